This is an optimization exercise on Yosys and OpenROAD, whose aim is small area and a short achievable clock period, not a production implementation.
At most, simulation tests tie the RTL to the original design; equivalence was not proved.
Runs are listed by start time; runs that overlapped did not see each other's results, and the first one shown may already differ from the original design.
Not every run is shown, and edits may drop behaviour that the tests do not exercise.
For runs 3, 4, 10 to 14, 16, 17, 19, 22, 24 and 31, only the layout was checked, not whether the RTL still works.
Power is estimated from default activity; no workload was simulated.

==> flow/design.v <==
`timescale 1ns/100ps
module	mfsr10 (
		count_i,
		count_o
	);
	input	[9:0]	count_i;
	output	[9:0]	count_o;
	assign	count_o	= {count_i[8:1], count_i[0]^count_i[3], count_i[9]};
endmodule	 
`timescale 1ns/100ps
module fastbits #(
	parameter	WIDTH	= 16,
	parameter	MSB	= WIDTH - 1
) (
	input	[MSB:0]	a_i,
	input	[MSB:0]	b_i,
	input	[1:0]	m_i,
	output	[MSB:0]	b_no,
	output		z_o
);
wire	[WIDTH:0]	c;
assign	c[0]	= 1'b1;
assign	z_o	= c[WIDTH];
genvar	ii;
generate
for (ii=0; ii<WIDTH; ii=ii+1)
begin : FASTBITS
	single_bit SB (
		.a_i	(a_i[ii]),
		.b_i	(b_i[ii]),
		.c_i	(c[ii]),
		.m_i	(m_i),
		.b_no	(b_no[ii]),
		.c_o	(c[ii+1])
	);
end	 
endgenerate
endmodule	 
module single_bit (
	input		a_i,
	input		b_i,
	input		c_i,
	input	[1:0]	m_i,
	output		b_no,
	output		c_o
);
assign	b_no	= m_i[1] ? (m_i[0] ? ~(a_i ^ b_i) : ~(a_i | b_i)) :	 
			   (m_i[0] ? (a_i & b_i) : ~(a_i & b_i)) ;	 
assign	c_o	= b_no ? c_i : 1'b0 ;
endmodule	 
`timescale 1ns/100ps
module tta_stream4to4_sync #(
	parameter	WIDTH	= 18,
	parameter	MSB	= WIDTH - 1,
	parameter	ENCLR	= 1
) (
	input		clock_i,
	input		enable_i,
	input	[1:0]	src_i,
	input	[1:0]	dst_i,
	input	[MSB:0]	data0_i,
	input	[MSB:0]	data1_i,
	input	[MSB:0]	data2_i,
	input	[MSB:0]	data3_i,
	output	reg [3:0]	srcsels_o,
	output	reg [3:0]	dstsels_o,
	output	reg [1:0]	dstpack_o,
	output	reg [MSB:0]	data_o
);
always @(posedge clock_i)
	if (enable_i) begin
		case (src_i)
		0:	srcsels_o	<= 1;
		1:	srcsels_o	<= 2;
		2:	srcsels_o	<= 4;
		3:	srcsels_o	<= 8;
		endcase
		case (src_i)
		0:	data_o		<= data0_i;
		1:	data_o		<= data1_i;	
		2:	data_o		<= data2_i;
		3:	data_o		<= data3_i;
		endcase
		case (dst_i)
		0:	dstsels_o	<= 1;
		1:	dstsels_o	<= 2;
		2:	dstsels_o	<= 4;
		3:	dstsels_o	<= 8;
		endcase
		dstpack_o	<= dst_i;
	end else begin
		srcsels_o	<= ENCLR ? 0 : srcsels_o;
		dstsels_o	<= ENCLR ? 0 : dstsels_o;
		dstpack_o	<= ENCLR ? 0 : dstpack_o;
	end
endmodule	 
`timescale 1ns/100ps
module tta_stream4to8_sync #(
	parameter	WIDTH	= 18,
	parameter	MSB	= WIDTH - 1,
	parameter	ENCLR	= 1
) (
	input		clock_i,
	input		enable_i,
	input	[1:0]	src_i,
	input	[2:0]	dst_i,
	input	[MSB:0]	data0_i,
	input	[MSB:0]	data1_i,
	input	[MSB:0]	data2_i,
	input	[MSB:0]	data3_i,
	output	reg [3:0]	srcsels_o,
	output	reg [2:0]	dstpack_o,
	output	reg [7:0]	dstsels_o,
	output	reg [MSB:0]	data_o
);
always @(posedge clock_i)
	if (enable_i) begin
		case (src_i)
		0:	srcsels_o	<= 1;
		1:	srcsels_o	<= 2;
		2:	srcsels_o	<= 4;
		3:	srcsels_o	<= 8;
		endcase
		case (src_i)
		0:	data_o		<= data0_i;
		1:	data_o		<= data1_i;	
		2:	data_o		<= data2_i;
		3:	data_o		<= data3_i;
		endcase
		case (dst_i)
		0:	dstsels_o	<= 1;
		1:	dstsels_o	<= 2;
		2:	dstsels_o	<= 4;
		3:	dstsels_o	<= 8;
		4:	dstsels_o	<= 16;
		5:	dstsels_o	<= 32;
		6:	dstsels_o	<= 64;
		7:	dstsels_o	<= 128;
		endcase
		dstpack_o	<= dst_i;
	end else begin
		srcsels_o	<= ENCLR ? 0 : srcsels_o;
		dstsels_o	<= ENCLR ? 0 : dstsels_o;
		dstpack_o	<= ENCLR ? 0 : dstpack_o;
	end
endmodule	 
`timescale 1ns/100ps
module tta_stream8to8_sync #(
	parameter	WIDTH	= 18,
	parameter	MSB	= WIDTH - 1,
	parameter	ENCLR	= 1
) (
	input	clock_i,
	input	enable_i,
	input	[2:0]	src_i,
	input	[2:0]	dst_i,
	input	[MSB:0]	data0_i,
	input	[MSB:0]	data1_i,
	input	[MSB:0]	data2_i,
	input	[MSB:0]	data3_i,
	input	[MSB:0]	data4_i,
	input	[MSB:0]	data5_i,
	input	[MSB:0]	data6_i,
	input	[MSB:0]	data7_i,
	output	reg	[7:0]	srcsels_o,
	output	reg	[7:0]	dstsels_o,
	output	reg	[2:0]	dstpack_o,
	output	reg	[MSB:0]	data_o
);
always @(posedge clock_i)
	if (enable_i) begin
		case (src_i)
		0:	srcsels_o	<= 1;
		1:	srcsels_o	<= 2;
		2:	srcsels_o	<= 4;
		3:	srcsels_o	<= 8;
		4:	srcsels_o	<= 16;
		5:	srcsels_o	<= 32;
		6:	srcsels_o	<= 64;
		7:	srcsels_o	<= 128;
		endcase
		case (src_i)
		0:	data_o		<= data0_i;
		1:	data_o		<= data1_i;	
		2:	data_o		<= data2_i;
		3:	data_o		<= data3_i;
		4:	data_o		<= data4_i;
		5:	data_o		<= data5_i;	
		6:	data_o		<= data6_i;
		7:	data_o		<= data7_i;
		endcase
		case (dst_i)
		0:	dstsels_o	<= 1;
		1:	dstsels_o	<= 2;
		2:	dstsels_o	<= 4;
		3:	dstsels_o	<= 8;
		4:	dstsels_o	<= 16;
		5:	dstsels_o	<= 32;
		6:	dstsels_o	<= 64;
		7:	dstsels_o	<= 128;
		endcase
		dstpack_o	<= dst_i;
	end else begin
		srcsels_o	<= ENCLR ? 0 : srcsels_o;
		dstsels_o	<= ENCLR ? 0 : dstsels_o;
		dstpack_o	<= ENCLR ? 0 : dstpack_o;
	end
endmodule	 
`timescale 1ns/100ps
module tta16 #(
	parameter	PCINIT	= 1,
	parameter	HIGHZ	= 0,
	parameter	WIDTH	= 16,
	parameter	INSTR	= 36,
	parameter	ADDRESS	= 23,
	parameter	PCBITS	= 10,
	parameter	WBBITS	= WIDTH,	 
	parameter	ENABLES	= WBBITS / 8,
	parameter	SEGBITS	= ADDRESS - WIDTH,	 
	parameter	PSB	= PCBITS - 1,
	parameter	MSB	= WIDTH - 1,
	parameter	ISB	= INSTR - 1,
	parameter	ESB	= ENABLES - 1,
	parameter	ASB	= ADDRESS - 1,
	parameter	WSB	= WBBITS - 1,
	parameter	SSB	= SEGBITS - 1
) (
	input		cpu_clk_i,
	input		cpu_rst_i,
	output	reg		wb_cyc_o,
 	output	reg	[1:0]	wb_stb_o,
	output	reg		wb_we_o,
	input			wb_ack_i,
	input			wb_rty_i,
	input			wb_err_i,
	output		[2:0]	wb_cti_o,
	output		[1:0]	wb_bte_o,
	output		[ASB:0]	wb_adr_o,
	output		[ESB:0]	wb_sel_o,
	output		[WSB:0]	wb_dat_o,
	input		[ESB:0]	wb_sel_i,
	input		[WSB:0]	wb_dat_i,
	output			imem_en_o,
	output		[PSB:0]	imem_adr_o,
	input		[31:0]	imem_dat_i,
	output		[1:0]	imem_we_o,
	output		[PSB:0]	imem_wadr_o,
	output		[MSB:0]	imem_wdat_o
);	 
reg	mem_stl_n;
wire	mem_op;
wire	bra_inhibit;
wire	bram0_wr, bram1_wr;
wire	[31:0]	instr;
reg	[PSB:0]	iadr;	 
reg	[MSB:0]	rf[15:0];	 
reg	[MSB:0]	t_reg0, t_reg1;
reg	[PSB:0]	pc_prev;
wire	[PSB:0]	pc, pc_next;
wire	[MSB-PCBITS:0]	pc_pad	= 0;
assign	wb_cti_o	= 0;
assign	wb_bte_o	= 0;
assign	wb_sel_o	= {ENABLES{1'b1}};
assign	imem_en_o	= f_stall_n;
assign	imem_adr_o	= pc;
assign	imem_we_o	= {bram1_wr, bram0_wr};
assign	imem_wadr_o	= iadr;
assign	imem_wdat_o	= t_com;
wire	[1:0]	f_src_a, f_src_b, f_src_c, f_dst_c;
wire	[2:0]	f_dst_a, f_dst_b, f_com;
wire	[3:0]	f_reg0, f_reg1;
wire	[MSB:0]	f_immed, f_limm;
wire	[MSB:0]	t_data_a, t_data_b, t_data_c, t_com;
wire	[7:0]	t_sels_a, t_sels_b;
wire	[2:0]	t_pack_a, t_pack_b;
wire	[3:0]	t_sels_c;
wire	[1:0]	t_pack_c;
reg	x_zf;
reg	x_bf;
reg	[MSB:0]	x_diff, x_plo, x_phi, x_bits_n, x_mem;
assign	mem_op	= (f_dst_a == 3'b010 || f_dst_a == 3'b011);
reg	mem_op_r;
always @(posedge cpu_clk_i)
	mem_op_r	<= mem_op;
wire	f_stall_n	= mem_stl_n;
wire	t_stall_n	= mem_stl_n;
wire	x_stall_n	= mem_stl_n;
always @(posedge cpu_clk_i)
	if (cpu_rst_i)		mem_stl_n	<= 1;
	else if (wb_ack_i)	mem_stl_n	<= 1;
	else if (mem_op)	mem_stl_n	<= 0;
assign	instr	= imem_dat_i;
assign	f_src_a	= instr[31:30];				 
assign	f_dst_a	= instr[29:27];
assign	f_src_b	= instr[26:25];				 
assign	f_dst_b	= instr[24:22];
assign	f_src_c	= instr[21:20];				 
assign	f_dst_c	= instr[19:18];
assign	f_com	= instr[17:15];				 
assign	f_reg1	= instr[14:11];				 
assign	f_reg0	= {instr[14], instr[10:8]};		 
assign	f_immed	= {{(WIDTH-7){instr[7]}}, instr[6:0]};	 
assign	f_limm	= {{(WIDTH-10){instr[10]}}, instr[9:0]}; 
tta_stream4to8_sync #(
	.WIDTH		(WIDTH),
	.ENCLR		(1)
) DPA (
	.clock_i	(cpu_clk_i),
	.enable_i	(t_stall_n),
	.src_i		(f_src_a),
	.dst_i		(f_dst_a),
	.data0_i	(t_com),
	.data1_i	(f_limm),
	.data2_i	(t_reg0),	 
	.data3_i	(x_mem),
	.data_o		(t_data_a),
	.dstsels_o	(t_sels_a),
	.dstpack_o	(t_pack_a)
);
tta_stream4to8_sync #(
	.WIDTH		(WIDTH),
	.ENCLR		(0)
) DPB (
	.clock_i	(cpu_clk_i),
	.enable_i	(t_stall_n),
	.src_i		(f_src_b),
	.dst_i		(f_dst_b),
	.data0_i	(t_com),
	.data1_i	(f_immed),
	.data2_i	(t_reg0),	 
	.data3_i	(x_mem),
	.data_o		(t_data_b),
	.dstsels_o	(t_sels_b),
	.dstpack_o	(t_pack_b)
);
tta_stream4to4_sync #(
	.WIDTH		(WIDTH),
	.ENCLR		(0)
) DPC (
	.clock_i	(cpu_clk_i),
	.enable_i	(t_stall_n),
	.src_i		(f_src_c),
	.dst_i		(f_dst_c),
	.data0_i	(t_com),
	.data1_i	(x_diff),
	.data2_i	(t_reg1),
	.data3_i	({pc_pad, pc_next}),
	.data_o		(t_data_c),
	.dstsels_o	(t_sels_c),
	.dstpack_o	(t_pack_c)
);
tta_stream8to8_sync #(
	.WIDTH		(WIDTH),
	.ENCLR		(1)
) COM (
	.clock_i	(cpu_clk_i),
	.enable_i	(t_stall_n),
	.src_i		(f_com),
	.dst_i		(0),
	.data0_i	(t_com),
	.data1_i	(f_immed),
	.data2_i	(t_reg1),
	.data3_i	(x_mem),
	.data4_i	(x_diff),
	.data5_i	(~x_bits_n),
	.data6_i	(x_plo),
	.data7_i	(x_phi),
	.srcsels_o	(),
	.dstsels_o	(),
	.data_o		(t_com)
);
wire	jmp;
reg	t_bra;
assign	jmp = (f_dst_a == 3'b001)          ||
		 (f_dst_a == 3'b101 && !x_bf) ||
		 (f_dst_a == 3'b100 && x_bf)   ||
		 (f_dst_a == 3'b111 && !x_zf) ||
		 (f_dst_a == 3'b110 && x_zf);
assign	pc	= t_bra ? t_data_a[PSB:0] : pc_next;
assign	bra_inhibit	= t_bra;
always @(posedge cpu_clk_i)
	if (cpu_rst_i)
		t_bra	<= 0;
	else if (!t_stall_n)
		t_bra	<= t_bra;
	else if (bra_inhibit)
		t_bra	<= 0;
	else
		t_bra	<= jmp;
always @(posedge cpu_clk_i)
	if (cpu_rst_i)		pc_prev	<= PCINIT;
	else if (!t_stall_n)	pc_prev	<= pc_prev;
	else			pc_prev	<= pc;
mfsr10 PC_NEXT (
	.count_i	(pc_prev),
	.count_o	(pc_next)
);
wire	rf_wr	= (x_stall_n && t_sels_c[2'b01]);
always @(posedge cpu_clk_i)
	if (t_stall_n) begin
		t_reg0	<= rf[f_reg0];
		t_reg1	<= rf[f_reg1];
	end
always @(posedge cpu_clk_i)
	if (rf_wr)	rf[f_reg1]	<= t_data_c;
wire	[WIDTH:0]	sub	= {t_data_b, 1'b0};
wire	[WIDTH:0]	min	= {t_com, t_sels_b[3'b010] & x_bf};	 
reg	unused;
wire	sub_t	= x_stall_n && (t_sels_b[3'b001] || t_sels_b[3'b010]);
always @(posedge cpu_clk_i)
	if (cpu_rst_i)	x_bf	<= 0;
	else if (sub_t)	{x_bf, x_diff, unused}	<= min - sub;
wire	mult_t	= x_stall_n && t_sels_c[2'b10];
always @(posedge cpu_clk_i)
	if (mult_t)	{x_phi, x_plo}	<= t_data_c * t_com;
wire	[MSB:0]	bits_n;
wire	zf;
wire	bits_t	= x_stall_n && (t_sels_b[3'b011] || t_pack_b[2]);
always @(posedge cpu_clk_i)
	if (cpu_rst_i)
		x_zf	<= 1;
	else if (bits_t) begin
		x_bits_n	<= bits_n;
		x_zf		<= zf;
	end
fastbits #(WIDTH) BITS (
	.a_i	(t_data_b),
	.b_i	(t_com),
	.m_i	(t_pack_b[1:0]),
	.b_no	(bits_n),
	.z_o	(zf)
);
reg	[SSB:0]	rseg;	 
reg	[SSB:0]	wseg;	 
assign	bram0_wr	= (x_stall_n && t_sels_c[2'b11] && t_data_c[2:0] == 4);
assign	bram1_wr	= (x_stall_n && t_sels_c[2'b11] && t_data_c[2:0] == 5);
always @(posedge cpu_clk_i)
	if (cpu_rst_i)	{rseg, wseg, iadr}	<= 0;
	else if (t_sels_c[2'b11]) case (t_data_c[2:0])
		0:	rseg	<= t_com;
		1:	wseg	<= t_com;
		2:	iadr	<= t_com[PSB:0];
	endcase
reg	[ASB:0]	wb_adr;
reg	[WSB:0]	wb_dat;
wire	wb_rd, wb_wr;
assign	wb_adr_o	= wb_adr;
assign	wb_dat_o	= wb_dat;
assign	wb_rd	= t_sels_a[3'b010]; 
assign	wb_wr	= t_sels_a[3'b011]; 
always @(posedge cpu_clk_i)
	if (cpu_rst_i)
		{wb_we_o, wb_cyc_o, wb_stb_o}	<= 0;
	else if (wb_wr) begin
		wb_cyc_o	<= 1;
		wb_we_o		<= 1;
		wb_adr		<= {wseg, t_data_a};
		wb_dat		<= t_data_c;
		wb_stb_o	<= wseg[SSB] ? 2'b10 : 2'b01 ;
	end else if (wb_rd) begin
		wb_cyc_o	<= 1;
		wb_we_o		<= 0;
		wb_adr		<= {rseg, t_data_a};
		wb_stb_o	<= rseg[SSB] ? 2'b10 : 2'b01 ;
	end else if (wb_ack_i || wb_rty_i)
		{wb_we_o, wb_cyc_o, wb_stb_o}	<= 0;
always @(posedge cpu_clk_i)
	if (wb_ack_i)	x_mem	<= wb_dat_i;
endmodule	 
==> flow/run.sh <==
#!/bin/bash
# synth_recipe.tcl (not shown) runs the flow's synth.tcl, then flattens the netlist and writes it again
# the make line also repeats each setting of config.mk as NAME=value (left out here)
make -C /OpenROAD-flow-scripts/flow DESIGN_CONFIG=/design/flow/config.mk WORK_HOME=/design/flow/orfs CLKGATE_MAP_FILE= SYNTH_SCRIPT=/design/flow/synth_recipe.tcl finish
==> flow/config.mk <==
export PLATFORM = sky130hd
export DESIGN_NAME = tta16
export DESIGN_NICKNAME = tta16
export VERILOG_FILES = /design/flow/design.v
export SDC_FILE = /design/flow/constraint.sdc
export NUM_CORES = 4
export LEC_CHECK = 0
export CAP_MARGIN = 20
export CORE_MARGIN = 2
export CORE_UTILIZATION = 40
export PLACE_DENSITY = 0.6
export SLEW_MARGIN = 20
==> flow/constraint.sdc <==
create_clock -name core_clock -period 8.0 [get_ports {cpu_clk_i}]
set_input_delay 1.6000 -clock core_clock [delete_from_list [all_inputs] [get_ports {cpu_clk_i}]]
set_output_delay 1.6000 -clock core_clock [all_outputs]
set_load 0.01 [all_outputs]
==> results of run 1 <==
-- per-layer routing --
layer	GRT usage [%]	up-vias	wire length (um)
li1	-	8667	-
met1	29.9	10712	38000
met2	35.9	869	44000
met3	3.57	166	6490
met4	7.77	2	3450
met5	0	-	13
-- through the flow --
stage	hold WS [ns]	instance area (um^2)	worst slack, ns	std cells
2_1_floorplan	0.400	32700	1.94	2387
3_3_place_gp	0.412	35200	1.23	3491
3_5_place_dp	0.405	35200	1.23	3491
4_1_cts	0.421	37200	1.12	3594
5_1_grt	0.437	37200	0.806	3595
6_report	0.419	37200	1.07	3595
-- Yosys cell counts (25+ instances only) --
cell type	count	area, um^2
buf_4	25	188
mux2_2	26	293
clkbuf_1	109	409
nor2_1	113	424
inv_1	315	1180
mux4_2	216	4860
ha_1	152	1900
a21oi_1	83	415
o21ai_0	32	160
dfxtp_1	44	881
xnor2_1	28	245
edfxtp_1	480	14400
nand2_1	180	676
and2_1	120	751
a211oi_1	28	210
a21o_1	31	233
mux2i_1	38	380
fa_1	195	3900
-- worst paths after layout --
check | from | to | slack, ns | cells past startpoint
worst min-delay path | DPA.data_o[15] | wb_adr[15] | 0.42 | 0
worst max register to register | DPC.data_o[9] | x_phi[15] | 1.07 | 17
worst min register to register | DPA.data_o[15] | wb_adr[15] | 0.42 | 0
worst max-delay path | DPC.data_o[9] | x_phi[15] | 1.07 | 17
-- worst max-delay path, cell delays in order (launching register included) --
cell and delay (ns):
edfxtp_1 0.98, nand2_1 0.18, fa_1 0.53, fa_1 0.58, fa_1 0.46, fa_1 0.54, inv_1 0.05, fa_1 0.47
inv_1 0.05, fa_1 0.47, inv_1 0.04, ha_1 0.33, o21ai_0 0.16, a2111oi_2 0.70, o311ai_1 0.25, a21oi_1 0.20
o22ai_1 0.11, xnor2_1 0.47
-- cell families (layout without fill, tap and decap cells) --
group,Yosys count,in the layout,synth area share [%]
mux,280,280,16.9
flops,524,524,46.8
simple gates,484,484,7.08
compound gates,227,227,4.55
other cells,2,7,0.0230
xor+xnor,41,41,1.10
buf+inv,477,625,5.82
fa+ha+maj,347,347,17.7
-- final cells by class --
type	count	share of cell area (%)
Clock buffer	71	4.08
Clock inverter	32	1.26
Inverter	315	3.18
Multi-Input combinational cell	1386	41.8
Sequential cell	524	41.1
Tap cell	1060	3.56
Timing Repair Buffer	207	4.98
-- placed cells by master, fill, tap and decap left out, drive strengths merged, types with 71 or more instances in the layout --
master and count:
mux4 216, clkbuf 71, nor2 113, nand2 180
edfxtp 480, buf 83, clkdlybuf4s50 124, ha 152
inv 317, and2 120, a21oi 85, fa 195
==> reports/results.tsv, run 1 <==
stage	metric	value	unit
drt	wire_per_inst	25.6	um
final_layout	ff_latch_area	15300	um^2
cts	clk_path_buf_depth	3	
final_layout	fillers	7050	
cts	clk-insertion-delay-late	0.64	ns
job	max_cap_violations	0	
timing	fmaxAchievable	0.144	GHz
floorplan	core_area	80800	um^2
synthesis	syn_inst	2382	
final_layout	final_nets	2891	
final_layout	area_growth	13.8	%
final_layout	largest-register	rf	
timing	setup_violations	0	
cts	clk_pin_slew_worst_paths	0.07	ns
floorplan	dieArea	84100	um^2
synthesis	ys_warn_count	6	
synthesis	yosys_register_bits	524	
drt	drc	0	
floorplan	start_util	40.5	%
cts	cts_tree	done	
timing	fin_tns_setup	0	ns
cts	clkSinkCount	524	
floorplan	fp.dieH	290	um
timing	slew_viol_final	0	
floorplan	die_w	290	um
floorplan	fp-row-count	104	
worst_setup_path	worstPathRequired	8.31	ns
global_routing	grt_pass1_vias	21430	
floorplan	io_pins	144	
cts	cts_root_buffer	clkbuf_16	
cts	hold_buffers	0	
global_routing	grt_overflow_total	0	
cts	post_cts_resized	0	
global_routing	grt_pass1_wl	138	mm
cts	cts_setup_buffers	0	
synthesis	ys_seq_area_share	46.8	%
placement	dp_hpwl	64.9	mm
timing	hold_violations	0	
drt	drtPass1Iterations	5	
cts	cts_made_buffers	55	
worst_setup_path	end_kind	register	
global_routing	grt_start_max_net_pins	69	
final_layout	multiInputGateArea	15600	um^2
timing	fin_skew	0.0564	ns
worst_setup_path	setup.worst_path.class	reg -> reg	
synthesis	netlist_area	32700	um^2
timing	maxSlewHeadroom	21.9	%
final_layout	final_core_util	46.1	%
drt	via_per_inst	5.68	
timing	rsz0062_at_grt	false	
synthesis	syn_area_per_cell	13.7	um^2
global_routing	grt_usage	22.0	%
synthesis	synth_flop_cell	edfxtp_1	
placement	gp_congestion	0.883	
worst_hold_path	hold_class	reg -> reg	
final_layout	largest_reg_flops	256	
synthesis	ys_types	67	
timing	tightest_slew	1.17	ns
timing	fin_crit_sh	86.6	%
drt	wl	91.9	mm
drt	ant_nets	0	
final_layout	drive_above_1_share	17.4	%
cts	htree_levels	2	
worst_setup_path	startpoint_type	register	
synthesis	async_flop_share	0	%
synthesis	synth_edf_count	480	
timing	min_period	6.93	ns
placement	io_buffers	133	
final_layout	num_antenna_cells	0	
drt	drtIter0Drc	1933	
worst_setup_path	worstPathMaxFanout	16	
global_routing	antenna_found_initial	4	
worst_setup_path	crit_arrival	7.24	ns
drt	dr_total_vias	20416	
run_status	status	timing/DRC/antenna clean	
Power of run 1 is left out: the tool's default activity adds up to more than one toggle a clock period on the data nets, which glitch-free logic cannot reach.
==> run 2, diff against run 1 <==
--- a/flow/config.mk
+++ b/flow/config.mk
@@ -5,8 +5,10 @@
 export SDC_FILE = /design/flow/constraint.sdc
 export NUM_CORES = 4
 export LEC_CHECK = 0
+export ABC_CLOCK_PERIOD_IN_PS = 5000
 export CAP_MARGIN = 20
 export CORE_MARGIN = 2
 export CORE_UTILIZATION = 40
 export PLACE_DENSITY = 0.6
+export SETUP_SLACK_MARGIN = 2.5
 export SLEW_MARGIN = 20
==> reports/results.tsv, run 2 <==
stage	metric	value	unit
synthesis	netlist_area	32700	um^2
cts	clkSinkCount	524	
timing	hold_violations	0	
final_layout	drive_above_1_share	22.6	%
synthesis	ys_warn_count	6	
global_routing	grt_pass1_wl	145	mm
timing	fin_crit_sh	75.0	%
floorplan	die_w	290	um
synthesis	syn_area_per_cell	13.7	um^2
cts	clk-insertion-delay-late	0.65	ns
floorplan	io_pins	144	
placement	dp.cells	3488	
drt	via_per_inst	5.72	
floorplan	fp.dieH	290	um
synthesis	ys_seq_area_share	46.8	%
synthesis	synth_area_leaders	edfxtp_1 (44%), mux4_2 (15%), fa_1 (12%)	
floorplan	core_area	80800	um^2
worst_setup_path	worstPathMaxFanout	5	
drt	wire_per_inst	26.3	um
worst_hold_path	hold_class	reg -> reg	
final_layout	largest-register	rf	
final_layout	fin_cells	3685	
floorplan	start_util	40.5	%
worst_setup_path	r2r-start	DPC.data_o[6]	
timing	worst_slack	2.00	ns
timing	fin_skew	0.0595	ns
job	max_cap_violations	0	
global_routing	antenna_found_initial	6	
placement	io_buffers	133	
worst_setup_path	worstPathRequired	8.40	ns
final_layout	final_nets	2980	
placement	dp_hpwl	65.2	mm
synthesis	yosys_register_bits	524	
worst_setup_path	startpoint_type	register	
run_status	status	timing/DRC/antenna clean	
timing	rsz0062_at_grt	true	
drt	drtIter0Drc	1888	
global_routing	grt_overflow_total	0	
synthesis	synth_edf_count	480	
worst_setup_path	setup.worst_path.class	reg -> reg	
synthesis	synth_top_cell_by_area	edfxtp_1	
cts	clk_pin_slew_worst_paths	0.06	ns
cts	clk_path_buf_depth	3	
synthesis	synth_top_area_share	44.1	%
drt	drtPass1Iterations	7	
timing	maxSlewHeadroom	22.8	%
placement	gp_congestion	0.866	
timing	fin_tns_setup	0	ns
final_layout	largest_reg_flops	256	
synthesis	yosysMostFrequentCell	edfxtp_1	
timing	fmaxAchievable	0.167	GHz
synthesis	ys_types	67	
synthesis	async_flop_share	0	%
final_layout	final_common_cell	edfxtp_1	
cts	cts_made_buffers	55	
timing	slew_viol_final	0	
timing	tightest_slew	1.16	ns
worst_setup_path	r2r_setup_slack	2.00	ns
drt	dr_total_vias	21074	
synthesis	syn_inst	2382	
synthesis	synth_flop_cell	edfxtp_1	
drt	wl	97.0	mm
drt	ant_nets	0	
worst_hold_path	min_path_cells	0	
worst_setup_path	regToRegEndpoint	x_phi[14]	
worst_hold_path	hold_start	DPA.data_o[10]	
cts	htree_levels	2	
floorplan	dieArea	84100	um^2
final_layout	num_antenna_cells	0	
timing	min_period	6.00	ns
worst_setup_path	crit_arrival	6.40	ns
worst_setup_path	end_kind	register	
cts	cts_root_buffer	clkbuf_16	
global_routing	grt_pass1_vias	21993	
final_layout	layout_common_cells	edfxtp_1 (480), inv_1 (310), mux4_2 (216)	
global_routing	grt_start_max_net_pins	66	
final_layout	fillers	6911	
global_routing	grt_usage	23.2	%
worst_hold_path	holdPathEnd	wb_adr[10]	
worst_setup_path	worstRegToRegCells	21	
synthesis	ys_top_cells_by_count	edfxtp_1 (480), inv_1 (315), mux4_2 (216)	
final_layout	area_growth	17.8	%
floorplan	fp-row-count	104	
timing	setup_violations	0	
cts	cts_tree	done	
drt	drc	0	
placement	preCtsSetupSlack	1.37	ns
run 2: cell count changes in the layout (fill, tap and decap cells not counted), sizes merged:
cell | previous run | this run
clkbuf | 71 | 72
buf | 83 | 171
clkinv | 16 | 19
bufinv | 9 | 6
inv | 317 | 316
clkinvlp | 5 | 7
run 2: area by class of cell:
class | count | area [um^2] | area share, %
clock buffer | 71 | 1470 | 3.80
clock inverter | 33 | 379 | 0.984
inverter | 315 | 1180 | 3.07
multi-input combinational | 1386 | 16000 | 41.6
sequential | 524 | 15300 | 39.7
tap | 1060 | 1330 | 3.44
timing repair buffer | 296 | 2850 | 7.40
run 2: metrics by stage:
step / util, % / area [um^2] / hold WS (ns)
final: 47.7 / 38500 / 0.430
after global placement: 43.8 / 35400 / 0.415
after global routing: 47.7 / 38500 / 0.438
after detailed placement: 43.8 / 35400 / 0.418
after CTS: 47.5 / 38400 / 0.433
after floorplan: - / 33100 / 0.400
run 2: what timing repair did:
| action | in CTS | in global routing |
|---|---|---|
| pin swaps | 21 | 5 |
| buffers inserted | 84 | 5 |
| cloned | 2 | 1 |
| resized for setup | 58 | 16 |
| hold buffers | 0 | 0 |
| setup endpoints to repair | 22 | 19 |
run 2: worst max-delay path: stages, from the launching register on:
cell,delay [ns]
edfxtp_1,0.44
buf_12,0.18
buf_4,0.15
and2_4,0.15
fa_1,0.49
inv_2,0.05
fa_2,0.53
fa_1,0.40
inv_1,0.08
fa_1,0.44
fa_1,0.50
inv_1,0.05
fa_1,0.49
inv_2,0.05
ha_4,0.29
nand2_4,0.07
or3b_4,0.41
nand3_4,0.11
o21ai_4,0.09
o31a_1,0.32
o31ai_2,0.20
xor2_1,0.27
run 2: worst max path at each step:
stage / slack (ns) / end / from
after floorplan: 2.25 / x_phi[13] / DPC.data_o[14]
after global placement: 1.45 / x_phi[10] / DPC.data_o[11]
after detailed placement: 1.37 / x_phi[10] / DPC.data_o[11]
after CTS: 2.01 / x_phi[14] / DPC.data_o[7]
after global routing: 1.85 / x_phi[14] / DPC.data_o[7]
final: 2.00 / x_phi[14] / DPC.data_o[6]
run 2: per-layer routing:
layer	wire length [um]	vias to the layer above	track usage, %
met2	46400	944	37.8
met5	16	-	0
met1	39000	11082	31.4
met3	7380	196	3.65
li1	-	8850	-
met4	4230	2	9.17
run 2: cells by family after synthesis:
family | Yosys count | share of synthesized area [%]
muxes | 280 | 16.9
xor gates and xnor gates | 41 | 1.10
and+or+nand+nor | 484 | 7.08
DFF | 524 | 46.8
buffers and inverters | 477 | 5.82
other | 2 | 0.0230
adders and majority gates | 347 | 17.7
AOI/OAI and AO/OA | 227 | 4.55
Power of run 2 is left out for the same reason.
==> run 3, diff against run 2 <==
==> flow/design.v (replaced) <==
module mul16_cs (
	input	[15:0]	a,
	input	[15:0]	b,
	output	[31:0]	s,
	output	[31:0]	c
);
wire one0 = b[0] ^ 1'b0;
wire two0 = (b[1] & ~b[0] & ~1'b0) | (~b[1] & b[0] & 1'b0);
wire neg0 = b[1];
wire pp0_0 = ((one0 & a[0]) | (two0 & 1'b0)) ^ neg0;
wire pp0_1 = ((one0 & a[1]) | (two0 & a[0])) ^ neg0;
wire pp0_2 = ((one0 & a[2]) | (two0 & a[1])) ^ neg0;
wire pp0_3 = ((one0 & a[3]) | (two0 & a[2])) ^ neg0;
wire pp0_4 = ((one0 & a[4]) | (two0 & a[3])) ^ neg0;
wire pp0_5 = ((one0 & a[5]) | (two0 & a[4])) ^ neg0;
wire pp0_6 = ((one0 & a[6]) | (two0 & a[5])) ^ neg0;
wire pp0_7 = ((one0 & a[7]) | (two0 & a[6])) ^ neg0;
wire pp0_8 = ((one0 & a[8]) | (two0 & a[7])) ^ neg0;
wire pp0_9 = ((one0 & a[9]) | (two0 & a[8])) ^ neg0;
wire pp0_10 = ((one0 & a[10]) | (two0 & a[9])) ^ neg0;
wire pp0_11 = ((one0 & a[11]) | (two0 & a[10])) ^ neg0;
wire pp0_12 = ((one0 & a[12]) | (two0 & a[11])) ^ neg0;
wire pp0_13 = ((one0 & a[13]) | (two0 & a[12])) ^ neg0;
wire pp0_14 = ((one0 & a[14]) | (two0 & a[13])) ^ neg0;
wire pp0_15 = ((one0 & a[15]) | (two0 & a[14])) ^ neg0;
wire pp0_16 = ((one0 & 1'b0) | (two0 & a[15])) ^ neg0;
wire one1 = b[2] ^ b[1];
wire two1 = (b[3] & ~b[2] & ~b[1]) | (~b[3] & b[2] & b[1]);
wire neg1 = b[3];
wire pp1_0 = ((one1 & a[0]) | (two1 & 1'b0)) ^ neg1;
wire pp1_1 = ((one1 & a[1]) | (two1 & a[0])) ^ neg1;
wire pp1_2 = ((one1 & a[2]) | (two1 & a[1])) ^ neg1;
wire pp1_3 = ((one1 & a[3]) | (two1 & a[2])) ^ neg1;
wire pp1_4 = ((one1 & a[4]) | (two1 & a[3])) ^ neg1;
wire pp1_5 = ((one1 & a[5]) | (two1 & a[4])) ^ neg1;
wire pp1_6 = ((one1 & a[6]) | (two1 & a[5])) ^ neg1;
wire pp1_7 = ((one1 & a[7]) | (two1 & a[6])) ^ neg1;
wire pp1_8 = ((one1 & a[8]) | (two1 & a[7])) ^ neg1;
wire pp1_9 = ((one1 & a[9]) | (two1 & a[8])) ^ neg1;
wire pp1_10 = ((one1 & a[10]) | (two1 & a[9])) ^ neg1;
wire pp1_11 = ((one1 & a[11]) | (two1 & a[10])) ^ neg1;
wire pp1_12 = ((one1 & a[12]) | (two1 & a[11])) ^ neg1;
wire pp1_13 = ((one1 & a[13]) | (two1 & a[12])) ^ neg1;
wire pp1_14 = ((one1 & a[14]) | (two1 & a[13])) ^ neg1;
wire pp1_15 = ((one1 & a[15]) | (two1 & a[14])) ^ neg1;
wire pp1_16 = ((one1 & 1'b0) | (two1 & a[15])) ^ neg1;
wire one2 = b[4] ^ b[3];
wire two2 = (b[5] & ~b[4] & ~b[3]) | (~b[5] & b[4] & b[3]);
wire neg2 = b[5];
wire pp2_0 = ((one2 & a[0]) | (two2 & 1'b0)) ^ neg2;
wire pp2_1 = ((one2 & a[1]) | (two2 & a[0])) ^ neg2;
wire pp2_2 = ((one2 & a[2]) | (two2 & a[1])) ^ neg2;
wire pp2_3 = ((one2 & a[3]) | (two2 & a[2])) ^ neg2;
wire pp2_4 = ((one2 & a[4]) | (two2 & a[3])) ^ neg2;
wire pp2_5 = ((one2 & a[5]) | (two2 & a[4])) ^ neg2;
wire pp2_6 = ((one2 & a[6]) | (two2 & a[5])) ^ neg2;
wire pp2_7 = ((one2 & a[7]) | (two2 & a[6])) ^ neg2;
wire pp2_8 = ((one2 & a[8]) | (two2 & a[7])) ^ neg2;
wire pp2_9 = ((one2 & a[9]) | (two2 & a[8])) ^ neg2;
wire pp2_10 = ((one2 & a[10]) | (two2 & a[9])) ^ neg2;
wire pp2_11 = ((one2 & a[11]) | (two2 & a[10])) ^ neg2;
wire pp2_12 = ((one2 & a[12]) | (two2 & a[11])) ^ neg2;
wire pp2_13 = ((one2 & a[13]) | (two2 & a[12])) ^ neg2;
wire pp2_14 = ((one2 & a[14]) | (two2 & a[13])) ^ neg2;
wire pp2_15 = ((one2 & a[15]) | (two2 & a[14])) ^ neg2;
wire pp2_16 = ((one2 & 1'b0) | (two2 & a[15])) ^ neg2;
wire one3 = b[6] ^ b[5];
wire two3 = (b[7] & ~b[6] & ~b[5]) | (~b[7] & b[6] & b[5]);
wire neg3 = b[7];
wire pp3_0 = ((one3 & a[0]) | (two3 & 1'b0)) ^ neg3;
wire pp3_1 = ((one3 & a[1]) | (two3 & a[0])) ^ neg3;
wire pp3_2 = ((one3 & a[2]) | (two3 & a[1])) ^ neg3;
wire pp3_3 = ((one3 & a[3]) | (two3 & a[2])) ^ neg3;
wire pp3_4 = ((one3 & a[4]) | (two3 & a[3])) ^ neg3;
wire pp3_5 = ((one3 & a[5]) | (two3 & a[4])) ^ neg3;
wire pp3_6 = ((one3 & a[6]) | (two3 & a[5])) ^ neg3;
wire pp3_7 = ((one3 & a[7]) | (two3 & a[6])) ^ neg3;
wire pp3_8 = ((one3 & a[8]) | (two3 & a[7])) ^ neg3;
wire pp3_9 = ((one3 & a[9]) | (two3 & a[8])) ^ neg3;
wire pp3_10 = ((one3 & a[10]) | (two3 & a[9])) ^ neg3;
wire pp3_11 = ((one3 & a[11]) | (two3 & a[10])) ^ neg3;
wire pp3_12 = ((one3 & a[12]) | (two3 & a[11])) ^ neg3;
wire pp3_13 = ((one3 & a[13]) | (two3 & a[12])) ^ neg3;
wire pp3_14 = ((one3 & a[14]) | (two3 & a[13])) ^ neg3;
wire pp3_15 = ((one3 & a[15]) | (two3 & a[14])) ^ neg3;
wire pp3_16 = ((one3 & 1'b0) | (two3 & a[15])) ^ neg3;
wire one4 = b[8] ^ b[7];
wire two4 = (b[9] & ~b[8] & ~b[7]) | (~b[9] & b[8] & b[7]);
wire neg4 = b[9];
wire pp4_0 = ((one4 & a[0]) | (two4 & 1'b0)) ^ neg4;
wire pp4_1 = ((one4 & a[1]) | (two4 & a[0])) ^ neg4;
wire pp4_2 = ((one4 & a[2]) | (two4 & a[1])) ^ neg4;
wire pp4_3 = ((one4 & a[3]) | (two4 & a[2])) ^ neg4;
wire pp4_4 = ((one4 & a[4]) | (two4 & a[3])) ^ neg4;
wire pp4_5 = ((one4 & a[5]) | (two4 & a[4])) ^ neg4;
wire pp4_6 = ((one4 & a[6]) | (two4 & a[5])) ^ neg4;
wire pp4_7 = ((one4 & a[7]) | (two4 & a[6])) ^ neg4;
wire pp4_8 = ((one4 & a[8]) | (two4 & a[7])) ^ neg4;
wire pp4_9 = ((one4 & a[9]) | (two4 & a[8])) ^ neg4;
wire pp4_10 = ((one4 & a[10]) | (two4 & a[9])) ^ neg4;
wire pp4_11 = ((one4 & a[11]) | (two4 & a[10])) ^ neg4;
wire pp4_12 = ((one4 & a[12]) | (two4 & a[11])) ^ neg4;
wire pp4_13 = ((one4 & a[13]) | (two4 & a[12])) ^ neg4;
wire pp4_14 = ((one4 & a[14]) | (two4 & a[13])) ^ neg4;
wire pp4_15 = ((one4 & a[15]) | (two4 & a[14])) ^ neg4;
wire pp4_16 = ((one4 & 1'b0) | (two4 & a[15])) ^ neg4;
wire one5 = b[10] ^ b[9];
wire two5 = (b[11] & ~b[10] & ~b[9]) | (~b[11] & b[10] & b[9]);
wire neg5 = b[11];
wire pp5_0 = ((one5 & a[0]) | (two5 & 1'b0)) ^ neg5;
wire pp5_1 = ((one5 & a[1]) | (two5 & a[0])) ^ neg5;
wire pp5_2 = ((one5 & a[2]) | (two5 & a[1])) ^ neg5;
wire pp5_3 = ((one5 & a[3]) | (two5 & a[2])) ^ neg5;
wire pp5_4 = ((one5 & a[4]) | (two5 & a[3])) ^ neg5;
wire pp5_5 = ((one5 & a[5]) | (two5 & a[4])) ^ neg5;
wire pp5_6 = ((one5 & a[6]) | (two5 & a[5])) ^ neg5;
wire pp5_7 = ((one5 & a[7]) | (two5 & a[6])) ^ neg5;
wire pp5_8 = ((one5 & a[8]) | (two5 & a[7])) ^ neg5;
wire pp5_9 = ((one5 & a[9]) | (two5 & a[8])) ^ neg5;
wire pp5_10 = ((one5 & a[10]) | (two5 & a[9])) ^ neg5;
wire pp5_11 = ((one5 & a[11]) | (two5 & a[10])) ^ neg5;
wire pp5_12 = ((one5 & a[12]) | (two5 & a[11])) ^ neg5;
wire pp5_13 = ((one5 & a[13]) | (two5 & a[12])) ^ neg5;
wire pp5_14 = ((one5 & a[14]) | (two5 & a[13])) ^ neg5;
wire pp5_15 = ((one5 & a[15]) | (two5 & a[14])) ^ neg5;
wire pp5_16 = ((one5 & 1'b0) | (two5 & a[15])) ^ neg5;
wire one6 = b[12] ^ b[11];
wire two6 = (b[13] & ~b[12] & ~b[11]) | (~b[13] & b[12] & b[11]);
wire neg6 = b[13];
wire pp6_0 = ((one6 & a[0]) | (two6 & 1'b0)) ^ neg6;
wire pp6_1 = ((one6 & a[1]) | (two6 & a[0])) ^ neg6;
wire pp6_2 = ((one6 & a[2]) | (two6 & a[1])) ^ neg6;
wire pp6_3 = ((one6 & a[3]) | (two6 & a[2])) ^ neg6;
wire pp6_4 = ((one6 & a[4]) | (two6 & a[3])) ^ neg6;
wire pp6_5 = ((one6 & a[5]) | (two6 & a[4])) ^ neg6;
wire pp6_6 = ((one6 & a[6]) | (two6 & a[5])) ^ neg6;
wire pp6_7 = ((one6 & a[7]) | (two6 & a[6])) ^ neg6;
wire pp6_8 = ((one6 & a[8]) | (two6 & a[7])) ^ neg6;
wire pp6_9 = ((one6 & a[9]) | (two6 & a[8])) ^ neg6;
wire pp6_10 = ((one6 & a[10]) | (two6 & a[9])) ^ neg6;
wire pp6_11 = ((one6 & a[11]) | (two6 & a[10])) ^ neg6;
wire pp6_12 = ((one6 & a[12]) | (two6 & a[11])) ^ neg6;
wire pp6_13 = ((one6 & a[13]) | (two6 & a[12])) ^ neg6;
wire pp6_14 = ((one6 & a[14]) | (two6 & a[13])) ^ neg6;
wire pp6_15 = ((one6 & a[15]) | (two6 & a[14])) ^ neg6;
wire pp6_16 = ((one6 & 1'b0) | (two6 & a[15])) ^ neg6;
wire one7 = b[14] ^ b[13];
wire two7 = (b[15] & ~b[14] & ~b[13]) | (~b[15] & b[14] & b[13]);
wire neg7 = b[15];
wire pp7_0 = ((one7 & a[0]) | (two7 & 1'b0)) ^ neg7;
wire pp7_1 = ((one7 & a[1]) | (two7 & a[0])) ^ neg7;
wire pp7_2 = ((one7 & a[2]) | (two7 & a[1])) ^ neg7;
wire pp7_3 = ((one7 & a[3]) | (two7 & a[2])) ^ neg7;
wire pp7_4 = ((one7 & a[4]) | (two7 & a[3])) ^ neg7;
wire pp7_5 = ((one7 & a[5]) | (two7 & a[4])) ^ neg7;
wire pp7_6 = ((one7 & a[6]) | (two7 & a[5])) ^ neg7;
wire pp7_7 = ((one7 & a[7]) | (two7 & a[6])) ^ neg7;
wire pp7_8 = ((one7 & a[8]) | (two7 & a[7])) ^ neg7;
wire pp7_9 = ((one7 & a[9]) | (two7 & a[8])) ^ neg7;
wire pp7_10 = ((one7 & a[10]) | (two7 & a[9])) ^ neg7;
wire pp7_11 = ((one7 & a[11]) | (two7 & a[10])) ^ neg7;
wire pp7_12 = ((one7 & a[12]) | (two7 & a[11])) ^ neg7;
wire pp7_13 = ((one7 & a[13]) | (two7 & a[12])) ^ neg7;
wire pp7_14 = ((one7 & a[14]) | (two7 & a[13])) ^ neg7;
wire pp7_15 = ((one7 & a[15]) | (two7 & a[14])) ^ neg7;
wire pp7_16 = ((one7 & 1'b0) | (two7 & a[15])) ^ neg7;
wire pp8_0 = a[0] & b[15];
wire pp8_1 = a[1] & b[15];
wire pp8_2 = a[2] & b[15];
wire pp8_3 = a[3] & b[15];
wire pp8_4 = a[4] & b[15];
wire pp8_5 = a[5] & b[15];
wire pp8_6 = a[6] & b[15];
wire pp8_7 = a[7] & b[15];
wire pp8_8 = a[8] & b[15];
wire pp8_9 = a[9] & b[15];
wire pp8_10 = a[10] & b[15];
wire pp8_11 = a[11] & b[15];
wire pp8_12 = a[12] & b[15];
wire pp8_13 = a[13] & b[15];
wire pp8_14 = a[14] & b[15];
wire pp8_15 = a[15] & b[15];
wire hs1 = neg1 ^ pp0_2;
wire hc2 = neg1 & pp0_2;
wire hs3 = pp0_3 ^ pp1_1;
wire hc4 = pp0_3 & pp1_1;
wire fs5 = neg2 ^ pp0_4 ^ pp1_2;
wire fc6 = (neg2 & pp0_4) | (pp1_2 & (neg2 ^ pp0_4));
wire hs7 = pp2_0 ^ hc4;
wire hc8 = pp2_0 & hc4;
wire fs9 = pp0_5 ^ pp1_3 ^ pp2_1;
wire fc10 = (pp0_5 & pp1_3) | (pp2_1 & (pp0_5 ^ pp1_3));
wire hs11 = fc6 ^ fs9;
wire hc12 = fc6 & fs9;
wire fs13 = neg3 ^ pp0_6 ^ pp1_4;
wire fc14 = (neg3 & pp0_6) | (pp1_4 & (neg3 ^ pp0_6));
wire fs15 = pp2_2 ^ pp3_0 ^ fc10;
wire fc16 = (pp2_2 & pp3_0) | (fc10 & (pp2_2 ^ pp3_0));
wire hs17 = fs13 ^ hc12;
wire hc18 = fs13 & hc12;
wire fs19 = pp0_7 ^ pp1_5 ^ pp2_3;
wire fc20 = (pp0_7 & pp1_5) | (pp2_3 & (pp0_7 ^ pp1_5));
wire fs21 = pp3_1 ^ fc14 ^ fs19;
wire fc22 = (pp3_1 & fc14) | (fs19 & (pp3_1 ^ fc14));
wire hs23 = fc16 ^ fs21;
wire hc24 = fc16 & fs21;
wire fs25 = neg4 ^ pp0_8 ^ pp1_6;
wire fc26 = (neg4 & pp0_8) | (pp1_6 & (neg4 ^ pp0_8));
wire fs27 = pp2_4 ^ pp3_2 ^ pp4_0;
wire fc28 = (pp2_4 & pp3_2) | (pp4_0 & (pp2_4 ^ pp3_2));
wire fs29 = fc20 ^ fs25 ^ fs27;
wire fc30 = (fc20 & fs25) | (fs27 & (fc20 ^ fs25));
wire hs31 = fc22 ^ fs29;
wire hc32 = fc22 & fs29;
wire fs33 = pp0_9 ^ pp1_7 ^ pp2_5;
wire fc34 = (pp0_9 & pp1_7) | (pp2_5 & (pp0_9 ^ pp1_7));
wire fs35 = pp3_3 ^ pp4_1 ^ fc26;
wire fc36 = (pp3_3 & pp4_1) | (fc26 & (pp3_3 ^ pp4_1));
wire fs37 = fc28 ^ fs33 ^ fc30;
wire fc38 = (fc28 & fs33) | (fc30 & (fc28 ^ fs33));
wire hs39 = fs35 ^ hc32;
wire hc40 = fs35 & hc32;
wire fs41 = neg5 ^ pp0_10 ^ pp1_8;
wire fc42 = (neg5 & pp0_10) | (pp1_8 & (neg5 ^ pp0_10));
wire fs43 = pp2_6 ^ pp3_4 ^ pp4_2;
wire fc44 = (pp2_6 & pp3_4) | (pp4_2 & (pp2_6 ^ pp3_4));
wire fs45 = pp5_0 ^ fc34 ^ fs41;
wire fc46 = (pp5_0 & fc34) | (fs41 & (pp5_0 ^ fc34));
wire fs47 = fs43 ^ fc36 ^ fs45;
wire fc48 = (fs43 & fc36) | (fs45 & (fs43 ^ fc36));
wire hs49 = fc38 ^ fs47;
wire hc50 = fc38 & fs47;
wire fs51 = pp0_11 ^ pp1_9 ^ pp2_7;
wire fc52 = (pp0_11 & pp1_9) | (pp2_7 & (pp0_11 ^ pp1_9));
wire fs53 = pp3_5 ^ pp4_3 ^ pp5_1;
wire fc54 = (pp3_5 & pp4_3) | (pp5_1 & (pp3_5 ^ pp4_3));
wire fs55 = fc42 ^ fc44 ^ fs51;
wire fc56 = (fc42 & fc44) | (fs51 & (fc42 ^ fc44));
wire fs57 = fs53 ^ fc46 ^ fs55;
wire fc58 = (fs53 & fc46) | (fs55 & (fs53 ^ fc46));
wire hs59 = fc48 ^ fs57;
wire hc60 = fc48 & fs57;
wire fs61 = neg6 ^ pp0_12 ^ pp1_10;
wire fc62 = (neg6 & pp0_12) | (pp1_10 & (neg6 ^ pp0_12));
wire fs63 = pp2_8 ^ pp3_6 ^ pp4_4;
wire fc64 = (pp2_8 & pp3_6) | (pp4_4 & (pp2_8 ^ pp3_6));
wire fs65 = pp5_2 ^ pp6_0 ^ fc52;
wire fc66 = (pp5_2 & pp6_0) | (fc52 & (pp5_2 ^ pp6_0));
wire fs67 = fc54 ^ fs61 ^ fs63;
wire fc68 = (fc54 & fs61) | (fs63 & (fc54 ^ fs61));
wire fs69 = fc56 ^ fs65 ^ fs67;
wire fc70 = (fc56 & fs65) | (fs67 & (fc56 ^ fs65));
wire hs71 = fc58 ^ fs69;
wire hc72 = fc58 & fs69;
wire fs73 = pp0_13 ^ pp1_11 ^ pp2_9;
wire fc74 = (pp0_13 & pp1_11) | (pp2_9 & (pp0_13 ^ pp1_11));
wire fs75 = pp3_7 ^ pp4_5 ^ pp5_3;
wire fc76 = (pp3_7 & pp4_5) | (pp5_3 & (pp3_7 ^ pp4_5));
wire fs77 = pp6_1 ^ fc62 ^ fc64;
wire fc78 = (pp6_1 & fc62) | (fc64 & (pp6_1 ^ fc62));
wire fs79 = fs73 ^ fs75 ^ fc66;
wire fc80 = (fs73 & fs75) | (fc66 & (fs73 ^ fs75));
wire fs81 = fc68 ^ fs77 ^ fs79;
wire fc82 = (fc68 & fs77) | (fs79 & (fc68 ^ fs77));
wire hs83 = fc70 ^ hc72;
wire hc84 = fc70 & hc72;
wire fs85 = neg7 ^ pp0_14 ^ pp1_12;
wire fc86 = (neg7 & pp0_14) | (pp1_12 & (neg7 ^ pp0_14));
wire fs87 = pp2_10 ^ pp3_8 ^ pp4_6;
wire fc88 = (pp2_10 & pp3_8) | (pp4_6 & (pp2_10 ^ pp3_8));
wire fs89 = pp5_4 ^ pp6_2 ^ pp7_0;
wire fc90 = (pp5_4 & pp6_2) | (pp7_0 & (pp5_4 ^ pp6_2));
wire fs91 = fc74 ^ fc76 ^ fs85;
wire fc92 = (fc74 & fc76) | (fs85 & (fc74 ^ fc76));
wire fs93 = fs87 ^ fs89 ^ fc78;
wire fc94 = (fs87 & fs89) | (fc78 & (fs87 ^ fs89));
wire fs95 = fs91 ^ fc80 ^ fs93;
wire fc96 = (fs91 & fc80) | (fs93 & (fs91 ^ fc80));
wire hs97 = fc82 ^ fs95;
wire hc98 = fc82 & fs95;
wire fs99 = pp0_15 ^ pp1_13 ^ pp2_11;
wire fc100 = (pp0_15 & pp1_13) | (pp2_11 & (pp0_15 ^ pp1_13));
wire fs101 = pp3_9 ^ pp4_7 ^ pp5_5;
wire fc102 = (pp3_9 & pp4_7) | (pp5_5 & (pp3_9 ^ pp4_7));
wire fs103 = pp6_3 ^ pp7_1 ^ fc86;
wire fc104 = (pp6_3 & pp7_1) | (fc86 & (pp6_3 ^ pp7_1));
wire fs105 = fc88 ^ fc90 ^ fs99;
wire fc106 = (fc88 & fc90) | (fs99 & (fc88 ^ fc90));
wire fs107 = fs101 ^ fc92 ^ fs103;
wire fc108 = (fs101 & fc92) | (fs103 & (fs101 ^ fc92));
wire fs109 = fs105 ^ fc94 ^ fs107;
wire fc110 = (fs105 & fc94) | (fs107 & (fs105 ^ fc94));
wire hs111 = fc96 ^ fs109;
wire hc112 = fc96 & fs109;
wire fs113 = pp8_0 ^ pp0_16 ^ pp1_14;
wire fc114 = (pp8_0 & pp0_16) | (pp1_14 & (pp8_0 ^ pp0_16));
wire fs115 = pp2_12 ^ pp3_10 ^ pp4_8;
wire fc116 = (pp2_12 & pp3_10) | (pp4_8 & (pp2_12 ^ pp3_10));
wire fs117 = pp5_6 ^ pp6_4 ^ pp7_2;
wire fc118 = (pp5_6 & pp6_4) | (pp7_2 & (pp5_6 ^ pp6_4));
wire fs119 = fc100 ^ fc102 ^ fs113;
wire fc120 = (fc100 & fc102) | (fs113 & (fc100 ^ fc102));
wire fs121 = fs115 ^ fs117 ^ fc104;
wire fc122 = (fs115 & fs117) | (fc104 & (fs115 ^ fs117));
wire fs123 = fc106 ^ fs119 ^ fc108;
wire fc124 = (fc106 & fs119) | (fc108 & (fc106 ^ fs119));
wire fs125 = fs121 ^ fc110 ^ fs123;
wire fc126 = (fs121 & fc110) | (fs123 & (fs121 ^ fc110));
wire fs127 = neg0 ^ pp8_1 ^ pp1_15;
wire fc128 = (neg0 & pp8_1) | (pp1_15 & (neg0 ^ pp8_1));
wire fs129 = pp2_13 ^ pp3_11 ^ pp4_9;
wire fc130 = (pp2_13 & pp3_11) | (pp4_9 & (pp2_13 ^ pp3_11));
wire fs131 = pp5_7 ^ pp6_5 ^ pp7_3;
wire fc132 = (pp5_7 & pp6_5) | (pp7_3 & (pp5_7 ^ pp6_5));
wire fs133 = fc114 ^ fc116 ^ fc118;
wire fc134 = (fc114 & fc116) | (fc118 & (fc114 ^ fc116));
wire fs135 = fs127 ^ fs129 ^ fs131;
wire fc136 = (fs127 & fs129) | (fs131 & (fs127 ^ fs129));
wire fs137 = fc120 ^ fs133 ^ fs135;
wire fc138 = (fc120 & fs133) | (fs135 & (fc120 ^ fs133));
wire fs139 = fc122 ^ fs137 ^ fc124;
wire fc140 = (fc122 & fs137) | (fc124 & (fc122 ^ fs137));
wire fs141 = neg0 ^ pp8_2 ^ pp1_16;
wire fc142 = (neg0 & pp8_2) | (pp1_16 & (neg0 ^ pp8_2));
wire fs143 = pp2_14 ^ pp3_12 ^ pp4_10;
wire fc144 = (pp2_14 & pp3_12) | (pp4_10 & (pp2_14 ^ pp3_12));
wire fs145 = pp5_8 ^ pp6_6 ^ pp7_4;
wire fc146 = (pp5_8 & pp6_6) | (pp7_4 & (pp5_8 ^ pp6_6));
wire fs147 = fc128 ^ fc130 ^ fc132;
wire fc148 = (fc128 & fc130) | (fc132 & (fc128 ^ fc130));
wire fs149 = fs141 ^ fs143 ^ fs145;
wire fc150 = (fs141 & fs143) | (fs145 & (fs141 ^ fs143));
wire fs151 = fc134 ^ fc136 ^ fs147;
wire fc152 = (fc134 & fc136) | (fs147 & (fc134 ^ fc136));
wire fs153 = fs149 ^ fc138 ^ fs151;
wire fc154 = (fs149 & fc138) | (fs151 & (fs149 ^ fc138));
wire fs155 = ~neg0 ^ ~neg1 ^ pp8_3;
wire fc156 = (~neg0 & ~neg1) | (pp8_3 & (~neg0 ^ ~neg1));
wire fs157 = pp2_15 ^ pp3_13 ^ pp4_11;
wire fc158 = (pp2_15 & pp3_13) | (pp4_11 & (pp2_15 ^ pp3_13));
wire fs159 = pp5_9 ^ pp6_7 ^ pp7_5;
wire fc160 = (pp5_9 & pp6_7) | (pp7_5 & (pp5_9 ^ pp6_7));
wire fs161 = fs155 ^ fc142 ^ fc144;
wire fc162 = (fs155 & fc142) | (fc144 & (fs155 ^ fc142));
wire fs163 = fc146 ^ fs157 ^ fs159;
wire fc164 = (fc146 & fs157) | (fs159 & (fc146 ^ fs157));
wire fs165 = fc148 ^ fc150 ^ fs161;
wire fc166 = (fc148 & fc150) | (fs161 & (fc148 ^ fc150));
wire fs167 = fs163 ^ fc152 ^ fs165;
wire fc168 = (fs163 & fc152) | (fs165 & (fs163 ^ fc152));
wire fs169 = 1'b1 ^ pp8_4 ^ fc156;
wire fc170 = (1'b1 & pp8_4) | (fc156 & (1'b1 ^ pp8_4));
wire fs171 = pp2_16 ^ pp3_14 ^ pp4_12;
wire fc172 = (pp2_16 & pp3_14) | (pp4_12 & (pp2_16 ^ pp3_14));
wire fs173 = pp5_10 ^ pp6_8 ^ pp7_6;
wire fc174 = (pp5_10 & pp6_8) | (pp7_6 & (pp5_10 ^ pp6_8));
wire fs175 = fs169 ^ fc158 ^ fc160;
wire fc176 = (fs169 & fc158) | (fc160 & (fs169 ^ fc158));
wire fs177 = fs171 ^ fs173 ^ fc162;
wire fc178 = (fs171 & fs173) | (fc162 & (fs171 ^ fs173));
wire fs179 = fc164 ^ fs175 ^ fc166;
wire fc180 = (fc164 & fs175) | (fc166 & (fc164 ^ fs175));
wire hs181 = fs177 ^ fc168;
wire hc182 = fs177 & fc168;
wire fs183 = ~neg2 ^ pp8_5 ^ pp3_15;
wire fc184 = (~neg2 & pp8_5) | (pp3_15 & (~neg2 ^ pp8_5));
wire fs185 = pp4_13 ^ pp5_11 ^ pp6_9;
wire fc186 = (pp4_13 & pp5_11) | (pp6_9 & (pp4_13 ^ pp5_11));
wire fs187 = pp7_7 ^ fc170 ^ fc172;
wire fc188 = (pp7_7 & fc170) | (fc172 & (pp7_7 ^ fc170));
wire fs189 = fc174 ^ fs183 ^ fs185;
wire fc190 = (fc174 & fs183) | (fs185 & (fc174 ^ fs183));
wire fs191 = fc176 ^ fs187 ^ fs189;
wire fc192 = (fc176 & fs187) | (fs189 & (fc176 ^ fs187));
wire fs193 = fc178 ^ fs191 ^ fc180;
wire fc194 = (fc178 & fs191) | (fc180 & (fc178 ^ fs191));
wire fs195 = 1'b1 ^ pp8_6 ^ pp3_16;
wire fc196 = (1'b1 & pp8_6) | (pp3_16 & (1'b1 ^ pp8_6));
wire fs197 = pp4_14 ^ pp5_12 ^ pp6_10;
wire fc198 = (pp4_14 & pp5_12) | (pp6_10 & (pp4_14 ^ pp5_12));
wire fs199 = pp7_8 ^ fc184 ^ fc186;
wire fc200 = (pp7_8 & fc184) | (fc186 & (pp7_8 ^ fc184));
wire fs201 = fs195 ^ fs197 ^ fc188;
wire fc202 = (fs195 & fs197) | (fc188 & (fs195 ^ fs197));
wire fs203 = fc190 ^ fs199 ^ fs201;
wire fc204 = (fc190 & fs199) | (fs201 & (fc190 ^ fs199));
wire hs205 = fc192 ^ fs203;
wire hc206 = fc192 & fs203;
wire fs207 = ~neg3 ^ pp8_7 ^ pp4_15;
wire fc208 = (~neg3 & pp8_7) | (pp4_15 & (~neg3 ^ pp8_7));
wire fs209 = pp5_13 ^ pp6_11 ^ pp7_9;
wire fc210 = (pp5_13 & pp6_11) | (pp7_9 & (pp5_13 ^ pp6_11));
wire fs211 = fc196 ^ fc198 ^ fs207;
wire fc212 = (fc196 & fc198) | (fs207 & (fc196 ^ fc198));
wire fs213 = fs209 ^ fc200 ^ fs211;
wire fc214 = (fs209 & fc200) | (fs211 & (fs209 ^ fc200));
wire fs215 = fc202 ^ fs213 ^ fc204;
wire fc216 = (fc202 & fs213) | (fc204 & (fc202 ^ fs213));
wire fs217 = 1'b1 ^ pp8_8 ^ pp4_16;
wire fc218 = (1'b1 & pp8_8) | (pp4_16 & (1'b1 ^ pp8_8));
wire fs219 = pp5_14 ^ pp6_12 ^ pp7_10;
wire fc220 = (pp5_14 & pp6_12) | (pp7_10 & (pp5_14 ^ pp6_12));
wire fs221 = fc208 ^ fc210 ^ fs217;
wire fc222 = (fc208 & fc210) | (fs217 & (fc208 ^ fc210));
wire fs223 = fs219 ^ fc212 ^ fs221;
wire fc224 = (fs219 & fc212) | (fs221 & (fs219 ^ fc212));
wire hs225 = fc214 ^ fs223;
wire hc226 = fc214 & fs223;
wire fs227 = ~neg4 ^ pp8_9 ^ pp5_15;
wire fc228 = (~neg4 & pp8_9) | (pp5_15 & (~neg4 ^ pp8_9));
wire fs229 = pp6_13 ^ pp7_11 ^ fc218;
wire fc230 = (pp6_13 & pp7_11) | (fc218 & (pp6_13 ^ pp7_11));
wire fs231 = fc220 ^ fs227 ^ fc222;
wire fc232 = (fc220 & fs227) | (fc222 & (fc220 ^ fs227));
wire fs233 = fs229 ^ fc224 ^ fs231;
wire fc234 = (fs229 & fc224) | (fs231 & (fs229 ^ fc224));
wire fs235 = 1'b1 ^ pp8_10 ^ pp5_16;
wire fc236 = (1'b1 & pp8_10) | (pp5_16 & (1'b1 ^ pp8_10));
wire fs237 = pp6_14 ^ pp7_12 ^ fc228;
wire fc238 = (pp6_14 & pp7_12) | (fc228 & (pp6_14 ^ pp7_12));
wire fs239 = fs235 ^ fc230 ^ fs237;
wire fc240 = (fs235 & fc230) | (fs237 & (fs235 ^ fc230));
wire hs241 = fc232 ^ fs239;
wire hc242 = fc232 & fs239;
wire fs243 = ~neg5 ^ pp8_11 ^ pp6_15;
wire fc244 = (~neg5 & pp8_11) | (pp6_15 & (~neg5 ^ pp8_11));
wire fs245 = pp7_13 ^ fc236 ^ fs243;
wire fc246 = (pp7_13 & fc236) | (fs243 & (pp7_13 ^ fc236));
wire fs247 = fc238 ^ fs245 ^ fc240;
wire fc248 = (fc238 & fs245) | (fc240 & (fc238 ^ fs245));
wire fs249 = 1'b1 ^ pp8_12 ^ pp6_16;
wire fc250 = (1'b1 & pp8_12) | (pp6_16 & (1'b1 ^ pp8_12));
wire fs251 = pp7_14 ^ fc244 ^ fs249;
wire fc252 = (pp7_14 & fc244) | (fs249 & (pp7_14 ^ fc244));
wire hs253 = fc246 ^ fs251;
wire hc254 = fc246 & fs251;
wire fs255 = ~neg6 ^ pp8_13 ^ pp7_15;
wire fc256 = (~neg6 & pp8_13) | (pp7_15 & (~neg6 ^ pp8_13));
wire fs257 = fc250 ^ fs255 ^ fc252;
wire fc258 = (fc250 & fs255) | (fc252 & (fc250 ^ fs255));
wire fs259 = 1'b1 ^ pp8_14 ^ pp7_16;
wire fc260 = (1'b1 & pp8_14) | (pp7_16 & (1'b1 ^ pp8_14));
wire hs261 = fc256 ^ fs259;
wire hc262 = fc256 & fs259;
wire fs263 = ~neg7 ^ pp8_15 ^ fc260;
wire fc264 = (~neg7 & pp8_15) | (fc260 & (~neg7 ^ pp8_15));
assign s[0] = pp0_0;
assign c[0] = neg0;
assign s[1] = pp0_1;
assign c[1] = 1'b0;
assign s[2] = pp1_0;
assign c[2] = hs1;
assign s[3] = hc2;
assign c[3] = hs3;
assign s[4] = fs5;
assign c[4] = hs7;
assign s[5] = hc8;
assign c[5] = hs11;
assign s[6] = fs15;
assign c[6] = hs17;
assign s[7] = hc18;
assign c[7] = hs23;
assign s[8] = hc24;
assign c[8] = hs31;
assign s[9] = fs37;
assign c[9] = hs39;
assign s[10] = hc40;
assign c[10] = hs49;
assign s[11] = hc50;
assign c[11] = hs59;
assign s[12] = hc60;
assign c[12] = hs71;
assign s[13] = fs81;
assign c[13] = hs83;
assign s[14] = hc84;
assign c[14] = hs97;
assign s[15] = hc98;
assign c[15] = hs111;
assign s[16] = hc112;
assign c[16] = fs125;
assign s[17] = fc126;
assign c[17] = fs139;
assign s[18] = fc140;
assign c[18] = fs153;
assign s[19] = fc154;
assign c[19] = fs167;
assign s[20] = fs179;
assign c[20] = hs181;
assign s[21] = hc182;
assign c[21] = fs193;
assign s[22] = fc194;
assign c[22] = hs205;
assign s[23] = hc206;
assign c[23] = fs215;
assign s[24] = fc216;
assign c[24] = hs225;
assign s[25] = hc226;
assign c[25] = fs233;
assign s[26] = fc234;
assign c[26] = hs241;
assign s[27] = hc242;
assign c[27] = fs247;
assign s[28] = fc248;
assign c[28] = hs253;
assign s[29] = hc254;
assign c[29] = fs257;
assign s[30] = fc258;
assign c[30] = hs261;
assign s[31] = hc262;
assign c[31] = fs263;
endmodule
`timescale 1ns/100ps
module tta16 (
	input		cpu_clk_i,
	input		cpu_rst_i,
	output	reg		wb_cyc_o,
	output		[1:0]	wb_stb_o,
	output	reg		wb_we_o,
	input			wb_ack_i,
	input			wb_rty_i,
	input			wb_err_i,
	output		[2:0]	wb_cti_o,
	output		[1:0]	wb_bte_o,
	output		[22:0]	wb_adr_o,
	output		[1:0]	wb_sel_o,
	output		[15:0]	wb_dat_o,
	input		[1:0]	wb_sel_i,
	input		[15:0]	wb_dat_i,
	output			imem_en_o,
	output		[9:0]	imem_adr_o,
	input		[31:0]	imem_dat_i,
	output		[1:0]	imem_we_o,
	output		[9:0]	imem_wadr_o,
	output		[15:0]	imem_wdat_o
);
reg		run;		 
reg	[15:0]	rf[15:0];
reg	[15:0]	t_reg0, t_reg1;
reg	[9:0]	pc_prev;
reg		t_bra;
reg	[9:0]	iadr;
reg	[6:0]	rseg, wseg;
reg	[15:0]	t_data_a, t_data_b, t_data_c, t_com;
reg		t_rad, t_wad;			 
reg		t_sub, t_bits;			 
reg	[1:0]	t_mode;				 
reg		t_reg, t_mul, t_msr;		 
reg		x_zf, x_bf;
reg	[15:0]	x_diff, x_bits, x_mem;
reg	[31:0]	x_ps;				 
reg	[31:0]	x_pc;				 
reg	[22:0]	wb_adr;
reg	[15:0]	wb_dat;
wire	[31:0]	instr	= imem_dat_i;
wire	[1:0]	f_src_a	= instr[31:30];
wire	[2:0]	f_dst_a	= instr[29:27];
wire	[1:0]	f_src_b	= instr[26:25];
wire	[2:0]	f_dst_b	= instr[24:22];
wire	[1:0]	f_src_c	= instr[21:20];
wire	[1:0]	f_dst_c	= instr[19:18];
wire	[2:0]	f_com	= instr[17:15];
wire	[3:0]	f_reg1	= instr[14:11];
wire	[3:0]	f_reg0	= {instr[14], instr[10:8]};
wire	[15:0]	f_immed	= {{9{instr[7]}}, instr[6:0]};
wire	[15:0]	f_limm	= {{6{instr[10]}}, instr[9:0]};
wire	[9:0]	pc_next	= {pc_prev[8:1], pc_prev[0]^pc_prev[3], pc_prev[9]};
wire	[9:0]	pc	= t_bra ? t_data_a[9:0] : pc_next;
wire	[31:0]	prod	= x_ps + {x_pc[31:2], 1'b0, x_pc[0]};
assign	wb_cti_o	= 3'b000;
assign	wb_bte_o	= 2'b00;
assign	wb_sel_o	= 2'b11;
assign	wb_adr_o	= wb_adr;
assign	wb_dat_o	= wb_dat;
assign	wb_stb_o	= {wb_adr[22], ~wb_adr[22]};
assign	imem_en_o	= run;
assign	imem_adr_o	= pc;
assign	imem_we_o	= {run & t_msr & (t_data_c[2:0] == 3'd5),
			   run & t_msr & (t_data_c[2:0] == 3'd4)};
assign	imem_wadr_o	= iadr;
assign	imem_wdat_o	= t_com;
wire	mem_op	= (f_dst_a == 3'd2 || f_dst_a == 3'd3);
always @(posedge cpu_clk_i)
	if (cpu_rst_i)		run	<= 1;
	else if (wb_ack_i)	run	<= 1;
	else if (mem_op)	run	<= 0;
always @(posedge cpu_clk_i)
	if (run) begin
		case (f_src_a)
		0:	t_data_a	<= t_com;
		1:	t_data_a	<= f_limm;
		2:	t_data_a	<= t_reg0;
		3:	t_data_a	<= x_mem;
		endcase
		case (f_src_b)
		0:	t_data_b	<= t_com;
		1:	t_data_b	<= f_immed;
		2:	t_data_b	<= t_reg0;
		3:	t_data_b	<= x_mem;
		endcase
		case (f_src_c)
		0:	t_data_c	<= t_com;
		1:	t_data_c	<= x_diff;
		2:	t_data_c	<= t_reg1;
		3:	t_data_c	<= {6'd0, pc_next};
		endcase
		case (f_com)
		0:	t_com	<= t_com;
		1:	t_com	<= f_immed;
		2:	t_com	<= t_reg1;
		3:	t_com	<= x_mem;
		4:	t_com	<= x_diff;
		5:	t_com	<= x_bits;
		6:	t_com	<= prod[15:0];
		7:	t_com	<= prod[31:16];
		endcase
		t_sub	<= (f_dst_b == 3'd1 || f_dst_b == 3'd2);
		t_bits	<= (f_dst_b == 3'd3 || f_dst_b[2]);
		t_mode	<= f_dst_b[1:0];
		t_reg	<= (f_dst_c == 2'd1);
		t_mul	<= (f_dst_c == 2'd2);
		t_msr	<= (f_dst_c == 2'd3);
		t_reg0	<= rf[f_reg0];
		t_reg1	<= rf[f_reg1];
	end
always @(posedge cpu_clk_i) begin
	t_rad	<= run & (f_dst_a == 3'd2);
	t_wad	<= run & (f_dst_a == 3'd3);
end
wire	jmp	= (f_dst_a == 3'd1) ||
		  (f_dst_a == 3'd5 && !x_bf) ||
		  (f_dst_a == 3'd4 && x_bf) ||
		  (f_dst_a == 3'd7 && !x_zf) ||
		  (f_dst_a == 3'd6 && x_zf);
always @(posedge cpu_clk_i)
	if (cpu_rst_i)		t_bra	<= 0;
	else if (run)		t_bra	<= !t_bra && jmp;
always @(posedge cpu_clk_i)
	if (cpu_rst_i)		pc_prev	<= 10'd1;
	else if (run)		pc_prev	<= pc;
always @(posedge cpu_clk_i)
	if (run && t_reg)	rf[f_reg1]	<= t_data_c;
always @(posedge cpu_clk_i)
	if (cpu_rst_i)		x_bf	<= 0;
	else if (run && t_sub)	{x_bf, x_diff}	<= {1'b0, t_com} - {1'b0, t_data_b};
wire	[31:0]	mul_s, mul_c;
mul16_cs MUL (
	.a	(t_data_c),
	.b	(t_com),
	.s	(mul_s),
	.c	(mul_c)
);
always @(posedge cpu_clk_i)
	if (run && t_mul) begin
		x_ps	<= mul_s;
		x_pc	<= mul_c;
	end
reg	[15:0]	bits_n;
always @(*)
	case (t_mode)
	0:	bits_n	= ~(t_data_b & t_com);
	1:	bits_n	= t_data_b & t_com;
	2:	bits_n	= ~(t_data_b | t_com);
	3:	bits_n	= ~(t_data_b ^ t_com);
	endcase
always @(posedge cpu_clk_i)
	if (cpu_rst_i)
		x_zf	<= 1;
	else if (run && t_bits) begin
		x_bits	<= ~bits_n;
		x_zf	<= &bits_n;
	end
always @(posedge cpu_clk_i)
	if (cpu_rst_i)	{rseg, wseg, iadr}	<= 0;
	else if (t_msr) case (t_data_c[2:0])
		0:	rseg	<= t_com[6:0];
		1:	wseg	<= t_com[6:0];
		2:	iadr	<= t_com[9:0];
	endcase
always @(posedge cpu_clk_i)
	if (cpu_rst_i)
		{wb_we_o, wb_cyc_o}	<= 0;
	else if (t_wad) begin
		wb_cyc_o	<= 1;
		wb_we_o		<= 1;
		wb_adr		<= {wseg, t_data_a};
		wb_dat		<= t_data_c;
	end else if (t_rad) begin
		wb_cyc_o	<= 1;
		wb_we_o		<= 0;
		wb_adr		<= {rseg, t_data_a};
	end else if (wb_ack_i || wb_rty_i)
		{wb_we_o, wb_cyc_o}	<= 0;
always @(posedge cpu_clk_i)
	if (wb_ack_i)	x_mem	<= wb_dat_i;
endmodule	 
==> flow/config.mk (replaced) <==
export PLATFORM = sky130hd
export DESIGN_NAME = tta16
export DESIGN_NICKNAME = tta16
export VERILOG_FILES = /design/flow/design.v
export SDC_FILE = /design/flow/constraint.sdc
export NUM_CORES = 4
export LEC_CHECK = 0
export ABC_CLOCK_PERIOD_IN_PS = 3500
export CAP_MARGIN = 20
export CORE_MARGIN = 2
export CORE_UTILIZATION = 40
export PLACE_DENSITY = 0.6
export SETUP_SLACK_MARGIN = 4.5
export SLEW_MARGIN = 20
==> reports/results.tsv, run 3 <==
stage	metric	value	unit
final_layout	final_common_cell	edfxtp_1	
cts	cts_tree	done	
worst_setup_path	worstPathMaxFanout	7	
cts	clkSinkCount	551	
final_layout	largest-register	rf	
run_status	status	timing/DRC/antenna clean	
timing	fin_tns_setup	0	ns
drt	dr_total_vias	27450	
synthesis	ys_types	75	
synthesis	syn_area_per_cell	11.7	um^2
drt	drtIter0Drc	3793	
drt	drtPass1Iterations	6	
synthesis	ys_warn_count	1	
global_routing	grt_start_max_net_pins	66	
timing	hold_violations	0	
cts	cts_root_buffer	clkbuf_16	
synthesis	netlist_area	35000	um^2
cts	clk_path_buf_depth	3	
synthesis	yosysMostFrequentCell	edfxtp_1	
floorplan	start_util	40.3	%
timing	fin_skew	0.0692	ns
cts	hold_buffers	0	
cts	cts_made_buffers	60	
floorplan	core_area	86800	um^2
timing	maxSlewHeadroom	29.5	%
worst_setup_path	startpoint_type	register	
synthesis	synth_flop_cell	edfxtp_1	
final_layout	fillers	7459	
timing	setup_violations	0	
synthesis	async_flop_share	0	%
drt	drc	0	
synthesis	yosys_register_bits	551	
placement	gp_congestion	0.930	
floorplan	fp.dieH	300	um
worst_setup_path	setup.worst_path.class	reg -> reg	
synthesis	synth_top_area_share	43.7	%
synthesis	ys_top_cells_by_count	edfxtp_1 (509), a21oi_1 (286), nor2_1 (215)	
final_layout	layout_common_cells	edfxtp_1 (509), a21oi_1 (276), nand2_1 (204)	
cts	clk-insertion-delay-late	0.67	ns
global_routing	antenna_found_initial	10	
worst_hold_path	hold_class	reg -> reg	
final_layout	multiInputGateArea	17900	um^2
job	max_cap_violations	0	
synthesis	synth_area_leaders	edfxtp_1 (44%), mux4_2 (13%), fa_1 (6.1%)	
placement	io_buffers	133	
floorplan	dieArea	89900	um^2
drt	wl	127	mm
global_routing	grt_usage	27.7	%
synthesis	ys_seq_area_share	46.1	%
cts	clk_pin_slew_worst_paths	0.06	ns
floorplan	fp-row-count	108	
timing	fmaxAchievable	0.255	GHz
timing	rsz0062_at_grt	true	
timing	tightest_slew	1.06	ns
final_layout	largest_reg_flops	256	
final_layout	drive_above_1_share	25.8	%
floorplan	io_pins	144	
timing	fin_crit_sh	49.1	%
global_routing	grt_pass1_wl	182	mm
synthesis	synth_top_cell_by_area	edfxtp_1	
timing	min_period	3.92	ns
placement	dp_hpwl	77.0	mm
synthesis	synth_edf_count	509	
synthesis	syn_inst	2991	
floorplan	die_w	300	um
final_layout	ff_latch_area	16100	um^2
timing	slew_viol_final	0	
drt	ant_nets	0	
worst_setup_path	worstPathRequired	8.35	ns
global_routing	grt_overflow_total	0	
worst_setup_path	crit_arrival	4.27	ns
final_layout	area_growth	22.7	%
worst_setup_path	end_kind	register	
final_layout	final_nets	3423	
global_routing	grt_pass1_vias	26113	
drt	via_per_inst	6.29	
cts	htree_levels	2	
drt	wire_per_inst	29.2	um
[run 3: cell count changes in the layout (fill, tap and decap cells not counted), sizes merged, moves of 37 or more]
| cell | previous run | this run |
|---|---|---|
| nand2b | 4 | 47 |
| ha | 152 | 105 |
| or3 | 4 | 43 |
| fa | 195 | 106 |
| o211ai | 6 | 50 |
| o21ai | 33 | 189 |
| and2 | 120 | 6 |
| nor2 | 113 | 216 |
| inv | 316 | 180 |
| buf | 171 | 218 |
| o22ai | 2 | 67 |
| maj3 | 0 | 37 |
| a21oi | 85 | 289 |
[run 3: worst paths after layout]
kind,start,to,slack (ns),cells past startpoint
max reg2reg,t_com[2],x_pc[16],4.08,12
min reg2reg,t_data_a[14],wb_adr[14],0.42,0
min,t_data_a[14],wb_adr[14],0.42,0
max,t_com[2],x_pc[16],4.08,12
[run 3: cells by family after synthesis]
family | count (synthesis) | share of synthesized area [%]
AOI/OAI and AO/OA | 745 | 12.9
xor gates and xnor gates | 69 | 1.73
adders and majority gates | 248 | 10.9
buffers and inverters | 462 | 5.11
DFF | 551 | 46.1
muxes | 260 | 14.7
other | 2 | 0.0215
and+or+nand+nor | 654 | 8.53
[run 3: routing by layer]
| layer | track usage [%] | wire, um |
|---|---|---|
| met1 | 38.3 | 49800 |
| met2 | 43.1 | 57300 |
| met3 | 5.62 | 14600 |
| met4 | 10.4 | 5710 |
| met5 | 0 | 26 |
[run 3: worst max-delay path, cell delays in order, from the launching register on]
cell and delay [ns]:
edfxtp_1 0.44, buf_12 0.18, buf_16 0.15, maj3_2 0.31, o22ai_2 0.17, a21oi_2 0.05
fa_2 0.54, inv_2 0.04, fa_2 0.34, fa_2 0.39, fa_1 0.51, inv_2 0.05
fa_2 0.45
[run 3: cell type report]
| class | instances | area share (%) |
|---|---|---|
| diodes | 3 | 0.0175 |
| clock buffers | 74 | 3.82 |
| clock inverters | 39 | 1.00 |
| inverters | 191 | 1.86 |
| multi-input cells | 1984 | 41.8 |
| flip-flops and latches | 551 | 37.6 |
| well taps | 1155 | 3.36 |
| repair buffers | 369 | 10.6 |
[run 3: what timing repair did]
item / CTS / global route
endpoints found under the hold margin: 0 / 0
buffers inserted: 104 / 26
pin swaps: 53 / 66
gates cloned: 27 / 5
endpoints found under the setup margin: 121 / 81
gates resized for setup: 300 / 148
[run 3: through the flow]
stage	instances	instance area, um^2	setup slack [ns]	utilization (%)	hold slack (ns)
5_1_grt	4363	42900	4.01	49.5	0.427
3_5_place_dp	4088	37500	2.98	43.2	0.406
2_1_floorplan	2996	35500	4.25	-	0.400
6_report	4366	43000	4.08	49.5	0.425
4_1_cts	4332	42200	4.15	48.7	0.420
3_3_place_gp	4084	37400	3.06	43.1	0.413
Power of run 3 is not shown: the default activity estimate is doubtful for this run.
==> run 4, diff against run 3 <==
==> flow/config.mk (replaced) <==
export PLATFORM = sky130hd
export DESIGN_NAME = tta16
export DESIGN_NICKNAME = tta16
export VERILOG_FILES = /design/flow/design.v
export SDC_FILE = /design/flow/constraint.sdc
export NUM_CORES = 4
export LEC_CHECK = 0
export CAP_MARGIN = 20
export CORE_MARGIN = 2
export CORE_UTILIZATION = 40
export PLACE_DENSITY = 0.6
export SLEW_MARGIN = 20
==> reports/results.tsv, run 4 <==
stage	metric	value	unit
cts	clk-insertion-delay-late	0.68	ns
worst_setup_path	crit_top_cell	fa_1	
timing	maxSlewHeadroom	26.5	%
timing	slew_viol_final	0	
timing	fin_crit_sh	63.6	%
synthesis	syn_inst	2991	
worst_setup_path	critPathSlowestCell	clkinv_1	
worst_setup_path	r2r-start	t_com[3]	
worst_hold_path	min_path_cells	0	
global_routing	grt_start_max_net_pins	100	
cts	post_cts_resized	0	
final_layout	fillers	7819	
placement	placed_area	37400	um^2
cts	cts_made_buffers	60	
synthesis	synth-adder-area-share	10.9	%
final_layout	largest_reg_flops	256	
run_status	status	timing/DRC/antenna clean	
worst_setup_path	worstPathMaxFanout	99	
placement	io_buffers	133	
floorplan	dieArea	89900	um^2
drt	wire_per_inst	25.1	um
worst_setup_path	end_kind	register	
final_layout	num_antenna_cells	0	
worst_setup_path	crit_arrival	5.43	ns
final_layout	final_nets	3268	
worst_setup_path	worstPathRequired	8.35	ns
drt	drtIter0Drc	2890	
cts	clkSinkCount	551	
drt	dr_total_vias	25570	
cts	cts_tree	done	
final_layout	drive_above_1_share	15.5	%
floorplan	core_area	86800	um^2
drt	ant_nets	0	
global_routing	grt_pass1_wl	157	mm
final_layout	largest-register	rf	
drt	drtPass1Iterations	6	
floorplan	die_w	300	um
final_layout	final_common_cell	edfxtp_1	
cts	htree_levels	2	
timing	fin_skew	0.0768	ns
synthesis	synth_area_leaders	edfxtp_1 (44%), mux4_2 (13%), fa_1 (6.1%)	
synthesis	synth_top_family_by_area	multiplexers	
synthesis	ys_seq_area_share	46.1	%
cts	clk_path_buf_depth	3	
cts	cts_root_buffer	clkbuf_16	
worst_hold_path	hold_class	reg -> reg	
synthesis	yosysMostFrequentCell	edfxtp_1	
placement	dp_hpwl	73.2	mm
synthesis	ys_top_cells_by_count	edfxtp_1 (509), a21oi_1 (286), nor2_1 (215)	
final_layout	area_growth	12.9	%
synthesis	netlist_area	35000	um^2
synthesis	muxShareOfSynthArea	14.7	%
timing	holdWs	0.388	ns
synthesis	synth_top_cell_by_area	edfxtp_1	
synthesis	synth_top_area_share	43.7	%
floorplan	fp-row-count	108	
global_routing	antenna_found_initial	5	
synthesis	ys_warn_count	1	
synthesis	synth_simple_gate_area_share	8.53	%
synthesis	yosys_register_bits	551	
worst_setup_path	critPathBufInv	4	
floorplan	fp.dieH	300	um
worst_setup_path	startpoint_type	register	
worst_setup_path	critPathTopFamily	adder cells	
worst_setup_path	r2r_setup_slack	2.91	ns
timing	worst_slack	2.91	ns
worst_setup_path	regToRegEndpoint	x_pc[16]	
synthesis	synth_edf_count	509	
timing	fin_tns_setup	0	ns
worst_setup_path	setup.worst_path.class	reg -> reg	
drt	via_per_inst	6.08	
worst_setup_path	worstRegToRegCells	12	
synthesis	ys_types	75	
worst_hold_path	holdPathEnd	wb_adr[12]	
cts	clk_pin_slew_worst_paths	0.06	ns
global_routing	grt_pass1_vias	25088	
floorplan	start_util	40.3	%
synthesis	async_flop_share	0	%
worst_hold_path	hold_start	t_data_a[12]	
cts	cts_setup_buffers	0	
timing	hold_violations	0	
synthesis	synth_flop_cell	edfxtp_1	
timing	rsz0062_at_grt	false	
final_layout	layout_common_cells	edfxtp_1 (509), a21oi_1 (286), nand2_1 (207)	
global_routing	grt_overflow_total	0	
drt	drc	0	
worst_setup_path	max_stage_delay	0.85	ns
synthesis	syn_area_per_cell	11.7	um^2
timing	setup_violations	0	
global_routing	grt_usage	23.1	%
placement	gp_congestion	0.905	
worst_setup_path	crit_chain	buf_4, clkinv_1, nand3_1, o21ai_0, a21oi_1, fa_1, inv_1, fa_1, fa_1, fa_1, inv_1, fa_1	
synthesis	synth_compound_gate_area_share	12.9	%
job	max_cap_violations	0	
cts	hold_buffers	0	
placement	preCtsSetupSlack	3.01	ns
final_layout	final_area	39500	um^2
timing	tightest_slew	1.10	ns
drt	wl	106	mm
timing	fmaxAchievable	0.197	GHz
floorplan	io_pins	144	
synthesis	synth-xor-area-share	1.73	%
timing	min_period	5.09	ns
==> run 4: cell types whose count changed in the layout (fill, tap and decap cells not counted), sizes merged, moves of 2 or more <==
cell	delta
clkdlybuf4s50	+22
bufbuf	-23
clkinvlp	-11
dlygate4sd2	-18
diode	-3
buf	-126
inv	+9
clkbuf	-5
dlymetal6s2s	-3
bufinv	+2
==> run 4: cell families after synthesis <==
group | Yosys count
mux | 260
compound gates | 745
other cells | 2
fa+ha+maj | 248
simple gates | 654
xor+xnor | 69
buf+inv | 462
flops | 551
==> run 4: worst register-to-register path: cells and delay by family (launching register included) <==
family | cells | cell delay, ns
flip-flops | 1 | 0.32
buffers and inverters | 4 | 1.82
AO/OA/AOI/OAI | 2 | 0.34
adder cells (fa/ha/maj) | 5 | 2.07
AND/OR/NAND/NOR | 1 | 0.27
==> run 4: how the worst max path moves through the flow <==
stage	slack, ns	startpoint	depth (start not counted)	to
2_1_floorplan	2.96	run	3	x_pc[0]
3_3_place_gp	3.04	t_com[3]	12	x_pc[16]
3_5_place_dp	3.01	t_com[3]	12	x_pc[16]
4_1_cts	2.98	t_com[3]	12	x_pc[16]
5_1_grt	2.66	t_com[3]	12	x_pc[16]
6_report	2.91	t_com[3]	12	x_pc[16]
==> run 4: area by class of cell <==
cell class                 instances  area (um^2)  area share (%)
clock buffer                      75         1670            4.23
tap                             1155         1450            3.66
inverter                         191          717            1.81
timing repair buffer             215         1890            4.79
multi-input combinational       1983        17200            43.5
sequential                       551        16100            40.8
clock inverter                    39          489            1.24
==> run 4: routing by layer <==
layer | share of wire [%] | GRT usage (%) | wire length, um
met5 | 0.024 | 0 | 25
met4 | 3.2 | 7.73 | 3350
met1 | 40 | 30.8 | 42000
met3 | 9.0 | 4.14 | 9530
met2 | 48 | 38.2 | 50600
==> run 4: metrics by stage <==
stage,cells,utilization [%]
2_1_floorplan,2996,-
3_3_place_gp,4093,43.1
3_5_place_dp,4093,43.1
4_1_cts,4207,45.6
5_1_grt,4209,45.6
6_report,4209,45.6
Power of run 4 is not shown: the default activity estimate is doubtful for this run.
==> run 5, diff against run 4 <==
==> flow/design.v (replaced) <==
module mul16_cs (
	input	[15:0]	a,
	input	[15:0]	b,
	output	[95:0]	r
);
wire one0 = b[0] ^ 1'b0;
wire two0 = (b[1] & ~b[0] & ~1'b0) | (~b[1] & b[0] & 1'b0);
wire neg0 = b[1];
wire pp0_0 = ((one0 & a[0]) | (two0 & 1'b0)) ^ neg0;
wire pp0_1 = ((one0 & a[1]) | (two0 & a[0])) ^ neg0;
wire pp0_2 = ((one0 & a[2]) | (two0 & a[1])) ^ neg0;
wire pp0_3 = ((one0 & a[3]) | (two0 & a[2])) ^ neg0;
wire pp0_4 = ((one0 & a[4]) | (two0 & a[3])) ^ neg0;
wire pp0_5 = ((one0 & a[5]) | (two0 & a[4])) ^ neg0;
wire pp0_6 = ((one0 & a[6]) | (two0 & a[5])) ^ neg0;
wire pp0_7 = ((one0 & a[7]) | (two0 & a[6])) ^ neg0;
wire pp0_8 = ((one0 & a[8]) | (two0 & a[7])) ^ neg0;
wire pp0_9 = ((one0 & a[9]) | (two0 & a[8])) ^ neg0;
wire pp0_10 = ((one0 & a[10]) | (two0 & a[9])) ^ neg0;
wire pp0_11 = ((one0 & a[11]) | (two0 & a[10])) ^ neg0;
wire pp0_12 = ((one0 & a[12]) | (two0 & a[11])) ^ neg0;
wire pp0_13 = ((one0 & a[13]) | (two0 & a[12])) ^ neg0;
wire pp0_14 = ((one0 & a[14]) | (two0 & a[13])) ^ neg0;
wire pp0_15 = ((one0 & a[15]) | (two0 & a[14])) ^ neg0;
wire pp0_16 = ((one0 & 1'b0) | (two0 & a[15])) ^ neg0;
wire one1 = b[2] ^ b[1];
wire two1 = (b[3] & ~b[2] & ~b[1]) | (~b[3] & b[2] & b[1]);
wire neg1 = b[3];
wire pp1_0 = ((one1 & a[0]) | (two1 & 1'b0)) ^ neg1;
wire pp1_1 = ((one1 & a[1]) | (two1 & a[0])) ^ neg1;
wire pp1_2 = ((one1 & a[2]) | (two1 & a[1])) ^ neg1;
wire pp1_3 = ((one1 & a[3]) | (two1 & a[2])) ^ neg1;
wire pp1_4 = ((one1 & a[4]) | (two1 & a[3])) ^ neg1;
wire pp1_5 = ((one1 & a[5]) | (two1 & a[4])) ^ neg1;
wire pp1_6 = ((one1 & a[6]) | (two1 & a[5])) ^ neg1;
wire pp1_7 = ((one1 & a[7]) | (two1 & a[6])) ^ neg1;
wire pp1_8 = ((one1 & a[8]) | (two1 & a[7])) ^ neg1;
wire pp1_9 = ((one1 & a[9]) | (two1 & a[8])) ^ neg1;
wire pp1_10 = ((one1 & a[10]) | (two1 & a[9])) ^ neg1;
wire pp1_11 = ((one1 & a[11]) | (two1 & a[10])) ^ neg1;
wire pp1_12 = ((one1 & a[12]) | (two1 & a[11])) ^ neg1;
wire pp1_13 = ((one1 & a[13]) | (two1 & a[12])) ^ neg1;
wire pp1_14 = ((one1 & a[14]) | (two1 & a[13])) ^ neg1;
wire pp1_15 = ((one1 & a[15]) | (two1 & a[14])) ^ neg1;
wire pp1_16 = ((one1 & 1'b0) | (two1 & a[15])) ^ neg1;
wire one2 = b[4] ^ b[3];
wire two2 = (b[5] & ~b[4] & ~b[3]) | (~b[5] & b[4] & b[3]);
wire neg2 = b[5];
wire pp2_0 = ((one2 & a[0]) | (two2 & 1'b0)) ^ neg2;
wire pp2_1 = ((one2 & a[1]) | (two2 & a[0])) ^ neg2;
wire pp2_2 = ((one2 & a[2]) | (two2 & a[1])) ^ neg2;
wire pp2_3 = ((one2 & a[3]) | (two2 & a[2])) ^ neg2;
wire pp2_4 = ((one2 & a[4]) | (two2 & a[3])) ^ neg2;
wire pp2_5 = ((one2 & a[5]) | (two2 & a[4])) ^ neg2;
wire pp2_6 = ((one2 & a[6]) | (two2 & a[5])) ^ neg2;
wire pp2_7 = ((one2 & a[7]) | (two2 & a[6])) ^ neg2;
wire pp2_8 = ((one2 & a[8]) | (two2 & a[7])) ^ neg2;
wire pp2_9 = ((one2 & a[9]) | (two2 & a[8])) ^ neg2;
wire pp2_10 = ((one2 & a[10]) | (two2 & a[9])) ^ neg2;
wire pp2_11 = ((one2 & a[11]) | (two2 & a[10])) ^ neg2;
wire pp2_12 = ((one2 & a[12]) | (two2 & a[11])) ^ neg2;
wire pp2_13 = ((one2 & a[13]) | (two2 & a[12])) ^ neg2;
wire pp2_14 = ((one2 & a[14]) | (two2 & a[13])) ^ neg2;
wire pp2_15 = ((one2 & a[15]) | (two2 & a[14])) ^ neg2;
wire pp2_16 = ((one2 & 1'b0) | (two2 & a[15])) ^ neg2;
wire one3 = b[6] ^ b[5];
wire two3 = (b[7] & ~b[6] & ~b[5]) | (~b[7] & b[6] & b[5]);
wire neg3 = b[7];
wire pp3_0 = ((one3 & a[0]) | (two3 & 1'b0)) ^ neg3;
wire pp3_1 = ((one3 & a[1]) | (two3 & a[0])) ^ neg3;
wire pp3_2 = ((one3 & a[2]) | (two3 & a[1])) ^ neg3;
wire pp3_3 = ((one3 & a[3]) | (two3 & a[2])) ^ neg3;
wire pp3_4 = ((one3 & a[4]) | (two3 & a[3])) ^ neg3;
wire pp3_5 = ((one3 & a[5]) | (two3 & a[4])) ^ neg3;
wire pp3_6 = ((one3 & a[6]) | (two3 & a[5])) ^ neg3;
wire pp3_7 = ((one3 & a[7]) | (two3 & a[6])) ^ neg3;
wire pp3_8 = ((one3 & a[8]) | (two3 & a[7])) ^ neg3;
wire pp3_9 = ((one3 & a[9]) | (two3 & a[8])) ^ neg3;
wire pp3_10 = ((one3 & a[10]) | (two3 & a[9])) ^ neg3;
wire pp3_11 = ((one3 & a[11]) | (two3 & a[10])) ^ neg3;
wire pp3_12 = ((one3 & a[12]) | (two3 & a[11])) ^ neg3;
wire pp3_13 = ((one3 & a[13]) | (two3 & a[12])) ^ neg3;
wire pp3_14 = ((one3 & a[14]) | (two3 & a[13])) ^ neg3;
wire pp3_15 = ((one3 & a[15]) | (two3 & a[14])) ^ neg3;
wire pp3_16 = ((one3 & 1'b0) | (two3 & a[15])) ^ neg3;
wire one4 = b[8] ^ b[7];
wire two4 = (b[9] & ~b[8] & ~b[7]) | (~b[9] & b[8] & b[7]);
wire neg4 = b[9];
wire pp4_0 = ((one4 & a[0]) | (two4 & 1'b0)) ^ neg4;
wire pp4_1 = ((one4 & a[1]) | (two4 & a[0])) ^ neg4;
wire pp4_2 = ((one4 & a[2]) | (two4 & a[1])) ^ neg4;
wire pp4_3 = ((one4 & a[3]) | (two4 & a[2])) ^ neg4;
wire pp4_4 = ((one4 & a[4]) | (two4 & a[3])) ^ neg4;
wire pp4_5 = ((one4 & a[5]) | (two4 & a[4])) ^ neg4;
wire pp4_6 = ((one4 & a[6]) | (two4 & a[5])) ^ neg4;
wire pp4_7 = ((one4 & a[7]) | (two4 & a[6])) ^ neg4;
wire pp4_8 = ((one4 & a[8]) | (two4 & a[7])) ^ neg4;
wire pp4_9 = ((one4 & a[9]) | (two4 & a[8])) ^ neg4;
wire pp4_10 = ((one4 & a[10]) | (two4 & a[9])) ^ neg4;
wire pp4_11 = ((one4 & a[11]) | (two4 & a[10])) ^ neg4;
wire pp4_12 = ((one4 & a[12]) | (two4 & a[11])) ^ neg4;
wire pp4_13 = ((one4 & a[13]) | (two4 & a[12])) ^ neg4;
wire pp4_14 = ((one4 & a[14]) | (two4 & a[13])) ^ neg4;
wire pp4_15 = ((one4 & a[15]) | (two4 & a[14])) ^ neg4;
wire pp4_16 = ((one4 & 1'b0) | (two4 & a[15])) ^ neg4;
wire one5 = b[10] ^ b[9];
wire two5 = (b[11] & ~b[10] & ~b[9]) | (~b[11] & b[10] & b[9]);
wire neg5 = b[11];
wire pp5_0 = ((one5 & a[0]) | (two5 & 1'b0)) ^ neg5;
wire pp5_1 = ((one5 & a[1]) | (two5 & a[0])) ^ neg5;
wire pp5_2 = ((one5 & a[2]) | (two5 & a[1])) ^ neg5;
wire pp5_3 = ((one5 & a[3]) | (two5 & a[2])) ^ neg5;
wire pp5_4 = ((one5 & a[4]) | (two5 & a[3])) ^ neg5;
wire pp5_5 = ((one5 & a[5]) | (two5 & a[4])) ^ neg5;
wire pp5_6 = ((one5 & a[6]) | (two5 & a[5])) ^ neg5;
wire pp5_7 = ((one5 & a[7]) | (two5 & a[6])) ^ neg5;
wire pp5_8 = ((one5 & a[8]) | (two5 & a[7])) ^ neg5;
wire pp5_9 = ((one5 & a[9]) | (two5 & a[8])) ^ neg5;
wire pp5_10 = ((one5 & a[10]) | (two5 & a[9])) ^ neg5;
wire pp5_11 = ((one5 & a[11]) | (two5 & a[10])) ^ neg5;
wire pp5_12 = ((one5 & a[12]) | (two5 & a[11])) ^ neg5;
wire pp5_13 = ((one5 & a[13]) | (two5 & a[12])) ^ neg5;
wire pp5_14 = ((one5 & a[14]) | (two5 & a[13])) ^ neg5;
wire pp5_15 = ((one5 & a[15]) | (two5 & a[14])) ^ neg5;
wire pp5_16 = ((one5 & 1'b0) | (two5 & a[15])) ^ neg5;
wire one6 = b[12] ^ b[11];
wire two6 = (b[13] & ~b[12] & ~b[11]) | (~b[13] & b[12] & b[11]);
wire neg6 = b[13];
wire pp6_0 = ((one6 & a[0]) | (two6 & 1'b0)) ^ neg6;
wire pp6_1 = ((one6 & a[1]) | (two6 & a[0])) ^ neg6;
wire pp6_2 = ((one6 & a[2]) | (two6 & a[1])) ^ neg6;
wire pp6_3 = ((one6 & a[3]) | (two6 & a[2])) ^ neg6;
wire pp6_4 = ((one6 & a[4]) | (two6 & a[3])) ^ neg6;
wire pp6_5 = ((one6 & a[5]) | (two6 & a[4])) ^ neg6;
wire pp6_6 = ((one6 & a[6]) | (two6 & a[5])) ^ neg6;
wire pp6_7 = ((one6 & a[7]) | (two6 & a[6])) ^ neg6;
wire pp6_8 = ((one6 & a[8]) | (two6 & a[7])) ^ neg6;
wire pp6_9 = ((one6 & a[9]) | (two6 & a[8])) ^ neg6;
wire pp6_10 = ((one6 & a[10]) | (two6 & a[9])) ^ neg6;
wire pp6_11 = ((one6 & a[11]) | (two6 & a[10])) ^ neg6;
wire pp6_12 = ((one6 & a[12]) | (two6 & a[11])) ^ neg6;
wire pp6_13 = ((one6 & a[13]) | (two6 & a[12])) ^ neg6;
wire pp6_14 = ((one6 & a[14]) | (two6 & a[13])) ^ neg6;
wire pp6_15 = ((one6 & a[15]) | (two6 & a[14])) ^ neg6;
wire pp6_16 = ((one6 & 1'b0) | (two6 & a[15])) ^ neg6;
wire one7 = b[14] ^ b[13];
wire two7 = (b[15] & ~b[14] & ~b[13]) | (~b[15] & b[14] & b[13]);
wire neg7 = b[15];
wire pp7_0 = ((one7 & a[0]) | (two7 & 1'b0)) ^ neg7;
wire pp7_1 = ((one7 & a[1]) | (two7 & a[0])) ^ neg7;
wire pp7_2 = ((one7 & a[2]) | (two7 & a[1])) ^ neg7;
wire pp7_3 = ((one7 & a[3]) | (two7 & a[2])) ^ neg7;
wire pp7_4 = ((one7 & a[4]) | (two7 & a[3])) ^ neg7;
wire pp7_5 = ((one7 & a[5]) | (two7 & a[4])) ^ neg7;
wire pp7_6 = ((one7 & a[6]) | (two7 & a[5])) ^ neg7;
wire pp7_7 = ((one7 & a[7]) | (two7 & a[6])) ^ neg7;
wire pp7_8 = ((one7 & a[8]) | (two7 & a[7])) ^ neg7;
wire pp7_9 = ((one7 & a[9]) | (two7 & a[8])) ^ neg7;
wire pp7_10 = ((one7 & a[10]) | (two7 & a[9])) ^ neg7;
wire pp7_11 = ((one7 & a[11]) | (two7 & a[10])) ^ neg7;
wire pp7_12 = ((one7 & a[12]) | (two7 & a[11])) ^ neg7;
wire pp7_13 = ((one7 & a[13]) | (two7 & a[12])) ^ neg7;
wire pp7_14 = ((one7 & a[14]) | (two7 & a[13])) ^ neg7;
wire pp7_15 = ((one7 & a[15]) | (two7 & a[14])) ^ neg7;
wire pp7_16 = ((one7 & 1'b0) | (two7 & a[15])) ^ neg7;
wire pp8_0 = a[0] & b[15];
wire pp8_1 = a[1] & b[15];
wire pp8_2 = a[2] & b[15];
wire pp8_3 = a[3] & b[15];
wire pp8_4 = a[4] & b[15];
wire pp8_5 = a[5] & b[15];
wire pp8_6 = a[6] & b[15];
wire pp8_7 = a[7] & b[15];
wire pp8_8 = a[8] & b[15];
wire pp8_9 = a[9] & b[15];
wire pp8_10 = a[10] & b[15];
wire pp8_11 = a[11] & b[15];
wire pp8_12 = a[12] & b[15];
wire pp8_13 = a[13] & b[15];
wire pp8_14 = a[14] & b[15];
wire pp8_15 = a[15] & b[15];
wire hs1 = neg2 ^ pp0_4;
wire hc2 = neg2 & pp0_4;
wire hs3 = pp0_5 ^ pp1_3;
wire hc4 = pp0_5 & pp1_3;
wire fs5 = neg3 ^ pp0_6 ^ pp1_4;
wire fc6 = (neg3 & pp0_6) | (pp1_4 & (neg3 ^ pp0_6));
wire hs7 = pp2_2 ^ pp3_0;
wire hc8 = pp2_2 & pp3_0;
wire fs9 = pp0_7 ^ pp1_5 ^ pp2_3;
wire fc10 = (pp0_7 & pp1_5) | (pp2_3 & (pp0_7 ^ pp1_5));
wire hs11 = pp3_1 ^ hc8;
wire hc12 = pp3_1 & hc8;
wire fs13 = neg4 ^ pp0_8 ^ pp1_6;
wire fc14 = (neg4 & pp0_8) | (pp1_6 & (neg4 ^ pp0_8));
wire fs15 = pp2_4 ^ pp3_2 ^ pp4_0;
wire fc16 = (pp2_4 & pp3_2) | (pp4_0 & (pp2_4 ^ pp3_2));
wire hs17 = fc10 ^ fs13;
wire hc18 = fc10 & fs13;
wire fs19 = pp0_9 ^ pp1_7 ^ pp2_5;
wire fc20 = (pp0_9 & pp1_7) | (pp2_5 & (pp0_9 ^ pp1_7));
wire fs21 = pp3_3 ^ pp4_1 ^ fc14;
wire fc22 = (pp3_3 & pp4_1) | (fc14 & (pp3_3 ^ pp4_1));
wire hs23 = fc16 ^ fs19;
wire hc24 = fc16 & fs19;
wire fs25 = neg5 ^ pp0_10 ^ pp1_8;
wire fc26 = (neg5 & pp0_10) | (pp1_8 & (neg5 ^ pp0_10));
wire fs27 = pp2_6 ^ pp3_4 ^ pp4_2;
wire fc28 = (pp2_6 & pp3_4) | (pp4_2 & (pp2_6 ^ pp3_4));
wire fs29 = pp5_0 ^ fc20 ^ fs25;
wire fc30 = (pp5_0 & fc20) | (fs25 & (pp5_0 ^ fc20));
wire hs31 = fs27 ^ hc24;
wire hc32 = fs27 & hc24;
wire fs33 = pp0_11 ^ pp1_9 ^ pp2_7;
wire fc34 = (pp0_11 & pp1_9) | (pp2_7 & (pp0_11 ^ pp1_9));
wire fs35 = pp3_5 ^ pp4_3 ^ pp5_1;
wire fc36 = (pp3_5 & pp4_3) | (pp5_1 & (pp3_5 ^ pp4_3));
wire fs37 = fc26 ^ fc28 ^ fs33;
wire fc38 = (fc26 & fc28) | (fs33 & (fc26 ^ fc28));
wire hs39 = fs35 ^ fc30;
wire hc40 = fs35 & fc30;
wire fs41 = neg6 ^ pp0_12 ^ pp1_10;
wire fc42 = (neg6 & pp0_12) | (pp1_10 & (neg6 ^ pp0_12));
wire fs43 = pp2_8 ^ pp3_6 ^ pp4_4;
wire fc44 = (pp2_8 & pp3_6) | (pp4_4 & (pp2_8 ^ pp3_6));
wire fs45 = pp5_2 ^ pp6_0 ^ fc34;
wire fc46 = (pp5_2 & pp6_0) | (fc34 & (pp5_2 ^ pp6_0));
wire fs47 = fc36 ^ fs41 ^ fs43;
wire fc48 = (fc36 & fs41) | (fs43 & (fc36 ^ fs41));
wire hs49 = fc38 ^ fs45;
wire hc50 = fc38 & fs45;
wire fs51 = pp0_13 ^ pp1_11 ^ pp2_9;
wire fc52 = (pp0_13 & pp1_11) | (pp2_9 & (pp0_13 ^ pp1_11));
wire fs53 = pp3_7 ^ pp4_5 ^ pp5_3;
wire fc54 = (pp3_7 & pp4_5) | (pp5_3 & (pp3_7 ^ pp4_5));
wire fs55 = pp6_1 ^ fc42 ^ fc44;
wire fc56 = (pp6_1 & fc42) | (fc44 & (pp6_1 ^ fc42));
wire fs57 = fs51 ^ fs53 ^ fc46;
wire fc58 = (fs51 & fs53) | (fc46 & (fs51 ^ fs53));
wire hs59 = fc48 ^ fs55;
wire hc60 = fc48 & fs55;
wire fs61 = neg7 ^ pp0_14 ^ pp1_12;
wire fc62 = (neg7 & pp0_14) | (pp1_12 & (neg7 ^ pp0_14));
wire fs63 = pp2_10 ^ pp3_8 ^ pp4_6;
wire fc64 = (pp2_10 & pp3_8) | (pp4_6 & (pp2_10 ^ pp3_8));
wire fs65 = pp5_4 ^ pp6_2 ^ pp7_0;
wire fc66 = (pp5_4 & pp6_2) | (pp7_0 & (pp5_4 ^ pp6_2));
wire fs67 = fc52 ^ fc54 ^ fs61;
wire fc68 = (fc52 & fc54) | (fs61 & (fc52 ^ fc54));
wire fs69 = fs63 ^ fs65 ^ fc56;
wire fc70 = (fs63 & fs65) | (fc56 & (fs63 ^ fs65));
wire hs71 = fs67 ^ hc60;
wire hc72 = fs67 & hc60;
wire fs73 = pp0_15 ^ pp1_13 ^ pp2_11;
wire fc74 = (pp0_15 & pp1_13) | (pp2_11 & (pp0_15 ^ pp1_13));
wire fs75 = pp3_9 ^ pp4_7 ^ pp5_5;
wire fc76 = (pp3_9 & pp4_7) | (pp5_5 & (pp3_9 ^ pp4_7));
wire fs77 = pp6_3 ^ pp7_1 ^ fc62;
wire fc78 = (pp6_3 & pp7_1) | (fc62 & (pp6_3 ^ pp7_1));
wire fs79 = fc64 ^ fc66 ^ fs73;
wire fc80 = (fc64 & fc66) | (fs73 & (fc64 ^ fc66));
wire fs81 = fs75 ^ fc68 ^ fs77;
wire fc82 = (fs75 & fc68) | (fs77 & (fs75 ^ fc68));
wire hs83 = fs79 ^ fc70;
wire hc84 = fs79 & fc70;
wire fs85 = pp8_0 ^ pp0_16 ^ pp1_14;
wire fc86 = (pp8_0 & pp0_16) | (pp1_14 & (pp8_0 ^ pp0_16));
wire fs87 = pp2_12 ^ pp3_10 ^ pp4_8;
wire fc88 = (pp2_12 & pp3_10) | (pp4_8 & (pp2_12 ^ pp3_10));
wire fs89 = pp5_6 ^ pp6_4 ^ pp7_2;
wire fc90 = (pp5_6 & pp6_4) | (pp7_2 & (pp5_6 ^ pp6_4));
wire fs91 = fc74 ^ fc76 ^ fs85;
wire fc92 = (fc74 & fc76) | (fs85 & (fc74 ^ fc76));
wire fs93 = fs87 ^ fs89 ^ fc78;
wire fc94 = (fs87 & fs89) | (fc78 & (fs87 ^ fs89));
wire fs95 = fc80 ^ fs91 ^ fc82;
wire fc96 = (fc80 & fs91) | (fc82 & (fc80 ^ fs91));
wire fs97 = neg0 ^ pp8_1 ^ pp1_15;
wire fc98 = (neg0 & pp8_1) | (pp1_15 & (neg0 ^ pp8_1));
wire fs99 = pp2_13 ^ pp3_11 ^ pp4_9;
wire fc100 = (pp2_13 & pp3_11) | (pp4_9 & (pp2_13 ^ pp3_11));
wire fs101 = pp5_7 ^ pp6_5 ^ pp7_3;
wire fc102 = (pp5_7 & pp6_5) | (pp7_3 & (pp5_7 ^ pp6_5));
wire fs103 = fc86 ^ fc88 ^ fc90;
wire fc104 = (fc86 & fc88) | (fc90 & (fc86 ^ fc88));
wire fs105 = fs97 ^ fs99 ^ fs101;
wire fc106 = (fs97 & fs99) | (fs101 & (fs97 ^ fs99));
wire fs107 = fc92 ^ fs103 ^ fs105;
wire fc108 = (fc92 & fs103) | (fs105 & (fc92 ^ fs103));
wire fs109 = neg0 ^ pp8_2 ^ pp1_16;
wire fc110 = (neg0 & pp8_2) | (pp1_16 & (neg0 ^ pp8_2));
wire fs111 = pp2_14 ^ pp3_12 ^ pp4_10;
wire fc112 = (pp2_14 & pp3_12) | (pp4_10 & (pp2_14 ^ pp3_12));
wire fs113 = pp5_8 ^ pp6_6 ^ pp7_4;
wire fc114 = (pp5_8 & pp6_6) | (pp7_4 & (pp5_8 ^ pp6_6));
wire fs115 = fc98 ^ fc100 ^ fc102;
wire fc116 = (fc98 & fc100) | (fc102 & (fc98 ^ fc100));
wire fs117 = fs109 ^ fs111 ^ fs113;
wire fc118 = (fs109 & fs111) | (fs113 & (fs109 ^ fs111));
wire fs119 = fc104 ^ fc106 ^ fs115;
wire fc120 = (fc104 & fc106) | (fs115 & (fc104 ^ fc106));
wire fs121 = ~neg0 ^ ~neg1 ^ pp8_3;
wire fc122 = (~neg0 & ~neg1) | (pp8_3 & (~neg0 ^ ~neg1));
wire fs123 = pp2_15 ^ pp3_13 ^ pp4_11;
wire fc124 = (pp2_15 & pp3_13) | (pp4_11 & (pp2_15 ^ pp3_13));
wire fs125 = pp5_9 ^ pp6_7 ^ pp7_5;
wire fc126 = (pp5_9 & pp6_7) | (pp7_5 & (pp5_9 ^ pp6_7));
wire fs127 = fs121 ^ fc110 ^ fc112;
wire fc128 = (fs121 & fc110) | (fc112 & (fs121 ^ fc110));
wire fs129 = fc114 ^ fs123 ^ fs125;
wire fc130 = (fc114 & fs123) | (fs125 & (fc114 ^ fs123));
wire fs131 = fc116 ^ fc118 ^ fs127;
wire fc132 = (fc116 & fc118) | (fs127 & (fc116 ^ fc118));
wire fs133 = 1'b1 ^ pp8_4 ^ fc122;
wire fc134 = (1'b1 & pp8_4) | (fc122 & (1'b1 ^ pp8_4));
wire fs135 = pp2_16 ^ pp3_14 ^ pp4_12;
wire fc136 = (pp2_16 & pp3_14) | (pp4_12 & (pp2_16 ^ pp3_14));
wire fs137 = pp5_10 ^ pp6_8 ^ pp7_6;
wire fc138 = (pp5_10 & pp6_8) | (pp7_6 & (pp5_10 ^ pp6_8));
wire fs139 = fs133 ^ fc124 ^ fc126;
wire fc140 = (fs133 & fc124) | (fc126 & (fs133 ^ fc124));
wire fs141 = fs135 ^ fs137 ^ fc128;
wire fc142 = (fs135 & fs137) | (fc128 & (fs135 ^ fs137));
wire hs143 = fc130 ^ fs139;
wire hc144 = fc130 & fs139;
wire fs145 = ~neg2 ^ pp8_5 ^ pp3_15;
wire fc146 = (~neg2 & pp8_5) | (pp3_15 & (~neg2 ^ pp8_5));
wire fs147 = pp4_13 ^ pp5_11 ^ pp6_9;
wire fc148 = (pp4_13 & pp5_11) | (pp6_9 & (pp4_13 ^ pp5_11));
wire fs149 = pp7_7 ^ fc134 ^ fc136;
wire fc150 = (pp7_7 & fc134) | (fc136 & (pp7_7 ^ fc134));
wire fs151 = fc138 ^ fs145 ^ fs147;
wire fc152 = (fc138 & fs145) | (fs147 & (fc138 ^ fs145));
wire fs153 = fc140 ^ fs149 ^ fs151;
wire fc154 = (fc140 & fs149) | (fs151 & (fc140 ^ fs149));
wire fs155 = 1'b1 ^ pp8_6 ^ pp3_16;
wire fc156 = (1'b1 & pp8_6) | (pp3_16 & (1'b1 ^ pp8_6));
wire fs157 = pp4_14 ^ pp5_12 ^ pp6_10;
wire fc158 = (pp4_14 & pp5_12) | (pp6_10 & (pp4_14 ^ pp5_12));
wire fs159 = pp7_8 ^ fc146 ^ fc148;
wire fc160 = (pp7_8 & fc146) | (fc148 & (pp7_8 ^ fc146));
wire fs161 = fs155 ^ fs157 ^ fc150;
wire fc162 = (fs155 & fs157) | (fc150 & (fs155 ^ fs157));
wire hs163 = fc152 ^ fs159;
wire hc164 = fc152 & fs159;
wire fs165 = ~neg3 ^ pp8_7 ^ pp4_15;
wire fc166 = (~neg3 & pp8_7) | (pp4_15 & (~neg3 ^ pp8_7));
wire fs167 = pp5_13 ^ pp6_11 ^ pp7_9;
wire fc168 = (pp5_13 & pp6_11) | (pp7_9 & (pp5_13 ^ pp6_11));
wire fs169 = fc156 ^ fc158 ^ fs165;
wire fc170 = (fc156 & fc158) | (fs165 & (fc156 ^ fc158));
wire fs171 = fs167 ^ fc160 ^ fs169;
wire fc172 = (fs167 & fc160) | (fs169 & (fs167 ^ fc160));
wire fs173 = 1'b1 ^ pp8_8 ^ pp4_16;
wire fc174 = (1'b1 & pp8_8) | (pp4_16 & (1'b1 ^ pp8_8));
wire fs175 = pp5_14 ^ pp6_12 ^ pp7_10;
wire fc176 = (pp5_14 & pp6_12) | (pp7_10 & (pp5_14 ^ pp6_12));
wire fs177 = fc166 ^ fc168 ^ fs173;
wire fc178 = (fc166 & fc168) | (fs173 & (fc166 ^ fc168));
wire hs179 = fs175 ^ fc170;
wire hc180 = fs175 & fc170;
wire fs181 = ~neg4 ^ pp8_9 ^ pp5_15;
wire fc182 = (~neg4 & pp8_9) | (pp5_15 & (~neg4 ^ pp8_9));
wire fs183 = pp6_13 ^ pp7_11 ^ fc174;
wire fc184 = (pp6_13 & pp7_11) | (fc174 & (pp6_13 ^ pp7_11));
wire fs185 = fc176 ^ fs181 ^ fc178;
wire fc186 = (fc176 & fs181) | (fc178 & (fc176 ^ fs181));
wire fs187 = 1'b1 ^ pp8_10 ^ pp5_16;
wire fc188 = (1'b1 & pp8_10) | (pp5_16 & (1'b1 ^ pp8_10));
wire fs189 = pp6_14 ^ pp7_12 ^ fc182;
wire fc190 = (pp6_14 & pp7_12) | (fc182 & (pp6_14 ^ pp7_12));
wire hs191 = fs187 ^ fc184;
wire hc192 = fs187 & fc184;
wire fs193 = ~neg5 ^ pp8_11 ^ pp6_15;
wire fc194 = (~neg5 & pp8_11) | (pp6_15 & (~neg5 ^ pp8_11));
wire fs195 = pp7_13 ^ fc188 ^ fs193;
wire fc196 = (pp7_13 & fc188) | (fs193 & (pp7_13 ^ fc188));
wire fs197 = 1'b1 ^ pp8_12 ^ pp6_16;
wire fc198 = (1'b1 & pp8_12) | (pp6_16 & (1'b1 ^ pp8_12));
wire hs199 = pp7_14 ^ fc194;
wire hc200 = pp7_14 & fc194;
wire fs201 = ~neg6 ^ pp8_13 ^ pp7_15;
wire fc202 = (~neg6 & pp8_13) | (pp7_15 & (~neg6 ^ pp8_13));
wire hs203 = 1'b1 ^ pp8_14;
wire hc204 = 1'b1 & pp8_14;
assign r[0] = pp0_0;
assign r[32] = neg0;
assign r[64] = 1'b0;
assign r[1] = pp0_1;
assign r[33] = 1'b0;
assign r[65] = 1'b0;
assign r[2] = pp0_2;
assign r[34] = pp1_0;
assign r[66] = neg1;
assign r[3] = pp0_3;
assign r[35] = pp1_1;
assign r[67] = 1'b0;
assign r[4] = pp1_2;
assign r[36] = pp2_0;
assign r[68] = hs1;
assign r[5] = pp2_1;
assign r[37] = hc2;
assign r[69] = hs3;
assign r[6] = hc4;
assign r[38] = fs5;
assign r[70] = hs7;
assign r[7] = fc6;
assign r[39] = fs9;
assign r[71] = hs11;
assign r[8] = fs15;
assign r[40] = hc12;
assign r[72] = hs17;
assign r[9] = hc18;
assign r[41] = fs21;
assign r[73] = hs23;
assign r[10] = fc22;
assign r[42] = fs29;
assign r[74] = hs31;
assign r[11] = fs37;
assign r[43] = hc32;
assign r[75] = hs39;
assign r[12] = fs47;
assign r[44] = hc40;
assign r[76] = hs49;
assign r[13] = hc50;
assign r[45] = fs57;
assign r[77] = hs59;
assign r[14] = fc58;
assign r[46] = fs69;
assign r[78] = hs71;
assign r[15] = fs81;
assign r[47] = hc72;
assign r[79] = hs83;
assign r[16] = fs93;
assign r[48] = hc84;
assign r[80] = fs95;
assign r[17] = fc94;
assign r[49] = fc96;
assign r[81] = fs107;
assign r[18] = fs117;
assign r[50] = fc108;
assign r[82] = fs119;
assign r[19] = fs129;
assign r[51] = fc120;
assign r[83] = fs131;
assign r[20] = fc132;
assign r[52] = fs141;
assign r[84] = hs143;
assign r[21] = hc144;
assign r[53] = fc142;
assign r[85] = fs153;
assign r[22] = fs161;
assign r[54] = fc154;
assign r[86] = hs163;
assign r[23] = hc164;
assign r[55] = fc162;
assign r[87] = fs171;
assign r[24] = fs177;
assign r[56] = fc172;
assign r[88] = hs179;
assign r[25] = fs183;
assign r[57] = hc180;
assign r[89] = fs185;
assign r[26] = fs189;
assign r[58] = fc186;
assign r[90] = hs191;
assign r[27] = fc190;
assign r[59] = hc192;
assign r[91] = fs195;
assign r[28] = fs197;
assign r[60] = fc196;
assign r[92] = hs199;
assign r[29] = fc198;
assign r[61] = hc200;
assign r[93] = fs201;
assign r[30] = pp7_16;
assign r[62] = fc202;
assign r[94] = hs203;
assign r[31] = ~neg7;
assign r[63] = pp8_15;
assign r[95] = hc204;
endmodule
module mul16_add (
	input	[95:0]	r,
	output	[31:0]	p
);
wire [31:0] x = r[31:0], y = r[63:32], z = r[95:64];
wire [31:0] s = x ^ y ^ z;
wire [31:0] c = (x & y) | (z & (x ^ y));
assign p = s + {c[30:0], 1'b0};
endmodule
`timescale 1ns/100ps
module tta16 (
	input		cpu_clk_i,
	input		cpu_rst_i,
	output	reg		wb_cyc_o,
	output		[1:0]	wb_stb_o,
	output	reg		wb_we_o,
	input			wb_ack_i,
	input			wb_rty_i,
	input			wb_err_i,
	output		[2:0]	wb_cti_o,
	output		[1:0]	wb_bte_o,
	output		[22:0]	wb_adr_o,
	output		[1:0]	wb_sel_o,
	output		[15:0]	wb_dat_o,
	input		[1:0]	wb_sel_i,
	input		[15:0]	wb_dat_i,
	output			imem_en_o,
	output		[9:0]	imem_adr_o,
	input		[31:0]	imem_dat_i,
	output		[1:0]	imem_we_o,
	output		[9:0]	imem_wadr_o,
	output		[15:0]	imem_wdat_o
);
reg		run;		 
reg	[15:0]	rf[15:0];
reg	[15:0]	t_reg0, t_reg1;
reg	[9:0]	pc_prev;
reg		t_bra;
reg	[9:0]	iadr;
reg	[6:0]	rseg, wseg;
reg	[15:0]	t_data_a, t_data_b, t_data_c, t_com;
reg		t_rad, t_wad;			 
reg		t_sub, t_bits;			 
reg	[1:0]	t_mode;				 
reg		t_reg, t_mul, t_msr;		 
reg		x_zf, x_bf;
reg	[15:0]	x_diff, x_bits, x_mem;
reg	[95:0]	x_prod;				 
reg	[22:0]	wb_adr;
reg	[15:0]	wb_dat;
wire	[31:0]	instr	= imem_dat_i;
wire	[1:0]	f_src_a	= instr[31:30];
wire	[2:0]	f_dst_a	= instr[29:27];
wire	[1:0]	f_src_b	= instr[26:25];
wire	[2:0]	f_dst_b	= instr[24:22];
wire	[1:0]	f_src_c	= instr[21:20];
wire	[1:0]	f_dst_c	= instr[19:18];
wire	[2:0]	f_com	= instr[17:15];
wire	[3:0]	f_reg1	= instr[14:11];
wire	[3:0]	f_reg0	= {instr[14], instr[10:8]};
wire	[15:0]	f_immed	= {{9{instr[7]}}, instr[6:0]};
wire	[15:0]	f_limm	= {{6{instr[10]}}, instr[9:0]};
wire	[9:0]	pc_next	= {pc_prev[8:1], pc_prev[0]^pc_prev[3], pc_prev[9]};
wire	[9:0]	pc	= t_bra ? t_data_a[9:0] : pc_next;
wire	[31:0]	prod;
mul16_add MULADD (
	.r	(x_prod),
	.p	(prod)
);
assign	wb_cti_o	= 3'b000;
assign	wb_bte_o	= 2'b00;
assign	wb_sel_o	= 2'b11;
assign	wb_adr_o	= wb_adr;
assign	wb_dat_o	= wb_dat;
assign	wb_stb_o	= {wb_adr[22], ~wb_adr[22]};
assign	imem_en_o	= run;
assign	imem_adr_o	= pc;
assign	imem_we_o	= {run & t_msr & (t_data_c[2:0] == 3'd5),
			   run & t_msr & (t_data_c[2:0] == 3'd4)};
assign	imem_wadr_o	= iadr;
assign	imem_wdat_o	= t_com;
wire	mem_op	= (f_dst_a == 3'd2 || f_dst_a == 3'd3);
always @(posedge cpu_clk_i)
	if (cpu_rst_i)		run	<= 1;
	else if (wb_ack_i)	run	<= 1;
	else if (mem_op)	run	<= 0;
always @(posedge cpu_clk_i)
	if (run) begin
		case (f_src_a)
		0:	t_data_a	<= t_com;
		1:	t_data_a	<= f_limm;
		2:	t_data_a	<= t_reg0;
		3:	t_data_a	<= x_mem;
		endcase
		case (f_src_b)
		0:	t_data_b	<= t_com;
		1:	t_data_b	<= f_immed;
		2:	t_data_b	<= t_reg0;
		3:	t_data_b	<= x_mem;
		endcase
		case (f_src_c)
		0:	t_data_c	<= t_com;
		1:	t_data_c	<= x_diff;
		2:	t_data_c	<= t_reg1;
		3:	t_data_c	<= {6'd0, pc_next};
		endcase
		case (f_com)
		0:	t_com	<= t_com;
		1:	t_com	<= f_immed;
		2:	t_com	<= t_reg1;
		3:	t_com	<= x_mem;
		4:	t_com	<= x_diff;
		5:	t_com	<= x_bits;
		6:	t_com	<= prod[15:0];
		7:	t_com	<= prod[31:16];
		endcase
		t_sub	<= (f_dst_b == 3'd1 || f_dst_b == 3'd2);
		t_bits	<= (f_dst_b == 3'd3 || f_dst_b[2]);
		t_mode	<= f_dst_b[1:0];
		t_reg	<= (f_dst_c == 2'd1);
		t_mul	<= (f_dst_c == 2'd2);
		t_msr	<= (f_dst_c == 2'd3);
		t_reg0	<= rf[f_reg0];
		t_reg1	<= rf[f_reg1];
	end
always @(posedge cpu_clk_i) begin
	t_rad	<= run & (f_dst_a == 3'd2);
	t_wad	<= run & (f_dst_a == 3'd3);
end
wire	jmp	= (f_dst_a == 3'd1) ||
		  (f_dst_a == 3'd5 && !x_bf) ||
		  (f_dst_a == 3'd4 && x_bf) ||
		  (f_dst_a == 3'd7 && !x_zf) ||
		  (f_dst_a == 3'd6 && x_zf);
always @(posedge cpu_clk_i)
	if (cpu_rst_i)		t_bra	<= 0;
	else if (run)		t_bra	<= !t_bra && jmp;
always @(posedge cpu_clk_i)
	if (cpu_rst_i)		pc_prev	<= 10'd1;
	else if (run)		pc_prev	<= pc;
always @(posedge cpu_clk_i)
	if (run && t_reg)	rf[f_reg1]	<= t_data_c;
always @(posedge cpu_clk_i)
	if (cpu_rst_i)		x_bf	<= 0;
	else if (run && t_sub)	{x_bf, x_diff}	<= {1'b0, t_com} - {1'b0, t_data_b};
wire	[95:0]	mul_r;
mul16_cs MUL (
	.a	(t_data_c),
	.b	(t_com),
	.r	(mul_r)
);
always @(posedge cpu_clk_i)
	if (run && t_mul)	x_prod	<= mul_r;
reg	[15:0]	bits_n;
always @(*)
	case (t_mode)
	0:	bits_n	= ~(t_data_b & t_com);
	1:	bits_n	= t_data_b & t_com;
	2:	bits_n	= ~(t_data_b | t_com);
	3:	bits_n	= ~(t_data_b ^ t_com);
	endcase
always @(posedge cpu_clk_i)
	if (cpu_rst_i)
		x_zf	<= 1;
	else if (run && t_bits) begin
		x_bits	<= ~bits_n;
		x_zf	<= &bits_n;
	end
always @(posedge cpu_clk_i)
	if (cpu_rst_i)	{rseg, wseg, iadr}	<= 0;
	else if (t_msr) case (t_data_c[2:0])
		0:	rseg	<= t_com[6:0];
		1:	wseg	<= t_com[6:0];
		2:	iadr	<= t_com[9:0];
	endcase
always @(posedge cpu_clk_i)
	if (cpu_rst_i)
		{wb_we_o, wb_cyc_o}	<= 0;
	else if (t_wad) begin
		wb_cyc_o	<= 1;
		wb_we_o		<= 1;
		wb_adr		<= {wseg, t_data_a};
		wb_dat		<= t_data_c;
	end else if (t_rad) begin
		wb_cyc_o	<= 1;
		wb_we_o		<= 0;
		wb_adr		<= {rseg, t_data_a};
	end else if (wb_ack_i || wb_rty_i)
		{wb_we_o, wb_cyc_o}	<= 0;
always @(posedge cpu_clk_i)
	if (wb_ack_i)	x_mem	<= wb_dat_i;
endmodule	 
--- a/flow/config.mk
+++ b/flow/config.mk
@@ -5,8 +5,10 @@
 export SDC_FILE = /design/flow/constraint.sdc
 export NUM_CORES = 4
 export LEC_CHECK = 0
+export ABC_CLOCK_PERIOD_IN_PS = 3500
 export CAP_MARGIN = 20
 export CORE_MARGIN = 2
 export CORE_UTILIZATION = 40
 export PLACE_DENSITY = 0.6
+export SETUP_SLACK_MARGIN = 4.5
 export SLEW_MARGIN = 20
==> reports/results.tsv, run 5 <==
stage	metric	value	unit
global_routing	antenna_found_initial	3	
global_routing	grt_start_max_net_pins	79	
cts	cts_tree	done	
synthesis	synth_area_leaders	edfxtp_1 (45%), mux4_2 (13%), fa_1 (6.1%)	
worst_setup_path	setup.worst_path.class	in -> reg	
cts	cts_made_buffers	59	
job	max_cap_violations	0	
final_layout	final_nets	3316	
floorplan	fp-row-count	109	
synthesis	synth_top_area_share	45.4	%
worst_setup_path	r2r-start	x_prod[18]	
floorplan	start_util	40.3	%
timing	slew_viol_final	0	
timing	tightest_slew	1.17	ns
worst_setup_path	worstRegToRegCells	8	
synthesis	synth_edf_count	538	
floorplan	io_pins	144	
timing	setup_violations	0	
synthesis	syn_inst	2968	
final_layout	layout_common_cells	edfxtp_1 (538), a21oi_1 (311), mux4_2 (202)	
final_layout	drive_above_1_share	18.6	%
timing	fin_skew	0.0484	ns
worst_hold_path	min_path_cells	0	
synthesis	ys_warn_count	1	
worst_setup_path	regToRegEndpoint	t_com[8]	
run_status	status	timing/DRC/antenna clean	
drt	drc	0	
synthesis	ys_types	76	
floorplan	core_area	88400	um^2
cts	clkSinkCount	580	
placement	gp_congestion	0.937	
synthesis	synth_flop_cell	edfxtp_1	
placement	io_buffers	133	
floorplan	die_w	302	um
worst_setup_path	r2r_setup_slack	4.48	ns
global_routing	grt_usage	24.0	%
floorplan	dieArea	91400	um^2
timing	fmaxAchievable	0.281	GHz
worst_setup_path	crit_arrival	3.88	ns
final_layout	area_growth	16.3	%
timing	fin_tns_setup	0	ns
worst_hold_path	hold_class	reg -> reg	
worst_setup_path	startpoint_type	primary input	
placement	dp_hpwl	73.9	mm
timing	maxSlewHeadroom	21.6	%
final_layout	largest-register	rf	
synthesis	synth_top_cell_by_area	edfxtp_1	
global_routing	grt_pass1_vias	24914	
final_layout	final_common_cell	edfxtp_1	
synthesis	ys_top_cells_by_count	edfxtp_1 (538), a21oi_1 (311), clkbuf_1 (215)	
cts	clk-insertion-delay-late	0.65	ns
synthesis	ys_seq_area_share	47.7	%
worst_setup_path	end_kind	register	
drt	drtIter0Drc	3186	
drt	drtPass1Iterations	8	
cts	cts_root_buffer	clkbuf_16	
cts	hold_buffers	0	
cts	clk_pin_slew_worst_paths	0.06	ns
worst_hold_path	holdPathEnd	wb_adr[12]	
synthesis	netlist_area	35600	um^2
timing	hold_violations	0	
cts	htree_levels	2	
drt	wl	112	mm
synthesis	yosys_register_bits	580	
drt	wire_per_inst	26.3	um
final_layout	largest_reg_flops	256	
cts	clk_path_buf_depth	3	
drt	via_per_inst	6.09	
drt	ant_nets	0	
worst_setup_path	worstPathRequired	8.33	ns
global_routing	grt_pass1_wl	163	mm
synthesis	yosysMostFrequentCell	edfxtp_1	
timing	rsz0062_at_grt	true	
timing	min_period	3.55	ns
global_routing	grt_overflow_total	0	
synthesis	async_flop_share	0	%
drt	dr_total_vias	25981	
floorplan	fp.dieH	302	um
worst_hold_path	hold_start	t_data_a[12]	
worst_setup_path	worstPathMaxFanout	23	
synthesis	syn_area_per_cell	12.0	um^2
timing	fin_crit_sh	44.4	%
==> run 5: cell count changes after synthesis, sizes merged, moves of 20 or more <==
cell,delta
inv,-47
or3,-24
nand2,-22
a21oi,+23
mux2i,+20
nand3,+20
edfxtp,+29
==> run 5: routing by layer <==
metal  wire length (um)  share of wire, %  vias to the layer above  global-route usage (%)
met5                 23             0.021                        -                       0
met4               3390               3.0                        4                    6.23
met3               9910               8.8                      221                    4.15
met2              53900                48                     1357                    39.8
met1              44900                40                    13077                    32.7
li1                   -                 -                    11322                       -
==> run 5: cells by family after synthesis <==
family / synth area share, %
flip-flops: 47.7
adder cells (fa/ha/maj): 10.3
multiplexers: 14.8
XOR/XNOR: 1.70
other: 0.0211
AND/OR/NAND/NOR: 8.08
buffers and inverters: 4.76
AO/OA/AOI/OAI: 12.6
==> run 5: how the worst max path moves through the flow <==
stage | from | endpoint | depth (start not counted)
after CTS | t_data_c[0] | imem_we_o[1] | 5
after global placement | imem_dat_i[16] | t_com[5] | 7
after detailed placement | imem_dat_i[16] | t_com[5] | 7
final | imem_dat_i[13] | rf[14][6] | 5
after global routing | imem_dat_i[13] | rf[14][6] | 5
after floorplan | imem_dat_i[14] | rf[13][0] | 4
==> run 5: cell type report <==
type | count | area [um^2]
Antenna cell | 1 | 2.50
Clock buffer | 68 | 1530
Clock inverter | 43 | 405
Fill cell | 7783 | 46900
Inverter | 145 | 591
Multi-Input combinational cell | 1961 | 17200
Sequential cell | 580 | 17000
Tap cell | 1165 | 1460
Timing Repair Buffer | 304 | 3260
==> run 5: worst max-delay path, cell delays in order <==
cell and delay [ns]:
clkdlybuf4s50_1 0.47, buf_4 0.42, nand2_1 0.20, nor2_1 0.77
buf_4 0.40
==> run 5: per-stage QoR <==
stage	util [%]	cell area, um^2	setup WS (ns)	hold WS [ns]	std cells
finish	46.9	41400	4.45	0.415	4267
detailed placement	42.9	37900	3.16	0.405	4065
CTS	46.4	41000	4.31	0.414	4241
global placement	42.9	37900	3.27	0.411	4064
floorplan	-	35700	4.27	0.400	2973
global route	46.9	41400	4.40	0.424	4266
==> run 5: timing repair <==
action,CTS,global route
cloned,9,5
buffers inserted,56,20
pin swaps,1,6
setup endpoints to repair,198,79
endpoints found under the hold margin,0,0
resized for setup,132,45
Power of run 5 is not shown: the default activity estimate is doubtful for this run.
==> run 6, diff against run 5 <==
==> flow/config.mk (replaced) <==
export PLATFORM = sky130hd
export DESIGN_NAME = tta16
export DESIGN_NICKNAME = tta16
export VERILOG_FILES = /design/flow/design.v
export SDC_FILE = /design/flow/constraint.sdc
export NUM_CORES = 4
export LEC_CHECK = 0
export ABC_CLOCK_PERIOD_IN_PS = 3000
export CAP_MARGIN = 20
export CORE_MARGIN = 2
export CORE_UTILIZATION = 40
export PLACE_DENSITY = 0.6
export SETUP_SLACK_MARGIN = 5
export SLEW_MARGIN = 20
==> reports/results.tsv, run 6 <==
stage	metric	value	unit
floorplan	io_pins	144	
run_status	status	timing/DRC/antenna clean	
synthesis	ys_warn_count	1	
drt	drt-met1-wl	47.5	mm
synthesis	syn_inst	2968	
worst_setup_path	critPathBufInv	5	
timing	hold_violations	0	
cts	clk_path_buf_depth	3	
drt	dr_total_vias	28669	
floorplan	fp-row-count	109	
cts	cts_root_buffer	clkbuf_16	
timing	fin_tns_setup	0	ns
worst_setup_path	max_stage_delay	0.80	ns
synthesis	ys_types	76	
floorplan	fp.dieH	302	um
timing	worst_slack	4.43	ns
cts	clkSinkCount	580	
timing	maxSlewHeadroom	25.5	%
global_routing	grt_start_max_net_pins	70	
drt	via_per_inst	6.34	
final_layout	final_nets	3572	
final_layout	fillers	7188	
synthesis	synth_flop_cell	edfxtp_1	
worst_setup_path	worstPathRequired	8.39	ns
placement	io_buffers	133	
synthesis	ys_seq_area_share	47.7	%
timing	setup_violations	0	
timing	fin_crit_sh	44.6	%
timing	tightest_slew	1.11	ns
floorplan	dieArea	91400	um^2
global_routing	grt_overflow_total	0	
worst_hold_path	hold_class	reg -> reg	
worst_setup_path	critPathSlowestCell	o21ai_0	
cts	htree_levels	2	
drt	wl_met3	14.8	mm
synthesis	yosys_register_bits	580	
timing	holdWs	0.426	ns
worst_setup_path	worst-path-stages	11	
cts	clk_pin_slew_worst_paths	0.06	ns
synthesis	synth_top_area_share	45.4	%
placement	dp_hpwl	74.0	mm
worst_setup_path	crit_chain	buf_6, buf_6, buf_4, bufbuf_16, o22ai_1, nor2_1, o21ai_0, fa_2, inv_2, fa_2, ha_4	
drt	wire_per_inst	29.0	um
worst_setup_path	worstPathMaxFanout	18	
synthesis	synth_top_cell_by_area	edfxtp_1	
placement	dp.cells	4054	
worst_setup_path	end_kind	register	
floorplan	die_w	302	um
timing	slew_viol_final	0	
worst_setup_path	critPathTopFamily	adder cells	
drt	ant_nets	0	
final_layout	area_growth	31.7	%
drt	wl_met2	60.8	mm
drt	drtIter0Drc	4411	
final_layout	fin_cells	4524	
synthesis	synth_area_leaders	edfxtp_1 (45%), mux4_2 (13%), fa_1 (6.1%)	
worst_hold_path	min_path_cells	0	
timing	rsz0062_at_grt	true	
cts	clk-insertion-delay-late	0.67	ns
worst_setup_path	setup.worst_path.class	reg -> reg	
global_routing	grt_pass1_vias	27114	
cts	cts_made_buffers	61	
synthesis	ys_top_cells_by_count	edfxtp_1 (538), a21oi_1 (311), clkbuf_1 (215)	
synthesis	yosysMostFrequentCell	edfxtp_1	
final_layout	largest-register	rf	
timing	fmaxAchievable	0.280	GHz
drt	drtPass1Iterations	9	
global_routing	antenna_found_initial	8	
final_layout	drive_above_1_share	34.6	%
floorplan	core_area	88400	um^2
worst_setup_path	startpoint_type	register	
synthesis	syn_area_per_cell	12.0	um^2
final_layout	layout_common_cells	edfxtp_1 (538), a21oi_1 (277), buf_4 (231)	
final_layout	num_antenna_cells	0	
worst_setup_path	worstRegToRegCells	11	
drt	highest_layer	met5	
global_routing	grt_pass1_wl	180	mm
timing	fin_skew	0.0382	ns
synthesis	async_flop_share	0	%
job	max_cap_violations	0	
placement	preCtsSetupSlack	3.38	ns
global_routing	grt_usage	26.8	%
final_layout	final_common_cell	edfxtp_1	
final_layout	largest_reg_flops	256	
drt	drc	0	
synthesis	netlist_area	35600	um^2
placement	gp_congestion	0.923	
timing	min_period	3.57	ns
cts	cts_tree	done	
floorplan	start_util	40.3	%
synthesis	synth_edf_count	538	
worst_setup_path	crit_arrival	3.96	ns
drt	wl	131	mm
cts	hold_buffers	0	
[run 6: cell counts after synthesis]
No cell type changed its count.
[run 6: final cells by class]
| cell class | instances | area, um^2 | share of cell area [%] |
|---|---|---|---|
| flip-flops and latches | 580 | 17000 | 36.3 |
| well taps | 1165 | 1460 | 3.11 |
| repair buffers | 556 | 6880 | 14.7 |
| inverters | 145 | 631 | 1.34 |
| clock buffers | 80 | 1650 | 3.52 |
| repair inverters | 1 | 5.00 | 0.0107 |
| clock inverters | 35 | 420 | 0.897 |
| multi-input cells | 1962 | 18800 | 40.2 |
[run 6: per-layer routing]
metal,vias to the layer above,GRT usage (%)
met5,-,0
met4,12,10.4
met3,577,5.60
met2,1968,43.9
met1,14264,35.0
li1,11848,-
[run 6: logic make-up (layout without fill, tap and decap cells)]
kind of cell    Yosys count  count (layout)  share of synthesized area (%)
compound gates          752             752                           12.6
simple gates            625             627                           8.08
flops                   580             580                           47.7
buf+inv                 433             817                           4.76
mux                     273             273                           14.8
fa+ha+maj               234             234                           10.3
xor+xnor                 69              69                           1.70
other cells               2               7                         0.0211
[run 6: path summary, 6_finish.rpt]
kind,end,startpoint,slack (ns)
setup / recovery,x_prod[79],t_com[11],4.43
setup reg to reg,x_prod[79],t_com[11],4.43
hold reg to reg,wb_adr[14],t_data_a[14],0.43
hold / removal,wb_adr[14],t_data_a[14],0.43
[run 6: what timing repair did]
action | 4_1_cts | 5_1_grt
gates cloned | 39 | 20
gates resized for setup | 536 | 314
pin swaps | 73 | 147
setup endpoints to repair | 470 | 105
setup buffers | 193 | 103
[run 6: stage by stage]
stage	utilization (%)	cell area, um^2
after floorplan	-	36300
after global placement	43.1	38000
after detailed placement	43.1	38000
after CTS	50.4	44500
after global routing	53.1	46900
final	53.1	46900
Power of run 6 is not shown: the default activity estimate is doubtful for this run.
==> run 7, diff against run 6 <==
==> flow/flow/run.sh (new file) <==
#!/bin/bash
# The standard layout, with faster port buffers (buf_4 in place of the
# delay-buffer cell buffer_ports picks by default), which the resizer may
# then size as usual.
set -euo pipefail
export BUFFER_PORTS_ARGS="-buffer_cell sky130_fd_sc_hd__buf_4"
bash standard.sh > standard.log 2>&1
==> flow/standard.sh (new file) <==
#!/bin/bash
# synth_recipe.tcl (not shown) runs the flow's synth.tcl, then flattens the netlist and writes it again
# the make line also repeats each setting of config.mk as NAME=value (left out here)
make -C /OpenROAD-flow-scripts/flow DESIGN_CONFIG=/design/flow/config.mk WORK_HOME=/design/flow/orfs CLKGATE_MAP_FILE= SYNTH_SCRIPT=/design/flow/synth_recipe.tcl "${@:-finish}"
==> flow/config.mk (replaced) <==
export PLATFORM = sky130hd
export DESIGN_NAME = tta16
export DESIGN_NICKNAME = tta16
export VERILOG_FILES = /design/flow/design.v
export SDC_FILE = /design/flow/constraint.sdc
export NUM_CORES = 4
export LEC_CHECK = 0
export ABC_CLOCK_PERIOD_IN_PS = 3500
export CAP_MARGIN = 20
export CORE_MARGIN = 2
export CORE_UTILIZATION = 40
export PLACE_DENSITY = 0.6
export SETUP_SLACK_MARGIN = 4.5
export SLEW_MARGIN = 20
removed: flow/run.sh
==> reports/results.tsv, run 7 <==
stage	metric	value	unit
run_status	status	timing/DRC/antenna clean	
synthesis	async_flop_share	0	%
synthesis	synth_top_cell_by_area	edfxtp_1	
floorplan	start_util	40.3	%
worst_setup_path	regToRegEndpoint	t_com[8]	
timing	min_period	3.51	ns
drt	drtPass1Iterations	6	
global_routing	grt_overflow_total	0	
job	max_cap_violations	0	
global_routing	grt_usage	23.4	%
floorplan	die_w	302	um
worst_setup_path	crit_chain	fa_1, ha_1, nand2_1, a2111o_1, o21ai_1, a21oi_1, xor2_1, o21ai_0	
cts	clk_path_buf_depth	3	
final_layout	num_antenna_cells	0	
timing	tightest_slew	1.02	ns
global_routing	grt_start_max_net_pins	72	
synthesis	synth-adder-area-share	10.3	%
drt	wire_per_inst	25.9	um
worst_hold_path	min_path_cells	0	
timing	setup_violations	0	
floorplan	fp.dieH	302	um
floorplan	dieArea	91400	um^2
cts	htree_levels	2	
final_layout	largest-register	rf	
worst_hold_path	holdPathEnd	wb_adr[13]	
final_layout	largest_reg_flops	256	
synthesis	synth_compound_gate_area_share	12.6	%
placement	io_buffers	133	
worst_setup_path	end_kind	register	
placement	dp_hpwl	73.5	mm
synthesis	synth_simple_gate_area_share	8.08	%
timing	maxSlewHeadroom	31.9	%
placement	gp_congestion	0.973	
synthesis	syn_area_per_cell	12.0	um^2
synthesis	synth_edf_count	538	
worst_setup_path	max_stage_delay	0.60	ns
final_layout	final_common_cell	edfxtp_1	
worst_setup_path	r2r_setup_slack	4.49	ns
timing	hold_violations	0	
worst_setup_path	worstPathRequired	8.38	ns
final_layout	final_core_util	46.3	%
synthesis	syn_inst	2968	
timing	slew_viol_final	0	
synthesis	netlist_area	35600	um^2
synthesis	synth_area_leaders	edfxtp_1 (45%), mux4_2 (13%), fa_1 (6.1%)	
worst_setup_path	critPathTopFamily	compound AO/OA/AOI/OAI gates	
timing	fin_crit_sh	43.9	%
cts	clk_pin_slew_worst_paths	0.07	ns
synthesis	ys_warn_count	1	
global_routing	grt_pass1_vias	24841	
drt	drc	0	
synthesis	yosysMostFrequentCell	edfxtp_1	
worst_setup_path	startpoint_type	register	
global_routing	grt_pass1_wl	159	mm
drt	dr_total_vias	25977	
synthesis	yosys_register_bits	580	
synthesis	ys_top_cells_by_count	edfxtp_1 (538), a21oi_1 (311), clkbuf_1 (215)	
final_layout	fillers	7870	
worst_setup_path	worstPathMaxFanout	9	
synthesis	ys_types	76	
cts	cts_made_buffers	61	
cts	cts_tree	done	
floorplan	fp-row-count	109	
final_layout	drive_above_1_share	22.2	%
synthesis	muxShareOfSynthArea	14.8	%
worst_setup_path	setup.worst_path.class	reg -> reg	
global_routing	antenna_found_initial	4	
worst_setup_path	critPathSlowestCell	ha_1	
worst_hold_path	hold_start	t_data_a[13]	
floorplan	io_pins	144	
synthesis	synth_top_family_by_area	multiplexers	
timing	fin_skew	0.0181	ns
worst_setup_path	r2r-start	x_prod[18]	
synthesis	synth_flop_cell	edfxtp_1	
floorplan	core_area	88400	um^2
cts	clk-insertion-delay-late	0.65	ns
timing	fin_tns_setup	0	ns
worst_setup_path	critPathBufInv	0	
drt	via_per_inst	6.11	
cts	clkSinkCount	580	
worst_setup_path	crit_arrival	3.89	ns
cts	hold_buffers	0	
timing	fmaxAchievable	0.285	GHz
final_layout	area_growth	14.8	%
final_layout	final_nets	3301	
drt	drtIter0Drc	3002	
synthesis	ys_seq_area_share	47.7	%
timing	rsz0062_at_grt	true	
final_layout	layout_common_cells	edfxtp_1 (538), a21oi_1 (311), buf_4 (233)	
cts	cts_root_buffer	clkbuf_16	
synthesis	synth-xor-area-share	1.70	%
worst_hold_path	hold_class	reg -> reg	
worst_setup_path	worstRegToRegCells	8	
drt	wl	110	mm
synthesis	synth_top_area_share	45.4	%
drt	ant_nets	0	
-- run 7: cell counts after synthesis --
Identical to the previous run, type by type.
-- run 7: worst register-to-register path, stage by stage (launching register included) --
cell and delay (ns):
edfxtp_1 0.40, fa_1 0.49, ha_1 0.60, nand2_1 0.23, a2111o_1 0.39, o21ai_1 0.50
a21oi_1 0.17, xor2_1 0.35, o21ai_0 0.13
-- run 7: metal layers --
layer  vias to the layer above  track usage (%)  share of wire (%)
li1                      11299                -                  -
met4                         8             6.94                3.1
met2                      1390             38.0                 48
met3                       205             3.72                9.0
met5                         -                0              0.043
met1                     13075             32.4                 40
-- run 7: final cells by class --
class	count	area, um^2	area share, %
clock inverters	37	345	0.845
well taps	1165	1460	3.57
repair buffers	287	2710	6.62
multi-input cells	1960	17100	41.9
flip-flops and latches	580	17000	41.6
repair inverters	1	5.00	0.0122
clock buffers	78	1620	3.97
inverters	145	603	1.48
-- run 7: metrics by stage --
stage | hold WS, ns | cell area, um^2 | setup WS, ns | cells
after floorplan | 0.400 | 35700 | 4.27 | 2973
after global placement | 0.410 | 37600 | 3.57 | 4056
after detailed placement | 0.405 | 37600 | 3.57 | 4057
after CTS | 0.421 | 40100 | 4.29 | 4208
after global routing | 0.426 | 40900 | 4.40 | 4253
final | 0.420 | 40900 | 4.49 | 4253
-- run 7: repair_timing --
action | CTS | global route
endpoints found under the setup margin | 151 | 90
pin swaps | 0 | 2
gates resized for setup | 67 | 62
cloned | 1 | 9
endpoints found under the hold margin | 0 | 0
buffers inserted | 35 | 35
-- run 7: worst max path at each step --
stage | from | to | cells after the start
after floorplan | imem_dat_i[14] | rf[13][0] | 4
after global placement | imem_dat_i[12] | rf[11][14] | 4
after detailed placement | imem_dat_i[12] | rf[11][12] | 4
after CTS | t_com[4] | x_prod[80] | 11
after global routing | t_com[3] | x_prod[80] | 11
final | x_prod[18] | t_com[8] | 8
-- run 7: logic make-up after synthesis --
group | Yosys count
AOI/OAI and AO/OA | 752
xor gates and xnor gates | 69
adders and majority gates | 234
buffers and inverters | 433
DFF | 580
muxes | 273
other | 2
and+or+nand+nor | 625
Power of run 7 is not shown: the default activity estimate is doubtful for this run.
==> run 8, diff against run 7 <==
==> flow/config.mk (replaced) <==
export PLATFORM = sky130hd
export DESIGN_NAME = tta16
export DESIGN_NICKNAME = tta16
export VERILOG_FILES = /design/flow/design.v
export SDC_FILE = /design/flow/constraint.sdc
export NUM_CORES = 4
export LEC_CHECK = 0
export ABC_CLOCK_PERIOD_IN_PS = 3200
export CAP_MARGIN = 20
export CORE_MARGIN = 2
export CORE_UTILIZATION = 40
export PLACE_DENSITY = 0.6
export SETUP_SLACK_MARGIN = 4.8
export SLEW_MARGIN = 20
==> reports/results.tsv, run 8 <==
stage	metric	value	unit
job	max_cap_violations	0	
final_layout	layout_common_cells	edfxtp_1 (538), a21oi_1 (302), buf_4 (276)	
global_routing	grt_start_max_net_pins	80	
worst_hold_path	hold_class	reg -> reg	
drt	via_per_inst	6.18	
cts	hold_buffers	0	
final_layout	final_common_cell	edfxtp_1	
floorplan	start_util	40.3	%
placement	gp_congestion	0.913	
floorplan	core_area	88400	um^2
timing	tightest_slew	1.10	ns
drt	drc	0	
drt	drtIter0Drc	3503	
final_layout	largest_reg_flops	256	
drt	wl	120	mm
placement	io_buffers	133	
global_routing	grt_pass1_wl	170	mm
synthesis	synth_top_cell_by_area	edfxtp_1	
worst_setup_path	end_kind	output port	
cts	clkSinkCount	580	
worst_setup_path	setup.worst_path.class	reg -> out	
floorplan	die_w	302	um
synthesis	yosys_register_bits	580	
worst_setup_path	startpoint_type	register	
timing	maxSlewHeadroom	26.5	%
timing	fin_tns_setup	0	ns
final_layout	fillers	7565	
worst_setup_path	r2r_setup_slack	4.73	ns
worst_setup_path	worstPathMaxFanout	4	
cts	clk_path_buf_depth	3	
final_layout	largest-register	rf	
cts	clk_pin_slew_worst_paths	0.06	ns
final_layout	final_nets	3417	
floorplan	fp-row-count	109	
synthesis	yosysMostFrequentCell	edfxtp_1	
synthesis	ys_types	76	
final_layout	final_area	43500	um^2
floorplan	dieArea	91400	um^2
synthesis	synth_edf_count	538	
synthesis	syn_inst	2968	
timing	fin_crit_sh	41.4	%
timing	fin_skew	0.0215	ns
final_layout	multiInputGateArea	17600	um^2
cts	htree_levels	2	
worst_setup_path	crit_arrival	1.71	ns
timing	slew_viol_final	0	
cts	cts_tree	done	
synthesis	netlist_area	35600	um^2
run_status	status	timing/DRC/antenna clean	
global_routing	grt_pass1_vias	25724	
placement	dp_hpwl	74.2	mm
synthesis	async_flop_share	0	%
timing	fmaxAchievable	0.302	GHz
cts	cts_made_buffers	61	
global_routing	grt_usage	25.1	%
drt	dr_total_vias	26989	
synthesis	synth_flop_cell	edfxtp_1	
synthesis	ys_seq_area_share	47.7	%
drt	drtPass1Iterations	8	
worst_setup_path	worstPathRequired	6.40	ns
final_layout	drive_above_1_share	28.0	%
timing	rsz0062_at_grt	true	
timing	hold_violations	0	
synthesis	ys_warn_count	1	
floorplan	io_pins	144	
synthesis	ys_top_cells_by_count	edfxtp_1 (538), a21oi_1 (311), clkbuf_1 (215)	
timing	setup_violations	0	
cts	clk-insertion-delay-late	0.65	ns
global_routing	antenna_found_initial	8	
synthesis	synth_top_area_share	45.4	%
timing	holdWs	0.420	ns
synthesis	syn_area_per_cell	12.0	um^2
floorplan	fp.dieH	302	um
synthesis	synth_area_leaders	edfxtp_1 (45%), mux4_2 (13%), fa_1 (6.1%)	
drt	ant_nets	0	
final_layout	num_antenna_cells	0	
timing	min_period	3.31	ns
final_layout	area_growth	22.0	%
placement	placed_area	37600	um^2
global_routing	grt_overflow_total	0	
final_layout	ff_latch_area	17000	um^2
cts	cts_root_buffer	clkbuf_16	
drt	wire_per_inst	27.4	um
==> run 8: cell counts after synthesis <==
No cell type changed its count.
==> run 8: through the flow <==
stage | util [%] | cells | worst slack (ns)
floorplan | - | 2973 | 4.69
global placement | 42.5 | 4045 | 3.27
detailed placement | 42.5 | 4045 | 3.21
CTS | 47.8 | 4297 | 4.69
global route | 49.2 | 4370 | 4.64
finish | 49.2 | 4370 | 4.69
==> run 8: cell type report <==
cell class              count  share of cell area [%]
multi-input cells        1961                    40.6
flip-flops and latches    580                    39.1
repair buffers            403                    10.6
clock buffers              83                    4.03
well taps                1165                    3.35
inverters                 145                    1.46
clock inverters            33                   0.823
==> run 8: path summary, 6_finish.rpt <==
path	start	endpoint	depth (start not counted)
setup reg to reg	t_com[3]	x_prod[80]	13
hold reg to reg	t_data_a[11]	wb_adr[11]	0
hold / removal	t_data_a[11]	wb_adr[11]	0
setup / recovery	t_com[3]	imem_wdat_o[3]	4
==> run 8: kinds of logic after synthesis <==
family / after synthesis / synth area share (%)
AOI/OAI and AO/OA: 752 / 12.6
and+or+nand+nor: 625 / 8.08
DFF: 580 / 47.7
buffers and inverters: 433 / 4.76
muxes: 273 / 14.8
adders and majority gates: 234 / 10.3
xor gates and xnor gates: 69 / 1.70
other: 2 / 0.0211
==> run 8: routing by layer <==
layer	up-vias	GRT usage, %	share of wire [%]
met5	-	0	0.057
met4	12	9.50	4.7
met3	362	5.89	11
met2	1553	39.8	46
met1	13515	33.7	38
li1	11547	-	-
==> run 8: timing repair <==
action	4_1_cts	5_1_grt
cloned	22	14
endpoints found under the hold margin	0	0
endpoints found under the setup margin	362	149
gates resized for setup	206	122
setup buffers	114	59
pin swaps	20	39
==> run 8: critical path, stage by stage (launching register included) <==
cell and delay (ns):
edfxtp_1 0.50, buf_12 0.19, buf_12 0.12, buf_16 0.13, buf_6 0.11
Power of run 8 is not shown: the default activity estimate is doubtful for this run.
==> run 9, diff against run 8 <==
--- a/flow/design.v
+++ b/flow/design.v
@@ -494,7 +494,7 @@
 	input		cpu_clk_i,
 	input		cpu_rst_i,
 	output	reg		wb_cyc_o,
-	output		[1:0]	wb_stb_o,
+	output	reg	[1:0]	wb_stb_o,
 	output	reg		wb_we_o,
 	input			wb_ack_i,
 	input			wb_rty_i,
@@ -507,11 +507,11 @@
 	input		[1:0]	wb_sel_i,
 	input		[15:0]	wb_dat_i,
 	output			imem_en_o,
-	output		[9:0]	imem_adr_o,
+	output	reg	[9:0]	imem_adr_o,
 	input		[31:0]	imem_dat_i,
-	output		[1:0]	imem_we_o,
+	output	reg	[1:0]	imem_we_o,
 	output		[9:0]	imem_wadr_o,
-	output		[15:0]	imem_wdat_o
+	output	reg	[15:0]	imem_wdat_o
 );
 reg		run;		 
 reg	[15:0]	rf[15:0];
@@ -543,7 +543,7 @@
 wire	[15:0]	f_immed	= {{9{instr[7]}}, instr[6:0]};
 wire	[15:0]	f_limm	= {{6{instr[10]}}, instr[9:0]};
 wire	[9:0]	pc_next	= {pc_prev[8:1], pc_prev[0]^pc_prev[3], pc_prev[9]};
-wire	[9:0]	pc	= t_bra ? t_data_a[9:0] : pc_next;
+wire	[9:0]	pc	= imem_adr_o;	 
 wire	[31:0]	prod;
 mul16_add MULADD (
 	.r	(x_prod),
@@ -554,56 +554,67 @@
 assign	wb_sel_o	= 2'b11;
 assign	wb_adr_o	= wb_adr;
 assign	wb_dat_o	= wb_dat;
-assign	wb_stb_o	= {wb_adr[22], ~wb_adr[22]};
 assign	imem_en_o	= run;
-assign	imem_adr_o	= pc;
-assign	imem_we_o	= {run & t_msr & (t_data_c[2:0] == 3'd5),
-			   run & t_msr & (t_data_c[2:0] == 3'd4)};
 assign	imem_wadr_o	= iadr;
-assign	imem_wdat_o	= t_com;
 wire	mem_op	= (f_dst_a == 3'd2 || f_dst_a == 3'd3);
 always @(posedge cpu_clk_i)
 	if (cpu_rst_i)		run	<= 1;
 	else if (wb_ack_i)	run	<= 1;
 	else if (mem_op)	run	<= 0;
+reg	[15:0]	rd0, rd1;
+integer	k;
+always @(*) begin
+	rd0	= 16'd0;
+	rd1	= 16'd0;
+	for (k = 0; k < 16; k = k + 1) begin
+		rd0	= rd0 | (rf[k] & {16{f_reg0 == k}});
+		rd1	= rd1 | (rf[k] & {16{f_reg1 == k}});
+	end
+end
+reg	[15:0]	data_a, data_c, com;
+always @(*) begin
+	case (f_src_a)
+	0:	data_a	= t_com;
+	1:	data_a	= f_limm;
+	2:	data_a	= t_reg0;
+	3:	data_a	= x_mem;
+	endcase
+	case (f_src_c)
+	0:	data_c	= t_com;
+	1:	data_c	= x_diff;
+	2:	data_c	= t_reg1;
+	3:	data_c	= {6'd0, pc_next};
+	endcase
+	case (f_com)
+	0:	com	= t_com;
+	1:	com	= f_immed;
+	2:	com	= t_reg1;
+	3:	com	= x_mem;
+	4:	com	= x_diff;
+	5:	com	= x_bits;
+	6:	com	= prod[15:0];
+	7:	com	= prod[31:16];
+	endcase
+end
 always @(posedge cpu_clk_i)
 	if (run) begin
-		case (f_src_a)
-		0:	t_data_a	<= t_com;
-		1:	t_data_a	<= f_limm;
-		2:	t_data_a	<= t_reg0;
-		3:	t_data_a	<= x_mem;
-		endcase
+		t_data_a	<= data_a;
+		t_data_c	<= data_c;
+		t_com		<= com;
 		case (f_src_b)
 		0:	t_data_b	<= t_com;
 		1:	t_data_b	<= f_immed;
 		2:	t_data_b	<= t_reg0;
 		3:	t_data_b	<= x_mem;
 		endcase
-		case (f_src_c)
-		0:	t_data_c	<= t_com;
-		1:	t_data_c	<= x_diff;
-		2:	t_data_c	<= t_reg1;
-		3:	t_data_c	<= {6'd0, pc_next};
-		endcase
-		case (f_com)
-		0:	t_com	<= t_com;
-		1:	t_com	<= f_immed;
-		2:	t_com	<= t_reg1;
-		3:	t_com	<= x_mem;
-		4:	t_com	<= x_diff;
-		5:	t_com	<= x_bits;
-		6:	t_com	<= prod[15:0];
-		7:	t_com	<= prod[31:16];
-		endcase
 		t_sub	<= (f_dst_b == 3'd1 || f_dst_b == 3'd2);
 		t_bits	<= (f_dst_b == 3'd3 || f_dst_b[2]);
 		t_mode	<= f_dst_b[1:0];
 		t_reg	<= (f_dst_c == 2'd1);
 		t_mul	<= (f_dst_c == 2'd2);
 		t_msr	<= (f_dst_c == 2'd3);
-		t_reg0	<= rf[f_reg0];
-		t_reg1	<= rf[f_reg1];
+		t_reg0	<= rd0;
+		t_reg1	<= rd1;
 	end
 always @(posedge cpu_clk_i) begin
 	t_rad	<= run & (f_dst_a == 3'd2);
@@ -614,13 +625,25 @@
 		  (f_dst_a == 3'd4 && x_bf) ||
 		  (f_dst_a == 3'd7 && !x_zf) ||
 		  (f_dst_a == 3'd6 && x_zf);
+wire	bra	= !t_bra && jmp;
 always @(posedge cpu_clk_i)
 	if (cpu_rst_i)		t_bra	<= 0;
-	else if (run)		t_bra	<= !t_bra && jmp;
+	else if (run)		t_bra	<= bra;
 always @(posedge cpu_clk_i)
 	if (cpu_rst_i)		pc_prev	<= 10'd1;
 	else if (run)		pc_prev	<= pc;
 always @(posedge cpu_clk_i)
+	if (cpu_rst_i)		imem_adr_o	<= 10'd2;
+	else if (run)		imem_adr_o	<= bra ? data_a[9:0] : {pc[8:1], pc[0]^pc[3], pc[9]};
+wire	run_n	= cpu_rst_i || wb_ack_i || (run && !mem_op);
+wire	msr_n	= run ? (f_dst_c == 2'd3) : t_msr;
+wire	[2:0]	dc_n	= run ? data_c[2:0] : t_data_c[2:0];
+always @(posedge cpu_clk_i)
+	imem_we_o	<= {run_n && msr_n && dc_n == 3'd5,
+			    run_n && msr_n && dc_n == 3'd4};
+always @(posedge cpu_clk_i)
+	if (run && f_dst_c == 2'd3)	imem_wdat_o	<= com;
+always @(posedge cpu_clk_i)
 	if (run && t_reg)	rf[f_reg1]	<= t_data_c;
 always @(posedge cpu_clk_i)
 	if (cpu_rst_i)		x_bf	<= 0;
@@ -657,18 +680,20 @@
 	endcase
 always @(posedge cpu_clk_i)
 	if (cpu_rst_i)
-		{wb_we_o, wb_cyc_o}	<= 0;
+		{wb_we_o, wb_cyc_o, wb_stb_o}	<= 0;
 	else if (t_wad) begin
 		wb_cyc_o	<= 1;
 		wb_we_o		<= 1;
 		wb_adr		<= {wseg, t_data_a};
 		wb_dat		<= t_data_c;
+		wb_stb_o	<= wseg[6] ? 2'b10 : 2'b01;
 	end else if (t_rad) begin
 		wb_cyc_o	<= 1;
 		wb_we_o		<= 0;
 		wb_adr		<= {rseg, t_data_a};
+		wb_stb_o	<= rseg[6] ? 2'b10 : 2'b01;
 	end else if (wb_ack_i || wb_rty_i)
-		{wb_we_o, wb_cyc_o}	<= 0;
+		{wb_we_o, wb_cyc_o, wb_stb_o}	<= 0;
 always @(posedge cpu_clk_i)
 	if (wb_ack_i)	x_mem	<= wb_dat_i;
 endmodule	 
==> flow/config.mk (replaced) <==
export PLATFORM = sky130hd
export DESIGN_NAME = tta16
export DESIGN_NICKNAME = tta16
export VERILOG_FILES = /design/flow/design.v
export SDC_FILE = /design/flow/constraint.sdc
export NUM_CORES = 4
export LEC_CHECK = 0
export ABC_CLOCK_PERIOD_IN_PS = 3500
export CAP_MARGIN = 20
export CORE_MARGIN = 2
export CORE_UTILIZATION = 40
export PLACE_DENSITY = 0.6
export SETUP_SLACK_MARGIN = 4.5
export SLEW_MARGIN = 20
==> reports/results.tsv, run 9 <==
stage	metric	value	unit
run_status	status	timing/DRC/antenna clean	
drt	dr_total_vias	28351	
timing	hold_violations	0	
synthesis	yosysMostFrequentCell	edfxtp_1	
worst_setup_path	critPathSlowestCell	nor3_4	
placement	gp_congestion	0.907	
floorplan	start_util	40.2	%
global_routing	grt_start_max_net_pins	77	
worst_hold_path	min_path_cells	0	
placement	io_buffers	133	
cts	hold_buffers	0	
drt	drtPass1Iterations	8	
timing	fin_tns_setup	0	ns
timing	fin_crit_sh	42.9	%
worst_setup_path	worstRegToRegCells	11	
drt	wl	128	mm
synthesis	async_flop_share	0	%
synthesis	ys_warn_count	1	
worst_setup_path	r2r_setup_slack	4.57	ns
cts	clk-insertion-delay-late	0.65	ns
synthesis	synth_top_cell_by_area	edfxtp_1	
cts	cts_tree	done	
synthesis	synth_edf_count	553	
synthesis	netlist_area	35400	um^2
drt	drtIter0Drc	4210	
job	max_cap_violations	0	
placement	dp_hpwl	80.8	mm
synthesis	syn_area_per_cell	11.1	um^2
worst_setup_path	r2r-start	x_prod[4]	
worst_setup_path	crit_arrival	3.69	ns
synthesis	synth_flop_cell	edfxtp_1	
worst_setup_path	end_kind	register	
timing	slew_viol_final	0	
final_layout	fillers	7945	
global_routing	grt_overflow_total	0	
synthesis	ys_seq_area_share	50.2	%
final_layout	ff_latch_area	17800	um^2
final_layout	drive_above_1_share	16.3	%
final_layout	layout_common_cells	edfxtp_1 (553), a21oi_1 (322), buf_4 (227)	
timing	min_period	3.43	ns
worst_hold_path	hold_class	reg -> reg	
final_layout	largest-register	rf	
global_routing	antenna_found_initial	6	
cts	cts_root_buffer	clkbuf_16	
cts	clk_path_buf_depth	3	
worst_setup_path	crit_start	imem_dat_i[12]	
timing	setup_violations	0	
worst_setup_path	critPathCapture	rf[1][10]	
synthesis	synth_area_leaders	edfxtp_1 (47%), fa_1 (6.1%), a21oi_1 (4.6%)	
drt	ant_nets	0	
final_layout	final_common_cell	edfxtp_1	
final_layout	final_core_util	46.5	%
timing	fin_skew	0.0414	ns
final_layout	multiInputGateArea	16300	um^2
worst_setup_path	regToRegEndpoint	imem_wdat_o[15]	
timing	maxSlewHeadroom	14.1	%
worst_setup_path	worstPathRequired	8.26	ns
worst_setup_path	worstPathMaxFanout	17	
cts	htree_levels	3	
worst_setup_path	startpoint_type	primary input	
worst_setup_path	crit_chain	buf_4, nand2b_1, nor3_4, and3_2	
floorplan	dieArea	90800	um^2
floorplan	fp.dieH	301	um
worst_setup_path	max_stage_delay	0.95	ns
floorplan	die_w	301	um
synthesis	syn_inst	3175	
timing	tightest_slew	1.28	ns
drt	wire_per_inst	28.6	um
final_layout	final_area	40900	um^2
floorplan	io_pins	144	
timing	rsz0062_at_grt	true	
synthesis	ys_top_cells_by_count	edfxtp_1 (553), a21oi_1 (323), clkbuf_1 (227)	
synthesis	yosys_register_bits	610	
final_layout	final_nets	3501	
global_routing	grt_pass1_vias	26054	
synthesis	ys_types	70	
synthesis	synth_top_area_share	47.0	%
global_routing	grt_pass1_wl	180	mm
worst_setup_path	setup.worst_path.class	in -> reg	
floorplan	core_area	88000	um^2
global_routing	grt_usage	27.3	%
timing	fmaxAchievable	0.291	GHz
placement	placed_area	37600	um^2
cts	cts_made_buffers	69	
final_layout	area_growth	15.6	%
cts	clkSinkCount	610	
drt	via_per_inst	6.36	
floorplan	fp-row-count	109	
cts	clk_pin_slew_worst_paths	0.06	ns
drt	drc	0	
final_layout	largest_reg_flops	256	
==> run 9: metrics by stage <==
stage               cells  hold slack, ns  worst slack (ns)
global route         4456           0.414              4.39
floorplan            3180           0.400              4.29
detailed placement   4280           0.406              3.52
CTS                  4440           0.406              4.48
global placement     4280           0.403              3.48
finish               4457           0.409              4.57
==> run 9: how the worst min path moves through the flow <==
| stage | start | to | slack, ns |
|---|---|---|---|
| floorplan | t_data_a[0] | wb_adr[0] | 0.40 |
| global placement | t_data_a[13] | wb_adr[13] | 0.40 |
| detailed placement | t_data_a[4] | wb_adr[4] | 0.41 |
| CTS | t_data_a[0] | wb_adr[0] | 0.41 |
| global route | t_data_a[1] | wb_adr[1] | 0.41 |
| finish | t_data_a[0] | wb_adr[0] | 0.41 |
==> run 9: worst max-delay path, delay by kind of cell <==
| family | cells | cell delay [ns] |
|---|---|---|
| buffers and inverters | 1 | 0.14 |
| and+or+nand+nor | 3 | 1.93 |
==> run 9: final cells by class <==
cell class	instances	share of cell area, %
Multi-Input combinational cell	2129	39.9
Tap cell	1165	3.56
Clock inverter	42	1.22
Antenna cell	1	0.00612
Sequential cell	610	43.4
Clock buffer	84	4.46
Timing Repair Buffer	270	5.93
Inverter	156	1.54
==> run 9: repair_timing <==
| action | 4_1_cts | 5_1_grt |
|---|---|---|
| buffers inserted | 32 | 11 |
| pin swaps | 1 | 15 |
| hold endpoints to repair | 0 | 0 |
| endpoints found under the setup margin | 82 | 94 |
| gates resized for setup | 68 | 77 |
| cloned | 2 | 3 |
==> run 9: cell families after synthesis <==
family / count (synthesis) / synth area share, %
simple gates: 662 / 8.49
xor+xnor: 67 / 1.66
other cells: 2 / 0.0212
fa+ha+maj: 237 / 10.5
mux: 112 / 4.70
flops: 610 / 50.2
compound gates: 1044 / 19.7
buf+inv: 441 / 4.77
==> run 9: metal layers <==
metal / GRT usage [%] / vias to the layer above / routed length (um)
met3: 6.02 / 350 / 15100
met5: 0 / - / 27
met4: 11.5 / 4 / 5710
li1: - / 12170 / -
met2: 41.7 / 1900 / 56600
met1: 37.6 / 13927 / 50200
Power of run 9 is not shown: the default activity estimate is doubtful for this run.
==> run 10, diff against run 9 <==
--- a/flow/design.v
+++ b/flow/design.v
@@ -648,10 +648,16 @@
 always @(posedge cpu_clk_i)
 	if (cpu_rst_i)		x_bf	<= 0;
 	else if (run && t_sub)	{x_bf, x_diff}	<= {1'b0, t_com} - {1'b0, t_data_b};
+reg	[15:0]	mul_a, mul_b;
+always @(posedge cpu_clk_i)
+	if (run && f_dst_c == 2'd2) begin
+		mul_a	<= data_c;
+		mul_b	<= com;
+	end
 wire	[95:0]	mul_r;
 mul16_cs MUL (
-	.a	(t_data_c),
-	.b	(t_com),
+	.a	(mul_a),
+	.b	(mul_b),
 	.r	(mul_r)
 );
 always @(posedge cpu_clk_i)
==> reports/results.tsv, run 10 <==
stage	metric	value	unit
global_routing	antenna_found_initial	7	
global_routing	grt_start_max_net_pins	75	
pwr	p_per_area	331	nW/um^2
timing	tightest_slew	1.18	ns
cts	cts_made_buffers	70	
worst_setup_path	r2r_setup_slack	4.42	ns
floorplan	fp-row-count	110	
floorplan	fp.dieH	305	um
final_layout	num_antenna_cells	0	
worst_setup_path	critPathSlowestCell	fa_1	
timing	min_period	3.58	ns
drt	dr_total_vias	28324	
synthesis	async_flop_share	0	%
worst_setup_path	critPathBufInv	2	
synthesis	synth_compound_gate_area_share	16.8	%
worst_setup_path	r2r-start	mul_b[1]	
final_layout	largest_reg_flops	256	
synthesis	ys_types	77	
synthesis	syn_inst	3215	
synthesis	muxShareOfSynthArea	5.23	%
floorplan	core_area	89900	um^2
drt	drc	0	
worst_setup_path	crit_chain	buf_8, buf_16, xor2_1, and2_1, a221oi_1, fa_1, fa_1, fa_1	
global_routing	grt_overflow_total	0	
pwr	seqPwrFrac	35.6	%
worst_setup_path	critPathTopFamily	adder cells	
pwr	switching_share	38.2	%
cts	clk_pin_slew_worst_paths	0.06	ns
floorplan	dieArea	93100	um^2
timing	fin_skew	0.0329	ns
synthesis	yosys_register_bits	642	
placement	dp_hpwl	84.4	mm
placement	placed_area	38600	um^2
worst_setup_path	worstPathRequired	8.35	ns
timing	hold_violations	0	
pwr	ir_drop	0.000225	V
pwr	power_switching	0.00531	W
timing	fin_tns_setup	0	ns
timing	rsz0062_at_grt	true	
pwr	pwr-share-comb	39.7	%
timing	maxSlewHeadroom	21.0	%
synthesis	synth_flop_cell	edfxtp_1	
worst_setup_path	crit_start	mul_b[1]	
final_layout	final_common_cell	edfxtp_1	
timing	setup_violations	0	
synthesis	ys_seq_area_share	51.6	%
synthesis	yosysMostFrequentCell	edfxtp_1	
worst_setup_path	max_stage_delay	0.57	ns
worst_setup_path	regToRegEndpoint	x_prod[80]	
cts	clk-insertion-delay-late	0.64	ns
global_routing	grt_pass1_vias	26255	
synthesis	syn_area_per_cell	11.3	um^2
global_routing	grt_pass1_wl	179	mm
final_layout	drive_above_1_share	16.3	%
drt	wire_per_inst	27.5	um
final_layout	area_growth	15.8	%
worst_setup_path	critPathCapture	x_prod[80]	
worst_setup_path	end_kind	register	
placement	gp_congestion	0.956	
worst_setup_path	worstPathMaxFanout	26	
pwr	p_leak	15.3	nW
synthesis	netlist_area	36300	um^2
timing	fmaxAchievable	0.279	GHz
cts	cts_tree	done	
synthesis	synth_simple_gate_area_share	9.81	%
worst_setup_path	setup.worst_path.class	reg -> reg	
floorplan	io_pins	144	
floorplan	start_util	40.3	%
timing	slew_viol_final	0	
synthesis	ys_warn_count	1	
timing	fin_crit_sh	44.8	%
synthesis	synth_top_family_by_area	compound AO/OA/AOI/OAI gates	
synthesis	synth-adder-area-share	10.3	%
cts	htree_levels	3	
worst_setup_path	startpoint_type	register	
cts	clkSinkCount	642	
cts	cts_root_buffer	clkbuf_16	
synthesis	synth_top_area_share	48.4	%
drt	drtIter0Drc	3852	
final_layout	final_nets	3572	
pwr	p_clk_share	24.7	%
drt	ant_nets	0	
cts	clk_path_buf_depth	3	
synthesis	synth-xor-area-share	1.79	%
worst_hold_path	hold_class	reg -> reg	
final_layout	largest-register	rf	
final_layout	fillers	8086	
floorplan	die_w	305	um
drt	wl	125	mm
synthesis	synth_top_cell_by_area	edfxtp_1	
pwr	internal-power	0.00859	W
worst_setup_path	worstRegToRegCells	8	
drt	drtPass1Iterations	8	
synthesis	synth_edf_count	585	
final_layout	ff_latch_area	18700	um^2
final_layout	multiInputGateArea	16500	um^2
global_routing	grt_usage	26.0	%
worst_setup_path	crit_arrival	3.93	ns
worst_setup_path	crit_top_cell	fa_1	
worst_setup_path	worst-path-stages	8	
final_layout	final_area	42000	um^2
job	max_cap_violations	0	
drt	via_per_inst	6.24	
synthesis	ys_top_cells_by_count	edfxtp_1 (585), nand2_1 (293), nor2_1 (262)	
synthesis	synth_area_leaders	edfxtp_1 (48%), fa_1 (6.0%), ha_1 (3.5%)	
placement	io_buffers	133	
run_status	status	timing/DRC/antenna clean	
final_layout	layout_common_cells	edfxtp_1 (585), nand2_1 (285), buf_4 (249)	
## run 10: cell count changes after synthesis, moves of 13 or more
cell      delta
a211oi_1    +14
a21oi_1     -81
a221oi_1    -60
a222oi_1    +23
a22o_1      -74
a22oi_1     +89
and2_1      +17
buf_1       -13
buf_2       +18
clkbuf_1    -33
edfxtp_1    +32
nand2_1     +87
nor2_1      +38
o22ai_1     -44
## run 10: timing repair
action	CTS	global route
hold buffers	0	0
setup endpoints to repair	204	108
cloned	1	1
gates resized for setup	64	43
pin swaps	6	8
buffers inserted	27	30
## run 10: final cells by class
type | count | share of cell area [%]
clock buffer | 83 | 4.36
clock inverter | 46 | 1.38
inverter | 153 | 1.44
multi-input combinational | 2168 | 39.3
sequential | 642 | 44.5
tap | 1176 | 3.50
timing repair buffer | 272 | 5.49
## run 10: how the worst min path moves through the flow
stage                       to  slack (ns)  depth (start not counted)         start
finish               wb_adr[7]        0.42                          0   t_data_a[7]
global route         wb_adr[7]        0.42                          0   t_data_a[7]
CTS                  wb_adr[2]        0.42                          0   t_data_a[2]
detailed placement   wb_adr[2]        0.41                          0   t_data_a[2]
global placement    wb_adr[11]        0.40                          0  t_data_a[11]
floorplan            wb_adr[0]        0.40                          0   t_data_a[0]
## run 10: cells by family (layout without fill, tap and decap cells)
| group | count (synthesis) | in the layout |
|---|---|---|
| AO/OA/AOI/OAI | 914 | 914 |
| XOR/XNOR | 74 | 74 |
| adder cells (fa/ha/maj) | 241 | 241 |
| buffers and inverters | 410 | 554 |
| flip-flops | 642 | 642 |
| multiplexers | 134 | 134 |
| other | 2 | 7 |
| AND/OR/NAND/NOR | 798 | 798 |
## run 10: metal layers
metal  vias to the layer above  wire length [um]  GRT usage [%]
li1                      12251                 -              -
met1                     13864             50300           36.0
met2                      1835             55600           39.6
met3                       368             13900           6.16
met4                         6              5120           9.69
met5                         -                34              0
## run 10: power by group through the flow
stage	Combinational [W]	Clock (W)	Sequential, W
3_3_place_gp	0.00524	0	0.00500
2_1_floorplan	0.00364	0	0.00477
5_1_grt	0.00605	0.00360	0.00499
6_report	0.00552	0.00343	0.00496
4_1_cts	0.00539	0.00347	0.00494
3_5_place_dp	0.00530	0	0.00500
## run 10: per-stage QoR
stage | hold slack (ns) | cells | total power (W) | util (%) | setup slack [ns]
finish | 0.422 | 4540 | 0.0139 | 46.7 | 4.42
global route | 0.424 | 4540 | 0.0146 | 46.7 | 4.37
CTS | 0.419 | 4509 | 0.0138 | 46.2 | 4.43
detailed placement | 0.405 | 4352 | 0.0103 | 42.9 | 3.36
global placement | 0.401 | 4352 | 0.0102 | 42.9 | 3.37
floorplan | 0.400 | 3220 | 0.00841 | - | 3.92
## run 10: worst register-to-register path: stages, from the launching register on
cell      delay, ns
edfxtp_1       0.40
buf_8          0.19
buf_16         0.21
xor2_1         0.19
and2_1         0.23
a221oi_1       0.54
fa_1           0.53
fa_1           0.57
fa_1           0.43
==> run 11, diff against run 10 <==
--- a/flow/design.v
+++ b/flow/design.v
@@ -179,306 +179,348 @@
 wire pp8_13 = a[13] & b[15];
 wire pp8_14 = a[14] & b[15];
 wire pp8_15 = a[15] & b[15];
-wire hs1 = neg2 ^ pp0_4;
-wire hc2 = neg2 & pp0_4;
-wire hs3 = pp0_5 ^ pp1_3;
-wire hc4 = pp0_5 & pp1_3;
-wire fs5 = neg3 ^ pp0_6 ^ pp1_4;
-wire fc6 = (neg3 & pp0_6) | (pp1_4 & (neg3 ^ pp0_6));
-wire hs7 = pp2_2 ^ pp3_0;
-wire hc8 = pp2_2 & pp3_0;
-wire fs9 = pp0_7 ^ pp1_5 ^ pp2_3;
-wire fc10 = (pp0_7 & pp1_5) | (pp2_3 & (pp0_7 ^ pp1_5));
-wire hs11 = pp3_1 ^ hc8;
-wire hc12 = pp3_1 & hc8;
-wire fs13 = neg4 ^ pp0_8 ^ pp1_6;
-wire fc14 = (neg4 & pp0_8) | (pp1_6 & (neg4 ^ pp0_8));
-wire fs15 = pp2_4 ^ pp3_2 ^ pp4_0;
-wire fc16 = (pp2_4 & pp3_2) | (pp4_0 & (pp2_4 ^ pp3_2));
-wire hs17 = fc10 ^ fs13;
-wire hc18 = fc10 & fs13;
-wire fs19 = pp0_9 ^ pp1_7 ^ pp2_5;
-wire fc20 = (pp0_9 & pp1_7) | (pp2_5 & (pp0_9 ^ pp1_7));
-wire fs21 = pp3_3 ^ pp4_1 ^ fc14;
-wire fc22 = (pp3_3 & pp4_1) | (fc14 & (pp3_3 ^ pp4_1));
-wire hs23 = fc16 ^ fs19;
-wire hc24 = fc16 & fs19;
-wire fs25 = neg5 ^ pp0_10 ^ pp1_8;
-wire fc26 = (neg5 & pp0_10) | (pp1_8 & (neg5 ^ pp0_10));
-wire fs27 = pp2_6 ^ pp3_4 ^ pp4_2;
-wire fc28 = (pp2_6 & pp3_4) | (pp4_2 & (pp2_6 ^ pp3_4));
-wire fs29 = pp5_0 ^ fc20 ^ fs25;
-wire fc30 = (pp5_0 & fc20) | (fs25 & (pp5_0 ^ fc20));
-wire hs31 = fs27 ^ hc24;
-wire hc32 = fs27 & hc24;
-wire fs33 = pp0_11 ^ pp1_9 ^ pp2_7;
-wire fc34 = (pp0_11 & pp1_9) | (pp2_7 & (pp0_11 ^ pp1_9));
-wire fs35 = pp3_5 ^ pp4_3 ^ pp5_1;
-wire fc36 = (pp3_5 & pp4_3) | (pp5_1 & (pp3_5 ^ pp4_3));
-wire fs37 = fc26 ^ fc28 ^ fs33;
-wire fc38 = (fc26 & fc28) | (fs33 & (fc26 ^ fc28));
-wire hs39 = fs35 ^ fc30;
-wire hc40 = fs35 & fc30;
-wire fs41 = neg6 ^ pp0_12 ^ pp1_10;
-wire fc42 = (neg6 & pp0_12) | (pp1_10 & (neg6 ^ pp0_12));
-wire fs43 = pp2_8 ^ pp3_6 ^ pp4_4;
-wire fc44 = (pp2_8 & pp3_6) | (pp4_4 & (pp2_8 ^ pp3_6));
-wire fs45 = pp5_2 ^ pp6_0 ^ fc34;
-wire fc46 = (pp5_2 & pp6_0) | (fc34 & (pp5_2 ^ pp6_0));
-wire fs47 = fc36 ^ fs41 ^ fs43;
-wire fc48 = (fc36 & fs41) | (fs43 & (fc36 ^ fs41));
-wire hs49 = fc38 ^ fs45;
-wire hc50 = fc38 & fs45;
-wire fs51 = pp0_13 ^ pp1_11 ^ pp2_9;
-wire fc52 = (pp0_13 & pp1_11) | (pp2_9 & (pp0_13 ^ pp1_11));
-wire fs53 = pp3_7 ^ pp4_5 ^ pp5_3;
-wire fc54 = (pp3_7 & pp4_5) | (pp5_3 & (pp3_7 ^ pp4_5));
-wire fs55 = pp6_1 ^ fc42 ^ fc44;
-wire fc56 = (pp6_1 & fc42) | (fc44 & (pp6_1 ^ fc42));
-wire fs57 = fs51 ^ fs53 ^ fc46;
-wire fc58 = (fs51 & fs53) | (fc46 & (fs51 ^ fs53));
-wire hs59 = fc48 ^ fs55;
-wire hc60 = fc48 & fs55;
-wire fs61 = neg7 ^ pp0_14 ^ pp1_12;
-wire fc62 = (neg7 & pp0_14) | (pp1_12 & (neg7 ^ pp0_14));
-wire fs63 = pp2_10 ^ pp3_8 ^ pp4_6;
-wire fc64 = (pp2_10 & pp3_8) | (pp4_6 & (pp2_10 ^ pp3_8));
-wire fs65 = pp5_4 ^ pp6_2 ^ pp7_0;
-wire fc66 = (pp5_4 & pp6_2) | (pp7_0 & (pp5_4 ^ pp6_2));
-wire fs67 = fc52 ^ fc54 ^ fs61;
-wire fc68 = (fc52 & fc54) | (fs61 & (fc52 ^ fc54));
-wire fs69 = fs63 ^ fs65 ^ fc56;
-wire fc70 = (fs63 & fs65) | (fc56 & (fs63 ^ fs65));
-wire hs71 = fs67 ^ hc60;
-wire hc72 = fs67 & hc60;
-wire fs73 = pp0_15 ^ pp1_13 ^ pp2_11;
-wire fc74 = (pp0_15 & pp1_13) | (pp2_11 & (pp0_15 ^ pp1_13));
-wire fs75 = pp3_9 ^ pp4_7 ^ pp5_5;
-wire fc76 = (pp3_9 & pp4_7) | (pp5_5 & (pp3_9 ^ pp4_7));
-wire fs77 = pp6_3 ^ pp7_1 ^ fc62;
-wire fc78 = (pp6_3 & pp7_1) | (fc62 & (pp6_3 ^ pp7_1));
-wire fs79 = fc64 ^ fc66 ^ fs73;
-wire fc80 = (fc64 & fc66) | (fs73 & (fc64 ^ fc66));
-wire fs81 = fs75 ^ fc68 ^ fs77;
-wire fc82 = (fs75 & fc68) | (fs77 & (fs75 ^ fc68));
-wire hs83 = fs79 ^ fc70;
-wire hc84 = fs79 & fc70;
-wire fs85 = pp8_0 ^ pp0_16 ^ pp1_14;
-wire fc86 = (pp8_0 & pp0_16) | (pp1_14 & (pp8_0 ^ pp0_16));
-wire fs87 = pp2_12 ^ pp3_10 ^ pp4_8;
-wire fc88 = (pp2_12 & pp3_10) | (pp4_8 & (pp2_12 ^ pp3_10));
-wire fs89 = pp5_6 ^ pp6_4 ^ pp7_2;
-wire fc90 = (pp5_6 & pp6_4) | (pp7_2 & (pp5_6 ^ pp6_4));
-wire fs91 = fc74 ^ fc76 ^ fs85;
-wire fc92 = (fc74 & fc76) | (fs85 & (fc74 ^ fc76));
-wire fs93 = fs87 ^ fs89 ^ fc78;
-wire fc94 = (fs87 & fs89) | (fc78 & (fs87 ^ fs89));
-wire fs95 = fc80 ^ fs91 ^ fc82;
-wire fc96 = (fc80 & fs91) | (fc82 & (fc80 ^ fs91));
-wire fs97 = neg0 ^ pp8_1 ^ pp1_15;
-wire fc98 = (neg0 & pp8_1) | (pp1_15 & (neg0 ^ pp8_1));
-wire fs99 = pp2_13 ^ pp3_11 ^ pp4_9;
-wire fc100 = (pp2_13 & pp3_11) | (pp4_9 & (pp2_13 ^ pp3_11));
-wire fs101 = pp5_7 ^ pp6_5 ^ pp7_3;
-wire fc102 = (pp5_7 & pp6_5) | (pp7_3 & (pp5_7 ^ pp6_5));
-wire fs103 = fc86 ^ fc88 ^ fc90;
-wire fc104 = (fc86 & fc88) | (fc90 & (fc86 ^ fc88));
-wire fs105 = fs97 ^ fs99 ^ fs101;
-wire fc106 = (fs97 & fs99) | (fs101 & (fs97 ^ fs99));
-wire fs107 = fc92 ^ fs103 ^ fs105;
-wire fc108 = (fc92 & fs103) | (fs105 & (fc92 ^ fs103));
-wire fs109 = neg0 ^ pp8_2 ^ pp1_16;
-wire fc110 = (neg0 & pp8_2) | (pp1_16 & (neg0 ^ pp8_2));
-wire fs111 = pp2_14 ^ pp3_12 ^ pp4_10;
-wire fc112 = (pp2_14 & pp3_12) | (pp4_10 & (pp2_14 ^ pp3_12));
-wire fs113 = pp5_8 ^ pp6_6 ^ pp7_4;
-wire fc114 = (pp5_8 & pp6_6) | (pp7_4 & (pp5_8 ^ pp6_6));
-wire fs115 = fc98 ^ fc100 ^ fc102;
-wire fc116 = (fc98 & fc100) | (fc102 & (fc98 ^ fc100));
-wire fs117 = fs109 ^ fs111 ^ fs113;
-wire fc118 = (fs109 & fs111) | (fs113 & (fs109 ^ fs111));
-wire fs119 = fc104 ^ fc106 ^ fs115;
-wire fc120 = (fc104 & fc106) | (fs115 & (fc104 ^ fc106));
-wire fs121 = ~neg0 ^ ~neg1 ^ pp8_3;
-wire fc122 = (~neg0 & ~neg1) | (pp8_3 & (~neg0 ^ ~neg1));
-wire fs123 = pp2_15 ^ pp3_13 ^ pp4_11;
-wire fc124 = (pp2_15 & pp3_13) | (pp4_11 & (pp2_15 ^ pp3_13));
-wire fs125 = pp5_9 ^ pp6_7 ^ pp7_5;
-wire fc126 = (pp5_9 & pp6_7) | (pp7_5 & (pp5_9 ^ pp6_7));
-wire fs127 = fs121 ^ fc110 ^ fc112;
-wire fc128 = (fs121 & fc110) | (fc112 & (fs121 ^ fc110));
-wire fs129 = fc114 ^ fs123 ^ fs125;
-wire fc130 = (fc114 & fs123) | (fs125 & (fc114 ^ fs123));
-wire fs131 = fc116 ^ fc118 ^ fs127;
-wire fc132 = (fc116 & fc118) | (fs127 & (fc116 ^ fc118));
-wire fs133 = 1'b1 ^ pp8_4 ^ fc122;
-wire fc134 = (1'b1 & pp8_4) | (fc122 & (1'b1 ^ pp8_4));
-wire fs135 = pp2_16 ^ pp3_14 ^ pp4_12;
-wire fc136 = (pp2_16 & pp3_14) | (pp4_12 & (pp2_16 ^ pp3_14));
-wire fs137 = pp5_10 ^ pp6_8 ^ pp7_6;
-wire fc138 = (pp5_10 & pp6_8) | (pp7_6 & (pp5_10 ^ pp6_8));
-wire fs139 = fs133 ^ fc124 ^ fc126;
-wire fc140 = (fs133 & fc124) | (fc126 & (fs133 ^ fc124));
-wire fs141 = fs135 ^ fs137 ^ fc128;
-wire fc142 = (fs135 & fs137) | (fc128 & (fs135 ^ fs137));
-wire hs143 = fc130 ^ fs139;
-wire hc144 = fc130 & fs139;
-wire fs145 = ~neg2 ^ pp8_5 ^ pp3_15;
-wire fc146 = (~neg2 & pp8_5) | (pp3_15 & (~neg2 ^ pp8_5));
-wire fs147 = pp4_13 ^ pp5_11 ^ pp6_9;
-wire fc148 = (pp4_13 & pp5_11) | (pp6_9 & (pp4_13 ^ pp5_11));
-wire fs149 = pp7_7 ^ fc134 ^ fc136;
-wire fc150 = (pp7_7 & fc134) | (fc136 & (pp7_7 ^ fc134));
-wire fs151 = fc138 ^ fs145 ^ fs147;
-wire fc152 = (fc138 & fs145) | (fs147 & (fc138 ^ fs145));
-wire fs153 = fc140 ^ fs149 ^ fs151;
-wire fc154 = (fc140 & fs149) | (fs151 & (fc140 ^ fs149));
-wire fs155 = 1'b1 ^ pp8_6 ^ pp3_16;
-wire fc156 = (1'b1 & pp8_6) | (pp3_16 & (1'b1 ^ pp8_6));
-wire fs157 = pp4_14 ^ pp5_12 ^ pp6_10;
-wire fc158 = (pp4_14 & pp5_12) | (pp6_10 & (pp4_14 ^ pp5_12));
-wire fs159 = pp7_8 ^ fc146 ^ fc148;
-wire fc160 = (pp7_8 & fc146) | (fc148 & (pp7_8 ^ fc146));
-wire fs161 = fs155 ^ fs157 ^ fc150;
-wire fc162 = (fs155 & fs157) | (fc150 & (fs155 ^ fs157));
-wire hs163 = fc152 ^ fs159;
-wire hc164 = fc152 & fs159;
-wire fs165 = ~neg3 ^ pp8_7 ^ pp4_15;
-wire fc166 = (~neg3 & pp8_7) | (pp4_15 & (~neg3 ^ pp8_7));
-wire fs167 = pp5_13 ^ pp6_11 ^ pp7_9;
-wire fc168 = (pp5_13 & pp6_11) | (pp7_9 & (pp5_13 ^ pp6_11));
-wire fs169 = fc156 ^ fc158 ^ fs165;
-wire fc170 = (fc156 & fc158) | (fs165 & (fc156 ^ fc158));
-wire fs171 = fs167 ^ fc160 ^ fs169;
-wire fc172 = (fs167 & fc160) | (fs169 & (fs167 ^ fc160));
-wire fs173 = 1'b1 ^ pp8_8 ^ pp4_16;
-wire fc174 = (1'b1 & pp8_8) | (pp4_16 & (1'b1 ^ pp8_8));
-wire fs175 = pp5_14 ^ pp6_12 ^ pp7_10;
-wire fc176 = (pp5_14 & pp6_12) | (pp7_10 & (pp5_14 ^ pp6_12));
-wire fs177 = fc166 ^ fc168 ^ fs173;
-wire fc178 = (fc166 & fc168) | (fs173 & (fc166 ^ fc168));
-wire hs179 = fs175 ^ fc170;
-wire hc180 = fs175 & fc170;
-wire fs181 = ~neg4 ^ pp8_9 ^ pp5_15;
-wire fc182 = (~neg4 & pp8_9) | (pp5_15 & (~neg4 ^ pp8_9));
-wire fs183 = pp6_13 ^ pp7_11 ^ fc174;
-wire fc184 = (pp6_13 & pp7_11) | (fc174 & (pp6_13 ^ pp7_11));
-wire fs185 = fc176 ^ fs181 ^ fc178;
-wire fc186 = (fc176 & fs181) | (fc178 & (fc176 ^ fs181));
-wire fs187 = 1'b1 ^ pp8_10 ^ pp5_16;
-wire fc188 = (1'b1 & pp8_10) | (pp5_16 & (1'b1 ^ pp8_10));
-wire fs189 = pp6_14 ^ pp7_12 ^ fc182;
-wire fc190 = (pp6_14 & pp7_12) | (fc182 & (pp6_14 ^ pp7_12));
-wire hs191 = fs187 ^ fc184;
-wire hc192 = fs187 & fc184;
-wire fs193 = ~neg5 ^ pp8_11 ^ pp6_15;
-wire fc194 = (~neg5 & pp8_11) | (pp6_15 & (~neg5 ^ pp8_11));
-wire fs195 = pp7_13 ^ fc188 ^ fs193;
-wire fc196 = (pp7_13 & fc188) | (fs193 & (pp7_13 ^ fc188));
-wire fs197 = 1'b1 ^ pp8_12 ^ pp6_16;
-wire fc198 = (1'b1 & pp8_12) | (pp6_16 & (1'b1 ^ pp8_12));
-wire hs199 = pp7_14 ^ fc194;
-wire hc200 = pp7_14 & fc194;
-wire fs201 = ~neg6 ^ pp8_13 ^ pp7_15;
-wire fc202 = (~neg6 & pp8_13) | (pp7_15 & (~neg6 ^ pp8_13));
-wire hs203 = 1'b1 ^ pp8_14;
-wire hc204 = 1'b1 & pp8_14;
-assign r[0] = pp0_0;
-assign r[32] = neg0;
+wire hs1 = neg0 ^ pp0_0;
+wire hc2 = neg0 & pp0_0;
+wire hs3 = pp0_1 ^ hc2;
+wire hc4 = pp0_1 & hc2;
+wire hs5 = neg1 ^ pp0_2;
+wire hc6 = neg1 & pp0_2;
+wire fs7 = pp1_0 ^ hs5 ^ hc4;
+wire fc8 = (pp1_0 & hs5) | (hc4 & (pp1_0 ^ hs5));
+wire hs9 = pp0_3 ^ pp1_1;
+wire hc10 = pp0_3 & pp1_1;
+wire fs11 = hc6 ^ hs9 ^ fc8;
+wire fc12 = (hc6 & hs9) | (fc8 & (hc6 ^ hs9));
+wire fs13 = neg2 ^ pp0_4 ^ pp1_2;
+wire fc14 = (neg2 & pp0_4) | (pp1_2 & (neg2 ^ pp0_4));
+wire hs15 = pp2_0 ^ hc10;
+wire hc16 = pp2_0 & hc10;
+wire fs17 = pp0_5 ^ pp1_3 ^ pp2_1;
+wire fc18 = (pp0_5 & pp1_3) | (pp2_1 & (pp0_5 ^ pp1_3));
+wire fs19 = fc14 ^ fs17 ^ hc16;
+wire fc20 = (fc14 & fs17) | (hc16 & (fc14 ^ fs17));
+wire fs21 = neg3 ^ pp0_6 ^ pp1_4;
+wire fc22 = (neg3 & pp0_6) | (pp1_4 & (neg3 ^ pp0_6));
+wire fs23 = pp2_2 ^ pp3_0 ^ fc18;
+wire fc24 = (pp2_2 & pp3_0) | (fc18 & (pp2_2 ^ pp3_0));
+wire fs25 = fs21 ^ fs23 ^ fc20;
+wire fc26 = (fs21 & fs23) | (fc20 & (fs21 ^ fs23));
+wire fs27 = pp0_7 ^ pp1_5 ^ pp2_3;
+wire fc28 = (pp0_7 & pp1_5) | (pp2_3 & (pp0_7 ^ pp1_5));
+wire fs29 = pp3_1 ^ fc22 ^ fs27;
+wire fc30 = (pp3_1 & fc22) | (fs27 & (pp3_1 ^ fc22));
+wire fs31 = neg4 ^ pp0_8 ^ pp1_6;
+wire fc32 = (neg4 & pp0_8) | (pp1_6 & (neg4 ^ pp0_8));
+wire fs33 = pp2_4 ^ pp3_2 ^ pp4_0;
+wire fc34 = (pp2_4 & pp3_2) | (pp4_0 & (pp2_4 ^ pp3_2));
+wire hs35 = fc28 ^ fs31;
+wire hc36 = fc28 & fs31;
+wire fs37 = fs33 ^ hs35 ^ fc30;
+wire fc38 = (fs33 & hs35) | (fc30 & (fs33 ^ hs35));
+wire fs39 = pp0_9 ^ pp1_7 ^ pp2_5;
+wire fc40 = (pp0_9 & pp1_7) | (pp2_5 & (pp0_9 ^ pp1_7));
+wire fs41 = pp3_3 ^ pp4_1 ^ fc32;
+wire fc42 = (pp3_3 & pp4_1) | (fc32 & (pp3_3 ^ pp4_1));
+wire fs43 = fc34 ^ fs39 ^ hc36;
+wire fc44 = (fc34 & fs39) | (hc36 & (fc34 ^ fs39));
+wire fs45 = fs41 ^ fs43 ^ fc38;
+wire fc46 = (fs41 & fs43) | (fc38 & (fs41 ^ fs43));
+wire fs47 = neg5 ^ pp0_10 ^ pp1_8;
+wire fc48 = (neg5 & pp0_10) | (pp1_8 & (neg5 ^ pp0_10));
+wire fs49 = pp2_6 ^ pp3_4 ^ pp4_2;
+wire fc50 = (pp2_6 & pp3_4) | (pp4_2 & (pp2_6 ^ pp3_4));
+wire fs51 = pp5_0 ^ fc40 ^ fs47;
+wire fc52 = (pp5_0 & fc40) | (fs47 & (pp5_0 ^ fc40));
+wire fs53 = fs49 ^ fc42 ^ fs51;
+wire fc54 = (fs49 & fc42) | (fs51 & (fs49 ^ fc42));
+wire fs55 = pp0_11 ^ pp1_9 ^ pp2_7;
+wire fc56 = (pp0_11 & pp1_9) | (pp2_7 & (pp0_11 ^ pp1_9));
+wire fs57 = pp3_5 ^ pp4_3 ^ pp5_1;
+wire fc58 = (pp3_5 & pp4_3) | (pp5_1 & (pp3_5 ^ pp4_3));
+wire fs59 = fc48 ^ fc50 ^ fs55;
+wire fc60 = (fc48 & fc50) | (fs55 & (fc48 ^ fc50));
+wire hs61 = fs57 ^ fc52;
+wire hc62 = fs57 & fc52;
+wire fs63 = neg6 ^ pp0_12 ^ pp1_10;
+wire fc64 = (neg6 & pp0_12) | (pp1_10 & (neg6 ^ pp0_12));
+wire fs65 = pp2_8 ^ pp3_6 ^ pp4_4;
+wire fc66 = (pp2_8 & pp3_6) | (pp4_4 & (pp2_8 ^ pp3_6));
+wire fs67 = pp5_2 ^ pp6_0 ^ fc56;
+wire fc68 = (pp5_2 & pp6_0) | (fc56 & (pp5_2 ^ pp6_0));
+wire fs69 = fc58 ^ fs63 ^ fs65;
+wire fc70 = (fc58 & fs63) | (fs65 & (fc58 ^ fs63));
+wire hs71 = fc60 ^ fs67;
+wire hc72 = fc60 & fs67;
+wire fs73 = fs69 ^ hc62 ^ hs71;
+wire fc74 = (fs69 & hc62) | (hs71 & (fs69 ^ hc62));
+wire fs75 = pp0_13 ^ pp1_11 ^ pp2_9;
+wire fc76 = (pp0_13 & pp1_11) | (pp2_9 & (pp0_13 ^ pp1_11));
+wire fs77 = pp3_7 ^ pp4_5 ^ pp5_3;
+wire fc78 = (pp3_7 & pp4_5) | (pp5_3 & (pp3_7 ^ pp4_5));
+wire fs79 = pp6_1 ^ fc64 ^ fc66;
+wire fc80 = (pp6_1 & fc64) | (fc66 & (pp6_1 ^ fc64));
+wire fs81 = fs75 ^ fs77 ^ fc68;
+wire fc82 = (fs75 & fs77) | (fc68 & (fs75 ^ fs77));
+wire fs83 = fc70 ^ fs79 ^ hc72;
+wire fc84 = (fc70 & fs79) | (hc72 & (fc70 ^ fs79));
+wire fs85 = neg7 ^ pp0_14 ^ pp1_12;
+wire fc86 = (neg7 & pp0_14) | (pp1_12 & (neg7 ^ pp0_14));
+wire fs87 = pp2_10 ^ pp3_8 ^ pp4_6;
+wire fc88 = (pp2_10 & pp3_8) | (pp4_6 & (pp2_10 ^ pp3_8));
+wire fs89 = pp5_4 ^ pp6_2 ^ pp7_0;
+wire fc90 = (pp5_4 & pp6_2) | (pp7_0 & (pp5_4 ^ pp6_2));
+wire fs91 = fc76 ^ fc78 ^ fs85;
+wire fc92 = (fc76 & fc78) | (fs85 & (fc76 ^ fc78));
+wire fs93 = fs87 ^ fs89 ^ fc80;
+wire fc94 = (fs87 & fs89) | (fc80 & (fs87 ^ fs89));
+wire hs95 = fs91 ^ fc82;
+wire hc96 = fs91 & fc82;
+wire fs97 = pp0_15 ^ pp1_13 ^ pp2_11;
+wire fc98 = (pp0_15 & pp1_13) | (pp2_11 & (pp0_15 ^ pp1_13));
+wire fs99 = pp3_9 ^ pp4_7 ^ pp5_5;
+wire fc100 = (pp3_9 & pp4_7) | (pp5_5 & (pp3_9 ^ pp4_7));
+wire fs101 = pp6_3 ^ pp7_1 ^ fc86;
+wire fc102 = (pp6_3 & pp7_1) | (fc86 & (pp6_3 ^ pp7_1));
+wire fs103 = fc88 ^ fc90 ^ fs97;
+wire fc104 = (fc88 & fc90) | (fs97 & (fc88 ^ fc90));
+wire fs105 = fs99 ^ fc92 ^ fs101;
+wire fc106 = (fs99 & fc92) | (fs101 & (fs99 ^ fc92));
+wire hs107 = fs103 ^ fc94;
+wire hc108 = fs103 & fc94;
+wire fs109 = pp8_0 ^ pp0_16 ^ pp1_14;
+wire fc110 = (pp8_0 & pp0_16) | (pp1_14 & (pp8_0 ^ pp0_16));
+wire fs111 = pp2_12 ^ pp3_10 ^ pp4_8;
+wire fc112 = (pp2_12 & pp3_10) | (pp4_8 & (pp2_12 ^ pp3_10));
+wire fs113 = pp5_6 ^ pp6_4 ^ pp7_2;
+wire fc114 = (pp5_6 & pp6_4) | (pp7_2 & (pp5_6 ^ pp6_4));
+wire fs115 = fc98 ^ fc100 ^ fs109;
+wire fc116 = (fc98 & fc100) | (fs109 & (fc98 ^ fc100));
+wire fs117 = fs111 ^ fs113 ^ fc102;
+wire fc118 = (fs111 & fs113) | (fc102 & (fs111 ^ fs113));
+wire fs119 = fc104 ^ fs115 ^ fc106;
+wire fc120 = (fc104 & fs115) | (fc106 & (fc104 ^ fs115));
+wire fs121 = neg0 ^ pp8_1 ^ pp1_15;
+wire fc122 = (neg0 & pp8_1) | (pp1_15 & (neg0 ^ pp8_1));
+wire fs123 = pp2_13 ^ pp3_11 ^ pp4_9;
+wire fc124 = (pp2_13 & pp3_11) | (pp4_9 & (pp2_13 ^ pp3_11));
+wire fs125 = pp5_7 ^ pp6_5 ^ pp7_3;
+wire fc126 = (pp5_7 & pp6_5) | (pp7_3 & (pp5_7 ^ pp6_5));
+wire fs127 = fc110 ^ fc112 ^ fc114;
+wire fc128 = (fc110 & fc112) | (fc114 & (fc110 ^ fc112));
+wire fs129 = fs121 ^ fs123 ^ fs125;
+wire fc130 = (fs121 & fs123) | (fs125 & (fs121 ^ fs123));
+wire fs131 = fc116 ^ fs127 ^ fs129;
+wire fc132 = (fc116 & fs127) | (fs129 & (fc116 ^ fs127));
+wire fs133 = neg0 ^ pp8_2 ^ pp1_16;
+wire fc134 = (neg0 & pp8_2) | (pp1_16 & (neg0 ^ pp8_2));
+wire fs135 = pp2_14 ^ pp3_12 ^ pp4_10;
+wire fc136 = (pp2_14 & pp3_12) | (pp4_10 & (pp2_14 ^ pp3_12));
+wire fs137 = pp5_8 ^ pp6_6 ^ pp7_4;
+wire fc138 = (pp5_8 & pp6_6) | (pp7_4 & (pp5_8 ^ pp6_6));
+wire fs139 = fc122 ^ fc124 ^ fc126;
+wire fc140 = (fc122 & fc124) | (fc126 & (fc122 ^ fc124));
+wire fs141 = fs133 ^ fs135 ^ fs137;
+wire fc142 = (fs133 & fs135) | (fs137 & (fs133 ^ fs135));
+wire fs143 = fc128 ^ fc130 ^ fs139;
+wire fc144 = (fc128 & fc130) | (fs139 & (fc128 ^ fc130));
+wire fs145 = ~neg0 ^ ~neg1 ^ pp8_3;
+wire fc146 = (~neg0 & ~neg1) | (pp8_3 & (~neg0 ^ ~neg1));
+wire fs147 = pp2_15 ^ pp3_13 ^ pp4_11;
+wire fc148 = (pp2_15 & pp3_13) | (pp4_11 & (pp2_15 ^ pp3_13));
+wire fs149 = pp5_9 ^ pp6_7 ^ pp7_5;
+wire fc150 = (pp5_9 & pp6_7) | (pp7_5 & (pp5_9 ^ pp6_7));
+wire fs151 = fs145 ^ fc134 ^ fc136;
+wire fc152 = (fs145 & fc134) | (fc136 & (fs145 ^ fc134));
+wire fs153 = fc138 ^ fs147 ^ fs149;
+wire fc154 = (fc138 & fs147) | (fs149 & (fc138 ^ fs147));
+wire fs155 = fc140 ^ fc142 ^ fs151;
+wire fc156 = (fc140 & fc142) | (fs151 & (fc140 ^ fc142));
+wire fs157 = 1'b1 ^ pp8_4 ^ fc146;
+wire fc158 = (1'b1 & pp8_4) | (fc146 & (1'b1 ^ pp8_4));
+wire fs159 = pp2_16 ^ pp3_14 ^ pp4_12;
+wire fc160 = (pp2_16 & pp3_14) | (pp4_12 & (pp2_16 ^ pp3_14));
+wire fs161 = pp5_10 ^ pp6_8 ^ pp7_6;
+wire fc162 = (pp5_10 & pp6_8) | (pp7_6 & (pp5_10 ^ pp6_8));
+wire fs163 = fs157 ^ fc148 ^ fc150;
+wire fc164 = (fs157 & fc148) | (fc150 & (fs157 ^ fc148));
+wire fs165 = fs159 ^ fs161 ^ fc152;
+wire fc166 = (fs159 & fs161) | (fc152 & (fs159 ^ fs161));
+wire hs167 = fc154 ^ fs163;
+wire hc168 = fc154 & fs163;
+wire fs169 = hs167 ^ fc156 ^ fs165;
+wire fc170 = (hs167 & fc156) | (fs165 & (hs167 ^ fc156));
+wire fs171 = ~neg2 ^ pp8_5 ^ pp3_15;
+wire fc172 = (~neg2 & pp8_5) | (pp3_15 & (~neg2 ^ pp8_5));
+wire fs173 = pp4_13 ^ pp5_11 ^ pp6_9;
+wire fc174 = (pp4_13 & pp5_11) | (pp6_9 & (pp4_13 ^ pp5_11));
+wire fs175 = pp7_7 ^ fc158 ^ fc160;
+wire fc176 = (pp7_7 & fc158) | (fc160 & (pp7_7 ^ fc158));
+wire fs177 = fc162 ^ fs171 ^ fs173;
+wire fc178 = (fc162 & fs171) | (fs173 & (fc162 ^ fs171));
+wire fs179 = fc164 ^ fs175 ^ fs177;
+wire fc180 = (fc164 & fs175) | (fs177 & (fc164 ^ fs175));
+wire hs181 = hc168 ^ fc166;
+wire hc182 = hc168 & fc166;
+wire fs183 = 1'b1 ^ pp8_6 ^ pp3_16;
+wire fc184 = (1'b1 & pp8_6) | (pp3_16 & (1'b1 ^ pp8_6));
+wire fs185 = pp4_14 ^ pp5_12 ^ pp6_10;
+wire fc186 = (pp4_14 & pp5_12) | (pp6_10 & (pp4_14 ^ pp5_12));
+wire fs187 = pp7_8 ^ fc172 ^ fc174;
+wire fc188 = (pp7_8 & fc172) | (fc174 & (pp7_8 ^ fc172));
+wire fs189 = fs183 ^ fs185 ^ fc176;
+wire fc190 = (fs183 & fs185) | (fc176 & (fs183 ^ fs185));
+wire fs191 = fc178 ^ fs187 ^ fs189;
+wire fc192 = (fc178 & fs187) | (fs189 & (fc178 ^ fs187));
+wire fs193 = ~neg3 ^ pp8_7 ^ pp4_15;
+wire fc194 = (~neg3 & pp8_7) | (pp4_15 & (~neg3 ^ pp8_7));
+wire fs195 = pp5_13 ^ pp6_11 ^ pp7_9;
+wire fc196 = (pp5_13 & pp6_11) | (pp7_9 & (pp5_13 ^ pp6_11));
+wire fs197 = fc184 ^ fc186 ^ fs193;
+wire fc198 = (fc184 & fc186) | (fs193 & (fc184 ^ fc186));
+wire fs199 = fs195 ^ fc188 ^ fs197;
+wire fc200 = (fs195 & fc188) | (fs197 & (fs195 ^ fc188));
+wire fs201 = 1'b1 ^ pp8_8 ^ pp4_16;
+wire fc202 = (1'b1 & pp8_8) | (pp4_16 & (1'b1 ^ pp8_8));
+wire fs203 = pp5_14 ^ pp6_12 ^ pp7_10;
+wire fc204 = (pp5_14 & pp6_12) | (pp7_10 & (pp5_14 ^ pp6_12));
+wire fs205 = fc194 ^ fc196 ^ fs201;
+wire fc206 = (fc194 & fc196) | (fs201 & (fc194 ^ fc196));
+wire hs207 = fs203 ^ fc198;
+wire hc208 = fs203 & fc198;
+wire fs209 = ~neg4 ^ pp8_9 ^ pp5_15;
+wire fc210 = (~neg4 & pp8_9) | (pp5_15 & (~neg4 ^ pp8_9));
+wire fs211 = pp6_13 ^ pp7_11 ^ fc202;
+wire fc212 = (pp6_13 & pp7_11) | (fc202 & (pp6_13 ^ pp7_11));
+wire fs213 = fc204 ^ fs209 ^ fc206;
+wire fc214 = (fc204 & fs209) | (fc206 & (fc204 ^ fs209));
+wire fs215 = 1'b1 ^ pp8_10 ^ pp5_16;
+wire fc216 = (1'b1 & pp8_10) | (pp5_16 & (1'b1 ^ pp8_10));
+wire fs217 = pp6_14 ^ pp7_12 ^ fc210;
+wire fc218 = (pp6_14 & pp7_12) | (fc210 & (pp6_14 ^ pp7_12));
+wire hs219 = fs215 ^ fc212;
+wire hc220 = fs215 & fc212;
+wire fs221 = fs217 ^ hs219 ^ fc214;
+wire fc222 = (fs217 & hs219) | (fc214 & (fs217 ^ hs219));
+wire fs223 = ~neg5 ^ pp8_11 ^ pp6_15;
+wire fc224 = (~neg5 & pp8_11) | (pp6_15 & (~neg5 ^ pp8_11));
+wire fs225 = pp7_13 ^ fc216 ^ fs223;
+wire fc226 = (pp7_13 & fc216) | (fs223 & (pp7_13 ^ fc216));
+wire hs227 = fc218 ^ fs225;
+wire hc228 = fc218 & fs225;
+wire fs229 = 1'b1 ^ pp8_12 ^ pp6_16;
+wire fc230 = (1'b1 & pp8_12) | (pp6_16 & (1'b1 ^ pp8_12));
+wire fs231 = pp7_14 ^ fc224 ^ fs229;
+wire fc232 = (pp7_14 & fc224) | (fs229 & (pp7_14 ^ fc224));
+wire fs233 = fc226 ^ fs231 ^ hc228;
+wire fc234 = (fc226 & fs231) | (hc228 & (fc226 ^ fs231));
+wire fs235 = ~neg6 ^ pp8_13 ^ pp7_15;
+wire fc236 = (~neg6 & pp8_13) | (pp7_15 & (~neg6 ^ pp8_13));
+wire hs237 = fc230 ^ fs235;
+wire hc238 = fc230 & fs235;
+wire fs239 = 1'b1 ^ pp8_14 ^ pp7_16;
+wire fc240 = (1'b1 & pp8_14) | (pp7_16 & (1'b1 ^ pp8_14));
+wire fs241 = fc236 ^ fs239 ^ hc238;
+wire fc242 = (fc236 & fs239) | (hc238 & (fc236 ^ fs239));
+wire hs243 = ~neg7 ^ pp8_15;
+wire hc244 = ~neg7 & pp8_15;
+wire fs245 = hs243 ^ fc240 ^ fc242;
+wire fc246 = (hs243 & fc240) | (fc242 & (hs243 ^ fc240));
+assign r[0] = hs1;
+assign r[32] = 1'b0;
 assign r[64] = 1'b0;
-assign r[1] = pp0_1;
+assign r[1] = hs3;
 assign r[33] = 1'b0;
 assign r[65] = 1'b0;
-assign r[2] = pp0_2;
-assign r[34] = pp1_0;
-assign r[66] = neg1;
-assign r[3] = pp0_3;
-assign r[35] = pp1_1;
+assign r[2] = fs7;
+assign r[34] = 1'b0;
+assign r[66] = 1'b0;
+assign r[3] = fs11;
+assign r[35] = 1'b0;
 assign r[67] = 1'b0;
-assign r[4] = pp1_2;
-assign r[36] = pp2_0;
-assign r[68] = hs1;
-assign r[5] = pp2_1;
-assign r[37] = hc2;
-assign r[69] = hs3;
-assign r[6] = hc4;
-assign r[38] = fs5;
-assign r[70] = hs7;
-assign r[7] = fc6;
-assign r[39] = fs9;
-assign r[71] = hs11;
-assign r[8] = fs15;
-assign r[40] = hc12;
-assign r[72] = hs17;
-assign r[9] = hc18;
-assign r[41] = fs21;
-assign r[73] = hs23;
-assign r[10] = fc22;
-assign r[42] = fs29;
-assign r[74] = hs31;
-assign r[11] = fs37;
-assign r[43] = hc32;
-assign r[75] = hs39;
-assign r[12] = fs47;
-assign r[44] = hc40;
-assign r[76] = hs49;
-assign r[13] = hc50;
-assign r[45] = fs57;
-assign r[77] = hs59;
-assign r[14] = fc58;
-assign r[46] = fs69;
-assign r[78] = hs71;
-assign r[15] = fs81;
-assign r[47] = hc72;
-assign r[79] = hs83;
-assign r[16] = fs93;
-assign r[48] = hc84;
-assign r[80] = fs95;
-assign r[17] = fc94;
-assign r[49] = fc96;
-assign r[81] = fs107;
-assign r[18] = fs117;
-assign r[50] = fc108;
-assign r[82] = fs119;
-assign r[19] = fs129;
-assign r[51] = fc120;
-assign r[83] = fs131;
-assign r[20] = fc132;
-assign r[52] = fs141;
-assign r[84] = hs143;
-assign r[21] = hc144;
-assign r[53] = fc142;
-assign r[85] = fs153;
-assign r[22] = fs161;
-assign r[54] = fc154;
-assign r[86] = hs163;
-assign r[23] = hc164;
-assign r[55] = fc162;
-assign r[87] = fs171;
-assign r[24] = fs177;
-assign r[56] = fc172;
-assign r[88] = hs179;
-assign r[25] = fs183;
-assign r[57] = hc180;
-assign r[89] = fs185;
-assign r[26] = fs189;
-assign r[58] = fc186;
-assign r[90] = hs191;
-assign r[27] = fc190;
-assign r[59] = hc192;
-assign r[91] = fs195;
-assign r[28] = fs197;
-assign r[60] = fc196;
-assign r[92] = hs199;
-assign r[29] = fc198;
-assign r[61] = hc200;
-assign r[93] = fs201;
-assign r[30] = pp7_16;
-assign r[62] = fc202;
-assign r[94] = hs203;
-assign r[31] = ~neg7;
-assign r[63] = pp8_15;
-assign r[95] = hc204;
+assign r[4] = fs13;
+assign r[36] = hs15;
+assign r[68] = fc12;
+assign r[5] = fs19;
+assign r[37] = 1'b0;
+assign r[69] = 1'b0;
+assign r[6] = fs25;
+assign r[38] = 1'b0;
+assign r[70] = 1'b0;
+assign r[7] = fc24;
+assign r[39] = fs29;
+assign r[71] = fc26;
+assign r[8] = fs37;
+assign r[40] = 1'b0;
+assign r[72] = 1'b0;
+assign r[9] = fs45;
+assign r[41] = 1'b0;
+assign r[73] = 1'b0;
+assign r[10] = fc44;
+assign r[42] = fs53;
+assign r[74] = fc46;
+assign r[11] = fs59;
+assign r[43] = hs61;
+assign r[75] = fc54;
+assign r[12] = fs73;
+assign r[44] = 1'b0;
+assign r[76] = 1'b0;
+assign r[13] = fs81;
+assign r[45] = fc74;
+assign r[77] = fs83;
+assign r[14] = fs93;
+assign r[46] = hs95;
+assign r[78] = fc84;
+assign r[15] = fs105;
+assign r[47] = hc96;
+assign r[79] = hs107;
+assign r[16] = fs117;
+assign r[48] = hc108;
+assign r[80] = fs119;
+assign r[17] = fc118;
+assign r[49] = fs131;
+assign r[81] = fc120;
+assign r[18] = fs141;
+assign r[50] = fc132;
+assign r[82] = fs143;
+assign r[19] = fs153;
+assign r[51] = fc144;
+assign r[83] = fs155;
+assign r[20] = fs169;
+assign r[52] = 1'b0;
+assign r[84] = 1'b0;
+assign r[21] = fs179;
+assign r[53] = hs181;
+assign r[85] = fc170;
+assign r[22] = fc180;
+assign r[54] = hc182;
+assign r[86] = fs191;
+assign r[23] = fc190;
+assign r[55] = fs199;
+assign r[87] = fc192;
+assign r[24] = fs205;
+assign r[56] = hs207;
+assign r[88] = fc200;
+assign r[25] = fs211;
+assign r[57] = hc208;
+assign r[89] = fs213;
+assign r[26] = fs221;
+assign r[58] = 1'b0;
+assign r[90] = 1'b0;
+assign r[27] = hc220;
+assign r[59] = hs227;
+assign r[91] = fc222;
+assign r[28] = fs233;
+assign r[60] = 1'b0;
+assign r[92] = 1'b0;
+assign r[29] = hs237;
+assign r[61] = fc232;
+assign r[93] = fc234;
+assign r[30] = fs241;
+assign r[62] = 1'b0;
+assign r[94] = 1'b0;
+assign r[31] = fs245;
+assign r[63] = 1'b0;
+assign r[95] = 1'b0;
 endmodule
 module mul16_add (
 	input	[95:0]	r,
@@ -648,16 +690,10 @@
 always @(posedge cpu_clk_i)
 	if (cpu_rst_i)		x_bf	<= 0;
 	else if (run && t_sub)	{x_bf, x_diff}	<= {1'b0, t_com} - {1'b0, t_data_b};
-reg	[15:0]	mul_a, mul_b;
-always @(posedge cpu_clk_i)
-	if (run && f_dst_c == 2'd2) begin
-		mul_a	<= data_c;
-		mul_b	<= com;
-	end
 wire	[95:0]	mul_r;
 mul16_cs MUL (
-	.a	(mul_a),
-	.b	(mul_b),
+	.a	(t_data_c),
+	.b	(t_com),
 	.r	(mul_r)
 );
 always @(posedge cpu_clk_i)
==> reports/results.tsv, run 11 <==
stage	metric	value	unit
run_status	status	timing/DRC/antenna clean	
worst_setup_path	critPathTopFamily	simple AND/OR/NAND/NOR gates	
cts	clk-insertion-delay-late	0.65	ns
timing	rsz0062_at_grt	true	
synthesis	muxShareOfSynthArea	5.01	%
worst_setup_path	critPathSlowestCell	buf_4	
cts	clkSinkCount	586	
cts	clk_path_buf_depth	3	
placement	gp_congestion	0.931	
final_layout	final_common_cell	edfxtp_1	
placement	io_buffers	133	
timing	fmaxAchievable	0.280	GHz
worst_setup_path	r2r-start	t_com[3]	
worst_hold_path	holdPathEnd	wb_adr[11]	
final_layout	largest-register	rf	
worst_setup_path	crit_top_cell	buf_4	
drt	drtIter0Drc	4684	
global_routing	grt_overflow_total	0	
placement	dp_hpwl	82.1	mm
worst_setup_path	worstPathMaxFanout	30	
worst_setup_path	worstRegToRegCells	11	
synthesis	synth_compound_gate_area_share	18.8	%
synthesis	yosys_register_bits	586	
worst_hold_path	hold_start	t_data_a[11]	
final_layout	layout_common_cells	edfxtp_1 (529), buf_4 (279), a21oi_1 (273)	
synthesis	netlist_area	35200	um^2
worst_setup_path	worstPathRequired	8.40	ns
floorplan	dieArea	90400	um^2
worst_setup_path	end_kind	register	
synthesis	ys_seq_area_share	48.3	%
timing	fin_tns_setup	0	ns
floorplan	start_util	40.5	%
floorplan	fp.dieH	301	um
cts	clk_pin_slew_worst_paths	0.06	ns
drt	drc	0	
synthesis	async_flop_share	0	%
final_layout	fillers	7757	
global_routing	antenna_found_initial	6	
worst_hold_path	hold_class	reg -> reg	
placement	dp.cells	4298	
synthesis	syn_inst	3212	
worst_hold_path	min_path_cells	0	
worst_setup_path	regToRegEndpoint	MULADD.r[20]	
synthesis	synth_top_area_share	45.1	%
drt	ant_nets	0	
final_layout	final_nets	3593	
global_routing	grt_pass1_wl	190	mm
timing	maxSlewHeadroom	16.5	%
synthesis	ys_types	88	
timing	hold_violations	0	
drt	dr_total_vias	29286	
global_routing	grt_start_max_net_pins	70	
worst_setup_path	startpoint_type	primary input	
drt	via_per_inst	6.45	
final_layout	final_core_util	48.0	%
worst_setup_path	worst-path-stages	8	
global_routing	grt_pass1_vias	27336	
synthesis	synth_area_leaders	edfxtp_1 (45%), fa_1 (6.7%), a21oi_1 (4.0%)	
timing	fin_skew	0.0362	ns
placement	preCtsSetupSlack	3.19	ns
worst_setup_path	r2r_setup_slack	4.48	ns
floorplan	core_area	87000	um^2
timing	worst_slack	4.43	ns
synthesis	synth_edf_count	529	
final_layout	drive_above_1_share	19.2	%
synthesis	synth_flop_cell	edfxtp_1	
synthesis	ys_warn_count	1	
worst_setup_path	max_stage_delay	0.46	ns
floorplan	fp-row-count	108	
worst_setup_path	crit_chain	buf_4, nand2_2, nor2_2, buf_4, a22o_1, a221oi_1, o2111ai_1, o21bai_1	
timing	tightest_slew	1.25	ns
final_layout	fin_cells	4542	
synthesis	syn_area_per_cell	11.0	um^2
global_routing	grt_usage	28.9	%
timing	setup_violations	0	
job	max_cap_violations	0	
synthesis	synth-xor-area-share	1.59	%
floorplan	die_w	301	um
worst_setup_path	setup.worst_path.class	in -> reg	
timing	slew_viol_final	0	
synthesis	yosysMostFrequentCell	edfxtp_1	
synthesis	synth_simple_gate_area_share	10.1	%
final_layout	area_growth	18.5	%
final_layout	largest_reg_flops	256	
drt	wl	135	mm
worst_setup_path	critPathBufInv	2	
synthesis	synth-adder-area-share	10.9	%
cts	cts_tree	done	
drt	wire_per_inst	29.6	um
floorplan	io_pins	144	
cts	cts_made_buffers	66	
synthesis	synth_top_family_by_area	compound AO/OA/AOI/OAI gates	
drt	drtPass1Iterations	8	
synthesis	ys_top_cells_by_count	edfxtp_1 (529), a21oi_1 (281), nor2_1 (224)	
timing	min_period	3.57	ns
timing	fin_crit_sh	44.7	%
synthesis	synth_top_cell_by_area	edfxtp_1	
worst_setup_path	crit_arrival	3.98	ns
cts	htree_levels	3	
cts	cts_root_buffer	clkbuf_16	
run 11: how the worst max path moves through the flow:
stage	endpoint	start
floorplan	rf[10][0]	imem_dat_i[11]
global placement	t_reg1[1]	imem_dat_i[14]
detailed placement	t_reg1[7]	imem_dat_i[14]
CTS	MULADD.r[20]	t_com[11]
global route	MULADD.r[20]	t_com[2]
finish	t_reg1[1]	imem_dat_i[12]
run 11: layout make-up:
| type | count | area [um^2] | area share (%) |
|---|---|---|---|
| Antenna cell | 2 | 5.00 | 0.0120 |
| Clock buffer | 82 | 1740 | 4.17 |
| Clock inverter | 40 | 483 | 1.16 |
| Inverter | 170 | 688 | 1.65 |
| Multi-Input combinational cell | 2165 | 16900 | 40.5 |
| Sequential cell | 586 | 17000 | 40.8 |
| Tap cell | 1155 | 1450 | 3.46 |
| Timing Repair Buffer | 341 | 3430 | 8.23 |
| Timing Repair inverter | 1 | 7.51 | 0.0180 |
run 11: logic make-up (layout without fill, tap and decap cells):
family / count (synthesis) / count (layout)
other: 2 / 9
multiplexers: 121 / 121
AO/OA/AOI/OAI: 987 / 987
flip-flops: 586 / 586
AND/OR/NAND/NOR: 743 / 743
adder cells (fa/ha/maj): 243 / 243
buffers and inverters: 466 / 634
XOR/XNOR: 64 / 64
run 11: routing by layer:
| layer | wire [um] | share of wire, % | vias to the layer above | GRT usage, % |
|---|---|---|---|---|
| met4 | 9710 | 7.2 | 4 | 16.8 |
| met5 | 26 | 0.019 | - | 0 |
| met1 | 48900 | 36 | 14215 | 37.3 |
| met3 | 17000 | 13 | 517 | 7.89 |
| met2 | 58900 | 44 | 2183 | 43.6 |
| li1 | - | - | 12367 | - |
run 11: through the flow:
step,hold slack (ns),cell area (um^2)
floorplan,0.400,35400
global placement,0.405,37400
detailed placement,0.405,37400
CTS,0.418,40900
global route,0.423,41700
finish,0.417,41700
run 11: worst reg2reg max path, delay by kind of cell (launching register included):
family | cells | cell delay, ns
AO/OA/AOI/OAI | 2 | 0.22
adder cells (fa/ha/maj) | 5 | 2.11
buffers and inverters | 4 | 0.47
flip-flops | 1 | 0.45
run 11: timing repair:
item	4_1_cts	5_1_grt
buffers inserted	62	33
hold buffers	0	0
pin swaps	4	22
gates resized for setup	83	101
gates cloned	15	9
endpoints found under the setup margin	183	97
hold endpoints to repair	0	0
Power of run 11 is not shown: the default activity estimate is doubtful for this run.
==> run 12, diff against run 11 <==
==> flow/flow/run.sh (replaced) <==
#!/bin/bash
# The standard layout, with faster port buffers (buf_2 in place of the
# delay-buffer cell buffer_ports picks by default), which the resizer may
# then size as usual.
set -euo pipefail
export BUFFER_PORTS_ARGS="-buffer_cell sky130_fd_sc_hd__buf_2"
bash standard.sh > standard.log 2>&1
--- a/flow/config.mk
+++ b/flow/config.mk
@@ -8,7 +8,7 @@
 export ABC_CLOCK_PERIOD_IN_PS = 3500
 export CAP_MARGIN = 20
 export CORE_MARGIN = 2
-export CORE_UTILIZATION = 40
-export PLACE_DENSITY = 0.6
+export CORE_UTILIZATION = 55
+export PLACE_DENSITY = 0.7
 export SETUP_SLACK_MARGIN = 4.5
 export SLEW_MARGIN = 20
==> reports/results.tsv, run 12 <==
stage	metric	value	unit
run_status	status	timing/DRC/antenna clean	
synthesis	syn_inst	3212	
timing	fmaxAchievable	0.276	GHz
floorplan	fp-row-count	92	
final_layout	fillers	4733	
drt	ant_nets	0	
cts	htree_levels	2	
drt	wire_per_inst	30.8	um
cts	cts_made_buffers	61	
drt	drtPass1Iterations	10	
cts	clk_pin_slew_worst_paths	0.06	ns
global_routing	grt_pass1_vias	28141	
synthesis	synth_flop_cell	edfxtp_1	
final_layout	final_core_util	64.3	%
timing	tightest_slew	1.23	ns
worst_setup_path	worstPathMaxFanout	22	
placement	gp_congestion	1.04	
worst_setup_path	end_kind	register	
timing	fin_skew	0.0438	ns
floorplan	io_pins	144	
drt	drc	0	
final_layout	final_common_cell	edfxtp_1	
worst_setup_path	startpoint_type	primary input	
final_layout	final_nets	3569	
drt	drtIter0Drc	5724	
synthesis	yosysMostFrequentCell	edfxtp_1	
drt	dr_total_vias	30110	
placement	io_buffers	133	
timing	maxSlewHeadroom	17.8	%
synthesis	netlist_area	35200	um^2
floorplan	die_w	257	um
global_routing	grt_overflow_total	0	
final_layout	layout_common_cells	edfxtp_1 (529), a21oi_1 (279), nand2_1 (211)	
floorplan	start_util	55.7	%
global_routing	grt_start_max_net_pins	86	
timing	setup_violations	0	
timing	min_period	3.63	ns
timing	slew_viol_final	0	
job	max_cap_violations	0	
synthesis	yosys_register_bits	586	
synthesis	ys_types	88	
floorplan	core_area	63200	um^2
global_routing	grt_pass1_wl	183	mm
worst_setup_path	setup.worst_path.class	in -> reg	
synthesis	syn_area_per_cell	11.0	um^2
cts	clk-insertion-delay-late	0.68	ns
global_routing	antenna_found_initial	6	
timing	holdWs	0.425	ns
drt	wl	129	mm
global_routing	grt_usage	37.2	%
worst_hold_path	hold_class	reg -> reg	
final_layout	drive_above_1_share	18.6	%
synthesis	ys_top_cells_by_count	edfxtp_1 (529), a21oi_1 (281), nor2_1 (224)	
cts	cts_root_buffer	clkbuf_16	
floorplan	dieArea	66100	um^2
placement	dp_hpwl	80.0	mm
timing	fin_crit_sh	45.3	%
floorplan	fp.dieH	257	um
synthesis	synth_area_leaders	edfxtp_1 (45%), fa_1 (6.7%), a21oi_1 (4.0%)	
timing	hold_violations	0	
cts	clk_path_buf_depth	3	
final_layout	largest-register	rf	
timing	rsz0062_at_grt	true	
synthesis	synth_top_area_share	45.1	%
synthesis	ys_seq_area_share	48.3	%
cts	cts_tree	done	
synthesis	ys_warn_count	1	
worst_setup_path	worstPathRequired	8.30	ns
synthesis	synth_top_cell_by_area	edfxtp_1	
synthesis	async_flop_share	0	%
final_layout	largest_reg_flops	256	
final_layout	area_growth	15.3	%
drt	via_per_inst	7.17	
worst_setup_path	crit_arrival	3.93	ns
cts	clkSinkCount	586	
timing	fin_tns_setup	0	ns
synthesis	synth_edf_count	529	
run 12: cell type report:
cell class | count | area (um^2) | share of cell area (%)
antenna | 1 | 2.50 | 0.00616
clock buffer | 75 | 1670 | 4.12
clock inverter | 35 | 390 | 0.961
inverter | 170 | 683 | 1.68
multi-input combinational | 2165 | 16800 | 41.4
sequential | 586 | 17000 | 41.9
tap | 846 | 1060 | 2.61
timing repair buffer | 323 | 2960 | 7.29
run 12: repair_timing:
action	4_1_cts	5_1_grt
setup buffers	41	37
setup endpoints to repair	140	51
cloned	10	10
gates resized for setup	127	100
pin swaps	12	50
hold buffers	0	0
run 12: per-layer routing:
metal | global-route usage (%) | share of wire [%] | vias to the layer above
li1 | - | - | 12316
met3 | 9.31 | 15 | 645
met4 | 18.7 | 6.3 | 6
met2 | 56.8 | 44 | 2696
met5 | 0 | 0.037 | -
met1 | 49.6 | 35 | 14447
run 12: critical path, stage by stage:
cell and delay [ns]:
buf_6 0.23, nand2b_1 0.52, nor3_4 0.21, buf_4 0.25
a22oi_1 0.26, nand2_1 0.07, a2111oi_0 0.44, nand4_1 0.31
run 12: logic make-up after synthesis:
family                   after synthesis  synth area share [%]
XOR/XNOR                              64                  1.59
multiplexers                         121                  5.01
other                                  2                0.0213
flip-flops                           586                  48.3
buffers and inverters                466                  5.29
adder cells (fa/ha/maj)              243                  10.9
AO/OA/AOI/OAI                        987                  18.8
AND/OR/NAND/NOR                      743                  10.1
run 12: worst paths after layout:
kind / start / to / slack (ns) / cells after the start
setup / recovery: imem_dat_i[14] / t_reg0[12] / 4.37 / 8
hold / removal: t_data_a[15] / wb_adr[15] / 0.42 / 0
setup reg to reg: t_com[12] / MULADD.r[20] / 4.51 / 10
hold reg to reg: t_data_a[15] / wb_adr[15] / 0.42 / 0
run 12: metrics by stage:
step                cells  setup slack, ns  instance area [um^2]
CTS                  4152             4.42                 39900
detailed placement   3991             3.21                 36600
finish               4201             4.37                 40600
floorplan            3217             4.35                 35400
global placement     3991             3.25                 36600
global route         4200             4.44                 40600
Power of run 12 is not shown: the default activity estimate is doubtful for this run.
--- run 13: outline of the changes from run 12 ---
flow/design.v: 741 -> 707 lines; modules unchanged: 1
  mul16_cs: edited, 524 -> 482 lines, shown in part
  tta16: edited, 207 -> 215 lines
==> module mul16_cs as of run 13, first 39 of 482 lines <==
module mul16_cs (
	input	[15:0]	a,
	input	[15:0]	b,
	output	[95:0]	r
);
wire one0 = b[0] ^ 1'b0;
wire two0 = (b[1] & ~b[0] & ~1'b0) | (~b[1] & b[0] & 1'b0);
wire neg0 = b[1];
wire pp0_0 = ((one0 & a[0]) | (two0 & 1'b0)) ^ neg0;
wire pp0_1 = ((one0 & a[1]) | (two0 & a[0])) ^ neg0;
wire pp0_2 = ((one0 & a[2]) | (two0 & a[1])) ^ neg0;
wire pp0_3 = ((one0 & a[3]) | (two0 & a[2])) ^ neg0;
wire pp0_4 = ((one0 & a[4]) | (two0 & a[3])) ^ neg0;
wire pp0_5 = ((one0 & a[5]) | (two0 & a[4])) ^ neg0;
wire pp0_6 = ((one0 & a[6]) | (two0 & a[5])) ^ neg0;
wire pp0_7 = ((one0 & a[7]) | (two0 & a[6])) ^ neg0;
wire pp0_8 = ((one0 & a[8]) | (two0 & a[7])) ^ neg0;
wire pp0_9 = ((one0 & a[9]) | (two0 & a[8])) ^ neg0;
wire pp0_10 = ((one0 & a[10]) | (two0 & a[9])) ^ neg0;
wire pp0_11 = ((one0 & a[11]) | (two0 & a[10])) ^ neg0;
wire pp0_12 = ((one0 & a[12]) | (two0 & a[11])) ^ neg0;
wire pp0_13 = ((one0 & a[13]) | (two0 & a[12])) ^ neg0;
wire pp0_14 = ((one0 & a[14]) | (two0 & a[13])) ^ neg0;
wire pp0_15 = ((one0 & a[15]) | (two0 & a[14])) ^ neg0;
wire pp0_16 = ((one0 & 1'b0) | (two0 & a[15])) ^ neg0;
wire one1 = b[2] ^ b[1];
wire two1 = (b[3] & ~b[2] & ~b[1]) | (~b[3] & b[2] & b[1]);
wire neg1 = b[3];
wire pp1_0 = ((one1 & a[0]) | (two1 & 1'b0)) ^ neg1;
wire pp1_1 = ((one1 & a[1]) | (two1 & a[0])) ^ neg1;
wire pp1_2 = ((one1 & a[2]) | (two1 & a[1])) ^ neg1;
wire pp1_3 = ((one1 & a[3]) | (two1 & a[2])) ^ neg1;
wire pp1_4 = ((one1 & a[4]) | (two1 & a[3])) ^ neg1;
wire pp1_5 = ((one1 & a[5]) | (two1 & a[4])) ^ neg1;
wire pp1_6 = ((one1 & a[6]) | (two1 & a[5])) ^ neg1;
wire pp1_7 = ((one1 & a[7]) | (two1 & a[6])) ^ neg1;
wire pp1_8 = ((one1 & a[8]) | (two1 & a[7])) ^ neg1;
wire pp1_9 = ((one1 & a[9]) | (two1 & a[8])) ^ neg1;
wire pp1_10 = ((one1 & a[10]) | (two1 & a[9])) ^ neg1;
==> module tta16, changes in run 13 <==
@@ -23,7 +23,10 @@
 );
 reg		run;		 
 reg	[15:0]	rf[15:0];
-reg	[15:0]	t_reg0, t_reg1;
+reg	[3:0]	t_idx0, t_idx1;		 
+reg		w_en;			 
+reg	[3:0]	w_idx;
+reg	[15:0]	w_data;
 reg	[9:0]	pc_prev;
 reg		t_bra;
 reg	[9:0]	iadr;
@@ -69,16 +72,23 @@
 	if (cpu_rst_i)		run	<= 1;
 	else if (wb_ack_i)	run	<= 1;
 	else if (mem_op)	run	<= 0;
-reg	[15:0]	rd0, rd1;
+reg	[15:0]	t_reg0, t_reg1;
 integer	k;
 always @(*) begin
-	rd0	= 16'd0;
-	rd1	= 16'd0;
+	t_reg0	= 16'd0;
+	t_reg1	= 16'd0;
 	for (k = 0; k < 16; k = k + 1) begin
-		rd0	= rd0 | (rf[k] & {16{f_reg0 == k}});
-		rd1	= rd1 | (rf[k] & {16{f_reg1 == k}});
+		t_reg0	= t_reg0 | (rf[k] & {16{t_idx0 == k}});
+		t_reg1	= t_reg1 | (rf[k] & {16{t_idx1 == k}});
 	end
 end
+always @(posedge cpu_clk_i)
+	if (run) begin
+		if (w_en)	rf[w_idx]	<= w_data;
+		w_en	<= t_reg;
+		w_idx	<= f_reg1;
+		w_data	<= t_data_c;
+	end
 reg	[15:0]	data_a, data_c, com;
 always @(*) begin
 	case (f_src_a)
@@ -121,8 +131,8 @@
 		t_reg	<= (f_dst_c == 2'd1);
 		t_mul	<= (f_dst_c == 2'd2);
 		t_msr	<= (f_dst_c == 2'd3);
-		t_reg0	<= rd0;
-		t_reg1	<= rd1;
+		t_idx0	<= f_reg0;
+		t_idx1	<= f_reg1;
 	end
 always @(posedge cpu_clk_i) begin
 	t_rad	<= run & (f_dst_a == 3'd2);
@@ -151,8 +161,6 @@
 			    run_n && msr_n && dc_n == 3'd4};
 always @(posedge cpu_clk_i)
 	if (run && f_dst_c == 2'd3)	imem_wdat_o	<= com;
-always @(posedge cpu_clk_i)
-	if (run && t_reg)	rf[f_reg1]	<= t_data_c;
 always @(posedge cpu_clk_i)
 	if (cpu_rst_i)		x_bf	<= 0;
 	else if (run && t_sub)	{x_bf, x_diff}	<= {1'b0, t_com} - {1'b0, t_data_b};
==> flow/flow/run.sh (replaced) <==
#!/bin/bash
# The standard layout, with faster port buffers (buf_4 in place of the
# delay-buffer cell buffer_ports picks by default), which the resizer may
# then size as usual.
set -euo pipefail
export BUFFER_PORTS_ARGS="-buffer_cell sky130_fd_sc_hd__buf_4"
bash standard.sh > standard.log 2>&1
--- a/flow/config.mk
+++ b/flow/config.mk
@@ -8,7 +8,7 @@
 export ABC_CLOCK_PERIOD_IN_PS = 3500
 export CAP_MARGIN = 20
 export CORE_MARGIN = 2
-export CORE_UTILIZATION = 55
-export PLACE_DENSITY = 0.7
+export CORE_UTILIZATION = 40
+export PLACE_DENSITY = 0.6
 export SETUP_SLACK_MARGIN = 4.5
 export SLEW_MARGIN = 20
==> reports/results.tsv, run 13 <==
stage	metric	value	unit
worst_setup_path	max_stage_delay	0.55	ns
worst_setup_path	crit_chain	fa_1, ha_4, or2_4, o221a_4, a2111oi_4, nor4_4, o41ai_4, o22ai_2, or4_4, a31oi_4	
timing	setup_violations	0	
cts	clk-insertion-delay-late	0.64	ns
floorplan	core_area	88800	um^2
synthesis	synth_flop_cell	edfxtp_1	
synthesis	synth_top_area_share	45.5	%
drt	drtIter0Drc	4571	
cts	htree_levels	3	
cts	clk_path_buf_depth	3	
global_routing	antenna_found_initial	5	
synthesis	ys_types	87	
drt	via_per_inst	6.37	
synthesis	ys_seq_area_share	48.7	%
synthesis	netlist_area	36000	um^2
worst_setup_path	worstPathRequired	8.45	ns
floorplan	fp.dieH	304	um
cts	cts_tree	done	
global_routing	grt_pass1_wl	189	mm
synthesis	ys_top_cells_by_count	edfxtp_1 (545), a21oi_1 (367), nand2_1 (271)	
worst_setup_path	crit_arrival	4.09	ns
worst_setup_path	critPathSlowestCell	fa_1	
timing	fin_skew	0.0350	ns
final_layout	final_nets	3757	
cts	hold_buffers	0	
synthesis	yosys_register_bits	602	
final_layout	area_growth	17.2	%
synthesis	synth_top_cell_by_area	edfxtp_1	
synthesis	synth_area_leaders	edfxtp_1 (45%), fa_1 (6.0%), a21oi_1 (5.1%)	
global_routing	grt_start_max_net_pins	83	
job	max_cap_violations	0	
final_layout	drive_above_1_share	17.7	%
cts	cts_root_buffer	clkbuf_16	
drt	drc	0	
placement	dp.cells	4509	
worst_hold_path	hold_class	reg -> reg	
final_layout	largest-register	rf	
floorplan	die_w	304	um
timing	slew_viol_final	0	
cts	clk_pin_slew_worst_paths	0.06	ns
final_layout	layout_common_cells	edfxtp_1 (545), a21oi_1 (358), buf_4 (275)	
final_layout	fillers	8027	
synthesis	syn_area_per_cell	10.6	um^2
worst_setup_path	setup.worst_path.class	reg -> reg	
global_routing	grt_usage	27.5	%
synthesis	synth_edf_count	545	
timing	maxSlewHeadroom	19.3	%
worst_setup_path	worstPathMaxFanout	3	
synthesis	ys_warn_count	1	
final_layout	fin_cells	4711	
cts	clkSinkCount	602	
floorplan	fp-row-count	109	
drt	wire_per_inst	28.1	um
timing	fin_tns_setup	0	ns
floorplan	dieArea	92400	um^2
global_routing	grt_pass1_vias	27675	
drt	drtPass1Iterations	8	
drt	dr_total_vias	30027	
timing	hold_violations	0	
synthesis	yosysMostFrequentCell	edfxtp_1	
timing	tightest_slew	1.21	ns
global_routing	grt_overflow_total	0	
timing	rsz0062_at_grt	true	
drt	wl	132	mm
final_layout	final_common_cell	edfxtp_1	
timing	fin_crit_sh	45.6	%
synthesis	async_flop_share	0	%
placement	dp_hpwl	87.8	mm
run_status	status	timing/DRC/antenna clean	
floorplan	start_util	40.5	%
cts	cts_made_buffers	67	
timing	min_period	3.65	ns
placement	gp_congestion	0.932	
synthesis	syn_inst	3402	
drt	ant_nets	0	
placement	io_buffers	133	
floorplan	io_pins	144	
timing	fmaxAchievable	0.274	GHz
final_layout	largest_reg_flops	256	
timing	worst_slack	4.35	ns
worst_setup_path	end_kind	register	
placement	preCtsSetupSlack	3.31	ns
worst_setup_path	startpoint_type	register	
-- run 13: kinds of logic after synthesis --
logic type	count (synthesis)	share of synthesized area, %
other	2	0.0209
buffers and inverters	470	5.01
adder cells (fa/ha/maj)	232	10.2
multiplexers	110	4.35
flip-flops	602	48.7
XOR/XNOR	70	1.70
AO/OA/AOI/OAI	1106	19.6
AND/OR/NAND/NOR	810	10.5
-- run 13: final timing paths --
kind | from | cells past startpoint | slack [ns] | to
worst max-delay path | x_prod[69] | 10 | 4.35 | t_com[14]
worst max register to register | x_prod[69] | 10 | 4.35 | t_com[14]
worst min-delay path | t_data_a[12] | 0 | 0.42 | wb_adr[12]
worst min register to register | t_data_a[12] | 0 | 0.42 | wb_adr[12]
-- run 13: layout make-up --
type,instances,area (um^2),share of cell area [%]
flip-flops and latches,602,17500,41.5
multi-input cells,2335,17300,41.1
diodes,1,2.50,0.00593
repair buffers,325,3000,7.12
clock buffers,86,1820,4.32
clock inverters,36,357,0.846
well taps,1165,1460,3.46
inverters,161,666,1.58
-- run 13: critical path, delay by kind of cell (launching register included) --
kind | cells | cell delay [ns]
compound gates | 5 | 1.53
fa+ha+maj | 2 | 0.74
flops | 1 | 0.39
simple gates | 3 | 0.81
-- run 13: metrics by stage --
step,utilization [%],area (um^2),hold slack [ns]
floorplan,-,36000,0.400
global placement,43.1,38300,0.405
detailed placement,43.1,38300,0.405
CTS,46.7,41400,0.416
global route,47.5,42200,0.420
finish,47.5,42200,0.415
-- run 13: what timing repair did --
| item | 4_1_cts | 5_1_grt |
|---|---|---|
| gates cloned | 4 | 6 |
| pin swaps | 22 | 13 |
| resized for setup | 125 | 82 |
| setup endpoints to repair | 170 | 55 |
| setup buffers | 32 | 36 |
-- run 13: routing by layer --
layer  global-route usage [%]  vias to the layer above  part of all wire, %  routed length, um
met5                        0                        -                0.030                 40
met4                     12.6                        8                  4.8               6340
met3                     7.07                      366                   13              17000
met2                     39.9                     2053                   43              56400
met1                     38.6                    14633                   40              52600
li1                         -                    12967                    -                  -
Power of run 13 is not shown: the default activity estimate is doubtful for this run.
==> run 14, diff against run 13 <==
--- a/flow/design.v
+++ b/flow/design.v
@@ -179,306 +179,348 @@
 wire pp8_13 = a[13] & b[15];
 wire pp8_14 = a[14] & b[15];
 wire pp8_15 = a[15] & b[15];
-wire hs1 = neg2 ^ pp0_4;
-wire hc2 = neg2 & pp0_4;
-wire hs3 = pp0_5 ^ pp1_3;
-wire hc4 = pp0_5 & pp1_3;
-wire fs5 = neg3 ^ pp0_6 ^ pp1_4;
-wire fc6 = (neg3 & pp0_6) | (pp1_4 & (neg3 ^ pp0_6));
-wire hs7 = pp2_2 ^ pp3_0;
-wire hc8 = pp2_2 & pp3_0;
-wire fs9 = pp0_7 ^ pp1_5 ^ pp2_3;
-wire fc10 = (pp0_7 & pp1_5) | (pp2_3 & (pp0_7 ^ pp1_5));
-wire hs11 = pp3_1 ^ hc8;
-wire hc12 = pp3_1 & hc8;
-wire fs13 = neg4 ^ pp0_8 ^ pp1_6;
-wire fc14 = (neg4 & pp0_8) | (pp1_6 & (neg4 ^ pp0_8));
-wire fs15 = pp2_4 ^ pp3_2 ^ pp4_0;
-wire fc16 = (pp2_4 & pp3_2) | (pp4_0 & (pp2_4 ^ pp3_2));
-wire hs17 = fc10 ^ fs13;
-wire hc18 = fc10 & fs13;
-wire fs19 = pp0_9 ^ pp1_7 ^ pp2_5;
-wire fc20 = (pp0_9 & pp1_7) | (pp2_5 & (pp0_9 ^ pp1_7));
-wire fs21 = pp3_3 ^ pp4_1 ^ fc14;
-wire fc22 = (pp3_3 & pp4_1) | (fc14 & (pp3_3 ^ pp4_1));
-wire hs23 = fc16 ^ fs19;
-wire hc24 = fc16 & fs19;
-wire fs25 = neg5 ^ pp0_10 ^ pp1_8;
-wire fc26 = (neg5 & pp0_10) | (pp1_8 & (neg5 ^ pp0_10));
-wire fs27 = pp2_6 ^ pp3_4 ^ pp4_2;
-wire fc28 = (pp2_6 & pp3_4) | (pp4_2 & (pp2_6 ^ pp3_4));
-wire fs29 = pp5_0 ^ fc20 ^ fs25;
-wire fc30 = (pp5_0 & fc20) | (fs25 & (pp5_0 ^ fc20));
-wire hs31 = fs27 ^ hc24;
-wire hc32 = fs27 & hc24;
-wire fs33 = pp0_11 ^ pp1_9 ^ pp2_7;
-wire fc34 = (pp0_11 & pp1_9) | (pp2_7 & (pp0_11 ^ pp1_9));
-wire fs35 = pp3_5 ^ pp4_3 ^ pp5_1;
-wire fc36 = (pp3_5 & pp4_3) | (pp5_1 & (pp3_5 ^ pp4_3));
-wire fs37 = fc26 ^ fc28 ^ fs33;
-wire fc38 = (fc26 & fc28) | (fs33 & (fc26 ^ fc28));
-wire hs39 = fs35 ^ fc30;
-wire hc40 = fs35 & fc30;
-wire fs41 = neg6 ^ pp0_12 ^ pp1_10;
-wire fc42 = (neg6 & pp0_12) | (pp1_10 & (neg6 ^ pp0_12));
-wire fs43 = pp2_8 ^ pp3_6 ^ pp4_4;
-wire fc44 = (pp2_8 & pp3_6) | (pp4_4 & (pp2_8 ^ pp3_6));
-wire fs45 = pp5_2 ^ pp6_0 ^ fc34;
-wire fc46 = (pp5_2 & pp6_0) | (fc34 & (pp5_2 ^ pp6_0));
-wire fs47 = fc36 ^ fs41 ^ fs43;
-wire fc48 = (fc36 & fs41) | (fs43 & (fc36 ^ fs41));
-wire hs49 = fc38 ^ fs45;
-wire hc50 = fc38 & fs45;
-wire fs51 = pp0_13 ^ pp1_11 ^ pp2_9;
-wire fc52 = (pp0_13 & pp1_11) | (pp2_9 & (pp0_13 ^ pp1_11));
-wire fs53 = pp3_7 ^ pp4_5 ^ pp5_3;
-wire fc54 = (pp3_7 & pp4_5) | (pp5_3 & (pp3_7 ^ pp4_5));
-wire fs55 = pp6_1 ^ fc42 ^ fc44;
-wire fc56 = (pp6_1 & fc42) | (fc44 & (pp6_1 ^ fc42));
-wire fs57 = fs51 ^ fs53 ^ fc46;
-wire fc58 = (fs51 & fs53) | (fc46 & (fs51 ^ fs53));
-wire hs59 = fc48 ^ fs55;
-wire hc60 = fc48 & fs55;
-wire fs61 = neg7 ^ pp0_14 ^ pp1_12;
-wire fc62 = (neg7 & pp0_14) | (pp1_12 & (neg7 ^ pp0_14));
-wire fs63 = pp2_10 ^ pp3_8 ^ pp4_6;
-wire fc64 = (pp2_10 & pp3_8) | (pp4_6 & (pp2_10 ^ pp3_8));
-wire fs65 = pp5_4 ^ pp6_2 ^ pp7_0;
-wire fc66 = (pp5_4 & pp6_2) | (pp7_0 & (pp5_4 ^ pp6_2));
-wire fs67 = fc52 ^ fc54 ^ fs61;
-wire fc68 = (fc52 & fc54) | (fs61 & (fc52 ^ fc54));
-wire fs69 = fs63 ^ fs65 ^ fc56;
-wire fc70 = (fs63 & fs65) | (fc56 & (fs63 ^ fs65));
-wire hs71 = fs67 ^ hc60;
-wire hc72 = fs67 & hc60;
-wire fs73 = pp0_15 ^ pp1_13 ^ pp2_11;
-wire fc74 = (pp0_15 & pp1_13) | (pp2_11 & (pp0_15 ^ pp1_13));
-wire fs75 = pp3_9 ^ pp4_7 ^ pp5_5;
-wire fc76 = (pp3_9 & pp4_7) | (pp5_5 & (pp3_9 ^ pp4_7));
-wire fs77 = pp6_3 ^ pp7_1 ^ fc62;
-wire fc78 = (pp6_3 & pp7_1) | (fc62 & (pp6_3 ^ pp7_1));
-wire fs79 = fc64 ^ fc66 ^ fs73;
-wire fc80 = (fc64 & fc66) | (fs73 & (fc64 ^ fc66));
-wire fs81 = fs75 ^ fc68 ^ fs77;
-wire fc82 = (fs75 & fc68) | (fs77 & (fs75 ^ fc68));
-wire hs83 = fs79 ^ fc70;
-wire hc84 = fs79 & fc70;
-wire fs85 = pp8_0 ^ pp0_16 ^ pp1_14;
-wire fc86 = (pp8_0 & pp0_16) | (pp1_14 & (pp8_0 ^ pp0_16));
-wire fs87 = pp2_12 ^ pp3_10 ^ pp4_8;
-wire fc88 = (pp2_12 & pp3_10) | (pp4_8 & (pp2_12 ^ pp3_10));
-wire fs89 = pp5_6 ^ pp6_4 ^ pp7_2;
-wire fc90 = (pp5_6 & pp6_4) | (pp7_2 & (pp5_6 ^ pp6_4));
-wire fs91 = fc74 ^ fc76 ^ fs85;
-wire fc92 = (fc74 & fc76) | (fs85 & (fc74 ^ fc76));
-wire fs93 = fs87 ^ fs89 ^ fc78;
-wire fc94 = (fs87 & fs89) | (fc78 & (fs87 ^ fs89));
-wire fs95 = fc80 ^ fs91 ^ fc82;
-wire fc96 = (fc80 & fs91) | (fc82 & (fc80 ^ fs91));
-wire fs97 = neg0 ^ pp8_1 ^ pp1_15;
-wire fc98 = (neg0 & pp8_1) | (pp1_15 & (neg0 ^ pp8_1));
-wire fs99 = pp2_13 ^ pp3_11 ^ pp4_9;
-wire fc100 = (pp2_13 & pp3_11) | (pp4_9 & (pp2_13 ^ pp3_11));
-wire fs101 = pp5_7 ^ pp6_5 ^ pp7_3;
-wire fc102 = (pp5_7 & pp6_5) | (pp7_3 & (pp5_7 ^ pp6_5));
-wire fs103 = fc86 ^ fc88 ^ fc90;
-wire fc104 = (fc86 & fc88) | (fc90 & (fc86 ^ fc88));
-wire fs105 = fs97 ^ fs99 ^ fs101;
-wire fc106 = (fs97 & fs99) | (fs101 & (fs97 ^ fs99));
-wire fs107 = fc92 ^ fs103 ^ fs105;
-wire fc108 = (fc92 & fs103) | (fs105 & (fc92 ^ fs103));
-wire fs109 = neg0 ^ pp8_2 ^ pp1_16;
-wire fc110 = (neg0 & pp8_2) | (pp1_16 & (neg0 ^ pp8_2));
-wire fs111 = pp2_14 ^ pp3_12 ^ pp4_10;
-wire fc112 = (pp2_14 & pp3_12) | (pp4_10 & (pp2_14 ^ pp3_12));
-wire fs113 = pp5_8 ^ pp6_6 ^ pp7_4;
-wire fc114 = (pp5_8 & pp6_6) | (pp7_4 & (pp5_8 ^ pp6_6));
-wire fs115 = fc98 ^ fc100 ^ fc102;
-wire fc116 = (fc98 & fc100) | (fc102 & (fc98 ^ fc100));
-wire fs117 = fs109 ^ fs111 ^ fs113;
-wire fc118 = (fs109 & fs111) | (fs113 & (fs109 ^ fs111));
-wire fs119 = fc104 ^ fc106 ^ fs115;
-wire fc120 = (fc104 & fc106) | (fs115 & (fc104 ^ fc106));
-wire fs121 = ~neg0 ^ ~neg1 ^ pp8_3;
-wire fc122 = (~neg0 & ~neg1) | (pp8_3 & (~neg0 ^ ~neg1));
-wire fs123 = pp2_15 ^ pp3_13 ^ pp4_11;
-wire fc124 = (pp2_15 & pp3_13) | (pp4_11 & (pp2_15 ^ pp3_13));
-wire fs125 = pp5_9 ^ pp6_7 ^ pp7_5;
-wire fc126 = (pp5_9 & pp6_7) | (pp7_5 & (pp5_9 ^ pp6_7));
-wire fs127 = fs121 ^ fc110 ^ fc112;
-wire fc128 = (fs121 & fc110) | (fc112 & (fs121 ^ fc110));
-wire fs129 = fc114 ^ fs123 ^ fs125;
-wire fc130 = (fc114 & fs123) | (fs125 & (fc114 ^ fs123));
-wire fs131 = fc116 ^ fc118 ^ fs127;
-wire fc132 = (fc116 & fc118) | (fs127 & (fc116 ^ fc118));
-wire fs133 = 1'b1 ^ pp8_4 ^ fc122;
-wire fc134 = (1'b1 & pp8_4) | (fc122 & (1'b1 ^ pp8_4));
-wire fs135 = pp2_16 ^ pp3_14 ^ pp4_12;
-wire fc136 = (pp2_16 & pp3_14) | (pp4_12 & (pp2_16 ^ pp3_14));
-wire fs137 = pp5_10 ^ pp6_8 ^ pp7_6;
-wire fc138 = (pp5_10 & pp6_8) | (pp7_6 & (pp5_10 ^ pp6_8));
-wire fs139 = fs133 ^ fc124 ^ fc126;
-wire fc140 = (fs133 & fc124) | (fc126 & (fs133 ^ fc124));
-wire fs141 = fs135 ^ fs137 ^ fc128;
-wire fc142 = (fs135 & fs137) | (fc128 & (fs135 ^ fs137));
-wire hs143 = fc130 ^ fs139;
-wire hc144 = fc130 & fs139;
-wire fs145 = ~neg2 ^ pp8_5 ^ pp3_15;
-wire fc146 = (~neg2 & pp8_5) | (pp3_15 & (~neg2 ^ pp8_5));
-wire fs147 = pp4_13 ^ pp5_11 ^ pp6_9;
-wire fc148 = (pp4_13 & pp5_11) | (pp6_9 & (pp4_13 ^ pp5_11));
-wire fs149 = pp7_7 ^ fc134 ^ fc136;
-wire fc150 = (pp7_7 & fc134) | (fc136 & (pp7_7 ^ fc134));
-wire fs151 = fc138 ^ fs145 ^ fs147;
-wire fc152 = (fc138 & fs145) | (fs147 & (fc138 ^ fs145));
-wire fs153 = fc140 ^ fs149 ^ fs151;
-wire fc154 = (fc140 & fs149) | (fs151 & (fc140 ^ fs149));
-wire fs155 = 1'b1 ^ pp8_6 ^ pp3_16;
-wire fc156 = (1'b1 & pp8_6) | (pp3_16 & (1'b1 ^ pp8_6));
-wire fs157 = pp4_14 ^ pp5_12 ^ pp6_10;
-wire fc158 = (pp4_14 & pp5_12) | (pp6_10 & (pp4_14 ^ pp5_12));
-wire fs159 = pp7_8 ^ fc146 ^ fc148;
-wire fc160 = (pp7_8 & fc146) | (fc148 & (pp7_8 ^ fc146));
-wire fs161 = fs155 ^ fs157 ^ fc150;
-wire fc162 = (fs155 & fs157) | (fc150 & (fs155 ^ fs157));
-wire hs163 = fc152 ^ fs159;
-wire hc164 = fc152 & fs159;
-wire fs165 = ~neg3 ^ pp8_7 ^ pp4_15;
-wire fc166 = (~neg3 & pp8_7) | (pp4_15 & (~neg3 ^ pp8_7));
-wire fs167 = pp5_13 ^ pp6_11 ^ pp7_9;
-wire fc168 = (pp5_13 & pp6_11) | (pp7_9 & (pp5_13 ^ pp6_11));
-wire fs169 = fc156 ^ fc158 ^ fs165;
-wire fc170 = (fc156 & fc158) | (fs165 & (fc156 ^ fc158));
-wire fs171 = fs167 ^ fc160 ^ fs169;
-wire fc172 = (fs167 & fc160) | (fs169 & (fs167 ^ fc160));
-wire fs173 = 1'b1 ^ pp8_8 ^ pp4_16;
-wire fc174 = (1'b1 & pp8_8) | (pp4_16 & (1'b1 ^ pp8_8));
-wire fs175 = pp5_14 ^ pp6_12 ^ pp7_10;
-wire fc176 = (pp5_14 & pp6_12) | (pp7_10 & (pp5_14 ^ pp6_12));
-wire fs177 = fc166 ^ fc168 ^ fs173;
-wire fc178 = (fc166 & fc168) | (fs173 & (fc166 ^ fc168));
-wire hs179 = fs175 ^ fc170;
-wire hc180 = fs175 & fc170;
-wire fs181 = ~neg4 ^ pp8_9 ^ pp5_15;
-wire fc182 = (~neg4 & pp8_9) | (pp5_15 & (~neg4 ^ pp8_9));
-wire fs183 = pp6_13 ^ pp7_11 ^ fc174;
-wire fc184 = (pp6_13 & pp7_11) | (fc174 & (pp6_13 ^ pp7_11));
-wire fs185 = fc176 ^ fs181 ^ fc178;
-wire fc186 = (fc176 & fs181) | (fc178 & (fc176 ^ fs181));
-wire fs187 = 1'b1 ^ pp8_10 ^ pp5_16;
-wire fc188 = (1'b1 & pp8_10) | (pp5_16 & (1'b1 ^ pp8_10));
-wire fs189 = pp6_14 ^ pp7_12 ^ fc182;
-wire fc190 = (pp6_14 & pp7_12) | (fc182 & (pp6_14 ^ pp7_12));
-wire hs191 = fs187 ^ fc184;
-wire hc192 = fs187 & fc184;
-wire fs193 = ~neg5 ^ pp8_11 ^ pp6_15;
-wire fc194 = (~neg5 & pp8_11) | (pp6_15 & (~neg5 ^ pp8_11));
-wire fs195 = pp7_13 ^ fc188 ^ fs193;
-wire fc196 = (pp7_13 & fc188) | (fs193 & (pp7_13 ^ fc188));
-wire fs197 = 1'b1 ^ pp8_12 ^ pp6_16;
-wire fc198 = (1'b1 & pp8_12) | (pp6_16 & (1'b1 ^ pp8_12));
-wire hs199 = pp7_14 ^ fc194;
-wire hc200 = pp7_14 & fc194;
-wire fs201 = ~neg6 ^ pp8_13 ^ pp7_15;
-wire fc202 = (~neg6 & pp8_13) | (pp7_15 & (~neg6 ^ pp8_13));
-wire hs203 = 1'b1 ^ pp8_14;
-wire hc204 = 1'b1 & pp8_14;
-assign r[0] = pp0_0;
-assign r[32] = neg0;
+wire hs1 = neg0 ^ pp0_0;
+wire hc2 = neg0 & pp0_0;
+wire hs3 = pp0_1 ^ hc2;
+wire hc4 = pp0_1 & hc2;
+wire hs5 = neg1 ^ pp0_2;
+wire hc6 = neg1 & pp0_2;
+wire fs7 = pp1_0 ^ hs5 ^ hc4;
+wire fc8 = (pp1_0 & hs5) | (hc4 & (pp1_0 ^ hs5));
+wire hs9 = pp0_3 ^ pp1_1;
+wire hc10 = pp0_3 & pp1_1;
+wire fs11 = hc6 ^ hs9 ^ fc8;
+wire fc12 = (hc6 & hs9) | (fc8 & (hc6 ^ hs9));
+wire fs13 = neg2 ^ pp0_4 ^ pp1_2;
+wire fc14 = (neg2 & pp0_4) | (pp1_2 & (neg2 ^ pp0_4));
+wire hs15 = pp2_0 ^ hc10;
+wire hc16 = pp2_0 & hc10;
+wire fs17 = pp0_5 ^ pp1_3 ^ pp2_1;
+wire fc18 = (pp0_5 & pp1_3) | (pp2_1 & (pp0_5 ^ pp1_3));
+wire fs19 = fc14 ^ fs17 ^ hc16;
+wire fc20 = (fc14 & fs17) | (hc16 & (fc14 ^ fs17));
+wire fs21 = neg3 ^ pp0_6 ^ pp1_4;
+wire fc22 = (neg3 & pp0_6) | (pp1_4 & (neg3 ^ pp0_6));
+wire fs23 = pp2_2 ^ pp3_0 ^ fc18;
+wire fc24 = (pp2_2 & pp3_0) | (fc18 & (pp2_2 ^ pp3_0));
+wire fs25 = fs21 ^ fs23 ^ fc20;
+wire fc26 = (fs21 & fs23) | (fc20 & (fs21 ^ fs23));
+wire fs27 = pp0_7 ^ pp1_5 ^ pp2_3;
+wire fc28 = (pp0_7 & pp1_5) | (pp2_3 & (pp0_7 ^ pp1_5));
+wire fs29 = pp3_1 ^ fc22 ^ fs27;
+wire fc30 = (pp3_1 & fc22) | (fs27 & (pp3_1 ^ fc22));
+wire fs31 = neg4 ^ pp0_8 ^ pp1_6;
+wire fc32 = (neg4 & pp0_8) | (pp1_6 & (neg4 ^ pp0_8));
+wire fs33 = pp2_4 ^ pp3_2 ^ pp4_0;
+wire fc34 = (pp2_4 & pp3_2) | (pp4_0 & (pp2_4 ^ pp3_2));
+wire hs35 = fc28 ^ fs31;
+wire hc36 = fc28 & fs31;
+wire fs37 = fs33 ^ hs35 ^ fc30;
+wire fc38 = (fs33 & hs35) | (fc30 & (fs33 ^ hs35));
+wire fs39 = pp0_9 ^ pp1_7 ^ pp2_5;
+wire fc40 = (pp0_9 & pp1_7) | (pp2_5 & (pp0_9 ^ pp1_7));
+wire fs41 = pp3_3 ^ pp4_1 ^ fc32;
+wire fc42 = (pp3_3 & pp4_1) | (fc32 & (pp3_3 ^ pp4_1));
+wire fs43 = fc34 ^ fs39 ^ hc36;
+wire fc44 = (fc34 & fs39) | (hc36 & (fc34 ^ fs39));
+wire fs45 = fs41 ^ fs43 ^ fc38;
+wire fc46 = (fs41 & fs43) | (fc38 & (fs41 ^ fs43));
+wire fs47 = neg5 ^ pp0_10 ^ pp1_8;
+wire fc48 = (neg5 & pp0_10) | (pp1_8 & (neg5 ^ pp0_10));
+wire fs49 = pp2_6 ^ pp3_4 ^ pp4_2;
+wire fc50 = (pp2_6 & pp3_4) | (pp4_2 & (pp2_6 ^ pp3_4));
+wire fs51 = pp5_0 ^ fc40 ^ fs47;
+wire fc52 = (pp5_0 & fc40) | (fs47 & (pp5_0 ^ fc40));
+wire fs53 = fs49 ^ fc42 ^ fs51;
+wire fc54 = (fs49 & fc42) | (fs51 & (fs49 ^ fc42));
+wire fs55 = pp0_11 ^ pp1_9 ^ pp2_7;
+wire fc56 = (pp0_11 & pp1_9) | (pp2_7 & (pp0_11 ^ pp1_9));
+wire fs57 = pp3_5 ^ pp4_3 ^ pp5_1;
+wire fc58 = (pp3_5 & pp4_3) | (pp5_1 & (pp3_5 ^ pp4_3));
+wire fs59 = fc48 ^ fc50 ^ fs55;
+wire fc60 = (fc48 & fc50) | (fs55 & (fc48 ^ fc50));
+wire hs61 = fs57 ^ fc52;
+wire hc62 = fs57 & fc52;
+wire fs63 = neg6 ^ pp0_12 ^ pp1_10;
+wire fc64 = (neg6 & pp0_12) | (pp1_10 & (neg6 ^ pp0_12));
+wire fs65 = pp2_8 ^ pp3_6 ^ pp4_4;
+wire fc66 = (pp2_8 & pp3_6) | (pp4_4 & (pp2_8 ^ pp3_6));
+wire fs67 = pp5_2 ^ pp6_0 ^ fc56;
+wire fc68 = (pp5_2 & pp6_0) | (fc56 & (pp5_2 ^ pp6_0));
+wire fs69 = fc58 ^ fs63 ^ fs65;
+wire fc70 = (fc58 & fs63) | (fs65 & (fc58 ^ fs63));
+wire hs71 = fc60 ^ fs67;
+wire hc72 = fc60 & fs67;
+wire fs73 = fs69 ^ hc62 ^ hs71;
+wire fc74 = (fs69 & hc62) | (hs71 & (fs69 ^ hc62));
+wire fs75 = pp0_13 ^ pp1_11 ^ pp2_9;
+wire fc76 = (pp0_13 & pp1_11) | (pp2_9 & (pp0_13 ^ pp1_11));
+wire fs77 = pp3_7 ^ pp4_5 ^ pp5_3;
+wire fc78 = (pp3_7 & pp4_5) | (pp5_3 & (pp3_7 ^ pp4_5));
+wire fs79 = pp6_1 ^ fc64 ^ fc66;
+wire fc80 = (pp6_1 & fc64) | (fc66 & (pp6_1 ^ fc64));
+wire fs81 = fs75 ^ fs77 ^ fc68;
+wire fc82 = (fs75 & fs77) | (fc68 & (fs75 ^ fs77));
+wire fs83 = fc70 ^ fs79 ^ hc72;
+wire fc84 = (fc70 & fs79) | (hc72 & (fc70 ^ fs79));
+wire fs85 = neg7 ^ pp0_14 ^ pp1_12;
+wire fc86 = (neg7 & pp0_14) | (pp1_12 & (neg7 ^ pp0_14));
+wire fs87 = pp2_10 ^ pp3_8 ^ pp4_6;
+wire fc88 = (pp2_10 & pp3_8) | (pp4_6 & (pp2_10 ^ pp3_8));
+wire fs89 = pp5_4 ^ pp6_2 ^ pp7_0;
+wire fc90 = (pp5_4 & pp6_2) | (pp7_0 & (pp5_4 ^ pp6_2));
+wire fs91 = fc76 ^ fc78 ^ fs85;
+wire fc92 = (fc76 & fc78) | (fs85 & (fc76 ^ fc78));
+wire fs93 = fs87 ^ fs89 ^ fc80;
+wire fc94 = (fs87 & fs89) | (fc80 & (fs87 ^ fs89));
+wire hs95 = fs91 ^ fc82;
+wire hc96 = fs91 & fc82;
+wire fs97 = pp0_15 ^ pp1_13 ^ pp2_11;
+wire fc98 = (pp0_15 & pp1_13) | (pp2_11 & (pp0_15 ^ pp1_13));
+wire fs99 = pp3_9 ^ pp4_7 ^ pp5_5;
+wire fc100 = (pp3_9 & pp4_7) | (pp5_5 & (pp3_9 ^ pp4_7));
+wire fs101 = pp6_3 ^ pp7_1 ^ fc86;
+wire fc102 = (pp6_3 & pp7_1) | (fc86 & (pp6_3 ^ pp7_1));
+wire fs103 = fc88 ^ fc90 ^ fs97;
+wire fc104 = (fc88 & fc90) | (fs97 & (fc88 ^ fc90));
+wire fs105 = fs99 ^ fc92 ^ fs101;
+wire fc106 = (fs99 & fc92) | (fs101 & (fs99 ^ fc92));
+wire hs107 = fs103 ^ fc94;
+wire hc108 = fs103 & fc94;
+wire fs109 = pp8_0 ^ pp0_16 ^ pp1_14;
+wire fc110 = (pp8_0 & pp0_16) | (pp1_14 & (pp8_0 ^ pp0_16));
+wire fs111 = pp2_12 ^ pp3_10 ^ pp4_8;
+wire fc112 = (pp2_12 & pp3_10) | (pp4_8 & (pp2_12 ^ pp3_10));
+wire fs113 = pp5_6 ^ pp6_4 ^ pp7_2;
+wire fc114 = (pp5_6 & pp6_4) | (pp7_2 & (pp5_6 ^ pp6_4));
+wire fs115 = fc98 ^ fc100 ^ fs109;
+wire fc116 = (fc98 & fc100) | (fs109 & (fc98 ^ fc100));
+wire fs117 = fs111 ^ fs113 ^ fc102;
+wire fc118 = (fs111 & fs113) | (fc102 & (fs111 ^ fs113));
+wire fs119 = fc104 ^ fs115 ^ fc106;
+wire fc120 = (fc104 & fs115) | (fc106 & (fc104 ^ fs115));
+wire fs121 = neg0 ^ pp8_1 ^ pp1_15;
+wire fc122 = (neg0 & pp8_1) | (pp1_15 & (neg0 ^ pp8_1));
+wire fs123 = pp2_13 ^ pp3_11 ^ pp4_9;
+wire fc124 = (pp2_13 & pp3_11) | (pp4_9 & (pp2_13 ^ pp3_11));
+wire fs125 = pp5_7 ^ pp6_5 ^ pp7_3;
+wire fc126 = (pp5_7 & pp6_5) | (pp7_3 & (pp5_7 ^ pp6_5));
+wire fs127 = fc110 ^ fc112 ^ fc114;
+wire fc128 = (fc110 & fc112) | (fc114 & (fc110 ^ fc112));
+wire fs129 = fs121 ^ fs123 ^ fs125;
+wire fc130 = (fs121 & fs123) | (fs125 & (fs121 ^ fs123));
+wire fs131 = fc116 ^ fs127 ^ fs129;
+wire fc132 = (fc116 & fs127) | (fs129 & (fc116 ^ fs127));
+wire fs133 = neg0 ^ pp8_2 ^ pp1_16;
+wire fc134 = (neg0 & pp8_2) | (pp1_16 & (neg0 ^ pp8_2));
+wire fs135 = pp2_14 ^ pp3_12 ^ pp4_10;
+wire fc136 = (pp2_14 & pp3_12) | (pp4_10 & (pp2_14 ^ pp3_12));
+wire fs137 = pp5_8 ^ pp6_6 ^ pp7_4;
+wire fc138 = (pp5_8 & pp6_6) | (pp7_4 & (pp5_8 ^ pp6_6));
+wire fs139 = fc122 ^ fc124 ^ fc126;
+wire fc140 = (fc122 & fc124) | (fc126 & (fc122 ^ fc124));
+wire fs141 = fs133 ^ fs135 ^ fs137;
+wire fc142 = (fs133 & fs135) | (fs137 & (fs133 ^ fs135));
+wire fs143 = fc128 ^ fc130 ^ fs139;
+wire fc144 = (fc128 & fc130) | (fs139 & (fc128 ^ fc130));
+wire fs145 = ~neg0 ^ ~neg1 ^ pp8_3;
+wire fc146 = (~neg0 & ~neg1) | (pp8_3 & (~neg0 ^ ~neg1));
+wire fs147 = pp2_15 ^ pp3_13 ^ pp4_11;
+wire fc148 = (pp2_15 & pp3_13) | (pp4_11 & (pp2_15 ^ pp3_13));
+wire fs149 = pp5_9 ^ pp6_7 ^ pp7_5;
+wire fc150 = (pp5_9 & pp6_7) | (pp7_5 & (pp5_9 ^ pp6_7));
+wire fs151 = fs145 ^ fc134 ^ fc136;
+wire fc152 = (fs145 & fc134) | (fc136 & (fs145 ^ fc134));
+wire fs153 = fc138 ^ fs147 ^ fs149;
+wire fc154 = (fc138 & fs147) | (fs149 & (fc138 ^ fs147));
+wire fs155 = fc140 ^ fc142 ^ fs151;
+wire fc156 = (fc140 & fc142) | (fs151 & (fc140 ^ fc142));
+wire fs157 = 1'b1 ^ pp8_4 ^ fc146;
+wire fc158 = (1'b1 & pp8_4) | (fc146 & (1'b1 ^ pp8_4));
+wire fs159 = pp2_16 ^ pp3_14 ^ pp4_12;
+wire fc160 = (pp2_16 & pp3_14) | (pp4_12 & (pp2_16 ^ pp3_14));
+wire fs161 = pp5_10 ^ pp6_8 ^ pp7_6;
+wire fc162 = (pp5_10 & pp6_8) | (pp7_6 & (pp5_10 ^ pp6_8));
+wire fs163 = fs157 ^ fc148 ^ fc150;
+wire fc164 = (fs157 & fc148) | (fc150 & (fs157 ^ fc148));
+wire fs165 = fs159 ^ fs161 ^ fc152;
+wire fc166 = (fs159 & fs161) | (fc152 & (fs159 ^ fs161));
+wire hs167 = fc154 ^ fs163;
+wire hc168 = fc154 & fs163;
+wire fs169 = hs167 ^ fc156 ^ fs165;
+wire fc170 = (hs167 & fc156) | (fs165 & (hs167 ^ fc156));
+wire fs171 = ~neg2 ^ pp8_5 ^ pp3_15;
+wire fc172 = (~neg2 & pp8_5) | (pp3_15 & (~neg2 ^ pp8_5));
+wire fs173 = pp4_13 ^ pp5_11 ^ pp6_9;
+wire fc174 = (pp4_13 & pp5_11) | (pp6_9 & (pp4_13 ^ pp5_11));
+wire fs175 = pp7_7 ^ fc158 ^ fc160;
+wire fc176 = (pp7_7 & fc158) | (fc160 & (pp7_7 ^ fc158));
+wire fs177 = fc162 ^ fs171 ^ fs173;
+wire fc178 = (fc162 & fs171) | (fs173 & (fc162 ^ fs171));
+wire fs179 = fc164 ^ fs175 ^ fs177;
+wire fc180 = (fc164 & fs175) | (fs177 & (fc164 ^ fs175));
+wire hs181 = hc168 ^ fc166;
+wire hc182 = hc168 & fc166;
+wire fs183 = 1'b1 ^ pp8_6 ^ pp3_16;
+wire fc184 = (1'b1 & pp8_6) | (pp3_16 & (1'b1 ^ pp8_6));
+wire fs185 = pp4_14 ^ pp5_12 ^ pp6_10;
+wire fc186 = (pp4_14 & pp5_12) | (pp6_10 & (pp4_14 ^ pp5_12));
+wire fs187 = pp7_8 ^ fc172 ^ fc174;
+wire fc188 = (pp7_8 & fc172) | (fc174 & (pp7_8 ^ fc172));
+wire fs189 = fs183 ^ fs185 ^ fc176;
+wire fc190 = (fs183 & fs185) | (fc176 & (fs183 ^ fs185));
+wire fs191 = fc178 ^ fs187 ^ fs189;
+wire fc192 = (fc178 & fs187) | (fs189 & (fc178 ^ fs187));
+wire fs193 = ~neg3 ^ pp8_7 ^ pp4_15;
+wire fc194 = (~neg3 & pp8_7) | (pp4_15 & (~neg3 ^ pp8_7));
+wire fs195 = pp5_13 ^ pp6_11 ^ pp7_9;
+wire fc196 = (pp5_13 & pp6_11) | (pp7_9 & (pp5_13 ^ pp6_11));
+wire fs197 = fc184 ^ fc186 ^ fs193;
+wire fc198 = (fc184 & fc186) | (fs193 & (fc184 ^ fc186));
+wire fs199 = fs195 ^ fc188 ^ fs197;
+wire fc200 = (fs195 & fc188) | (fs197 & (fs195 ^ fc188));
+wire fs201 = 1'b1 ^ pp8_8 ^ pp4_16;
+wire fc202 = (1'b1 & pp8_8) | (pp4_16 & (1'b1 ^ pp8_8));
+wire fs203 = pp5_14 ^ pp6_12 ^ pp7_10;
+wire fc204 = (pp5_14 & pp6_12) | (pp7_10 & (pp5_14 ^ pp6_12));
+wire fs205 = fc194 ^ fc196 ^ fs201;
+wire fc206 = (fc194 & fc196) | (fs201 & (fc194 ^ fc196));
+wire hs207 = fs203 ^ fc198;
+wire hc208 = fs203 & fc198;
+wire fs209 = ~neg4 ^ pp8_9 ^ pp5_15;
+wire fc210 = (~neg4 & pp8_9) | (pp5_15 & (~neg4 ^ pp8_9));
+wire fs211 = pp6_13 ^ pp7_11 ^ fc202;
+wire fc212 = (pp6_13 & pp7_11) | (fc202 & (pp6_13 ^ pp7_11));
+wire fs213 = fc204 ^ fs209 ^ fc206;
+wire fc214 = (fc204 & fs209) | (fc206 & (fc204 ^ fs209));
+wire fs215 = 1'b1 ^ pp8_10 ^ pp5_16;
+wire fc216 = (1'b1 & pp8_10) | (pp5_16 & (1'b1 ^ pp8_10));
+wire fs217 = pp6_14 ^ pp7_12 ^ fc210;
+wire fc218 = (pp6_14 & pp7_12) | (fc210 & (pp6_14 ^ pp7_12));
+wire hs219 = fs215 ^ fc212;
+wire hc220 = fs215 & fc212;
+wire fs221 = fs217 ^ hs219 ^ fc214;
+wire fc222 = (fs217 & hs219) | (fc214 & (fs217 ^ hs219));
+wire fs223 = ~neg5 ^ pp8_11 ^ pp6_15;
+wire fc224 = (~neg5 & pp8_11) | (pp6_15 & (~neg5 ^ pp8_11));
+wire fs225 = pp7_13 ^ fc216 ^ fs223;
+wire fc226 = (pp7_13 & fc216) | (fs223 & (pp7_13 ^ fc216));
+wire hs227 = fc218 ^ fs225;
+wire hc228 = fc218 & fs225;
+wire fs229 = 1'b1 ^ pp8_12 ^ pp6_16;
+wire fc230 = (1'b1 & pp8_12) | (pp6_16 & (1'b1 ^ pp8_12));
+wire fs231 = pp7_14 ^ fc224 ^ fs229;
+wire fc232 = (pp7_14 & fc224) | (fs229 & (pp7_14 ^ fc224));
+wire fs233 = fc226 ^ fs231 ^ hc228;
+wire fc234 = (fc226 & fs231) | (hc228 & (fc226 ^ fs231));
+wire fs235 = ~neg6 ^ pp8_13 ^ pp7_15;
+wire fc236 = (~neg6 & pp8_13) | (pp7_15 & (~neg6 ^ pp8_13));
+wire hs237 = fc230 ^ fs235;
+wire hc238 = fc230 & fs235;
+wire fs239 = 1'b1 ^ pp8_14 ^ pp7_16;
+wire fc240 = (1'b1 & pp8_14) | (pp7_16 & (1'b1 ^ pp8_14));
+wire fs241 = fc236 ^ fs239 ^ hc238;
+wire fc242 = (fc236 & fs239) | (hc238 & (fc236 ^ fs239));
+wire hs243 = ~neg7 ^ pp8_15;
+wire hc244 = ~neg7 & pp8_15;
+wire fs245 = hs243 ^ fc240 ^ fc242;
+wire fc246 = (hs243 & fc240) | (fc242 & (hs243 ^ fc240));
+assign r[0] = hs1;
+assign r[32] = 1'b0;
 assign r[64] = 1'b0;
-assign r[1] = pp0_1;
+assign r[1] = hs3;
 assign r[33] = 1'b0;
 assign r[65] = 1'b0;
-assign r[2] = pp0_2;
-assign r[34] = pp1_0;
-assign r[66] = neg1;
-assign r[3] = pp0_3;
-assign r[35] = pp1_1;
+assign r[2] = fs7;
+assign r[34] = 1'b0;
+assign r[66] = 1'b0;
+assign r[3] = fs11;
+assign r[35] = 1'b0;
 assign r[67] = 1'b0;
-assign r[4] = pp1_2;
-assign r[36] = pp2_0;
-assign r[68] = hs1;
-assign r[5] = pp2_1;
-assign r[37] = hc2;
-assign r[69] = hs3;
-assign r[6] = hc4;
-assign r[38] = fs5;
-assign r[70] = hs7;
-assign r[7] = fc6;
-assign r[39] = fs9;
-assign r[71] = hs11;
-assign r[8] = fs15;
-assign r[40] = hc12;
-assign r[72] = hs17;
-assign r[9] = hc18;
-assign r[41] = fs21;
-assign r[73] = hs23;
-assign r[10] = fc22;
-assign r[42] = fs29;
-assign r[74] = hs31;
-assign r[11] = fs37;
-assign r[43] = hc32;
-assign r[75] = hs39;
-assign r[12] = fs47;
-assign r[44] = hc40;
-assign r[76] = hs49;
-assign r[13] = hc50;
-assign r[45] = fs57;
-assign r[77] = hs59;
-assign r[14] = fc58;
-assign r[46] = fs69;
-assign r[78] = hs71;
-assign r[15] = fs81;
-assign r[47] = hc72;
-assign r[79] = hs83;
-assign r[16] = fs93;
-assign r[48] = hc84;
-assign r[80] = fs95;
-assign r[17] = fc94;
-assign r[49] = fc96;
-assign r[81] = fs107;
-assign r[18] = fs117;
-assign r[50] = fc108;
-assign r[82] = fs119;
-assign r[19] = fs129;
-assign r[51] = fc120;
-assign r[83] = fs131;
-assign r[20] = fc132;
-assign r[52] = fs141;
-assign r[84] = hs143;
-assign r[21] = hc144;
-assign r[53] = fc142;
-assign r[85] = fs153;
-assign r[22] = fs161;
-assign r[54] = fc154;
-assign r[86] = hs163;
-assign r[23] = hc164;
-assign r[55] = fc162;
-assign r[87] = fs171;
-assign r[24] = fs177;
-assign r[56] = fc172;
-assign r[88] = hs179;
-assign r[25] = fs183;
-assign r[57] = hc180;
-assign r[89] = fs185;
-assign r[26] = fs189;
-assign r[58] = fc186;
-assign r[90] = hs191;
-assign r[27] = fc190;
-assign r[59] = hc192;
-assign r[91] = fs195;
-assign r[28] = fs197;
-assign r[60] = fc196;
-assign r[92] = hs199;
-assign r[29] = fc198;
-assign r[61] = hc200;
-assign r[93] = fs201;
-assign r[30] = pp7_16;
-assign r[62] = fc202;
-assign r[94] = hs203;
-assign r[31] = ~neg7;
-assign r[63] = pp8_15;
-assign r[95] = hc204;
+assign r[4] = fs13;
+assign r[36] = hs15;
+assign r[68] = fc12;
+assign r[5] = fs19;
+assign r[37] = 1'b0;
+assign r[69] = 1'b0;
+assign r[6] = fs25;
+assign r[38] = 1'b0;
+assign r[70] = 1'b0;
+assign r[7] = fc24;
+assign r[39] = fs29;
+assign r[71] = fc26;
+assign r[8] = fs37;
+assign r[40] = 1'b0;
+assign r[72] = 1'b0;
+assign r[9] = fs45;
+assign r[41] = 1'b0;
+assign r[73] = 1'b0;
+assign r[10] = fc44;
+assign r[42] = fs53;
+assign r[74] = fc46;
+assign r[11] = fs59;
+assign r[43] = hs61;
+assign r[75] = fc54;
+assign r[12] = fs73;
+assign r[44] = 1'b0;
+assign r[76] = 1'b0;
+assign r[13] = fs81;
+assign r[45] = fc74;
+assign r[77] = fs83;
+assign r[14] = fs93;
+assign r[46] = hs95;
+assign r[78] = fc84;
+assign r[15] = fs105;
+assign r[47] = hc96;
+assign r[79] = hs107;
+assign r[16] = fs117;
+assign r[48] = hc108;
+assign r[80] = fs119;
+assign r[17] = fc118;
+assign r[49] = fs131;
+assign r[81] = fc120;
+assign r[18] = fs141;
+assign r[50] = fc132;
+assign r[82] = fs143;
+assign r[19] = fs153;
+assign r[51] = fc144;
+assign r[83] = fs155;
+assign r[20] = fs169;
+assign r[52] = 1'b0;
+assign r[84] = 1'b0;
+assign r[21] = fs179;
+assign r[53] = hs181;
+assign r[85] = fc170;
+assign r[22] = fc180;
+assign r[54] = hc182;
+assign r[86] = fs191;
+assign r[23] = fc190;
+assign r[55] = fs199;
+assign r[87] = fc192;
+assign r[24] = fs205;
+assign r[56] = hs207;
+assign r[88] = fc200;
+assign r[25] = fs211;
+assign r[57] = hc208;
+assign r[89] = fs213;
+assign r[26] = fs221;
+assign r[58] = 1'b0;
+assign r[90] = 1'b0;
+assign r[27] = hc220;
+assign r[59] = hs227;
+assign r[91] = fc222;
+assign r[28] = fs233;
+assign r[60] = 1'b0;
+assign r[92] = 1'b0;
+assign r[29] = hs237;
+assign r[61] = fc232;
+assign r[93] = fc234;
+assign r[30] = fs241;
+assign r[62] = 1'b0;
+assign r[94] = 1'b0;
+assign r[31] = fs245;
+assign r[63] = 1'b0;
+assign r[95] = 1'b0;
 endmodule
 module mul16_add (
 	input	[95:0]	r,
==> reports/results.tsv, run 14 <==
stage	metric	value	unit
run_status	status	timing/DRC/antenna clean	
final_layout	layout_common_cells	edfxtp_1 (521), a21oi_1 (321), nand2_1 (294)	
drt	via_per_inst	6.44	
worst_setup_path	crit_top_cell	fa_1	
synthesis	async_flop_share	0	%
final_layout	final_area	42000	um^2
synthesis	yosys_register_bits	578	
worst_setup_path	worst-path-stages	12	
placement	dp_hpwl	86.2	mm
synthesis	ys_types	82	
worst_setup_path	crit_chain	buf_6, clkinvlp_4, buf_4, nand3_1, o211ai_1, o21ai_0, o21ai_0, fa_1, fa_1, inv_1, ha_1, fa_1	
synthesis	syn_inst	3429	
synthesis	netlist_area	36200	um^2
cts	clk_pin_slew_worst_paths	0.06	ns
worst_setup_path	worstPathRequired	8.36	ns
worst_setup_path	regToRegEndpoint	MULADD.r[20]	
global_routing	grt_start_max_net_pins	79	
timing	fmaxAchievable	0.286	GHz
floorplan	io_pins	144	
floorplan	dieArea	92900	um^2
placement	dp.cells	4521	
global_routing	grtUsageMet2	44.8	%
cts	cts_tree	done	
global_routing	grt_usage	28.8	%
worst_setup_path	worstPathMaxFanout	25	
timing	fin_skew	0.0241	ns
drt	wire_per_inst	29.1	um
synthesis	synth_top_cell_by_area	edfxtp_1	
worst_setup_path	crit_arrival	3.86	ns
global_routing	antenna_found_initial	3	
final_layout	largest-register	rf	
global_routing	grt_busiest_layer	met2	
floorplan	core_area	89900	um^2
placement	placed_area	38200	um^2
timing	fin_crit_sh	43.7	%
synthesis	ys_top_cells_by_count	edfxtp_1 (521), a21oi_1 (321), nand2_1 (297)	
worst_setup_path	max_stage_delay	0.53	ns
drt	drc	0	
global_routing	gr-usage-met3	7.13	%
synthesis	synth_area_leaders	edfxtp_1 (43%), fa_1 (6.5%), a21oi_1 (4.4%)	
timing	hold_violations	0	
worst_setup_path	critPathCapture	MULADD.r[20]	
cts	clk_path_buf_depth	3	
pwr	ir_drop	0.000273	V
worst_setup_path	setup.worst_path.class	reg -> reg	
final_layout	final_common_cell	edfxtp_1	
synthesis	ys_seq_area_share	46.4	%
synthesis	synth_edf_count	521	
cts	clk-insertion-delay-late	0.63	ns
worst_setup_path	startpoint_type	register	
cts	cts_root_buffer	clkbuf_16	
worst_setup_path	r2r_setup_slack	4.50	ns
worst_setup_path	crit_start	t_data_c[4]	
worst_setup_path	critPathSlowestCell	fa_1	
drt	wl	138	mm
drt	dr_total_vias	30408	
timing	maxSlewHeadroom	23.9	%
timing	setup_violations	0	
worst_setup_path	end_kind	register	
timing	slew_viol_final	0	
floorplan	fp.dieH	305	um
global_routing	grt_overflow_total	0	
synthesis	yosysMostFrequentCell	edfxtp_1	
synthesis	synth_flop_cell	edfxtp_1	
worst_setup_path	r2r-start	t_data_c[4]	
synthesis	synth_top_area_share	43.2	%
final_layout	final_nets	3760	
pwr	p_total	0.0190	W
cts	clkSinkCount	578	
drt	drtIter0Drc	4131	
timing	tightest_slew	1.14	ns
job	max_cap_violations	0	
worst_hold_path	hold_class	reg -> reg	
floorplan	die_w	305	um
final_layout	fillers	8291	
pwr	p_leak	15.3	nW
final_layout	fin_cells	4725	
final_layout	largest_reg_flops	256	
cts	htree_levels	3	
synthesis	ys_warn_count	1	
global_routing	grt_pass1_wl	197	mm
timing	rsz0062_at_grt	true	
floorplan	start_util	40.3	%
placement	io_buffers	133	
synthesis	syn_area_per_cell	10.6	um^2
drt	drtPass1Iterations	8	
worst_setup_path	critPathTopFamily	adder cells	
global_routing	grt_util_met1	37.5	%
final_layout	num_antenna_cells	0	
global_routing	grt_pass1_vias	28200	
cts	cts_made_buffers	66	
pwr	p_per_area	453	nW/um^2
floorplan	fp-row-count	110	
final_layout	drive_above_1_share	17.2	%
drt	ant_nets	0	
final_layout	final_core_util	46.7	%
worst_setup_path	critPathBufInv	4	
final_layout	area_growth	16.0	%
placement	gp_congestion	0.931	
timing	min_period	3.50	ns
timing	fin_tns_setup	0	ns
worst_setup_path	worstRegToRegCells	12	
-- run 14: cells by family (layout without fill, tap and decap cells) --
group | after synthesis | count (layout) | share of synthesized area [%]
adders and majority gates | 251 | 251 | 10.8
buffers and inverters | 483 | 598 | 5.42
muxes | 177 | 177 | 6.63
DFF | 578 | 578 | 46.4
AOI/OAI and AO/OA | 1026 | 1026 | 18.3
and+or+nand+nor | 845 | 845 | 10.8
other | 2 | 7 | 0.0208
xor gates and xnor gates | 67 | 67 | 1.62
-- run 14: cell type report --
| cell class | instances | area, um^2 | share of cell area [%] |
|---|---|---|---|
| repair buffers | 315 | 3150 | 7.50 |
| clock buffers | 82 | 1780 | 4.25 |
| well taps | 1176 | 1470 | 3.50 |
| clock inverters | 37 | 377 | 0.897 |
| repair inverters | 1 | 7.51 | 0.0179 |
| inverters | 163 | 667 | 1.59 |
| multi-input cells | 2373 | 17700 | 42.3 |
| flip-flops and latches | 578 | 16800 | 40.0 |
-- run 14: where the power goes --
part / internal [W] / total [W] / switching (W)
clock: 0.00179 / 0.00309 / 0.00130
combinational: 0.00444 / 0.0110 / 0.00660
sequential: 0.00452 / 0.00488 / 0.000351
-- run 14: timing repair --
action	in CTS	in global routing
gates cloned	15	3
hold buffers	0	0
setup buffers	48	17
pin swaps	8	7
hold endpoints to repair	0	0
endpoints found under the setup margin	254	62
resized for setup	113	55
-- run 14: worst register-to-register path: stages, from the launching register on --
cell and delay [ns]:
edfxtp_1 0.35, buf_6 0.31, clkinvlp_4 0.25, buf_4 0.19, nand3_1 0.08, o211ai_1 0.08
o21ai_0 0.08, o21ai_0 0.14, fa_1 0.53, fa_1 0.45, inv_1 0.07, ha_1 0.23
fa_1 0.50
-- run 14: worst min path at each step --
stage / startpoint / endpoint / cells past startpoint / slack [ns]
after detailed placement: t_data_a[14] / wb_adr[14] / 0 / 0.40
after global placement: t_data_a[9] / wb_adr[9] / 0 / 0.40
final: t_data_a[3] / wb_adr[3] / 0 / 0.42
after global routing: t_data_a[2] / wb_adr[2] / 0 / 0.42
after CTS: t_data_a[2] / wb_adr[2] / 0 / 0.41
after floorplan: t_reg / w_en / 0 / 0.40
-- run 14: per-stage QoR --
step / setup WS (ns) / hold slack [ns]
2_1_floorplan: 4.51 / 0.400
3_3_place_gp: 3.63 / 0.404
3_5_place_dp: 3.61 / 0.405
4_1_cts: 4.49 / 0.412
5_1_grt: 4.40 / 0.418
6_report: 4.50 / 0.418
-- run 14: layer usage --
metal | share of wire, % | vias to the layer above
met1 | 38 | 14951
met5 | 0 | -
met3 | 11 | 458
li1 | - | 12948
met2 | 45 | 2051
met4 | 5.7 | 0
==> run 15, diff against run 14 <==
==> flow/design.v: back to that of run 9 <==
--- a/flow/config.mk
+++ b/flow/config.mk
@@ -5,7 +5,7 @@
 export SDC_FILE = /design/flow/constraint.sdc
 export NUM_CORES = 4
 export LEC_CHECK = 0
-export ABC_CLOCK_PERIOD_IN_PS = 3500
+export ABC_CLOCK_PERIOD_IN_PS = 2000
 export CAP_MARGIN = 20
 export CORE_MARGIN = 2
 export CORE_UTILIZATION = 40
==> reports/results.tsv, run 15 <==
stage	metric	value	unit
timing	hold_violations	0	
run_status	status	timing/DRC/antenna clean	
worst_setup_path	r2r_setup_slack	4.57	ns
worst_setup_path	crit_arrival	3.69	ns
cts	cts_made_buffers	69	
worst_hold_path	holdPathEnd	wb_adr[0]	
global_routing	grt_start_max_net_pins	77	
floorplan	fp-row-count	109	
synthesis	yosysMostFrequentCell	edfxtp_1	
final_layout	layout_common_cells	edfxtp_1 (553), a21oi_1 (322), buf_4 (227)	
timing	slew_viol_final	0	
worst_hold_path	hold_class	reg -> reg	
synthesis	netlist_area	35400	um^2
final_layout	drive_above_1_share	16.3	%
worst_setup_path	worstPathRequired	8.26	ns
synthesis	async_flop_share	0	%
synthesis	synth_flop_cell	edfxtp_1	
final_layout	final_common_cell	edfxtp_1	
cts	cts_tree	done	
cts	clk_pin_slew_worst_paths	0.06	ns
synthesis	synth_top_area_share	47.0	%
global_routing	grt_pass1_wl	180	mm
synthesis	synth_edf_count	553	
drt	dr_total_vias	28351	
timing	rsz0062_at_grt	true	
placement	dp_hpwl	80.8	mm
drt	drtIter0Drc	4210	
placement	io_buffers	133	
synthesis	syn_inst	3175	
timing	fmaxAchievable	0.291	GHz
synthesis	yosys_register_bits	610	
worst_setup_path	setup.worst_path.class	in -> reg	
synthesis	ys_top_cells_by_count	edfxtp_1 (553), a21oi_1 (323), clkbuf_1 (227)	
synthesis	synth_area_leaders	edfxtp_1 (47%), fa_1 (6.1%), a21oi_1 (4.6%)	
timing	tightest_slew	1.28	ns
synthesis	ys_seq_area_share	50.2	%
final_layout	final_nets	3501	
drt	ant_nets	0	
drt	drtPass1Iterations	8	
placement	dp.cells	4280	
floorplan	start_util	40.2	%
synthesis	ys_types	70	
final_layout	area_growth	15.6	%
floorplan	core_area	88000	um^2
drt	drc	0	
cts	clkSinkCount	610	
cts	clk_path_buf_depth	3	
global_routing	grt_overflow_total	0	
worst_hold_path	hold_start	t_data_a[0]	
synthesis	synth_top_cell_by_area	edfxtp_1	
floorplan	fp.dieH	301	um
global_routing	grt_usage	27.3	%
worst_setup_path	startpoint_type	primary input	
drt	via_per_inst	6.36	
timing	min_period	3.43	ns
final_layout	final_area	40900	um^2
floorplan	dieArea	90800	um^2
timing	worst_slack	4.57	ns
final_layout	fillers	7945	
placement	preCtsSetupSlack	3.52	ns
final_layout	fin_cells	4457	
final_layout	largest_reg_flops	256	
global_routing	antenna_found_initial	6	
worst_hold_path	min_path_cells	0	
worst_setup_path	worstRegToRegCells	11	
final_layout	ff_latch_area	17800	um^2
cts	clk-insertion-delay-late	0.65	ns
drt	wire_per_inst	28.6	um
timing	maxSlewHeadroom	14.1	%
timing	fin_skew	0.0414	ns
worst_setup_path	worstPathMaxFanout	17	
worst_setup_path	end_kind	register	
final_layout	largest-register	rf	
cts	cts_root_buffer	clkbuf_16	
placement	placed_area	37600	um^2
worst_setup_path	r2r-start	x_prod[4]	
synthesis	ys_warn_count	1	
timing	fin_crit_sh	42.9	%
placement	gp_congestion	0.907	
synthesis	syn_area_per_cell	11.1	um^2
worst_setup_path	regToRegEndpoint	imem_wdat_o[15]	
worst_setup_path	crit_start	imem_dat_i[12]	
cts	htree_levels	3	
global_routing	grt_pass1_vias	26054	
job	max_cap_violations	0	
timing	fin_tns_setup	0	ns
final_layout	multiInputGateArea	16300	um^2
timing	setup_violations	0	
floorplan	io_pins	144	
floorplan	die_w	301	um
drt	wl	128	mm
## run 15: cell types whose count changed after synthesis, sizes merged, moves of 26 or more
cell / delta
o21ai: -49
buf: -48
nand4: +28
edfxtp: +32
mux2: -40
a22oi: -31
a22o: +95
nand3: -35
nand2: -91
a221oi: +100
a32oi: -26
## run 15: kinds of logic (layout without fill, tap and decap cells)
group	after synthesis	count (layout)	share of synthesized area (%)
compound gates	1044	1044	19.7
simple gates	662	662	8.49
flops	610	610	50.2
buf+inv	441	552	4.77
fa+ha+maj	237	237	10.5
mux	112	112	4.70
xor+xnor	67	67	1.66
other cells	2	8	0.0212
## run 15: critical path, stage by stage
cell and delay [ns]:
buf_4 0.14, nand2b_1 0.23, nor3_4 0.95, and3_2 0.75
## run 15: cell type report
| class | count | share of cell area, % |
|---|---|---|
| Clock inverter | 42 | 1.22 |
| Antenna cell | 1 | 0.00612 |
| Sequential cell | 610 | 43.4 |
| Clock buffer | 84 | 4.46 |
| Tap cell | 1165 | 3.56 |
| Multi-Input combinational cell | 2129 | 39.9 |
| Timing Repair Buffer | 270 | 5.93 |
| Inverter | 156 | 1.54 |
## run 15: how the worst max path moves through the flow
stage / to / slack (ns) / cells past startpoint
detailed placement: x_prod[87] / 3.52 / 9
global route: imem_wdat_o[15] / 4.39 / 11
CTS: imem_wdat_o[8] / 4.48 / 10
floorplan: rf[0][0] / 4.29 / 4
global placement: x_prod[87] / 3.48 / 9
finish: rf[1][10] / 4.57 / 4
## run 15: routing by layer
| layer | wire length, um | global-route usage, % | up-vias | share of wire [%] |
|---|---|---|---|---|
| met2 | 56600 | 41.7 | 1900 | 44 |
| met5 | 27 | 0 | - | 0.021 |
| met1 | 50200 | 37.6 | 13927 | 39 |
| li1 | - | - | 12170 | - |
| met3 | 15100 | 6.02 | 350 | 12 |
| met4 | 5710 | 11.5 | 4 | 4.5 |
## run 15: metrics by stage
stage               utilization (%)  hold slack, ns
global placement               42.7           0.403
CTS                            46.0           0.406
global route                   46.5           0.414
finish                         46.5           0.409
detailed placement             42.7           0.406
floorplan                         -           0.400
## run 15: timing repair
action                     in CTS  in global routing
hold endpoints to repair        0                  0
buffers inserted               32                 11
setup endpoints to repair      82                 94
gates resized for setup        68                 77
gates cloned                    2                  3
pin swaps                       1                 15
hold buffers                    0                  0
Power of run 15 is not shown: the default activity estimate is doubtful for this run.
==> run 16, diff against run 15 <==
--- a/flow/design.v
+++ b/flow/design.v
@@ -515,7 +515,10 @@
 );
 reg		run;		 
 reg	[15:0]	rf[15:0];
-reg	[15:0]	t_reg0, t_reg1;
+reg	[3:0]	t_idx0, t_idx1;		 
+reg		w_en;			 
+reg	[3:0]	w_idx;
+reg	[15:0]	w_data;
 reg	[9:0]	pc_prev;
 reg		t_bra;
 reg	[9:0]	iadr;
@@ -561,16 +564,23 @@
 	if (cpu_rst_i)		run	<= 1;
 	else if (wb_ack_i)	run	<= 1;
 	else if (mem_op)	run	<= 0;
-reg	[15:0]	rd0, rd1;
+reg	[15:0]	t_reg0, t_reg1;
 integer	k;
 always @(*) begin
-	rd0	= 16'd0;
-	rd1	= 16'd0;
+	t_reg0	= 16'd0;
+	t_reg1	= 16'd0;
 	for (k = 0; k < 16; k = k + 1) begin
-		rd0	= rd0 | (rf[k] & {16{f_reg0 == k}});
-		rd1	= rd1 | (rf[k] & {16{f_reg1 == k}});
+		t_reg0	= t_reg0 | (rf[k] & {16{t_idx0 == k}});
+		t_reg1	= t_reg1 | (rf[k] & {16{t_idx1 == k}});
 	end
 end
+always @(posedge cpu_clk_i)
+	if (run) begin
+		if (w_en)	rf[w_idx]	<= w_data;
+		w_en	<= t_reg;
+		w_idx	<= f_reg1;
+		w_data	<= t_data_c;
+	end
 reg	[15:0]	data_a, data_c, com;
 always @(*) begin
 	case (f_src_a)
@@ -613,8 +623,8 @@
 		t_reg	<= (f_dst_c == 2'd1);
 		t_mul	<= (f_dst_c == 2'd2);
 		t_msr	<= (f_dst_c == 2'd3);
-		t_reg0	<= rd0;
-		t_reg1	<= rd1;
+		t_idx0	<= f_reg0;
+		t_idx1	<= f_reg1;
 	end
 always @(posedge cpu_clk_i) begin
 	t_rad	<= run & (f_dst_a == 3'd2);
@@ -644,8 +654,6 @@
 always @(posedge cpu_clk_i)
 	if (run && f_dst_c == 2'd3)	imem_wdat_o	<= com;
 always @(posedge cpu_clk_i)
-	if (run && t_reg)	rf[f_reg1]	<= t_data_c;
-always @(posedge cpu_clk_i)
 	if (cpu_rst_i)		x_bf	<= 0;
 	else if (run && t_sub)	{x_bf, x_diff}	<= {1'b0, t_com} - {1'b0, t_data_b};
 wire	[95:0]	mul_r;
==> reports/results.tsv, run 16 <==
stage	metric	value	unit
timing	holdWs	0.415	ns
worst_setup_path	r2r-start	x_prod[69]	
drt	wl	132	mm
synthesis	synth_edf_count	545	
worst_setup_path	worstPathMaxFanout	3	
worst_setup_path	startpoint_type	register	
worst_setup_path	crit_chain	fa_1, ha_4, or2_4, o221a_4, a2111oi_4, nor4_4, o41ai_4, o22ai_2, or4_4, a31oi_4	
synthesis	synth_flop_cell	edfxtp_1	
timing	setup_violations	0	
worst_hold_path	hold_start	t_data_a[12]	
drt	ant_nets	0	
synthesis	ys_top_cells_by_count	edfxtp_1 (545), a21oi_1 (367), nand2_1 (271)	
timing	hold_violations	0	
final_layout	final_common_cell	edfxtp_1	
cts	clkSinkCount	602	
cts	cts_root_buffer	clkbuf_16	
timing	tightest_slew	1.21	ns
run_status	status	timing/DRC/antenna clean	
floorplan	fp-row-count	109	
final_layout	layout_common_cells	edfxtp_1 (545), a21oi_1 (358), buf_4 (275)	
synthesis	ys_seq_area_share	48.7	%
synthesis	synth_top_cell_by_area	edfxtp_1	
cts	cts_made_buffers	67	
synthesis	syn_inst	3402	
global_routing	grt_usage	27.5	%
synthesis	yosys_register_bits	602	
worst_setup_path	regToRegEndpoint	t_com[14]	
synthesis	synth_area_leaders	edfxtp_1 (45%), fa_1 (6.0%), a21oi_1 (5.1%)	
placement	gp_congestion	0.932	
cts	hold_buffers	0	
final_layout	area_growth	17.2	%
floorplan	dieArea	92400	um^2
drt	wire_per_inst	28.1	um
floorplan	start_util	40.5	%
global_routing	grt_pass1_wl	189	mm
worst_setup_path	worstPathRequired	8.45	ns
floorplan	die_w	304	um
worst_setup_path	max_stage_delay	0.55	ns
synthesis	async_flop_share	0	%
cts	clk_path_buf_depth	3	
worst_setup_path	crit_arrival	4.09	ns
drt	drc	0	
synthesis	synth_top_area_share	45.5	%
cts	cts_tree	done	
placement	io_buffers	133	
timing	fin_skew	0.0350	ns
worst_hold_path	min_path_cells	0	
synthesis	ys_warn_count	1	
timing	maxSlewHeadroom	19.3	%
timing	slew_viol_final	0	
floorplan	core_area	88800	um^2
global_routing	grt_pass1_vias	27675	
cts	htree_levels	3	
timing	fin_tns_setup	0	ns
final_layout	final_nets	3757	
timing	fmaxAchievable	0.274	GHz
final_layout	largest-register	rf	
synthesis	netlist_area	36000	um^2
cts	clk_pin_slew_worst_paths	0.06	ns
synthesis	ys_types	87	
timing	rsz0062_at_grt	true	
timing	min_period	3.65	ns
worst_hold_path	holdPathEnd	wb_adr[12]	
worst_setup_path	end_kind	register	
worst_setup_path	critPathSlowestCell	fa_1	
placement	dp_hpwl	87.8	mm
synthesis	syn_area_per_cell	10.6	um^2
final_layout	final_core_util	47.5	%
worst_setup_path	r2r_setup_slack	4.35	ns
worst_setup_path	worstRegToRegCells	10	
global_routing	antenna_found_initial	5	
job	max_cap_violations	0	
synthesis	yosysMostFrequentCell	edfxtp_1	
global_routing	grt_overflow_total	0	
timing	fin_crit_sh	45.6	%
drt	drtIter0Drc	4571	
worst_hold_path	hold_class	reg -> reg	
drt	drtPass1Iterations	8	
floorplan	fp.dieH	304	um
final_layout	largest_reg_flops	256	
drt	dr_total_vias	30027	
floorplan	io_pins	144	
global_routing	grt_start_max_net_pins	83	
final_layout	drive_above_1_share	17.7	%
worst_setup_path	setup.worst_path.class	reg -> reg	
drt	via_per_inst	6.37	
cts	clk-insertion-delay-late	0.64	ns
## run 16: what timing repair did
item / CTS / global route
setup buffers: 32 / 36
resized for setup: 125 / 82
pin swaps: 22 / 13
gates cloned: 4 / 6
endpoints found under the setup margin: 170 / 55
## run 16: how the worst max path moves through the flow
stage	cells after the start	slack [ns]	from	end
after floorplan	10	4.52	x_prod[2]	imem_wdat_o[14]
after detailed placement	11	3.31	t_com[4]	x_diff[15]
after global placement	11	3.42	t_com[4]	x_diff[15]
after CTS	10	4.40	x_prod[69]	imem_wdat_o[14]
final	10	4.35	x_prod[69]	t_com[14]
after global routing	10	4.29	x_prod[68]	t_com[14]
## run 16: area by class of cell
class	instances	area, um^2
repair buffers	325	3000
clock buffers	86	1820
clock inverters	36	357
diodes	1	2.50
flip-flops and latches	602	17500
multi-input cells	2335	17300
well taps	1165	1460
inverters	161	666
fillers	8027	46600
## run 16: critical path: cells and delay by family, from the launching register on
kind | cells | cell delay (ns)
DFF | 1 | 0.39
adders and majority gates | 2 | 0.74
and+or+nand+nor | 3 | 0.81
AOI/OAI and AO/OA | 5 | 1.53
## run 16: kinds of logic (layout without fill, tap and decap cells)
| family | Yosys count | in the layout | share of synthesized area [%] |
|---|---|---|---|
| AND/OR/NAND/NOR | 810 | 810 | 10.5 |
| multiplexers | 110 | 110 | 4.35 |
| XOR/XNOR | 70 | 70 | 1.70 |
| other | 2 | 8 | 0.0209 |
| flip-flops | 602 | 602 | 48.7 |
| buffers and inverters | 470 | 608 | 5.01 |
| AO/OA/AOI/OAI | 1106 | 1106 | 19.6 |
| adder cells (fa/ha/maj) | 232 | 232 | 10.2 |
## run 16: per-stage QoR
stage / cell area (um^2) / worst slack, ns / std cells
after floorplan: 36000 / 4.52 / 3407
after global placement: 38300 / 3.42 / 4509
after detailed placement: 38300 / 3.31 / 4509
after CTS: 41400 / 4.40 / 4667
after global routing: 42200 / 4.29 / 4710
final: 42200 / 4.35 / 4711
## run 16: metal layers
metal / GRT usage (%) / vias to the layer above / part of all wire (%)
li1: - / 12967 / -
met1: 38.6 / 14633 / 40
met2: 39.9 / 2053 / 43
met3: 7.07 / 366 / 13
met4: 12.6 / 8 / 4.8
met5: 0 / - / 0.030
Power of run 16 is not shown: the default activity estimate is doubtful for this run.
==> run 17, diff against run 16 <==
--- a/flow/config.mk
+++ b/flow/config.mk
@@ -5,7 +5,7 @@
 export SDC_FILE = /design/flow/constraint.sdc
 export NUM_CORES = 4
 export LEC_CHECK = 0
-export ABC_CLOCK_PERIOD_IN_PS = 2000
+export ABC_AREA = 1
 export CAP_MARGIN = 20
 export CORE_MARGIN = 2
 export CORE_UTILIZATION = 40
==> reports/results.tsv, run 17 <==
stage	metric	value	unit
run_status	status	timing/DRC/antenna clean	
synthesis	synth_edf_count	545	
cts	cts_made_buffers	70	
floorplan	core_area	83400	um^2
final_layout	final_nets	3966	
placement	dp_hpwl	89.4	mm
timing	min_period	3.56	ns
worst_setup_path	regToRegEndpoint	imem_wdat_o[6]	
placement	dp.cells	4615	
synthesis	yosys_register_bits	602	
worst_setup_path	r2r_setup_slack	4.44	ns
timing	rsz0062_at_grt	true	
worst_setup_path	startpoint_type	register	
synthesis	ys_warn_count	1	
timing	fin_tns_setup	0	ns
global_routing	grt_pass1_vias	26474	
worst_hold_path	holdPathEnd	w_en	
synthesis	async_flop_share	0	%
floorplan	fp.dieH	294	um
placement	gp_congestion	0.973	
floorplan	dieArea	86300	um^2
global_routing	grt_pass1_wl	183	mm
worst_setup_path	crit_arrival	3.95	ns
final_layout	layout_common_cells	nand2_1 (661), edfxtp_1 (545), inv_1 (424)	
timing	slew_viol_final	0	
timing	fin_skew	0.0391	ns
global_routing	grt_usage	29.4	%
timing	setup_violations	0	
worst_setup_path	r2r-start	t_idx0[3]	
placement	io_buffers	133	
floorplan	io_pins	144	
placement	placed_area	36000	um^2
cts	cts_root_buffer	clkbuf_16	
synthesis	synth_flop_cell	edfxtp_1	
final_layout	largest-register	rf	
worst_setup_path	worstPathMaxFanout	11	
drt	via_per_inst	5.84	
synthesis	synth-adder-area-share	10.2	%
cts	clkSinkCount	602	
synthesis	synth_top_area_share	48.7	%
worst_hold_path	hold_start	t_reg	
final_layout	largest_reg_flops	256	
job	max_cap_violations	0	
cts	clk_pin_slew_worst_paths	0.06	ns
cts	clk_path_buf_depth	3	
synthesis	syn_inst	3463	
synthesis	synth_top_cell_by_area	edfxtp_1	
final_layout	area_growth	17.6	%
synthesis	netlist_area	33600	um^2
synthesis	yosysMostFrequentCell	nand2_1	
final_layout	final_core_util	47.4	%
worst_setup_path	worstRegToRegCells	10	
timing	hold_violations	0	
synthesis	synth-xor-area-share	3.96	%
synthesis	synth_area_leaders	edfxtp_1 (49%), nand2_1 (7.5%), fa_1 (6.4%)	
synthesis	synth_top_family_by_area	simple AND/OR/NAND/NOR gates	
global_routing	grt_start_max_net_pins	84	
drt	dr_total_vias	28228	
drt	wl	129	mm
drt	drtIter0Drc	3958	
drt	wire_per_inst	26.7	um
synthesis	ys_seq_area_share	52.1	%
timing	fin_crit_sh	44.5	%
final_layout	drive_above_1_share	13.1	%
final_layout	final_area	39500	um^2
synthesis	muxShareOfSynthArea	0	%
drt	ant_nets	0	
worst_hold_path	hold_class	reg -> reg	
timing	tightest_slew	1.25	ns
synthesis	syn_area_per_cell	9.70	um^2
worst_setup_path	setup.worst_path.class	reg -> reg	
drt	drtPass1Iterations	9	
worst_setup_path	end_kind	register	
floorplan	die_w	294	um
final_layout	fin_cells	4837	
floorplan	fp-row-count	106	
cts	clk-insertion-delay-late	0.66	ns
final_layout	num_antenna_cells	0	
worst_hold_path	min_path_cells	0	
final_layout	final_common_cell	nand2_1	
timing	fmaxAchievable	0.281	GHz
synthesis	ys_types	50	
synthesis	synth_simple_gate_area_share	14.7	%
timing	maxSlewHeadroom	16.4	%
global_routing	antenna_found_initial	3	
cts	cts_tree	done	
synthesis	ys_top_cells_by_count	nand2_1 (667), edfxtp_1 (545), inv_1 (447)	
drt	drc	0	
worst_setup_path	worstPathRequired	8.39	ns
global_routing	grt_overflow_total	0	
cts	htree_levels	3	
floorplan	start_util	40.3	%
synthesis	synth_compound_gate_area_share	12.3	%
-- run 17: cell type report --
type                       instances  area, um^2
clock buffer                      84        1860
clock inverter                    44         524
fill                            7872       43900
inverter                         462        1820
multi-input combinational       2284       14100
sequential                       602       17500
tap                             1080        1350
timing repair buffer             281        2310
-- run 17: how the worst max path moves through the flow --
stage | slack, ns | cells after the start | to | startpoint
3_5_place_dp | 3.79 | 9 | imem_wdat_o[9] | imem_dat_i[17]
6_report | 4.44 | 10 | imem_wdat_o[6] | t_idx0[3]
3_3_place_gp | 3.81 | 9 | imem_wdat_o[9] | imem_dat_i[17]
2_1_floorplan | 4.51 | 10 | x_prod[87] | t_com[7]
5_1_grt | 4.38 | 10 | imem_wdat_o[0] | x_prod[6]
4_1_cts | 4.50 | 12 | x_prod[80] | t_com[7]
-- run 17: stage by stage --
stage	worst slack, ns	hold WS [ns]
2_1_floorplan	4.51	0.400
3_3_place_gp	3.81	0.400
4_1_cts	4.50	0.428
3_5_place_dp	3.79	0.405
5_1_grt	4.38	0.433
6_report	4.44	0.430
-- run 17: cell families (layout without fill, tap and decap cells) --
logic type	after synthesis	after routing
buffers and inverters	582	871
adder cells (fa/ha/maj)	210	210
AO/OA/AOI/OAI	704	704
AND/OR/NAND/NOR	1211	1211
other	2	7
XOR/XNOR	152	152
flip-flops	602	602
-- run 17: layer usage --
metal	GRT usage [%]	up-vias	share of wire, %
met5	0	-	0.027
met4	13.5	6	5.3
met3	7.57	355	12
met2	43.0	1895	42
met1	41.0	13635	40
li1	-	12337	-
-- run 17: timing repair --
item	in CTS	in global routing
buffers inserted	69	21
setup endpoints to repair	76	47
pin swaps	1	4
hold buffers	0	0
gates cloned	0	2
gates resized for setup	48	46
-- run 17: worst max-delay path, cell delays in order, from the launching register on --
cell and delay [ns]:
edfxtp_1 0.58, buf_4 0.23, nor2_4 0.33, nand2_1 0.46
clkinvlp_4 0.46, nand2_1 0.08, o211ai_1 0.09, nor2_1 0.07
nand3_1 0.47, a21oi_1 0.14, a21oi_1 0.39
Power of run 17 is not shown: the default activity estimate is doubtful for this run.
==> run 18, diff against run 17 <==
--- a/flow/design.v
+++ b/flow/design.v
@@ -515,10 +515,7 @@
 );
 reg		run;		 
 reg	[15:0]	rf[15:0];
-reg	[3:0]	t_idx0, t_idx1;		 
-reg		w_en;			 
-reg	[3:0]	w_idx;
-reg	[15:0]	w_data;
+reg	[15:0]	t_reg0, t_reg1;
 reg	[9:0]	pc_prev;
 reg		t_bra;
 reg	[9:0]	iadr;
@@ -564,23 +561,16 @@
 	if (cpu_rst_i)		run	<= 1;
 	else if (wb_ack_i)	run	<= 1;
 	else if (mem_op)	run	<= 0;
-reg	[15:0]	t_reg0, t_reg1;
+reg	[15:0]	rd0, rd1;
 integer	k;
 always @(*) begin
-	t_reg0	= 16'd0;
-	t_reg1	= 16'd0;
+	rd0	= 16'd0;
+	rd1	= 16'd0;
 	for (k = 0; k < 16; k = k + 1) begin
-		t_reg0	= t_reg0 | (rf[k] & {16{t_idx0 == k}});
-		t_reg1	= t_reg1 | (rf[k] & {16{t_idx1 == k}});
+		rd0	= rd0 | (rf[k] & {16{f_reg0 == k}});
+		rd1	= rd1 | (rf[k] & {16{f_reg1 == k}});
 	end
 end
-always @(posedge cpu_clk_i)
-	if (run) begin
-		if (w_en)	rf[w_idx]	<= w_data;
-		w_en	<= t_reg;
-		w_idx	<= f_reg1;
-		w_data	<= t_data_c;
-	end
 reg	[15:0]	data_a, data_c, com;
 always @(*) begin
 	case (f_src_a)
@@ -623,8 +613,8 @@
 		t_reg	<= (f_dst_c == 2'd1);
 		t_mul	<= (f_dst_c == 2'd2);
 		t_msr	<= (f_dst_c == 2'd3);
-		t_idx0	<= f_reg0;
-		t_idx1	<= f_reg1;
+		t_reg0	<= rd0;
+		t_reg1	<= rd1;
 	end
 always @(posedge cpu_clk_i) begin
 	t_rad	<= run & (f_dst_a == 3'd2);
@@ -654,6 +644,8 @@
 always @(posedge cpu_clk_i)
 	if (run && f_dst_c == 2'd3)	imem_wdat_o	<= com;
 always @(posedge cpu_clk_i)
+	if (run && t_reg)	rf[f_reg1]	<= t_data_c;
+always @(posedge cpu_clk_i)
 	if (cpu_rst_i)		x_bf	<= 0;
 	else if (run && t_sub)	{x_bf, x_diff}	<= {1'b0, t_com} - {1'b0, t_data_b};
 wire	[95:0]	mul_r;
--- a/flow/config.mk
+++ b/flow/config.mk
@@ -10,5 +10,5 @@
 export CORE_MARGIN = 2
 export CORE_UTILIZATION = 40
 export PLACE_DENSITY = 0.6
-export SETUP_SLACK_MARGIN = 4.5
+export SETUP_SLACK_MARGIN = 4.8
 export SLEW_MARGIN = 20
==> reports/results.tsv, run 18 <==
stage	metric	value	unit
run_status	status	timing/DRC/antenna clean	
cts	cts_root_buffer	clkbuf_16	
timing	holdWs	0.420	ns
synthesis	ys_top_cells_by_count	nand2_1 (723), edfxtp_1 (553), inv_1 (504)	
worst_setup_path	crit_chain	clkinvlp_4, o22ai_2, xor2_1, fa_2, inv_1, fa_2, fa_2, fa_2	
final_layout	drive_above_1_share	17.4	%
cts	cts_made_buffers	69	
placement	dp_hpwl	84.8	mm
drt	wire_per_inst	25.7	um
cts	htree_levels	3	
synthesis	ys_seq_area_share	52.4	%
timing	hold_violations	0	
floorplan	die_w	295	um
floorplan	fp-row-count	106	
drt	drtIter0Drc	3715	
synthesis	ys_warn_count	1	
global_routing	grtUsageMet2	43.9	%
job	max_cap_violations	0	
final_layout	largest_reg_flops	256	
timing	maxSlewHeadroom	29.2	%
placement	placed_area	36200	um^2
global_routing	grt_usage	28.3	%
timing	min_period	3.37	ns
final_layout	area_growth	19.1	%
drt	wl	125	mm
cts	cts_tree	done	
worst_setup_path	startpoint_type	register	
global_routing	grt_pass1_wl	177	mm
global_routing	gr-usage-met3	7.50	%
worst_setup_path	max_stage_delay	0.54	ns
final_layout	final_nets	3932	
worst_setup_path	setup.worst_path.class	reg -> reg	
timing	rsz0062_at_grt	true	
floorplan	io_pins	144	
global_routing	grt_busiest_layer	met2	
worst_hold_path	min_path_cells	0	
drt	ant_nets	0	
worst_setup_path	crit_top_cell	fa_2	
final_layout	largest-register	rf	
worst_setup_path	worstPathMaxFanout	16	
cts	clk_pin_slew_worst_paths	0.06	ns
timing	fmaxAchievable	0.296	GHz
synthesis	async_flop_share	0	%
placement	gp_congestion	0.985	
final_layout	final_common_cell	nand2_1	
synthesis	syn_inst	3398	
worst_setup_path	worstPathRequired	8.38	ns
final_layout	final_area	40400	um^2
cts	clk-insertion-delay-late	0.64	ns
synthesis	netlist_area	33900	um^2
synthesis	synth_top_cell_by_area	edfxtp_1	
global_routing	antenna_found_initial	6	
drt	dr_total_vias	27536	
timing	tightest_slew	1.06	ns
drt	drc	0	
final_layout	layout_common_cells	nand2_1 (705), edfxtp_1 (553), inv_1 (473)	
worst_setup_path	worstRegToRegCells	8	
floorplan	core_area	83800	um^2
synthesis	synth_edf_count	553	
timing	fin_crit_sh	42.2	%
synthesis	synth_area_leaders	edfxtp_1 (49%), nand2_1 (8.0%), fa_1 (6.4%)	
timing	fin_skew	0.0327	ns
drt	via_per_inst	5.67	
floorplan	dieArea	87100	um^2
drt	drtPass1Iterations	6	
synthesis	synth_flop_cell	edfxtp_1	
synthesis	yosysMostFrequentCell	nand2_1	
synthesis	syn_area_per_cell	9.97	um^2
worst_setup_path	end_kind	register	
worst_setup_path	crit_arrival	3.76	ns
synthesis	ys_types	53	
global_routing	grt_start_max_net_pins	71	
timing	fin_tns_setup	0	ns
global_routing	grt_pass1_vias	26438	
synthesis	yosys_register_bits	610	
final_layout	final_core_util	48.2	%
placement	io_buffers	133	
synthesis	synth_top_area_share	49.0	%
floorplan	start_util	40.4	%
timing	slew_viol_final	0	
global_routing	grt_util_met1	37.8	%
cts	clkSinkCount	610	
global_routing	grt_overflow_total	0	
worst_setup_path	critPathSlowestCell	edfxtp_1	
cts	clk_path_buf_depth	3	
floorplan	fp.dieH	295	um
worst_hold_path	hold_class	reg -> reg	
timing	setup_violations	0	
## run 18: cell types whose count changed in the layout (fill, tap and decap cells not counted), sizes merged, moves of 13 or more
cell and change:
nor2 -123, o21ai -97, inv +85, nand2 +56, nand3 -44, buf +36, a221oi +35, o2111ai +26
a21oi -20, o211ai +19, o22ai -19, nor3 +17, a21boi -13
## run 18: cells by family (layout without fill, tap and decap cells)
kind of cell | count (synthesis) | count (layout) | share of synthesized area (%)
flops | 610 | 610 | 52.4
compound gates | 636 | 636 | 12.0
fa+ha+maj | 210 | 210 | 10.1
simple gates | 1117 | 1117 | 13.7
buf+inv | 668 | 983 | 7.80
other cells | 2 | 10 | 0.0222
xor+xnor | 155 | 155 | 4.01
## run 18: what timing repair did
item / 4_1_cts / 5_1_grt
cloned: 2 / 1
buffers inserted: 107 / 24
hold buffers: 0 / 0
pin swaps: 27 / 30
resized for setup: 126 / 64
endpoints found under the setup margin: 203 / 129
## run 18: final timing paths
| path | slack [ns] | startpoint | endpoint |
|---|---|---|---|
| setup / recovery | 4.63 | t_data_c[11] | x_prod[80] |
| hold / removal | 0.42 | t_data_a[0] | wb_adr[0] |
| setup reg to reg | 4.63 | t_data_c[11] | x_prod[80] |
| hold reg to reg | 0.42 | t_data_a[0] | wb_adr[0] |
## run 18: stage by stage
step / instances / setup WS, ns
4_1_cts: 4827 / 4.57
6_report: 4855 / 4.63
2_1_floorplan: 3403 / 4.80
5_1_grt: 4854 / 4.60
3_3_place_gp: 4596 / 3.74
3_5_place_dp: 4596 / 3.71
## run 18: final cells by class
type,instances,area (um^2)
repair buffers,317,2720
diodes,3,7.51
fillers,7759,43500
multi-input cells,2125,14200
flip-flops and latches,610,17800
clock inverters,38,308
inverters,543,2120
repair inverters,1,7.51
well taps,1134,1420
clock buffers,84,1840
## run 18: metal layers
layer  share of wire, %  vias up
met5              0.022        -
met3                 11      335
li1                   -    12166
met1                 40    13328
met4                4.3        4
met2                 45     1703
## run 18: worst max-delay path: cells and delay by family (launching register included)
family,cells,cell delay [ns]
buf+inv,2,0.52
xor+xnor,1,0.11
compound gates,1,0.24
flops,1,0.54
fa+ha+maj,4,1.70
Power of run 18 is not shown: the default activity estimate is doubtful for this run.
==> run 19, diff against run 18 <==
==> flow/design.v: back to that of run 11 <==
--- a/flow/config.mk
+++ b/flow/config.mk
@@ -10,5 +10,5 @@
 export CORE_MARGIN = 2
 export CORE_UTILIZATION = 40
 export PLACE_DENSITY = 0.6
-export SETUP_SLACK_MARGIN = 4.8
+export SETUP_SLACK_MARGIN = 4.5
 export SLEW_MARGIN = 20
==> reports/results.tsv, run 19 <==
stage	metric	value	unit
cts	cts_root_buffer	clkbuf_16	
final_layout	area_growth	19.1	%
worst_hold_path	min_path_cells	0	
synthesis	yosys_register_bits	586	
floorplan	die_w	288	um
drt	wire_per_inst	27.0	um
synthesis	ys_seq_area_share	52.6	%
timing	setup_violations	0	
cts	clkSinkCount	586	
drt	ant_nets	0	
synthesis	ys_types	46	
timing	hold_violations	0	
worst_hold_path	holdPathEnd	wb_adr[7]	
timing	fin_skew	0.0312	ns
cts	clk-insertion-delay-late	0.62	ns
drt	drtIter0Drc	3831	
synthesis	ys_top_cells_by_count	nand2_1 (631), edfxtp_1 (529), inv_1 (445)	
final_layout	drive_above_1_share	16.4	%
synthesis	synth_simple_gate_area_share	12.6	%
final_layout	final_common_cell	nand2_1	
synthesis	synth_area_leaders	edfxtp_1 (49%), nand2_1 (7.3%), fa_1 (7.3%)	
global_routing	grt_usage	29.1	%
worst_setup_path	end_kind	register	
final_layout	largest_reg_flops	256	
worst_setup_path	worstRegToRegCells	15	
synthesis	yosysMostFrequentCell	nand2_1	
synthesis	ys_warn_count	1	
final_layout	final_core_util	48.0	%
worst_setup_path	worstPathMaxFanout	10	
cts	htree_levels	3	
worst_setup_path	r2r_setup_slack	4.47	ns
floorplan	fp.dieH	288	um
timing	fin_tns_setup	0	ns
floorplan	core_area	80300	um^2
synthesis	netlist_area	32300	um^2
timing	slew_viol_final	0	
cts	cts_made_buffers	67	
synthesis	synth_edf_count	529	
worst_hold_path	hold_start	t_data_a[7]	
drt	wl	124	mm
placement	io_buffers	133	
global_routing	grt_pass1_wl	173	mm
timing	rsz0062_at_grt	true	
run_status	status	timing/DRC/antenna clean	
global_routing	grt_start_max_net_pins	71	
synthesis	synth-adder-area-share	10.7	%
synthesis	synth_top_area_share	49.1	%
cts	cts_tree	done	
worst_hold_path	hold_class	reg -> reg	
final_layout	layout_common_cells	nand2_1 (625), edfxtp_1 (529), inv_1 (423)	
worst_setup_path	crit_arrival	3.93	ns
drt	drtPass1Iterations	7	
drt	drc	0	
timing	fin_crit_sh	45.5	%
cts	clk_path_buf_depth	3	
timing	fmaxAchievable	0.274	GHz
synthesis	synth_compound_gate_area_share	13.1	%
synthesis	synth_flop_cell	edfxtp_1	
job	max_cap_violations	0	
placement	dp_hpwl	84.5	mm
drt	dr_total_vias	26762	
global_routing	grt_overflow_total	0	
final_layout	num_antenna_cells	0	
worst_setup_path	r2r-start	t_com[4]	
synthesis	muxShareOfSynthArea	0	%
final_layout	largest-register	rf	
timing	tightest_slew	1.12	ns
worst_setup_path	regToRegEndpoint	MULADD.r[77]	
synthesis	synth_top_family_by_area	compound AO/OA/AOI/OAI gates	
drt	wl_met3	13.9	mm
drt	wl_met2	54.2	mm
floorplan	dieArea	83100	um^2
floorplan	fp-row-count	104	
synthesis	syn_inst	3185	
timing	min_period	3.64	ns
timing	holdWs	0.414	ns
cts	clk_pin_slew_worst_paths	0.06	ns
drt	via_per_inst	5.84	
worst_setup_path	setup.worst_path.class	in -> reg	
worst_setup_path	startpoint_type	primary input	
synthesis	synth_top_cell_by_area	edfxtp_1	
drt	highest_layer	met5	
timing	maxSlewHeadroom	25.4	%
final_layout	final_nets	3735	
floorplan	start_util	40.3	%
synthesis	synth-xor-area-share	3.93	%
global_routing	antenna_found_initial	4	
floorplan	io_pins	144	
placement	gp_congestion	1.00	
drt	drt-met1-wl	47.5	mm
synthesis	syn_area_per_cell	10.2	um^2
worst_setup_path	worstPathRequired	8.29	ns
global_routing	grt_pass1_vias	25390	
synthesis	async_flop_share	0	%
## run 19: changes by cell type in the layout (fill, tap and decap cells not counted), sizes merged, moves of 12 or more
cell and change:
nand2 -83, nor2 -16, o21ai +30, a221oi +16
o22ai -19, inv -76, edfxtp -24, a21oi +17
nor3 -20, ha -13, nand3 -12
## run 19: cells by family after synthesis
group                      count (synthesis)
adders and majority gates                207
and+or+nand+nor                          989
xor gates and xnor gates                 145
DFF                                      586
other                                      2
AOI/OAI and AO/OA                        674
buffers and inverters                    582
## run 19: per-stage QoR
step	cells	instance area (um^2)	setup WS [ns]
after detailed placement	4333	34700	3.65
after global routing	4581	38500	4.40
after floorplan	3190	32400	4.50
final	4581	38500	4.36
after CTS	4529	37700	4.43
after global placement	4333	34700	3.69
## run 19: how the worst max path moves through the flow
stage | to | slack [ns] | startpoint | cells after the start
after floorplan | MULADD.r[20] | 4.50 | t_com[9] | 12
after global placement | t_reg0[4] | 3.69 | imem_dat_i[9] | 9
after detailed placement | t_reg0[4] | 3.65 | imem_dat_i[9] | 9
after CTS | MULADD.r[9] | 4.43 | t_data_c[2] | 8
after global routing | MULADD.r[12] | 4.40 | t_com[1] | 14
final | t_reg0[11] | 4.36 | imem_dat_i[8] | 9
## run 19: timing repair
| item | 4_1_cts | 5_1_grt |
|---|---|---|
| resized for setup | 63 | 83 |
| pin swaps | 3 | 39 |
| buffers inserted | 79 | 51 |
| setup endpoints to repair | 47 | 56 |
| gates cloned | 0 | 1 |
| hold buffers | 0 | 0 |
## run 19: cell type report
| cell class | instances | area [um^2] |
|---|---|---|
| clock buffer | 81 | 1770 |
| sequential | 586 | 17000 |
| multi-input combinational | 2022 | 13500 |
| inverter | 471 | 1830 |
| tap | 1060 | 1330 |
| clock inverter | 36 | 364 |
| fill | 7364 | 41800 |
| timing repair buffer | 325 | 2690 |
## run 19: layer usage
layer  vias up  GRT usage, %
met1     12866          38.1
met3       453          6.63
met5         -             0
li1      11625             -
met2      1816          44.9
met4         2          15.8
## run 19: worst max-delay path, cell delays in order
cell and delay (ns):
buf_4 0.16, inv_1 0.15, nor2_1 0.10, nand2_1 0.46, inv_2 0.34, nand2_1 0.14
o2111ai_1 0.18, nor3_1 0.49, nand4_1 0.30
Power of run 19 is not shown: the default activity estimate is doubtful for this run.
==> run 20, diff against run 19 <==
==> flow/design.v: back to that of run 9 <==
==> reports/results.tsv, run 20 <==
stage	metric	value	unit
timing	setup_violations	0	
floorplan	die_w	295	um
synthesis	ys_top_cells_by_count	nand2_1 (723), edfxtp_1 (553), inv_1 (504)	
global_routing	grt_start_max_net_pins	66	
final_layout	largest-register	rf	
cts	cts_tree	done	
worst_setup_path	regToRegEndpoint	x_prod[81]	
global_routing	antenna_found_initial	6	
timing	fmaxAchievable	0.292	GHz
job	max_cap_violations	0	
drt	via_per_inst	5.68	
synthesis	synth_top_area_share	49.0	%
worst_setup_path	worstRegToRegCells	12	
cts	clk-insertion-delay-late	0.64	ns
worst_hold_path	hold_class	reg -> reg	
synthesis	ys_types	53	
placement	gp_congestion	0.981	
synthesis	yosys_register_bits	610	
placement	dp_hpwl	86.0	mm
timing	hold_violations	0	
worst_hold_path	min_path_cells	0	
global_routing	grt_pass1_wl	174	mm
global_routing	grt_overflow_total	0	
drt	wl_met2	55.6	mm
timing	slew_viol_final	0	
drt	ant_nets	0	
floorplan	start_util	40.4	%
floorplan	fp-row-count	106	
worst_setup_path	setup.worst_path.class	reg -> reg	
final_layout	final_common_cell	nand2_1	
placement	io_buffers	133	
final_layout	area_growth	16.3	%
drt	drtIter0Drc	3521	
synthesis	ys_warn_count	1	
cts	hold_buffers	0	
synthesis	synth_area_leaders	edfxtp_1 (49%), nand2_1 (8.0%), fa_1 (6.4%)	
cts	clkSinkCount	610	
timing	maxSlewHeadroom	29.8	%
drt	wl_met3	13.1	mm
worst_setup_path	end_kind	register	
worst_setup_path	startpoint_type	register	
final_layout	layout_common_cells	nand2_1 (718), edfxtp_1 (553), inv_1 (487)	
drt	drtPass1Iterations	6	
floorplan	core_area	83800	um^2
timing	fin_skew	0.0246	ns
drt	dr_total_vias	27287	
synthesis	yosysMostFrequentCell	nand2_1	
worst_setup_path	worstPathRequired	8.37	ns
synthesis	synth_top_cell_by_area	edfxtp_1	
worst_hold_path	holdPathEnd	wb_adr[2]	
cts	cts_made_buffers	71	
worst_hold_path	hold_start	t_data_a[2]	
final_layout	largest_reg_flops	256	
global_routing	grt_usage	27.6	%
synthesis	netlist_area	33900	um^2
cts	clk_pin_slew_worst_paths	0.06	ns
drt	drc	0	
cts	htree_levels	3	
worst_setup_path	r2r-start	t_com[7]	
run_status	status	timing/DRC/antenna clean	
synthesis	syn_inst	3398	
timing	tightest_slew	1.05	ns
timing	fin_crit_sh	42.8	%
worst_setup_path	r2r_setup_slack	4.58	ns
synthesis	synth_flop_cell	edfxtp_1	
timing	rsz0062_at_grt	true	
final_layout	final_nets	3885	
floorplan	dieArea	87100	um^2
timing	min_period	3.42	ns
synthesis	async_flop_share	0	%
floorplan	fp.dieH	295	um
drt	wl	122	mm
final_layout	num_antenna_cells	0	
timing	fin_tns_setup	0	ns
worst_setup_path	crit_arrival	3.79	ns
synthesis	ys_seq_area_share	52.4	%
synthesis	syn_area_per_cell	9.97	um^2
global_routing	grt_pass1_vias	25863	
drt	highest_layer	met5	
synthesis	synth_edf_count	553	
floorplan	io_pins	144	
cts	clk_path_buf_depth	3	
drt	drt-met1-wl	48.6	mm
cts	cts_root_buffer	clkbuf_16	
drt	wire_per_inst	25.4	um
worst_setup_path	worstPathMaxFanout	11	
final_layout	drive_above_1_share	13.4	%
[run 20: changes by cell type after synthesis, moves of 13 or more]
cell,change
edfxtp_1,+24
nor3_1,+18
a221oi_1,-16
o21ai_0,-41
inv_1,+59
inv_2,+20
ha_1,+13
a21oi_1,-20
nand2_1,+92
o22ai_1,+19
[run 20: critical path, cell delays in order, from the launching register on]
cell and delay [ns]:
edfxtp_1 0.42, buf_12 0.19, nand2_1 0.08, inv_1 0.07
nor2_4 0.12, clkinvlp_4 0.21, buf_4 0.21, o22ai_2 0.15
xor2_1 0.20, fa_2 0.48, fa_1 0.51, inv_1 0.06
fa_1 0.46
[run 20: through the flow]
stage | cells | hold WS (ns) | setup slack [ns] | util [%] | area (um^2)
2_1_floorplan | 3403 | 0.400 | 4.54 | - | 33900
3_3_place_gp | 4606 | 0.402 | 3.81 | 43.2 | 36200
3_5_place_dp | 4606 | 0.405 | 3.84 | 43.2 | 36200
4_1_cts | 4780 | 0.417 | 4.49 | 46.5 | 39000
5_1_grt | 4808 | 0.420 | 4.46 | 47.0 | 39400
6_report | 4808 | 0.417 | 4.58 | 47.0 | 39400
[run 20: worst max path at each step]
stage	depth (start not counted)	endpoint	slack [ns]	startpoint
floorplan	12	x_prod[80]	4.54	t_com[1]
global placement	11	x_prod[80]	3.81	t_com[3]
detailed placement	5	rf[0][12]	3.84	imem_dat_i[11]
CTS	8	x_prod[80]	4.49	t_data_c[12]
global route	12	x_prod[80]	4.46	t_com[1]
finish	12	x_prod[81]	4.58	t_com[7]
[run 20: layout make-up]
cell class / count / area (um^2)
repair buffers: 269 / 2200
clock inverters: 45 / 448
multi-input cells: 2125 / 13700
fillers: 7916 / 44400
inverters: 543 / 2100
well taps: 1134 / 1420
clock buffers: 82 / 1830
flip-flops and latches: 610 / 17800
[run 20: per-layer routing]
layer	up-vias	global-route usage, %
li1	12079	-
met1	13276	37.2
met2	1651	44.0
met3	279	5.83
met4	2	10.1
met5	-	0
[run 20: what timing repair did]
item	in CTS	in global routing
setup endpoints to repair	35	18
setup buffers	46	27
gates cloned	1	1
pin swaps	0	6
resized for setup	27	40
[run 20: cells by family after synthesis]
| logic type | after synthesis | share of synthesized area, % |
|---|---|---|
| AND/OR/NAND/NOR | 1117 | 13.7 |
| buffers and inverters | 668 | 7.80 |
| XOR/XNOR | 155 | 4.01 |
| AO/OA/AOI/OAI | 636 | 12.0 |
| other | 2 | 0.0222 |
| adder cells (fa/ha/maj) | 210 | 10.1 |
| flip-flops | 610 | 52.4 |
Power of run 20 is not shown: the default activity estimate is doubtful for this run.
==> run 21, diff against run 20 <==
--- a/flow/config.mk
+++ b/flow/config.mk
@@ -8,7 +8,7 @@
 export ABC_AREA = 1
 export CAP_MARGIN = 20
 export CORE_MARGIN = 2
-export CORE_UTILIZATION = 40
-export PLACE_DENSITY = 0.6
+export CORE_UTILIZATION = 50
+export PLACE_DENSITY = 0.75
 export SETUP_SLACK_MARGIN = 4.5
 export SLEW_MARGIN = 20
==> reports/results.tsv, run 21 <==
stage	metric	value	unit
worst_setup_path	max_stage_delay	0.73	ns
synthesis	synth_area_leaders	edfxtp_1 (49%), nand2_1 (8.0%), fa_1 (6.4%)	
final_layout	largest-register	rf	
synthesis	ys_types	53	
global_routing	grt_pass1_wl	168	mm
worst_setup_path	worstPathRequired	8.27	ns
synthesis	ys_top_cells_by_count	nand2_1 (723), edfxtp_1 (553), inv_1 (504)	
worst_setup_path	end_kind	register	
global_routing	grt_pass1_vias	26087	
placement	io_buffers	133	
worst_hold_path	hold_start	t_data_a[7]	
worst_setup_path	critPathSlowestCell	nand2_1	
synthesis	muxShareOfSynthArea	0	%
worst_setup_path	r2r_setup_slack	4.51	ns
worst_hold_path	holdPathEnd	wb_adr[7]	
worst_setup_path	crit_arrival	3.83	ns
synthesis	synth_top_cell_by_area	edfxtp_1	
synthesis	synth_top_family_by_area	simple AND/OR/NAND/NOR gates	
global_routing	antenna_found_initial	4	
job	max_cap_violations	0	
drt	wl	117	mm
drt	dr_total_vias	27843	
synthesis	synth_edf_count	553	
synthesis	ys_seq_area_share	52.4	%
worst_setup_path	worstPathMaxFanout	15	
drt	via_per_inst	6.14	
synthesis	synth_top_area_share	49.0	%
final_layout	fillers	5503	
cts	clk-insertion-delay-late	0.62	ns
final_layout	final_common_cell	nand2_1	
global_routing	grt_start_max_net_pins	67	
drt	drtIter0Drc	4376	
timing	min_period	3.56	ns
worst_setup_path	worstRegToRegCells	8	
final_layout	largest_reg_flops	256	
synthesis	netlist_area	33900	um^2
worst_setup_path	crit_chain	buf_4, nand2_1, inv_1, nand2_1, o22ai_1, nor3_1, nand3_1	
timing	hold_violations	0	
cts	hold_buffers	0	
worst_setup_path	startpoint_type	primary input	
timing	fmaxAchievable	0.281	GHz
cts	cts_made_buffers	69	
worst_setup_path	critPathTopFamily	simple AND/OR/NAND/NOR gates	
synthesis	synth-xor-area-share	4.01	%
cts	clk_path_buf_depth	3	
final_layout	layout_common_cells	nand2_1 (714), edfxtp_1 (553), inv_1 (487)	
cts	clk_pin_slew_worst_paths	0.06	ns
worst_setup_path	regToRegEndpoint	x_prod[80]	
synthesis	ys_warn_count	1	
floorplan	fp.dieH	264	um
cts	cts_root_buffer	clkbuf_16	
synthesis	yosys_register_bits	610	
floorplan	dieArea	69900	um^2
floorplan	fp-row-count	95	
synthesis	syn_area_per_cell	9.97	um^2
global_routing	grt_overflow_total	0	
floorplan	die_w	264	um
floorplan	core_area	67200	um^2
timing	maxSlewHeadroom	26.3	%
worst_setup_path	r2r-start	t_data_c[9]	
timing	rsz0062_at_grt	true	
cts	htree_levels	3	
synthesis	synth_simple_gate_area_share	13.7	%
timing	fin_crit_sh	44.5	%
worst_setup_path	critPathBufInv	2	
final_layout	final_nets	3870	
placement	dp_hpwl	79.9	mm
run_status	status	timing/DRC/antenna clean	
drt	drc	0	
worst_setup_path	crit_start	imem_dat_i[12]	
drt	wire_per_inst	25.7	um
floorplan	io_pins	144	
drt	drtPass1Iterations	9	
worst_setup_path	setup.worst_path.class	in -> reg	
drt	ant_nets	0	
timing	setup_violations	0	
timing	fin_skew	0.0273	ns
final_layout	drive_above_1_share	13.5	%
final_layout	area_growth	15.2	%
cts	cts_tree	done	
global_routing	grt_usage	32.8	%
cts	clkSinkCount	610	
floorplan	start_util	50.5	%
placement	gp_congestion	1.06	
synthesis	synth_flop_cell	edfxtp_1	
timing	slew_viol_final	0	
synthesis	synth-adder-area-share	10.1	%
timing	fin_tns_setup	0	ns
synthesis	syn_inst	3398	
timing	tightest_slew	1.10	ns
synthesis	async_flop_share	0	%
worst_hold_path	min_path_cells	0	
synthesis	yosysMostFrequentCell	nand2_1	
synthesis	synth_compound_gate_area_share	12.0	%
worst_setup_path	crit_top_cell	nand2_1	
worst_hold_path	hold_class	reg -> reg	
-- run 21: worst max-delay path by stage --
| stage | endpoint | cells after the start |
|---|---|---|
| 2_1_floorplan | x_prod[80] | 12 |
| 3_3_place_gp | x_prod[80] | 12 |
| 3_5_place_dp | x_prod[80] | 12 |
| 4_1_cts | x_prod[80] | 11 |
| 5_1_grt | x_prod[80] | 11 |
| 6_report | t_reg1[10] | 7 |
-- run 21: repair_timing --
item,in CTS,in global routing
cloned,2,1
setup buffers,34,28
pin swaps,1,12
endpoints found under the hold margin,0,0
gates resized for setup,34,52
setup endpoints to repair,41,59
-- run 21: cell type report --
type                    instances  area, um^2  share of cell area [%]
clock buffers                  86        1880                    4.83
well taps                     873        1090                    2.80
repair inverters                1        7.51                  0.0192
diodes                          2        5.00                  0.0128
multi-input cells            2125       13700                    35.1
inverters                     543        2090                    5.36
repair buffers                255        2110                    5.41
clock inverters                39         387                   0.991
flip-flops and latches        610       17800                    45.5
-- run 21: kinds of logic after synthesis --
group	count (synthesis)
AO/OA/AOI/OAI	636
XOR/XNOR	155
adder cells (fa/ha/maj)	210
buffers and inverters	668
flip-flops	610
other	2
AND/OR/NAND/NOR	1117
-- run 21: metal layers --
layer | routed length [um] | vias to the layer above | track usage, %
li1 | - | 12059 | -
met1 | 41900 | 13258 | 42.6
met3 | 15800 | 458 | 8.83
met2 | 50900 | 2066 | 50.5
met5 | 8 | - | 0
met4 | 7930 | 2 | 17.3
-- run 21: per-stage QoR --
stage          setup WS [ns]  instances  utilization [%]  area [um^2]  hold WS (ns)
2_1_floorplan           4.54       3403                -        33900         0.400
3_3_place_gp            3.74       4342             53.4        35900         0.402
3_5_place_dp            3.73       4342             53.4        35900         0.405
4_1_cts                 4.46       4503             57.5        38600         0.417
5_1_grt                 4.44       4532             58.1        39000         0.422
6_report                4.44       4534             58.1        39000         0.417
Power of run 21 is not shown: the default activity estimate is doubtful for this run.
==> run 22, diff against run 21 <==
--- a/flow/design.v
+++ b/flow/design.v
@@ -511,7 +511,7 @@
 	input		[31:0]	imem_dat_i,
 	output	reg	[1:0]	imem_we_o,
 	output		[9:0]	imem_wadr_o,
-	output	reg	[15:0]	imem_wdat_o
+	output		[15:0]	imem_wdat_o
 );
 reg		run;		 
 reg	[15:0]	rf[15:0];
@@ -556,6 +556,7 @@
 assign	wb_dat_o	= wb_dat;
 assign	imem_en_o	= run;
 assign	imem_wadr_o	= iadr;
+assign	imem_wdat_o	= t_com;
 wire	mem_op	= (f_dst_a == 3'd2 || f_dst_a == 3'd3);
 always @(posedge cpu_clk_i)
 	if (cpu_rst_i)		run	<= 1;
@@ -642,8 +643,6 @@
 	imem_we_o	<= {run_n && msr_n && dc_n == 3'd5,
 			    run_n && msr_n && dc_n == 3'd4};
 always @(posedge cpu_clk_i)
-	if (run && f_dst_c == 2'd3)	imem_wdat_o	<= com;
-always @(posedge cpu_clk_i)
 	if (run && t_reg)	rf[f_reg1]	<= t_data_c;
 always @(posedge cpu_clk_i)
 	if (cpu_rst_i)		x_bf	<= 0;
--- a/flow/config.mk
+++ b/flow/config.mk
@@ -8,7 +8,7 @@
 export ABC_AREA = 1
 export CAP_MARGIN = 20
 export CORE_MARGIN = 2
-export CORE_UTILIZATION = 50
-export PLACE_DENSITY = 0.75
+export CORE_UTILIZATION = 40
+export PLACE_DENSITY = 0.6
 export SETUP_SLACK_MARGIN = 4.5
 export SLEW_MARGIN = 20
==> reports/results.tsv, run 22 <==
stage	metric	value	unit
timing	setup_violations	0	
synthesis	synth-adder-area-share	10.4	%
worst_setup_path	critPathCapture	rf[1][8]	
final_layout	largest-register	rf	
synthesis	synth-xor-area-share	3.99	%
synthesis	yosysMostFrequentCell	nand2_1	
synthesis	ys_seq_area_share	52.1	%
global_routing	antenna_found_initial	5	
cts	clk_pin_slew_worst_paths	0.06	ns
synthesis	yosys_register_bits	594	
synthesis	async_flop_share	0	%
final_layout	final_common_cell	nand2_1	
worst_setup_path	r2r_setup_slack	4.53	ns
synthesis	synth_area_leaders	edfxtp_1 (49%), nand2_1 (9.1%), fa_1 (6.5%)	
floorplan	fp.dieH	292	um
worst_setup_path	r2r-start	t_data_c[8]	
synthesis	synth_top_cell_by_area	edfxtp_1	
drt	drtIter0Drc	3665	
timing	fin_tns_setup	0	ns
timing	hold_violations	0	
global_routing	grt_overflow_total	0	
synthesis	synth_top_family_by_area	simple AND/OR/NAND/NOR gates	
synthesis	synth_top_area_share	48.6	%
cts	hold_buffers	0	
final_layout	largest_reg_flops	256	
floorplan	core_area	82100	um^2
placement	io_buffers	133	
timing	rsz0062_at_grt	true	
worst_setup_path	worstPathRequired	8.29	ns
final_layout	final_area	38900	um^2
final_layout	final_nets	3867	
drt	wl	125	mm
run_status	status	timing/DRC/antenna clean	
synthesis	muxShareOfSynthArea	0	%
drt	wire_per_inst	26.5	um
placement	dp_hpwl	86.2	mm
timing	holdWs	0.418	ns
drt	drtPass1Iterations	7	
drt	ant_nets	0	
synthesis	synth_simple_gate_area_share	14.5	%
timing	tightest_slew	1.15	ns
floorplan	fp-row-count	105	
global_routing	grt_start_max_net_pins	80	
worst_setup_path	regToRegEndpoint	x_prod[80]	
worst_setup_path	worstPathMaxFanout	11	
worst_setup_path	end_kind	register	
cts	cts_tree	done	
synthesis	ys_top_cells_by_count	nand2_1 (800), edfxtp_1 (537), inv_1 (475)	
final_layout	area_growth	17.4	%
final_layout	fillers	7655	
cts	htree_levels	3	
synthesis	syn_area_per_cell	9.84	um^2
placement	gp_congestion	0.980	
cts	cts_root_buffer	clkbuf_16	
timing	slew_viol_final	0	
floorplan	start_util	40.4	%
global_routing	grt_pass1_wl	176	mm
timing	fmaxAchievable	0.283	GHz
worst_setup_path	worstRegToRegCells	8	
final_layout	layout_common_cells	nand2_1 (798), edfxtp_1 (537), inv_1 (457)	
synthesis	ys_types	48	
floorplan	io_pins	144	
floorplan	dieArea	85200	um^2
job	max_cap_violations	0	
synthesis	ys_warn_count	1	
drt	dr_total_vias	27192	
worst_setup_path	setup.worst_path.class	in -> reg	
synthesis	netlist_area	33100	um^2
final_layout	drive_above_1_share	12.9	%
drt	drc	0	
synthesis	synth_flop_cell	edfxtp_1	
cts	clk-insertion-delay-late	0.64	ns
synthesis	synth_compound_gate_area_share	11.6	%
worst_hold_path	hold_class	reg -> reg	
timing	fin_crit_sh	44.2	%
worst_setup_path	crit_arrival	3.82	ns
worst_setup_path	startpoint_type	primary input	
worst_setup_path	crit_start	imem_dat_i[12]	
cts	cts_made_buffers	70	
floorplan	die_w	292	um
timing	min_period	3.53	ns
global_routing	grt_usage	28.6	%
synthesis	synth_edf_count	537	
drt	via_per_inst	5.75	
synthesis	syn_inst	3370	
timing	fin_skew	0.0375	ns
global_routing	grt_pass1_vias	25512	
cts	clk_path_buf_depth	3	
timing	maxSlewHeadroom	23.1	%
cts	clkSinkCount	594	
placement	placed_area	35500	um^2
## run 22: final cells by class
type / count / area (um^2) / share of cell area [%]
sequential: 594 / 17300 / 44.4
clock buffer: 88 / 1870 / 4.81
clock inverter: 42 / 474 / 1.22
antenna: 3 / 7.51 / 0.0193
inverter: 495 / 1920 / 4.93
timing repair buffer: 278 / 2340 / 6.02
multi-input combinational: 2163 / 13700 / 35.2
tap: 1070 / 1340 / 3.44
## run 22: layer usage
metal,wire [um],share of wire [%],vias to the layer above,GRT usage [%]
li1,-,-,11981,-
met1,49300,39,13055,38.5
met2,55200,44,1802,44.1
met3,14700,12,350,6.65
met4,6040,4.8,4,12.3
met5,26,0.021,-,0
## run 22: critical path, cell delays in order
cell,delay [ns]
buf_4,0.13
inv_1,0.06
nand2_1,0.22
nor2_4,0.53
inv_1,0.42
nor2_2,0.49
buf_4,0.37
## run 22: through the flow
stage	utilization, %	setup slack [ns]	instances
finish	47.4	4.47	4733
global route	47.4	4.47	4730
CTS	46.7	4.42	4689
detailed placement	43.2	3.43	4522
global placement	43.2	3.35	4521
floorplan	-	4.52	3375
## run 22: how the worst min path moves through the flow
stage                             from          to  slack (ns)  depth (start not counted)
after floorplan            t_data_a[0]   wb_adr[0]        0.40                          0
after global placement     t_data_a[3]   wb_adr[3]        0.40                          0
after detailed placement  t_data_a[10]  wb_adr[10]        0.40                          0
after CTS                 t_data_a[10]  wb_adr[10]        0.42                          0
final                     t_data_a[10]  wb_adr[10]        0.42                          0
after global routing      t_data_a[10]  wb_adr[10]        0.42                          0
## run 22: kinds of logic after synthesis
group                    after synthesis
other                                  2
adder cells (fa/ha/maj)              210
flip-flops                           594
XOR/XNOR                             151
AO/OA/AOI/OAI                        607
buffers and inverters                618
AND/OR/NAND/NOR                     1188
## run 22: what timing repair did
action                     CTS  global route
setup endpoints to repair   75            16
cloned                       1             2
gates resized for setup     35            51
buffers inserted            36            39
pin swaps                    1            17
Power of run 22 is not shown: the default activity estimate is doubtful for this run.
==> run 23, diff against run 22 <==
--- a/flow/design.v
+++ b/flow/design.v
@@ -511,7 +511,7 @@
 	input		[31:0]	imem_dat_i,
 	output	reg	[1:0]	imem_we_o,
 	output		[9:0]	imem_wadr_o,
-	output		[15:0]	imem_wdat_o
+	output	reg	[15:0]	imem_wdat_o
 );
 reg		run;		 
 reg	[15:0]	rf[15:0];
@@ -556,7 +556,6 @@
 assign	wb_dat_o	= wb_dat;
 assign	imem_en_o	= run;
 assign	imem_wadr_o	= iadr;
-assign	imem_wdat_o	= t_com;
 wire	mem_op	= (f_dst_a == 3'd2 || f_dst_a == 3'd3);
 always @(posedge cpu_clk_i)
 	if (cpu_rst_i)		run	<= 1;
@@ -643,6 +642,8 @@
 	imem_we_o	<= {run_n && msr_n && dc_n == 3'd5,
 			    run_n && msr_n && dc_n == 3'd4};
 always @(posedge cpu_clk_i)
+	if (run && f_dst_c == 2'd3)	imem_wdat_o	<= com;
+always @(posedge cpu_clk_i)
 	if (run && t_reg)	rf[f_reg1]	<= t_data_c;
 always @(posedge cpu_clk_i)
 	if (cpu_rst_i)		x_bf	<= 0;
--- a/flow/config.mk
+++ b/flow/config.mk
@@ -10,5 +10,5 @@
 export CORE_MARGIN = 2
 export CORE_UTILIZATION = 40
 export PLACE_DENSITY = 0.6
-export SETUP_SLACK_MARGIN = 4.5
+export SETUP_SLACK_MARGIN = 4.2
 export SLEW_MARGIN = 20
==> reports/results.tsv, run 23 <==
stage	metric	value	unit
run_status	status	timing/DRC/antenna clean	
timing	min_period	3.84	ns
timing	fin_tns_setup	0	ns
timing	tightest_slew	1.01	ns
worst_setup_path	r2r-start	t_com[7]	
synthesis	synth_flop_cell	edfxtp_1	
floorplan	die_w	295	um
timing	fin_skew	0.0246	ns
worst_setup_path	end_kind	register	
synthesis	ys_seq_area_share	52.4	%
worst_setup_path	crit_start	imem_dat_i[13]	
worst_hold_path	hold_class	reg -> reg	
timing	holdWs	0.419	ns
floorplan	start_util	40.4	%
timing	fin_crit_sh	48.0	%
cts	clk_pin_slew_worst_paths	0.06	ns
global_routing	grt_overflow_total	0	
placement	dp_hpwl	85.3	mm
final_layout	layout_common_cells	nand2_1 (722), edfxtp_1 (553), inv_1 (496)	
floorplan	fp-row-count	106	
drt	wl	120	mm
final_layout	final_nets	3842	
cts	clk_path_buf_depth	3	
drt	drtIter0Drc	3566	
worst_setup_path	worstRegToRegCells	12	
job	max_cap_violations	0	
global_routing	grt_pass1_vias	25659	
timing	slew_viol_final	0	
timing	fmaxAchievable	0.261	GHz
cts	clkSinkCount	610	
worst_setup_path	crit_chain	buf_4, inv_1, nand2_1, inv_1, nand2_1, inv_1, nand2_1, o211ai_1, nor3_1, nand4_1	
placement	gp_congestion	0.983	
synthesis	syn_inst	3398	
worst_setup_path	startpoint_type	primary input	
worst_setup_path	worstPathMaxFanout	11	
placement	io_buffers	133	
synthesis	synth_top_area_share	49.0	%
timing	setup_violations	0	
final_layout	drive_above_1_share	11.5	%
synthesis	async_flop_share	0	%
floorplan	io_pins	144	
synthesis	yosysMostFrequentCell	nand2_1	
synthesis	synth_top_cell_by_area	edfxtp_1	
cts	cts_made_buffers	70	
final_layout	largest-register	rf	
floorplan	fp.dieH	295	um
worst_setup_path	critPathSlowestCell	nor3_1	
final_layout	final_common_cell	nand2_1	
timing	maxSlewHeadroom	32.9	%
worst_setup_path	setup.worst_path.class	in -> reg	
cts	htree_levels	3	
global_routing	grt_start_max_net_pins	74	
worst_setup_path	critPathCapture	t_reg1[1]	
floorplan	dieArea	87100	um^2
synthesis	netlist_area	33900	um^2
final_layout	largest_reg_flops	256	
synthesis	yosys_register_bits	610	
cts	hold_buffers	0	
worst_setup_path	regToRegEndpoint	x_prod[80]	
global_routing	grt_usage	27.2	%
worst_setup_path	crit_arrival	4.11	ns
synthesis	ys_top_cells_by_count	nand2_1 (723), edfxtp_1 (553), inv_1 (504)	
drt	wire_per_inst	25.1	um
drt	drtPass1Iterations	8	
synthesis	ys_warn_count	1	
cts	cts_root_buffer	clkbuf_16	
global_routing	grt_pass1_wl	172	mm
final_layout	multiInputGateArea	13600	um^2
synthesis	synth_edf_count	553	
cts	cts_tree	done	
drt	dr_total_vias	27054	
final_layout	area_growth	14.6	%
drt	drc	0	
worst_setup_path	worstPathRequired	8.27	ns
floorplan	core_area	83800	um^2
timing	rsz0062_at_grt	true	
synthesis	syn_area_per_cell	9.97	um^2
synthesis	synth_area_leaders	edfxtp_1 (49%), nand2_1 (8.0%), fa_1 (6.4%)	
cts	clk-insertion-delay-late	0.63	ns
timing	hold_violations	0	
global_routing	antenna_found_initial	4	
worst_setup_path	max_stage_delay	0.53	ns
drt	ant_nets	0	
final_layout	fillers	8004	
worst_setup_path	r2r_setup_slack	4.27	ns
drt	via_per_inst	5.67	
final_layout	ff_latch_area	17800	um^2
synthesis	ys_types	53	
==> run 23: cell families after synthesis <==
| logic type | share of synthesized area, % |
|---|---|
| buffers and inverters | 7.80 |
| AND/OR/NAND/NOR | 13.7 |
| other | 0.0222 |
| adder cells (fa/ha/maj) | 10.1 |
| XOR/XNOR | 4.01 |
| AO/OA/AOI/OAI | 12.0 |
| flip-flops | 52.4 |
==> run 23: layer usage <==
metal / wire (um) / vias to the layer above / GRT usage [%]
met3: 13000 / 286 / 6.00
met1: 47900 / 13142 / 36.8
met5: 12 / - / 0
met4: 5000 / 2 / 10.8
li1: - / 11994 / -
met2: 54000 / 1630 / 42.6
==> run 23: worst min path at each step <==
stage | start | end | slack [ns] | cells past startpoint
floorplan | t_data_a[0] | wb_adr[0] | 0.40 | 0
global placement | t_data_a[10] | wb_adr[10] | 0.40 | 0
detailed placement | t_data_a[11] | wb_adr[11] | 0.40 | 0
CTS | t_data_a[11] | wb_adr[11] | 0.42 | 0
global route | t_data_a[13] | wb_adr[13] | 0.42 | 0
finish | t_data_a[11] | wb_adr[11] | 0.42 | 0
==> run 23: cell type report <==
| cell class | instances | share of cell area [%] |
|---|---|---|
| Multi-Input combinational cell | 2125 | 35.0 |
| Inverter | 543 | 5.33 |
| Antenna cell | 4 | 0.0258 |
| Timing Repair Buffer | 227 | 4.51 |
| Clock inverter | 42 | 1.06 |
| Tap cell | 1134 | 3.65 |
| Sequential cell | 610 | 45.7 |
| Clock buffer | 85 | 4.76 |
==> run 23: worst max-delay path: cells and delay by family <==
kind	cells	cell delay, ns
AND/OR/NAND/NOR	5	1.70
buffers and inverters	4	0.69
AO/OA/AOI/OAI	1	0.10
==> run 23: timing repair <==
action                     CTS  global route
pin swaps                    0             0
buffers inserted            19            14
setup endpoints to repair   11            11
hold endpoints to repair     0             0
gates resized for setup      9             8
==> run 23: per-stage QoR <==
| step | utilization, % | cells | cell area, um^2 | setup slack (ns) |
|---|---|---|---|---|
| global route | 46.3 | 4767 | 38800 | 4.12 |
| finish | 46.3 | 4770 | 38800 | 4.16 |
| global placement | 43.2 | 4605 | 36200 | 3.77 |
| floorplan | - | 3403 | 33900 | 4.33 |
| CTS | 46.1 | 4752 | 38700 | 4.22 |
| detailed placement | 43.2 | 4606 | 36200 | 3.75 |
Power of run 23 is not shown: the default activity estimate is doubtful for this run.
==> run 24, diff against run 23 <==
--- a/flow/design.v
+++ b/flow/design.v
@@ -511,7 +511,7 @@
 	input		[31:0]	imem_dat_i,
 	output	reg	[1:0]	imem_we_o,
 	output		[9:0]	imem_wadr_o,
-	output	reg	[15:0]	imem_wdat_o
+	output		[15:0]	imem_wdat_o
 );
 reg		run;		 
 reg	[15:0]	rf[15:0];
@@ -556,6 +556,7 @@
 assign	wb_dat_o	= wb_dat;
 assign	imem_en_o	= run;
 assign	imem_wadr_o	= iadr;
+assign	imem_wdat_o	= t_com;
 wire	mem_op	= (f_dst_a == 3'd2 || f_dst_a == 3'd3);
 always @(posedge cpu_clk_i)
 	if (cpu_rst_i)		run	<= 1;
@@ -642,8 +643,6 @@
 	imem_we_o	<= {run_n && msr_n && dc_n == 3'd5,
 			    run_n && msr_n && dc_n == 3'd4};
 always @(posedge cpu_clk_i)
-	if (run && f_dst_c == 2'd3)	imem_wdat_o	<= com;
-always @(posedge cpu_clk_i)
 	if (run && t_reg)	rf[f_reg1]	<= t_data_c;
 always @(posedge cpu_clk_i)
 	if (cpu_rst_i)		x_bf	<= 0;
==> flow/flow/run.sh (replaced) <==
#!/bin/bash
# The standard layout, with faster port buffers (buf_2 in place of the
# delay-buffer cell buffer_ports picks by default), which the resizer may
# then size as usual.
set -euo pipefail
export BUFFER_PORTS_ARGS="-buffer_cell sky130_fd_sc_hd__buf_2"
bash standard.sh > standard.log 2>&1
--- a/flow/config.mk
+++ b/flow/config.mk
@@ -10,5 +10,5 @@
 export CORE_MARGIN = 2
 export CORE_UTILIZATION = 40
 export PLACE_DENSITY = 0.6
-export SETUP_SLACK_MARGIN = 4.2
+export SETUP_SLACK_MARGIN = 4.5
 export SLEW_MARGIN = 20
==> reports/results.tsv, run 24 <==
stage	metric	value	unit
run_status	status	timing/DRC/antenna clean	
placement	dp_hpwl	84.0	mm
synthesis	synth_edf_count	537	
global_routing	grt_usage	28.0	%
placement	io_buffers	133	
worst_setup_path	startpoint_type	primary input	
synthesis	ys_warn_count	1	
floorplan	core_area	82100	um^2
worst_setup_path	critPathTopFamily	simple AND/OR/NAND/NOR gates	
floorplan	dieArea	85200	um^2
timing	fmaxAchievable	0.280	GHz
synthesis	synth_top_area_share	48.6	%
timing	fin_tns_setup	0	ns
synthesis	synth_flop_cell	edfxtp_1	
global_routing	grt_start_max_net_pins	77	
cts	hold_buffers	0	
cts	cts_tree	done	
timing	setup_violations	0	
worst_setup_path	crit_arrival	3.86	ns
timing	fin_skew	0.0227	ns
global_routing	grt_overflow_total	0	
synthesis	syn_area_per_cell	9.84	um^2
final_layout	area_growth	15.8	%
synthesis	ys_seq_area_share	52.1	%
synthesis	yosys_register_bits	594	
synthesis	netlist_area	33100	um^2
synthesis	ys_top_cells_by_count	nand2_1 (800), edfxtp_1 (537), inv_1 (475)	
floorplan	fp-row-count	105	
synthesis	syn_inst	3370	
synthesis	yosysMostFrequentCell	nand2_1	
timing	tightest_slew	1.20	ns
worst_setup_path	crit_top_cell	nand2_1	
cts	clk_path_buf_depth	3	
worst_setup_path	worstPathMaxFanout	9	
cts	clk_pin_slew_worst_paths	0.07	ns
timing	slew_viol_final	0	
drt	drtPass1Iterations	6	
timing	fin_crit_sh	44.6	%
floorplan	start_util	40.4	%
global_routing	grt_pass1_wl	173	mm
final_layout	final_nets	3861	
floorplan	die_w	292	um
synthesis	ys_types	48	
worst_setup_path	critPathBufInv	3	
global_routing	antenna_found_initial	8	
final_layout	largest-register	rf	
worst_setup_path	max_stage_delay	0.48	ns
timing	min_period	3.57	ns
drt	wl_met3	14.6	mm
placement	gp_congestion	0.982	
timing	rsz0062_at_grt	true	
worst_setup_path	end_kind	register	
cts	cts_root_buffer	clkbuf_16	
worst_setup_path	critPathSlowestCell	clkinvlp_4	
timing	hold_violations	0	
drt	dr_total_vias	27163	
synthesis	synth_top_cell_by_area	edfxtp_1	
floorplan	io_pins	144	
synthesis	synth_area_leaders	edfxtp_1 (49%), nand2_1 (9.1%), fa_1 (6.5%)	
floorplan	fp.dieH	292	um
drt	drt-met1-wl	47.5	mm
cts	clk-insertion-delay-late	0.63	ns
global_routing	grt_pass1_vias	25497	
synthesis	async_flop_share	0	%
drt	wl	122	mm
final_layout	layout_common_cells	nand2_1 (799), edfxtp_1 (537), inv_1 (460)	
timing	maxSlewHeadroom	19.7	%
cts	clkSinkCount	594	
worst_setup_path	setup.worst_path.class	in -> reg	
cts	htree_levels	3	
worst_setup_path	r2r_setup_slack	4.51	ns
worst_setup_path	worstPathRequired	8.29	ns
final_layout	drive_above_1_share	12.7	%
drt	drtIter0Drc	3208	
worst_setup_path	crit_chain	buf_2, nand2_1, inv_1, nand2_2, clkinvlp_4, nand2_1, nand3_1, a221oi_1, nand4_1	
drt	via_per_inst	5.75	
drt	wire_per_inst	25.9	um
cts	cts_made_buffers	68	
final_layout	fillers	7672	
drt	ant_nets	0	
drt	drc	0	
worst_hold_path	hold_class	reg -> reg	
final_layout	final_common_cell	nand2_1	
drt	wl_met2	53.3	mm
job	max_cap_violations	0	
drt	highest_layer	met5	
final_layout	largest_reg_flops	256	
[run 24: cells by family (layout without fill, tap and decap cells)]
kind of cell	after synthesis	in the layout	synth area share, %
compound gates	607	607	11.6
xor+xnor	151	151	3.99
fa+ha+maj	210	210	10.4
buf+inv	618	893	7.36
flops	594	594	52.1
other cells	2	10	0.0227
simple gates	1188	1188	14.5
[run 24: metrics by stage]
| stage | utilization (%) | cell area [um^2] | setup slack (ns) | instances | hold slack, ns |
|---|---|---|---|---|---|
| final | 46.7 | 38400 | 4.43 | 4723 | 0.417 |
| after global routing | 46.7 | 38400 | 4.41 | 4720 | 0.425 |
| after CTS | 46.3 | 38000 | 4.50 | 4688 | 0.420 |
| after detailed placement | 42.8 | 35100 | 3.50 | 4518 | 0.405 |
| after global placement | 42.8 | 35100 | 3.49 | 4518 | 0.403 |
| after floorplan | - | 33200 | 4.52 | 3375 | 0.400 |
[run 24: path summary, 6_finish.rpt]
kind / start / endpoint / depth (start not counted)
worst max-delay path: imem_dat_i[14] / t_reg1[15] / 9
worst min-delay path: t_data_a[11] / wb_adr[11] / 0
worst max register to register: t_com[2] / x_prod[49] / 11
worst min register to register: t_data_a[11] / wb_adr[11] / 0
[run 24: area by class of cell]
type / count / area, um^2 / share of cell area (%)
clock buffer: 87 / 1820 / 4.75
tap: 1070 / 1340 / 3.49
inverter: 495 / 1910 / 4.99
sequential: 594 / 17300 / 45.0
multi-input combinational: 2163 / 13600 / 35.6
clock inverter: 37 / 427 / 1.11
timing repair buffer: 273 / 1950 / 5.08
timing repair inverter: 1 / 5.00 / 0.0130
antenna: 3 / 7.51 / 0.0196
[run 24: repair_timing]
item,in CTS,in global routing
gates resized for setup,35,32
gates cloned,0,3
pin swaps,1,6
setup endpoints to repair,75,32
buffers inserted,46,29
[run 24: per-layer routing]
metal	vias up	track usage, %
li1	11993	-
met1	12955	37.3
met2	1846	42.8
met3	363	6.45
met4	6	14.2
met5	-	0
Power of run 24 is not shown: the default activity estimate is doubtful for this run.
==> run 25, diff against run 24 <==
--- a/flow/design.v
+++ b/flow/design.v
@@ -511,7 +511,7 @@
 	input		[31:0]	imem_dat_i,
 	output	reg	[1:0]	imem_we_o,
 	output		[9:0]	imem_wadr_o,
-	output		[15:0]	imem_wdat_o
+	output	reg	[15:0]	imem_wdat_o
 );
 reg		run;		 
 reg	[15:0]	rf[15:0];
@@ -556,7 +556,6 @@
 assign	wb_dat_o	= wb_dat;
 assign	imem_en_o	= run;
 assign	imem_wadr_o	= iadr;
-assign	imem_wdat_o	= t_com;
 wire	mem_op	= (f_dst_a == 3'd2 || f_dst_a == 3'd3);
 always @(posedge cpu_clk_i)
 	if (cpu_rst_i)		run	<= 1;
@@ -643,6 +642,8 @@
 	imem_we_o	<= {run_n && msr_n && dc_n == 3'd5,
 			    run_n && msr_n && dc_n == 3'd4};
 always @(posedge cpu_clk_i)
+	if (run && f_dst_c == 2'd3)	imem_wdat_o	<= com;
+always @(posedge cpu_clk_i)
 	if (run && t_reg)	rf[f_reg1]	<= t_data_c;
 always @(posedge cpu_clk_i)
 	if (cpu_rst_i)		x_bf	<= 0;
--- a/flow/config.mk
+++ b/flow/config.mk
@@ -9,6 +9,7 @@
 export CAP_MARGIN = 20
 export CORE_MARGIN = 2
 export CORE_UTILIZATION = 40
+export CTS_BUF_LIST = sky130_fd_sc_hd__clkbuf_8
 export PLACE_DENSITY = 0.6
 export SETUP_SLACK_MARGIN = 4.5
 export SLEW_MARGIN = 20
==> reports/results.tsv, run 25 <==
stage	metric	value	unit
final_layout	largest-register	rf	
synthesis	synth_top_area_share	49.0	%
floorplan	die_w	295	um
synthesis	syn_area_per_cell	9.97	um^2
worst_setup_path	setup.worst_path.class	reg -> reg	
synthesis	synth_edf_count	553	
worst_setup_path	critPathBufInv	3	
worst_setup_path	critPathTopFamily	adder cells	
worst_setup_path	crit_arrival	3.92	ns
synthesis	synth_area_leaders	edfxtp_1 (49%), nand2_1 (8.0%), fa_1 (6.4%)	
global_routing	grt_usage	28.1	%
cts	clk-insertion-delay-late	0.76	ns
worst_setup_path	worstPathRequired	8.47	ns
final_layout	layout_common_cells	nand2_1 (720), edfxtp_1 (553), inv_1 (515)	
floorplan	dieArea	87100	um^2
floorplan	fp.dieH	295	um
final_layout	fillers	8047	
timing	fin_skew	0.0408	ns
timing	tightest_slew	0.911	ns
synthesis	yosys_register_bits	610	
drt	wire_per_inst	25.3	um
worst_setup_path	end_kind	register	
floorplan	start_util	40.4	%
global_routing	grt_start_max_net_pins	68	
drt	dr_total_vias	27466	
placement	dp_hpwl	86.1	mm
worst_setup_path	crit_top_cell	fa_1	
worst_setup_path	crit_chain	buf_12, nor2_1, a21oi_2, buf_4, o22ai_2, xor2_1, fa_1, fa_1, inv_1, fa_1	
timing	slew_viol_final	0	
placement	gp_congestion	0.971	
timing	rsz0062_at_grt	false	
synthesis	syn_inst	3398	
floorplan	fp-row-count	106	
timing	hold_violations	0	
timing	fin_crit_sh	43.2	%
worst_setup_path	worstPathMaxFanout	22	
cts	cts_tree	done	
synthesis	ys_types	53	
synthesis	synth_top_cell_by_area	edfxtp_1	
drt	via_per_inst	5.63	
final_layout	final_nets	3921	
drt	wl	123	mm
worst_hold_path	hold_class	reg -> reg	
synthesis	ys_top_cells_by_count	nand2_1 (723), edfxtp_1 (553), inv_1 (504)	
final_layout	multiInputGateArea	13600	um^2
run_status	status	timing/DRC/antenna clean	
synthesis	netlist_area	33900	um^2
final_layout	drive_above_1_share	14.1	%
timing	fmaxAchievable	0.289	GHz
cts	hold_buffers	0	
floorplan	io_pins	144	
worst_setup_path	critPathSlowestCell	fa_1	
job	max_cap_violations	0	
timing	min_period	3.46	ns
drt	drc	0	
worst_setup_path	max_stage_delay	0.55	ns
global_routing	grt_pass1_wl	176	mm
global_routing	grt_pass1_vias	26121	
cts	htree_levels	3	
cts	clk_path_buf_depth	3	
synthesis	async_flop_share	0	%
floorplan	core_area	83800	um^2
final_layout	ff_latch_area	17800	um^2
drt	drtIter0Drc	3646	
drt	drtPass1Iterations	6	
cts	cts_root_buffer	clkbuf_8	
timing	setup_violations	0	
worst_setup_path	startpoint_type	register	
synthesis	ys_warn_count	1	
timing	maxSlewHeadroom	38.9	%
final_layout	area_growth	14.4	%
final_layout	final_common_cell	nand2_1	
placement	io_buffers	133	
cts	clkSinkCount	610	
cts	clk_pin_slew_worst_paths	0.06	ns
synthesis	synth_flop_cell	edfxtp_1	
drt	ant_nets	0	
synthesis	ys_seq_area_share	52.4	%
cts	cts_made_buffers	104	
global_routing	grt_overflow_total	0	
final_layout	largest_reg_flops	256	
timing	fin_tns_setup	0	ns
global_routing	antenna_found_initial	12	
synthesis	yosysMostFrequentCell	nand2_1	
## run 25: cell families (layout without fill, tap and decap cells)
logic type	after synthesis	count (layout)	share of synthesized area, %
AO/OA/AOI/OAI	636	636	12.0
XOR/XNOR	155	155	4.01
adder cells (fa/ha/maj)	210	210	10.1
buffers and inverters	668	1006	7.80
flip-flops	610	610	52.4
other	2	12	0.0222
AND/OR/NAND/NOR	1117	1117	13.7
## run 25: per-stage QoR
stage / area [um^2] / hold slack, ns / cells / utilization, % / setup slack [ns]
2_1_floorplan: 33900 / 0.400 / 3403 / - / 4.54
3_3_place_gp: 35900 / 0.402 / 4613 / 42.9 / 3.73
3_5_place_dp: 35900 / 0.405 / 4613 / 42.9 / 3.71
4_1_cts: 38400 / 0.417 / 4840 / 45.8 / 4.49
5_1_grt: 38800 / 0.430 / 4876 / 46.3 / 4.49
6_report: 38800 / 0.419 / 4880 / 46.3 / 4.54
## run 25: layer usage
| layer | global-route usage (%) | wire [um] | vias to the layer above |
|---|---|---|---|
| li1 | - | - | 12188 |
| met1 | 37.5 | 49600 | 13277 |
| met2 | 43.2 | 54800 | 1669 |
| met3 | 7.29 | 13600 | 326 |
| met4 | 12.0 | 5410 | 6 |
| met5 | 0 | 42 | - |
## run 25: path summary, 6_finish.rpt
kind | cells after the start | to | slack, ns | from
max | 10 | x_prod[87] | 4.54 | t_com[7]
min | 0 | wb_adr[6] | 0.42 | t_data_a[6]
max reg2reg | 10 | x_prod[87] | 4.54 | t_com[7]
min reg2reg | 0 | wb_adr[6] | 0.42 | t_data_a[6]
## run 25: cell type report
cell class | count | share of cell area [%]
diodes | 5 | 0.0323
multi-input cells | 2125 | 35.1
well taps | 1134 | 3.66
clock buffers | 110 | 3.90
inverters | 543 | 5.42
repair buffers | 272 | 4.86
clock inverters | 81 | 1.21
flip-flops and latches | 610 | 45.8
## run 25: timing repair
action | 4_1_cts | 5_1_grt
pin swaps | 0 | 9
endpoints found under the setup margin | 38 | 19
endpoints found under the hold margin | 0 | 0
resized for setup | 30 | 32
setup buffers | 35 | 34
gates cloned | 1 | 1
Power of run 25 is not shown: the default activity estimate is doubtful for this run.
==> run 26, diff against run 25 <==
--- a/flow/config.mk
+++ b/flow/config.mk
@@ -9,7 +9,7 @@
 export CAP_MARGIN = 20
 export CORE_MARGIN = 2
 export CORE_UTILIZATION = 40
-export CTS_BUF_LIST = sky130_fd_sc_hd__clkbuf_8
+export CTS_BUF_LIST = sky130_fd_sc_hd__clkbuf_4 sky130_fd_sc_hd__clkbuf_8
 export PLACE_DENSITY = 0.6
 export SETUP_SLACK_MARGIN = 4.5
 export SLEW_MARGIN = 20
==> reports/results.tsv, run 26 <==
stage	metric	value	unit
run_status	status	timing/DRC/antenna clean	
floorplan	start_util	40.4	%
synthesis	syn_inst	3398	
timing	tightest_slew	0.917	ns
synthesis	yosysMostFrequentCell	nand2_1	
floorplan	io_pins	144	
cts	clk-insertion-delay-late	0.75	ns
drt	drc	0	
worst_setup_path	crit_arrival	3.86	ns
cts	clk_pin_slew_worst_paths	0.06	ns
timing	rsz0062_at_grt	false	
global_routing	grt_pass1_vias	26110	
synthesis	synth_top_area_share	49.0	%
global_routing	grt_util_met1	37.7	%
timing	setup_violations	0	
floorplan	dieArea	87100	um^2
final_layout	final_nets	3925	
drt	wire_per_inst	25.3	um
timing	fmaxAchievable	0.289	GHz
final_layout	drive_above_1_share	15.0	%
global_routing	grt_start_max_net_pins	68	
cts	cts_root_buffer	clkbuf_8	
drt	wl	124	mm
drt	via_per_inst	5.63	
timing	hold_violations	0	
timing	maxSlewHeadroom	38.7	%
timing	fin_crit_sh	43.3	%
worst_setup_path	worstPathRequired	8.39	ns
final_layout	multiInputGateArea	13600	um^2
global_routing	grt_busiest_layer	met2	
cts	clk_path_buf_depth	3	
worst_setup_path	setup.worst_path.class	in -> reg	
global_routing	grt_pass1_wl	176	mm
synthesis	ys_types	53	
cts	clkSinkCount	610	
final_layout	final_common_cell	nand2_1	
timing	fin_tns_setup	0	ns
worst_setup_path	startpoint_type	primary input	
final_layout	largest_reg_flops	256	
drt	dr_total_vias	27507	
synthesis	yosys_register_bits	610	
synthesis	syn_area_per_cell	9.97	um^2
cts	cts_made_buffers	104	
global_routing	grt_overflow_total	0	
placement	dp_hpwl	86.1	mm
final_layout	fillers	8018	
synthesis	ys_seq_area_share	52.4	%
drt	drtPass1Iterations	8	
placement	gp_congestion	0.971	
synthesis	ys_warn_count	1	
global_routing	antenna_found_initial	12	
final_layout	final_area	39000	um^2
timing	slew_viol_final	0	
floorplan	core_area	83800	um^2
final_layout	area_growth	15.0	%
final_layout	largest-register	rf	
global_routing	grt_usage	28.1	%
final_layout	ff_latch_area	17800	um^2
synthesis	async_flop_share	0	%
synthesis	synth_top_cell_by_area	edfxtp_1	
synthesis	netlist_area	33900	um^2
cts	htree_levels	3	
cts	cts_tree	done	
final_layout	layout_common_cells	nand2_1 (720), edfxtp_1 (553), inv_1 (485)	
synthesis	synth_flop_cell	edfxtp_1	
worst_hold_path	hold_class	reg -> reg	
synthesis	synth_edf_count	553	
worst_setup_path	end_kind	register	
drt	drtIter0Drc	3671	
timing	fin_skew	0.0346	ns
timing	min_period	3.46	ns
worst_setup_path	r2r_setup_slack	4.55	ns
placement	placed_area	35900	um^2
drt	ant_nets	0	
synthesis	synth_area_leaders	edfxtp_1 (49%), nand2_1 (8.0%), fa_1 (6.4%)	
job	max_cap_violations	0	
placement	io_buffers	133	
floorplan	fp-row-count	106	
worst_setup_path	worstPathMaxFanout	11	
synthesis	ys_top_cells_by_count	nand2_1 (723), edfxtp_1 (553), inv_1 (504)	
global_routing	gr-usage-met3	7.03	%
global_routing	grtUsageMet2	43.3	%
floorplan	fp.dieH	295	um
final_layout	fin_cells	4884	
placement	dp.cells	4613	
floorplan	die_w	295	um
-- run 26: cell counts after synthesis --
No cell type changed its count.
-- run 26: worst paths after layout --
check | from | to | cells past startpoint
setup / recovery | imem_dat_i[13] | t_reg1[1] | 10
hold / removal | t_data_a[6] | wb_adr[6] | 0
setup reg to reg | t_com[7] | x_prod[87] | 10
hold reg to reg | t_data_a[6] | wb_adr[6] | 0
-- run 26: area by class of cell --
| type | instances | area share [%] |
|---|---|---|
| clock inverters | 50 | 0.906 |
| repair buffers | 276 | 4.98 |
| diodes | 5 | 0.0321 |
| well taps | 1134 | 3.64 |
| multi-input cells | 2125 | 35.0 |
| flip-flops and latches | 610 | 45.6 |
| clock buffers | 141 | 4.48 |
| inverters | 543 | 5.38 |
-- run 26: repair_timing --
item,in CTS,in global routing
gates cloned,1,1
pin swaps,0,9
setup buffers,35,38
setup endpoints to repair,38,19
resized for setup,30,33
hold buffers,0,0
-- run 26: cells by family (layout without fill, tap and decap cells) --
family | count (synthesis) | after routing | synth area share, %
other cells | 2 | 12 | 0.0222
compound gates | 636 | 636 | 12.0
simple gates | 1117 | 1117 | 13.7
flops | 610 | 610 | 52.4
xor+xnor | 155 | 155 | 4.01
buf+inv | 668 | 1010 | 7.80
fa+ha+maj | 210 | 210 | 10.1
-- run 26: metrics by stage --
step	util (%)	hold WS, ns	setup slack, ns
2_1_floorplan	-	0.400	4.54
3_3_place_gp	42.9	0.402	3.73
3_5_place_dp	42.9	0.405	3.71
4_1_cts	45.9	0.417	4.49
5_1_grt	46.5	0.430	4.48
6_report	46.5	0.420	4.54
-- run 26: layer usage --
layer	vias to the layer above	wire length (um)
met1	13240	49100
met5	-	69
met2	1736	54700
met4	6	5580
met3	345	14000
li1	12180	-
-- run 26: worst max-delay path: stages --
cell	delay, ns
buf_2	0.14
inv_1	0.09
nand2_1	0.09
inv_1	0.11
nand2_1	0.43
inv_1	0.33
nand2_1	0.12
o211ai_1	0.10
nor3_2	0.46
nand4_1	0.37
Power of run 26 is not shown: the default activity estimate is doubtful for this run.
==> run 27, diff against run 26 <==
--- a/flow/config.mk
+++ b/flow/config.mk
@@ -9,7 +9,7 @@
 export CAP_MARGIN = 20
 export CORE_MARGIN = 2
 export CORE_UTILIZATION = 40
-export CTS_BUF_LIST = sky130_fd_sc_hd__clkbuf_4 sky130_fd_sc_hd__clkbuf_8
 export PLACE_DENSITY = 0.6
 export SETUP_SLACK_MARGIN = 4.5
 export SLEW_MARGIN = 20
+export TNS_END_PERCENT = 0
==> reports/results.tsv, run 27 <==
stage	metric	value	unit
run_status	status	timing/DRC/antenna clean	
cts	htree_levels	3	
synthesis	synth_simple_gate_area_share	13.7	%
final_layout	fillers	7941	
synthesis	syn_inst	3398	
cts	clk_pin_slew_worst_paths	0.06	ns
worst_setup_path	r2r-start	t_com[5]	
timing	tightest_slew	1.08	ns
global_routing	grt_start_max_net_pins	82	
final_layout	final_nets	3862	
cts	clkSinkCount	610	
worst_setup_path	crit_arrival	3.90	ns
drt	drtIter0Drc	3547	
timing	maxSlewHeadroom	27.7	%
placement	gp_congestion	1.00	
final_layout	largest-register	rf	
drt	wire_per_inst	25.3	um
synthesis	synth-adder-area-share	10.1	%
global_routing	grt_usage	27.5	%
synthesis	ys_top_cells_by_count	nand2_1 (723), edfxtp_1 (553), inv_1 (504)	
final_layout	drive_above_1_share	12.5	%
drt	via_per_inst	5.70	
final_layout	area_growth	14.7	%
synthesis	synth_top_cell_by_area	edfxtp_1	
final_layout	final_common_cell	nand2_1	
cts	clk_path_buf_depth	3	
drt	drc	0	
synthesis	synth-xor-area-share	4.01	%
cts	cts_tree	done	
timing	setup_violations	0	
cts	clk-insertion-delay-late	0.65	ns
floorplan	start_util	40.4	%
synthesis	ys_warn_count	1	
worst_hold_path	hold_class	reg -> reg	
floorplan	die_w	295	um
global_routing	grt_pass1_wl	174	mm
synthesis	yosysMostFrequentCell	nand2_1	
floorplan	dieArea	87100	um^2
cts	cts_root_buffer	clkbuf_16	
worst_setup_path	worstPathMaxFanout	12	
worst_setup_path	crit_start	imem_dat_i[12]	
timing	fin_skew	0.0307	ns
floorplan	io_pins	144	
placement	dp_hpwl	85.5	mm
worst_hold_path	hold_start	t_data_a[9]	
timing	rsz0062_at_grt	true	
synthesis	yosys_register_bits	610	
timing	fin_crit_sh	45.0	%
final_layout	multiInputGateArea	13600	um^2
synthesis	synth_flop_cell	edfxtp_1	
worst_setup_path	end_kind	register	
floorplan	core_area	83800	um^2
worst_setup_path	startpoint_type	primary input	
synthesis	ys_seq_area_share	52.4	%
global_routing	antenna_found_initial	5	
cts	cts_made_buffers	71	
synthesis	syn_area_per_cell	9.97	um^2
synthesis	async_flop_share	0	%
global_routing	grt_pass1_vias	25752	
floorplan	fp.dieH	295	um
synthesis	synth_compound_gate_area_share	12.0	%
job	max_cap_violations	0	
drt	drtPass1Iterations	7	
worst_setup_path	setup.worst_path.class	in -> reg	
timing	hold_violations	0	
drt	dr_total_vias	27286	
global_routing	grt_overflow_total	0	
synthesis	synth_edf_count	553	
cts	hold_buffers	0	
timing	slew_viol_final	0	
drt	ant_nets	0	
worst_setup_path	worstPathRequired	8.30	ns
drt	wl	121	mm
timing	fin_tns_setup	0	ns
synthesis	netlist_area	33900	um^2
synthesis	synth_top_area_share	49.0	%
placement	io_buffers	133	
synthesis	synth_top_family_by_area	simple AND/OR/NAND/NOR gates	
synthesis	ys_types	53	
final_layout	layout_common_cells	nand2_1 (722), edfxtp_1 (553), inv_1 (492)	
floorplan	fp-row-count	106	
final_layout	final_core_util	46.4	%
synthesis	synth_area_leaders	edfxtp_1 (49%), nand2_1 (8.0%), fa_1 (6.4%)	
timing	holdWs	0.419	ns
final_layout	ff_latch_area	17800	um^2
timing	min_period	3.60	ns
timing	fmaxAchievable	0.278	GHz
synthesis	muxShareOfSynthArea	0	%
final_layout	largest_reg_flops	256	
-- run 27: cell count changes in the layout (fill, tap and decap cells not counted), sizes merged --
cell | before | now
bufinv | 4 | 7
clkinvlp | 19 | 12
buf | 274 | 245
diode | 5 | 2
clkbuf | 142 | 88
inv | 524 | 533
clkinv | 46 | 33
bufbuf | 1 | 0
-- run 27: worst paths after layout --
kind | end | slack, ns | cells after the start
max | t_reg1[15] | 4.40 | 9
min | wb_adr[9] | 0.42 | 0
max reg2reg | x_prod[85] | 4.44 | 10
min reg2reg | wb_adr[9] | 0.42 | 0
-- run 27: through the flow --
stage               setup WS, ns  cell area, um^2  std cells
finish                      4.40            38900       4789
global route                4.32            38900       4788
CTS                         4.43            38600       4766
detailed placement          3.64            35800       4601
global placement            3.60            35800       4601
floorplan                   4.40            33900       3403
-- run 27: layout make-up --
| type | instances | share of cell area, % |
|---|---|---|
| flip-flops and latches | 610 | 45.7 |
| multi-input cells | 2125 | 35.0 |
| inverters | 543 | 5.35 |
| clock buffers | 87 | 5.00 |
| repair buffers | 246 | 4.13 |
| well taps | 1134 | 3.65 |
| clock inverters | 42 | 1.16 |
| diodes | 2 | 0.0129 |
-- run 27: routing by layer --
| layer | vias up | share of wire, % | GRT usage [%] |
|---|---|---|---|
| met5 | - | 0 | 0 |
| met4 | 0 | 3.7 | 9.48 |
| met3 | 277 | 11 | 6.16 |
| met2 | 1652 | 45 | 43.2 |
| met1 | 13310 | 40 | 37.6 |
| li1 | 12047 | - | - |
-- run 27: logic make-up after synthesis --
kind of cell,Yosys count
AND/OR/NAND/NOR,1117
AO/OA/AOI/OAI,636
flip-flops,610
other,2
adder cells (fa/ha/maj),210
XOR/XNOR,155
buffers and inverters,668
-- run 27: what timing repair did --
item,CTS,global route
endpoints found under the setup margin,64,51
pin swaps,1,0
cloned,0,0
hold endpoints to repair,0,0
gates resized for setup,23,16
buffers inserted,36,21
-- run 27: worst max-delay path, stage by stage --
cell	delay, ns
buf_2	0.13
nand2_1	0.14
inv_1	0.14
nand2_1	0.54
inv_1	0.37
nand2_1	0.14
nand3_1	0.10
a211oi_1	0.45
nand3_1	0.29
Power of run 27 is not shown: the default activity estimate is doubtful for this run.
==> run 28, diff against run 27 <==
--- a/flow/config.mk
+++ b/flow/config.mk
@@ -12,4 +12,4 @@
 export PLACE_DENSITY = 0.6
 export SETUP_SLACK_MARGIN = 4.5
 export SLEW_MARGIN = 20
-export TNS_END_PERCENT = 0
+export TNS_END_PERCENT = 30
==> reports/results.tsv, run 28 <==
stage	metric	value	unit
worst_setup_path	startpoint_type	primary input	
final_layout	largest_reg_flops	256	
final_layout	layout_common_cells	nand2_1 (722), edfxtp_1 (553), inv_1 (490)	
timing	holdWs	0.419	ns
timing	tightest_slew	1.12	ns
synthesis	synth_area_leaders	edfxtp_1 (49%), nand2_1 (8.0%), fa_1 (6.4%)	
worst_setup_path	setup.worst_path.class	in -> reg	
synthesis	ys_warn_count	1	
synthesis	yosysMostFrequentCell	nand2_1	
synthesis	syn_inst	3398	
global_routing	grt_pass1_wl	174	mm
timing	fmaxAchievable	0.275	GHz
cts	clk_pin_slew_worst_paths	0.06	ns
timing	fin_skew	0.0276	ns
worst_setup_path	worstPathMaxFanout	11	
global_routing	grt_start_max_net_pins	82	
worst_setup_path	critPathSlowestCell	nand2_1	
worst_setup_path	regToRegEndpoint	x_prod[81]	
placement	gp_congestion	1.00	
final_layout	largest-register	rf	
worst_setup_path	crit_arrival	3.91	ns
cts	cts_root_buffer	clkbuf_16	
synthesis	syn_area_per_cell	9.97	um^2
worst_setup_path	max_stage_delay	0.48	ns
synthesis	ys_seq_area_share	52.4	%
global_routing	antenna_found_initial	5	
timing	slew_viol_final	0	
timing	min_period	3.63	ns
worst_hold_path	min_path_cells	0	
drt	drc	0	
drt	drtPass1Iterations	6	
worst_hold_path	hold_class	reg -> reg	
final_layout	final_common_cell	nand2_1	
synthesis	ys_top_cells_by_count	nand2_1 (723), edfxtp_1 (553), inv_1 (504)	
final_layout	drive_above_1_share	13.2	%
worst_setup_path	r2r_setup_slack	4.58	ns
drt	ant_nets	0	
global_routing	grt_usage	27.5	%
worst_setup_path	r2r-start	t_data_c[7]	
worst_setup_path	end_kind	register	
cts	clkSinkCount	610	
worst_hold_path	holdPathEnd	wb_adr[9]	
worst_setup_path	crit_chain	buf_2, inv_1, nand2_1, inv_1, nand2_1, inv_1, nand2_1, o211ai_1, nor3_2, nand4_1	
timing	setup_violations	0	
floorplan	start_util	40.4	%
synthesis	netlist_area	33900	um^2
cts	htree_levels	3	
placement	io_buffers	133	
synthesis	synth_flop_cell	edfxtp_1	
floorplan	core_area	83800	um^2
cts	clk_path_buf_depth	3	
timing	hold_violations	0	
global_routing	grt_overflow_total	0	
timing	maxSlewHeadroom	25.2	%
drt	wl	122	mm
drt	via_per_inst	5.68	
floorplan	io_pins	144	
synthesis	yosys_register_bits	610	
job	max_cap_violations	0	
final_layout	area_growth	15.5	%
placement	dp_hpwl	85.5	mm
synthesis	ys_types	53	
floorplan	die_w	295	um
worst_setup_path	critPathBufInv	4	
placement	dp.cells	4601	
timing	fin_crit_sh	45.4	%
timing	fin_tns_setup	0	ns
cts	hold_buffers	0	
synthesis	synth_top_area_share	49.0	%
cts	cts_tree	done	
worst_setup_path	critPathTopFamily	simple AND/OR/NAND/NOR gates	
global_routing	grt_pass1_vias	25721	
final_layout	final_nets	3881	
worst_setup_path	worstPathRequired	8.28	ns
floorplan	fp-row-count	106	
synthesis	synth_edf_count	553	
timing	rsz0062_at_grt	true	
drt	dr_total_vias	27325	
floorplan	dieArea	87100	um^2
worst_hold_path	hold_start	t_data_a[9]	
floorplan	fp.dieH	295	um
drt	wire_per_inst	25.4	um
worst_setup_path	worstRegToRegCells	8	
cts	clk-insertion-delay-late	0.64	ns
run_status	status	timing/DRC/antenna clean	
final_layout	fin_cells	4807	
synthesis	synth_top_cell_by_area	edfxtp_1	
cts	cts_made_buffers	71	
drt	drtIter0Drc	3856	
synthesis	async_flop_share	0	%
-- run 28: changes by cell type in the layout (fill, tap and decap cells not counted), moves of 2 or more --
cell,previous run,this run
buf_4,103,114
buf_12,6,10
buf_6,3,6
nor2_4,4,7
o22ai_1,196,193
o22ai_2,1,4
fa_1,107,105
fa_2,1,3
inv_1,492,490
nor2_1,168,166
-- run 28: kinds of logic (layout without fill, tap and decap cells) --
kind of cell	count (synthesis)	after routing	synth area share [%]
buffers and inverters	668	937	7.80
adder cells (fa/ha/maj)	210	210	10.1
flip-flops	610	610	52.4
XOR/XNOR	155	155	4.01
other	2	8	0.0222
AND/OR/NAND/NOR	1117	1117	13.7
AO/OA/AOI/OAI	636	636	12.0
-- run 28: final cells by class --
class                      instances  area [um^2]
antenna                            1         2.50
clock buffer                      87         1940
clock inverter                    42          450
fill                            7908        44700
inverter                         543         2090
multi-input combinational       2125        13700
sequential                       610        17800
tap                             1134         1420
timing repair buffer             265         1830
-- run 28: per-stage QoR --
| step | area [um^2] | util, % | setup slack, ns |
|---|---|---|---|
| after detailed placement | 35800 | 42.8 | 3.64 |
| final | 39100 | 46.7 | 4.37 |
| after global routing | 39100 | 46.7 | 4.35 |
| after CTS | 38600 | 46.1 | 4.44 |
| after global placement | 35800 | 42.8 | 3.60 |
| after floorplan | 33900 | - | 4.40 |
-- run 28: what timing repair did --
| item | CTS | global route |
|---|---|---|
| pin swaps | 1 | 7 |
| endpoints found under the setup margin | 64 | 49 |
| buffers inserted | 38 | 37 |
| gates resized for setup | 28 | 35 |
| gates cloned | 0 | 1 |
| endpoints found under the hold margin | 0 | 0 |
-- run 28: worst max path at each step --
stage | startpoint | endpoint | slack, ns | cells past startpoint
floorplan | t_com[1] | x_prod[80] | 4.40 | 12
global placement | t_com[1] | x_prod[80] | 3.60 | 12
detailed placement | t_com[1] | x_prod[80] | 3.64 | 12
CTS | imem_dat_i[14] | t_reg1[1] | 4.44 | 9
global route | imem_dat_i[14] | t_reg1[10] | 4.35 | 10
finish | imem_dat_i[13] | t_reg1[1] | 4.37 | 10
-- run 28: layer usage --
| metal | GRT usage [%] | share of wire, % | vias up |
|---|---|---|---|
| met5 | 0 | 0 | - |
| met4 | 9.34 | 3.5 | 0 |
| met3 | 6.18 | 11 | 269 |
| met2 | 43.2 | 45 | 1736 |
| met1 | 37.7 | 40 | 13232 |
| li1 | - | - | 12088 |
Power of run 28 is not shown: the default activity estimate is doubtful for this run.
==> run 29, diff against run 28 <==
--- a/flow/config.mk
+++ b/flow/config.mk
@@ -12,4 +12,3 @@
 export PLACE_DENSITY = 0.6
 export SETUP_SLACK_MARGIN = 4.5
 export SLEW_MARGIN = 20
-export TNS_END_PERCENT = 30
==> reports/results.tsv, run 29 <==
stage	metric	value	unit
cts	clk_pin_slew_worst_paths	0.06	ns
placement	io_buffers	133	
worst_setup_path	worstPathRequired	8.39	ns
final_layout	area_growth	15.5	%
worst_setup_path	r2r_setup_slack	4.50	ns
synthesis	syn_area_per_cell	9.97	um^2
final_layout	largest-register	rf	
timing	fin_tns_setup	0	ns
floorplan	fp.dieH	295	um
synthesis	yosys_register_bits	610	
timing	fin_crit_sh	43.7	%
floorplan	io_pins	144	
synthesis	synth-adder-area-share	10.1	%
placement	dp_hpwl	86.1	mm
synthesis	yosysMostFrequentCell	nand2_1	
synthesis	synth_edf_count	553	
floorplan	dieArea	87100	um^2
floorplan	fp-row-count	106	
cts	hold_buffers	0	
timing	fin_skew	0.0344	ns
cts	clk-insertion-delay-late	0.65	ns
worst_setup_path	regToRegEndpoint	x_prod[80]	
synthesis	ys_warn_count	1	
synthesis	synth_simple_gate_area_share	13.7	%
drt	via_per_inst	5.64	
synthesis	async_flop_share	0	%
drt	drtIter0Drc	3493	
drt	wire_per_inst	25.6	um
global_routing	grt_pass1_vias	25775	
worst_hold_path	holdPathEnd	wb_adr[6]	
final_layout	fillers	7982	
synthesis	synth_flop_cell	edfxtp_1	
cts	cts_made_buffers	71	
cts	clkSinkCount	610	
synthesis	synth-xor-area-share	4.01	%
timing	rsz0062_at_grt	true	
drt	drtPass1Iterations	6	
worst_setup_path	end_kind	register	
worst_hold_path	hold_class	reg -> reg	
worst_setup_path	worstPathMaxFanout	3	
worst_setup_path	crit_arrival	3.88	ns
final_layout	drive_above_1_share	13.6	%
synthesis	synth_top_area_share	49.0	%
worst_hold_path	hold_start	t_data_a[6]	
timing	slew_viol_final	0	
synthesis	ys_top_cells_by_count	nand2_1 (723), edfxtp_1 (553), inv_1 (504)	
worst_setup_path	startpoint_type	register	
synthesis	synth_area_leaders	edfxtp_1 (49%), nand2_1 (8.0%), fa_1 (6.4%)	
global_routing	antenna_found_initial	8	
global_routing	grt_overflow_total	0	
floorplan	core_area	83800	um^2
synthesis	synth_compound_gate_area_share	12.0	%
placement	gp_congestion	0.971	
timing	setup_violations	0	
synthesis	syn_inst	3398	
synthesis	synth_top_cell_by_area	edfxtp_1	
cts	cts_tree	done	
global_routing	grt_usage	28.0	%
global_routing	grt_start_max_net_pins	68	
drt	ant_nets	0	
floorplan	start_util	40.4	%
synthesis	ys_types	53	
drt	dr_total_vias	27185	
timing	tightest_slew	0.951	ns
worst_setup_path	worstRegToRegCells	11	
cts	htree_levels	3	
drt	wl	123	mm
synthesis	muxShareOfSynthArea	0	%
timing	hold_violations	0	
synthesis	synth_top_family_by_area	simple AND/OR/NAND/NOR gates	
timing	maxSlewHeadroom	36.2	%
worst_hold_path	min_path_cells	0	
timing	fmaxAchievable	0.286	GHz
final_layout	final_area	39200	um^2
worst_setup_path	setup.worst_path.class	reg -> reg	
final_layout	layout_common_cells	nand2_1 (719), edfxtp_1 (553), inv_1 (486)	
timing	min_period	3.50	ns
job	max_cap_violations	0	
floorplan	die_w	295	um
cts	cts_root_buffer	clkbuf_16	
cts	clk_path_buf_depth	3	
synthesis	netlist_area	33900	um^2
worst_setup_path	r2r-start	t_com[2]	
final_layout	final_nets	3892	
synthesis	ys_seq_area_share	52.4	%
drt	drc	0	
placement	placed_area	35900	um^2
final_layout	final_common_cell	nand2_1	
global_routing	grt_pass1_wl	176	mm
run_status	status	timing/DRC/antenna clean	
final_layout	largest_reg_flops	256	
run 29: through the flow:
stage | instances | util, % | hold slack (ns) | setup slack (ns)
2_1_floorplan | 3403 | - | 0.400 | 4.54
3_3_place_gp | 4613 | 42.9 | 0.402 | 3.73
3_5_place_dp | 4613 | 42.9 | 0.405 | 3.71
4_1_cts | 4773 | 46.1 | 0.419 | 4.47
5_1_grt | 4817 | 46.7 | 0.428 | 4.43
6_report | 4818 | 46.7 | 0.419 | 4.50
run 29: how the worst max path moves through the flow:
stage          depth (start not counted)    endpoint      startpoint
3_5_place_dp                          10   t_reg1[1]  imem_dat_i[13]
3_3_place_gp                           9   t_reg1[1]  imem_dat_i[14]
2_1_floorplan                         12  x_prod[80]        t_com[1]
5_1_grt                               11  x_prod[80]        t_com[2]
4_1_cts                               12  x_prod[80]        t_com[0]
6_report                              11  x_prod[80]        t_com[2]
run 29: logic make-up after synthesis:
kind of cell / count (synthesis)
AND/OR/NAND/NOR: 1117
other: 2
flip-flops: 610
AO/OA/AOI/OAI: 636
XOR/XNOR: 155
buffers and inverters: 668
adder cells (fa/ha/maj): 210
run 29: per-layer routing:
| metal | vias to the layer above | share of wire, % | wire length [um] | track usage [%] |
|---|---|---|---|---|
| li1 | 12107 | - | - | - |
| met1 | 13153 | 40 | 49200 | 37.8 |
| met2 | 1618 | 45 | 55000 | 43.6 |
| met3 | 305 | 11 | 13600 | 6.49 |
| met4 | 2 | 4.5 | 5570 | 11.4 |
| met5 | - | 0.011 | 13 | 0 |
run 29: final cells by class:
cell class | instances | area [um^2] | share of cell area [%]
well taps | 1134 | 1420 | 3.62
clock inverters | 45 | 407 | 1.04
diodes | 1 | 2.50 | 0.00639
flip-flops and latches | 610 | 17800 | 45.3
repair buffers | 276 | 1930 | 4.93
clock buffers | 84 | 1920 | 4.90
multi-input cells | 2125 | 13600 | 34.8
inverters | 543 | 2100 | 5.36
run 29: critical path, stage by stage, from the launching register on:
cell and delay, ns:
edfxtp_1 0.50, nand2_1 0.13, inv_1 0.08, nor2_4 0.14
clkinvlp_4 0.20, o22ai_2 0.20, xor2_1 0.11, fa_1 0.52
inv_1 0.05, fa_1 0.45, fa_2 0.38, fa_1 0.48
run 29: repair_timing:
action / CTS / global route
setup buffers: 30 / 43
gates cloned: 1 / 1
pin swaps: 0 / 3
endpoints found under the setup margin: 39 / 37
resized for setup: 24 / 37
Power of run 29 is not shown: the default activity estimate is doubtful for this run.
==> run 30, diff against run 29 <==
--- a/flow/config.mk
+++ b/flow/config.mk
@@ -10,5 +10,5 @@
 export CORE_MARGIN = 2
 export CORE_UTILIZATION = 40
 export PLACE_DENSITY = 0.6
-export SETUP_SLACK_MARGIN = 4.5
+export SETUP_SLACK_MARGIN = 4.65
 export SLEW_MARGIN = 20
==> reports/results.tsv, run 30 <==
stage	metric	value	unit
placement	gp_congestion	0.990	
global_routing	grt_pass1_wl	177	mm
timing	tightest_slew	1.15	ns
cts	cts_root_buffer	clkbuf_16	
cts	clkSinkCount	610	
global_routing	grt_usage	28.1	%
drt	dr_total_vias	27680	
synthesis	yosys_register_bits	610	
floorplan	fp.dieH	295	um
placement	dp_hpwl	85.2	mm
timing	maxSlewHeadroom	23.0	%
placement	placed_area	35800	um^2
synthesis	synth-adder-area-share	10.1	%
final_layout	largest_reg_flops	256	
synthesis	synth_flop_cell	edfxtp_1	
final_layout	fin_cells	4870	
floorplan	io_pins	144	
final_layout	ff_latch_area	17800	um^2
synthesis	yosysMostFrequentCell	nand2_1	
floorplan	core_area	83800	um^2
placement	dp.cells	4598	
synthesis	syn_inst	3398	
floorplan	dieArea	87100	um^2
timing	fin_tns_setup	0	ns
worst_setup_path	setup.worst_path.class	in -> reg	
timing	hold_violations	0	
timing	rsz0062_at_grt	true	
final_layout	layout_common_cells	nand2_1 (710), edfxtp_1 (553), inv_1 (483)	
final_layout	multiInputGateArea	13900	um^2
synthesis	synth_edf_count	553	
timing	fin_skew	0.0280	ns
worst_setup_path	max_stage_delay	0.48	ns
global_routing	grt_overflow_total	0	
final_layout	final_area	40100	um^2
cts	cts_made_buffers	72	
worst_setup_path	crit_chain	buf_2, nor2_2, nand2_1, inv_1, nand2_1, o21ai_0, a221oi_1, nand3_1	
worst_setup_path	critPathBufInv	2	
worst_setup_path	worstPathRequired	8.33	ns
worst_setup_path	critPathTopFamily	simple AND/OR/NAND/NOR gates	
synthesis	ys_types	53	
placement	io_buffers	133	
cts	clk_pin_slew_worst_paths	0.06	ns
synthesis	ys_top_cells_by_count	nand2_1 (723), edfxtp_1 (553), inv_1 (504)	
worst_setup_path	startpoint_type	primary input	
floorplan	fp-row-count	106	
worst_hold_path	hold_class	reg -> reg	
cts	clk-insertion-delay-late	0.64	ns
run_status	status	timing/DRC/antenna clean	
cts	hold_buffers	0	
synthesis	synth_top_family_by_area	simple AND/OR/NAND/NOR gates	
worst_setup_path	worstPathMaxFanout	11	
drt	drc	0	
final_layout	final_common_cell	nand2_1	
global_routing	antenna_found_initial	8	
synthesis	muxShareOfSynthArea	0	%
worst_setup_path	critPathSlowestCell	nand2_1	
timing	fmaxAchievable	0.291	GHz
final_layout	largest-register	rf	
worst_setup_path	crit_arrival	3.76	ns
final_layout	area_growth	18.3	%
global_routing	grt_pass1_vias	26003	
timing	slew_viol_final	0	
final_layout	drive_above_1_share	16.2	%
synthesis	netlist_area	33900	um^2
synthesis	synth_simple_gate_area_share	13.7	%
final_layout	fillers	7794	
drt	via_per_inst	5.68	
cts	htree_levels	3	
cts	cts_tree	done	
synthesis	async_flop_share	0	%
timing	fin_crit_sh	43.0	%
drt	wl	125	mm
synthesis	synth-xor-area-share	4.01	%
drt	ant_nets	0	
drt	wire_per_inst	25.6	um
floorplan	start_util	40.4	%
global_routing	grt_start_max_net_pins	82	
drt	drtIter0Drc	3531	
synthesis	synth_top_area_share	49.0	%
timing	min_period	3.44	ns
synthesis	syn_area_per_cell	9.97	um^2
synthesis	ys_seq_area_share	52.4	%
final_layout	final_nets	3939	
synthesis	synth_top_cell_by_area	edfxtp_1	
synthesis	synth_area_leaders	edfxtp_1 (49%), nand2_1 (8.0%), fa_1 (6.4%)	
worst_setup_path	crit_top_cell	nand2_1	
floorplan	die_w	295	um
synthesis	ys_warn_count	1	
synthesis	synth_compound_gate_area_share	12.0	%
cts	clk_path_buf_depth	3	
worst_setup_path	r2r_setup_slack	4.59	ns
job	max_cap_violations	0	
drt	drtPass1Iterations	6	
worst_setup_path	end_kind	register	
timing	setup_violations	0	
==> run 30: cell count changes in the layout (fill, tap and decap cells not counted), moves of 7 or more <==
cell       delta
nor2_2        +7
clkinv_2      -7
clkbuf_16     +7
nor2_1       -12
nand2_1       -9
o22ai_2      +11
nand2_2       +9
o22ai_1      -14
fa_1         -13
buf_4        +34
fa_2         +13
==> run 30: cell type report <==
class / count / area share [%]
Antenna cell: 5 / 0.0312
Clock buffer: 92 / 5.08
Clock inverter: 39 / 1.05
Inverter: 543 / 5.24
Multi-Input combinational cell: 2125 / 34.8
Sequential cell: 610 / 44.3
Tap cell: 1134 / 3.54
Timing Repair Buffer: 322 / 6.04
==> run 30: final timing paths <==
check                                    start         end  depth (start not counted)
worst max-delay path            imem_dat_i[10]   t_reg0[0]                          8
worst min-delay path               t_data_a[4]   wb_adr[4]                          0
worst max register to register        t_com[3]  x_prod[80]                          9
worst min register to register     t_data_a[4]   wb_adr[4]                          0
==> run 30: metrics by stage <==
step,hold slack (ns),util [%],worst slack (ns)
after floorplan,0.400,-,4.66
after global routing,0.424,47.8,4.52
after detailed placement,0.405,42.8,3.76
final,0.415,47.8,4.56
after CTS,0.417,46.9,4.60
after global placement,0.403,42.8,3.80
==> run 30: repair_timing <==
action | 4_1_cts | 5_1_grt
cloned | 3 | 4
gates resized for setup | 76 | 63
setup buffers | 72 | 57
pin swaps | 7 | 28
setup endpoints to repair | 123 | 64
==> run 30: kinds of logic (layout without fill, tap and decap cells) <==
group | after synthesis | count (layout)
xor gates and xnor gates | 155 | 155
AOI/OAI and AO/OA | 636 | 636
buffers and inverters | 668 | 996
adders and majority gates | 210 | 210
DFF | 610 | 610
and+or+nand+nor | 1117 | 1117
other | 2 | 12
==> run 30: layer usage <==
metal	track usage [%]	wire length, um	part of all wire [%]
met1	37.8	49700	40
met2	44.3	56200	45
met3	6.32	13400	11
met4	10.4	5440	4.4
met5	0	7	0.0056
Power of run 30 is not shown: the default activity estimate is doubtful for this run.
==> run 31, diff against run 30 <==
--- a/flow/design.v
+++ b/flow/design.v
@@ -515,7 +515,10 @@
 );
 reg		run;		 
 reg	[15:0]	rf[15:0];
-reg	[15:0]	t_reg0, t_reg1;
+reg	[3:0]	t_idx0, t_idx1;		 
+reg		w_en;			 
+reg	[3:0]	w_idx;
+reg	[15:0]	w_data;
 reg	[9:0]	pc_prev;
 reg		t_bra;
 reg	[9:0]	iadr;
@@ -561,16 +564,23 @@
 	if (cpu_rst_i)		run	<= 1;
 	else if (wb_ack_i)	run	<= 1;
 	else if (mem_op)	run	<= 0;
-reg	[15:0]	rd0, rd1;
+reg	[15:0]	t_reg0, t_reg1;
 integer	k;
 always @(*) begin
-	rd0	= 16'd0;
-	rd1	= 16'd0;
+	t_reg0	= 16'd0;
+	t_reg1	= 16'd0;
 	for (k = 0; k < 16; k = k + 1) begin
-		rd0	= rd0 | (rf[k] & {16{f_reg0 == k}});
-		rd1	= rd1 | (rf[k] & {16{f_reg1 == k}});
+		t_reg0	= t_reg0 | (rf[k] & {16{t_idx0 == k}});
+		t_reg1	= t_reg1 | (rf[k] & {16{t_idx1 == k}});
 	end
 end
+always @(posedge cpu_clk_i)
+	if (run) begin
+		if (w_en)	rf[w_idx]	<= w_data;
+		w_en	<= t_reg;
+		w_idx	<= f_reg1;
+		w_data	<= t_data_c;
+	end
 reg	[15:0]	data_a, data_c, com;
 always @(*) begin
 	case (f_src_a)
@@ -613,8 +623,8 @@
 		t_reg	<= (f_dst_c == 2'd1);
 		t_mul	<= (f_dst_c == 2'd2);
 		t_msr	<= (f_dst_c == 2'd3);
-		t_reg0	<= rd0;
-		t_reg1	<= rd1;
+		t_idx0	<= f_reg0;
+		t_idx1	<= f_reg1;
 	end
 always @(posedge cpu_clk_i) begin
 	t_rad	<= run & (f_dst_a == 3'd2);
@@ -644,8 +654,6 @@
 always @(posedge cpu_clk_i)
 	if (run && f_dst_c == 2'd3)	imem_wdat_o	<= com;
 always @(posedge cpu_clk_i)
-	if (run && t_reg)	rf[f_reg1]	<= t_data_c;
-always @(posedge cpu_clk_i)
 	if (cpu_rst_i)		x_bf	<= 0;
 	else if (run && t_sub)	{x_bf, x_diff}	<= {1'b0, t_com} - {1'b0, t_data_b};
 wire	[95:0]	mul_r;
--- a/flow/config.mk
+++ b/flow/config.mk
@@ -10,5 +10,5 @@
 export CORE_MARGIN = 2
 export CORE_UTILIZATION = 40
 export PLACE_DENSITY = 0.6
-export SETUP_SLACK_MARGIN = 4.65
+export SETUP_SLACK_MARGIN = 4.5
 export SLEW_MARGIN = 20
==> reports/results.tsv, run 31 <==
stage	metric	value	unit
drt	drtIter0Drc	3793	
timing	rsz0062_at_grt	false	
synthesis	ys_top_cells_by_count	nand2_1 (667), edfxtp_1 (545), inv_1 (447)	
cts	hold_buffers	0	
final_layout	fin_cells	4857	
synthesis	synth_area_leaders	edfxtp_1 (49%), nand2_1 (7.5%), fa_1 (6.4%)	
drt	wl	128	mm
cts	clk_pin_slew_worst_paths	0.06	ns
placement	dp.cells	4618	
timing	tightest_slew	1.25	ns
final_layout	area_growth	16.7	%
synthesis	synth_edf_count	545	
floorplan	core_area	83400	um^2
timing	fin_crit_sh	44.2	%
drt	wire_per_inst	26.4	um
placement	dp_hpwl	89.0	mm
floorplan	fp-row-count	106	
final_layout	layout_common_cells	nand2_1 (658), edfxtp_1 (545), inv_1 (426)	
synthesis	yosys_register_bits	602	
cts	cts_root_buffer	clkbuf_16	
placement	gp_congestion	0.991	
synthesis	synth_top_cell_by_area	edfxtp_1	
cts	clk_path_buf_depth	3	
synthesis	syn_area_per_cell	9.70	um^2
drt	drtPass1Iterations	6	
synthesis	ys_warn_count	1	
global_routing	grt_pass1_vias	26090	
timing	hold_violations	0	
final_layout	largest-register	rf	
cts	clkSinkCount	602	
worst_setup_path	end_kind	register	
synthesis	ys_types	50	
synthesis	syn_inst	3463	
drt	via_per_inst	5.77	
synthesis	synth_top_area_share	48.7	%
floorplan	fp.dieH	294	um
drt	drc	0	
synthesis	netlist_area	33600	um^2
worst_setup_path	setup.worst_path.class	in -> reg	
worst_setup_path	startpoint_type	primary input	
run_status	status	timing/DRC/antenna clean	
drt	dr_total_vias	28035	
global_routing	grt_start_max_net_pins	67	
synthesis	async_flop_share	0	%
final_layout	final_core_util	47.0	%
synthesis	ys_seq_area_share	52.1	%
timing	fin_skew	0.0275	ns
timing	maxSlewHeadroom	16.3	%
final_layout	final_nets	3987	
global_routing	antenna_found_initial	6	
job	max_cap_violations	0	
worst_setup_path	crit_chain	buf_2, clkinvlp_4, nand3_2, inv_1, a22o_1, nor4_1, a21oi_1	
final_layout	num_antenna_cells	0	
final_layout	final_common_cell	nand2_1	
worst_setup_path	critPathTopFamily	buffers and inverters	
placement	io_buffers	133	
floorplan	die_w	294	um
drt	ant_nets	0	
worst_setup_path	critPathSlowestCell	nor4_1	
floorplan	start_util	40.3	%
floorplan	io_pins	144	
timing	fin_tns_setup	0	ns
floorplan	dieArea	86300	um^2
synthesis	yosysMostFrequentCell	nand2_1	
timing	setup_violations	0	
final_layout	drive_above_1_share	13.7	%
timing	slew_viol_final	0	
worst_setup_path	critPathBufInv	3	
cts	cts_made_buffers	70	
worst_setup_path	worstPathRequired	8.32	ns
worst_setup_path	max_stage_delay	0.52	ns
synthesis	synth_flop_cell	edfxtp_1	
cts	htree_levels	3	
final_layout	largest_reg_flops	256	
global_routing	grt_usage	28.8	%
cts	cts_tree	done	
worst_setup_path	crit_arrival	3.85	ns
timing	fmaxAchievable	0.283	GHz
global_routing	grt_pass1_wl	179	mm
timing	min_period	3.54	ns
worst_hold_path	hold_class	reg -> reg	
cts	clk-insertion-delay-late	0.64	ns
worst_setup_path	worstPathMaxFanout	12	
global_routing	grt_overflow_total	0	
run 31: cell count changes after synthesis, sizes merged, moves of 20 or more:
cell     before  now
nor2        193  316
o21ai       125  222
inv         537  452
nand2       728  672
nand3       102  146
a221oi       48   13
buf          70   37
clkbuf       55   83
o2111ai      32    6
a21oi       133  153
run 31: cells by family after synthesis:
group / synth area share, %
AOI/OAI and AO/OA: 12.3
other: 0.0224
xor gates and xnor gates: 3.96
and+or+nand+nor: 14.7
adders and majority gates: 10.2
DFF: 52.1
buffers and inverters: 6.71
run 31: worst register-to-register path, delay by kind of cell (launching register included):
kind	cells	cell delay (ns)
buffers and inverters	2	0.59
AOI/OAI and AO/OA	2	0.35
DFF	1	0.61
and+or+nand+nor	8	1.76
run 31: metrics by stage:
step | instance area (um^2) | hold slack, ns | setup WS (ns)
2_1_floorplan | 33700 | 0.400 | 4.51
4_1_cts | 38500 | 0.413 | 4.50
3_3_place_gp | 35600 | 0.405 | 3.69
3_5_place_dp | 35600 | 0.405 | 3.65
5_1_grt | 39200 | 0.421 | 4.47
6_report | 39200 | 0.411 | 4.46
run 31: final timing paths:
path                                     start         endpoint  slack, ns  depth (start not counted)
worst min register to register           t_reg             w_en       0.41                          0
worst max register to register        w_idx[1]  imem_wdat_o[12]       4.50                         12
worst max-delay path            imem_dat_i[15]         t_com[1]       4.46                          7
worst min-delay path                     t_reg             w_en       0.41                          0
run 31: timing repair:
action	CTS	global route
buffers inserted	56	51
resized for setup	60	52
cloned	1	3
endpoints found under the hold margin	0	0
endpoints found under the setup margin	59	46
pin swaps	1	9
run 31: routing by layer:
layer / global-route usage, % / vias to the layer above / share of wire (%)
met2: 41.1 / 1889 / 41
met5: 0 / - / 0.047
met1: 40.2 / 13401 / 40
met3: 7.28 / 368 / 13
met4: 15.4 / 8 / 5.9
li1: - / 12369 / -
run 31: area by class of cell:
cell class	instances	area, um^2
multi-input combinational	2284	14200
tap	1080	1350
clock buffer	88	1890
inverter	462	1830
fill	7849	44200
timing repair inverter	1	7.51
clock inverter	39	330
timing repair buffer	301	2130
sequential	602	17500
Power of run 31 is not shown: the default activity estimate is doubtful for this run.
==> run 32, diff against run 31 <==
--- a/flow/design.v
+++ b/flow/design.v
@@ -515,10 +515,7 @@
 );
 reg		run;		 
 reg	[15:0]	rf[15:0];
-reg	[3:0]	t_idx0, t_idx1;		 
-reg		w_en;			 
-reg	[3:0]	w_idx;
-reg	[15:0]	w_data;
+reg	[15:0]	t_reg0, t_reg1;
 reg	[9:0]	pc_prev;
 reg		t_bra;
 reg	[9:0]	iadr;
@@ -564,23 +561,16 @@
 	if (cpu_rst_i)		run	<= 1;
 	else if (wb_ack_i)	run	<= 1;
 	else if (mem_op)	run	<= 0;
-reg	[15:0]	t_reg0, t_reg1;
+reg	[15:0]	rd0, rd1;
 integer	k;
 always @(*) begin
-	t_reg0	= 16'd0;
-	t_reg1	= 16'd0;
+	rd0	= 16'd0;
+	rd1	= 16'd0;
 	for (k = 0; k < 16; k = k + 1) begin
-		t_reg0	= t_reg0 | (rf[k] & {16{t_idx0 == k}});
-		t_reg1	= t_reg1 | (rf[k] & {16{t_idx1 == k}});
+		rd0	= rd0 | (rf[k] & {16{f_reg0 == k}});
+		rd1	= rd1 | (rf[k] & {16{f_reg1 == k}});
 	end
 end
-always @(posedge cpu_clk_i)
-	if (run) begin
-		if (w_en)	rf[w_idx]	<= w_data;
-		w_en	<= t_reg;
-		w_idx	<= f_reg1;
-		w_data	<= t_data_c;
-	end
 reg	[15:0]	data_a, data_c, com;
 always @(*) begin
 	case (f_src_a)
@@ -623,8 +613,8 @@
 		t_reg	<= (f_dst_c == 2'd1);
 		t_mul	<= (f_dst_c == 2'd2);
 		t_msr	<= (f_dst_c == 2'd3);
-		t_idx0	<= f_reg0;
-		t_idx1	<= f_reg1;
+		t_reg0	<= rd0;
+		t_reg1	<= rd1;
 	end
 always @(posedge cpu_clk_i) begin
 	t_rad	<= run & (f_dst_a == 3'd2);
@@ -654,6 +644,8 @@
 always @(posedge cpu_clk_i)
 	if (run && f_dst_c == 2'd3)	imem_wdat_o	<= com;
 always @(posedge cpu_clk_i)
+	if (run && t_reg)	rf[f_reg1]	<= t_data_c;
+always @(posedge cpu_clk_i)
 	if (cpu_rst_i)		x_bf	<= 0;
 	else if (run && t_sub)	{x_bf, x_diff}	<= {1'b0, t_com} - {1'b0, t_data_b};
 wire	[95:0]	mul_r;
--- a/flow/config.mk
+++ b/flow/config.mk
@@ -9,6 +9,7 @@
 export CAP_MARGIN = 20
 export CORE_MARGIN = 2
 export CORE_UTILIZATION = 40
+export GPL_ROUTABILITY_DRIVEN = 0
 export PLACE_DENSITY = 0.6
 export SETUP_SLACK_MARGIN = 4.5
 export SLEW_MARGIN = 20
==> reports/results.tsv, run 32 <==
stage	metric	value	unit
drt	dr_total_vias	27282	
floorplan	die_w	295	um
worst_hold_path	holdPathEnd	wb_adr[10]	
final_layout	final_area	39300	um^2
timing	slew_viol_final	0	
worst_setup_path	crit_arrival	3.81	ns
placement	io_buffers	133	
worst_hold_path	hold_start	t_data_a[10]	
synthesis	ys_seq_area_share	52.4	%
final_layout	fin_cells	4819	
placement	dp.cells	4610	
drt	drc	0	
synthesis	yosys_register_bits	610	
floorplan	fp.dieH	295	um
synthesis	synth_top_cell_by_area	edfxtp_1	
drt	ant_nets	0	
worst_hold_path	min_path_cells	0	
timing	maxSlewHeadroom	23.6	%
timing	hold_violations	0	
synthesis	ys_warn_count	1	
final_layout	drive_above_1_share	13.6	%
global_routing	grt_start_max_net_pins	84	
job	max_cap_violations	0	
worst_setup_path	setup.worst_path.class	in -> reg	
final_layout	final_nets	3888	
synthesis	ys_types	53	
cts	htree_levels	3	
worst_setup_path	max_stage_delay	0.53	ns
timing	fin_skew	0.0295	ns
timing	tightest_slew	1.14	ns
timing	rsz0062_at_grt	true	
floorplan	fp-row-count	106	
cts	clk_path_buf_depth	3	
synthesis	netlist_area	33900	um^2
worst_setup_path	r2r_setup_slack	4.56	ns
final_layout	multiInputGateArea	13600	um^2
drt	wl	121	mm
cts	hold_buffers	0	
worst_setup_path	regToRegEndpoint	x_prod[80]	
worst_setup_path	worstRegToRegCells	12	
timing	setup_violations	0	
run_status	status	timing/DRC/antenna clean	
worst_setup_path	end_kind	register	
floorplan	io_pins	144	
cts	clk-insertion-delay-late	0.63	ns
synthesis	synth_flop_cell	edfxtp_1	
synthesis	async_flop_share	0	%
synthesis	synth_edf_count	553	
worst_setup_path	r2r-start	t_com[1]	
final_layout	layout_common_cells	nand2_1 (719), edfxtp_1 (553), inv_1 (487)	
cts	cts_root_buffer	clkbuf_16	
global_routing	grt_pass1_wl	173	mm
final_layout	largest-register	rf	
floorplan	start_util	40.4	%
global_routing	grt_overflow_total	0	
timing	fin_crit_sh	44.0	%
floorplan	dieArea	87100	um^2
cts	cts_made_buffers	71	
placement	placed_area	35900	um^2
synthesis	synth_top_area_share	49.0	%
cts	clk_pin_slew_worst_paths	0.06	ns
drt	wire_per_inst	25.1	um
final_layout	ff_latch_area	17800	um^2
worst_setup_path	worstPathMaxFanout	13	
final_layout	final_common_cell	nand2_1	
cts	cts_tree	done	
worst_setup_path	crit_top_cell	nand2_1	
global_routing	antenna_found_initial	9	
drt	drtIter0Drc	3641	
worst_setup_path	crit_chain	buf_2, nand2_1, inv_1, nand2_1, inv_1, nand2_1, o2111ai_1, a211oi_1, nand3_1	
timing	fmaxAchievable	0.284	GHz
final_layout	fillers	7915	
worst_setup_path	crit_start	imem_dat_i[14]	
final_layout	largest_reg_flops	256	
synthesis	yosysMostFrequentCell	nand2_1	
global_routing	grt_pass1_vias	25633	
global_routing	grt_usage	27.4	%
synthesis	syn_inst	3398	
cts	clkSinkCount	610	
timing	fin_tns_setup	0	ns
worst_hold_path	hold_class	reg -> reg	
final_layout	area_growth	15.9	%
placement	dp_hpwl	83.7	mm
synthesis	syn_area_per_cell	9.97	um^2
drt	via_per_inst	5.66	
timing	min_period	3.52	ns
worst_setup_path	worstPathRequired	8.29	ns
synthesis	ys_top_cells_by_count	nand2_1 (723), edfxtp_1 (553), inv_1 (504)	
drt	drtPass1Iterations	6	
synthesis	synth_area_leaders	edfxtp_1 (49%), nand2_1 (8.0%), fa_1 (6.4%)	
worst_setup_path	critPathSlowestCell	nand2_1	
worst_setup_path	startpoint_type	primary input	
floorplan	core_area	83800	um^2
[run 32: timing repair]
item,CTS,global route
resized for setup,29,32
cloned,1,1
hold endpoints to repair,0,0
setup buffers,29,43
setup endpoints to repair,48,21
pin swaps,1,2
[run 32: worst max-delay path: cells and delay by family]
family,cells,cell delay [ns]
and+or+nand+nor,4,1.09
AOI/OAI and AO/OA,2,0.52
buffers and inverters,3,0.59
[run 32: per-layer routing]
layer	routed length (um)	up-vias	track usage [%]
met4	6110	0	11.8
met3	14400	315	6.38
met5	0	-	0
li1	-	12092	-
met2	53600	1771	42.5
met1	47100	13104	36.7
[run 32: cells by family (layout without fill, tap and decap cells)]
group                      Yosys count  count (layout)  share of synthesized area (%)
AOI/OAI and AO/OA                  636             636                           12.0
buffers and inverters              668             947                           7.80
adders and majority gates          210             210                           10.1
xor gates and xnor gates           155             155                           4.01
other                                2              10                         0.0222
DFF                                610             610                           52.4
and+or+nand+nor                   1117            1117                           13.7
[run 32: how the worst max path moves through the flow]
stage | end | slack (ns) | cells after the start
3_3_place_gp | t_reg1[1] | 3.68 | 9
3_5_place_dp | t_reg1[1] | 3.67 | 9
2_1_floorplan | x_prod[80] | 4.54 | 12
5_1_grt | x_prod[83] | 4.46 | 12
6_report | t_reg1[15] | 4.48 | 9
4_1_cts | x_prod[80] | 4.45 | 13
[run 32: stage by stage]
stage | hold slack, ns | setup WS [ns] | util [%]
final | 0.416 | 4.48 | 46.8
after global routing | 0.423 | 4.46 | 46.8
after CTS | 0.415 | 4.45 | 46.2
after detailed placement | 0.405 | 3.67 | 42.8
after global placement | 0.402 | 3.68 | 42.8
after floorplan | 0.400 | 4.54 | -
[run 32: area by class of cell]
class / instances / area share [%]
Sequential cell: 610 / 45.2
Multi-Input combinational cell: 2125 / 34.7
Inverter: 543 / 5.35
Clock buffer: 86 / 4.88
Timing Repair Buffer: 272 / 4.88
Tap cell: 1134 / 3.61
Clock inverter: 46 / 1.31
Antenna cell: 3 / 0.0191
Power of run 32 is not shown: the default activity estimate is doubtful for this run.
==> run 33, diff against run 32 <==
--- a/flow/config.mk
+++ b/flow/config.mk
@@ -9,7 +9,6 @@
 export CAP_MARGIN = 20
 export CORE_MARGIN = 2
 export CORE_UTILIZATION = 40
-export GPL_ROUTABILITY_DRIVEN = 0
-export PLACE_DENSITY = 0.6
+export PLACE_DENSITY = 0.5
 export SETUP_SLACK_MARGIN = 4.5
 export SLEW_MARGIN = 20
==> reports/results.tsv, run 33 <==
stage	metric	value	unit
run_status	status	timing/DRC/antenna clean	
cts	hold_buffers	0	
synthesis	ys_seq_area_share	52.4	%
timing	setup_violations	0	
drt	ant_nets	0	
synthesis	ys_warn_count	1	
worst_setup_path	critPathBufInv	4	
floorplan	fp-row-count	106	
synthesis	synth_area_leaders	edfxtp_1 (49%), nand2_1 (8.0%), fa_1 (6.4%)	
global_routing	grt_pass1_vias	26721	
cts	clk-insertion-delay-late	0.66	ns
cts	clk_path_buf_depth	3	
cts	cts_tree	done	
timing	slew_viol_final	0	
synthesis	yosys_register_bits	610	
timing	fin_crit_sh	44.5	%
worst_setup_path	setup.worst_path.class	in -> reg	
floorplan	dieArea	87100	um^2
worst_setup_path	critPathSlowestCell	a211oi_1	
floorplan	start_util	40.4	%
drt	wl	133	mm
cts	clkSinkCount	610	
drt	via_per_inst	5.65	
placement	io_buffers	133	
worst_setup_path	crit_arrival	3.88	ns
worst_setup_path	end_kind	register	
synthesis	synth_top_area_share	49.0	%
worst_hold_path	hold_class	reg -> reg	
job	max_cap_violations	0	
cts	cts_root_buffer	clkbuf_16	
synthesis	yosysMostFrequentCell	nand2_1	
worst_setup_path	critPathTopFamily	simple AND/OR/NAND/NOR gates	
global_routing	grt_usage	30.3	%
synthesis	async_flop_share	0	%
final_layout	drive_above_1_share	14.8	%
synthesis	synth_top_cell_by_area	edfxtp_1	
timing	rsz0062_at_grt	true	
timing	hold_violations	0	
floorplan	die_w	295	um
worst_setup_path	max_stage_delay	0.66	ns
global_routing	grt_start_max_net_pins	71	
worst_setup_path	worstPathRequired	8.33	ns
synthesis	synth_edf_count	553	
final_layout	layout_common_cells	nand2_1 (714), edfxtp_1 (553), inv_1 (485)	
final_layout	final_common_cell	nand2_1	
synthesis	synth_flop_cell	edfxtp_1	
final_layout	area_growth	16.9	%
floorplan	core_area	83800	um^2
cts	cts_made_buffers	73	
synthesis	syn_area_per_cell	9.97	um^2
final_layout	largest-register	rf	
timing	tightest_slew	1.06	ns
global_routing	grt_overflow_total	0	
synthesis	ys_types	53	
timing	min_period	3.56	ns
worst_setup_path	crit_chain	buf_2, inv_1, nand2_1, inv_1, nand2_2, inv_1, nand2_1, o2111ai_1, a211oi_1, nand3_1	
global_routing	grt_pass1_wl	188	mm
drt	drtPass1Iterations	6	
cts	clk_pin_slew_worst_paths	0.06	ns
drt	wire_per_inst	27.5	um
drt	drtIter0Drc	3322	
floorplan	io_pins	144	
placement	dp_hpwl	94.0	mm
synthesis	syn_inst	3398	
synthesis	netlist_area	33900	um^2
drt	drc	0	
timing	maxSlewHeadroom	29.0	%
worst_setup_path	worstPathMaxFanout	11	
final_layout	final_nets	3919	
cts	htree_levels	3	
synthesis	ys_top_cells_by_count	nand2_1 (723), edfxtp_1 (553), inv_1 (504)	
global_routing	antenna_found_initial	12	
floorplan	fp.dieH	295	um
placement	gp_congestion	0.954	
final_layout	largest_reg_flops	256	
worst_setup_path	startpoint_type	primary input	
worst_setup_path	crit_top_cell	inv_1	
timing	fmaxAchievable	0.281	GHz
timing	fin_skew	0.0512	ns
drt	dr_total_vias	27380	
timing	fin_tns_setup	0	ns
run 33: cell type report:
class | count | area, um^2
flip-flops and latches | 610 | 17800
clock buffers | 83 | 1860
diodes | 3 | 7.51
fillers | 7962 | 44200
multi-input cells | 2125 | 13800
inverters | 543 | 2110
repair buffers | 301 | 2150
well taps | 1134 | 1420
clock inverters | 50 | 576
run 33: final timing paths:
kind	from	end	slack [ns]	cells past startpoint
max reg2reg	t_data_c[13]	x_prod[80]	4.57	8
min	t_data_a[13]	wb_adr[13]	0.42	0
min reg2reg	t_data_a[13]	wb_adr[13]	0.42	0
max	imem_dat_i[13]	t_reg1[15]	4.44	10
run 33: logic make-up after synthesis:
kind of cell,count (synthesis),synth area share [%]
DFF,610,52.4
and+or+nand+nor,1117,13.7
xor gates and xnor gates,155,4.01
buffers and inverters,668,7.80
other,2,0.0222
AOI/OAI and AO/OA,636,12.0
adders and majority gates,210,10.1
run 33: per-stage QoR:
step / cells / instance area (um^2) / hold WS, ns / utilization (%) / setup slack [ns]
floorplan: 3403 / 33900 / 0.400 / - / 4.54
global placement: 4611 / 35900 / 0.408 / 42.9 / 3.47
detailed placement: 4611 / 35900 / 0.405 / 42.9 / 3.50
CTS: 4808 / 39100 / 0.420 / 46.6 / 4.50
global route: 4846 / 39600 / 0.438 / 47.3 / 4.49
finish: 4849 / 39600 / 0.422 / 47.3 / 4.44
run 33: repair_timing:
item / CTS / global route
gates cloned: 0 / 3
buffers inserted: 64 / 34
gates resized for setup: 50 / 39
pin swaps: 3 / 2
endpoints found under the setup margin: 47 / 37
run 33: routing by layer:
layer	vias to the layer above	GRT usage (%)	share of wire [%]	wire length [um]
met2	1451	45.9	44	58100
met5	-	0.887	0.12	161
met4	12	12.0	4.2	5550
met3	298	7.66	10	13400
met1	13453	41.5	42	56200
li1	12166	-	-	-
run 33: worst reg2reg max path, stage by stage (launching register included):
cell and delay [ns]:
edfxtp_1 0.32, buf_4 0.30, clkinvlp_4 0.32, buf_4 0.27, o22ai_1 0.18, xor2_1 0.25, fa_1 0.47, fa_1 0.62
fa_1 0.44
Power of run 33 is not shown: the default activity estimate is doubtful for this run.
==> run 34, diff against run 33 <==
--- a/flow/config.mk
+++ b/flow/config.mk
@@ -9,6 +9,6 @@
 export CAP_MARGIN = 20
 export CORE_MARGIN = 2
 export CORE_UTILIZATION = 40
-export PLACE_DENSITY = 0.5
-export SETUP_SLACK_MARGIN = 4.5
+export PLACE_DENSITY = 0.6
+export SETUP_SLACK_MARGIN = 4.4
 export SLEW_MARGIN = 20
==> reports/results.tsv, run 34 <==
stage	metric	value	unit
run_status	status	timing/DRC/antenna clean	
cts	clk_pin_slew_worst_paths	0.06	ns
worst_hold_path	hold_class	reg -> reg	
timing	tightest_slew	1.15	ns
global_routing	grt_pass1_wl	173	mm
global_routing	grt_pass1_vias	25711	
timing	maxSlewHeadroom	23.1	%
synthesis	synth-adder-area-share	10.1	%
worst_setup_path	worstPathMaxFanout	11	
timing	setup_violations	0	
synthesis	syn_area_per_cell	9.97	um^2
global_routing	grt_usage	27.5	%
drt	drtIter0Drc	3745	
timing	hold_violations	0	
worst_setup_path	crit_chain	buf_2, inv_1, nand2_1, inv_1, nand2_1, inv_1, nand2_1, o211ai_1, nor3_2, nand4_1	
final_layout	layout_common_cells	nand2_1 (722), edfxtp_1 (553), inv_1 (492)	
synthesis	ys_seq_area_share	52.4	%
drt	wl_met2	54.3	mm
placement	gp_congestion	1.00	
synthesis	muxShareOfSynthArea	0	%
cts	clk-insertion-delay-late	0.65	ns
cts	cts_made_buffers	71	
final_layout	largest-register	rf	
timing	worst_slack	4.44	ns
worst_setup_path	worstPathRequired	8.28	ns
synthesis	ys_types	53	
drt	drtPass1Iterations	6	
floorplan	core_area	83800	um^2
drt	wl_met3	13.0	mm
drt	wl	121	mm
drt	highest_layer	met4	
job	max_cap_violations	0	
cts	cts_root_buffer	clkbuf_16	
timing	min_period	3.56	ns
timing	fmaxAchievable	0.281	GHz
global_routing	grt_start_max_net_pins	82	
drt	wire_per_inst	25.3	um
synthesis	synth-xor-area-share	4.01	%
worst_setup_path	crit_arrival	3.84	ns
floorplan	io_pins	144	
floorplan	fp.dieH	295	um
drt	via_per_inst	5.65	
synthesis	synth_compound_gate_area_share	12.0	%
placement	preCtsSetupSlack	3.64	ns
timing	fin_crit_sh	44.5	%
cts	cts_tree	done	
placement	dp_hpwl	85.5	mm
worst_setup_path	setup.worst_path.class	in -> reg	
worst_setup_path	max_stage_delay	0.47	ns
floorplan	die_w	295	um
final_layout	largest_reg_flops	256	
drt	drt-met1-wl	48.9	mm
global_routing	grt_overflow_total	0	
drt	dr_total_vias	27056	
synthesis	ys_warn_count	1	
synthesis	synth_edf_count	553	
synthesis	netlist_area	33900	um^2
synthesis	synth_simple_gate_area_share	13.7	%
global_routing	antenna_found_initial	5	
final_layout	area_growth	14.8	%
cts	clk_path_buf_depth	3	
drt	ant_nets	0	
timing	slew_viol_final	0	
floorplan	dieArea	87100	um^2
final_layout	final_nets	3862	
worst_setup_path	end_kind	register	
timing	fin_tns_setup	0	ns
synthesis	synth_area_leaders	edfxtp_1 (49%), nand2_1 (8.0%), fa_1 (6.4%)	
worst_setup_path	worstRegToRegCells	12	
cts	clkSinkCount	610	
final_layout	final_common_cell	nand2_1	
worst_hold_path	min_path_cells	0	
drt	drc	0	
synthesis	synth_flop_cell	edfxtp_1	
synthesis	yosys_register_bits	610	
cts	htree_levels	3	
timing	rsz0062_at_grt	false	
synthesis	synth_top_family_by_area	simple AND/OR/NAND/NOR gates	
floorplan	fp-row-count	106	
worst_setup_path	critPathSlowestCell	nand2_1	
final_layout	drive_above_1_share	12.6	%
synthesis	ys_top_cells_by_count	nand2_1 (723), edfxtp_1 (553), inv_1 (504)	
synthesis	syn_inst	3398	
floorplan	start_util	40.4	%
synthesis	yosysMostFrequentCell	nand2_1	
worst_setup_path	startpoint_type	primary input	
timing	fin_skew	0.0315	ns
final_layout	fillers	7933	
synthesis	async_flop_share	0	%
placement	io_buffers	133	
synthesis	synth_top_area_share	49.0	%
synthesis	synth_top_cell_by_area	edfxtp_1	
## run 34: cell counts after synthesis
No cell type changed its count.
## run 34: metal layers
layer	GRT usage [%]	up-vias
met5	0	-
met4	10.0	0
met3	6.50	303
met2	42.9	1603
met1	37.3	13107
li1	-	12043
## run 34: timing repair
item / in CTS / in global routing
hold buffers: 0 / 0
gates cloned: 0 / 1
buffers inserted: 29 / 27
endpoints found under the setup margin: 34 / 44
pin swaps: 1 / 3
gates resized for setup: 18 / 32
## run 34: final timing paths
| check | from | endpoint | slack (ns) |
|---|---|---|---|
| max | imem_dat_i[13] | t_reg1[1] | 4.44 |
| min | t_data_a[9] | wb_adr[9] | 0.42 |
| max reg2reg | t_com[3] | x_prod[80] | 4.49 |
| min reg2reg | t_data_a[9] | wb_adr[9] | 0.42 |
## run 34: critical path, delay by kind of cell
family / cells / cell delay, ns
AOI/OAI and AO/OA: 1 / 0.10
buffers and inverters: 4 / 0.68
and+or+nand+nor: 5 / 1.44
## run 34: layout make-up
| class | count | area [um^2] | share of cell area, % |
|---|---|---|---|
| diodes | 2 | 5.00 | 0.0129 |
| clock inverters | 42 | 450 | 1.16 |
| repair buffers | 246 | 1630 | 4.19 |
| clock buffers | 87 | 1940 | 4.99 |
| inverters | 543 | 2080 | 5.35 |
| multi-input cells | 2125 | 13600 | 35.0 |
| flip-flops and latches | 610 | 17800 | 45.6 |
| well taps | 1134 | 1420 | 3.65 |
## run 34: cell families after synthesis
kind of cell,Yosys count
compound gates,636
xor+xnor,155
fa+ha+maj,210
buf+inv,668
flops,610
other cells,2
simple gates,1117
## run 34: metrics by stage
| stage | cells | util (%) | hold slack, ns | area, um^2 |
|---|---|---|---|---|
| floorplan | 3403 | - | 0.400 | 33900 |
| global placement | 4601 | 42.8 | 0.403 | 35800 |
| detailed placement | 4601 | 42.8 | 0.405 | 35800 |
| CTS | 4759 | 46.0 | 0.419 | 38500 |
| global route | 4788 | 46.4 | 0.429 | 38900 |
| finish | 4789 | 46.4 | 0.419 | 38900 |
Power of run 34 is not shown: the default activity estimate is doubtful for this run.

## port drivers added, routing unchanged
Ports are ideal in the flow. The routed layouts listed here were re-timed in OpenROAD.
Step 1: set_driving_cell puts a clkbuf_16 on cpu_clk_i and a buf_2 on each other input, an assumption about the parent block.
Step 2 moves the port delays by t, midway between the first and last clock arrival at a register: inputs arrive t later, outputs are due t later. That takes back most of the time a late clock gives input paths.
a / b / c = ideal / step 1 / step 2; a / b = the first two.
run	t, ns	slack for setup (ns)	worst register clock-pin slew, ns	cell pins on the clock port's net
run 1	0.675	1.075 / 1.075 / 1.075	0.07 / 0.07	1
run 2	0.680	2.002 / 2.002 / 2.002	0.07 / 0.07	1
run 3	0.706	4.075 / 4.075 / 3.841	0.07 / 0.07	1
run 4	0.707	2.915 / 2.915 / 2.915	0.07 / 0.07	1
run 5	0.695	4.446 / 4.472 / 3.790	0.07 / 0.07	1
run 6	0.720	4.429 / 4.429 / 4.148	0.07 / 0.07	1
run 7	0.706	4.490 / 4.490 / 4.007	0.07 / 0.07	1
run 8	0.704	4.691 / 4.625 / 4.176	0.07 / 0.07	1
run 9	0.701	4.566 / 4.570 / 3.907	0.07 / 0.07	1
run 10	0.684	4.419 / 4.419 / 3.818	0.07 / 0.07	1
run 11	0.704	4.427 / 4.443 / 3.739	0.06 / 0.06	1
run 12	0.720	4.373 / 4.400 / 3.680	0.09 / 0.09	1
run 13	0.688	4.352 / 4.352 / 3.915	0.07 / 0.07	1
run 14	0.685	4.501 / 4.501 / 3.938	0.07 / 0.07	1
run 15	0.701	4.566 / 4.570 / 3.907	0.07 / 0.07	1
run 16	0.688	4.352 / 4.352 / 3.915	0.07 / 0.07	1
run 17	0.707	4.438 / 4.438 / 3.812	0.07 / 0.07	1
run 18	0.689	4.626 / 4.626 / 3.962	0.07 / 0.07	1
run 19	0.671	4.356 / 4.397 / 3.726	0.07 / 0.07	1
run 20	0.688	4.576 / 4.576 / 3.928	0.06 / 0.06	1
run 21	0.675	4.437 / 4.480 / 3.805	0.07 / 0.07	1
run 22	0.679	4.467 / 4.508 / 3.829	0.07 / 0.07	1
run 23	0.682	4.164 / 4.194 / 3.511	0.06 / 0.06	1
run 24	0.685	4.430 / 4.474 / 3.789	0.07 / 0.07	1
run 25	0.795	4.545 / 4.545 / 3.786	0.07 / 0.07	1
run 26	0.796	4.538 / 4.549 / 3.763	0.07 / 0.07	1
run 27	0.691	4.401 / 4.428 / 3.737	0.07 / 0.07	1
run 28	0.690	4.367 / 4.398 / 3.709	0.07 / 0.07	1
run 29	0.692	4.505 / 4.505 / 3.929	0.07 / 0.07	1
run 30	0.684	4.561 / 4.588 / 3.915	0.07 / 0.07	1
run 31	0.684	4.461 / 4.498 / 3.817	0.07 / 0.07	1
run 32	0.678	4.480 / 4.490 / 3.811	0.07 / 0.07	1
run 33	0.702	4.443 / 4.483 / 3.781	0.07 / 0.07	1
run 34	0.690	4.437 / 4.414 / 3.778	0.07 / 0.07	1
After both steps every run listed still meets setup and hold. The setup slack of run 26, which loses most, moves by +0.011 ns with the drivers and by -0.775 ns with both steps.
